Context: an optimization exercise on an open-source flow, tuned for small area, a short achievable clock period and few clock cycles per item. The choices shown serve that exercise and are no tape-out recipe. At most, simulation tests tie the RTL to the original design; equivalence was not proved. Runs are listed by start time; runs that overlapped did not see each other's results, and the first one shown may already differ from the original design. Some runs may be left out. An edit can pass the tests and still lose a function that they never use. Only the layout flow was run in runs 3, 4, 14, 32 and 36; the RTL was not checked for function there. Power figures rest on the tool's default switching activity, not on a simulated workload.

File: flow/design.v
module compare_block #(
    parameter SIZE_DATA = 8
)(
    input logic [SIZE_DATA-1:0]     i_data_a        ,
    input logic [SIZE_DATA-1:0]     i_data_b        ,
    input logic                     i_mode          ,
    output logic [SIZE_DATA-1:0]    o_less_data     ,
    output logic [SIZE_DATA-1:0]    o_greater_data  
);
logic w_compare_result;
assign w_compare_result = (i_data_a < i_data_b);
logic w_after_compare_result;
assign w_after_compare_result = w_compare_result ^ i_mode;
always_comb begin
    o_less_data = (w_after_compare_result) ? i_data_a : i_data_b;
    o_greater_data = (w_after_compare_result) ? i_data_b : i_data_a;
end
endmodule
module insertionSort #(
    parameter NUM_VALS = 32,
    parameter SIZE_DATA = 16
)(
    input  logic                         i_clk,
    input  logic                         i_rst_n,
    input  logic                         i_start,
    input  logic [NUM_VALS*SIZE_DATA-1:0] i_data,
    output logic                         o_done,
    output logic [NUM_VALS*SIZE_DATA-1:0] o_data
);
    typedef enum logic [2:0] {
        b0,  
        b1,  
        b2,  
        b3,  
        b4,  
        b5,  
        b6,  
        b7   
    } state_t;
    state_t state;
    logic [SIZE_DATA-1:0] arr_temp [NUM_VALS-1:0];
    logic [SIZE_DATA-1:0] key;
    logic signed [$clog2(NUM_VALS)+1:0] i_sign;  
    logic [SIZE_DATA-1:0] w_less_data;
    logic [SIZE_DATA-1:0] w_greater_data;
    logic w_shift;
    assign w_shift = (i_sign >= 0) && (key < arr_temp[i_sign]);
    always_ff @(posedge i_clk or negedge i_rst_n) begin
        if (!i_rst_n) begin
            state <= b2;
            o_done <= 1'b0;
            i_sign <= 0;
        end else begin
            case (state)
                b2: begin
                    o_done <= 1'b0;
                    if (i_start)
                        state <= b3;
                end
                b3: begin
                    i_sign <= 2;  
                    state <= b4;
                end
                b4: begin
                    if (i_sign < NUM_VALS) begin
                        i_sign <= i_sign - 1;
                        state <= b5;
                    end else begin
                        state <= b7;
                    end
                end
                b5: begin
                    if (w_shift) begin
                        i_sign <= i_sign - 1;
                        state <= b5;  
                    end else begin
                        state <= b6;
                    end
                end
                b6: begin
                    i_sign <= i_sign + 2;
                    state <= b4;
                end
                b7: begin
                    o_done <= 1'b1;
                    state <= b2;  
                end
                default: state <= b2;
            endcase
        end
    end
    always_ff @(posedge i_clk) begin
        case (state)
            b2: begin
                if (i_start) begin
                    for (int i = 0; i < NUM_VALS; i++) begin
                        arr_temp[i] <= i_data[i*SIZE_DATA +: SIZE_DATA];
                    end
                end
            end
            b3: begin
                arr_temp[0] <= w_less_data;
                arr_temp[1] <= w_greater_data;
            end
            b4: begin
                if (i_sign < NUM_VALS)
                    key <= arr_temp[i_sign];
            end
            b5: begin
                if (w_shift)
                    arr_temp[i_sign + 1] <= arr_temp[i_sign];
            end
            b6: begin
                arr_temp[i_sign + 1] <= key;
            end
            b7: begin
                for (int i = 0; i < NUM_VALS; i++) begin
                    o_data[i*SIZE_DATA +: SIZE_DATA] <= arr_temp[i];
                end
            end
            default: ;
        endcase
    end
    compare_block #(
        .SIZE_DATA(SIZE_DATA)
    ) u_compare_block (
        .i_data_a(arr_temp[0]),
        .i_data_b(arr_temp[1]),
        .i_mode(1'b0),
        .o_less_data(w_less_data),
        .o_greater_data(w_greater_data)
    );
endmodule
File: flow/run.sh
#!/bin/bash
# synth_recipe.tcl (not shown) runs the flow's synth.tcl, then flattens the netlist and writes it again
# the make line also repeats each setting of config.mk as NAME=value (left out here)
make -C /OpenROAD-flow-scripts/flow DESIGN_CONFIG=/design/flow/config.mk WORK_HOME=/design/flow/orfs CLKGATE_MAP_FILE= SYNTH_SCRIPT=/design/flow/synth_recipe.tcl finish
File: flow/config.mk
export PLATFORM = sky130hd
export DESIGN_NAME = insertionSort
export DESIGN_NICKNAME = insertionSort
export VERILOG_FILES = /design/flow/design.v
export SDC_FILE = /design/flow/constraint.sdc
export NUM_CORES = 8
export LEC_CHECK = 0
export CAP_MARGIN = 20
export CORE_MARGIN = 2
export CORE_UTILIZATION = 40
export SLEW_MARGIN = 20
File: flow/constraint.sdc
create_clock -name core_clock -period 10.0 [get_ports {i_clk}]
set_input_delay 2.0000 -clock core_clock [delete_from_list [all_inputs] [get_ports {i_clk}]]
set_output_delay 2.0000 -clock core_clock [all_outputs]
set_load 0.01 [all_outputs]
==> results.yml, run 1 <==
cells_and_area:
  final_area_sq_um: 58590
  fin_nets: 4030
  area_growth_pct: 33.48
  drive_gt1_share_pct: 9.804
  final_cells: 4992
  fillCellCount: 8681
  post-route-util_pct: 53.82
grt:
  grt_pass1_vias: 30830
  grt_remaining_overflow: 0
  antenna_found_initial: 21
  grtUsageTotal_pct: 34.36
  grt_max_degree: 193
  grt_pass1_wl_mm: 262.5
clocking:
  clock_sinks: 1051
  cts-htree-levels: 3
  cts_root_buf: "clkbuf_16"
  cts_setup_buffers: 0
  hold_buffers: 0
  cts_max_path_buffers: 3
  cts_buffers: 110
  tritoncts: "yes"
  cts.clk_slew.worst_paths_ns: 0.06
  clock_latency_ns: 0.72
  ctsResizeCount: 0
worst_setup_path:
  critical_path.cell_chain: "buf_4 -> buf_4 -> mux2i_1 -> a21oi_1 -> nand3_1 -> nand4_1 -> inv_1 -> ha_1 -> o21ai_0 -> a21oi_1 -> a21oi_1 -> nor4bb_1 -> a31oi_4 -> buf_4 -> a21oi_2 -> nand2b_1"
  crit_required_ns: 10.32
  end_kind: "flip-flop"
  crit_slowest_cell: "dfrtp_4"
  criticalPathCategory: "reg2reg"
  startpoint_type: "flip-flop"
  crit_arrival_ns: 7.68
  crit_fanout: 37
  slowest_delay_ns: 0.97
placement:
  place.gp.congestion: 0.9878
  place_ws_ns: 2.772
  port_buffers: 1027
  placed_area_sq_um: 55090
  detailed_place_hpwl_mm: 147.6
  post-place-cells: 4778
timing:
  fmax_mhz: 135.8
  setup_ws_ns: 2.637
  relSlewSlack_pct: 17.76
  grt_setup_unrepaired: "no"
  whs_ns: 0.4424
  skew_ns: 0.03389
  finalHoldViolCount: 0
  worst_pin_slew_ns: 1.234
  finalSetupTns_ns: 0
  min_period_over_period_pct: 73.63
  finalCriticalPeriod_ns: 7.363
  slew_violations: 0
  setup_violations: 0
logic_synthesis:
  seq_area_frac_synth_pct: 71.78
  synth_cells: 2503
  synthArstFlopShare_pct: 1.047
  synth-warning-count: 2
  synth_top_area_cell: "edfxtp_1"
  synth_top_cell_area_share_pct: 71.15
  syn-cell-area_sq_um: 43890
  synth_cell_types: 56
  synth_fp_nets: 3057
  avgSynthCellArea_sq_um: 17.54
  synth_ff_type: "edfxtp_1"
  synth.area.top_cells: "edfxtp_1, o22a_1, mux2i_1, mux4_2, buf_6"
  ys_ff_latch: 1051
  synth_edf_count: 1040
power:
  power_mw: 15.60
  p_switching_mw: 5.674
  power_density_nw_per_um2: 266.2
  pwr-share-seq_pct: 43.9
  leakagePower_nw: 19.64
  switching_share_pct: 36.38
  p_int_mw: 9.924
  vdd_drop_max_mv: 0.1555
  pwr-share-clk_pct: 25.8
  power_frac_comb_pct: 30.3
die:
  fp.dieW_microns: 335.3
  ios: 1028
  die_area_sq_um: 112400
  num_rows: 121
  core_sq_um: 108900
  start_util_pct: 40.32
  fp.dieH_microns: 335.3
drt:
  firstDrtPassIters: 6
  vias: 31560
  avgViaCountPerCell: 6.321
  drt_iter0_markers: 5180
  drt_wl_total_mm: 199.3
  wl_per_cell_microns: 39.93
  ant_nets: 0
  drc: 0
worst_hold_path:
  hold_path_class: "reg2reg"
run_status:
  status: "timing/DRC/antenna clean"
flow_run:
  drv_cap: 0
-- final cells by class --
cell class,instances,area (sq um),share of cell area (%)
Clock buffer,128,2841,4.850
Tap cell,1414,1769,3.020
Sequential cell,1051,31520,53.79
Clock inverter,78,640.6,1.093
Timing Repair Buffer,1059,10570,18.05
Antenna cell,8,20.02,0.03417
Inverter,40,150.1,0.2563
Multi-Input combinational cell,1214,11080,18.91
-- per-layer routing --
layer / vias up / share of wire, % / global-route usage (%)
li1: 12340 / - / -
met1: 16160 / 36 / 42.45
met2: 2509 / 49 / 57.05
met3: 530 / 10 / 7.906
met4: 20 / 5.4 / 16.42
met5: - / 0.064 / 0
-- path summary, 6_finish.rpt --
| kind | start | slack [ns] | depth (start not counted) | end |
|---|---|---|---|---|
| setup / recovery | i_sign[1] | 2.64 | 16 | arr_temp[30][11] |
| hold / removal | arr_temp[2][4] | 0.44 | 0 | o_data[36] |
| setup reg to reg | i_sign[1] | 2.64 | 16 | arr_temp[30][11] |
| hold reg to reg | arr_temp[2][4] | 0.44 | 0 | o_data[36] |
| max in group asynchronous | i_rst_n | 7.86 | 1 | i_sign[0] |
| min in group asynchronous | i_rst_n | 1.67 | 1 | i_sign[3] |
-- cell families after synthesis --
logic type                 Yosys count  synth area share, %
AOI/OAI and AO/OA                  740                14.61
xor gates and xnor gates             4              0.07983
adders and majority gates           39                1.112
buffers and inverters              238                3.096
DFF                               1051                71.78
muxes                              223                7.029
and+or+nand+nor                    208                2.292
-- Yosys cell counts (6+ instances only) --
cell type	instances
edfxtp_1	1040
o22a_1	485
mux2i_1	153
nand2_1	86
clkbuf_1	78
mux4_2	68
buf_2	62
a21oi_1	60
a22oi_1	45
buf_6	44
inv_1	40
ha_1	39
nand2b_1	35
o211ai_1	31
a2bb2oi_2	26
a21oi_2	24
nand3_1	22
nand4_1	20
nor2_1	20
o22a_4	13
o21ai_0	12
dfrtp_1	10
o22ai_1	9
nor3_1	8
a21oi_4	6
buf_1	6
-- critical path: cells and delay by family (launching register included) --
family | cells | cell delay, ns
AOI/OAI and AO/OA | 6 | 1.92
adders and majority gates | 1 | 0.24
buffers and inverters | 4 | 1.54
DFF | 1 | 0.97
muxes | 1 | 0.28
and+or+nand+nor | 4 | 1.94
-- power by group through the flow --
| stage | Combinational (mW) | Sequential [mW] | Clock (mW) |
|---|---|---|---|
| floorplan | 2.55 | 6.54 | 0 |
| global placement | 4.58 | 6.93 | 0 |
| detailed placement | 4.63 | 6.91 | 0 |
| CTS | 4.65 | 6.83 | 4.03 |
| global route | 4.89 | 6.87 | 4.20 |
| finish | 4.72 | 6.85 | 4.03 |
-- sequential cells by signal, indices dropped and copies added (netlist names) --
signal and count:
o_data 512, state 3, i_sign 7, key 16, arr_temp 512, o_done 1
-- placed cells by master, fill, tap and decap left out, drive strengths merged, types with 9 or more instances in the layout --
| cell type | Yosys | layout |
|---|---|---|
| edfxtp | 1040 | 1040 |
| clkdlybuf4s50 | 0 | 1027 |
| o22a | 498 | 498 |
| mux2i | 153 | 153 |
| clkbuf | 78 | 128 |
| a21oi | 90 | 90 |
| nand2 | 86 | 86 |
| mux4 | 68 | 68 |
| clkinv | 0 | 60 |
| a22oi | 45 | 45 |
| inv | 40 | 43 |
| ha | 39 | 39 |
| nand2b | 35 | 35 |
| buf | 120 | 32 |
| o211ai | 31 | 31 |
| a2bb2oi | 30 | 30 |
| nand3 | 22 | 22 |
| nor2 | 21 | 21 |
| nand4 | 20 | 20 |
| o21ai | 12 | 12 |
| dfrtp | 10 | 10 |
| o22ai | 9 | 9 |
Testbench counts, summed over its fixed seeds: cycles 210,588, sorts 192.
==> run 2: changes to the inputs <==
==> flow/design.v (replaced) <==
module compare_block #(
    parameter SIZE_DATA = 16
)(
    input  logic [SIZE_DATA-1:0] i_a,
    input  logic [SIZE_DATA-1:0] i_b,
    output logic [SIZE_DATA-1:0] o_lo,
    output logic [SIZE_DATA-1:0] o_hi
);
    logic w_swap;
    assign w_swap = (i_b < i_a);
    assign o_lo = w_swap ? i_b : i_a;
    assign o_hi = w_swap ? i_a : i_b;
endmodule
module insertionSort #(
    parameter NUM_VALS = 32,
    parameter SIZE_DATA = 16
)(
    input  logic                          i_clk,
    input  logic                          i_rst_n,
    input  logic                          i_start,
    input  logic [NUM_VALS*SIZE_DATA-1:0] i_data,
    output logic                          o_done,
    output logic [NUM_VALS*SIZE_DATA-1:0] o_data
);
    localparam int N = NUM_VALS;
    localparam int W = SIZE_DATA;
    localparam int STEPS = N / 2;            
    logic             r_busy;
    logic [$clog2(STEPS)-1:0] r_cnt;
    logic [W-1:0] r_key [N];                 
    logic [W-1:0] w_a   [N];                 
    logic [W-1:0] w_b   [N];                 
    for (genvar p = 0; p < N/2; p++) begin : g_even
        compare_block #(.SIZE_DATA(W)) u_ce (
            .i_a(r_key[2*p]), .i_b(r_key[2*p+1]),
            .o_lo(w_a[2*p]),  .o_hi(w_a[2*p+1])
        );
    end
    assign w_b[0]   = w_a[0];
    assign w_b[N-1] = w_a[N-1];
    for (genvar p = 0; p < N/2-1; p++) begin : g_odd
        compare_block #(.SIZE_DATA(W)) u_ce (
            .i_a(w_a[2*p+1]), .i_b(w_a[2*p+2]),
            .o_lo(w_b[2*p+1]), .o_hi(w_b[2*p+2])
        );
    end
    always_ff @(posedge i_clk or negedge i_rst_n) begin
        if (!i_rst_n) begin
            r_busy <= 1'b0;
            r_cnt  <= '0;
            o_done <= 1'b0;
        end else begin
            o_done <= r_busy && (r_cnt == STEPS-1);
            if (!r_busy) begin
                r_busy <= i_start;
                r_cnt  <= '0;
            end else begin
                r_cnt <= r_cnt + 1'b1;
                if (r_cnt == STEPS-1)
                    r_busy <= 1'b0;
            end
        end
    end
    always_ff @(posedge i_clk) begin
        for (int i = 0; i < N; i++)
            r_key[i] <= r_busy ? w_b[i] : i_data[i*W +: W];
    end
    for (genvar i = 0; i < N; i++) begin : g_out
        assign o_data[i*W +: W] = r_key[i];
    end
endmodule
==> results.yml, run 2 <==
run_status:
  status: "timing/DRC/antenna clean"
timing:
  finalCriticalPeriod_ns: 6.270
  finalHoldViolCount: 0
  whs_ns: 0.4588
  slew_violations: 0
  finalSetupTns_ns: 0
  setup_ws_ns: 3.730
  grt_setup_unrepaired: "no"
  min_period_over_period_pct: 62.70
  skew_ns: 0.02768
  setup_violations: 0
  fmax_mhz: 159.5
  worst_pin_slew_ns: 1.136
  relSlewSlack_pct: 24.30
logic_synthesis:
  synth_top_area_cell: "dfxtp_1"
  seq_area_frac_synth_pct: 28.73
  synthTopCellsByCount: "nor2_1, dfxtp_1, ha_1, inv_1, a21oi_1"
  synthArstFlopShare_pct: 1.158
  synth.most_common_cell: "nor2_1"
  syn-cell-area_sq_um: 37320
  synth_top_cell_area_share_pct: 25.75
  synth_fp_nets: 5209
  synth_cell_types: 85
  ys_ff_latch: 518
  avgSynthCellArea_sq_um: 8.826
  synth_edf_count: 32
  synth-warning-count: 6
  synth.area.top_cells: "dfxtp_1, ha_1, mux2i_1, mux2_2, a21oi_1"
  synth_cells: 4228
  synth_ff_type: "dfxtp_1"
worst_setup_path:
  criticalPathCategory: "reg2reg"
  crit_required_ns: 10.50
  end_kind: "flip-flop"
  critical_path.top_delay_family: "compound AO/OA/AOI/OAI gates"
  crit_arrival_ns: 6.77
  slowest_delay_ns: 0.79
  path_buf_inv: 4
  critical_path.cell_chain: "inv_1 -> ha_1 -> a211o_1 -> a21oi_1 -> o211a_1 -> nand2_1 -> a21oi_4 -> buf_4 -> mux2i_1 -> inv_1 -> ha_1 -> a21o_1 -> a21oi_1 -> a21oi_1 -> o41ai_1 -> nand2_1 -> o31ai_4 -> buf_4 -> mux2i_1 -> mux2_2"
  cpMostUsedCell: "a21oi_1"
  startpoint_type: "flip-flop"
  crit_slowest_cell: "o31ai_4"
  crit_fanout: 16
cells_and_area:
  largest_register: "r_key"
  fillCellCount: 8751
  area_growth_pct: 36.47
  reg.largest.list: "r_key x512, r_cnt x4"
  drive_gt1_share_pct: 9.529
  mostFrequentLayoutCells: "clkdlybuf4s50_1, nor2_1, dfxtp_1, ha_1, inv_1"
  largest_reg_flops: 512
  final_common_cell: "clkdlybuf4s50_1"
  fin_nets: 6134
clocking:
  cts_buffers: 69
  cts_max_path_buffers: 3
  tritoncts: "yes"
  cts.clk_slew.worst_paths_ns: 0.06
  cts_root_buf: "clkbuf_16"
  hold_buffers: 0
  ctsResizeCount: 0
  clock_latency_ns: 0.63
  cts-htree-levels: 3
  clock_sinks: 518
  cts_setup_buffers: 0
drt:
  vias: 36750
  drc: 0
  ant_nets: 0
  wl_per_cell_microns: 26.02
  drt_iter0_markers: 2864
  firstDrtPassIters: 6
  drt_wl_total_mm: 168.9
  avgViaCountPerCell: 5.660
die:
  ios: 1028
  num_rows: 112
  fp.dieH_microns: 309.4
  start_util_pct: 40.16
  fp.dieW_microns: 309.4
  die_area_sq_um: 95750
  core_sq_um: 92910
placement:
  detailed_place_hpwl_mm: 138.6
  place.gp.congestion: 1.003
  port_buffers: 1027
  place_ws_ns: 3.823
worst_hold_path:
  hold_path_class: "reg2reg"
grt:
  grt_pass1_vias: 35590
  grt_max_degree: 139
  antenna_found_initial: 50
  grtUsageTotal_pct: 33.59
  grt_remaining_overflow: 0
  grt_pass1_wl_mm: 239.1
flow_run:
  drv_cap: 0
-- run 2: layout make-up --
type / instances / area [sq um] / area share (%)
well taps: 1254 / 1569 / 3.081
clock buffers: 103 / 1987 / 3.902
clock inverters: 20 / 118.9 / 0.2334
repair buffers: 1071 / 10640 / 20.90
multi-input cells: 3032 / 24070 / 47.26
flip-flops and latches: 518 / 10720 / 21.06
diodes: 34 / 85.08 / 0.1671
inverters: 461 / 1733 / 3.403
-- run 2: kinds of logic (layout without fill, tap and decap cells) --
family,after synthesis,after routing,synth area share [%]
adder cells (fa/ha/maj),466,466,15.62
AND/OR/NAND/NOR,837,837,9.824
multiplexers,661,661,18.61
other,0,34,0
AO/OA/AOI/OAI,1066,1066,19.91
XOR/XNOR,2,2,0.04695
flip-flops,518,518,28.73
buffers and inverters,678,1655,7.259
-- run 2: worst paths after layout --
check / startpoint / to / slack (ns) / depth (start not counted)
min in group asynchronous: i_rst_n / o_done / 1.62 / 1
hold reg to reg: r_cnt[0] / r_cnt[0] / 0.46 / 1
setup reg to reg: r_key[20][9] / r_key[19][9] / 3.73 / 20
hold / removal: r_cnt[0] / r_cnt[0] / 0.46 / 1
setup / recovery: r_key[20][9] / r_key[19][9] / 3.73 / 20
max in group asynchronous: i_rst_n / r_busy / 8.13 / 1
-- run 2: stage by stage --
stage	std cells	utilization [%]	area [sq um]
2_1_floorplan	4228	-	37320
4_1_cts	6458	54.67	50800
3_5_place_dp	6335	52.41	48690
6_report	6493	54.81	50930
5_1_grt	6489	54.80	50920
3_3_place_gp	6335	52.41	48690
-- run 2: layer usage --
metal | vias up | share of wire, % | GRT usage, %
met2 | 1381 | 47 | 55.10
met3 | 337 | 8.2 | 9.188
met1 | 17630 | 40 | 40.88
li1 | 17360 | - | -
met4 | 34 | 4.4 | 15.29
met5 | - | 0.14 | 0
Testbench counts for the RTL of run 2, summed over its fixed seeds: cycles 3,264, sorts 192.
Power of run 2 is left out: the tool's default activity adds up to more than one toggle a clock period on the data nets, which glitch-free logic cannot reach.
==> run 3: changes to the inputs <==
==> flow/design.v (replaced) <==
module compare_block #(
    parameter SIZE_DATA = 16
)(
    input  logic [SIZE_DATA-1:0] i_a,
    input  logic [SIZE_DATA-1:0] i_b,
    input  logic                 i_en,
    input  logic                 i_dn,
    output logic [SIZE_DATA-1:0] o_a,
    output logic [SIZE_DATA-1:0] o_b
);
    localparam int D = $clog2(SIZE_DATA);
    logic [SIZE_DATA-1:0] w_lt [D+1];
    logic [SIZE_DATA-1:0] w_gt [D+1];
    assign w_lt[0] = i_a & ~i_b;
    assign w_gt[0] = ~i_a & i_b;
    for (genvar d = 1; d <= D; d++) begin : g_lv
        for (genvar j = 0; j < (SIZE_DATA >> d); j++) begin : g_nd
            assign w_lt[d][j] = w_lt[d-1][2*j+1] | (~w_gt[d-1][2*j+1] & w_lt[d-1][2*j]);
            assign w_gt[d][j] = w_gt[d-1][2*j+1] | (~w_lt[d-1][2*j+1] & w_gt[d-1][2*j]);
        end
        if ((SIZE_DATA >> d) < SIZE_DATA) begin : g_pad
            assign w_lt[d][SIZE_DATA-1:(SIZE_DATA >> d)] = '0;
            assign w_gt[d][SIZE_DATA-1:(SIZE_DATA >> d)] = '0;
        end
    end
    logic w_swap;
    assign w_swap = i_en & (w_lt[D][0] ^ i_dn);
    assign o_a = w_swap ? i_b : i_a;
    assign o_b = w_swap ? i_a : i_b;
endmodule
module insertionSort #(
    parameter NUM_VALS = 32,
    parameter SIZE_DATA = 16
)(
    input  logic                          i_clk,
    input  logic                          i_rst_n,
    input  logic                          i_start,
    input  logic [NUM_VALS*SIZE_DATA-1:0] i_data,
    output logic                          o_done,
    output logic [NUM_VALS*SIZE_DATA-1:0] o_data
);
    localparam int N = 32;
    localparam int W = 16;
    localparam int L = 2;
    localparam int STEPS = 11;
    logic             r_busy;
    logic [3:0]      r_cnt;
    logic [N*W-1:0]     r_key;           
    logic [(L+1)*N*W-1:0] w_lv;          
    logic [L*N/2-1:0]   w_en;            
    logic [L*N/2-1:0]   w_dn;            
    always_comb begin
        w_en = '0;
        w_dn = '0;
        case (r_cnt)
            4'd0: begin w_en[0 +: 16] = 16'h0000; w_dn[0 +: 16] = 16'h0000; w_en[16 +: 16] = 16'hffff; w_dn[16 +: 16] = 16'haaaa; end
            4'd1: begin w_en[0 +: 16] = 16'h0000; w_dn[0 +: 16] = 16'h0000; w_en[16 +: 16] = 16'h0000; w_dn[16 +: 16] = 16'h0000; end
            4'd2: begin w_en[0 +: 16] = 16'h0000; w_dn[0 +: 16] = 16'h0000; w_en[16 +: 16] = 16'hffff; w_dn[16 +: 16] = 16'haaaa; end
            4'd3: begin w_en[0 +: 16] = 16'hffff; w_dn[0 +: 16] = 16'hcccc; w_en[16 +: 16] = 16'h0000; w_dn[16 +: 16] = 16'h0000; end
            4'd4: begin w_en[0 +: 16] = 16'h0000; w_dn[0 +: 16] = 16'h0000; w_en[16 +: 16] = 16'hffff; w_dn[16 +: 16] = 16'haaaa; end
            4'd5: begin w_en[0 +: 16] = 16'hffff; w_dn[0 +: 16] = 16'hcccc; w_en[16 +: 16] = 16'hffff; w_dn[16 +: 16] = 16'hf0f0; end
            4'd6: begin w_en[0 +: 16] = 16'h0000; w_dn[0 +: 16] = 16'h0000; w_en[16 +: 16] = 16'hffff; w_dn[16 +: 16] = 16'haaaa; end
            4'd7: begin w_en[0 +: 16] = 16'hffff; w_dn[0 +: 16] = 16'hcccc; w_en[16 +: 16] = 16'hffff; w_dn[16 +: 16] = 16'hf0f0; end
            4'd8: begin w_en[0 +: 16] = 16'hffff; w_dn[0 +: 16] = 16'hff00; w_en[16 +: 16] = 16'hffff; w_dn[16 +: 16] = 16'h0000; end
            4'd9: begin w_en[0 +: 16] = 16'hffff; w_dn[0 +: 16] = 16'h0000; w_en[16 +: 16] = 16'hffff; w_dn[16 +: 16] = 16'h0000; end
            4'd10: begin w_en[0 +: 16] = 16'hffff; w_dn[0 +: 16] = 16'h0000; w_en[16 +: 16] = 16'hffff; w_dn[16 +: 16] = 16'h0000; end
            default: ;
        endcase
    end
    assign w_lv[0 +: N*W] = r_key;
    for (genvar l = 0; l < L; l++) begin : g_lv
        for (genvar k = 0; k < N/2; k++) begin : g_ce
            localparam int PA = (2*k) >> 1;
            localparam int PB = ((2*k+1) >> 1) | (N/2);
            compare_block #(.SIZE_DATA(W)) u_ce (
                .i_a   (w_lv[(l*N + PA)*W +: W]),
                .i_b   (w_lv[(l*N + PB)*W +: W]),
                .i_en  (w_en[l*N/2 + k]),
                .i_dn  (w_dn[l*N/2 + k]),
                .o_a   (w_lv[((l+1)*N + 2*k)*W +: W]),
                .o_b   (w_lv[((l+1)*N + 2*k+1)*W +: W])
            );
        end
    end
    always_ff @(posedge i_clk or negedge i_rst_n) begin
        if (!i_rst_n) begin
            r_busy <= 1'b0;
            r_cnt  <= '0;
            o_done <= 1'b0;
        end else begin
            o_done <= r_busy && (r_cnt == STEPS-1);
            if (!r_busy) begin
                r_busy <= i_start;
                r_cnt  <= '0;
            end else begin
                r_cnt <= r_cnt + 1'b1;
                if (r_cnt == STEPS-1)
                    r_busy <= 1'b0;
            end
        end
    end
    always_ff @(posedge i_clk) begin
        r_key[0*W +: W] <= r_busy ? w_lv[(L*N + 0)*W +: W] : i_data[0*W +: W];
        r_key[8*W +: W] <= r_busy ? w_lv[(L*N + 8)*W +: W] : i_data[1*W +: W];
        r_key[16*W +: W] <= r_busy ? w_lv[(L*N + 16)*W +: W] : i_data[2*W +: W];
        r_key[24*W +: W] <= r_busy ? w_lv[(L*N + 24)*W +: W] : i_data[3*W +: W];
        r_key[1*W +: W] <= r_busy ? w_lv[(L*N + 1)*W +: W] : i_data[4*W +: W];
        r_key[9*W +: W] <= r_busy ? w_lv[(L*N + 9)*W +: W] : i_data[5*W +: W];
        r_key[17*W +: W] <= r_busy ? w_lv[(L*N + 17)*W +: W] : i_data[6*W +: W];
        r_key[25*W +: W] <= r_busy ? w_lv[(L*N + 25)*W +: W] : i_data[7*W +: W];
        r_key[2*W +: W] <= r_busy ? w_lv[(L*N + 2)*W +: W] : i_data[8*W +: W];
        r_key[10*W +: W] <= r_busy ? w_lv[(L*N + 10)*W +: W] : i_data[9*W +: W];
        r_key[18*W +: W] <= r_busy ? w_lv[(L*N + 18)*W +: W] : i_data[10*W +: W];
        r_key[26*W +: W] <= r_busy ? w_lv[(L*N + 26)*W +: W] : i_data[11*W +: W];
        r_key[3*W +: W] <= r_busy ? w_lv[(L*N + 3)*W +: W] : i_data[12*W +: W];
        r_key[11*W +: W] <= r_busy ? w_lv[(L*N + 11)*W +: W] : i_data[13*W +: W];
        r_key[19*W +: W] <= r_busy ? w_lv[(L*N + 19)*W +: W] : i_data[14*W +: W];
        r_key[27*W +: W] <= r_busy ? w_lv[(L*N + 27)*W +: W] : i_data[15*W +: W];
        r_key[4*W +: W] <= r_busy ? w_lv[(L*N + 4)*W +: W] : i_data[16*W +: W];
        r_key[12*W +: W] <= r_busy ? w_lv[(L*N + 12)*W +: W] : i_data[17*W +: W];
        r_key[20*W +: W] <= r_busy ? w_lv[(L*N + 20)*W +: W] : i_data[18*W +: W];
        r_key[28*W +: W] <= r_busy ? w_lv[(L*N + 28)*W +: W] : i_data[19*W +: W];
        r_key[5*W +: W] <= r_busy ? w_lv[(L*N + 5)*W +: W] : i_data[20*W +: W];
        r_key[13*W +: W] <= r_busy ? w_lv[(L*N + 13)*W +: W] : i_data[21*W +: W];
        r_key[21*W +: W] <= r_busy ? w_lv[(L*N + 21)*W +: W] : i_data[22*W +: W];
        r_key[29*W +: W] <= r_busy ? w_lv[(L*N + 29)*W +: W] : i_data[23*W +: W];
        r_key[6*W +: W] <= r_busy ? w_lv[(L*N + 6)*W +: W] : i_data[24*W +: W];
        r_key[14*W +: W] <= r_busy ? w_lv[(L*N + 14)*W +: W] : i_data[25*W +: W];
        r_key[22*W +: W] <= r_busy ? w_lv[(L*N + 22)*W +: W] : i_data[26*W +: W];
        r_key[30*W +: W] <= r_busy ? w_lv[(L*N + 30)*W +: W] : i_data[27*W +: W];
        r_key[7*W +: W] <= r_busy ? w_lv[(L*N + 7)*W +: W] : i_data[28*W +: W];
        r_key[15*W +: W] <= r_busy ? w_lv[(L*N + 15)*W +: W] : i_data[29*W +: W];
        r_key[23*W +: W] <= r_busy ? w_lv[(L*N + 23)*W +: W] : i_data[30*W +: W];
        r_key[31*W +: W] <= r_busy ? w_lv[(L*N + 31)*W +: W] : i_data[31*W +: W];
    end
    assign o_data[0*W +: W] = r_key[0*W +: W];
    assign o_data[1*W +: W] = r_key[1*W +: W];
    assign o_data[2*W +: W] = r_key[2*W +: W];
    assign o_data[3*W +: W] = r_key[3*W +: W];
    assign o_data[4*W +: W] = r_key[4*W +: W];
    assign o_data[5*W +: W] = r_key[5*W +: W];
    assign o_data[6*W +: W] = r_key[6*W +: W];
    assign o_data[7*W +: W] = r_key[7*W +: W];
    assign o_data[8*W +: W] = r_key[8*W +: W];
    assign o_data[9*W +: W] = r_key[9*W +: W];
    assign o_data[10*W +: W] = r_key[10*W +: W];
    assign o_data[11*W +: W] = r_key[11*W +: W];
    assign o_data[12*W +: W] = r_key[12*W +: W];
    assign o_data[13*W +: W] = r_key[13*W +: W];
    assign o_data[14*W +: W] = r_key[14*W +: W];
    assign o_data[15*W +: W] = r_key[15*W +: W];
    assign o_data[16*W +: W] = r_key[16*W +: W];
    assign o_data[17*W +: W] = r_key[17*W +: W];
    assign o_data[18*W +: W] = r_key[18*W +: W];
    assign o_data[19*W +: W] = r_key[19*W +: W];
    assign o_data[20*W +: W] = r_key[20*W +: W];
    assign o_data[21*W +: W] = r_key[21*W +: W];
    assign o_data[22*W +: W] = r_key[22*W +: W];
    assign o_data[23*W +: W] = r_key[23*W +: W];
    assign o_data[24*W +: W] = r_key[24*W +: W];
    assign o_data[25*W +: W] = r_key[25*W +: W];
    assign o_data[26*W +: W] = r_key[26*W +: W];
    assign o_data[27*W +: W] = r_key[27*W +: W];
    assign o_data[28*W +: W] = r_key[28*W +: W];
    assign o_data[29*W +: W] = r_key[29*W +: W];
    assign o_data[30*W +: W] = r_key[30*W +: W];
    assign o_data[31*W +: W] = r_key[31*W +: W];
endmodule
--- a/flow/config.mk
+++ b/flow/config.mk
@@ -9,3 +9,4 @@
 export CORE_MARGIN = 2
-export CORE_UTILIZATION = 40
+export CORE_UTILIZATION = 60
+export SETUP_SLACK_MARGIN = 5
 export SLEW_MARGIN = 20
==> results.yml, run 3 <==
run_status:
  status: "did not finish"
  stop_stage: "3_2_place_iop"
  stop_error: "[ERROR PPL-0024] Number of IO pins (1028) exceeds maximum number of available positions (950). Increase the die perimeter from 1055.62um to 1398.08um."
logic_synthesis:
  seq_area_frac_synth_pct: 25.66
  synth_fp_nets: 5558
  avgSynthCellArea_sq_um: 8.045
  synthTopCellsByCount: "dfxtp_1, mux2i_1, nand2_1, a21oi_1, nor2_1"
  synth_edf_count: 0
  synth.area.top_cells: "dfxtp_1, mux2i_1, mux2_2, maj3_1, a21oi_1"
  synth_cell_types: 95
  synth-warning-count: 4
  ys_ff_latch: 518
  syn-cell-area_sq_um: 40530
  synth_top_area_cell: "dfxtp_1"
  synth_cells: 5038
  synth.most_common_cell: "dfxtp_1"
  synthArstFlopShare_pct: 1.158
  synth_top_cell_area_share_pct: 25.29
  synth_ff_type: "dfxtp_1"
die:
  fp.dieW_microns: 263.9
  num_rows: 95
  fp.dieH_microns: 263.9
  start_util_pct: 60.46
## run 3: logic make-up after synthesis
family	Yosys count	share of synthesized area (%)
compound gates	1495	25.24
xor+xnor	1	0.02161
fa+ha+maj	217	5.421
buf+inv	581	6.051
flops	518	25.66
mux	824	21.49
simple gates	1402	16.11
==> run 4: changes to the inputs <==
--- a/flow/config.mk
+++ b/flow/config.mk
@@ -9,3 +9,3 @@
 export CORE_MARGIN = 2
-export CORE_UTILIZATION = 60
+export CORE_UTILIZATION = 40
 export SETUP_SLACK_MARGIN = 5
==> results.yml, run 4 <==
cells_and_area:
  fillCellCount: 8724
  final_common_cell: "clkdlybuf4s50_1"
  largest_register: "r_key"
  mostFrequentLayoutCells: "clkdlybuf4s50_1, nand2_1, dfxtp_1, nor2_1, mux2i_1"
  area_growth_pct: 54.36
  reg.largest.list: "r_key x512, r_cnt x4"
  final_area_sq_um: 62560
  fin_nets: 6740
  drive_gt1_share_pct: 24.33
  multi_input_area_sq_um: 32090
  largest_reg_flops: 512
  regArea_sq_um: 10640
grt:
  grtUsageTotal_pct: 49.19
  met2_usage_pct: 73.81
  grt_pass1_wl_mm: 361.1
  use_met1_pct: 58.03
  met3_usage_pct: 15.35
  antenna_found_initial: 67
  grt_remaining_overflow: 0
  top_usage_layer: "met2"
  grt_pass1_vias: 46350
  grt_max_degree: 197
run_status:
  status: "timing/DRC/antenna clean"
logic_synthesis:
  ys_ff_latch: 518
  synth_fp_nets: 5558
  synthTopCellsByCount: "dfxtp_1, mux2i_1, nand2_1, a21oi_1, nor2_1"
  synth.most_common_cell: "dfxtp_1"
  synthArstFlopShare_pct: 1.158
  synth_top_area_cell: "dfxtp_1"
  synth_cell_types: 95
  synth_cells: 5038
  syn-cell-area_sq_um: 40530
  synth.area.top_cells: "dfxtp_1, mux2i_1, mux2_2, maj3_1, a21oi_1"
  synth_top_cell_area_share_pct: 25.29
  synth_ff_type: "dfxtp_1"
  avgSynthCellArea_sq_um: 8.045
  synth_edf_count: 0
  synth-warning-count: 4
  seq_area_frac_synth_pct: 25.66
clocking:
  cts-htree-levels: 3
  cts_max_path_buffers: 3
  cts_root_buf: "clkbuf_16"
  clock_sinks: 518
  tritoncts: "yes"
  cts_buffers: 68
  clock_latency_ns: 0.66
  cts.clk_slew.worst_paths_ns: 0.06
flow_run:
  drv_cap: 0
die:
  num_rows: 116
  start_util_pct: 40.41
  core_sq_um: 100300
  die_area_sq_um: 103900
  fp.dieW_microns: 322.3
  fp.dieH_microns: 322.3
  ios: 1028
drt:
  avgViaCountPerCell: 6.664
  drt_wl_total_mm: 274.7
  drt_iter0_markers: 7517
  vias: 51070
  firstDrtPassIters: 9
  drc: 0
  ant_nets: 0
  wl_per_cell_microns: 35.84
timing:
  finalHoldViolCount: 0
  setup_violations: 0
  min_period_over_period_pct: 53.38
  slew_violations: 0
  finalCriticalPeriod_ns: 5.338
  setup_ws_ns: 4.662
  grt_setup_unrepaired: "yes"
  skew_ns: 0.02822
  worst_pin_slew_ns: 1.198
  relSlewSlack_pct: 19.95
  fmax_mhz: 187.3
  finalSetupTns_ns: 0
worst_hold_path:
  hold_path_class: "reg2reg"
worst_setup_path:
  startpoint_type: "flip-flop"
  slowest_delay_ns: 0.57
  end_kind: "flip-flop"
  crit_required_ns: 10.59
  path_buf_inv: 6
  critical_path.top_delay_family: "compound AO/OA/AOI/OAI gates"
  cpMostUsedCell: "buf_4"
  crit_arrival_ns: 5.92
  critical_path.cell_chain: "inv_1 -> maj3_1 -> maj3_1 -> a21oi_2 -> or4_4 -> nand3_4 -> buf_4 -> and2_4 -> buf_4 -> buf_4 -> o21ai_2 -> a21oi_1 -> o311ai_1 -> a211oi_4 -> o31ai_4 -> mux2i_4 -> buf_6 -> buf_12 -> mux2i_4 -> mux2_4"
  crit_slowest_cell: "dfxtp_1"
  criticalPathCategory: "reg2reg"
  crit_fanout: 6
placement:
  port_buffers: 1027
  place_ws_ns: 2.931
  placed_area_sq_um: 51800
  detailed_place_hpwl_mm: 206.9
  place.gp.congestion: 1.067
==> run 4: logic make-up after synthesis <==
logic type,share of synthesized area [%]
compound gates,25.24
flops,25.66
fa+ha+maj,5.421
simple gates,16.11
xor+xnor,0.02161
buf+inv,6.051
mux,21.49
==> run 4: metrics by stage <==
stage / util (%) / std cells / hold WS [ns]
floorplan: - / 5038 / 0.5058
global placement: 51.65 / 7171 / 0.5268
detailed placement: 51.65 / 7171 / 0.5513
CTS: 58.45 / 7461 / 0.5977
global route: 62.33 / 7644 / 0.5678
finish: 62.38 / 7664 / 0.5535
==> run 4: worst paths after layout <==
kind / start / depth (start not counted) / slack, ns / end
setup reg to reg: r_key[229] / 20 / 4.66 / r_key[403]
hold / removal: r_cnt[2] / 1 / 0.55 / o_done
max in group asynchronous: i_rst_n / 1 / 8.16 / r_busy
setup / recovery: r_key[229] / 20 / 4.66 / r_key[403]
hold reg to reg: r_cnt[2] / 1 / 0.55 / o_done
min in group asynchronous: i_rst_n / 1 / 1.60 / o_done
==> run 4: repair_timing <==
action | in CTS | in global routing
hold buffers | 0 | 0
endpoints found under the setup margin | 502 | 490
pin swaps | 51 | 124
hold endpoints to repair | 0 | 0
gates resized for setup | 606 | 531
buffers inserted | 123 | 135
gates cloned | 48 | 30
==> run 4: worst reg2reg max path, delay by kind of cell (launching register included) <==
kind / cells / cell delay [ns]
and+or+nand+nor: 3 / 0.48
muxes: 3 / 1.01
DFF: 1 / 0.57
buffers and inverters: 6 / 0.96
adders and majority gates: 2 / 0.74
AOI/OAI and AO/OA: 6 / 1.49
==> run 4: final cells by class <==
class	instances	share of cell area (%)
multi-input cells	3968	51.30
repair buffers	1389	23.53
flip-flops and latches	518	17.00
clock buffers	89	3.108
well taps	1357	2.714
inverters	275	1.668
clock inverters	30	0.5340
diodes	38	0.1520
==> run 4: metal layers <==
layer | wire [microns] | share of wire (%)
met1 | 96780 | 35
met5 | 294 | 0.11
met4 | 27470 | 10
met3 | 35390 | 13
met2 | 114800 | 42
Power of run 4 is left out for the same reason.
==> run 5: changes to the inputs <==
==> flow/design.v (replaced) <==
module compare_block #(
    parameter SIZE_DATA = 16
)(
    input  logic                   i_load,
    input  logic [1:0]             i_kind,
    input  logic [7:0]             i_rank,
    input  logic [4*SIZE_DATA-1:0] i_x,
    input  logic [4*SIZE_DATA-1:0] i_din,
    output logic [4*SIZE_DATA-1:0] o_y
);
    localparam int W = SIZE_DATA;
    localparam int D = $clog2(SIZE_DATA);
    logic [W-1:0] x [4];
    for (genvar i = 0; i < 4; i++) begin : g_x
        assign x[i] = i_x[i*W +: W];
    end
    logic [15:0] b;
    for (genvar i = 0; i < 4; i++) begin : g_ci
        for (genvar j = 0; j < 4; j++) begin : g_cj
            if (i < j) begin : g_c
                logic [W-1:0] lt [D+1];
                logic [W-1:0] gt [D+1];
                assign lt[0] = x[j] & ~x[i];
                assign gt[0] = ~x[j] & x[i];
                for (genvar d = 1; d <= D; d++) begin : g_lv
                    for (genvar m = 0; m < (W >> d); m++) begin : g_nd
                        assign gt[d][m] = gt[d-1][2*m+1] | (~lt[d-1][2*m+1] & gt[d-1][2*m]);
                        assign lt[d][m] = lt[d-1][2*m+1] | (~gt[d-1][2*m+1] & lt[d-1][2*m]);
                    end
                    assign gt[d][W-1:(W >> d)] = '0;
                    assign lt[d][W-1:(W >> d)] = '0;
                end
                assign b[i*4+j] = gt[D][0];
            end else begin : g_n
                assign b[i*4+j] = 1'b0;
            end
        end
    end
    logic [3:0] c [4];
    always_comb begin
        for (int i = 0; i < 4; i++)
            for (int j = 0; j < 4; j++)
                c[i][j] = (i < j) ? b[i*4+j] : (i > j) ? !b[j*4+i] : 1'b0;
    end
    logic [3:0] r1h [4];
    always_comb begin
        for (int i = 0; i < 4; i++) begin
            logic p, q, s;
            p = c[i][(i+1)%4]; q = c[i][(i+2)%4]; s = c[i][(i+3)%4];
            r1h[i][0] = !p & !q & !s;
            r1h[i][1] = (p & !q & !s) | (!p & q & !s) | (!p & !q & s);
            r1h[i][2] = (p & q & !s) | (p & !q & s) | (!p & q & s);
            r1h[i][3] = p & q & s;
        end
    end
    logic [3:0] sel [4];
    always_comb begin
        for (int k = 0; k < 4; k++) begin
            sel[k] = 4'b0;
            case (i_kind)
                2'd0: sel[k][k] = 1'b1;
                2'd1: for (int i = 0; i < 4; i++) sel[k][i] = r1h[i][i_rank[2*k +: 2]];
                default: ;
            endcase
        end
        if (i_kind == 2'd2) begin
            sel[0] = (b[1] ^ i_rank[0]) ? 4'b0010 : 4'b0001;
            sel[1] = (b[1] ^ i_rank[0]) ? 4'b0001 : 4'b0010;
            sel[2] = (b[11] ^ i_rank[2]) ? 4'b1000 : 4'b0100;
            sel[3] = (b[11] ^ i_rank[2]) ? 4'b0100 : 4'b1000;
        end else if (i_kind == 2'd3) begin
            sel[0] = (b[2] ^ i_rank[0]) ? 4'b0100 : 4'b0001;
            sel[2] = (b[2] ^ i_rank[0]) ? 4'b0001 : 4'b0100;
            sel[1] = (b[7] ^ i_rank[2]) ? 4'b1000 : 4'b0010;
            sel[3] = (b[7] ^ i_rank[2]) ? 4'b0010 : 4'b1000;
        end
    end
    always_comb begin
        for (int k = 0; k < 4; k++) begin
            o_y[k*W +: W] = i_load ? i_din[k*W +: W] :
                            ({W{sel[k][0]}} & x[0]) | ({W{sel[k][1]}} & x[1]) |
                            ({W{sel[k][2]}} & x[2]) | ({W{sel[k][3]}} & x[3]);
        end
    end
endmodule
module insertionSort #(
    parameter NUM_VALS = 32,
    parameter SIZE_DATA = 16
)(
    input  logic                          i_clk,
    input  logic                          i_rst_n,
    input  logic                          i_start,
    input  logic [NUM_VALS*SIZE_DATA-1:0] i_data,
    output logic                          o_done,
    output logic [NUM_VALS*SIZE_DATA-1:0] o_data
);
    localparam int N = 32;
    localparam int W = 16;
    localparam int G = N / 4;
    localparam int STEPS = 9;
    logic             r_busy;
    logic [3:0]      r_cnt;
    logic [N*W-1:0]   r_key;             
    logic [N*W-1:0]   w_perm;            
    logic [N*W-1:0]   w_next;            
    logic [N*W-1:0]   w_din;             
    logic [G*2-1:0]   w_kind;            
    logic [G*8-1:0]   w_rank;            
    always_comb begin
        w_kind = '0;
        w_rank = '0;
        case (r_cnt)
            4'd0: begin w_kind = 16'h5555; w_rank = 64'h2727d8d82727d8d8; end
            4'd1: begin w_kind = 16'h0000; w_rank = 64'he4e4e4e4e4e4e4e4; end
            4'd2: begin w_kind = 16'h5555; w_rank = 64'h2727d8d82727d8d8; end
            4'd3: begin w_kind = 16'haaaa; w_rank = 64'h0505050500000000; end
            4'd4: begin w_kind = 16'h5555; w_rank = 64'h2727d8d82727d8d8; end
            4'd5: begin w_kind = 16'h5555; w_rank = 64'h27272727d8d8d8d8; end
            4'd6: begin w_kind = 16'h5555; w_rank = 64'hd8d8d8d8d8d8d8d8; end
            4'd7: begin w_kind = 16'h5555; w_rank = 64'hd8d8d8d8d8d8d8d8; end
            4'd8: begin w_kind = 16'haaaa; w_rank = 64'h0000000000000000; end
            default: ;
        endcase
    end
    assign w_perm[0*W +: W] = r_key[0*W +: W];
    assign w_perm[1*W +: W] = r_key[16*W +: W];
    assign w_perm[2*W +: W] = r_key[4*W +: W];
    assign w_perm[3*W +: W] = r_key[20*W +: W];
    assign w_perm[4*W +: W] = r_key[1*W +: W];
    assign w_perm[5*W +: W] = r_key[17*W +: W];
    assign w_perm[6*W +: W] = r_key[5*W +: W];
    assign w_perm[7*W +: W] = r_key[21*W +: W];
    assign w_perm[8*W +: W] = r_key[2*W +: W];
    assign w_perm[9*W +: W] = r_key[18*W +: W];
    assign w_perm[10*W +: W] = r_key[6*W +: W];
    assign w_perm[11*W +: W] = r_key[22*W +: W];
    assign w_perm[12*W +: W] = r_key[3*W +: W];
    assign w_perm[13*W +: W] = r_key[19*W +: W];
    assign w_perm[14*W +: W] = r_key[7*W +: W];
    assign w_perm[15*W +: W] = r_key[23*W +: W];
    assign w_perm[16*W +: W] = r_key[8*W +: W];
    assign w_perm[17*W +: W] = r_key[24*W +: W];
    assign w_perm[18*W +: W] = r_key[12*W +: W];
    assign w_perm[19*W +: W] = r_key[28*W +: W];
    assign w_perm[20*W +: W] = r_key[9*W +: W];
    assign w_perm[21*W +: W] = r_key[25*W +: W];
    assign w_perm[22*W +: W] = r_key[13*W +: W];
    assign w_perm[23*W +: W] = r_key[29*W +: W];
    assign w_perm[24*W +: W] = r_key[10*W +: W];
    assign w_perm[25*W +: W] = r_key[26*W +: W];
    assign w_perm[26*W +: W] = r_key[14*W +: W];
    assign w_perm[27*W +: W] = r_key[30*W +: W];
    assign w_perm[28*W +: W] = r_key[11*W +: W];
    assign w_perm[29*W +: W] = r_key[27*W +: W];
    assign w_perm[30*W +: W] = r_key[15*W +: W];
    assign w_perm[31*W +: W] = r_key[31*W +: W];
    for (genvar g = 0; g < G; g++) begin : g_grp
        compare_block #(.SIZE_DATA(W)) u_grp (
            .i_load (~r_busy),
            .i_kind (w_kind[2*g +: 2]),
            .i_rank (w_rank[8*g +: 8]),
            .i_x    (w_perm[4*g*W +: 4*W]),
            .i_din  (w_din[4*g*W +: 4*W]),
            .o_y    (w_next[4*g*W +: 4*W])
        );
    end
    assign w_din[0*W +: W] = i_data[0*W +: W];
    assign w_din[4*W +: W] = i_data[1*W +: W];
    assign w_din[16*W +: W] = i_data[2*W +: W];
    assign w_din[20*W +: W] = i_data[3*W +: W];
    assign w_din[2*W +: W] = i_data[4*W +: W];
    assign w_din[6*W +: W] = i_data[5*W +: W];
    assign w_din[18*W +: W] = i_data[6*W +: W];
    assign w_din[22*W +: W] = i_data[7*W +: W];
    assign w_din[1*W +: W] = i_data[8*W +: W];
    assign w_din[5*W +: W] = i_data[9*W +: W];
    assign w_din[17*W +: W] = i_data[10*W +: W];
    assign w_din[21*W +: W] = i_data[11*W +: W];
    assign w_din[3*W +: W] = i_data[12*W +: W];
    assign w_din[7*W +: W] = i_data[13*W +: W];
    assign w_din[19*W +: W] = i_data[14*W +: W];
    assign w_din[23*W +: W] = i_data[15*W +: W];
    assign w_din[8*W +: W] = i_data[16*W +: W];
    assign w_din[12*W +: W] = i_data[17*W +: W];
    assign w_din[24*W +: W] = i_data[18*W +: W];
    assign w_din[28*W +: W] = i_data[19*W +: W];
    assign w_din[10*W +: W] = i_data[20*W +: W];
    assign w_din[14*W +: W] = i_data[21*W +: W];
    assign w_din[26*W +: W] = i_data[22*W +: W];
    assign w_din[30*W +: W] = i_data[23*W +: W];
    assign w_din[9*W +: W] = i_data[24*W +: W];
    assign w_din[13*W +: W] = i_data[25*W +: W];
    assign w_din[25*W +: W] = i_data[26*W +: W];
    assign w_din[29*W +: W] = i_data[27*W +: W];
    assign w_din[11*W +: W] = i_data[28*W +: W];
    assign w_din[15*W +: W] = i_data[29*W +: W];
    assign w_din[27*W +: W] = i_data[30*W +: W];
    assign w_din[31*W +: W] = i_data[31*W +: W];
    always_ff @(posedge i_clk or negedge i_rst_n) begin
        if (!i_rst_n) begin
            r_busy <= 1'b0;
            r_cnt  <= '0;
            o_done <= 1'b0;
        end else begin
            o_done <= r_busy && (r_cnt == STEPS-1);
            if (!r_busy) begin
                r_busy <= i_start;
                r_cnt  <= '0;
            end else begin
                r_cnt <= r_cnt + 1'b1;
                if (r_cnt == STEPS-1)
                    r_busy <= 1'b0;
            end
        end
    end
    always_ff @(posedge i_clk)
        r_key <= w_next;
    assign o_data[0*W +: W] = r_key[0*W +: W];
    assign o_data[1*W +: W] = r_key[1*W +: W];
    assign o_data[16*W +: W] = r_key[2*W +: W];
    assign o_data[17*W +: W] = r_key[3*W +: W];
    assign o_data[4*W +: W] = r_key[4*W +: W];
    assign o_data[5*W +: W] = r_key[5*W +: W];
    assign o_data[20*W +: W] = r_key[6*W +: W];
    assign o_data[21*W +: W] = r_key[7*W +: W];
    assign o_data[2*W +: W] = r_key[8*W +: W];
    assign o_data[3*W +: W] = r_key[9*W +: W];
    assign o_data[18*W +: W] = r_key[10*W +: W];
    assign o_data[19*W +: W] = r_key[11*W +: W];
    assign o_data[6*W +: W] = r_key[12*W +: W];
    assign o_data[7*W +: W] = r_key[13*W +: W];
    assign o_data[22*W +: W] = r_key[14*W +: W];
    assign o_data[23*W +: W] = r_key[15*W +: W];
    assign o_data[8*W +: W] = r_key[16*W +: W];
    assign o_data[9*W +: W] = r_key[17*W +: W];
    assign o_data[24*W +: W] = r_key[18*W +: W];
    assign o_data[25*W +: W] = r_key[19*W +: W];
    assign o_data[12*W +: W] = r_key[20*W +: W];
    assign o_data[13*W +: W] = r_key[21*W +: W];
    assign o_data[28*W +: W] = r_key[22*W +: W];
    assign o_data[29*W +: W] = r_key[23*W +: W];
    assign o_data[10*W +: W] = r_key[24*W +: W];
    assign o_data[11*W +: W] = r_key[25*W +: W];
    assign o_data[26*W +: W] = r_key[26*W +: W];
    assign o_data[27*W +: W] = r_key[27*W +: W];
    assign o_data[14*W +: W] = r_key[28*W +: W];
    assign o_data[15*W +: W] = r_key[29*W +: W];
    assign o_data[30*W +: W] = r_key[30*W +: W];
    assign o_data[31*W +: W] = r_key[31*W +: W];
endmodule
==> flow/flow/run.sh (new file) <==
#!/bin/bash
# The standard ORFS layout (standard.sh, standard synthesis unchanged)
# with two changes: the port buffers the standard flow's flow inserts use a small buffer
# cell instead of the delay buffer buffer_ports picks by default, and repair
# aims for a setup slack margin of MARGIN ns against the 10 ns clock.
# Each tool's output goes to ORFS's own logs under orfs/logs; the make output
# is kept in standard.log.
set -euo pipefail
MARGIN=$(cat flow/margin.txt)
PORTBUF=$(cat flow/portbuf.txt)
bash standard.sh "SETUP_SLACK_MARGIN=${MARGIN}" \
    "BUFFER_PORTS_ARGS=-buffer_cell ${PORTBUF}" finish > standard.log 2>&1
==> flow/flow/margin.txt (new file) <==
6.0
==> flow/flow/portbuf.txt (new file) <==
sky130_fd_sc_hd__buf_2
==> flow/standard.sh (new file) <==
#!/bin/bash
# synth_recipe.tcl (not shown) runs the flow's synth.tcl, then flattens the netlist and writes it again
# the make line also repeats each setting of config.mk as NAME=value (left out here)
make -C /OpenROAD-flow-scripts/flow DESIGN_CONFIG=/design/flow/config.mk WORK_HOME=/design/flow/orfs CLKGATE_MAP_FILE= SYNTH_SCRIPT=/design/flow/synth_recipe.tcl "${@:-finish}"
--- a/flow/config.mk
+++ b/flow/config.mk
@@ -8,5 +8,4 @@
 export CAP_MARGIN = 20
-export CORE_MARGIN = 2
-export CORE_UTILIZATION = 40
-export SETUP_SLACK_MARGIN = 5
+export CORE_AREA = 2 2 318 318
+export DIE_AREA = 0 0 320 320
 export SLEW_MARGIN = 20
removed: flow/run.sh
==> results.yml, run 5 <==
cells_and_area:
  fillCellCount: 9357
  largest_reg_flops: 512
  fin_nets: 8113
  largest_register: "r_key"
  final_area_sq_um: 59470
  post-route-util_pct: 60.25
  regArea_sq_um: 10790
  mostFrequentLayoutCells: "buf_2, nor2_1, nand2_1, a21oi_1, inv_1"
  drive_gt1_share_pct: 27.57
  reg.largest.list: "r_key x512, r_cnt x4"
  multi_input_area_sq_um: 34460
  area_growth_pct: 26.68
  final_common_cell: "buf_2"
timing:
  relSlewSlack_pct: 8.956
  skew_ns: 0.03244
  finalSetupTns_ns: 0
  setup_violations: 0
  finalHoldViolCount: 0
  grt_setup_unrepaired: "yes"
  worst_pin_slew_ns: 1.364
  fmax_mhz: 236.5
  finalCriticalPeriod_ns: 4.228
  min_period_over_period_pct: 42.28
  slew_violations: 0
drt:
  drt_wl_total_mm: 336.8
  drt_iter0_markers: 14640
  ant_nets: 0
  firstDrtPassIters: 15
  vias: 68700
  wl_per_cell_microns: 37.53
  avgViaCountPerCell: 7.655
  drc: 0
worst_setup_path:
  crit_fanout: 12
  end_kind: "primary output"
  slowest_delay_ns: 1.22
  crit_required_ns: 8.00
  criticalPathCategory: "reg2out"
  path_buf_inv: 1
  critical_path.cell_chain: "buf_2"
  crit_slowest_cell: "dfxtp_1"
  startpoint_type: "flip-flop"
  critical_path.top_delay_family: "flip-flops"
  crit_arrival_ns: 2.23
logic_synthesis:
  synthAdderAreaFrac_pct: 7.323
  synthArstFlopShare_pct: 1.158
  synth.most_common_cell: "nor2_1"
  ys_ff_latch: 518
  synth_top_area_cell: "dfxtp_1"
  synth-warning-count: 18
  synth-xor-area-share_pct: 1.567
  synth_cells: 6808
  synth_edf_count: 0
  synth.area.top_cells: "dfxtp_1, maj3_1, nor2_1, nand2_1, a221oi_1"
  synthTopCellsByCount: "nor2_1, nand2_1, clkbuf_1, dfxtp_1, a21oi_1"
  synth_fp_nets: 7330
  synthSimpleGateAreaFrac_pct: 22.11
  synth_cell_types: 107
  synth_compound_area_share_pct: 36.90
  synth_top_family_by_area: "compound AO/OA/AOI/OAI gates"
  synth_top_cell_area_share_pct: 21.83
  syn-cell-area_sq_um: 46950
  synthMuxAreaShare_pct: 0.8448
  seq_area_frac_synth_pct: 22.15
  avgSynthCellArea_sq_um: 6.896
  synth_ff_type: "dfxtp_1"
die:
  fp.dieW_microns: 320
  die_area_sq_um: 102400
  core_sq_um: 98710
  start_util_pct: 47.56
  ios: 1028
  fp.dieH_microns: 320
  num_rows: 115
placement:
  placed_area_sq_um: 52800
  port_buffers: 1027
  detailed_place_hpwl_mm: 238.3
  place.gp.congestion: 1.137
clocking:
  cts-htree-levels: 3
  cts_root_buf: "clkbuf_16"
  hold_buffers: 0
  clock_latency_ns: 0.70
  tritoncts: "yes"
  clock_sinks: 518
  cts_max_path_buffers: 3
  cts.clk_slew.worst_paths_ns: 0.06
  cts_buffers: 67
grt:
  grtUsageTotal_pct: 61.10
  antenna_found_initial: 39
  grt_max_degree: 175
  grt_remaining_overflow: 0
  grt_pass1_vias: 61530
  grt_pass1_wl_mm: 456.2
worst_hold_path:
  hold_path_class: "reg2reg"
flow_run:
  drv_cap: 0
run_status:
  status: "timing/DRC/antenna clean"
run 5: cell types whose count changed after synthesis, moves of 87 or more:
cell	before	now
a22oi_1	40	148
a21oi_1	366	453
nor2_1	341	839
a222oi_1	5	153
clkbuf_1	203	575
mux2i_1	487	36
a221oi_1	32	296
inv_1	273	396
mux2_2	331	2
maj3_1	202	328
o21ai_0	236	367
a31oi_1	45	263
nand2_1	466	709
run 5: cell type report:
class | count | area share [%]
repair buffers | 1398 | 14.37
diodes | 43 | 0.1809
flip-flops and latches | 518 | 18.15
inverters | 404 | 2.581
well taps | 1287 | 2.708
multi-input cells | 5202 | 57.95
clock inverters | 40 | 0.9362
clock buffers | 83 | 3.126
run 5: logic make-up after synthesis:
kind of cell	after synthesis
buf+inv	1096
mux	39
simple gates	2295
fa+ha+maj	341
compound gates	2435
flops	518
xor+xnor	84
run 5: final timing paths:
check	depth (start not counted)	slack (ns)	to	from
worst max register to register	14	5.83	r_key[312]	r_key[388]
worst min-delay path	2	0.58	r_key[279]	r_key[135]
worst max-delay path	1	5.77	o_data[415]	r_key[319]
max in group asynchronous	1	8.51	r_cnt[2]	i_rst_n
worst min register to register	2	0.58	r_key[279]	r_key[135]
min in group asynchronous	1	1.19	o_done	i_rst_n
run 5: per-layer routing:
metal  part of all wire, %  vias to the layer above  global-route usage, %
met4                    14                       24                  63.13
met3                    18                     2661                  34.00
li1                      -                    26920                      -
met2                    37                     7526                  81.50
met5                 0.089                        -                  2.553
met1                    31                    31570                  65.37
run 5: worst min-delay path, cell delays in order (launching register included):
cell and delay [ns]:
dfxtp_4 0.40, nand2_1 0.07, a31oi_1 0.06
run 5: repair_timing:
item	in CTS	in global routing
cloned	2	9
setup buffers	55	103
gates resized for setup	347	363
pin swaps	36	94
setup endpoints to repair	512	494
run 5: through the flow:
stage               setup WS [ns]  hold slack [ns]  std cells
finish                      5.772           0.5779       8975
global route                5.850           0.5807       8939
global placement            4.630           0.5974       8640
CTS                         5.899           0.5707       8820
floorplan                   6.303           0.5108       6808
detailed placement          4.570           0.6051       8640
Testbench counts for the RTL of run 5, summed over its fixed seeds: cycles 1,920, sorts 192.
Power of run 5 is left out for the same reason.
==> run 6: changes to the inputs <==
==> flow/flow/margin.txt (replaced) <==
6.5
==> results.yml, run 6 <==
die:
  ios: 1028
  fp.dieH_microns: 320
  fp.dieW_microns: 320
  num_rows: 115
  start_util_pct: 47.56
run_status:
  stop_error: "[ERROR GRT-0232] Routing congestion too high. Check the congestion heatmap in the GUI."
  stop_stage: "5_1_grt"
  status: "did not finish"
logic_synthesis:
  synth_cells: 6808
  synth.most_common_cell: "nor2_1"
  synth.area.top_cells: "dfxtp_1, maj3_1, nor2_1, nand2_1, a221oi_1"
  synth_ff_type: "dfxtp_1"
  synth_top_cell_area_share_pct: 21.83
  synth-xor-area-share_pct: 1.567
  ys_ff_latch: 518
  synth_fp_nets: 7330
  synthMuxAreaShare_pct: 0.8448
  synth_cell_types: 107
  synth-warning-count: 18
  synthArstFlopShare_pct: 1.158
  synthSimpleGateAreaFrac_pct: 22.11
  syn-cell-area_sq_um: 46950
  avgSynthCellArea_sq_um: 6.896
  synth_top_area_cell: "dfxtp_1"
  synthTopCellsByCount: "nor2_1, nand2_1, clkbuf_1, dfxtp_1, a21oi_1"
  seq_area_frac_synth_pct: 22.15
  synth_top_family_by_area: "compound AO/OA/AOI/OAI gates"
  synth_compound_area_share_pct: 36.90
  synth_edf_count: 0
  synthAdderAreaFrac_pct: 7.323
grt:
  grtUsageTotal_pct: 76.79
  grt_remaining_overflow: 5
  grt_max_degree: 178
placement:
  port_buffers: 1027
  place.gp.congestion: 1.150
  detailed_place_hpwl_mm: 243.4
clocking:
  hold_buffers: 0
  cts_max_path_buffers: 3
  cts_buffers: 68
  cts-htree-levels: 3
  cts_root_buf: "clkbuf_16"
  clock_sinks: 518
-- run 6: cell counts after synthesis --
Identical to the previous run, type by type.
-- run 6: worst max path at each step --
stage	cells after the start	slack, ns	endpoint
CTS	14	6.18	r_key[333]
detailed placement	11	3.92	r_key[227]
floorplan	14	6.48	r_key[185]
global placement	11	3.96	r_key[227]
-- run 6: kinds of logic after synthesis --
group	Yosys count
AOI/OAI and AO/OA	2435
xor gates and xnor gates	84
adders and majority gates	341
buffers and inverters	1096
DFF	518
muxes	39
and+or+nand+nor	2295
-- run 6: per-layer routing --
layer,GRT usage [%],overflow
met5,32.86,0
met2,92.84,4
met1,75.53,0
met3,63.72,0
met4,76.68,1
-- run 6: timing repair --
action	in CTS
buffers inserted	405
gates cloned	47
resized for setup	1516
pin swaps	448
setup endpoints to repair	850
-- run 6: through the flow --
stage	cell area, sq um	util [%]	instances	worst slack, ns
after CTS	64510	65.35	9198	6.179
after detailed placement	52850	53.54	8625	3.918
after global placement	52820	53.51	8625	3.960
after floorplan	47300	-	6808	6.483
==> run 7: changes to the inputs <==
==> flow/flow/margin.txt (replaced) <==
6.8
--- a/flow/config.mk
+++ b/flow/config.mk
@@ -7,5 +7,6 @@
 export LEC_CHECK = 0
+export ABC_AREA = 1
 export CAP_MARGIN = 20
-export CORE_AREA = 2 2 318 318
-export DIE_AREA = 0 0 320 320
+export CORE_AREA = 2 2 358 358
+export DIE_AREA = 0 0 360 360
 export SLEW_MARGIN = 20
==> results.yml, run 7 <==
grt:
  top_usage_layer: "met2"
  antenna_found_initial: 58
  grt_pass1_wl_mm: 543.8
  grtUsageTotal_pct: 58.10
  met2_usage_pct: 75.26
  grt_pass1_vias: 73430
  grt_max_degree: 204
  grt_remaining_overflow: 0
  use_met1_pct: 67.61
  met3_usage_pct: 31.98
cells_and_area:
  fillCellCount: 12240
  fin_nets: 12050
  regArea_sq_um: 12140
  final_area_sq_um: 76770
  multi_input_area_sq_um: 39760
  final_common_cell: "nand2_1"
  largest_register: "r_key"
  reg.largest.list: "r_key x512, r_cnt x4"
  mostFrequentLayoutCells: "nand2_1, nor2_1, nand3_1, buf_4, inv_1"
  area_growth_pct: 45.04
  drive_gt1_share_pct: 31.25
  largest_reg_flops: 512
worst_setup_path:
  crit_arrival_ns: 1.44
  crit_slowest_cell: "dfxtp_4"
  crit_required_ns: 8.00
  r2r_setup_slack_ns: 6.59
  slowest_delay_ns: 0.43
  criticalPathCategory: "reg2out"
  critical_path.top_delay_family: "flip-flops"
  startpoint_type: "flip-flop"
  critical_path.cell_chain: "buf_12 -> buf_6"
  end_kind: "primary output"
  crit_fanout: 3
  path_buf_inv: 2
drt:
  vias: 85510
  firstDrtPassIters: 17
  avgViaCountPerCell: 6.442
  drt_iter0_markers: 17460
  wl_per_cell_microns: 30.97
  ant_nets: 0
  drt_wl_total_mm: 411.0
  drc: 0
logic_synthesis:
  synth.most_common_cell: "nand2_1"
  synth_top_family_by_area: "simple AND/OR/NAND/NOR gates"
  synth_compound_area_share_pct: 14.18
  synth.area.top_cells: "nand2_1, dfxtp_1, nand3_1, nor2_1, inv_1"
  synth_top_cell_area_share_pct: 23.67
  synthArstFlopShare_pct: 1.158
  synth_top_area_cell: "nand2_1"
  avgSynthCellArea_sq_um: 5.292
  synth-xor-area-share_pct: 0.04964
  seq_area_frac_synth_pct: 19.65
  syn-cell-area_sq_um: 52930
  synth_ff_type: "dfxtp_1"
  synth_cells: 10000
  synthSimpleGateAreaFrac_pct: 53.69
  synthTopCellsByCount: "nand2_1, nor2_1, nand3_1, inv_1, dfxtp_1"
  ys_ff_latch: 518
  synth_fp_nets: 10530
  synth_edf_count: 0
  synthAdderAreaFrac_pct: 0.1655
  synth-warning-count: 18
  synth_cell_types: 63
  synthMuxAreaShare_pct: 0.01891
die:
  core_sq_um: 125700
  num_rows: 130
  fp.dieW_microns: 360
  ios: 1028
  fp.dieH_microns: 360
  start_util_pct: 42.10
  die_area_sq_um: 129600
clocking:
  tritoncts: "yes"
  hold_buffers: 0
  cts.clk_slew.worst_paths_ns: 0.06
  cts-htree-levels: 3
  cts_max_path_buffers: 3
  cts_buffers: 69
  clock_latency_ns: 0.73
  cts_root_buf: "clkbuf_16"
  clock_sinks: 518
placement:
  port_buffers: 1027
  place.gp.congestion: 1.093
  detailed_place_hpwl_mm: 279.2
  placed_area_sq_um: 58020
timing:
  fmax_mhz: 290.8
  setup_violations: 0
  finalHoldViolCount: 0
  skew_ns: 0.05296
  relSlewSlack_pct: 7.548
  grt_setup_unrepaired: "yes"
  min_period_over_period_pct: 34.39
  worst_pin_slew_ns: 1.382
  finalCriticalPeriod_ns: 3.439
  slew_violations: 0
  finalSetupTns_ns: 0
flow_run:
  drv_cap: 0
run_status:
  status: "timing/DRC/antenna clean"
worst_hold_path:
  hold_path_class: "reg2reg"
-- run 7: cell count changes after synthesis, moves of 296 or more --
cell      before   now
inv_1        396   735
clkbuf_1     575   148
maj3_1       328     0
nand3_1      106  1323
nand2_1      709  3338
a221oi_1     296     0
nor2_1       839  1637
-- run 7: final timing paths --
kind,depth (start not counted),start,to
worst min-delay path,2,r_key[7],r_key[7]
worst min register to register,2,r_key[7],r_key[7]
worst max-delay path,2,r_key[380],o_data[476]
worst max register to register,18,r_key[394],r_key[266]
max in group asynchronous,1,i_rst_n,r_busy
min in group asynchronous,1,i_rst_n,r_cnt[3]
-- run 7: final cells by class --
cell class,count,share of cell area (%)
Sequential cell,518,15.81
Timing Repair Buffer,2008,21.81
Tap cell,1650,2.689
Multi-Input combinational cell,8024,51.79
Clock inverter,41,0.5997
Inverter,900,4.703
Clock buffer,84,2.388
Timing Repair inverter,7,0.07334
Antenna cell,41,0.1336
-- run 7: worst register-to-register path, stage by stage, from the launching register on --
cell,delay (ns)
dfxtp_2,0.34
buf_12,0.13
buf_6,0.21
inv_2,0.12
a31oi_1,0.20
nor2b_1,0.29
nor2_4,0.09
a21oi_4,0.30
buf_4,0.18
o21ai_2,0.07
nand3_2,0.10
nor2_1,0.06
o21ai_2,0.19
nand2_4,0.16
buf_4,0.23
nand2_1,0.08
nand3_1,0.10
nor2_2,0.28
nor2_1,0.11
-- run 7: kinds of logic (layout without fill, tap and decap cells) --
| logic type | after synthesis | in the layout |
|---|---|---|
| other | 0 | 41 |
| XOR/XNOR | 3 | 3 |
| multiplexers | 1 | 1 |
| adder cells (fa/ha/maj) | 7 | 7 |
| AND/OR/NAND/NOR | 6760 | 6782 |
| AO/OA/AOI/OAI | 1228 | 1231 |
| flip-flops | 518 | 518 |
| buffers and inverters | 1486 | 3040 |
-- run 7: routing by layer --
metal	wire length, microns	up-vias
met5	1773	-
met4	49130	59
met3	78530	2596
met2	145400	8611
met1	136200	38810
li1	-	35430
-- run 7: repair_timing --
action                      CTS  global route
gates cloned                  7            31
setup endpoints to repair  1025           728
gates resized for setup    1845           715
buffers inserted            657           196
pin swaps                    17           140
-- run 7: metrics by stage --
step | setup slack, ns | hold WS, ns | util [%] | std cells
floorplan | 7.545 | 0.5338 | - | 10000
global placement | 5.471 | 0.5640 | 46.14 | 12220
detailed placement | 5.422 | 0.5761 | 46.15 | 12220
CTS | 6.610 | 0.5235 | 56.97 | 13010
global route | 6.581 | 0.5728 | 61.02 | 13260
finish | 6.561 | 0.5507 | 61.06 | 13270
Power of run 7 is left out for the same reason.
==> run 8: changes to the inputs <==
==> flow/design.v (replaced) <==
module compare_block #(
    parameter SIZE_DATA = 16
)(
    input  logic [SIZE_DATA-1:0] i_a,
    input  logic [SIZE_DATA-1:0] i_b,
    input  logic                 i_en,
    input  logic                 i_dn,
    output logic [SIZE_DATA-1:0] o_a,
    output logic [SIZE_DATA-1:0] o_b
);
    localparam int D = $clog2(SIZE_DATA);
    logic [SIZE_DATA-1:0] w_lt [D+1];
    logic [SIZE_DATA-1:0] w_gt [D+1];
    assign w_lt[0] = i_a & ~i_b;
    assign w_gt[0] = ~i_a & i_b;
    for (genvar d = 1; d <= D; d++) begin : g_lv
        for (genvar j = 0; j < (SIZE_DATA >> d); j++) begin : g_nd
            assign w_lt[d][j] = w_lt[d-1][2*j+1] | (~w_gt[d-1][2*j+1] & w_lt[d-1][2*j]);
            assign w_gt[d][j] = w_gt[d-1][2*j+1] | (~w_lt[d-1][2*j+1] & w_gt[d-1][2*j]);
        end
        if ((SIZE_DATA >> d) < SIZE_DATA) begin : g_pad
            assign w_lt[d][SIZE_DATA-1:(SIZE_DATA >> d)] = '0;
            assign w_gt[d][SIZE_DATA-1:(SIZE_DATA >> d)] = '0;
        end
    end
    logic w_swap;
    assign w_swap = i_en & (w_lt[D][0] ^ i_dn);
    assign o_a = w_swap ? i_b : i_a;
    assign o_b = w_swap ? i_a : i_b;
endmodule
module insertionSort #(
    parameter NUM_VALS = 32,
    parameter SIZE_DATA = 16
)(
    input  logic                          i_clk,
    input  logic                          i_rst_n,
    input  logic                          i_start,
    input  logic [NUM_VALS*SIZE_DATA-1:0] i_data,
    output logic                          o_done,
    output logic [NUM_VALS*SIZE_DATA-1:0] o_data
);
    localparam int N = 32;
    localparam int W = 16;
    localparam int L = 1;
    localparam int STEPS = 21;
    logic             r_busy;
    logic [4:0]      r_cnt;
    logic [N*W-1:0]     r_key;           
    logic [(L+1)*N*W-1:0] w_lv;          
    logic [L*N/2-1:0]   w_en;            
    logic [L*N/2-1:0]   w_dn;            
    always_comb begin
        w_en = '0;
        w_dn = '0;
        case (r_cnt)
            5'd0: begin w_en[0 +: 16] = 16'hffff; w_dn[0 +: 16] = 16'haaaa; end
            5'd1: begin w_en[0 +: 16] = 16'h0000; w_dn[0 +: 16] = 16'h0000; end
            5'd2: begin w_en[0 +: 16] = 16'h0000; w_dn[0 +: 16] = 16'h0000; end
            5'd3: begin w_en[0 +: 16] = 16'h0000; w_dn[0 +: 16] = 16'h0000; end
            5'd4: begin w_en[0 +: 16] = 16'hffff; w_dn[0 +: 16] = 16'haaaa; end
            5'd5: begin w_en[0 +: 16] = 16'hffff; w_dn[0 +: 16] = 16'hcccc; end
            5'd6: begin w_en[0 +: 16] = 16'h0000; w_dn[0 +: 16] = 16'h0000; end
            5'd7: begin w_en[0 +: 16] = 16'h0000; w_dn[0 +: 16] = 16'h0000; end
            5'd8: begin w_en[0 +: 16] = 16'hffff; w_dn[0 +: 16] = 16'haaaa; end
            5'd9: begin w_en[0 +: 16] = 16'hffff; w_dn[0 +: 16] = 16'hcccc; end
            5'd10: begin w_en[0 +: 16] = 16'hffff; w_dn[0 +: 16] = 16'hf0f0; end
            5'd11: begin w_en[0 +: 16] = 16'h0000; w_dn[0 +: 16] = 16'h0000; end
            5'd12: begin w_en[0 +: 16] = 16'hffff; w_dn[0 +: 16] = 16'haaaa; end
            5'd13: begin w_en[0 +: 16] = 16'hffff; w_dn[0 +: 16] = 16'hcccc; end
            5'd14: begin w_en[0 +: 16] = 16'hffff; w_dn[0 +: 16] = 16'hf0f0; end
            5'd15: begin w_en[0 +: 16] = 16'hffff; w_dn[0 +: 16] = 16'hff00; end
            5'd16: begin w_en[0 +: 16] = 16'hffff; w_dn[0 +: 16] = 16'h0000; end
            5'd17: begin w_en[0 +: 16] = 16'hffff; w_dn[0 +: 16] = 16'h0000; end
            5'd18: begin w_en[0 +: 16] = 16'hffff; w_dn[0 +: 16] = 16'h0000; end
            5'd19: begin w_en[0 +: 16] = 16'hffff; w_dn[0 +: 16] = 16'h0000; end
            5'd20: begin w_en[0 +: 16] = 16'hffff; w_dn[0 +: 16] = 16'h0000; end
            default: ;
        endcase
    end
    assign w_lv[0 +: N*W] = r_key;
    for (genvar l = 0; l < L; l++) begin : g_lv
        for (genvar k = 0; k < N/2; k++) begin : g_ce
            localparam int PA = (2*k) >> 1;
            localparam int PB = ((2*k+1) >> 1) | (N/2);
            compare_block #(.SIZE_DATA(W)) u_ce (
                .i_a   (w_lv[(l*N + PA)*W +: W]),
                .i_b   (w_lv[(l*N + PB)*W +: W]),
                .i_en  (w_en[l*N/2 + k]),
                .i_dn  (w_dn[l*N/2 + k]),
                .o_a   (w_lv[((l+1)*N + 2*k)*W +: W]),
                .o_b   (w_lv[((l+1)*N + 2*k+1)*W +: W])
            );
        end
    end
    always_ff @(posedge i_clk or negedge i_rst_n) begin
        if (!i_rst_n) begin
            r_busy <= 1'b0;
            r_cnt  <= '0;
            o_done <= 1'b0;
        end else begin
            o_done <= r_busy && (r_cnt == STEPS-1);
            if (!r_busy) begin
                r_busy <= i_start;
                r_cnt  <= '0;
            end else begin
                r_cnt <= r_cnt + 1'b1;
                if (r_cnt == STEPS-1)
                    r_busy <= 1'b0;
            end
        end
    end
    always_ff @(posedge i_clk) begin
        r_key[0*W +: W] <= r_busy ? w_lv[(L*N + 0)*W +: W] : i_data[0*W +: W];
        r_key[16*W +: W] <= r_busy ? w_lv[(L*N + 16)*W +: W] : i_data[1*W +: W];
        r_key[1*W +: W] <= r_busy ? w_lv[(L*N + 1)*W +: W] : i_data[2*W +: W];
        r_key[17*W +: W] <= r_busy ? w_lv[(L*N + 17)*W +: W] : i_data[3*W +: W];
        r_key[2*W +: W] <= r_busy ? w_lv[(L*N + 2)*W +: W] : i_data[4*W +: W];
        r_key[18*W +: W] <= r_busy ? w_lv[(L*N + 18)*W +: W] : i_data[5*W +: W];
        r_key[3*W +: W] <= r_busy ? w_lv[(L*N + 3)*W +: W] : i_data[6*W +: W];
        r_key[19*W +: W] <= r_busy ? w_lv[(L*N + 19)*W +: W] : i_data[7*W +: W];
        r_key[4*W +: W] <= r_busy ? w_lv[(L*N + 4)*W +: W] : i_data[8*W +: W];
        r_key[20*W +: W] <= r_busy ? w_lv[(L*N + 20)*W +: W] : i_data[9*W +: W];
        r_key[5*W +: W] <= r_busy ? w_lv[(L*N + 5)*W +: W] : i_data[10*W +: W];
        r_key[21*W +: W] <= r_busy ? w_lv[(L*N + 21)*W +: W] : i_data[11*W +: W];
        r_key[6*W +: W] <= r_busy ? w_lv[(L*N + 6)*W +: W] : i_data[12*W +: W];
        r_key[22*W +: W] <= r_busy ? w_lv[(L*N + 22)*W +: W] : i_data[13*W +: W];
        r_key[7*W +: W] <= r_busy ? w_lv[(L*N + 7)*W +: W] : i_data[14*W +: W];
        r_key[23*W +: W] <= r_busy ? w_lv[(L*N + 23)*W +: W] : i_data[15*W +: W];
        r_key[8*W +: W] <= r_busy ? w_lv[(L*N + 8)*W +: W] : i_data[16*W +: W];
        r_key[24*W +: W] <= r_busy ? w_lv[(L*N + 24)*W +: W] : i_data[17*W +: W];
        r_key[9*W +: W] <= r_busy ? w_lv[(L*N + 9)*W +: W] : i_data[18*W +: W];
        r_key[25*W +: W] <= r_busy ? w_lv[(L*N + 25)*W +: W] : i_data[19*W +: W];
        r_key[10*W +: W] <= r_busy ? w_lv[(L*N + 10)*W +: W] : i_data[20*W +: W];
        r_key[26*W +: W] <= r_busy ? w_lv[(L*N + 26)*W +: W] : i_data[21*W +: W];
        r_key[11*W +: W] <= r_busy ? w_lv[(L*N + 11)*W +: W] : i_data[22*W +: W];
        r_key[27*W +: W] <= r_busy ? w_lv[(L*N + 27)*W +: W] : i_data[23*W +: W];
        r_key[12*W +: W] <= r_busy ? w_lv[(L*N + 12)*W +: W] : i_data[24*W +: W];
        r_key[28*W +: W] <= r_busy ? w_lv[(L*N + 28)*W +: W] : i_data[25*W +: W];
        r_key[13*W +: W] <= r_busy ? w_lv[(L*N + 13)*W +: W] : i_data[26*W +: W];
        r_key[29*W +: W] <= r_busy ? w_lv[(L*N + 29)*W +: W] : i_data[27*W +: W];
        r_key[14*W +: W] <= r_busy ? w_lv[(L*N + 14)*W +: W] : i_data[28*W +: W];
        r_key[30*W +: W] <= r_busy ? w_lv[(L*N + 30)*W +: W] : i_data[29*W +: W];
        r_key[15*W +: W] <= r_busy ? w_lv[(L*N + 15)*W +: W] : i_data[30*W +: W];
        r_key[31*W +: W] <= r_busy ? w_lv[(L*N + 31)*W +: W] : i_data[31*W +: W];
    end
    assign o_data[0*W +: W] = r_key[0*W +: W];
    assign o_data[1*W +: W] = r_key[1*W +: W];
    assign o_data[2*W +: W] = r_key[2*W +: W];
    assign o_data[3*W +: W] = r_key[3*W +: W];
    assign o_data[4*W +: W] = r_key[4*W +: W];
    assign o_data[5*W +: W] = r_key[5*W +: W];
    assign o_data[6*W +: W] = r_key[6*W +: W];
    assign o_data[7*W +: W] = r_key[7*W +: W];
    assign o_data[8*W +: W] = r_key[8*W +: W];
    assign o_data[9*W +: W] = r_key[9*W +: W];
    assign o_data[10*W +: W] = r_key[10*W +: W];
    assign o_data[11*W +: W] = r_key[11*W +: W];
    assign o_data[12*W +: W] = r_key[12*W +: W];
    assign o_data[13*W +: W] = r_key[13*W +: W];
    assign o_data[14*W +: W] = r_key[14*W +: W];
    assign o_data[15*W +: W] = r_key[15*W +: W];
    assign o_data[16*W +: W] = r_key[16*W +: W];
    assign o_data[17*W +: W] = r_key[17*W +: W];
    assign o_data[18*W +: W] = r_key[18*W +: W];
    assign o_data[19*W +: W] = r_key[19*W +: W];
    assign o_data[20*W +: W] = r_key[20*W +: W];
    assign o_data[21*W +: W] = r_key[21*W +: W];
    assign o_data[22*W +: W] = r_key[22*W +: W];
    assign o_data[23*W +: W] = r_key[23*W +: W];
    assign o_data[24*W +: W] = r_key[24*W +: W];
    assign o_data[25*W +: W] = r_key[25*W +: W];
    assign o_data[26*W +: W] = r_key[26*W +: W];
    assign o_data[27*W +: W] = r_key[27*W +: W];
    assign o_data[28*W +: W] = r_key[28*W +: W];
    assign o_data[29*W +: W] = r_key[29*W +: W];
    assign o_data[30*W +: W] = r_key[30*W +: W];
    assign o_data[31*W +: W] = r_key[31*W +: W];
endmodule
==> flow/flow/margin.txt (replaced) <==
6.5
--- a/flow/config.mk
+++ b/flow/config.mk
@@ -7,6 +7,5 @@
 export LEC_CHECK = 0
-export ABC_AREA = 1
 export CAP_MARGIN = 20
-export CORE_AREA = 2 2 358 358
-export DIE_AREA = 0 0 360 360
+export CORE_AREA = 2 2 318 318
+export DIE_AREA = 0 0 320 320
 export SLEW_MARGIN = 20
==> results.yml, run 8 <==
grt:
  antenna_found_initial: 46
  grtUsageTotal_pct: 32.01
  grt_remaining_overflow: 0
  grt_pass1_vias: 28560
  grt_pass1_wl_mm: 230.4
  grt_max_degree: 213
placement:
  placed_area_sq_um: 34200
  detailed_place_hpwl_mm: 138.5
  post-place-cells: 5368
  port_buffers: 1027
  place.gp.congestion: 1.055
worst_setup_path:
  slowest_delay_ns: 0.56
  critical_path.cell_chain: "buf_2"
  end_kind: "primary output"
  r2r_start: "r_key[216]"
  path_buf_inv: 1
  crit_fanout: 6
  crit_slowest_cell: "dfxtp_1"
  r2r-end: "r_key[426]"
  critical_path.top_delay_family: "flip-flops"
  criticalPathCategory: "reg2out"
  crit_arrival_ns: 1.51
  r2r_setup_slack_ns: 6.55
  crit_required_ns: 8.00
  r2r_cells: 11
  startpoint_type: "flip-flop"
cells_and_area:
  area_growth_pct: 32.31
  reg.largest.list: "r_key x512, r_cnt x5"
  final_area_sq_um: 37190
  largest_reg_flops: 512
  mostFrequentLayoutCells: "buf_2, nor2_1, a21oi_1, dfxtp_1, mux2i_1"
  final_common_cell: "buf_2"
  largest_register: "r_key"
  drive_gt1_share_pct: 33.77
  final_cells: 5540
  fin_nets: 4709
die:
  fp.dieH_microns: 320
  start_util_pct: 28.48
  ios: 1028
  core_sq_um: 98710
  num_rows: 115
  fp.dieW_microns: 320
  die_area_sq_um: 102400
worst_hold_path:
  hold_path_depth: 1
  hold_end: "r_key[400]"
  hold_path_class: "reg2reg"
  hold_start: "r_key[448]"
timing:
  fmax_mhz: 285.1
  grt_setup_unrepaired: "yes"
  min_period_over_period_pct: 35.08
  worst_pin_slew_ns: 1.035
  slew_violations: 0
  skew_ns: 0.03193
  finalSetupTns_ns: 0
  finalHoldViolCount: 0
  finalCriticalPeriod_ns: 3.508
  setup_violations: 0
  relSlewSlack_pct: 31.03
drt:
  route.met3.wl_mm: 12.84
  ant_nets: 0
  avgViaCountPerCell: 5.528
  dr_wl_met2_mm: 80.45
  m1WireLength_mm: 70.59
  dr.max_layer_used: "met5"
  firstDrtPassIters: 5
  drc: 0
  wl_per_cell_microns: 31.42
  drt_iter0_markers: 3370
  vias: 30630
  drt_wl_total_mm: 174.1
logic_synthesis:
  ys_ff_latch: 519
  synth_ff_type: "dfxtp_1"
  synth.area.top_cells: "dfxtp_1, mux2i_1, a21oi_1, nor2_1, maj3_1"
  synth_top_area_cell: "dfxtp_1"
  synth_edf_count: 32
  synthTopCellsByCount: "dfxtp_1, nor2_1, a21oi_1, mux2i_1, inv_1"
  synth_cell_types: 79
  synth-warning-count: 4
  synth_fp_nets: 3750
  seq_area_frac_synth_pct: 38.22
  syn-cell-area_sq_um: 28110
  avgSynthCellArea_sq_um: 8.716
  synth_top_cell_area_share_pct: 34.18
  synthArstFlopShare_pct: 1.349
  synth.most_common_cell: "dfxtp_1"
  synth_cells: 3225
run_status:
  status: "timing/DRC/antenna clean"
clocking:
  cts_buffers: 61
  hold_buffers: 0
  tritoncts: "yes"
  cts.clk_slew.worst_paths_ns: 0.06
  cts_max_path_buffers: 3
  clock_sinks: 519
  clock_latency_ns: 0.69
  cts_root_buf: "clkbuf_16"
  cts-htree-levels: 2
flow_run:
  drv_cap: 0
==> run 8: cell families after synthesis <==
group / Yosys count / synth area share, %
compound gates: 790 / 19.00
xor+xnor: 10 / 0.3116
fa+ha+maj: 152 / 5.528
buf+inv: 375 / 6.009
flops: 519 / 38.22
mux: 369 / 13.33
simple gates: 1010 / 17.60
==> run 8: layout make-up <==
type | instances | area (sq um)
clock buffers | 81 | 1653
flip-flops and latches | 519 | 10910
clock inverters | 35 | 415.4
repair buffers | 1096 | 5854
diodes | 16 | 40.04
multi-input cells | 2335 | 16070
inverters | 171 | 641.9
fillers | 10360 | 61510
well taps | 1287 | 1610
==> run 8: worst max path at each step <==
stage | startpoint | endpoint | slack, ns | depth (start not counted)
after floorplan | r_key[240] | r_key[496] | 6.87 | 10
after global placement | r_cnt[1] | r_key[305] | 5.38 | 10
after CTS | r_cnt[0] | r_key[305] | 6.21 | 12
final | r_key[223] | o_data[223] | 6.49 | 1
after global routing | r_key[88] | r_key[175] | 6.42 | 10
after detailed placement | r_cnt[0] | r_key[305] | 5.41 | 10
==> run 8: layer usage <==
| metal | vias up | GRT usage (%) |
|---|---|---|
| li1 | 13520 | - |
| met3 | 426 | 6.225 |
| met4 | 38 | 16.43 |
| met2 | 1673 | 52.70 |
| met1 | 14970 | 39.63 |
| met5 | - | 0 |
==> run 8: through the flow <==
| step | hold slack (ns) | util [%] | setup slack (ns) |
|---|---|---|---|
| final | 0.5530 | 37.68 | 6.492 |
| after global routing | 0.5915 | 37.66 | 6.421 |
| after CTS | 0.5522 | 37.14 | 6.208 |
| after detailed placement | 0.5357 | 34.64 | 5.406 |
| after global placement | 0.5208 | 34.61 | 5.381 |
| after floorplan | 0.5261 | - | 6.875 |
==> run 8: timing repair <==
action | in CTS | in global routing
buffers inserted | 6 | 28
resized for setup | 147 | 50
endpoints found under the setup margin | 454 | 363
pin swaps | 4 | 6
cloned | 3 | 3
Testbench counts for the RTL of run 8, summed over its fixed seeds: cycles 4,224, sorts 192.
Power of run 8 is not shown: the default activity estimate is doubtful for this run.
==> run 9: changes to the inputs <==
--- a/flow/config.mk
+++ b/flow/config.mk
@@ -9,2 +9,4 @@
 export CORE_AREA = 2 2 318 318
+export CTS_CLUSTER_DIAMETER = 120
+export CTS_CLUSTER_SIZE = 20
 export DIE_AREA = 0 0 320 320
==> results.yml, run 9 <==
cells_and_area:
  largest_register: "r_key"
  largest_reg_flops: 512
  fin_nets: 4660
  mostFrequentLayoutCells: "buf_2, dfxtp_1, nor2_1, a21oi_1, mux2i_1"
  final_cells: 5454
  reg.largest.list: "r_key x512, r_cnt x5"
  area_growth_pct: 27.87
  drive_gt1_share_pct: 31.26
  final_common_cell: "buf_2"
clocking:
  cts-htree-levels: 2
  cts_buffers: 34
  cts_root_buf: "clkbuf_16"
  clock_latency_ns: 0.61
  tritoncts: "yes"
  cts.clk_slew.worst_paths_ns: 0.09
  hold_buffers: 0
  cts_max_path_buffers: 3
  clock_sinks: 519
placement:
  post-place-cells: 5368
  detailed_place_hpwl_mm: 138.5
  place.gp.congestion: 1.055
  place_ws_ns: 5.406
  port_buffers: 1027
worst_setup_path:
  slowest_delay_ns: 0.65
  criticalPathCategory: "reg2out"
  crit_slowest_cell: "dfxtp_1"
  end_kind: "primary output"
  critical_path.cell_chain: "buf_2"
  crit_fanout: 5
  r2r-end: "r_key[41]"
  startpoint_type: "flip-flop"
  crit_required_ns: 8.00
  r2r_start: "r_key[24]"
  path_buf_inv: 1
  r2r_setup_slack_ns: 6.55
  critical_path.top_delay_family: "flip-flops"
  crit_arrival_ns: 1.49
  r2r_cells: 10
logic_synthesis:
  synth_ff_type: "dfxtp_1"
  syn-cell-area_sq_um: 28110
  ys_ff_latch: 519
  seq_area_frac_synth_pct: 38.22
  synthTopCellsByCount: "dfxtp_1, nor2_1, a21oi_1, mux2i_1, inv_1"
  synth_top_area_cell: "dfxtp_1"
  synth_fp_nets: 3750
  synthArstFlopShare_pct: 1.349
  avgSynthCellArea_sq_um: 8.716
  synth.most_common_cell: "dfxtp_1"
  synth_cell_types: 79
  synth_cells: 3225
  synth-warning-count: 4
  synth.area.top_cells: "dfxtp_1, mux2i_1, a21oi_1, nor2_1, maj3_1"
  synth_top_cell_area_share_pct: 34.18
  synth_edf_count: 32
drt:
  avgViaCountPerCell: 5.532
  vias: 30170
  drt_iter0_markers: 3076
  drc: 0
  drt_wl_total_mm: 172.8
  ant_nets: 0
  wl_per_cell_microns: 31.68
  firstDrtPassIters: 6
worst_hold_path:
  hold_end: "r_key[400]"
  hold_start: "r_key[448]"
  hold_path_depth: 1
  hold_path_class: "reg2reg"
die:
  fp.dieH_microns: 320
  fp.dieW_microns: 320
  ios: 1028
  die_area_sq_um: 102400
  num_rows: 115
  start_util_pct: 28.48
  core_sq_um: 98710
flow_run:
  drv_cap: 0
timing:
  min_period_over_period_pct: 34.89
  relSlewSlack_pct: 33.84
  skew_ns: 0.02458
  worst_pin_slew_ns: 0.9924
  finalHoldViolCount: 0
  fmax_mhz: 286.6
  setup_ws_ns: 6.511
  slew_violations: 0
  setup_violations: 0
  grt_setup_unrepaired: "yes"
  finalSetupTns_ns: 0
  finalCriticalPeriod_ns: 3.489
grt:
  grt_pass1_vias: 28360
  grtUsageTotal_pct: 31.87
  met3_usage_pct: 6.073
  met2_usage_pct: 52.16
  use_met1_pct: 39.59
  grt_max_degree: 213
  top_usage_layer: "met2"
  antenna_found_initial: 38
  grt_remaining_overflow: 0
  grt_pass1_wl_mm: 229.4
run_status:
  status: "timing/DRC/antenna clean"
[run 9: worst max-delay path by stage]
stage	startpoint	to	slack, ns	cells after the start
finish	r_key[377]	o_data[377]	6.51	1
global route	r_cnt[1]	r_key[388]	6.46	12
CTS	r_key[400]	r_key[305]	6.29	11
detailed placement	r_cnt[0]	r_key[305]	5.41	10
global placement	r_cnt[1]	r_key[305]	5.38	10
floorplan	r_key[240]	r_key[496]	6.87	10
[run 9: cell families (layout without fill, tap and decap cells)]
kind of cell / Yosys count / after routing / synth area share, %
and+or+nand+nor: 1010 / 1014 / 17.60
buffers and inverters: 375 / 1298 / 6.009
xor gates and xnor gates: 10 / 10 / 0.3116
muxes: 369 / 369 / 13.33
adders and majority gates: 152 / 152 / 5.528
AOI/OAI and AO/OA: 790 / 790 / 19.00
DFF: 519 / 519 / 38.22
other: 0 / 15 / 0
[run 9: routing by layer]
layer / share of wire (%) / wire (microns)
met1: 41 / 70120
met2: 46 / 79270
met3: 7.3 / 12630
met4: 6.1 / 10550
met5: 0.12 / 203
[run 9: final cells by class]
cell class | instances | area, sq um
fillers | 10470 | 62760
multi-input cells | 2335 | 16100
flip-flops and latches | 519 | 10820
repair buffers | 1074 | 5664
well taps | 1287 | 1610
clock buffers | 45 | 965.9
inverters | 171 | 641.9
clock inverters | 8 | 100.1
diodes | 15 | 37.54
[run 9: what timing repair did]
action,CTS,global route
setup endpoints to repair,394,303
gates cloned,3,2
buffers inserted,12,1
resized for setup,87,50
pin swaps,4,5
[run 9: stage by stage]
| step | area (sq um) | hold slack (ns) | utilization [%] |
|---|---|---|---|
| finish | 35940 | 0.5609 | 36.42 |
| global route | 35920 | 0.5968 | 36.39 |
| CTS | 35650 | 0.5617 | 36.12 |
| detailed placement | 34200 | 0.5357 | 34.64 |
| global placement | 34170 | 0.5208 | 34.61 |
| floorplan | 28110 | 0.5261 | - |
Power of run 9 is not shown: the default activity estimate is doubtful for this run.
==> run 10: changes to the inputs <==
--- a/flow/config.mk
+++ b/flow/config.mk
@@ -9,4 +9,3 @@
 export CORE_AREA = 2 2 318 318
-export CTS_CLUSTER_DIAMETER = 120
-export CTS_CLUSTER_SIZE = 20
+export CTS_BUF_LIST = sky130_fd_sc_hd__clkbuf_8
 export DIE_AREA = 0 0 320 320
==> results.yml, run 10 <==
worst_setup_path:
  criticalPathCategory: "reg2out"
  crit_slowest_cell: "dfxtp_2"
  critical_path.cell_chain: "buf_2"
  critical_path.top_delay_family: "flip-flops"
  crit_fanout: 5
  end_kind: "primary output"
  crit_required_ns: 8.00
  slowest_delay_ns: 0.45
  crit_arrival_ns: 1.45
  startpoint_type: "flip-flop"
  path_buf_inv: 1
drt:
  ant_nets: 0
  firstDrtPassIters: 6
  drc: 0
  vias: 30850
  wl_per_cell_microns: 31.23
  avgViaCountPerCell: 5.497
  drt_iter0_markers: 3190
  drt_wl_total_mm: 175.3
die:
  ios: 1028
  num_rows: 115
  fp.dieH_microns: 320
  die_area_sq_um: 102400
  start_util_pct: 28.48
  fp.dieW_microns: 320
  core_sq_um: 98710
timing:
  min_period_over_period_pct: 34.54
  finalHoldViolCount: 0
  grt_setup_unrepaired: "yes"
  whs_ns: 0.5509
  worst_pin_slew_ns: 1.031
  relSlewSlack_pct: 31.29
  finalSetupTns_ns: 0
  slew_violations: 0
  skew_ns: 0.04933
  finalCriticalPeriod_ns: 3.454
  fmax_mhz: 289.5
  setup_violations: 0
grt:
  grt_max_degree: 213
  met3_usage_pct: 7.105
  grtUsageTotal_pct: 32.45
  grt_remaining_overflow: 0
  grt_pass1_wl_mm: 233.3
  top_usage_layer: "met2"
  met2_usage_pct: 52.89
  antenna_found_initial: 46
  use_met1_pct: 39.73
  grt_pass1_vias: 29210
logic_synthesis:
  avgSynthCellArea_sq_um: 8.716
  synth_cells: 3225
  synth_fp_nets: 3750
  synthArstFlopShare_pct: 1.349
  synth.area.top_cells: "dfxtp_1, mux2i_1, a21oi_1, nor2_1, maj3_1"
  synth_top_cell_area_share_pct: 34.18
  synthTopCellsByCount: "dfxtp_1, nor2_1, a21oi_1, mux2i_1, inv_1"
  synth.most_common_cell: "dfxtp_1"
  synth_ff_type: "dfxtp_1"
  synth_cell_types: 79
  synth_top_area_cell: "dfxtp_1"
  synth_edf_count: 32
  ys_ff_latch: 519
  seq_area_frac_synth_pct: 38.22
  synth-warning-count: 4
  syn-cell-area_sq_um: 28110
clocking:
  cts_max_path_buffers: 3
  cts_buffers: 97
  tritoncts: "yes"
  cts_root_buf: "clkbuf_8"
  clock_latency_ns: 0.78
  clock_sinks: 519
  hold_buffers: 0
  cts-htree-levels: 3
  cts.clk_slew.worst_paths_ns: 0.06
cells_and_area:
  drive_gt1_share_pct: 40.57
  final_common_cell: "buf_2"
  reg.largest.list: "r_key x512, r_cnt x5"
  area_growth_pct: 34.94
  largest_reg_flops: 512
  final_cells: 5613
  final_area_sq_um: 37930
  largest_register: "r_key"
  mostFrequentLayoutCells: "buf_2, nor2_1, a21oi_1, mux2i_1, dfxtp_2"
  fin_nets: 4752
placement:
  post-place-cells: 5368
  placed_area_sq_um: 34200
  detailed_place_hpwl_mm: 138.5
  port_buffers: 1027
  place.gp.congestion: 1.055
worst_hold_path:
  hold_path_class: "reg2reg"
flow_run:
  drv_cap: 0
run_status:
  status: "timing/DRC/antenna clean"
[run 10: cells by family (layout without fill, tap and decap cells)]
logic type	after synthesis	count (layout)	synth area share [%]
buffers and inverters	375	1452	6.009
AND/OR/NAND/NOR	1010	1014	17.60
XOR/XNOR	10	10	0.3116
AO/OA/AOI/OAI	790	790	19.00
adder cells (fa/ha/maj)	152	152	5.528
multiplexers	369	369	13.33
flip-flops	519	519	38.22
other	0	20	0
[run 10: cell type report]
cell class	count	area, sq um
clock buffer	123	1693
sequential	519	11400
inverter	171	641.9
timing repair buffer	1103	5972
multi-input combinational	2335	16060
fill	10410	60780
clock inverter	55	498.0
tap	1287	1610
antenna	20	50.05
[run 10: worst paths after layout]
path | startpoint | end | slack, ns | cells after the start
worst max-delay path | r_key[371] | o_data[371] | 6.55 | 1
worst min-delay path | r_key[448] | r_key[400] | 0.55 | 1
worst max register to register | r_key[280] | r_key[59] | 6.55 | 11
worst min register to register | r_key[448] | r_key[400] | 0.55 | 1
max in group asynchronous | i_rst_n | r_busy | 8.67 | 1
min in group asynchronous | i_rst_n | r_cnt[1] | 1.10 | 1
[run 10: per-layer routing]
layer | routed length (microns) | up-vias
li1 | - | 13590
met1 | 69330 | 15020
met2 | 80440 | 1733
met3 | 14310 | 463
met4 | 10980 | 40
met5 | 241 | -
[run 10: repair_timing]
action / CTS / global route
setup buffers: 33 / 9
pin swaps: 5 / 4
gates cloned: 3 / 2
hold endpoints to repair: 0 / 0
endpoints found under the setup margin: 717 / 287
gates resized for setup: 499 / 50
[run 10: through the flow]
stage,util [%],setup WS (ns)
after floorplan,-,6.875
after global placement,34.61,5.381
after detailed placement,34.64,5.406
after CTS,38.08,6.434
after global routing,38.39,6.488
final,38.43,6.546
Power of run 10 is not shown: the default activity estimate is doubtful for this run.
==> run 11: changes to the inputs <==
==> flow/flow/portbuf.txt (replaced) <==
sky130_fd_sc_hd__buf_1
--- a/flow/config.mk
+++ b/flow/config.mk
@@ -9,3 +9,4 @@
 export CORE_AREA = 2 2 318 318
-export CTS_BUF_LIST = sky130_fd_sc_hd__clkbuf_8
+export CTS_CLUSTER_DIAMETER = 120
+export CTS_CLUSTER_SIZE = 20
 export DIE_AREA = 0 0 320 320
==> results.yml, run 11 <==
die:
  start_util_pct: 28.48
  die_area_sq_um: 102400
  num_rows: 115
  fp.dieW_microns: 320
  fp.dieH_microns: 320
  core_sq_um: 98710
  ios: 1028
worst_setup_path:
  crit_fanout: 5
  critical_path.top_delay_family: "flip-flops"
  crit_arrival_ns: 1.49
  crit_slowest_cell: "dfxtp_1"
  slowest_delay_ns: 0.63
  r2r_cells: 10
  startpoint_type: "flip-flop"
  critical_path.cell_chain: "buf_1"
  criticalPathCategory: "reg2out"
  end_kind: "primary output"
  crit_required_ns: 8.00
  path_buf_inv: 1
  crit_cells: 1
logic_synthesis:
  synth_fp_nets: 3750
  synthArstFlopShare_pct: 1.349
  synth-warning-count: 4
  synth_cell_types: 79
  seq_area_frac_synth_pct: 38.22
  synthTopCellsByCount: "dfxtp_1, nor2_1, a21oi_1, mux2i_1, inv_1"
  synth_top_area_cell: "dfxtp_1"
  synth_top_cell_area_share_pct: 34.18
  avgSynthCellArea_sq_um: 8.716
  syn-cell-area_sq_um: 28110
  synth.most_common_cell: "dfxtp_1"
  synth_cells: 3225
  synth_ff_type: "dfxtp_1"
  synth_edf_count: 32
  ys_ff_latch: 519
  synth.area.top_cells: "dfxtp_1, mux2i_1, a21oi_1, nor2_1, maj3_1"
run_status:
  status: "timing/DRC/antenna clean"
cells_and_area:
  final_common_cell: "buf_1"
  fillCellCount: 10680
  largest_reg_flops: 512
  drive_gt1_share_pct: 9.146
  largest_register: "r_key"
  mostFrequentLayoutCells: "buf_1, nor2_1, a21oi_1, dfxtp_1, mux2i_1"
  fin_nets: 4659
  area_growth_pct: 23.28
  reg.largest.list: "r_key x512, r_cnt x5"
clocking:
  cts_max_path_buffers: 3
  cts-htree-levels: 1
  tritoncts: "yes"
  clock_sinks: 519
  cts_root_buf: "clkbuf_16"
  hold_buffers: 0
  clock_latency_ns: 0.67
  cts.clk_slew.worst_paths_ns: 0.09
  cts_buffers: 31
grt:
  grt_pass1_wl_mm: 228.3
  antenna_found_initial: 23
  grtUsageTotal_pct: 31.74
  grt_pass1_vias: 28120
  grt_max_degree: 241
  grt_remaining_overflow: 0
timing:
  min_period_over_period_pct: 34.91
  finalCriticalPeriod_ns: 3.491
  setup_violations: 0
  worst_pin_slew_ns: 1.067
  grt_setup_unrepaired: "yes"
  relSlewSlack_pct: 28.88
  fmax_mhz: 286.5
  finalHoldViolCount: 0
  finalSetupTns_ns: 0
  slew_violations: 0
  skew_ns: 0.02947
worst_hold_path:
  hold_path_class: "reg2reg"
  hold_path_depth: 1
drt:
  firstDrtPassIters: 6
  drt_iter0_markers: 3101
  wl_per_cell_microns: 31.76
  ant_nets: 0
  drc: 0
  drt_wl_total_mm: 172.8
  avgViaCountPerCell: 5.568
  vias: 30300
placement:
  detailed_place_hpwl_mm: 138.5
  port_buffers: 1027
  place.gp.congestion: 0.9912
flow_run:
  drv_cap: 0
-- run 11: cell counts after synthesis --
Identical to the previous run, type by type.
-- run 11: timing repair --
| item | 4_1_cts | 5_1_grt |
|---|---|---|
| hold endpoints to repair | 0 | 0 |
| gates resized for setup | 201 | 62 |
| pin swaps | 4 | 4 |
| cloned | 2 | 3 |
| setup endpoints to repair | 462 | 221 |
| buffers inserted | 9 | 4 |
-- run 11: cells by family (layout without fill, tap and decap cells) --
family	count (synthesis)	after routing	synth area share (%)
fa+ha+maj	152	152	5.528
mux	369	369	13.33
other cells	0	10	0
buf+inv	375	1290	6.009
simple gates	1010	1013	17.60
compound gates	790	791	19.00
xor+xnor	10	10	0.3116
flops	519	519	38.22
-- run 11: cell type report --
type                    instances  area (sq um)  area share [%]
clock buffers                  39         805.8           2.325
inverters                     171         641.9           1.852
clock inverters                 4         50.05          0.1444
repair buffers               1076          4409           12.72
flip-flops and latches        519         10920           31.51
multi-input cells            2335         16190           46.73
diodes                         10         25.02         0.07221
well taps                    1287          1610           4.647
-- run 11: path summary, 6_finish.rpt --
path,from,slack [ns],end
worst max-delay path,r_key[328],6.51,o_data[328]
worst min-delay path,r_key[448],0.57,r_key[384]
worst max register to register,r_key[324],6.56,r_key[155]
worst min register to register,r_key[448],0.57,r_key[384]
max in group asynchronous,i_rst_n,8.22,r_busy
min in group asynchronous,i_rst_n,1.31,r_busy
-- run 11: per-layer routing --
metal / track usage [%] / wire, microns
met5: 0 / 163
met1: 39.37 / 69370
met4: 17.63 / 11300
met2: 51.98 / 79190
met3: 5.598 / 12820
-- run 11: through the flow --
step / instance area, sq um / hold slack (ns) / worst slack [ns] / utilization (%) / std cells
2_1_floorplan: 28110 / 0.5261 / 6.875 / - / 3225
3_3_place_gp: 32880 / 0.5208 / 5.399 / 33.31 / 5369
3_5_place_dp: 32910 / 0.5610 / 5.479 / 33.34 / 5370
4_1_cts: 34330 / 0.5806 / 6.438 / 34.78 / 5424
5_1_grt: 34630 / 0.6111 / 6.488 / 35.09 / 5432
6_report: 34650 / 0.5723 / 6.509 / 35.11 / 5441
Power of run 11 is not shown: the default activity estimate is doubtful for this run.
==> run 12: changes to the inputs <==
==> flow/flow/margin.txt (replaced) <==
6.8
==> results.yml, run 12 <==
logic_synthesis:
  synth_ff_type: "dfxtp_1"
  synth.most_common_cell: "dfxtp_1"
  ys_ff_latch: 519
  seq_area_frac_synth_pct: 38.22
  synth_edf_count: 32
  synth-warning-count: 4
  synth_cells: 3225
  synth_top_cell_area_share_pct: 34.18
  synth.area.top_cells: "dfxtp_1, mux2i_1, a21oi_1, nor2_1, maj3_1"
  synth_cell_types: 79
  synthArstFlopShare_pct: 1.349
  syn-cell-area_sq_um: 28110
  synthTopCellsByCount: "dfxtp_1, nor2_1, a21oi_1, mux2i_1, inv_1"
  synth_top_area_cell: "dfxtp_1"
  synth_fp_nets: 3750
  avgSynthCellArea_sq_um: 8.716
drt:
  vias: 33850
  ant_nets: 0
  drc: 0
  drt_wl_total_mm: 190.6
  wl_per_cell_microns: 31.50
  firstDrtPassIters: 6
  avgViaCountPerCell: 5.596
  drt_iter0_markers: 3588
timing:
  relSlewSlack_pct: 32.62
  grt_setup_unrepaired: "yes"
  worst_pin_slew_ns: 1.011
  fmax_mhz: 297.9
  slew_violations: 0
  skew_ns: 0.03349
  setup_violations: 0
  finalCriticalPeriod_ns: 3.357
  finalSetupTns_ns: 0
  finalHoldViolCount: 0
  min_period_over_period_pct: 33.57
grt:
  use_met1_pct: 40.57
  grt_pass1_wl_mm: 248.8
  grt_remaining_overflow: 0
  grt_max_degree: 241
  antenna_found_initial: 24
  top_usage_layer: "met2"
  met3_usage_pct: 7.567
  met2_usage_pct: 55.52
  grtUsageTotal_pct: 34.46
  grt_pass1_vias: 31880
worst_setup_path:
  startpoint_type: "flip-flop"
  crit_slowest_cell: "buf_4"
  critical_path.top_delay_family: "buffers and inverters"
  crit_required_ns: 10.50
  crit_fanout: 240
  critical_path.cell_chain: "buf_4 -> buf_16 -> nor2_1 -> a21oi_1"
  crit_arrival_ns: 3.86
  criticalPathCategory: "reg2reg"
  path_buf_inv: 2
  slowest_delay_ns: 0.80
  end_kind: "flip-flop"
cells_and_area:
  largest_register: "r_key"
  fillCellCount: 9611
  final_common_cell: "buf_4"
  area_growth_pct: 61.16
  regArea_sq_um: 12480
  fin_nets: 5268
  reg.largest.list: "r_key x512, r_cnt x5"
  largest_reg_flops: 512
  multi_input_area_sq_um: 17530
  mostFrequentLayoutCells: "buf_4, buf_1, dfxtp_4, nor2_1, buf_6"
  drive_gt1_share_pct: 41.55
placement:
  place.gp.congestion: 0.9912
  port_buffers: 1027
  detailed_place_hpwl_mm: 138.5
die:
  num_rows: 115
  fp.dieW_microns: 320
  ios: 1028
  die_area_sq_um: 102400
  start_util_pct: 28.48
  fp.dieH_microns: 320
  core_sq_um: 98710
flow_run:
  drv_cap: 0
clocking:
  tritoncts: "yes"
  cts_max_path_buffers: 3
  cts-htree-levels: 1
  clock_latency_ns: 0.68
  cts.clk_slew.worst_paths_ns: 0.10
  hold_buffers: 0
  cts_root_buf: "clkbuf_16"
  cts_buffers: 31
  clock_sinks: 519
worst_hold_path:
  hold_path_class: "reg2reg"
run_status:
  status: "timing/DRC/antenna clean"
-- run 12: changes by cell type in the layout (fill, tap and decap cells not counted), sizes merged --
| cell | delta |
|---|---|
| nand2 | +4 |
| bufbuf | +2 |
| buf | +569 |
| clkbuf | +34 |
-- run 12: final cells by class --
cell class,instances,share of cell area [%]
antenna,10,0.05524
clock buffer,39,1.779
clock inverter,4,0.1105
inverter,171,1.417
multi-input combinational,2339,38.69
sequential,519,27.54
tap,1287,3.555
timing repair buffer,1681,26.85
-- run 12: metrics by stage --
| stage | utilization, % | worst slack [ns] | cell area [sq um] | std cells | hold WS [ns] |
|---|---|---|---|---|---|
| 2_1_floorplan | - | 6.875 | 28110 | 3225 | 0.5261 |
| 3_3_place_gp | 33.31 | 5.399 | 32880 | 5369 | 0.5208 |
| 3_5_place_dp | 33.34 | 5.479 | 32910 | 5370 | 0.5610 |
| 4_1_cts | 43.50 | 6.671 | 42940 | 5950 | 0.5752 |
| 5_1_grt | 45.88 | 6.605 | 45290 | 6044 | 0.5481 |
| 6_report | 45.90 | 6.643 | 45300 | 6050 | 0.5309 |
-- run 12: repair_timing --
item,CTS,global route
pin swaps,19,78
cloned,10,12
setup endpoints to repair,999,642
setup buffers,527,78
resized for setup,1958,296
-- run 12: cells by family (layout without fill, tap and decap cells) --
| group | after synthesis | after routing | synth area share (%) |
|---|---|---|---|
| AND/OR/NAND/NOR | 1010 | 1017 | 17.60 |
| other | 0 | 10 | 0 |
| multiplexers | 369 | 369 | 13.33 |
| adder cells (fa/ha/maj) | 152 | 152 | 5.528 |
| flip-flops | 519 | 519 | 38.22 |
| buffers and inverters | 375 | 1895 | 6.009 |
| AO/OA/AOI/OAI | 790 | 791 | 19.00 |
| XOR/XNOR | 10 | 10 | 0.3116 |
-- run 12: per-layer routing --
layer  share of wire [%]  wire (microns)  up-vias
met5               0.089             170        -
met4                 9.2           17600       26
met3                 8.5           16240      686
met2                  45           84860     2197
met1                  38           71720    16350
li1                    -               -    14600
-- run 12: worst paths after layout --
| kind | start | endpoint | slack (ns) | cells past startpoint |
|---|---|---|---|---|
| worst max-delay path | r_busy | r_key[379] | 6.64 | 4 |
| worst min register to register | r_cnt[0] | r_cnt[0] | 0.53 | 1 |
| worst max register to register | r_busy | r_key[379] | 6.64 | 4 |
| min in group asynchronous | i_rst_n | r_busy | 1.33 | 1 |
| worst min-delay path | r_cnt[0] | r_cnt[0] | 0.53 | 1 |
| max in group asynchronous | i_rst_n | r_cnt[0] | 8.17 | 1 |
-- run 12: worst reg2reg max path: cells and delay by family, from the launching register on --
kind,cells,cell delay [ns]
buffers and inverters,2,1.61
DFF,1,0.72
AOI/OAI and AO/OA,1,0.53
and+or+nand+nor,1,0.32
Power of run 12 is not shown: the default activity estimate is doubtful for this run.
==> run 13: changes to the inputs <==
==> flow/design.v: back to that of run 5 <==
==> flow/flow/margin.txt (replaced) <==
6.0
--- a/flow/config.mk
+++ b/flow/config.mk
@@ -7,7 +7,8 @@
 export LEC_CHECK = 0
+export ABC_AREA = 0
 export CAP_MARGIN = 20
-export CORE_AREA = 2 2 318 318
+export CORE_AREA = 2 2 408 408
 export CTS_CLUSTER_DIAMETER = 120
 export CTS_CLUSTER_SIZE = 20
-export DIE_AREA = 0 0 320 320
+export DIE_AREA = 0 0 410 410
 export SLEW_MARGIN = 20
==> results.yml, run 13 <==
drt:
  drt_wl_total_mm: 392.6
  drt_iter0_markers: 12510
  wl_per_cell_microns: 39.74
  ant_nets: 0
  firstDrtPassIters: 14
  vias: 67040
  drc: 0
  avgViaCountPerCell: 6.787
worst_setup_path:
  criticalPathCategory: "reg2reg"
  startpoint_type: "flip-flop"
  r2r_start: "r_key[400]"
  end_kind: "flip-flop"
  crit_required_ns: 10.53
  r2r_setup_slack_ns: 5.90
  crit_fanout: 8
  r2r-end: "r_key[329]"
  crit_arrival_ns: 4.63
  r2r_cells: 13
logic_synthesis:
  synth.area.top_cells: "dfxtp_1, maj3_1, nor2_1, nand2_1, a221oi_1"
  syn-cell-area_sq_um: 46950
  synthTopCellsByCount: "nor2_1, nand2_1, clkbuf_1, dfxtp_1, a21oi_1"
  synthArstFlopShare_pct: 1.158
  ys_ff_latch: 518
  synth_ff_type: "dfxtp_1"
  synth_top_cell_area_share_pct: 21.83
  synth.most_common_cell: "nor2_1"
  synth_fp_nets: 7330
  synth_top_area_cell: "dfxtp_1"
  synth_cells: 6808
  seq_area_frac_synth_pct: 22.15
  avgSynthCellArea_sq_um: 6.896
  synth_edf_count: 0
  synth_cell_types: 107
  synth-warning-count: 18
timing:
  finalHoldViolCount: 0
  finalCriticalPeriod_ns: 4.104
  setup_violations: 0
  skew_ns: 0.06091
  finalSetupTns_ns: 0
  whs_ns: 0.5795
  relSlewSlack_pct: 15.42
  min_period_over_period_pct: 41.04
  worst_pin_slew_ns: 1.269
  slew_violations: 0
  grt_setup_unrepaired: "yes"
  fmax_mhz: 243.7
cells_and_area:
  area_growth_pct: 25.65
  drive_gt1_share_pct: 15.12
  mostFrequentLayoutCells: "buf_1, nor2_1, nand2_1, a21oi_1, inv_1"
  largest_register: "r_key"
  largest_reg_flops: 512
  fillCellCount: 17820
  final_common_cell: "buf_1"
  multi_input_area_sq_um: 34750
  reg.largest.list: "r_key x512, r_cnt x4"
  regArea_sq_um: 10900
  fin_nets: 8175
worst_hold_path:
  hold_end: "r_cnt[0]"
  hold_start: "r_cnt[0]"
  hold_path_depth: 1
  hold_path_class: "reg2reg"
clocking:
  hold_buffers: 0
  clock_sinks: 518
  cts_max_path_buffers: 3
  cts_root_buf: "clkbuf_16"
  tritoncts: "yes"
  clock_latency_ns: 0.68
  cts-htree-levels: 2
  cts.clk_slew.worst_paths_ns: 0.10
  cts_buffers: 36
grt:
  grt_pass1_vias: 61170
  grt_pass1_wl_mm: 519.6
  grtUsageTotal_pct: 43.71
  antenna_found_initial: 50
  grt_max_degree: 159
  grt_remaining_overflow: 0
die:
  fp.dieH_microns: 410
  num_rows: 149
  core_sq_um: 164200
  ios: 1028
  fp.dieW_microns: 410
  die_area_sq_um: 168100
  start_util_pct: 28.59
placement:
  place.gp.congestion: 1.039
  detailed_place_hpwl_mm: 288.8
  port_buffers: 1027
run_status:
  status: "timing/DRC/antenna clean"
flow_run:
  drv_cap: 0
run 13: cell types whose count changed in the layout (fill, tap and decap cells not counted), sizes merged, moves of 144 or more:
cell and change:
nor2 +446, a221oi +277, buf -157, inv +237, o21ai +353, a22oi +144, maj3 +192, mux2i -299
nand2 +546, a222oi +146, a31oi +258
run 13: how the worst max path moves through the flow:
stage	start	end	slack [ns]	depth (start not counted)
finish	r_key[400]	r_key[329]	5.90	13
global route	r_key[400]	r_key[328]	5.91	14
CTS	r_cnt[3]	r_key[224]	5.90	11
detailed placement	r_key[313]	r_key[236]	4.08	11
global placement	r_key[313]	r_key[228]	3.79	11
floorplan	r_key[185]	r_key[489]	6.30	16
run 13: critical path: stages (launching register included):
cell      delay (ns)
dfxtp_4         0.40
nor2b_4         0.14
maj3_2          0.30
maj3_2          0.30
maj3_2          0.30
a222oi_1        0.43
o31ai_2         0.17
a21oi_4         0.17
buf_12          0.16
xor2_4          0.18
a211oi_4        0.12
a211oi_4        0.50
a222oi_1        0.24
a31oi_2         0.53
run 13: metrics by stage:
| step | worst slack [ns] | cell area (sq um) | std cells | util [%] |
|---|---|---|---|---|
| global route | 5.910 | 58970 | 9869 | 35.91 |
| detailed placement | 4.079 | 53080 | 9593 | 32.32 |
| global placement | 3.789 | 52930 | 9586 | 32.23 |
| floorplan | 6.303 | 46950 | 6808 | - |
| finish | 5.896 | 58990 | 9877 | 35.92 |
| CTS | 5.899 | 56930 | 9752 | 34.66 |
run 13: repair_timing:
item,in CTS,in global routing
setup endpoints to repair,514,451
pin swaps,65,79
hold endpoints to repair,0,0
buffers inserted,93,100
cloned,11,7
gates resized for setup,487,340
run 13: routing by layer:
metal / up-vias / wire, microns / global-route usage [%]
met5: - / 222 / 0
met1: 32390 / 138800 / 51.68
met2: 6046 / 160100 / 64.20
li1: 26950 / - / -
met3: 1616 / 51330 / 14.14
met4: 32 / 42070 / 36.12
run 13: cells by family after synthesis:
kind of cell / count (synthesis) / share of synthesized area (%)
buffers and inverters: 1096 / 9.106
multiplexers: 39 / 0.8448
adder cells (fa/ha/maj): 341 / 7.323
flip-flops: 518 / 22.15
XOR/XNOR: 84 / 1.567
AO/OA/AOI/OAI: 2435 / 36.90
AND/OR/NAND/NOR: 2295 / 22.11
run 13: final cells by class:
class | instances | share of cell area, %
tap | 2189 | 4.643
clock inverter | 14 | 0.2906
sequential | 518 | 18.48
timing repair buffer | 1486 | 13.41
multi-input combinational | 5207 | 58.90
antenna | 18 | 0.07635
clock buffer | 41 | 1.610
inverter | 404 | 2.590
Testbench counts for the RTL of run 13, summed over its fixed seeds: cycles 1,920, sorts 192.
Power of run 13 is not shown: default switching activity piles up to over one toggle a cycle in this logic, so the estimate is an artifact.
==> run 14: changes to the inputs <==
==> flow/design.v (replaced) <==
module compare_block #(
    parameter SIZE_DATA = 16
)(
    input  logic                   i_load,
    input  logic [1:0]             i_kind,
    input  logic [7:0]             i_rank,
    input  logic [4*SIZE_DATA-1:0] i_x,
    input  logic [4*SIZE_DATA-1:0] i_din,
    output logic [4*SIZE_DATA-1:0] o_y
);
    localparam int W = SIZE_DATA;
    logic [W-1:0] x [4];
    for (genvar i = 0; i < 4; i++) begin : g_x
        assign x[i] = i_x[i*W +: W];
    end
    function automatic logic lt(input logic [W-1:0] a, input logic [W-1:0] b);
        logic [W-1:0] l, g;
        logic nl, ng;
        integer w, m;
        l = ~a & b;
        g = a & ~b;
        for (w = W; w > 1; w = w / 2)
            for (m = 0; m < w / 2; m = m + 1) begin
                nl = l[2*m+1] | (~g[2*m+1] & l[2*m]);
                ng = g[2*m+1] | (~l[2*m+1] & g[2*m]);
                l[m] = nl;
                g[m] = ng;
            end
        lt = g[0];
    endfunction
    logic s01, s23, s02, s13;
    assign s01 = lt(x[0], x[1]) ^ i_rank[0];
    assign s23 = lt(x[2], x[3]) ^ i_rank[2];
    assign s02 = lt(x[0], x[2]) ^ i_rank[0];
    assign s13 = lt(x[1], x[3]) ^ i_rank[2];
    logic [3:0] sel [4];
    always_comb begin
        for (int k = 0; k < 4; k++)
            sel[k] = 4'b1 << k;
        if (i_kind == 2'd2) begin
            if (s01) begin sel[0] = 4'b0010; sel[1] = 4'b0001; end
            if (s23) begin sel[2] = 4'b1000; sel[3] = 4'b0100; end
        end else if (i_kind == 2'd3) begin
            if (s02) begin sel[0] = 4'b0100; sel[2] = 4'b0001; end
            if (s13) begin sel[1] = 4'b1000; sel[3] = 4'b0010; end
        end
    end
    always_comb begin
        for (int k = 0; k < 4; k++) begin
            o_y[k*W +: W] = i_load ? i_din[k*W +: W] :
                            ({W{sel[k][0]}} & x[0]) | ({W{sel[k][1]}} & x[1]) |
                            ({W{sel[k][2]}} & x[2]) | ({W{sel[k][3]}} & x[3]);
        end
    end
endmodule
module insertionSort #(
    parameter NUM_VALS = 32,
    parameter SIZE_DATA = 16
)(
    input  logic                          i_clk,
    input  logic                          i_rst_n,
    input  logic                          i_start,
    input  logic [NUM_VALS*SIZE_DATA-1:0] i_data,
    output logic                          o_done,
    output logic [NUM_VALS*SIZE_DATA-1:0] o_data
);
    localparam int N = 32;
    localparam int W = 16;
    localparam int G = N / 4;
    localparam int STEPS = 16;
    logic             r_busy;
    logic [3:0]      r_cnt;
    logic [N*W-1:0]   r_key;             
    logic [N*W-1:0]   w_perm;            
    logic [N*W-1:0]   w_next;            
    logic [N*W-1:0]   w_din;             
    logic [G*2-1:0]   w_kind;            
    logic [G*8-1:0]   w_rank;            
    always_comb begin
        w_kind = '0;
        w_rank = '0;
        case (r_cnt)
            4'd0: begin w_kind = 16'haaaa; w_rank = 64'h0500050005000500; end
            4'd1: begin w_kind = 16'hffff; w_rank = 64'h0505000005050000; end
            4'd2: begin w_kind = 16'hffff; w_rank = 64'h0505050500000000; end
            4'd3: begin w_kind = 16'haaaa; w_rank = 64'h0500050005000500; end
            4'd4: begin w_kind = 16'haaaa; w_rank = 64'h0404040404040404; end
            4'd5: begin w_kind = 16'haaaa; w_rank = 64'h0505000005050000; end
            4'd6: begin w_kind = 16'h0000; w_rank = 64'he4e4e4e4e4e4e4e4; end
            4'd7: begin w_kind = 16'haaaa; w_rank = 64'h0500050005000500; end
            4'd8: begin w_kind = 16'haaaa; w_rank = 64'h0404040404040404; end
            4'd9: begin w_kind = 16'haaaa; w_rank = 64'h0505000005050000; end
            4'd10: begin w_kind = 16'haaaa; w_rank = 64'h0505050500000000; end
            4'd11: begin w_kind = 16'haaaa; w_rank = 64'h0000000000000000; end
            4'd12: begin w_kind = 16'haaaa; w_rank = 64'h0000000000000000; end
            4'd13: begin w_kind = 16'haaaa; w_rank = 64'h0000000000000000; end
            4'd14: begin w_kind = 16'haaaa; w_rank = 64'h0000000000000000; end
            4'd15: begin w_kind = 16'haaaa; w_rank = 64'h0000000000000000; end
            default: ;
        endcase
    end
    assign w_perm[0*W +: W] = r_key[0*W +: W];
    assign w_perm[1*W +: W] = r_key[16*W +: W];
    assign w_perm[2*W +: W] = r_key[4*W +: W];
    assign w_perm[3*W +: W] = r_key[20*W +: W];
    assign w_perm[4*W +: W] = r_key[1*W +: W];
    assign w_perm[5*W +: W] = r_key[17*W +: W];
    assign w_perm[6*W +: W] = r_key[5*W +: W];
    assign w_perm[7*W +: W] = r_key[21*W +: W];
    assign w_perm[8*W +: W] = r_key[2*W +: W];
    assign w_perm[9*W +: W] = r_key[18*W +: W];
    assign w_perm[10*W +: W] = r_key[6*W +: W];
    assign w_perm[11*W +: W] = r_key[22*W +: W];
    assign w_perm[12*W +: W] = r_key[3*W +: W];
    assign w_perm[13*W +: W] = r_key[19*W +: W];
    assign w_perm[14*W +: W] = r_key[7*W +: W];
    assign w_perm[15*W +: W] = r_key[23*W +: W];
    assign w_perm[16*W +: W] = r_key[8*W +: W];
    assign w_perm[17*W +: W] = r_key[24*W +: W];
    assign w_perm[18*W +: W] = r_key[12*W +: W];
    assign w_perm[19*W +: W] = r_key[28*W +: W];
    assign w_perm[20*W +: W] = r_key[9*W +: W];
    assign w_perm[21*W +: W] = r_key[25*W +: W];
    assign w_perm[22*W +: W] = r_key[13*W +: W];
    assign w_perm[23*W +: W] = r_key[29*W +: W];
    assign w_perm[24*W +: W] = r_key[10*W +: W];
    assign w_perm[25*W +: W] = r_key[26*W +: W];
    assign w_perm[26*W +: W] = r_key[14*W +: W];
    assign w_perm[27*W +: W] = r_key[30*W +: W];
    assign w_perm[28*W +: W] = r_key[11*W +: W];
    assign w_perm[29*W +: W] = r_key[27*W +: W];
    assign w_perm[30*W +: W] = r_key[15*W +: W];
    assign w_perm[31*W +: W] = r_key[31*W +: W];
    for (genvar g = 0; g < G; g++) begin : g_grp
        compare_block #(.SIZE_DATA(W)) u_grp (
            .i_load (~r_busy),
            .i_kind (w_kind[2*g +: 2]),
            .i_rank (w_rank[8*g +: 8]),
            .i_x    (w_perm[4*g*W +: 4*W]),
            .i_din  (w_din[4*g*W +: 4*W]),
            .o_y    (w_next[4*g*W +: 4*W])
        );
    end
    assign w_din[0*W +: W] = i_data[0*W +: W];
    assign w_din[16*W +: W] = i_data[1*W +: W];
    assign w_din[1*W +: W] = i_data[2*W +: W];
    assign w_din[17*W +: W] = i_data[3*W +: W];
    assign w_din[4*W +: W] = i_data[4*W +: W];
    assign w_din[20*W +: W] = i_data[5*W +: W];
    assign w_din[5*W +: W] = i_data[6*W +: W];
    assign w_din[21*W +: W] = i_data[7*W +: W];
    assign w_din[2*W +: W] = i_data[8*W +: W];
    assign w_din[18*W +: W] = i_data[9*W +: W];
    assign w_din[3*W +: W] = i_data[10*W +: W];
    assign w_din[19*W +: W] = i_data[11*W +: W];
    assign w_din[6*W +: W] = i_data[12*W +: W];
    assign w_din[22*W +: W] = i_data[13*W +: W];
    assign w_din[7*W +: W] = i_data[14*W +: W];
    assign w_din[23*W +: W] = i_data[15*W +: W];
    assign w_din[8*W +: W] = i_data[16*W +: W];
    assign w_din[24*W +: W] = i_data[17*W +: W];
    assign w_din[9*W +: W] = i_data[18*W +: W];
    assign w_din[25*W +: W] = i_data[19*W +: W];
    assign w_din[12*W +: W] = i_data[20*W +: W];
    assign w_din[28*W +: W] = i_data[21*W +: W];
    assign w_din[13*W +: W] = i_data[22*W +: W];
    assign w_din[29*W +: W] = i_data[23*W +: W];
    assign w_din[10*W +: W] = i_data[24*W +: W];
    assign w_din[26*W +: W] = i_data[25*W +: W];
    assign w_din[11*W +: W] = i_data[26*W +: W];
    assign w_din[27*W +: W] = i_data[27*W +: W];
    assign w_din[14*W +: W] = i_data[28*W +: W];
    assign w_din[30*W +: W] = i_data[29*W +: W];
    assign w_din[15*W +: W] = i_data[30*W +: W];
    assign w_din[31*W +: W] = i_data[31*W +: W];
    always_ff @(posedge i_clk or negedge i_rst_n) begin
        if (!i_rst_n) begin
            r_busy <= 1'b0;
            r_cnt  <= '0;
            o_done <= 1'b0;
        end else begin
            o_done <= r_busy && (r_cnt == STEPS-1);
            if (!r_busy) begin
                r_busy <= i_start;
                r_cnt  <= '0;
            end else begin
                r_cnt <= r_cnt + 1'b1;
                if (r_cnt == STEPS-1)
                    r_busy <= 1'b0;
            end
        end
    end
    always_ff @(posedge i_clk)
        r_key <= w_next;
    assign o_data[0*W +: W] = r_key[0*W +: W];
    assign o_data[1*W +: W] = r_key[1*W +: W];
    assign o_data[4*W +: W] = r_key[2*W +: W];
    assign o_data[5*W +: W] = r_key[3*W +: W];
    assign o_data[2*W +: W] = r_key[4*W +: W];
    assign o_data[3*W +: W] = r_key[5*W +: W];
    assign o_data[6*W +: W] = r_key[6*W +: W];
    assign o_data[7*W +: W] = r_key[7*W +: W];
    assign o_data[8*W +: W] = r_key[8*W +: W];
    assign o_data[9*W +: W] = r_key[9*W +: W];
    assign o_data[12*W +: W] = r_key[10*W +: W];
    assign o_data[13*W +: W] = r_key[11*W +: W];
    assign o_data[10*W +: W] = r_key[12*W +: W];
    assign o_data[11*W +: W] = r_key[13*W +: W];
    assign o_data[14*W +: W] = r_key[14*W +: W];
    assign o_data[15*W +: W] = r_key[15*W +: W];
    assign o_data[16*W +: W] = r_key[16*W +: W];
    assign o_data[17*W +: W] = r_key[17*W +: W];
    assign o_data[20*W +: W] = r_key[18*W +: W];
    assign o_data[21*W +: W] = r_key[19*W +: W];
    assign o_data[18*W +: W] = r_key[20*W +: W];
    assign o_data[19*W +: W] = r_key[21*W +: W];
    assign o_data[22*W +: W] = r_key[22*W +: W];
    assign o_data[23*W +: W] = r_key[23*W +: W];
    assign o_data[24*W +: W] = r_key[24*W +: W];
    assign o_data[25*W +: W] = r_key[25*W +: W];
    assign o_data[28*W +: W] = r_key[26*W +: W];
    assign o_data[29*W +: W] = r_key[27*W +: W];
    assign o_data[26*W +: W] = r_key[28*W +: W];
    assign o_data[27*W +: W] = r_key[29*W +: W];
    assign o_data[30*W +: W] = r_key[30*W +: W];
    assign o_data[31*W +: W] = r_key[31*W +: W];
endmodule
==> flow/flow/margin.txt (replaced) <==
6.5
--- a/flow/config.mk
+++ b/flow/config.mk
@@ -7,8 +7,7 @@
 export LEC_CHECK = 0
-export ABC_AREA = 0
 export CAP_MARGIN = 20
-export CORE_AREA = 2 2 408 408
+export CORE_AREA = 2 2 318 318
 export CTS_CLUSTER_DIAMETER = 120
 export CTS_CLUSTER_SIZE = 20
-export DIE_AREA = 0 0 410 410
+export DIE_AREA = 0 0 320 320
 export SLEW_MARGIN = 20
==> results.yml, run 14 <==
drt:
  drt_wl_total_mm: 259.0
  drc: 0
  firstDrtPassIters: 9
  vias: 45440
  avgViaCountPerCell: 6.795
  wl_per_cell_microns: 38.73
  drt_iter0_markers: 7601
  ant_nets: 0
logic_synthesis:
  syn-cell-area_sq_um: 33970
  synth-warning-count: 4
  synthTopCellsByCount: "dfxtp_1, nor2_1, nand2_1, a21oi_1, inv_1"
  seq_area_frac_synth_pct: 30.62
  synth.most_common_cell: "dfxtp_1"
  avgSynthCellArea_sq_um: 7.735
  synth_edf_count: 0
  synth_top_cell_area_share_pct: 30.18
  synthArstFlopShare_pct: 1.158
  synth.area.top_cells: "dfxtp_1, maj3_1, a221o_1, a21oi_1, nor2_1"
  synth_cells: 4391
  synth_fp_nets: 4912
  synth_top_area_cell: "dfxtp_1"
  ys_ff_latch: 518
  synth_cell_types: 93
  synth_ff_type: "dfxtp_1"
cells_and_area:
  largest_reg_flops: 512
  fillCellCount: 10400
  final_common_cell: "buf_1"
  multi_input_area_sq_um: 22240
  drive_gt1_share_pct: 13.92
  mostFrequentLayoutCells: "buf_1, nand2_1, nor2_1, a21oi_1, inv_1"
  fin_nets: 5891
  reg.largest.list: "r_key x512, r_cnt x4"
  regArea_sq_um: 10840
  area_growth_pct: 26.91
  largest_register: "r_key"
worst_setup_path:
  startpoint_type: "flip-flop"
  r2r_setup_slack_ns: 6.42
  end_kind: "flip-flop"
  criticalPathCategory: "reg2reg"
  crit_fanout: 5
  r2r_cells: 12
  crit_arrival_ns: 4.10
  r2r_start: "r_key[353]"
  r2r-end: "r_key[182]"
  crit_required_ns: 10.52
clocking:
  clock_sinks: 518
  cts_max_path_buffers: 3
  cts_buffers: 36
  clock_latency_ns: 0.61
  tritoncts: "yes"
  cts_root_buf: "clkbuf_16"
  hold_buffers: 0
  cts.clk_slew.worst_paths_ns: 0.09
  cts-htree-levels: 2
timing:
  relSlewSlack_pct: 38.65
  slew_violations: 0
  finalSetupTns_ns: 0
  finalHoldViolCount: 0
  setup_violations: 0
  skew_ns: 0.04125
  worst_pin_slew_ns: 0.9169
  finalCriticalPeriod_ns: 3.581
  min_period_over_period_pct: 35.81
  grt_setup_unrepaired: "yes"
  fmax_mhz: 279.3
grt:
  grtUsageTotal_pct: 46.94
  grt_max_degree: 171
  antenna_found_initial: 39
  grt_remaining_overflow: 0
  grt_pass1_vias: 40400
  grt_pass1_wl_mm: 337.5
die:
  core_sq_um: 98710
  ios: 1028
  num_rows: 115
  start_util_pct: 34.41
  fp.dieH_microns: 320
  fp.dieW_microns: 320
  die_area_sq_um: 102400
placement:
  detailed_place_hpwl_mm: 194.7
  place.gp.congestion: 1.069
  port_buffers: 1027
worst_hold_path:
  hold_end: "r_cnt[0]"
  hold_path_class: "reg2reg"
  hold_path_depth: 1
  hold_start: "r_cnt[0]"
flow_run:
  drv_cap: 0
run_status:
  status: "timing/DRC/antenna clean"
run 14: cell types whose count changed after synthesis, sizes merged, moves of 60 or more:
cell | previous run | this run
a31oi | 264 | 62
clkbuf | 575 | 215
a221o | 59 | 207
o2bb2ai | 3 | 102
nand2 | 709 | 461
xnor2 | 71 | 11
nor2 | 839 | 469
a221oi | 298 | 157
inv | 404 | 290
a22oi | 149 | 69
o21ai | 401 | 168
a21oi | 456 | 349
a222oi | 153 | 25
run 14: kinds of logic (layout without fill, tap and decap cells):
group | Yosys count | count (layout) | synth area share (%)
compound gates | 1476 | 1477 | 32.17
simple gates | 1454 | 1463 | 19.59
buf+inv | 602 | 1583 | 7.301
flops | 518 | 518 | 30.62
fa+ha+maj | 306 | 306 | 9.169
xor+xnor | 18 | 18 | 0.5084
mux | 17 | 17 | 0.6447
other cells | 0 | 18 | 0
run 14: layout make-up:
cell class | instances | area share, %
diodes | 18 | 0.1045
flip-flops and latches | 518 | 25.16
inverters | 292 | 2.581
clock buffers | 40 | 2.221
repair buffers | 1241 | 14.28
multi-input cells | 3281 | 51.59
well taps | 1287 | 3.736
clock inverters | 10 | 0.3338
run 14: routing by layer:
metal	vias to the layer above	GRT usage, %	wire [microns]
met5	-	0	243
met4	36	33.51	25220
met3	1271	13.98	33790
met2	4178	72.47	109800
met1	21740	55.48	89930
li1	18210	-	-
run 14: critical path, stage by stage, from the launching register on:
cell	delay, ns
dfxtp_4	0.43
inv_2	0.09
maj3_2	0.35
maj3_2	0.31
o2111ai_2	0.21
a31oi_1	0.13
maj3_2	0.36
a221oi_4	0.39
mux2i_4	0.45
nand2_4	0.15
nor2_4	0.27
buf_6	0.13
a221o_2	0.24
run 14: how the worst max path moves through the flow:
stage                     startpoint    endpoint  slack (ns)  cells after the start
final                     r_key[353]  r_key[182]        6.42                     12
after global routing      r_key[105]  r_key[169]        6.36                     11
after CTS                  r_key[79]  o_data[47]        6.49                      1
after detailed placement   r_key[48]  r_key[226]        5.33                     12
after global placement     r_key[48]  r_key[226]        5.27                     12
after floorplan           r_key[496]  r_key[493]        6.73                     12
run 14: per-stage QoR:
step	hold slack (ns)	utilization, %	cells	instance area, sq um	setup WS (ns)
CTS	0.5319	42.19	6603	41640	6.489
floorplan	0.4982	-	4391	33970	6.734
finish	0.5339	43.67	6687	43100	6.419
detailed placement	0.5337	39.32	6483	38810	5.330
global route	0.5463	43.63	6671	43060	6.357
global placement	0.5274	39.31	6482	38800	5.266
run 14: what timing repair did:
action,4_1_cts,5_1_grt
setup endpoints to repair,677,392
pin swaps,34,82
gates cloned,7,17
buffers inserted,63,49
gates resized for setup,389,200
Power of run 14 is not shown: the default activity estimate is doubtful for this run.
==> run 15: changes to the inputs <==
==> flow/design.v (replaced) <==
module compare_block #(
    parameter SIZE_DATA = 16
)(
    input  logic                   i_load,
    input  logic [1:0]             i_kind,
    input  logic [7:0]             i_rank,
    input  logic [4*SIZE_DATA-1:0] i_x,
    input  logic [4*SIZE_DATA-1:0] i_din,
    output logic [4*SIZE_DATA-1:0] o_y
);
    localparam int W = SIZE_DATA;
    localparam int D = $clog2(SIZE_DATA);
    logic [W-1:0] x [4];
    for (genvar i = 0; i < 4; i++) begin : g_x
        assign x[i] = i_x[i*W +: W];
    end
    logic [15:0] b;
    for (genvar i = 0; i < 4; i++) begin : g_ci
        for (genvar j = 0; j < 4; j++) begin : g_cj
            if (i < j) begin : g_c
                logic [W-1:0] lt [D+1];
                logic [W-1:0] gt [D+1];
                assign lt[0] = x[j] & ~x[i];
                assign gt[0] = ~x[j] & x[i];
                for (genvar d = 1; d <= D; d++) begin : g_lv
                    for (genvar m = 0; m < (W >> d); m++) begin : g_nd
                        assign gt[d][m] = gt[d-1][2*m+1] | (~lt[d-1][2*m+1] & gt[d-1][2*m]);
                        assign lt[d][m] = lt[d-1][2*m+1] | (~gt[d-1][2*m+1] & lt[d-1][2*m]);
                    end
                    assign gt[d][W-1:(W >> d)] = '0;
                    assign lt[d][W-1:(W >> d)] = '0;
                end
                assign b[i*4+j] = gt[D][0];
            end else begin : g_n
                assign b[i*4+j] = 1'b0;
            end
        end
    end
    logic [3:0] c [4];
    always_comb begin
        for (int i = 0; i < 4; i++)
            for (int j = 0; j < 4; j++)
                c[i][j] = (i < j) ? b[i*4+j] : (i > j) ? !b[j*4+i] : 1'b0;
    end
    logic [3:0] r1h [4];
    always_comb begin
        for (int i = 0; i < 4; i++) begin
            logic p, q, s;
            p = c[i][(i+1)%4]; q = c[i][(i+2)%4]; s = c[i][(i+3)%4];
            r1h[i][0] = !p & !q & !s;
            r1h[i][1] = (p & !q & !s) | (!p & q & !s) | (!p & !q & s);
            r1h[i][2] = (p & q & !s) | (p & !q & s) | (!p & q & s);
            r1h[i][3] = p & q & s;
        end
    end
    logic [3:0] sel [4];
    always_comb begin
        for (int k = 0; k < 4; k++) begin
            sel[k] = 4'b0;
            case (i_kind)
                2'd0: sel[k][k] = 1'b1;
                2'd1: for (int i = 0; i < 4; i++) sel[k][i] = r1h[i][i_rank[2*k +: 2]];
                default: ;
            endcase
        end
        if (i_kind == 2'd2) begin
            sel[0] = (b[1] ^ i_rank[0]) ? 4'b0010 : 4'b0001;
            sel[1] = (b[1] ^ i_rank[0]) ? 4'b0001 : 4'b0010;
            sel[2] = (b[11] ^ i_rank[2]) ? 4'b1000 : 4'b0100;
            sel[3] = (b[11] ^ i_rank[2]) ? 4'b0100 : 4'b1000;
        end else if (i_kind == 2'd3) begin
            sel[0] = (b[2] ^ i_rank[0]) ? 4'b0100 : 4'b0001;
            sel[2] = (b[2] ^ i_rank[0]) ? 4'b0001 : 4'b0100;
            sel[1] = (b[7] ^ i_rank[2]) ? 4'b1000 : 4'b0010;
            sel[3] = (b[7] ^ i_rank[2]) ? 4'b0010 : 4'b1000;
        end
    end
    always_comb begin
        for (int k = 0; k < 4; k++) begin
            o_y[k*W +: W] = i_load ? i_din[k*W +: W] :
                            ({W{sel[k][0]}} & x[0]) | ({W{sel[k][1]}} & x[1]) |
                            ({W{sel[k][2]}} & x[2]) | ({W{sel[k][3]}} & x[3]);
        end
    end
endmodule
module insertionSort #(
    parameter NUM_VALS = 32,
    parameter SIZE_DATA = 16
)(
    input  logic                          i_clk,
    input  logic                          i_rst_n,
    input  logic                          i_start,
    input  logic [NUM_VALS*SIZE_DATA-1:0] i_data,
    output logic                          o_done,
    output logic [NUM_VALS*SIZE_DATA-1:0] o_data
);
    localparam int N = 32;
    localparam int W = 16;
    localparam int G = N / 4;
    localparam int STEPS = 9;
    logic             r_busy;
    logic [3:0]      r_cnt;
    logic [N*W-1:0]   r_key;             
    logic [N*W-1:0]   w_perm;            
    logic [N*W-1:0]   w_next;            
    logic [N*W-1:0]   w_din;             
    logic [G*2-1:0]   w_kind;            
    logic [G*8-1:0]   w_rank;            
    logic [G*2-1:0]   r_kind;            
    logic [G*8-1:0]   r_rank;            
    logic [3:0]      w_step;            
    assign w_step = r_busy ? r_cnt + 1'b1 : '0;
    always_ff @(posedge i_clk) begin
        r_kind <= w_kind;
        r_rank <= w_rank;
    end
    always_comb begin
        w_kind = '0;
        w_rank = '0;
        case (w_step)
            4'd0: begin w_kind = 16'h5555; w_rank = 64'h2727d8d82727d8d8; end
            4'd1: begin w_kind = 16'h0000; w_rank = 64'he4e4e4e4e4e4e4e4; end
            4'd2: begin w_kind = 16'h5555; w_rank = 64'h2727d8d82727d8d8; end
            4'd3: begin w_kind = 16'haaaa; w_rank = 64'h0505050500000000; end
            4'd4: begin w_kind = 16'h5555; w_rank = 64'h2727d8d82727d8d8; end
            4'd5: begin w_kind = 16'h5555; w_rank = 64'h27272727d8d8d8d8; end
            4'd6: begin w_kind = 16'h5555; w_rank = 64'hd8d8d8d8d8d8d8d8; end
            4'd7: begin w_kind = 16'h5555; w_rank = 64'hd8d8d8d8d8d8d8d8; end
            4'd8: begin w_kind = 16'haaaa; w_rank = 64'h0000000000000000; end
            default: ;
        endcase
    end
    assign w_perm[0*W +: W] = r_key[0*W +: W];
    assign w_perm[1*W +: W] = r_key[16*W +: W];
    assign w_perm[2*W +: W] = r_key[4*W +: W];
    assign w_perm[3*W +: W] = r_key[20*W +: W];
    assign w_perm[4*W +: W] = r_key[1*W +: W];
    assign w_perm[5*W +: W] = r_key[17*W +: W];
    assign w_perm[6*W +: W] = r_key[5*W +: W];
    assign w_perm[7*W +: W] = r_key[21*W +: W];
    assign w_perm[8*W +: W] = r_key[2*W +: W];
    assign w_perm[9*W +: W] = r_key[18*W +: W];
    assign w_perm[10*W +: W] = r_key[6*W +: W];
    assign w_perm[11*W +: W] = r_key[22*W +: W];
    assign w_perm[12*W +: W] = r_key[3*W +: W];
    assign w_perm[13*W +: W] = r_key[19*W +: W];
    assign w_perm[14*W +: W] = r_key[7*W +: W];
    assign w_perm[15*W +: W] = r_key[23*W +: W];
    assign w_perm[16*W +: W] = r_key[8*W +: W];
    assign w_perm[17*W +: W] = r_key[24*W +: W];
    assign w_perm[18*W +: W] = r_key[12*W +: W];
    assign w_perm[19*W +: W] = r_key[28*W +: W];
    assign w_perm[20*W +: W] = r_key[9*W +: W];
    assign w_perm[21*W +: W] = r_key[25*W +: W];
    assign w_perm[22*W +: W] = r_key[13*W +: W];
    assign w_perm[23*W +: W] = r_key[29*W +: W];
    assign w_perm[24*W +: W] = r_key[10*W +: W];
    assign w_perm[25*W +: W] = r_key[26*W +: W];
    assign w_perm[26*W +: W] = r_key[14*W +: W];
    assign w_perm[27*W +: W] = r_key[30*W +: W];
    assign w_perm[28*W +: W] = r_key[11*W +: W];
    assign w_perm[29*W +: W] = r_key[27*W +: W];
    assign w_perm[30*W +: W] = r_key[15*W +: W];
    assign w_perm[31*W +: W] = r_key[31*W +: W];
    for (genvar g = 0; g < G; g++) begin : g_grp
        compare_block #(.SIZE_DATA(W)) u_grp (
            .i_load (~r_busy),
            .i_kind (r_kind[2*g +: 2]),
            .i_rank (r_rank[8*g +: 8]),
            .i_x    (w_perm[4*g*W +: 4*W]),
            .i_din  (w_din[4*g*W +: 4*W]),
            .o_y    (w_next[4*g*W +: 4*W])
        );
    end
    assign w_din[0*W +: W] = i_data[0*W +: W];
    assign w_din[4*W +: W] = i_data[1*W +: W];
    assign w_din[16*W +: W] = i_data[2*W +: W];
    assign w_din[20*W +: W] = i_data[3*W +: W];
    assign w_din[2*W +: W] = i_data[4*W +: W];
    assign w_din[6*W +: W] = i_data[5*W +: W];
    assign w_din[18*W +: W] = i_data[6*W +: W];
    assign w_din[22*W +: W] = i_data[7*W +: W];
    assign w_din[1*W +: W] = i_data[8*W +: W];
    assign w_din[5*W +: W] = i_data[9*W +: W];
    assign w_din[17*W +: W] = i_data[10*W +: W];
    assign w_din[21*W +: W] = i_data[11*W +: W];
    assign w_din[3*W +: W] = i_data[12*W +: W];
    assign w_din[7*W +: W] = i_data[13*W +: W];
    assign w_din[19*W +: W] = i_data[14*W +: W];
    assign w_din[23*W +: W] = i_data[15*W +: W];
    assign w_din[8*W +: W] = i_data[16*W +: W];
    assign w_din[12*W +: W] = i_data[17*W +: W];
    assign w_din[24*W +: W] = i_data[18*W +: W];
    assign w_din[28*W +: W] = i_data[19*W +: W];
    assign w_din[10*W +: W] = i_data[20*W +: W];
    assign w_din[14*W +: W] = i_data[21*W +: W];
    assign w_din[26*W +: W] = i_data[22*W +: W];
    assign w_din[30*W +: W] = i_data[23*W +: W];
    assign w_din[9*W +: W] = i_data[24*W +: W];
    assign w_din[13*W +: W] = i_data[25*W +: W];
    assign w_din[25*W +: W] = i_data[26*W +: W];
    assign w_din[29*W +: W] = i_data[27*W +: W];
    assign w_din[11*W +: W] = i_data[28*W +: W];
    assign w_din[15*W +: W] = i_data[29*W +: W];
    assign w_din[27*W +: W] = i_data[30*W +: W];
    assign w_din[31*W +: W] = i_data[31*W +: W];
    always_ff @(posedge i_clk or negedge i_rst_n) begin
        if (!i_rst_n) begin
            r_busy <= 1'b0;
            r_cnt  <= '0;
            o_done <= 1'b0;
        end else begin
            o_done <= r_busy && (r_cnt == STEPS-1);
            if (!r_busy) begin
                r_busy <= i_start;
                r_cnt  <= '0;
            end else begin
                r_cnt <= r_cnt + 1'b1;
                if (r_cnt == STEPS-1)
                    r_busy <= 1'b0;
            end
        end
    end
    always_ff @(posedge i_clk)
        r_key <= w_next;
    assign o_data[0*W +: W] = r_key[0*W +: W];
    assign o_data[1*W +: W] = r_key[1*W +: W];
    assign o_data[16*W +: W] = r_key[2*W +: W];
    assign o_data[17*W +: W] = r_key[3*W +: W];
    assign o_data[4*W +: W] = r_key[4*W +: W];
    assign o_data[5*W +: W] = r_key[5*W +: W];
    assign o_data[20*W +: W] = r_key[6*W +: W];
    assign o_data[21*W +: W] = r_key[7*W +: W];
    assign o_data[2*W +: W] = r_key[8*W +: W];
    assign o_data[3*W +: W] = r_key[9*W +: W];
    assign o_data[18*W +: W] = r_key[10*W +: W];
    assign o_data[19*W +: W] = r_key[11*W +: W];
    assign o_data[6*W +: W] = r_key[12*W +: W];
    assign o_data[7*W +: W] = r_key[13*W +: W];
    assign o_data[22*W +: W] = r_key[14*W +: W];
    assign o_data[23*W +: W] = r_key[15*W +: W];
    assign o_data[8*W +: W] = r_key[16*W +: W];
    assign o_data[9*W +: W] = r_key[17*W +: W];
    assign o_data[24*W +: W] = r_key[18*W +: W];
    assign o_data[25*W +: W] = r_key[19*W +: W];
    assign o_data[12*W +: W] = r_key[20*W +: W];
    assign o_data[13*W +: W] = r_key[21*W +: W];
    assign o_data[28*W +: W] = r_key[22*W +: W];
    assign o_data[29*W +: W] = r_key[23*W +: W];
    assign o_data[10*W +: W] = r_key[24*W +: W];
    assign o_data[11*W +: W] = r_key[25*W +: W];
    assign o_data[26*W +: W] = r_key[26*W +: W];
    assign o_data[27*W +: W] = r_key[27*W +: W];
    assign o_data[14*W +: W] = r_key[28*W +: W];
    assign o_data[15*W +: W] = r_key[29*W +: W];
    assign o_data[30*W +: W] = r_key[30*W +: W];
    assign o_data[31*W +: W] = r_key[31*W +: W];
endmodule
==> flow/flow/margin.txt (replaced) <==
6.2
--- a/flow/config.mk
+++ b/flow/config.mk
@@ -7,7 +7,8 @@
 export LEC_CHECK = 0
+export ABC_AREA = 1
 export CAP_MARGIN = 20
-export CORE_AREA = 2 2 318 318
+export CORE_AREA = 2 2 378 378
 export CTS_CLUSTER_DIAMETER = 120
 export CTS_CLUSTER_SIZE = 20
-export DIE_AREA = 0 0 320 320
+export DIE_AREA = 0 0 380 380
 export SLEW_MARGIN = 20
==> results.yml, run 15 <==
run_status:
  status: "timing/DRC/antenna clean"
clocking:
  cts-htree-levels: 2
  clock_sinks: 538
  cts_max_path_buffers: 3
  cts.clk_slew.worst_paths_ns: 0.10
  tritoncts: "yes"
  cts_root_buf: "clkbuf_16"
  hold_buffers: 0
  clock_latency_ns: 0.69
  cts_buffers: 38
drt:
  drt_iter0_markers: 12180
  ant_nets: 0
  wl_per_cell_microns: 30.89
  vias: 78130
  drt_wl_total_mm: 395.1
  firstDrtPassIters: 9
  drc: 0
  avgViaCountPerCell: 6.108
logic_synthesis:
  synth_top_area_cell: "nand2_1"
  synth_fp_nets: 10740
  synth-xor-area-share_pct: 0.04875
  synth_top_family_by_area: "simple AND/OR/NAND/NOR gates"
  synth.area.top_cells: "nand2_1, dfxtp_1, nand3_1, nor2_1, inv_1"
  synthMuxAreaShare_pct: 0
  synth_ff_type: "dfxtp_1"
  synthAdderAreaFrac_pct: 0.04643
  synth-warning-count: 18
  synth_cells: 10220
  syn-cell-area_sq_um: 53900
  synth_edf_count: 0
  ys_ff_latch: 538
  seq_area_frac_synth_pct: 20.04
  synth.most_common_cell: "nand2_1"
  synthTopCellsByCount: "nand2_1, nor2_1, nand3_1, inv_1, dfxtp_1"
  synth_top_cell_area_share_pct: 25.70
  synthSimpleGateAreaFrac_pct: 54.43
  synth_cell_types: 57
  synthArstFlopShare_pct: 1.115
  avgSynthCellArea_sq_um: 5.272
  synth_compound_area_share_pct: 13.53
timing:
  setup_ws_ns: 6.116
  grt_setup_unrepaired: "yes"
  finalSetupTns_ns: 0
  finalHoldViolCount: 0
  worst_pin_slew_ns: 1.160
  finalCriticalPeriod_ns: 3.884
  setup_violations: 0
  relSlewSlack_pct: 22.38
  skew_ns: 0.04324
  slew_violations: 0
  min_period_over_period_pct: 38.84
  fmax_mhz: 257.4
cells_and_area:
  area_growth_pct: 11.41
  final_common_cell: "nand2_1"
  reg.largest.list: "r_key x512, r_rank x19, r_cnt x4"
  mostFrequentLayoutCells: "nand2_1, nor2_1, nand3_1, buf_1, inv_1"
  fin_nets: 11390
  drive_gt1_share_pct: 7.787
  largest_reg_flops: 512
  fillCellCount: 15980
  largest_register: "r_key"
grt:
  grt_remaining_overflow: 0
  grt_pass1_wl_mm: 537.0
  antenna_found_initial: 46
  grt_max_degree: 172
  grt_pass1_vias: 69670
  grtUsageTotal_pct: 51.64
die:
  fp.dieW_microns: 380
  start_util_pct: 38.53
  core_sq_um: 139900
  fp.dieH_microns: 380
  ios: 1028
  num_rows: 137
  die_area_sq_um: 144400
worst_setup_path:
  crit_fanout: 16
  end_kind: "flip-flop"
  r2r_start: "r_key[293]"
  crit_arrival_ns: 4.38
  crit_start: "r_key[293]"
  crit_required_ns: 10.50
  startpoint_type: "flip-flop"
  criticalPathCategory: "reg2reg"
  r2r_cells: 13
worst_hold_path:
  hold_path_depth: 1
  hold_path_class: "reg2reg"
  hold_start: "r_cnt[0]"
flow_run:
  drv_cap: 0
placement:
  place_ws_ns: 5.378
  place.gp.congestion: 1.100
  port_buffers: 1027
  detailed_place_hpwl_mm: 305.1
run 15: cell count changes after synthesis, moves of 135 or more:
cell	delta
maj3_1	-271
inv_1	+430
nand2_1	+3231
nor2b_1	-135
a221o_1	-207
nor2_1	+1138
a221oi_1	-155
nand4_1	+246
buf_2	+218
nand3_1	+1102
run 15: cell families (layout without fill, tap and decap cells):
kind of cell,count (synthesis),after routing
simple gates,7009,7009
buf+inv,1453,2120
compound gates,1218,1218
flops,538,538
xor+xnor,3,3
fa+ha+maj,2,2
other cells,0,26
run 15: path summary, 6_finish.rpt:
| check | slack (ns) | end |
|---|---|---|
| hold reg to reg | 0.55 | r_cnt[0] |
| max in group asynchronous | 8.20 | r_busy |
| hold / removal | 0.55 | r_cnt[0] |
| setup / recovery | 6.12 | r_key[181] |
| setup reg to reg | 6.12 | r_key[181] |
| min in group asynchronous | 1.30 | r_cnt[3] |
run 15: per-layer routing:
layer,share of wire [%],global-route usage (%)
met5,0.089,0.3307
met4,11,44.81
met3,14,20.14
met2,40,75.10
met1,34,58.83
run 15: timing repair:
action	CTS	global route
resized for setup	67	132
setup endpoints to repair	114	304
setup buffers	0	10
gates cloned	1	0
run 15: worst max-delay path, stage by stage, from the launching register on:
cell and delay, ns:
dfxtp_2 0.64, inv_1 0.30, nand2_1 0.15, nand2_1 0.06, o21ai_1 0.43, o21bai_1 0.19
nand2_1 0.08, nand2_2 0.16, nand2_2 0.11, nand2_1 0.06, o21ai_1 0.11, o21ai_4 0.61
nand2_1 0.22, a41oi_4 0.53
run 15: layout make-up:
cell class | count | area (sq um) | area share (%)
diodes | 26 | 65.06 | 0.1083
clock buffers | 44 | 1005 | 1.673
clock inverters | 17 | 207.7 | 0.3459
inverters | 863 | 3261 | 5.430
multi-input cells | 8232 | 36960 | 61.54
flip-flops and latches | 538 | 10970 | 18.26
well taps | 1876 | 2347 | 3.909
repair buffers | 1196 | 5243 | 8.730
run 15: metrics by stage:
step	hold slack [ns]	cells	cell area, sq um	utilization (%)
detailed placement	0.5303	12690	58200	41.61
finish	0.5527	12790	60050	42.93
CTS	0.5448	12760	59590	42.60
floorplan	0.4584	10220	53900	-
global route	0.5947	12770	59990	42.89
global placement	0.5242	12690	58170	41.58
Testbench counts for the RTL of run 15, summed over its fixed seeds: cycles 1,920, sorts 192.
Power of run 15 is not shown: default switching activity piles up to over one toggle a cycle in this logic, so the estimate is an artifact.
==> run 16: changes to the inputs <==
--- a/flow/design.v
+++ b/flow/design.v
@@ -108,10 +108,2 @@
     logic [G*8-1:0]   w_rank;            
-    logic [G*2-1:0]   r_kind;            
-    logic [G*8-1:0]   r_rank;            
-    logic [3:0]      w_step;            
-    assign w_step = r_busy ? r_cnt + 1'b1 : '0;
-    always_ff @(posedge i_clk) begin
-        r_kind <= w_kind;
-        r_rank <= w_rank;
-    end
     always_comb begin
@@ -119,3 +111,3 @@
         w_rank = '0;
-        case (w_step)
+        case (r_cnt)
             4'd0: begin w_kind = 16'h5555; w_rank = 64'h2727d8d82727d8d8; end
@@ -167,4 +159,4 @@
             .i_load (~r_busy),
-            .i_kind (r_kind[2*g +: 2]),
-            .i_rank (r_rank[8*g +: 8]),
+            .i_kind (w_kind[2*g +: 2]),
+            .i_rank (w_rank[8*g +: 8]),
             .i_x    (w_perm[4*g*W +: 4*W]),
==> flow/flow/margin.txt (replaced) <==
6.0
--- a/flow/config.mk
+++ b/flow/config.mk
@@ -9,6 +9,6 @@
 export CAP_MARGIN = 20
-export CORE_AREA = 2 2 378 378
+export CORE_AREA = 2 2 408 408
 export CTS_CLUSTER_DIAMETER = 120
 export CTS_CLUSTER_SIZE = 20
-export DIE_AREA = 0 0 380 380
+export DIE_AREA = 0 0 410 410
 export SLEW_MARGIN = 20
==> results.yml, run 16 <==
run_status:
  status: "timing/DRC/antenna clean"
logic_synthesis:
  synth.most_common_cell: "nand2_1"
  synth.area.top_cells: "nand2_1, dfxtp_1, nand3_1, nor2_1, inv_1"
  synth_cells: 10000
  synth-warning-count: 18
  synth_top_area_cell: "nand2_1"
  synthTopCellsByCount: "nand2_1, nor2_1, nand3_1, inv_1, dfxtp_1"
  synth_edf_count: 0
  synth_ff_type: "dfxtp_1"
  ys_ff_latch: 518
  avgSynthCellArea_sq_um: 5.292
  seq_area_frac_synth_pct: 19.65
  synth_cell_types: 63
  synthArstFlopShare_pct: 1.158
  syn-cell-area_sq_um: 52930
  synth_top_cell_area_share_pct: 23.67
  synth_fp_nets: 10530
grt:
  grt_max_degree: 207
  grt_pass1_wl_mm: 506.5
  grt_remaining_overflow: 0
  grtUsageTotal_pct: 41.91
  antenna_found_initial: 69
  grt_pass1_vias: 65720
drt:
  vias: 75580
  drt_iter0_markers: 12410
  firstDrtPassIters: 11
  avgViaCountPerCell: 5.882
  drc: 0
  drt_wl_total_mm: 374.0
  ant_nets: 0
  wl_per_cell_microns: 29.11
cells_and_area:
  reg.largest.list: "r_key x512, r_cnt x4"
  fin_nets: 11130
  area_growth_pct: 11.30
  largest_reg_flops: 512
  final_common_cell: "nand2_1"
  drive_gt1_share_pct: 6.768
  mostFrequentLayoutCells: "nand2_1, nor2_1, nand3_1, buf_1, inv_1"
  largest_register: "r_key"
worst_setup_path:
  crit_fanout: 20
  path_buf_inv: 4
  startpoint_type: "flip-flop"
  end_kind: "flip-flop"
  cpMostUsedCell: "nand2_1"
  slowest_delay_ns: 0.62
  critical_path.cell_chain: "inv_2 -> nor2_2 -> nor2_1 -> buf_4 -> inv_2 -> nand2_1 -> inv_4 -> nand3_1 -> nand2_1 -> nand2_1 -> nand4_1 -> o22a_1"
  criticalPathCategory: "reg2reg"
  critical_path.top_delay_family: "simple AND/OR/NAND/NOR gates"
  crit_arrival_ns: 4.59
  crit_slowest_cell: "nand2_1"
  crit_required_ns: 10.50
clocking:
  clock_latency_ns: 0.70
  cts-htree-levels: 2
  tritoncts: "yes"
  clock_sinks: 518
  cts.clk_slew.worst_paths_ns: 0.10
  cts_max_path_buffers: 3
  cts_buffers: 37
  cts_root_buf: "clkbuf_16"
timing:
  grt_setup_unrepaired: "yes"
  skew_ns: 0.06491
  min_period_over_period_pct: 40.95
  finalHoldViolCount: 0
  relSlewSlack_pct: 24.39
  slew_violations: 0
  worst_pin_slew_ns: 1.134
  setup_violations: 0
  fmax_mhz: 244.2
  finalCriticalPeriod_ns: 4.095
  finalSetupTns_ns: 0
placement:
  place.gp.congestion: 1.086
  port_buffers: 1027
  detailed_place_hpwl_mm: 288.5
die:
  die_area_sq_um: 168100
  ios: 1028
  fp.dieW_microns: 410
  start_util_pct: 32.23
  fp.dieH_microns: 410
  num_rows: 149
  core_sq_um: 164200
flow_run:
  drv_cap: 0
worst_hold_path:
  hold_path_class: "reg2reg"
[run 16: changes by cell type after synthesis, sizes merged, moves of 45 or more]
cell | previous run | this run
nand2 | 3813 | 3445
nand3 | 1262 | 1359
nand4 | 251 | 196
o21ai | 437 | 387
a41oi | 88 | 42
a21oi | 423 | 378
[run 16: tightest hold or removal path, stage by stage, from the launching register on]
cell and delay, ns:
dfxtp_1 0.39, nand2_1 0.09, a41oi_1 0.10
[run 16: stage by stage]
stage | hold WS (ns) | worst slack [ns] | cell area (sq um) | utilization [%] | std cells
floorplan | 0.5338 | 7.545 | 52930 | - | 10000
global placement | 0.5968 | 5.748 | 57370 | 34.93 | 12750
detailed placement | 0.5960 | 5.659 | 57370 | 34.93 | 12750
CTS | 0.6100 | 5.997 | 58540 | 35.64 | 12810
global route | 0.6344 | 5.899 | 58880 | 35.85 | 12840
finish | 0.6158 | 5.905 | 58910 | 35.87 | 12850
[run 16: cell families (layout without fill, tap and decap cells)]
kind of cell | after synthesis | after routing | synth area share, %
AOI/OAI and AO/OA | 1228 | 1228 | 14.18
xor gates and xnor gates | 3 | 3 | 0.04965
adders and majority gates | 7 | 7 | 0.1655
buffers and inverters | 1486 | 2106 | 12.25
DFF | 518 | 518 | 19.65
muxes | 1 | 1 | 0.01891
other | 0 | 37 | 0
and+or+nand+nor | 6760 | 6760 | 53.69
[run 16: timing repair]
action,4_1_cts,5_1_grt
hold buffers,0,0
gates cloned,0,1
endpoints found under the setup margin,207,281
setup buffers,0,6
resized for setup,12,106
pin swaps,0,1
[run 16: worst paths after layout]
kind,cells past startpoint,end,slack (ns),startpoint
setup / recovery,12,r_key[186],5.91,r_cnt[0]
hold / removal,2,r_key[0],0.62,r_key[0]
setup reg to reg,12,r_key[186],5.91,r_cnt[0]
hold reg to reg,2,r_key[0],0.62,r_key[0]
max in group asynchronous,1,r_busy,8.52,i_rst_n
min in group asynchronous,1,r_busy,1.21,i_rst_n
[run 16: metal layers]
metal,track usage (%),up-vias,share of wire (%)
met5,0.3736,-,0.11
met4,31.13,44,9.0
met3,17.24,1511,16
met2,57.24,6262,39
met1,52.05,34300,37
li1,-,33460,-
[run 16: final cells by class]
cell class	count	area, sq um
timing repair buffer	1150	4840
clock buffer	41	950.9
fill	19280	105300
tap	2189	2739
clock inverter	14	186.4
sequential	518	10490
inverter	900	3420
timing repair inverter	1	7.507
antenna	37	92.59
multi-input combinational	7999	36190
Testbench counts for the RTL of run 16, summed over its fixed seeds: cycles 1,920, sorts 192.
Power of run 16 is left out for the same reason.
==> run 17: changes to the inputs <==
--- a/flow/design.v
+++ b/flow/design.v
@@ -108,2 +108,10 @@
     logic [G*8-1:0]   w_rank;            
+    logic [G*2-1:0]   r_kind;            
+    logic [G*8-1:0]   r_rank;            
+    logic [3:0]      w_step;            
+    assign w_step = r_busy ? r_cnt + 1'b1 : '0;
+    always_ff @(posedge i_clk) begin
+        r_kind <= w_kind;
+        r_rank <= w_rank;
+    end
     always_comb begin
@@ -111,3 +119,3 @@
         w_rank = '0;
-        case (r_cnt)
+        case (w_step)
             4'd0: begin w_kind = 16'h5555; w_rank = 64'h2727d8d82727d8d8; end
@@ -159,4 +167,4 @@
             .i_load (~r_busy),
-            .i_kind (w_kind[2*g +: 2]),
-            .i_rank (w_rank[8*g +: 8]),
+            .i_kind (r_kind[2*g +: 2]),
+            .i_rank (r_rank[8*g +: 8]),
             .i_x    (w_perm[4*g*W +: 4*W]),
==> flow/flow/margin.txt (replaced) <==
6.3
--- a/flow/config.mk
+++ b/flow/config.mk
@@ -9,6 +9,6 @@
 export CAP_MARGIN = 20
-export CORE_AREA = 2 2 408 408
+export CORE_AREA = 2 2 358 358
 export CTS_CLUSTER_DIAMETER = 120
 export CTS_CLUSTER_SIZE = 20
-export DIE_AREA = 0 0 410 410
+export DIE_AREA = 0 0 360 360
 export SLEW_MARGIN = 20
==> results.yml, run 17 <==
worst_setup_path:
  crit_required_ns: 8.00
  criticalPathCategory: "reg2out"
  end_kind: "primary output"
  path_buf_inv: 1
  critical_path.cell_chain: "buf_1"
  critical_path.top_delay_family: "flip-flops"
  slowest_delay_ns: 0.87
  crit_slowest_cell: "dfxtp_1"
  startpoint_type: "flip-flop"
  crit_fanout: 9
  crit_arrival_ns: 1.80
flow_run:
  drv_cap: 0
logic_synthesis:
  synthTopCellsByCount: "nand2_1, nor2_1, nand3_1, inv_1, dfxtp_1"
  synthArstFlopShare_pct: 1.115
  synth-warning-count: 18
  ys_ff_latch: 538
  synth_cell_types: 57
  avgSynthCellArea_sq_um: 5.272
  synth.area.top_cells: "nand2_1, dfxtp_1, nand3_1, nor2_1, inv_1"
  synth.most_common_cell: "nand2_1"
  synth_top_cell_area_share_pct: 25.70
  synth_edf_count: 0
  seq_area_frac_synth_pct: 20.04
  synth_top_area_cell: "nand2_1"
  synth_fp_nets: 10740
  synth_cells: 10220
  syn-cell-area_sq_um: 53900
  synth_ff_type: "dfxtp_1"
grt:
  grtUsageTotal_pct: 55.53
  grt_remaining_overflow: 0
  grt_max_degree: 227
  antenna_found_initial: 44
  grt_pass1_wl_mm: 520.3
  grt_pass1_vias: 69830
clocking:
  cts.clk_slew.worst_paths_ns: 0.09
  cts_max_path_buffers: 3
  clock_latency_ns: 0.71
  hold_buffers: 0
  cts_buffers: 37
  cts_root_buf: "clkbuf_16"
  tritoncts: "yes"
  clock_sinks: 538
  cts-htree-levels: 2
drt:
  drt_wl_total_mm: 380.7
  wl_per_cell_microns: 30.38
  drt_iter0_markers: 14140
  avgViaCountPerCell: 6.335
  drc: 0
  vias: 79380
  firstDrtPassIters: 13
  ant_nets: 0
cells_and_area:
  largest_register: "r_key"
  multi_input_area_sq_um: 36950
  fillCellCount: 14030
  area_growth_pct: 10.46
  reg.largest.list: "r_key x512, r_rank x19, r_cnt x4"
  drive_gt1_share_pct: 8.291
  fin_nets: 11350
  final_common_cell: "nand2_1"
  mostFrequentLayoutCells: "nand2_1, nor2_1, nand3_1, buf_1, inv_1"
  largest_reg_flops: 512
  regArea_sq_um: 11070
die:
  core_sq_um: 125700
  ios: 1028
  die_area_sq_um: 129600
  fp.dieH_microns: 360
  num_rows: 130
  fp.dieW_microns: 360
  start_util_pct: 42.87
placement:
  place.gp.congestion: 1.145
  detailed_place_hpwl_mm: 288.5
  place_ws_ns: 5.542
  port_buffers: 1027
timing:
  min_period_over_period_pct: 37.95
  skew_ns: 0.04390
  finalCriticalPeriod_ns: 3.795
  grt_setup_unrepaired: "yes"
  setup_ws_ns: 6.205
  finalSetupTns_ns: 0
  worst_pin_slew_ns: 1.249
  fmax_mhz: 263.5
  finalHoldViolCount: 0
  slew_violations: 0
  setup_violations: 0
  relSlewSlack_pct: 16.43
run_status:
  status: "timing/DRC/antenna clean"
worst_hold_path:
  hold_path_class: "reg2reg"
## run 17: per-layer routing
metal,track usage [%],up-vias,wire length [microns]
li1,-,34080,-
met1,62.68,35720,126000
met2,77.52,7257,145800
met3,22.31,2272,59240
met4,55.42,50,48870
met5,1.924,-,726
## run 17: cell families after synthesis
logic type / Yosys count / synth area share [%]
buf+inv: 1453 / 11.91
compound gates: 1218 / 13.53
xor+xnor: 3 / 0.04876
flops: 538 / 20.04
fa+ha+maj: 2 / 0.04642
simple gates: 7009 / 54.43
## run 17: stage by stage
step                utilization (%)  cells  hold slack, ns  area, sq um
detailed placement            45.89  12440          0.4982        57700
floorplan                         -  10220          0.4584        53900
global route                  47.30  12510          0.5660        59480
CTS                           47.02  12500          0.5140        59120
finish                        47.35  12530          0.5224        59540
global placement              45.88  12440          0.4946        57690
## run 17: layout make-up
type	count	share of cell area, %
Clock inverter	13	0.2753
Multi-Input combinational cell	8233	62.07
Timing Repair Buffer	1164	8.295
Antenna cell	26	0.1093
Clock buffer	44	1.721
Tap cell	1650	3.468
Inverter	863	5.460
Sequential cell	538	18.60
## run 17: final timing paths
check | start | end | slack [ns] | depth (start not counted)
max | r_key[30] | o_data[30] | 6.20 | 1
min | r_cnt[2] | o_done | 0.52 | 1
max reg2reg | r_key[467] | r_key[322] | 6.25 | 17
min reg2reg | r_cnt[2] | o_done | 0.52 | 1
max in group asynchronous | i_rst_n | r_busy | 8.36 | 1
min in group asynchronous | i_rst_n | o_done | 1.25 | 1
## run 17: timing repair
action                     in CTS  in global routing
gates cloned                    1                  0
setup endpoints to repair     292                316
gates resized for setup       110                181
pin swaps                       1                  1
setup buffers                   1                  2
Testbench counts for the RTL of run 17, summed over its fixed seeds: cycles 1,920, sorts 192.
Power of run 17 is left out for the same reason.
==> run 18: changes to the inputs <==
==> flow/flow/margin.txt (replaced) <==
6.5
--- a/flow/config.mk
+++ b/flow/config.mk
@@ -9,6 +9,6 @@
 export CAP_MARGIN = 20
-export CORE_AREA = 2 2 358 358
+export CORE_AREA = 2 2 378 378
 export CTS_CLUSTER_DIAMETER = 120
 export CTS_CLUSTER_SIZE = 20
-export DIE_AREA = 0 0 360 360
+export DIE_AREA = 0 0 380 380
 export SLEW_MARGIN = 20
==> results.yml, run 18 <==
clocking:
  cts-htree-levels: 2
  tritoncts: "yes"
  cts_root_buf: "clkbuf_16"
  clock_sinks: 538
  hold_buffers: 0
  cts.clk_slew.worst_paths_ns: 0.09
  cts_max_path_buffers: 3
  clock_latency_ns: 0.69
  cts_buffers: 38
drt:
  firstDrtPassIters: 12
  drt_wl_total_mm: 395.1
  drt_iter0_markers: 12100
  wl_per_cell_microns: 30.83
  ant_nets: 0
  avgViaCountPerCell: 6.105
  drc: 0
  vias: 78230
grt:
  antenna_found_initial: 55
  top_usage_layer: "met2"
  grtUsageTotal_pct: 51.63
  grt_pass1_wl_mm: 537.3
  grt_pass1_vias: 69780
  grt_max_degree: 172
  met3_usage_pct: 19.95
  grt_remaining_overflow: 0
  use_met1_pct: 58.63
  met2_usage_pct: 75.17
worst_setup_path:
  path_buf_inv: 1
  slowest_delay_ns: 0.62
  criticalPathCategory: "reg2out"
  crit_fanout: 8
  critical_path.top_delay_family: "flip-flops"
  crit_slowest_cell: "dfxtp_2"
  crit_arrival_ns: 1.55
  startpoint_type: "flip-flop"
  critical_path.cell_chain: "buf_1"
  crit_required_ns: 8.00
  end_kind: "primary output"
logic_synthesis:
  synth_edf_count: 0
  syn-cell-area_sq_um: 53900
  synth_ff_type: "dfxtp_1"
  synth_top_cell_area_share_pct: 25.70
  synthArstFlopShare_pct: 1.115
  ys_ff_latch: 538
  synthTopCellsByCount: "nand2_1, nor2_1, nand3_1, inv_1, dfxtp_1"
  synth.most_common_cell: "nand2_1"
  synth.area.top_cells: "nand2_1, dfxtp_1, nand3_1, nor2_1, inv_1"
  synth-warning-count: 18
  synth_top_area_cell: "nand2_1"
  seq_area_frac_synth_pct: 20.04
  synth_fp_nets: 10740
  avgSynthCellArea_sq_um: 5.272
  synth_cell_types: 57
  synth_cells: 10220
placement:
  placed_area_sq_um: 58200
  place.gp.congestion: 1.100
  port_buffers: 1027
  detailed_place_hpwl_mm: 305.1
die:
  core_sq_um: 139900
  start_util_pct: 38.53
  fp.dieW_microns: 380
  ios: 1028
  die_area_sq_um: 144400
  num_rows: 137
  fp.dieH_microns: 380
cells_and_area:
  largest_reg_flops: 512
  mostFrequentLayoutCells: "nand2_1, nor2_1, nand3_1, buf_1, inv_1"
  area_growth_pct: 13.92
  fin_nets: 11410
  drive_gt1_share_pct: 10.89
  post-route-util_pct: 43.90
  reg.largest.list: "r_key x512, r_rank x19, r_cnt x4"
  final_area_sq_um: 61400
  largest_register: "r_key"
  final_common_cell: "nand2_1"
timing:
  fmax_mhz: 281.5
  finalSetupTns_ns: 0
  slew_violations: 0
  finalCriticalPeriod_ns: 3.553
  skew_ns: 0.03925
  worst_pin_slew_ns: 1.106
  setup_violations: 0
  relSlewSlack_pct: 26.27
  grt_setup_unrepaired: "yes"
  whs_ns: 0.5524
  min_period_over_period_pct: 35.53
  finalHoldViolCount: 0
run_status:
  status: "timing/DRC/antenna clean"
worst_hold_path:
  hold_path_class: "reg2reg"
flow_run:
  drv_cap: 0
run 18: final cells by class:
type                            instances  area, sq um
Multi-Input combinational cell       8232        37440
Clock buffer                           44         1005
Antenna cell                           28        70.07
Timing Repair Buffer                 1217         5599
Clock inverter                         17        207.7
Sequential cell                       538        11460
Inverter                              863         3272
Tap cell                             1876         2347
Fill cell                           15910        78470
run 18: repair_timing:
| action | in CTS | in global routing |
|---|---|---|
| gates resized for setup | 511 | 191 |
| endpoints found under the setup margin | 732 | 383 |
| endpoints found under the hold margin | 0 | 0 |
| gates cloned | 1 | 1 |
| setup buffers | 9 | 21 |
| pin swaps | 1 | 6 |
run 18: layer usage:
layer  up-vias  share of wire [%]
met5         -              0.091
met4        44                 11
met3      1815                 14
met2      6327                 40
met1     35850                 34
li1      34200                  -
run 18: cell families after synthesis:
logic type / after synthesis / synth area share [%]
AO/OA/AOI/OAI: 1218 / 13.53
XOR/XNOR: 3 / 0.04876
adder cells (fa/ha/maj): 2 / 0.04642
buffers and inverters: 1453 / 11.91
flip-flops: 538 / 20.04
AND/OR/NAND/NOR: 7009 / 54.43
run 18: path summary, 6_finish.rpt:
kind | from | end | slack (ns) | cells past startpoint
min | r_cnt[0] | r_cnt[0] | 0.55 | 1
min in group asynchronous | i_rst_n | r_cnt[3] | 1.29 | 1
max reg2reg | r_busy | r_key[181] | 6.49 | 5
min reg2reg | r_cnt[0] | r_cnt[0] | 0.55 | 1
max | r_key[60] | o_data[284] | 6.45 | 1
max in group asynchronous | i_rst_n | r_busy | 8.21 | 1
run 18: through the flow:
| step | instances | setup slack, ns |
|---|---|---|
| 3_3_place_gp | 12690 | 5.308 |
| 2_1_floorplan | 10220 | 7.532 |
| 4_1_cts | 12770 | 6.350 |
| 3_5_place_dp | 12690 | 5.378 |
| 5_1_grt | 12790 | 6.452 |
| 6_report | 12820 | 6.447 |
Power of run 18 is left out for the same reason.
==> run 19: changes to the inputs <==
--- a/flow/config.mk
+++ b/flow/config.mk
@@ -14 +14,2 @@
 export SLEW_MARGIN = 20
+export TNS_END_PERCENT = 10
==> results.yml, run 19 <==
logic_synthesis:
  synth_fp_nets: 10740
  synth_cells: 10220
  synth_cell_types: 57
  synth_top_cell_area_share_pct: 25.70
  seq_area_frac_synth_pct: 20.04
  syn-cell-area_sq_um: 53900
  synth-warning-count: 18
  synth_top_area_cell: "nand2_1"
  ys_ff_latch: 538
  synth.area.top_cells: "nand2_1, dfxtp_1, nand3_1, nor2_1, inv_1"
  synth_ff_type: "dfxtp_1"
  synthArstFlopShare_pct: 1.115
  synth-xor-area-share_pct: 0.04875
  synthSimpleGateAreaFrac_pct: 54.43
  synth_compound_area_share_pct: 13.53
  avgSynthCellArea_sq_um: 5.272
  synth_edf_count: 0
  synthMuxAreaShare_pct: 0
  synthAdderAreaFrac_pct: 0.04643
  synth.most_common_cell: "nand2_1"
  synth_top_family_by_area: "simple AND/OR/NAND/NOR gates"
  synthTopCellsByCount: "nand2_1, nor2_1, nand3_1, inv_1, dfxtp_1"
drt:
  drc: 0
  drt_iter0_markers: 12480
  ant_nets: 0
  avgViaCountPerCell: 6.123
  wl_per_cell_microns: 30.88
  firstDrtPassIters: 8
  drt_wl_total_mm: 395.2
  vias: 78360
die:
  start_util_pct: 38.53
  die_area_sq_um: 144400
  ios: 1028
  core_sq_um: 139900
  fp.dieH_microns: 380
  num_rows: 137
  fp.dieW_microns: 380
grt:
  grt_pass1_wl_mm: 536.9
  antenna_found_initial: 57
  met3_usage_pct: 20.33
  grtUsageTotal_pct: 51.64
  met2_usage_pct: 75.28
  use_met1_pct: 58.61
  top_usage_layer: "met2"
  grt_max_degree: 172
  grt_pass1_vias: 69710
  grt_remaining_overflow: 0
worst_setup_path:
  r2r_start: "r_key[297]"
  crit_required_ns: 10.52
  slowest_delay_ns: 0.65
  critical_path.cell_chain: "inv_1 -> nand2_1 -> nand2_1 -> nand2_1 -> nand2_1 -> a21oi_1 -> nand2_1 -> nand2_4 -> nand3_1 -> nand2_1 -> nand3_2 -> o21ai_0 -> o21ai_0 -> nand2_1"
  startpoint_type: "flip-flop"
  crit_slowest_cell: "dfxtp_2"
  r2r_cells: 14
  r2r_setup_slack_ns: 6.14
  criticalPathCategory: "reg2reg"
  end_kind: "flip-flop"
  cpMostUsedCell: "nand2_1"
  crit_arrival_ns: 4.38
  crit_fanout: 16
  r2r-end: "r_key[131]"
  path_buf_inv: 1
  critical_path.top_delay_family: "simple AND/OR/NAND/NOR gates"
worst_hold_path:
  hold_path_class: "reg2reg"
  hold_end: "r_cnt[0]"
  hold_path_depth: 1
  hold_start: "r_cnt[0]"
clocking:
  cts_buffers: 38
  cts-htree-levels: 2
  clock_latency_ns: 0.69
  tritoncts: "yes"
  clock_sinks: 538
  cts_root_buf: "clkbuf_16"
  hold_buffers: 0
  cts_max_path_buffers: 3
  cts.clk_slew.worst_paths_ns: 0.10
cells_and_area:
  largest_register: "r_key"
  mostFrequentLayoutCells: "nand2_1, nor2_1, nand3_1, buf_1, inv_1"
  final_common_cell: "nand2_1"
  largest_reg_flops: 512
  reg.largest.list: "r_key x512, r_rank x19, r_cnt x4"
  fin_nets: 11400
  fillCellCount: 15940
  area_growth_pct: 12.46
  drive_gt1_share_pct: 9.101
placement:
  port_buffers: 1027
  place.gp.congestion: 1.100
  detailed_place_hpwl_mm: 305.1
timing:
  finalHoldViolCount: 0
  setup_violations: 0
  skew_ns: 0.04179
  worst_pin_slew_ns: 1.207
  min_period_over_period_pct: 38.60
  fmax_mhz: 259.1
  slew_violations: 0
  relSlewSlack_pct: 19.24
  grt_setup_unrepaired: "yes"
  finalSetupTns_ns: 0
  finalCriticalPeriod_ns: 3.860
run_status:
  status: "timing/DRC/antenna clean"
flow_run:
  drv_cap: 0
-- run 19: kinds of logic (layout without fill, tap and decap cells) --
group,Yosys count,count (layout)
xor+xnor,3,3
other cells,0,23
fa+ha+maj,2,2
simple gates,7009,7009
flops,538,538
compound gates,1218,1218
buf+inv,1453,2130
-- run 19: through the flow --
stage	hold WS [ns]	worst slack [ns]	cell area [sq um]	utilization, %	cells
global placement	0.5242	5.308	58170	41.58	12690
floorplan	0.4584	7.532	53900	-	10220
global route	0.5947	6.264	60570	43.30	12780
CTS	0.5448	6.243	59830	42.78	12760
finish	0.5601	6.140	60620	43.34	12800
detailed placement	0.5303	5.378	58200	41.61	12690
-- run 19: routing by layer --
metal  share of wire [%]  up-vias  routed length (microns)
met5                0.11        -                      444
met4                  11       62                    43770
met3                  15     1871                    57520
met2                  40     6442                   158200
met1                  34    35820                   135300
li1                    -    34160                        -
-- run 19: timing repair --
item                                    CTS  global route
resized for setup                       159           246
endpoints found under the setup margin  732           775
cloned                                    1             0
pin swaps                                 1             5
buffers inserted                          6            14
-- run 19: cell type report --
cell class | instances | area (sq um) | share of cell area (%)
multi-input cells | 8232 | 37250 | 61.45
flip-flops and latches | 538 | 11170 | 18.43
repair buffers | 1206 | 5314 | 8.766
inverters | 863 | 3267 | 5.390
well taps | 1876 | 2347 | 3.872
clock buffers | 44 | 1005 | 1.658
clock inverters | 17 | 207.7 | 0.3426
diodes | 23 | 57.56 | 0.09495
-- run 19: worst max path at each step --
stage	start	end	slack [ns]	cells after the start
detailed placement	r_key[293]	r_key[181]	5.38	13
finish	r_key[297]	r_key[131]	6.14	14
floorplan	r_key[295]	o_data[391]	7.53	0
global route	r_key[495]	r_key[390]	6.26	15
CTS	r_key[290]	o_data[386]	6.24	1
global placement	r_key[293]	r_key[181]	5.31	13
Power of run 19 is left out for the same reason.
==> run 20: changes to the inputs <==
==> flow/flow/margin.txt (replaced) <==
6.6
--- a/flow/config.mk
+++ b/flow/config.mk
@@ -14,2 +14 @@
 export SLEW_MARGIN = 20
-export TNS_END_PERCENT = 10
==> results.yml, run 20 <==
cells_and_area:
  final_common_cell: "nand2_1"
  reg.largest.list: "r_key x512, r_rank x19, r_cnt x4"
  largest_register: "r_key"
  fin_nets: 11560
  area_growth_pct: 19.89
  final_cells: 12970
  drive_gt1_share_pct: 14.11
  largest_reg_flops: 512
  mostFrequentLayoutCells: "nand2_1, nor2_1, nand3_1, buf_1, inv_1"
timing:
  slew_violations: 0
  grt_setup_unrepaired: "yes"
  fmax_mhz: 291.0
  setup_violations: 0
  finalHoldViolCount: 0
  skew_ns: 0.04175
  finalCriticalPeriod_ns: 3.437
  finalSetupTns_ns: 0
  relSlewSlack_pct: 28.13
  worst_pin_slew_ns: 1.074
  min_period_over_period_pct: 34.37
die:
  fp.dieH_microns: 380
  fp.dieW_microns: 380
  ios: 1028
  num_rows: 137
  start_util_pct: 38.53
  die_area_sq_um: 144400
  core_sq_um: 139900
grt:
  antenna_found_initial: 56
  grtUsageTotal_pct: 52.52
  grt_pass1_vias: 70750
  grt_pass1_wl_mm: 545.9
  grt_max_degree: 172
  grt_remaining_overflow: 0
drt:
  drt_wl_total_mm: 402.6
  ant_nets: 0
  drc: 0
  wl_per_cell_microns: 31.04
  drt_iter0_markers: 12370
  avgViaCountPerCell: 6.133
  vias: 79550
  firstDrtPassIters: 12
clocking:
  tritoncts: "yes"
  cts.clk_slew.worst_paths_ns: 0.09
  cts_root_buf: "clkbuf_16"
  cts_buffers: 38
  cts_max_path_buffers: 3
  clock_sinks: 538
  clock_latency_ns: 0.70
  cts-htree-levels: 2
logic_synthesis:
  synth-warning-count: 18
  synth_cell_types: 57
  synth_ff_type: "dfxtp_1"
  synth_cells: 10220
  ys_ff_latch: 538
  syn-cell-area_sq_um: 53900
  synth.area.top_cells: "nand2_1, dfxtp_1, nand3_1, nor2_1, inv_1"
  synth_top_area_cell: "nand2_1"
  synthTopCellsByCount: "nand2_1, nor2_1, nand3_1, inv_1, dfxtp_1"
  seq_area_frac_synth_pct: 20.04
  synth_edf_count: 0
  synth_fp_nets: 10740
  synth_top_cell_area_share_pct: 25.70
  synth.most_common_cell: "nand2_1"
  synthArstFlopShare_pct: 1.115
  avgSynthCellArea_sq_um: 5.272
placement:
  port_buffers: 1027
  place.gp.congestion: 1.100
  detailed_place_hpwl_mm: 305.1
  post-place-cells: 12690
worst_hold_path:
  hold_start: "r_cnt[0]"
  hold_path_class: "reg2reg"
  hold_end: "r_cnt[0]"
  hold_path_depth: 1
worst_setup_path:
  critical_path.cell_chain: "buf_1"
  r2r_cells: 15
  r2r_start: "r_key[297]"
  crit_required_ns: 8.00
  crit_arrival_ns: 1.44
  crit_fanout: 8
  crit_slowest_cell: "dfxtp_4"
  end_kind: "primary output"
  slowest_delay_ns: 0.51
  startpoint_type: "flip-flop"
  r2r_setup_slack_ns: 6.57
  r2r-end: "r_key[128]"
  path_buf_inv: 1
  critical_path.top_delay_family: "flip-flops"
  criticalPathCategory: "reg2out"
  crit_cells: 1
flow_run:
  drv_cap: 0
run_status:
  status: "timing/DRC/antenna clean"
[run 20: logic make-up after synthesis]
kind of cell               Yosys count  synth area share [%]
buffers and inverters             1453                 11.91
DFF                                538                 20.04
AOI/OAI and AO/OA                 1218                 13.53
xor gates and xnor gates             3               0.04876
and+or+nand+nor                   7009                 54.43
adders and majority gates            2               0.04642
[run 20: area by class of cell]
| type | instances | area [sq um] |
|---|---|---|
| multi-input combinational | 8232 | 37730 |
| timing repair buffer | 1373 | 7985 |
| timing repair inverter | 1 | 7.507 |
| antenna | 25 | 62.56 |
| tap | 1876 | 2347 |
| clock buffer | 44 | 1005 |
| clock inverter | 17 | 207.7 |
| fill | 15640 | 75250 |
| inverter | 863 | 3269 |
| sequential | 538 | 12010 |
[run 20: how the worst max path moves through the flow]
stage,startpoint,end
3_3_place_gp,r_key[293],r_key[181]
3_5_place_dp,r_key[293],r_key[181]
2_1_floorplan,r_key[295],o_data[391]
4_1_cts,r_key[181],o_data[309]
5_1_grt,r_key[260],r_key[53]
6_report,r_key[60],o_data[284]
[run 20: timing repair]
item                                    in CTS  in global routing
hold buffers                                 0                  0
pin swaps                                    2                  5
endpoints found under the setup margin     958                462
setup buffers                              108                 78
gates resized for setup                   1063                299
cloned                                       1                  2
[run 20: metal layers]
metal,share of wire (%),GRT usage [%],wire (microns)
met1,34,59.21,136500
met2,40,75.83,160900
met3,14,20.48,57610
met4,12,48.42,46880
met5,0.14,0.2976,580
[run 20: metrics by stage]
stage	worst slack (ns)	utilization [%]	instance area, sq um	hold WS [ns]
2_1_floorplan	7.532	-	53900	0.4584
3_3_place_gp	5.308	41.58	58170	0.5242
3_5_place_dp	5.378	41.61	58200	0.5303
4_1_cts	6.456	44.85	62740	0.5447
5_1_grt	6.431	46.15	64560	0.5949
6_report	6.563	46.20	64620	0.5489
Power of run 20 is left out for the same reason.
==> run 21: changes to the inputs <==
==> flow/flow/margin.txt (replaced) <==
6.5
--- a/flow/config.mk
+++ b/flow/config.mk
@@ -13,2 +13,3 @@
 export DIE_AREA = 0 0 380 380
+export PLACE_DENSITY = 0.7
 export SLEW_MARGIN = 20
==> results.yml, run 21 <==
run_status:
  status: "timing/DRC/antenna clean"
drt:
  drc: 0
  drt_iter0_markers: 12690
  drt_wl_total_mm: 393.2
  avgViaCountPerCell: 6.107
  firstDrtPassIters: 10
  ant_nets: 0
  wl_per_cell_microns: 30.84
  vias: 77860
cells_and_area:
  regArea_sq_um: 11520
  final_common_cell: "nand2_1"
  fillCellCount: 16320
  fin_nets: 11360
  drive_gt1_share_pct: 10.59
  largest_register: "r_key"
  mostFrequentLayoutCells: "nand2_1, nor2_1, nand3_1, buf_1, inv_1"
  area_growth_pct: 12.90
  reg.largest.list: "r_key x512, r_rank x19, r_cnt x4"
  largest_reg_flops: 512
  multi_input_area_sq_um: 37260
worst_setup_path:
  critical_path.top_delay_family: "flip-flops"
  end_kind: "primary output"
  criticalPathCategory: "reg2out"
  crit_slowest_cell: "dfxtp_2"
  path_buf_inv: 1
  critical_path.cell_chain: "buf_1"
  crit_fanout: 8
  slowest_delay_ns: 0.56
  crit_arrival_ns: 1.55
  startpoint_type: "flip-flop"
  crit_required_ns: 8.00
timing:
  grt_setup_unrepaired: "yes"
  fmax_mhz: 281.9
  min_period_over_period_pct: 35.48
  worst_pin_slew_ns: 1.147
  whs_ns: 0.5635
  finalHoldViolCount: 0
  setup_violations: 0
  slew_violations: 0
  finalSetupTns_ns: 0
  finalCriticalPeriod_ns: 3.548
  skew_ns: 0.03183
  relSlewSlack_pct: 23.22
grt:
  grt_pass1_vias: 69040
  antenna_found_initial: 48
  met2_usage_pct: 71.60
  grtUsageTotal_pct: 51.51
  use_met1_pct: 60.18
  grt_pass1_wl_mm: 533.8
  top_usage_layer: "met2"
  grt_max_degree: 181
  met3_usage_pct: 20.57
  grt_remaining_overflow: 0
clocking:
  cts_buffers: 36
  tritoncts: "yes"
  cts-htree-levels: 2
  clock_latency_ns: 0.68
  cts.clk_slew.worst_paths_ns: 0.10
  cts_root_buf: "clkbuf_16"
  cts_max_path_buffers: 3
  hold_buffers: 0
  clock_sinks: 538
die:
  die_area_sq_um: 144400
  core_sq_um: 139900
  num_rows: 137
  ios: 1028
  start_util_pct: 38.53
  fp.dieH_microns: 380
  fp.dieW_microns: 380
logic_synthesis:
  synth.most_common_cell: "nand2_1"
  synth-warning-count: 18
  synth_cells: 10220
  synth_top_cell_area_share_pct: 25.70
  seq_area_frac_synth_pct: 20.04
  synthArstFlopShare_pct: 1.115
  synth-xor-area-share_pct: 0.04875
  synthSimpleGateAreaFrac_pct: 54.43
  synth_edf_count: 0
  synthTopCellsByCount: "nand2_1, nor2_1, nand3_1, inv_1, dfxtp_1"
  synth_cell_types: 57
  synth_top_area_cell: "nand2_1"
  synth_top_family_by_area: "simple AND/OR/NAND/NOR gates"
  syn-cell-area_sq_um: 53900
  synth_ff_type: "dfxtp_1"
  synth_fp_nets: 10740
  synth.area.top_cells: "nand2_1, dfxtp_1, nand3_1, nor2_1, inv_1"
  synthAdderAreaFrac_pct: 0.04643
  synth_compound_area_share_pct: 13.53
  synthMuxAreaShare_pct: 0
  ys_ff_latch: 538
  avgSynthCellArea_sq_um: 5.272
placement:
  detailed_place_hpwl_mm: 299.4
  port_buffers: 1027
  place.gp.congestion: 1.145
worst_hold_path:
  hold_path_class: "reg2reg"
flow_run:
  drv_cap: 0
[run 21: cell types whose count changed in the layout (fill, tap and decap cells not counted), moves of 29 or more]
cell	before	now
dfxtp_4	271	90
dfxtp_2	150	302
buf_1	880	991
buf_4	205	100
buf_2	113	29
buf_12	70	11
nor2_1	1501	1549
dfxtp_1	111	140
[run 21: kinds of logic after synthesis]
group	count (synthesis)
buffers and inverters	1453
and+or+nand+nor	7009
adders and majority gates	2
DFF	538
xor gates and xnor gates	3
AOI/OAI and AO/OA	1218
[run 21: what timing repair did]
item,CTS,global route
pin swaps,0,1
resized for setup,529,193
endpoints found under the setup margin,730,393
buffers inserted,1,14
cloned,0,1
[run 21: worst paths after layout]
path                       slack (ns)        from     endpoint  depth (start not counted)
max in group asynchronous        7.90     i_rst_n       r_busy                          1
min in group asynchronous        1.44     i_rst_n     r_cnt[1]                          1
hold reg to reg                  0.56    r_cnt[0]     r_cnt[0]                          1
setup / recovery                 6.45  r_key[318]  o_data[414]                          1
setup reg to reg                 6.46  r_key[362]   r_key[172]                         17
hold / removal                   0.56    r_cnt[0]     r_cnt[0]                          1
[run 21: per-layer routing]
| layer | routed length [microns] | part of all wire, % |
|---|---|---|
| met3 | 60460 | 15 |
| met5 | 596 | 0.15 |
| met4 | 44850 | 11 |
| met2 | 152100 | 39 |
| met1 | 135100 | 34 |
[run 21: stage by stage]
| stage | cell area, sq um | utilization [%] | std cells | worst slack [ns] |
|---|---|---|---|---|
| floorplan | 53900 | - | 10220 | 7.532 |
| global placement | 58000 | 41.46 | 12670 | 6.029 |
| detailed placement | 58000 | 41.46 | 12670 | 6.019 |
| CTS | 60010 | 42.90 | 12720 | 6.369 |
| global route | 60820 | 43.49 | 12740 | 6.390 |
| finish | 60850 | 43.50 | 12750 | 6.452 |
[run 21: cell type report]
class                           instances  share of cell area, %
Antenna cell                           12                0.04935
Sequential cell                       538                  18.93
Clock inverter                         12                 0.2056
Tap cell                             1876                  3.857
Multi-Input combinational cell       8233                  61.23
Inverter                              863                  5.359
Timing Repair Buffer                 1173                  8.768
Clock buffer                           42                  1.604
Power of run 21 is left out for the same reason.
==> run 22: changes to the inputs <==
--- a/flow/config.mk
+++ b/flow/config.mk
@@ -13,3 +13,3 @@
 export DIE_AREA = 0 0 380 380
-export PLACE_DENSITY = 0.7
+export PLACE_DENSITY = 0.5
 export SLEW_MARGIN = 20
==> results.yml, run 22 <==
worst_setup_path:
  startpoint_type: "flip-flop"
  r2r_cells: 10
  criticalPathCategory: "reg2reg"
  r2r-end: "r_key[368]"
  crit_arrival_ns: 4.19
  crit_required_ns: 10.61
  r2r_setup_slack_ns: 6.42
  r2r_start: "r_rank[12]"
  end_kind: "flip-flop"
  crit_fanout: 79
die:
  die_area_sq_um: 144400
  start_util_pct: 38.53
  ios: 1028
  num_rows: 137
  core_sq_um: 139900
  fp.dieW_microns: 380
  fp.dieH_microns: 380
timing:
  finalHoldViolCount: 0
  fmax_mhz: 279.2
  setup_violations: 0
  slew_violations: 0
  finalSetupTns_ns: 0
  grt_setup_unrepaired: "yes"
  skew_ns: 0.05406
  min_period_over_period_pct: 35.82
  relSlewSlack_pct: 18.74
  finalCriticalPeriod_ns: 3.582
  worst_pin_slew_ns: 1.214
run_status:
  status: "timing/DRC/antenna clean"
cells_and_area:
  mostFrequentLayoutCells: "nand2_1, nor2_1, nand3_1, buf_1, inv_1"
  reg.largest.list: "r_key x512, r_rank x19, r_cnt x4"
  area_growth_pct: 13.64
  largest_register: "r_key"
  final_common_cell: "nand2_1"
  fin_nets: 11420
  largest_reg_flops: 512
  drive_gt1_share_pct: 10.40
drt:
  drt_wl_total_mm: 394.6
  drc: 0
  drt_iter0_markers: 12740
  vias: 78830
  avgViaCountPerCell: 6.151
  wl_per_cell_microns: 30.79
  ant_nets: 0
  firstDrtPassIters: 8
grt:
  antenna_found_initial: 48
  grt_remaining_overflow: 0
  grt_pass1_vias: 69390
  grtUsageTotal_pct: 51.28
  grt_max_degree: 98
  grt_pass1_wl_mm: 532.0
clocking:
  cts.clk_slew.worst_paths_ns: 0.10
  clock_latency_ns: 0.71
  cts-htree-levels: 2
  tritoncts: "yes"
  cts_buffers: 38
  clock_sinks: 538
  cts_root_buf: "clkbuf_16"
  cts_max_path_buffers: 3
logic_synthesis:
  synth_cells: 10220
  synth_edf_count: 0
  avgSynthCellArea_sq_um: 5.272
  synth-warning-count: 18
  synth_cell_types: 57
  synth.most_common_cell: "nand2_1"
  synth_ff_type: "dfxtp_1"
  seq_area_frac_synth_pct: 20.04
  synth_top_area_cell: "nand2_1"
  synth_fp_nets: 10740
  ys_ff_latch: 538
  synth.area.top_cells: "nand2_1, dfxtp_1, nand3_1, nor2_1, inv_1"
  syn-cell-area_sq_um: 53900
  synthArstFlopShare_pct: 1.115
  synth_top_cell_area_share_pct: 25.70
  synthTopCellsByCount: "nand2_1, nor2_1, nand3_1, inv_1, dfxtp_1"
worst_hold_path:
  hold_path_class: "reg2reg"
  hold_end: "r_cnt[0]"
  hold_start: "r_cnt[0]"
  hold_path_depth: 1
placement:
  port_buffers: 1027
  detailed_place_hpwl_mm: 298.4
  place.gp.congestion: 1.101
flow_run:
  drv_cap: 0
run 22: cell counts after synthesis:
No cell type changed its count.
run 22: cell families (layout without fill, tap and decap cells):
kind of cell    after synthesis  count (layout)  share of synthesized area, %
compound gates             1218            1218                         13.53
other cells                   0              18                             0
fa+ha+maj                     2               2                       0.04642
buf+inv                    1453            2151                         11.91
flops                       538             538                         20.04
xor+xnor                      3               3                       0.04876
simple gates               7009            7009                         54.43
run 22: metrics by stage:
step                      hold slack, ns  setup slack, ns  instance area (sq um)  util (%)  std cells
after detailed placement          0.5387            5.854                  58340     41.71      12720
after global placement            0.5278            5.879                  58340     41.71      12720
after CTS                         0.5524            6.416                  60550     43.29      12780
final                             0.5703            6.418                  61250     43.79      12820
after floorplan                   0.4584            7.532                  53900         -      10220
after global routing              0.5906            6.333                  61220     43.77      12800
run 22: metal layers:
layer / up-vias / global-route usage [%] / share of wire, %
li1: 34200 / - / -
met1: 36240 / 59.78 / 35
met2: 6476 / 74.59 / 40
met3: 1869 / 17.07 / 14
met4: 50 / 45.66 / 11
met5: - / 0 / 0.082
run 22: how the worst max path moves through the flow:
stage / slack [ns] / startpoint / end
after detailed placement: 5.85 / r_rank[12] / r_key[256]
final: 6.42 / r_rank[12] / r_key[368]
after CTS: 6.42 / r_key[393] / r_key[256]
after floorplan: 7.53 / r_key[295] / o_data[391]
after global placement: 5.88 / r_key[391] / r_key[256]
after global routing: 6.33 / r_rank[12] / r_key[253]
run 22: layout make-up:
class	instances	area [sq um]
inverters	863	3252
fillers	15930	78620
repair buffers	1228	5754
repair inverters	1	7.507
clock inverters	17	256.5
multi-input cells	8232	37150
diodes	18	45.04
flip-flops and latches	538	11450
well taps	1876	2347
clock buffers	42	997.2
run 22: worst max-delay path, cell delays in order, from the launching register on:
cell      delay (ns)
dfxtp_1         0.59
inv_2           0.21
nor2_4          0.14
clkbuf_8        0.58
buf_16          0.38
o211ai_1        0.23
nand2_1         0.43
inv_1           0.32
o22ai_1         0.19
nor2_1          0.09
a21oi_1         0.15
run 22: timing repair:
item                                    CTS  global route
resized for setup                       495           141
gates cloned                              2             1
setup buffers                             0            15
hold buffers                              0             0
endpoints found under the setup margin  688           373
hold endpoints to repair                  0             0
pin swaps                                 0             3
Power of run 22 is left out for the same reason.
==> run 23: changes to the inputs <==
==> flow/flow/run.sh (replaced) <==
#!/bin/bash
# The standard ORFS layout (standard.sh, standard synthesis unchanged)
# with three changes: the port buffers the standard flow's flow inserts use a small buffer
# cell instead of the delay buffer buffer_ports picks by default; repair aims
# for a setup slack margin of MARGIN ns against the 10 ns clock; and after the
# floorplan the key-array flip-flops get the drive strength in flopcell.txt
# (same cell type, stronger output), before placement.
# ORFS writes each step's log under orfs/logs; the make output goes to
# standard_*.log and the resizing step's output to upsize.log.
set -euo pipefail
MARGIN=$(cat flow/margin.txt)
PORTBUF=$(cat flow/portbuf.txt)
ARGS=("SETUP_SLACK_MARGIN=${MARGIN}" "BUFFER_PORTS_ARGS=-buffer_cell ${PORTBUF}")
bash standard.sh "${ARGS[@]}" floorplan > standard_floorplan.log 2>&1
RES=$(ls -d orfs/results/*/insertionSort/base) FLOPCELL=$(cat flow/flopcell.txt) \
    openroad -no_init -exit flow/upsize.tcl > upsize.log 2>&1
bash standard.sh "${ARGS[@]}" finish > standard_finish.log 2>&1
==> flow/flow/flopcell.txt (new file) <==
sky130_fd_sc_hd__dfxtp_4
==> flow/flow/upsize.tcl (new file) <==
# Give the key-array flip-flops (r_key*) a stronger drive strength of the same
# flip-flop type, in the floorplan database, before placement.
set res $::env(RES)
read_db $res/2_floorplan.odb
set db [ord::get_db]
set to [$db findMaster $::env(FLOPCELL)]
set n 0
foreach inst [[ord::get_db_block] getInsts] {
  if {[[$inst getMaster] getName] eq "sky130_fd_sc_hd__dfxtp_1" && [string match "r_key*" [$inst getName]]} {
    $inst swapMaster $to
    incr n
  }
}
puts "resized $n flip-flops to $::env(FLOPCELL)"
write_db $res/2_floorplan.odb
--- a/flow/config.mk
+++ b/flow/config.mk
@@ -13,3 +13,2 @@
 export DIE_AREA = 0 0 380 380
-export PLACE_DENSITY = 0.5
 export SLEW_MARGIN = 20
==> results.yml, run 23 <==
die:
  fp.dieW_microns: 380
  num_rows: 137
  fp.dieH_microns: 380
  die_area_sq_um: 144400
  start_util_pct: 38.53
  core_sq_um: 139900
  ios: 1028
cells_and_area:
  reg.largest.list: "r_key x512, r_rank x19, r_cnt x4"
  final_common_cell: "nand2_1"
  area_growth_pct: 13.74
  largest_register: "r_key"
  largest_reg_flops: 512
  multi_input_area_sq_um: 37110
  fillCellCount: 15700
  regArea_sq_um: 12730
  drive_gt1_share_pct: 10.87
  fin_nets: 11280
  mostFrequentLayoutCells: "nand2_1, nor2_1, nand3_1, buf_1, inv_1"
logic_synthesis:
  synthArstFlopShare_pct: 1.115
  ys_ff_latch: 538
  synth_cell_types: 57
  seq_area_frac_synth_pct: 20.04
  avgSynthCellArea_sq_um: 5.272
  syn-cell-area_sq_um: 53900
  synth_edf_count: 0
  synth_top_cell_area_share_pct: 25.70
  synth.area.top_cells: "nand2_1, dfxtp_1, nand3_1, nor2_1, inv_1"
  synth-warning-count: 18
  synth.most_common_cell: "nand2_1"
  synth_top_area_cell: "nand2_1"
  synthTopCellsByCount: "nand2_1, nor2_1, nand3_1, inv_1, dfxtp_1"
  synth_ff_type: "dfxtp_1"
  synth_fp_nets: 10740
  synth_cells: 10220
timing:
  setup_violations: 0
  grt_setup_unrepaired: "yes"
  finalHoldViolCount: 0
  finalSetupTns_ns: 0
  slew_violations: 0
  relSlewSlack_pct: 22.31
  finalCriticalPeriod_ns: 3.639
  fmax_mhz: 274.8
  setup_ws_ns: 6.361
  worst_pin_slew_ns: 1.157
  skew_ns: 0.04115
  min_period_over_period_pct: 36.39
clocking:
  cts_buffers: 40
  cts_max_path_buffers: 3
  cts-htree-levels: 2
  cts_root_buf: "clkbuf_16"
  cts.clk_slew.worst_paths_ns: 0.10
  clock_latency_ns: 0.70
  tritoncts: "yes"
  clock_sinks: 538
  hold_buffers: 0
grt:
  grt_pass1_vias: 69470
  grtUsageTotal_pct: 51.09
  grt_max_degree: 195
  grt_remaining_overflow: 0
  antenna_found_initial: 53
  grt_pass1_wl_mm: 530.6
worst_setup_path:
  crit_fanout: 6
  crit_required_ns: 8.00
  critical_path.cell_chain: "buf_4 -> buf_1"
  startpoint_type: "flip-flop"
  slowest_delay_ns: 0.58
  end_kind: "primary output"
  criticalPathCategory: "reg2out"
  crit_slowest_cell: "dfxtp_4"
  crit_arrival_ns: 1.64
drt:
  wl_per_cell_microns: 30.89
  drt_wl_total_mm: 392.2
  drt_iter0_markers: 12340
  avgViaCountPerCell: 6.157
  ant_nets: 0
  vias: 78160
  drc: 0
  firstDrtPassIters: 10
run_status:
  status: "timing/DRC/antenna clean"
placement:
  place_ws_ns: 5.954
  place.gp.congestion: 1.096
  port_buffers: 1027
  detailed_place_hpwl_mm: 298.3
flow_run:
  drv_cap: 0
worst_hold_path:
  hold_path_class: "reg2reg"
==> run 23: cell count changes in the layout (fill, tap and decap cells not counted), moves of 7 or more <==
cell      previous run  this run
buf_4              142        50
dfxtp_4             82       512
clkbuf_1             2         9
buf_6               49         4
diode_2             18        29
nor2_2              63        83
nor2_1            1557      1545
nand2_2            112       120
nor2_4              25        17
dfxtp_1            182        20
dfxtp_2            268         0
==> run 23: cell families after synthesis <==
logic type | after synthesis | synth area share (%)
AND/OR/NAND/NOR | 7009 | 54.43
XOR/XNOR | 3 | 0.04876
AO/OA/AOI/OAI | 1218 | 13.53
buffers and inverters | 1453 | 11.91
flip-flops | 538 | 20.04
adder cells (fa/ha/maj) | 2 | 0.04642
==> run 23: per-stage QoR <==
| stage | hold slack, ns | instance area [sq um] | std cells | utilization [%] |
|---|---|---|---|---|
| CTS | 0.5529 | 60660 | 12650 | 43.37 |
| global placement | 0.5202 | 59130 | 12570 | 42.27 |
| floorplan | 0.4584 | 53900 | 10220 | - |
| global route | 0.5893 | 61250 | 12670 | 43.79 |
| finish | 0.5696 | 61310 | 12690 | 43.83 |
| detailed placement | 0.5401 | 59130 | 12570 | 42.27 |
==> run 23: what timing repair did <==
item / CTS / global route
setup buffers: 8 / 17
endpoints found under the hold margin: 0 / 0
pin swaps: 0 / 6
resized for setup: 53 / 105
setup endpoints to repair: 185 / 219
==> run 23: worst paths after layout <==
kind	from	to	slack, ns	cells after the start
setup / recovery	r_key[270]	o_data[142]	6.36	2
setup reg to reg	r_key[266]	r_key[30]	6.50	15
hold reg to reg	r_cnt[0]	r_cnt[0]	0.57	1
min in group asynchronous	i_rst_n	o_done	1.37	1
max in group asynchronous	i_rst_n	r_busy	8.06	1
hold / removal	r_cnt[0]	r_cnt[0]	0.57	1
==> run 23: final cells by class <==
cell class              instances  area share (%)
clock inverters                19          0.3918
multi-input cells            8232           60.54
repair buffers               1085           7.235
clock buffers                  52           1.810
well taps                    1876           3.829
flip-flops and latches        538           20.76
inverters                     863           5.321
diodes                         29          0.1184
==> run 23: critical path: cells and delay by family, from the launching register on <==
family	cells	cell delay, ns
buf+inv	2	0.35
flops	1	0.58
==> run 23: layer usage <==
metal  vias to the layer above  track usage, %  wire [microns]
met1                     35760           58.51          135400
met4                        44           48.79           45160
li1                      33980               -               -
met2                      6517           73.53          156200
met5                         -          0.4299             404
met3                      1862           17.69           55000
Power of run 23 is left out for the same reason.
==> run 24: changes to the inputs <==
==> flow/flow/flopcell.txt (replaced) <==
sky130_fd_sc_hd__dfxtp_2
==> results.yml, run 24 <==
logic_synthesis:
  avgSynthCellArea_sq_um: 5.272
  seq_area_frac_synth_pct: 20.04
  synth_fp_nets: 10740
  synth_edf_count: 0
  synth_top_cell_area_share_pct: 25.70
  synthTopCellsByCount: "nand2_1, nor2_1, nand3_1, inv_1, dfxtp_1"
  synth-warning-count: 18
  synth_cells: 10220
  synth_ff_type: "dfxtp_1"
  synth.area.top_cells: "nand2_1, dfxtp_1, nand3_1, nor2_1, inv_1"
  synth_top_area_cell: "nand2_1"
  synth.most_common_cell: "nand2_1"
  syn-cell-area_sq_um: 53900
  ys_ff_latch: 538
  synthArstFlopShare_pct: 1.115
  synth_cell_types: 57
timing:
  min_period_over_period_pct: 35.56
  fmax_mhz: 281.2
  relSlewSlack_pct: 13.84
  worst_pin_slew_ns: 1.292
  skew_ns: 0.03965
  setup_violations: 0
  setup_ws_ns: 6.444
  finalCriticalPeriod_ns: 3.556
  slew_violations: 0
  grt_setup_unrepaired: "yes"
  finalHoldViolCount: 0
  finalSetupTns_ns: 0
die:
  fp.dieH_microns: 380
  num_rows: 137
  start_util_pct: 38.53
  ios: 1028
  core_sq_um: 139900
  die_area_sq_um: 144400
  fp.dieW_microns: 380
grt:
  grtUsageTotal_pct: 52.93
  grt_pass1_wl_mm: 545.7
  grt_pass1_vias: 69130
  antenna_found_initial: 48
  grt_max_degree: 199
  grt_remaining_overflow: 0
worst_setup_path:
  end_kind: "flip-flop"
  r2r_cells: 18
  crit_arrival_ns: 4.12
  startpoint_type: "flip-flop"
  crit_slowest_cell: "dfxtp_4"
  crit_fanout: 16
  slowest_delay_ns: 0.60
  criticalPathCategory: "reg2reg"
  critical_path.cell_chain: "inv_1 -> nand2_1 -> nand3_1 -> nand2_1 -> nand2_1 -> nand2_1 -> nand2_1 -> nand2_1 -> nor2_1 -> nor2_2 -> nand3_1 -> nand3_1 -> nand2_1 -> nand2_1 -> nand4_1 -> nand3_1 -> nor2_1 -> nor2_1"
  crit_required_ns: 10.57
  cpMostUsedCell: "nand2_1"
drt:
  avgViaCountPerCell: 6.221
  route.met3.wl_mm: 59.12
  drc: 0
  firstDrtPassIters: 7
  dr_wl_met2_mm: 158.6
  dr.max_layer_used: "met5"
  wl_per_cell_microns: 31.90
  vias: 79020
  ant_nets: 0
  drt_iter0_markers: 12160
  drt_wl_total_mm: 405.2
  m1WireLength_mm: 139.3
cells_and_area:
  mostFrequentLayoutCells: "nand2_1, nor2_1, nand3_1, buf_1, inv_1"
  area_growth_pct: 12.17
  largest_register: "r_key"
  reg.largest.list: "r_key x512, r_rank x19, r_cnt x4"
  largest_reg_flops: 512
  drive_gt1_share_pct: 10.87
  fin_nets: 11290
  fillCellCount: 15980
  final_common_cell: "nand2_1"
placement:
  detailed_place_hpwl_mm: 305.4
  place.gp.congestion: 1.096
  place_ws_ns: 5.457
  port_buffers: 1027
clocking:
  cts_max_path_buffers: 3
  tritoncts: "yes"
  cts_root_buf: "clkbuf_16"
  cts.clk_slew.worst_paths_ns: 0.10
  cts-htree-levels: 2
  clock_sinks: 538
  cts_buffers: 37
  clock_latency_ns: 0.69
worst_hold_path:
  hold_path_depth: 1
  hold_path_class: "reg2reg"
flow_run:
  drv_cap: 0
run_status:
  status: "timing/DRC/antenna clean"
[run 24: cell types whose count changed in the layout (fill, tap and decap cells not counted), sizes merged]
cell | before | now
buf | 1085 | 1092
clkbuf | 52 | 45
clkinv | 20 | 15
clkinvlp | 5 | 10
diode | 29 | 40
inv | 856 | 852
nor2 | 1645 | 1646
[run 24: metrics by stage]
step / instance area (sq um) / hold slack (ns) / std cells / util (%)
final: 60460 / 0.5399 / 12700 / 43.22
after global routing: 60370 / 0.6009 / 12660 / 43.16
after CTS: 59740 / 0.5379 / 12640 / 42.71
after detailed placement: 57850 / 0.5246 / 12570 / 41.36
after global placement: 57850 / 0.5237 / 12570 / 41.36
after floorplan: 53900 / 0.4584 / 10220 / -
[run 24: final cells by class]
type,count,area (sq um),area share [%]
Timing Repair inverter,1,5.005,0.008278
Sequential cell,538,11960,19.77
Inverter,863,3271,5.410
Clock inverter,14,182.7,0.3021
Tap cell,1876,2347,3.882
Multi-Input combinational cell,8233,37140,61.43
Clock buffer,42,964.7,1.596
Antenna cell,40,100.1,0.1656
Timing Repair Buffer,1095,4496,7.436
[run 24: cells by family after synthesis]
family | share of synthesized area (%)
xor+xnor | 0.04876
compound gates | 13.53
buf+inv | 11.91
simple gates | 54.43
fa+ha+maj | 0.04642
flops | 20.04
[run 24: worst max-delay path: cells and delay by family (launching register included)]
family / cells / cell delay (ns)
buf+inv: 1 / 0.22
flops: 1 / 0.60
simple gates: 17 / 2.60
[run 24: repair_timing]
item / in CTS / in global routing
setup endpoints to repair: 555 / 340
resized for setup: 238 / 124
pin swaps: 1 / 3
hold buffers: 0 / 0
setup buffers: 13 / 22
cloned: 1 / 1
[run 24: worst paths after layout]
path                       slack (ns)         end       start
setup / recovery                 6.44  r_key[262]  r_key[457]
hold reg to reg                  0.54    r_cnt[0]    r_cnt[0]
min in group asynchronous        1.36      o_done     i_rst_n
setup reg to reg                 6.44  r_key[262]  r_key[457]
hold / removal                   0.54    r_cnt[0]    r_cnt[0]
max in group asynchronous        8.05      r_busy     i_rst_n
[run 24: routing by layer]
metal	GRT usage, %	vias to the layer above
li1	-	33990
met1	61.21	36260
met2	74.21	6791
met3	20.03	1933
met4	50.58	38
met5	0	-
Power of run 24 is left out for the same reason.
==> run 25: changes to the inputs <==
==> flow/flow/run.sh (replaced) <==
#!/bin/bash
# The standard ORFS layout (standard.sh, standard synthesis unchanged)
# with two changes: the port buffers the standard flow's flow inserts use a small buffer
# cell instead of the delay buffer buffer_ports picks by default, and repair
# aims for a setup slack margin of MARGIN ns against the 10 ns clock.
# Each tool's output goes to ORFS's own logs under orfs/logs; the make output
# is kept in standard.log.
set -euo pipefail
MARGIN=$(cat flow/margin.txt)
PORTBUF=$(cat flow/portbuf.txt)
bash standard.sh "SETUP_SLACK_MARGIN=${MARGIN}" \
    "BUFFER_PORTS_ARGS=-buffer_cell ${PORTBUF}" finish > standard.log 2>&1
--- a/flow/config.mk
+++ b/flow/config.mk
@@ -10,4 +10,4 @@
 export CORE_AREA = 2 2 378 378
-export CTS_CLUSTER_DIAMETER = 120
-export CTS_CLUSTER_SIZE = 20
+export CTS_CLUSTER_DIAMETER = 100
+export CTS_CLUSTER_SIZE = 16
 export DIE_AREA = 0 0 380 380
removed: flow/flow/flopcell.txt
removed: flow/flow/upsize.tcl
==> results.yml, run 25 <==
logic_synthesis:
  synth_cells: 10220
  synth_fp_nets: 10740
  ys_ff_latch: 538
  synth-warning-count: 18
  synth_cell_types: 57
  syn-cell-area_sq_um: 53900
  synth_top_area_cell: "nand2_1"
  synth_ff_type: "dfxtp_1"
  seq_area_frac_synth_pct: 20.04
  synth_edf_count: 0
  synthArstFlopShare_pct: 1.115
  avgSynthCellArea_sq_um: 5.272
  synthTopCellsByCount: "nand2_1, nor2_1, nand3_1, inv_1, dfxtp_1"
  synth_top_cell_area_share_pct: 25.70
  synth.most_common_cell: "nand2_1"
  synth.area.top_cells: "nand2_1, dfxtp_1, nand3_1, nor2_1, inv_1"
timing:
  relSlewSlack_pct: 25.16
  setup_violations: 0
  skew_ns: 0.04173
  finalSetupTns_ns: 0
  finalCriticalPeriod_ns: 3.565
  fmax_mhz: 280.5
  worst_pin_slew_ns: 1.123
  min_period_over_period_pct: 35.65
  slew_violations: 0
  grt_setup_unrepaired: "yes"
  finalHoldViolCount: 0
worst_setup_path:
  end_kind: "flip-flop"
  crit_arrival_ns: 4.11
  crit_start: "r_busy"
  slowest_delay_ns: 0.82
  crit_fanout: 54
  criticalPathCategory: "reg2reg"
  critical_path.cell_chain: "inv_6 -> buf_4 -> buf_4 -> a21oi_1 -> a41oi_4"
  r2r_start: "r_busy"
  crit_slowest_cell: "buf_4"
  startpoint_type: "flip-flop"
  cpMostUsedCell: "buf_4"
  crit_required_ns: 10.54
  r2r_setup_slack_ns: 6.43
grt:
  grt_pass1_vias: 70030
  top_usage_layer: "met2"
  grt_pass1_wl_mm: 538.9
  grt_max_degree: 172
  met3_usage_pct: 20.05
  grtUsageTotal_pct: 51.79
  met2_usage_pct: 75.28
  grt_remaining_overflow: 0
  use_met1_pct: 58.88
  antenna_found_initial: 51
die:
  fp.dieH_microns: 380
  core_sq_um: 139900
  fp.dieW_microns: 380
  start_util_pct: 38.53
  num_rows: 137
  ios: 1028
  die_area_sq_um: 144400
placement:
  detailed_place_hpwl_mm: 305.1
  port_buffers: 1027
  placed_area_sq_um: 58200
  place.gp.congestion: 1.100
clocking:
  clock_latency_ns: 0.71
  cts-htree-levels: 2
  hold_buffers: 0
  cts.clk_slew.worst_paths_ns: 0.08
  tritoncts: "yes"
  cts_root_buf: "clkbuf_16"
  clock_sinks: 538
  cts_max_path_buffers: 3
  cts_buffers: 47
cells_and_area:
  largest_reg_flops: 512
  fin_nets: 11410
  reg.largest.list: "r_key x512, r_rank x19, r_cnt x4"
  final_common_cell: "nand2_1"
  regArea_sq_um: 11500
  final_area_sq_um: 61660
  drive_gt1_share_pct: 11.10
  largest_register: "r_key"
  mostFrequentLayoutCells: "nand2_1, nor2_1, nand3_1, buf_1, inv_1"
  fillCellCount: 15870
  area_growth_pct: 14.40
  multi_input_area_sq_um: 37400
drt:
  ant_nets: 0
  drt_iter0_markers: 12250
  drc: 0
  wl_per_cell_microns: 30.94
  vias: 78680
  firstDrtPassIters: 10
  avgViaCountPerCell: 6.139
  drt_wl_total_mm: 396.5
flow_run:
  drv_cap: 0
run_status:
  status: "timing/DRC/antenna clean"
worst_hold_path:
  hold_path_class: "reg2reg"
  hold_start: "r_cnt[0]"
run 25: cell counts after synthesis:
Identical to the previous run, type by type.
run 25: path summary, 6_finish.rpt:
kind                               to  cells past startpoint
setup / recovery           r_key[181]                      5
min in group asynchronous      r_busy                      1
setup reg to reg           r_key[181]                      5
hold reg to reg              r_cnt[0]                      1
max in group asynchronous      r_busy                      1
hold / removal               r_cnt[0]                      1
run 25: logic make-up after synthesis:
group	Yosys count	share of synthesized area (%)
adder cells (fa/ha/maj)	2	0.04642
AND/OR/NAND/NOR	7009	54.43
XOR/XNOR	3	0.04876
buffers and inverters	1453	11.91
AO/OA/AOI/OAI	1218	13.53
flip-flops	538	20.04
run 25: cell type report:
type                       count  share of cell area [%]
multi-input combinational   8232                   60.66
sequential                   538                   18.65
timing repair buffer        1209                   9.054
inverter                     863                   5.306
tap                         1876                   3.807
clock buffer                  57                   2.033
clock inverter                18                  0.3997
antenna                       23                 0.09334
run 25: per-stage QoR:
step | instances | utilization, % | setup slack, ns | hold WS, ns
2_1_floorplan | 10220 | - | 7.532 | 0.4584
3_3_place_gp | 12690 | 41.58 | 5.308 | 0.5242
3_5_place_dp | 12690 | 41.61 | 5.378 | 0.5303
4_1_cts | 12780 | 43.53 | 6.386 | 0.5425
5_1_grt | 12800 | 44.05 | 6.397 | 0.5922
6_report | 12820 | 44.08 | 6.435 | 0.5481
run 25: timing repair:
action / in CTS / in global routing
cloned: 1 / 1
pin swaps: 1 / 4
hold endpoints to repair: 0 / 0
endpoints found under the setup margin: 764 / 361
setup buffers: 11 / 11
gates resized for setup: 560 / 173
run 25: layer usage:
metal  vias up  routed length, microns
li1      34190                       -
met4        46                   44780
met1     36160                  135800
met5         -                     377
met3      1905                   57060
met2      6377                  158500
run 25: worst max-delay path: cells and delay by family, from the launching register on:
family	cells	cell delay [ns]
flops	1	0.72
buf+inv	3	1.92
compound gates	2	0.64
Power of run 25 is left out for the same reason.
==> run 26: changes to the inputs <==
--- a/flow/config.mk
+++ b/flow/config.mk
@@ -9,6 +9,6 @@
 export CAP_MARGIN = 20
-export CORE_AREA = 2 2 378 378
-export CTS_CLUSTER_DIAMETER = 100
-export CTS_CLUSTER_SIZE = 16
-export DIE_AREA = 0 0 380 380
+export CORE_AREA = 2 2 398 398
+export CTS_CLUSTER_DIAMETER = 120
+export CTS_CLUSTER_SIZE = 20
+export DIE_AREA = 0 0 400 400
 export SLEW_MARGIN = 20
==> results.yml, run 26 <==
drt:
  vias: 78100
  avgViaCountPerCell: 6.014
  drt_wl_total_mm: 399.5
  wl_per_cell_microns: 30.76
  drc: 0
  firstDrtPassIters: 12
  ant_nets: 0
  drt_iter0_markers: 11400
die:
  num_rows: 145
  core_sq_um: 156000
  ios: 1028
  die_area_sq_um: 160000
  fp.dieW_microns: 400
  start_util_pct: 34.55
  fp.dieH_microns: 400
cells_and_area:
  mostFrequentLayoutCells: "nand2_1, nor2_1, nand3_1, buf_1, inv_1"
  final_cells: 12990
  largest_reg_flops: 512
  area_growth_pct: 14.63
  drive_gt1_share_pct: 10.91
  largest_register: "r_key"
  final_common_cell: "nand2_1"
  final_area_sq_um: 61790
  reg.largest.list: "r_key x512, r_rank x19, r_cnt x4"
  fin_nets: 11400
logic_synthesis:
  synth_fp_nets: 10740
  synth.area.top_cells: "nand2_1, dfxtp_1, nand3_1, nor2_1, inv_1"
  synth_top_area_cell: "nand2_1"
  avgSynthCellArea_sq_um: 5.272
  synthTopCellsByCount: "nand2_1, nor2_1, nand3_1, inv_1, dfxtp_1"
  synth_cells: 10220
  seq_area_frac_synth_pct: 20.04
  synth-warning-count: 18
  synthArstFlopShare_pct: 1.115
  synth_cell_types: 57
  synth_top_cell_area_share_pct: 25.70
  syn-cell-area_sq_um: 53900
  ys_ff_latch: 538
  synth_ff_type: "dfxtp_1"
  synth.most_common_cell: "nand2_1"
  synth_edf_count: 0
placement:
  place.gp.congestion: 1.092
  placed_area_sq_um: 58370
  port_buffers: 1027
  post-place-cells: 12870
  detailed_place_hpwl_mm: 303.3
grt:
  grt_max_degree: 208
  grt_remaining_overflow: 0
  grt_pass1_wl_mm: 538.3
  grtUsageTotal_pct: 47.41
  grt_pass1_vias: 69720
  antenna_found_initial: 41
worst_setup_path:
  crit_start: "r_kind[15]"
  criticalPathCategory: "reg2reg"
  crit_fanout: 11
  end_kind: "flip-flop"
  path_buf_inv: 4
  crit_required_ns: 10.53
  crit_slowest_cell: "nor2_2"
  slowest_delay_ns: 0.74
  startpoint_type: "flip-flop"
  r2r_start: "r_kind[15]"
  critical_path.top_delay_family: "simple AND/OR/NAND/NOR gates"
  critical_path.cell_chain: "inv_1 -> nor2_2 -> inv_1 -> buf_4 -> a21oi_1 -> o21ai_2 -> nand2_1 -> clkinvlp_4 -> nand2_1 -> o21ai_0 -> nor2_2 -> nor2_1"
  crit_arrival_ns: 4.17
timing:
  fmax_mhz: 274.3
  skew_ns: 0.05353
  setup_violations: 0
  worst_pin_slew_ns: 1.163
  grt_setup_unrepaired: "yes"
  min_period_over_period_pct: 36.45
  slew_violations: 0
  finalCriticalPeriod_ns: 3.645
  finalHoldViolCount: 0
  finalSetupTns_ns: 0
  relSlewSlack_pct: 22.45
clocking:
  tritoncts: "yes"
  cts-htree-levels: 2
  clock_sinks: 538
  cts_buffers: 40
  hold_buffers: 0
  cts_root_buf: "clkbuf_16"
  cts_max_path_buffers: 3
  cts.clk_slew.worst_paths_ns: 0.09
  clock_latency_ns: 0.69
flow_run:
  drv_cap: 0
worst_hold_path:
  hold_path_class: "reg2reg"
  hold_start: "r_cnt[0]"
run_status:
  status: "timing/DRC/antenna clean"
==> run 26: changes by cell type in the layout (fill, tap and decap cells not counted), moves of 8 or more <==
cell     change
buf_4       -19
dfxtp_4     +19
nor2_1      +16
buf_8       +12
dfxtp_1     -12
nor2_2      -12
nand2_2      -9
nand2_1      +8
==> run 26: metal layers <==
metal | global-route usage [%] | vias up | part of all wire [%]
li1 | - | 34170 | -
met1 | 55.26 | 35650 | 35
met2 | 67.93 | 6362 | 40
met3 | 15.82 | 1883 | 14
met4 | 44.04 | 40 | 11
met5 | 1.059 | - | 0.11
==> run 26: cell families after synthesis <==
group,count (synthesis),share of synthesized area [%]
xor gates and xnor gates,3,0.04876
buffers and inverters,1453,11.91
DFF,538,20.04
and+or+nand+nor,7009,54.43
AOI/OAI and AO/OA,1218,13.53
adders and majority gates,2,0.04642
==> run 26: cell type report <==
cell class	count	area [sq um]
flip-flops and latches	538	11560
fillers	17870	94240
inverters	863	3271
clock inverters	19	240.2
multi-input cells	8233	37290
well taps	2058	2575
repair buffers	1208	5733
diodes	21	52.55
clock buffers	47	1059
==> run 26: worst register-to-register path: cells and delay by family, from the launching register on <==
kind	cells	cell delay, ns
AOI/OAI and AO/OA	3	0.47
buffers and inverters	4	0.90
DFF	1	0.46
and+or+nand+nor	5	1.69
==> run 26: repair_timing <==
action | in CTS | in global routing
resized for setup | 575 | 202
pin swaps | 1 | 6
setup buffers | 3 | 23
endpoints found under the hold margin | 0 | 0
endpoints found under the setup margin | 810 | 350
gates cloned | 2 | 0
==> run 26: path summary, 6_finish.rpt <==
check | end | cells past startpoint | slack (ns)
max in group asynchronous | r_busy | 1 | 8.33
min reg2reg | r_cnt[0] | 1 | 0.56
max reg2reg | r_key[170] | 12 | 6.35
min | r_cnt[0] | 1 | 0.56
min in group asynchronous | o_done | 1 | 1.26
max | r_key[170] | 12 | 6.35
==> run 26: stage by stage <==
stage                     worst slack (ns)  hold WS (ns)  util, %
after floorplan                      7.532        0.4584        -
after global placement               5.599        0.5204    37.41
after detailed placement             5.491        0.5360    37.41
after CTS                            6.398        0.5499    38.95
after global routing                 6.451        0.5895    39.57
final                                6.355        0.5630    39.60
Power of run 26 is left out for the same reason.
==> run 27: changes to the inputs <==
==> flow/flow/margin.txt (replaced) <==
6.55
--- a/flow/config.mk
+++ b/flow/config.mk
@@ -9,6 +9,6 @@
 export CAP_MARGIN = 20
-export CORE_AREA = 2 2 398 398
+export CORE_AREA = 2 2 378 378
 export CTS_CLUSTER_DIAMETER = 120
 export CTS_CLUSTER_SIZE = 20
-export DIE_AREA = 0 0 400 400
+export DIE_AREA = 0 0 380 380
 export SLEW_MARGIN = 20
==> results.yml, run 27 <==
timing:
  relSlewSlack_pct: 6.679
  finalCriticalPeriod_ns: 3.514
  worst_pin_slew_ns: 1.395
  setup_violations: 0
  slew_violations: 0
  min_period_over_period_pct: 35.14
  fmax_mhz: 284.6
  finalSetupTns_ns: 0
  finalHoldViolCount: 0
  grt_setup_unrepaired: "yes"
  skew_ns: 0.04018
drt:
  wl_per_cell_microns: 30.93
  drt_wl_total_mm: 396.8
  vias: 78490
  ant_nets: 0
  drt_iter0_markers: 12740
  firstDrtPassIters: 12
  drc: 0
  avgViaCountPerCell: 6.119
run_status:
  status: "timing/DRC/antenna clean"
worst_setup_path:
  r2r_start: "r_key[303]"
  crit_required_ns: 8.00
  crit_fanout: 11
  r2r-end: "r_key[131]"
  startpoint_type: "flip-flop"
  r2r_cells: 16
  criticalPathCategory: "reg2out"
  r2r_setup_slack_ns: 6.53
  crit_arrival_ns: 1.51
  end_kind: "primary output"
placement:
  detailed_place_hpwl_mm: 305.1
  place.gp.congestion: 1.100
  port_buffers: 1027
worst_hold_path:
  hold_path_class: "reg2reg"
  hold_path_depth: 1
  hold_end: "r_cnt[0]"
  hold_start: "r_cnt[0]"
clocking:
  tritoncts: "yes"
  hold_buffers: 0
  cts-htree-levels: 2
  clock_latency_ns: 0.69
  cts_root_buf: "clkbuf_16"
  cts_max_path_buffers: 3
  cts.clk_slew.worst_paths_ns: 0.09
  clock_sinks: 538
  cts_buffers: 38
cells_and_area:
  largest_reg_flops: 512
  fillCellCount: 15830
  largest_register: "r_key"
  reg.largest.list: "r_key x512, r_rank x19, r_cnt x4"
  fin_nets: 11420
  final_common_cell: "nand2_1"
  area_growth_pct: 15.41
  mostFrequentLayoutCells: "nand2_1, nor2_1, nand3_1, buf_1, inv_1"
  drive_gt1_share_pct: 11.60
logic_synthesis:
  synth_fp_nets: 10740
  avgSynthCellArea_sq_um: 5.272
  synth_cells: 10220
  syn-cell-area_sq_um: 53900
  synth_cell_types: 57
  synth_ff_type: "dfxtp_1"
  synth.area.top_cells: "nand2_1, dfxtp_1, nand3_1, nor2_1, inv_1"
  synthArstFlopShare_pct: 1.115
  seq_area_frac_synth_pct: 20.04
  synth_top_area_cell: "nand2_1"
  synthTopCellsByCount: "nand2_1, nor2_1, nand3_1, inv_1, dfxtp_1"
  synth_edf_count: 0
  ys_ff_latch: 538
  synth.most_common_cell: "nand2_1"
  synth_top_cell_area_share_pct: 25.70
  synth-warning-count: 18
die:
  core_sq_um: 139900
  start_util_pct: 38.53
  ios: 1028
  fp.dieW_microns: 380
  num_rows: 137
  fp.dieH_microns: 380
  die_area_sq_um: 144400
grt:
  antenna_found_initial: 51
  grtUsageTotal_pct: 51.82
  grt_remaining_overflow: 0
  grt_max_degree: 172
  grt_pass1_vias: 70150
  grt_pass1_wl_mm: 539.0
flow_run:
  drv_cap: 0
run 27: cell type report:
type                    instances  area (sq um)  share of cell area (%)
repair buffers               1233          6053                   9.731
clock buffers                  44          1005                   1.615
clock inverters                17         207.7                  0.3339
diodes                         24         60.06                 0.09654
inverters                     863          3276                   5.266
repair inverters                1         7.507                 0.01207
flip-flops and latches        538         11650                   18.73
multi-input cells            8232         37600                   60.44
well taps                    1876          2347                   3.773
run 27: metal layers:
layer | routed length, microns | vias up | track usage (%)
met2 | 159000 | 6345 | 75.28
met4 | 44370 | 44 | 45.76
met5 | 394 | - | 0
li1 | - | 34230 | -
met1 | 136000 | 35950 | 59.11
met3 | 57000 | 1926 | 19.73
run 27: kinds of logic (layout without fill, tap and decap cells):
logic type / Yosys count / in the layout / synth area share (%)
simple gates: 7009 / 7009 / 54.43
buf+inv: 1453 / 2158 / 11.91
compound gates: 1218 / 1218 / 13.53
flops: 538 / 538 / 20.04
xor+xnor: 3 / 3 / 0.04876
fa+ha+maj: 2 / 2 / 0.04642
other cells: 0 / 24 / 0
run 27: how the worst max path moves through the flow:
| stage | endpoint | from | slack, ns | cells past startpoint |
|---|---|---|---|---|
| floorplan | o_data[391] | r_key[295] | 7.53 | 0 |
| detailed placement | r_key[181] | r_key[293] | 5.38 | 13 |
| finish | o_data[172] | r_key[396] | 6.49 | 2 |
| CTS | o_data[309] | r_key[181] | 6.46 | 1 |
| global placement | r_key[181] | r_key[293] | 5.31 | 13 |
| global route | r_key[131] | r_key[360] | 6.47 | 14 |
run 27: through the flow:
step / util (%) / area, sq um / setup WS [ns] / cells / hold WS (ns)
4_1_cts: 43.72 / 61150 / 6.456 / 12790 / 0.5447
6_report: 44.47 / 62210 / 6.486 / 12830 / 0.5503
3_3_place_gp: 41.58 / 58170 / 5.308 / 12690 / 0.5242
3_5_place_dp: 41.61 / 58200 / 5.378 / 12690 / 0.5303
5_1_grt: 44.43 / 62150 / 6.469 / 12800 / 0.5949
2_1_floorplan: - / 53900 / 7.532 / 10220 / 0.4584
run 27: repair_timing:
action	4_1_cts	5_1_grt
cloned	1	2
setup buffers	30	16
endpoints found under the setup margin	865	333
gates resized for setup	715	220
pin swaps	2	4
run 27: critical path, stage by stage (launching register included):
cell     delay, ns
dfxtp_1       0.41
buf_8         0.24
buf_2         0.18
Power of run 27 is left out for the same reason.
==> run 28: changes to the inputs <==
==> flow/flow/margin.txt (replaced) <==
6.45
==> results.yml, run 28 <==
logic_synthesis:
  synth.most_common_cell: "nand2_1"
  synth_fp_nets: 10740
  synthTopCellsByCount: "nand2_1, nor2_1, nand3_1, inv_1, dfxtp_1"
  ys_ff_latch: 538
  seq_area_frac_synth_pct: 20.04
  syn-cell-area_sq_um: 53900
  avgSynthCellArea_sq_um: 5.272
  synth_top_area_cell: "nand2_1"
  synthArstFlopShare_pct: 1.115
  synth-warning-count: 18
  synth_cells: 10220
  synth_cell_types: 57
  synth_compound_area_share_pct: 13.53
  synth-xor-area-share_pct: 0.04875
  synthAdderAreaFrac_pct: 0.04643
  synth_edf_count: 0
  synth_ff_type: "dfxtp_1"
  synth.area.top_cells: "nand2_1, dfxtp_1, nand3_1, nor2_1, inv_1"
  synthMuxAreaShare_pct: 0
  synth_top_family_by_area: "simple AND/OR/NAND/NOR gates"
  synth_top_cell_area_share_pct: 25.70
  synthSimpleGateAreaFrac_pct: 54.43
die:
  fp.dieH_microns: 380
  fp.dieW_microns: 380
  num_rows: 137
  ios: 1028
  core_sq_um: 139900
  start_util_pct: 38.53
  die_area_sq_um: 144400
timing:
  worst_pin_slew_ns: 1.082
  skew_ns: 0.03629
  finalCriticalPeriod_ns: 3.618
  slew_violations: 0
  fmax_mhz: 276.4
  setup_violations: 0
  grt_setup_unrepaired: "yes"
  finalSetupTns_ns: 0
  min_period_over_period_pct: 36.18
  relSlewSlack_pct: 27.85
  finalHoldViolCount: 0
clocking:
  cts_buffers: 38
  clock_sinks: 538
  clock_latency_ns: 0.69
  cts_max_path_buffers: 3
  tritoncts: "yes"
  cts.clk_slew.worst_paths_ns: 0.10
  cts_root_buf: "clkbuf_16"
  cts-htree-levels: 2
drt:
  ant_nets: 0
  drt_iter0_markers: 11950
  drt_wl_total_mm: 395.1
  drc: 0
  wl_per_cell_microns: 30.83
  firstDrtPassIters: 12
  vias: 78310
  avgViaCountPerCell: 6.111
cells_and_area:
  reg.largest.list: "r_key x512, r_rank x19, r_cnt x4"
  fin_nets: 11400
  mostFrequentLayoutCells: "nand2_1, nor2_1, nand3_1, buf_1, inv_1"
  final_common_cell: "nand2_1"
  fillCellCount: 15920
  drive_gt1_share_pct: 10.35
  largest_register: "r_key"
  area_growth_pct: 13.09
  largest_reg_flops: 512
worst_setup_path:
  startpoint_type: "flip-flop"
  crit_arrival_ns: 4.14
  criticalPathCategory: "reg2reg"
  crit_fanout: 10
  crit_required_ns: 10.53
  r2r_setup_slack_ns: 6.38
  end_kind: "flip-flop"
placement:
  port_buffers: 1027
  place.gp.congestion: 1.100
  detailed_place_hpwl_mm: 305.1
grt:
  grt_max_degree: 172
  met2_usage_pct: 74.84
  grt_pass1_wl_mm: 537.1
  grt_pass1_vias: 69710
  grtUsageTotal_pct: 51.64
  use_met1_pct: 58.45
  antenna_found_initial: 52
  grt_remaining_overflow: 0
  met3_usage_pct: 20.23
  top_usage_layer: "met2"
flow_run:
  drv_cap: 0
worst_hold_path:
  hold_path_class: "reg2reg"
run_status:
  status: "timing/DRC/antenna clean"
==> run 28: cell types whose count changed in the layout (fill, tap and decap cells not counted), sizes merged <==
cell | previous run | this run
clkinvlp | 10 | 5
clkbuf | 55 | 48
buf | 1221 | 1208
clkinv | 13 | 14
diode | 24 | 33
inv | 856 | 859
==> run 28: layout make-up <==
class | instances | area, sq um | area share (%)
timing repair buffer | 1213 | 5449 | 8.939
inverter | 863 | 3261 | 5.349
clock buffer | 44 | 1005 | 1.648
tap | 1876 | 2347 | 3.851
sequential | 538 | 11290 | 18.52
multi-input combinational | 8232 | 37310 | 61.21
clock inverter | 17 | 207.7 | 0.3407
antenna | 33 | 82.58 | 0.1355
==> run 28: stage by stage <==
step           hold slack, ns  area [sq um]  std cells  utilization (%)  setup WS (ns)
6_report               0.5510         60960      12820            43.58          6.382
5_1_grt                0.5947         60880      12780            43.52          6.410
4_1_cts                0.5448         60100      12760            42.97          6.310
3_5_place_dp           0.5303         58200      12690            41.61          5.378
3_3_place_gp           0.5242         58170      12690            41.58          5.308
2_1_floorplan          0.4584         53900      10220                -          7.532
==> run 28: metal layers <==
layer | up-vias | share of wire [%]
met5 | - | 0.18
met1 | 35820 | 34
met3 | 1915 | 14
met2 | 6334 | 40
met4 | 54 | 11
li1 | 34190 | -
==> run 28: cells by family after synthesis <==
kind of cell / Yosys count
buf+inv: 1453
compound gates: 1218
flops: 538
fa+ha+maj: 2
simple gates: 7009
xor+xnor: 3
==> run 28: final timing paths <==
kind | end | cells after the start | startpoint
worst max-delay path | r_key[183] | 15 | r_key[297]
worst min-delay path | r_cnt[0] | 1 | r_cnt[0]
worst max register to register | r_key[183] | 15 | r_key[297]
worst min register to register | r_cnt[0] | 1 | r_cnt[0]
max in group asynchronous | r_busy | 1 | i_rst_n
min in group asynchronous | r_cnt[3] | 1 | i_rst_n
==> run 28: what timing repair did <==
action                     4_1_cts  5_1_grt
gates cloned                     1        0
hold buffers                     0        0
pin swaps                        0        7
resized for setup              374      172
buffers inserted                 3       24
setup endpoints to repair      582      344
==> run 28: critical path, cell delays in order (launching register included) <==
cell     delay (ns)
dfxtp_2        0.65
inv_1          0.24
nand2_1        0.15
nand2_1        0.13
nand2_1        0.09
nand2_1        0.07
a21oi_1        0.34
nand2_1        0.16
nand2_4        0.17
a21oi_1        0.10
o21ai_2        0.17
nand2_1        0.16
a31oi_4        0.27
buf_4          0.29
nand2_1        0.07
a41oi_1        0.39
Power of run 28 is left out for the same reason.
==> run 29: changes to the inputs <==
--- a/flow/design.v
+++ b/flow/design.v
@@ -4,4 +4,3 @@
     input  logic                   i_load,
-    input  logic [1:0]             i_kind,
-    input  logic [7:0]             i_rank,
+    input  logic [23:0]            i_ctl,
     input  logic [4*SIZE_DATA-1:0] i_x,
@@ -55,23 +54,29 @@
     end
+    logic s01, s23, s02, s13;
+    assign s01 = i_ctl[16] & (b[1] ^ i_ctl[18]);
+    assign s23 = i_ctl[16] & (b[11] ^ i_ctl[19]);
+    assign s02 = i_ctl[17] & (b[2] ^ i_ctl[18]);
+    assign s13 = i_ctl[17] & (b[7] ^ i_ctl[19]);
     logic [3:0] sel [4];
-    always_comb begin
-        for (int k = 0; k < 4; k++) begin
-            sel[k] = 4'b0;
-            case (i_kind)
-                2'd0: sel[k][k] = 1'b1;
-                2'd1: for (int i = 0; i < 4; i++) sel[k][i] = r1h[i][i_rank[2*k +: 2]];
-                default: ;
-            endcase
-        end
-        if (i_kind == 2'd2) begin
-            sel[0] = (b[1] ^ i_rank[0]) ? 4'b0010 : 4'b0001;
-            sel[1] = (b[1] ^ i_rank[0]) ? 4'b0001 : 4'b0010;
-            sel[2] = (b[11] ^ i_rank[2]) ? 4'b1000 : 4'b0100;
-            sel[3] = (b[11] ^ i_rank[2]) ? 4'b0100 : 4'b1000;
-        end else if (i_kind == 2'd3) begin
-            sel[0] = (b[2] ^ i_rank[0]) ? 4'b0100 : 4'b0001;
-            sel[2] = (b[2] ^ i_rank[0]) ? 4'b0001 : 4'b0100;
-            sel[1] = (b[7] ^ i_rank[2]) ? 4'b1000 : 4'b0010;
-            sel[3] = (b[7] ^ i_rank[2]) ? 4'b0010 : 4'b1000;
-        end
+    logic [3:0] keep;
+    assign keep[0] = i_ctl[20] | (i_ctl[16] & !s01) | (i_ctl[17] & !s02);
+    assign keep[1] = i_ctl[20] | (i_ctl[16] & !s01) | (i_ctl[17] & !s13);
+    assign keep[2] = i_ctl[20] | (i_ctl[16] & !s23) | (i_ctl[17] & !s02);
+    assign keep[3] = i_ctl[20] | (i_ctl[16] & !s23) | (i_ctl[17] & !s13);
+    always_comb begin
+        for (int k = 0; k < 4; k++)
+            for (int i = 0; i < 4; i++)
+                sel[k][i] = |(i_ctl[4*k +: 4] & r1h[i]);
+        sel[0][0] = sel[0][0] | keep[0];
+        sel[1][1] = sel[1][1] | keep[1];
+        sel[2][2] = sel[2][2] | keep[2];
+        sel[3][3] = sel[3][3] | keep[3];
+        sel[0][1] = sel[0][1] | s01;
+        sel[1][0] = sel[1][0] | s01;
+        sel[2][3] = sel[2][3] | s23;
+        sel[3][2] = sel[3][2] | s23;
+        sel[0][2] = sel[0][2] | s02;
+        sel[2][0] = sel[2][0] | s02;
+        sel[1][3] = sel[1][3] | s13;
+        sel[3][1] = sel[3][1] | s13;
     end
@@ -106,25 +111,20 @@
     logic [N*W-1:0]   w_din;             
-    logic [G*2-1:0]   w_kind;            
-    logic [G*8-1:0]   w_rank;            
-    logic [G*2-1:0]   r_kind;            
-    logic [G*8-1:0]   r_rank;            
+    logic [G*24-1:0]  w_ctl;             
+    logic [G*24-1:0]  r_ctl;             
     logic [3:0]      w_step;            
     assign w_step = r_busy ? r_cnt + 1'b1 : '0;
-    always_ff @(posedge i_clk) begin
-        r_kind <= w_kind;
-        r_rank <= w_rank;
-    end
-    always_comb begin
-        w_kind = '0;
-        w_rank = '0;
+    always_ff @(posedge i_clk)
+        r_ctl <= w_ctl;
+    always_comb begin
+        w_ctl = '0;
         case (w_step)
-            4'd0: begin w_kind = 16'h5555; w_rank = 64'h2727d8d82727d8d8; end
-            4'd1: begin w_kind = 16'h0000; w_rank = 64'he4e4e4e4e4e4e4e4; end
-            4'd2: begin w_kind = 16'h5555; w_rank = 64'h2727d8d82727d8d8; end
-            4'd3: begin w_kind = 16'haaaa; w_rank = 64'h0505050500000000; end
-            4'd4: begin w_kind = 16'h5555; w_rank = 64'h2727d8d82727d8d8; end
-            4'd5: begin w_kind = 16'h5555; w_rank = 64'h27272727d8d8d8d8; end
-            4'd6: begin w_kind = 16'h5555; w_rank = 64'hd8d8d8d8d8d8d8d8; end
-            4'd7: begin w_kind = 16'h5555; w_rank = 64'hd8d8d8d8d8d8d8d8; end
-            4'd8: begin w_kind = 16'haaaa; w_rank = 64'h0000000000000000; end
+            4'd0: w_ctl = 192'h001428001428008241008241001428001428008241008241;
+            4'd1: w_ctl = 192'h100000100000100000100000100000100000100000100000;
+            4'd2: w_ctl = 192'h001428001428008241008241001428001428008241008241;
+            4'd3: w_ctl = 192'h0d00000d00000d00000d0000010000010000010000010000;
+            4'd4: w_ctl = 192'h001428001428008241008241001428001428008241008241;
+            4'd5: w_ctl = 192'h001428001428001428001428008241008241008241008241;
+            4'd6: w_ctl = 192'h008241008241008241008241008241008241008241008241;
+            4'd7: w_ctl = 192'h008241008241008241008241008241008241008241008241;
+            4'd8: w_ctl = 192'h010000010000010000010000010000010000010000010000;
             default: ;
@@ -167,4 +167,3 @@
             .i_load (~r_busy),
-            .i_kind (r_kind[2*g +: 2]),
-            .i_rank (r_rank[8*g +: 8]),
+            .i_ctl  (r_ctl[24*g +: 24]),
             .i_x    (w_perm[4*g*W +: 4*W]),
==> flow/flow/margin.txt (replaced) <==
6.5
==> results.yml, run 29 <==
logic_synthesis:
  synthArstFlopShare_pct: 1.136
  synthMuxAreaShare_pct: 0
  synth_compound_area_share_pct: 10.41
  synthAdderAreaFrac_pct: 0.04897
  synth_ff_type: "dfxtp_1"
  synth_top_cell_area_share_pct: 31.74
  synth.area.top_cells: "nand2_1, dfxtp_1, nor2_1, nand3_1, inv_1"
  syn-cell-area_sq_um: 51100
  seq_area_frac_synth_pct: 20.75
  synth_cells: 9890
  synth-xor-area-share_pct: 0.01714
  synth_edf_count: 0
  synth.most_common_cell: "nand2_1"
  synth_top_area_cell: "nand2_1"
  synthSimpleGateAreaFrac_pct: 57.76
  synth-warning-count: 18
  ys_ff_latch: 528
  synth_fp_nets: 10410
  avgSynthCellArea_sq_um: 5.166
  synth_cell_types: 57
  synthTopCellsByCount: "nand2_1, nor2_1, nand3_1, inv_1, dfxtp_1"
  synth_top_family_by_area: "simple AND/OR/NAND/NOR gates"
cells_and_area:
  fillCellCount: 16040
  final_common_cell: "nand2_1"
  mostFrequentLayoutCells: "nand2_1, nor2_1, buf_1, nand3_1, inv_1"
  area_growth_pct: 13.40
  reg.largest.list: "r_key x512, r_ctl x10, r_cnt x4"
  fin_nets: 11050
  regArea_sq_um: 11250
  drive_gt1_share_pct: 10.61
  largest_register: "r_key"
  multi_input_area_sq_um: 35210
  largest_reg_flops: 512
timing:
  fmax_mhz: 282.9
  relSlewSlack_pct: 23.19
  grt_setup_unrepaired: "yes"
  finalSetupTns_ns: 0
  worst_pin_slew_ns: 1.149
  whs_ns: 0.5177
  finalHoldViolCount: 0
  min_period_over_period_pct: 35.35
  finalCriticalPeriod_ns: 3.535
  skew_ns: 0.05881
  setup_violations: 0
  slew_violations: 0
grt:
  grt_remaining_overflow: 0
  grt_pass1_wl_mm: 495.0
  antenna_found_initial: 31
  grt_max_degree: 169
  grt_pass1_vias: 63270
  grtUsageTotal_pct: 48.00
drt:
  drc: 0
  vias: 72250
  avgViaCountPerCell: 5.807
  wl_per_cell_microns: 29.48
  ant_nets: 0
  firstDrtPassIters: 9
  drt_iter0_markers: 11020
  drt_wl_total_mm: 366.9
clocking:
  cts_root_buf: "clkbuf_16"
  clock_sinks: 528
  hold_buffers: 0
  cts-htree-levels: 2
  cts_buffers: 38
  clock_latency_ns: 0.69
  cts.clk_slew.worst_paths_ns: 0.09
  cts_max_path_buffers: 3
  tritoncts: "yes"
worst_setup_path:
  crit_arrival_ns: 1.54
  r2r_start: "r_key[365]"
  end_kind: "primary output"
  criticalPathCategory: "reg2out"
  crit_required_ns: 8.00
  startpoint_type: "flip-flop"
  crit_fanout: 11
  slowest_delay_ns: 0.56
  critical_path.cell_chain: "buf_1"
  critical_path.top_delay_family: "flip-flops"
  path_buf_inv: 1
  crit_slowest_cell: "dfxtp_2"
  crit_start: "r_key[462]"
die:
  core_sq_um: 139900
  die_area_sq_um: 144400
  ios: 1028
  fp.dieW_microns: 380
  fp.dieH_microns: 380
  num_rows: 137
  start_util_pct: 36.53
placement:
  place.gp.congestion: 1.104
  port_buffers: 1027
  detailed_place_hpwl_mm: 285.7
worst_hold_path:
  hold_start: "r_cnt[2]"
  hold_path_class: "reg2reg"
flow_run:
  drv_cap: 0
run_status:
  status: "timing/DRC/antenna clean"
-- run 29: cell count changes after synthesis, moves of 60 or more --
| cell | previous run | this run |
|---|---|---|
| a41oi_1 | 88 | 1 |
| a21oi_1 | 390 | 232 |
| nand2_1 | 3690 | 4321 |
| nand3_1 | 1230 | 936 |
| inv_1 | 720 | 578 |
| nor2_1 | 1600 | 1681 |
| nand4_1 | 251 | 98 |
| o21ai_0 | 277 | 217 |
-- run 29: cells by family after synthesis --
kind of cell | count (synthesis)
AO/OA/AOI/OAI | 842
XOR/XNOR | 1
adder cells (fa/ha/maj) | 2
buffers and inverters | 1277
flip-flops | 528
AND/OR/NAND/NOR | 7240
-- run 29: timing repair --
action,CTS,global route
gates cloned,0,0
buffers inserted,5,23
resized for setup,533,85
pin swaps,1,4
setup endpoints to repair,652,160
-- run 29: final cells by class --
| type | instances | share of cell area [%] |
|---|---|---|
| diodes | 16 | 0.06910 |
| clock buffers | 44 | 1.751 |
| clock inverters | 16 | 0.4600 |
| inverters | 727 | 4.738 |
| multi-input cells | 8085 | 60.77 |
| flip-flops and latches | 528 | 19.42 |
| well taps | 1876 | 4.051 |
| repair buffers | 1151 | 8.737 |
-- run 29: worst paths after layout --
check                              end  depth (start not counted)  slack, ns
setup / recovery           o_data[238]                          1       6.46
hold / removal                  o_done                          1       0.52
setup reg to reg            r_key[191]                         17       6.48
hold reg to reg                 o_done                          1       0.52
max in group asynchronous       r_busy                          1       8.24
min in group asynchronous       o_done                          1       1.32
-- run 29: layer usage --
layer	global-route usage [%]	vias to the layer above	wire [microns]
met5	0	-	108
met4	38.85	14	36300
met3	15.15	1185	51440
met2	66.85	5663	142800
met1	60.34	33280	136300
li1	-	32110	-
-- run 29: metrics by stage --
| stage | instance area (sq um) | util, % | setup WS (ns) | std cells |
|---|---|---|---|---|
| after floorplan | 51100 | - | 7.538 | 9890 |
| after global placement | 55150 | 39.43 | 5.653 | 12340 |
| after detailed placement | 55150 | 39.43 | 5.681 | 12340 |
| after CTS | 57330 | 40.99 | 6.501 | 12400 |
| after global routing | 57920 | 41.41 | 6.399 | 12430 |
| final | 57940 | 41.42 | 6.465 | 12440 |
Testbench counts for the RTL of run 29, summed over its fixed seeds: cycles 1,920, sorts 192.
Power of run 29 is not shown: the default activity estimate is doubtful for this run.
==> run 30: changes to the inputs <==
==> flow/flow/margin.txt (replaced) <==
6.6
==> results.yml, run 30 <==
worst_setup_path:
  r2r_start: "r_key[60]"
  r2r_cells: 16
  cpMostUsedCell: "nand2_1"
  crit_fanout: 16
  criticalPathCategory: "reg2reg"
  crit_slowest_cell: "nor2_1"
  crit_start: "r_key[60]"
  crit_end: "r_key[242]"
  r2r-end: "r_key[242]"
  crit_required_ns: 10.50
  crit_arrival_ns: 3.95
  critical_path.cell_chain: "buf_4 -> inv_1 -> nor2_1 -> nand2_1 -> nand2_1 -> a21oi_1 -> nand2_1 -> a21oi_4 -> inv_4 -> nand3_2 -> o22ai_4 -> buf_4 -> nand2_1 -> nand3_1 -> nor2_1 -> nor2_1"
  end_kind: "flip-flop"
  startpoint_type: "flip-flop"
  r2r_setup_slack_ns: 6.55
  slowest_delay_ns: 0.66
grt:
  antenna_found_initial: 37
  grt_remaining_overflow: 0
  grt_pass1_wl_mm: 498.7
  grt_max_degree: 169
  grtUsageTotal_pct: 48.36
  grt_pass1_vias: 63660
clocking:
  cts_buffers: 38
  clock_sinks: 528
  cts_max_path_buffers: 3
  hold_buffers: 0
  clock_latency_ns: 0.69
  cts.clk_slew.worst_paths_ns: 0.09
  cts_root_buf: "clkbuf_16"
  cts-htree-levels: 2
  tritoncts: "yes"
cells_and_area:
  final_common_cell: "nand2_1"
  fin_nets: 11130
  area_growth_pct: 17.05
  mostFrequentLayoutCells: "nand2_1, nor2_1, nand3_1, buf_1, inv_1"
  reg.largest.list: "r_key x512, r_ctl x10, r_cnt x4"
  largest_register: "r_key"
  largest_reg_flops: 512
  drive_gt1_share_pct: 12.57
logic_synthesis:
  avgSynthCellArea_sq_um: 5.166
  synth_cell_types: 57
  synth.most_common_cell: "nand2_1"
  seq_area_frac_synth_pct: 20.75
  synthTopCellsByCount: "nand2_1, nor2_1, nand3_1, inv_1, dfxtp_1"
  synth_top_cell_area_share_pct: 31.74
  synthArstFlopShare_pct: 1.136
  ys_ff_latch: 528
  synth.area.top_cells: "nand2_1, dfxtp_1, nor2_1, nand3_1, inv_1"
  synth_ff_type: "dfxtp_1"
  synth_fp_nets: 10410
  synth_edf_count: 0
  synth-warning-count: 18
  synth_cells: 9890
  synth_top_area_cell: "nand2_1"
  syn-cell-area_sq_um: 51100
flow_run:
  drv_cap: 0
timing:
  grt_setup_unrepaired: "yes"
  min_period_over_period_pct: 34.51
  relSlewSlack_pct: 23.70
  fmax_mhz: 289.8
  finalCriticalPeriod_ns: 3.451
  finalSetupTns_ns: 0
  skew_ns: 0.06278
  worst_pin_slew_ns: 1.141
  setup_violations: 0
  finalHoldViolCount: 0
  slew_violations: 0
drt:
  firstDrtPassIters: 8
  drt_wl_total_mm: 369.2
  vias: 72770
  avgViaCountPerCell: 5.808
  wl_per_cell_microns: 29.47
  drc: 0
  drt_iter0_markers: 10740
  ant_nets: 0
placement:
  place.gp.congestion: 1.104
  detailed_place_hpwl_mm: 285.7
  port_buffers: 1027
die:
  fp.dieH_microns: 380
  start_util_pct: 36.53
  ios: 1028
  fp.dieW_microns: 380
  die_area_sq_um: 144400
  core_sq_um: 139900
  num_rows: 137
run_status:
  status: "timing/DRC/antenna clean"
worst_hold_path:
  hold_path_class: "reg2reg"
run 30: cell count changes in the layout (fill, tap and decap cells not counted), moves of 8 or more:
cell,previous run,this run
buf_6,15,31
nand3_4,20,28
nor2_2,43,58
buf_8,0,11
dfxtp_4,56,283
dfxtp_2,352,182
nand3_2,43,35
dfxtp_1,114,57
buf_4,101,157
nor2_1,1641,1622
buf_2,42,80
buf_1,979,923
buf_12,12,26
run 30: worst min path at each step:
stage	depth (start not counted)	end	startpoint
after detailed placement	1	o_done	r_cnt[2]
after CTS	1	o_done	r_cnt[2]
after global routing	1	o_done	r_cnt[2]
final	1	o_done	r_cnt[2]
after floorplan	1	o_done	r_cnt[2]
after global placement	1	o_done	r_cnt[2]
run 30: cells by family (layout without fill, tap and decap cells):
group / count (synthesis) / count (layout) / share of synthesized area (%)
AO/OA/AOI/OAI: 842 / 842 / 10.41
AND/OR/NAND/NOR: 7240 / 7240 / 57.76
other: 0 / 18 / 0
buffers and inverters: 1277 / 2022 / 11.02
XOR/XNOR: 1 / 1 / 0.01714
flip-flops: 528 / 528 / 20.75
adder cells (fa/ha/maj): 2 / 2 / 0.04897
run 30: routing by layer:
layer | part of all wire (%) | vias up | GRT usage [%]
met1 | 37 | 33530 | 60.29
li1 | - | 32300 | -
met2 | 39 | 5701 | 67.52
met3 | 14 | 1211 | 15.89
met4 | 10 | 28 | 39.04
met5 | 0.049 | - | 0
run 30: what timing repair did:
item / 4_1_cts / 5_1_grt
endpoints found under the hold margin: 0 / 0
buffers inserted: 73 / 39
pin swaps: 4 / 5
setup endpoints to repair: 802 / 168
gates resized for setup: 953 / 121
run 30: metrics by stage:
stage | cell area, sq um | hold WS, ns | cells | setup WS, ns | util, %
global route | 59780 | 0.5563 | 12520 | 6.509 | 42.74
floorplan | 51100 | 0.4640 | 9890 | 7.538 | -
global placement | 55150 | 0.5026 | 12340 | 5.653 | 39.43
CTS | 58920 | 0.5184 | 12470 | 6.600 | 42.13
finish | 59810 | 0.5215 | 12530 | 6.549 | 42.76
detailed placement | 55150 | 0.5037 | 12340 | 5.681 | 39.43
run 30: final cells by class:
class | instances | area, sq um
Sequential cell | 528 | 11890
Clock inverter | 16 | 266.5
Multi-Input combinational cell | 8085 | 35370
Clock buffer | 44 | 1015
Tap cell | 1876 | 2347
Fill cell | 15910 | 80070
Antenna cell | 18 | 45.04
Timing Repair Buffer | 1235 | 6123
Inverter | 727 | 2745
run 30: worst max-delay path, delay by kind of cell, from the launching register on:
family / cells / cell delay, ns
buffers and inverters: 4 / 0.70
DFF: 1 / 0.42
AOI/OAI and AO/OA: 3 / 0.61
and+or+nand+nor: 9 / 1.51
Power of run 30 is not shown: the default activity estimate is doubtful for this run.
==> run 31: changes to the inputs <==
==> flow/flow/margin.txt (replaced) <==
6.7
==> results.yml, run 31 <==
logic_synthesis:
  avgSynthCellArea_sq_um: 5.166
  seq_area_frac_synth_pct: 20.75
  synthArstFlopShare_pct: 1.136
  synth_top_cell_area_share_pct: 31.74
  synth_top_area_cell: "nand2_1"
  synth_cell_types: 57
  synth.area.top_cells: "nand2_1, dfxtp_1, nor2_1, nand3_1, inv_1"
  synth_fp_nets: 10410
  synth-warning-count: 18
  synth_edf_count: 0
  synthTopCellsByCount: "nand2_1, nor2_1, nand3_1, inv_1, dfxtp_1"
  synth_ff_type: "dfxtp_1"
  synth_cells: 9890
  ys_ff_latch: 528
  syn-cell-area_sq_um: 51100
  synth.most_common_cell: "nand2_1"
cells_and_area:
  fin_nets: 11630
  final_common_cell: "nand2_1"
  reg.largest.list: "r_key x512, r_ctl x10, r_cnt x4"
  mostFrequentLayoutCells: "nand2_1, nor2_1, nand3_1, buf_1, buf_4"
  drive_gt1_share_pct: 18.11
  area_growth_pct: 27.71
  largest_register: "r_key"
  largest_reg_flops: 512
die:
  core_sq_um: 139900
  fp.dieH_microns: 380
  start_util_pct: 36.53
  die_area_sq_um: 144400
  num_rows: 137
  ios: 1028
  fp.dieW_microns: 380
timing:
  finalCriticalPeriod_ns: 3.438
  finalSetupTns_ns: 0
  min_period_over_period_pct: 34.38
  setup_ws_ns: 6.562
  slew_violations: 0
  grt_setup_unrepaired: "yes"
  finalHoldViolCount: 0
  worst_pin_slew_ns: 1.066
  skew_ns: 0.06325
  fmax_mhz: 290.9
  relSlewSlack_pct: 28.96
  setup_violations: 0
drt:
  drt_iter0_markers: 11690
  ant_nets: 0
  wl_per_cell_microns: 29.79
  drc: 0
  firstDrtPassIters: 10
  vias: 76160
  drt_wl_total_mm: 388.2
  avgViaCountPerCell: 5.843
worst_setup_path:
  crit_required_ns: 8.00
  r2r_start: "r_key[151]"
  crit_slowest_cell: "dfxtp_4"
  critical_path.cell_chain: "buf_6 -> buf_6"
  critical_path.top_delay_family: "flip-flops"
  slowest_delay_ns: 0.52
  end_kind: "primary output"
  criticalPathCategory: "reg2out"
  crit_arrival_ns: 1.44
  crit_fanout: 3
  r2r_setup_slack_ns: 6.60
  r2r_cells: 20
  cpMostUsedCell: "buf_6"
  path_buf_inv: 2
  r2r-end: "r_key[336]"
  startpoint_type: "flip-flop"
clocking:
  cts_buffers: 38
  cts_root_buf: "clkbuf_16"
  cts.clk_slew.worst_paths_ns: 0.10
  cts-htree-levels: 2
  tritoncts: "yes"
  cts_max_path_buffers: 3
  clock_latency_ns: 0.70
  clock_sinks: 528
worst_hold_path:
  hold_start: "r_key[94]"
  hold_end: "r_key[126]"
  hold_path_class: "reg2reg"
  hold_path_depth: 2
grt:
  grt_pass1_vias: 66500
  grt_remaining_overflow: 0
  grt_pass1_wl_mm: 521.6
  grtUsageTotal_pct: 50.73
  antenna_found_initial: 42
  grt_max_degree: 169
flow_run:
  drv_cap: 0
placement:
  place.gp.congestion: 1.104
  port_buffers: 1027
  detailed_place_hpwl_mm: 285.7
  place_ws_ns: 5.681
run_status:
  status: "timing/DRC/antenna clean"
==> run 31: worst reg2reg max path: stages, from the launching register on <==
cell and delay [ns]:
dfxtp_4 0.52, buf_4 0.21, buf_12 0.12, inv_1 0.06, nand2_1 0.08, nand2_1 0.10
a21oi_1 0.16, nand2_1 0.06, nand2_1 0.18, nand2_1 0.13, nand2_2 0.15, nand2_1 0.09
nand3_1 0.14, nand2_4 0.16, inv_2 0.12, nand3_4 0.26, buf_4 0.26, nand2_1 0.05
nand2_1 0.05, nor2_1 0.29, nor2_1 0.11
==> run 31: final cells by class <==
class / instances / area [sq um]
timing repair buffer: 1736 / 10740
clock buffer: 44 / 1015
clock inverter: 16 / 266.5
tap: 1876 / 2347
inverter: 727 / 2758
fill: 15460 / 74620
sequential: 528 / 12360
antenna: 21 / 52.55
multi-input combinational: 8085 / 35720
==> run 31: worst max-delay path by stage <==
stage                           from         end  slack, ns  cells past startpoint
after CTS                 r_key[157]  o_data[61]       6.60                      1
final                     r_key[151]  o_data[55]       6.56                      2
after global routing      r_key[334]   r_key[54]       6.56                     14
after floorplan           r_key[194]  o_data[98]       7.54                      0
after global placement    r_key[148]  r_key[342]       5.65                     16
after detailed placement  r_key[148]  r_key[342]       5.68                     16
==> run 31: metrics by stage <==
stage	std cells	utilization (%)	hold WS (ns)	area (sq um)
6_report	13030	46.65	0.4988	65260
5_1_grt	13020	46.64	0.5442	65230
4_1_cts	12930	45.56	0.5184	63730
3_5_place_dp	12340	39.43	0.5037	55150
3_3_place_gp	12340	39.43	0.5026	55150
2_1_floorplan	9890	-	0.4640	51100
==> run 31: routing by layer <==
metal / vias to the layer above / share of wire (%) / global-route usage [%]
met5: - / 0.045 / 0
met4: 26 / 11 / 43.77
met3: 1542 / 15 / 17.96
met2: 6268 / 38 / 69.93
met1: 35000 / 36 / 62.13
li1: 33320 / - / -
==> run 31: kinds of logic (layout without fill, tap and decap cells) <==
kind of cell | count (synthesis) | count (layout) | synth area share [%]
AOI/OAI and AO/OA | 842 | 842 | 10.41
xor gates and xnor gates | 1 | 1 | 0.01714
adders and majority gates | 2 | 2 | 0.04897
buffers and inverters | 1277 | 2523 | 11.02
DFF | 528 | 528 | 20.75
other | 0 | 21 | 0
and+or+nand+nor | 7240 | 7240 | 57.76
==> run 31: what timing repair did <==
item / CTS / global route
gates resized for setup: 1394 / 180
pin swaps: 5 / 19
hold buffers: 0 / 0
endpoints found under the setup margin: 888 / 326
setup buffers: 529 / 84
Power of run 31 is not shown: the default activity estimate is doubtful for this run.
==> run 32: changes to the inputs <==
--- a/flow/design.v
+++ b/flow/design.v
@@ -84,3 +84,3 @@
         for (int k = 0; k < 4; k++) begin
-            o_y[k*W +: W] = i_load ? i_din[k*W +: W] :
+            o_y[k*W +: W] = ({W{i_load}} & i_din[k*W +: W]) |
                             ({W{sel[k][0]}} & x[0]) | ({W{sel[k][1]}} & x[1]) |
@@ -114,5 +114,11 @@
     logic [3:0]      w_step;            
+    logic             w_run;             
     assign w_step = r_busy ? r_cnt + 1'b1 : '0;
-    always_ff @(posedge i_clk)
-        r_ctl <= w_ctl;
+    assign w_run  = r_busy ? (r_cnt != STEPS-1) : i_start;
+    always_ff @(posedge i_clk or negedge i_rst_n) begin
+        if (!i_rst_n)
+            r_ctl <= '0;
+        else
+            r_ctl <= w_run ? w_ctl : '0;
+    end
     always_comb begin
==> flow/flow/margin.txt (replaced) <==
6.5
==> results.yml, run 32 <==
cells_and_area:
  area_growth_pct: 13.99
  reg.largest.list: "r_key x512, r_ctl x10, r_cnt x4"
  final_area_sq_um: 57050
  final_common_cell: "nand2_1"
  final_cells: 12350
  largest_register: "r_key"
  fillCellCount: 16200
  drive_gt1_share_pct: 9.356
  fin_nets: 10960
  largest_reg_flops: 512
  mostFrequentLayoutCells: "nand2_1, buf_1, nor2_1, inv_1, nand3_1"
logic_synthesis:
  synth_top_area_cell: "nand2_1"
  synthTopCellsByCount: "nand2_1, nor2_1, inv_1, dfxtp_1, nand3_1"
  syn-cell-area_sq_um: 50050
  avgSynthCellArea_sq_um: 5.171
  synth_fp_nets: 10200
  synth.most_common_cell: "nand2_1"
  synth_cell_types: 55
  synth_edf_count: 0
  synth.area.top_cells: "nand2_1, dfxtp_1, nor2_1, inv_1, nand3_1"
  synth_cells: 9678
  synth-warning-count: 18
  synth_ff_type: "dfxtp_1"
  synth_top_cell_area_share_pct: 36.83
  ys_ff_latch: 528
  seq_area_frac_synth_pct: 21.28
  synthArstFlopShare_pct: 3.030
clocking:
  clock_sinks: 528
  tritoncts: "yes"
  cts-htree-levels: 2
  clock_latency_ns: 0.67
  cts.clk_slew.worst_paths_ns: 0.09
  cts_buffers: 37
  cts_root_buf: "clkbuf_16"
  hold_buffers: 0
  cts_max_path_buffers: 3
timing:
  relSlewSlack_pct: 23.66
  min_period_over_period_pct: 36.50
  finalSetupTns_ns: 0
  finalCriticalPeriod_ns: 3.650
  finalHoldViolCount: 0
  grt_setup_unrepaired: "yes"
  skew_ns: 0.04798
  worst_pin_slew_ns: 1.142
  slew_violations: 0
  setup_violations: 0
  fmax_mhz: 274.0
worst_setup_path:
  slowest_delay_ns: 0.57
  path_buf_inv: 1
  end_kind: "primary output"
  startpoint_type: "flip-flop"
  crit_fanout: 11
  criticalPathCategory: "reg2out"
  crit_arrival_ns: 1.65
  critical_path.cell_chain: "buf_1"
  crit_slowest_cell: "dfxtp_4"
  crit_required_ns: 8.00
  critical_path.top_delay_family: "flip-flops"
drt:
  drt_wl_total_mm: 376.0
  drc: 0
  vias: 71440
  wl_per_cell_microns: 30.45
  firstDrtPassIters: 7
  avgViaCountPerCell: 5.785
  drt_iter0_markers: 11160
  ant_nets: 0
placement:
  placed_area_sq_um: 54670
  detailed_place_hpwl_mm: 295.8
  place.gp.congestion: 1.101
  post-place-cells: 12250
  port_buffers: 1027
die:
  start_util_pct: 35.78
  fp.dieW_microns: 380
  fp.dieH_microns: 380
  num_rows: 137
  ios: 1028
  die_area_sq_um: 144400
  core_sq_um: 139900
grt:
  grt_pass1_vias: 63730
  grt_remaining_overflow: 0
  grt_max_degree: 150
  grtUsageTotal_pct: 49.35
  antenna_found_initial: 46
  grt_pass1_wl_mm: 506.5
flow_run:
  drv_cap: 0
worst_hold_path:
  hold_path_class: "reg2reg"
run_status:
  status: "timing/DRC/antenna clean"
-- run 32: changes by cell type after synthesis, moves of 19 or more --
cell / before / now
o21ai_1: 113 / 35
clkbuf_2: 7 / 38
nand4_1: 98 / 194
buf_2: 292 / 218
a22oi_1: 1 / 66
inv_1: 578 / 860
clkbuf_1: 121 / 81
nand3_1: 936 / 511
inv_2: 142 / 117
nand2_1: 4321 / 4911
nor2_1: 1681 / 869
a21boi_0: 2 / 43
a21oi_1: 232 / 396
o21ai_0: 217 / 236
-- run 32: path summary, 6_finish.rpt --
check	start	endpoint	slack, ns	depth (start not counted)
worst max-delay path	r_key[211]	o_data[115]	6.35	1
worst min-delay path	r_cnt[2]	o_done	0.49	1
worst max register to register	r_key[398]	r_key[262]	6.45	15
worst min register to register	r_cnt[2]	o_done	0.49	1
max in group asynchronous	i_rst_n	r_busy	7.86	1
min in group asynchronous	i_rst_n	o_done	1.48	1
-- run 32: cells by family after synthesis --
family / count (synthesis) / share of synthesized area (%)
AO/OA/AOI/OAI: 1041 / 12.60
XOR/XNOR: 1 / 0.01750
adder cells (fa/ha/maj): 2 / 0.04999
buffers and inverters: 1419 / 12.10
flip-flops: 528 / 21.28
AND/OR/NAND/NOR: 6687 / 53.95
-- run 32: routing by layer --
metal  vias up  GRT usage [%]  wire length, microns
met3      1486          15.49                 49960
met1     32660          59.28                135800
met4        32          42.09                 39510
met5         -         0.3307                   209
li1      31560              -                     -
met2      5713          71.18                150500
-- run 32: worst reg2reg max path, delay by kind of cell (launching register included) --
family                 cells  cell delay, ns
DFF                        1            0.32
buffers and inverters      4            0.73
AOI/OAI and AO/OA          4            1.13
and+or+nand+nor            7            1.10
-- run 32: per-stage QoR --
step	util [%]	hold slack (ns)	setup slack, ns
3_5_place_dp	39.09	0.4969	6.004
5_1_grt	40.76	0.5269	6.364
4_1_cts	40.44	0.4913	6.247
2_1_floorplan	-	0.4640	7.436
6_report	40.79	0.4947	6.350
3_3_place_gp	39.09	0.4942	5.953
-- run 32: timing repair --
item                                    CTS  global route
pin swaps                                 3             7
setup buffers                             4            23
endpoints found under the setup margin  519           141
resized for setup                       449            81
-- run 32: final cells by class --
type                    count  area (sq um)  area share [%]
repair buffers           1157          4965           8.702
diodes                     20         50.05         0.08772
flip-flops and latches    528         11310           19.82
well taps                1876          2347           4.114
multi-input cells        7731         33550           58.81
inverters                 984          3716           6.513
clock inverters            13         167.7          0.2939
clock buffers              40         947.2           1.660
Power of run 32 is not shown: the default activity estimate is doubtful for this run.
==> run 33: changes to the inputs <==
--- a/flow/design.v
+++ b/flow/design.v
@@ -4,3 +4,3 @@
     input  logic                   i_load,
-    input  logic [23:0]            i_ctl,
+    input  logic [4:0]             i_ctl,
     input  logic [4*SIZE_DATA-1:0] i_x,
@@ -54,17 +54,18 @@
     end
-    logic s01, s23, s02, s13;
-    assign s01 = i_ctl[16] & (b[1] ^ i_ctl[18]);
-    assign s23 = i_ctl[16] & (b[11] ^ i_ctl[19]);
-    assign s02 = i_ctl[17] & (b[2] ^ i_ctl[18]);
-    assign s13 = i_ctl[17] & (b[7] ^ i_ctl[19]);
+    logic s01, s23;
+    assign s01 = i_ctl[2] & (b[1] ^ i_ctl[3]);
+    assign s23 = i_ctl[2] & (b[11] ^ i_ctl[3]);
     logic [3:0] sel [4];
     logic [3:0] keep;
-    assign keep[0] = i_ctl[20] | (i_ctl[16] & !s01) | (i_ctl[17] & !s02);
-    assign keep[1] = i_ctl[20] | (i_ctl[16] & !s01) | (i_ctl[17] & !s13);
-    assign keep[2] = i_ctl[20] | (i_ctl[16] & !s23) | (i_ctl[17] & !s02);
-    assign keep[3] = i_ctl[20] | (i_ctl[16] & !s23) | (i_ctl[17] & !s13);
-    always_comb begin
-        for (int k = 0; k < 4; k++)
-            for (int i = 0; i < 4; i++)
-                sel[k][i] = |(i_ctl[4*k +: 4] & r1h[i]);
+    assign keep[0] = i_ctl[4] | (i_ctl[2] & !s01);
+    assign keep[1] = i_ctl[4] | (i_ctl[2] & !s01);
+    assign keep[2] = i_ctl[4] | (i_ctl[2] & !s23);
+    assign keep[3] = i_ctl[4] | (i_ctl[2] & !s23);
+    always_comb begin
+        for (int i = 0; i < 4; i++) begin
+            sel[0][i] = (i_ctl[0] & r1h[i][0]) | (i_ctl[1] & r1h[i][3]);
+            sel[1][i] = (i_ctl[0] & r1h[i][2]) | (i_ctl[1] & r1h[i][1]);
+            sel[2][i] = (i_ctl[0] & r1h[i][1]) | (i_ctl[1] & r1h[i][2]);
+            sel[3][i] = (i_ctl[0] & r1h[i][3]) | (i_ctl[1] & r1h[i][0]);
+        end
         sel[0][0] = sel[0][0] | keep[0];
@@ -77,6 +78,2 @@
         sel[3][2] = sel[3][2] | s23;
-        sel[0][2] = sel[0][2] | s02;
-        sel[2][0] = sel[2][0] | s02;
-        sel[1][3] = sel[1][3] | s13;
-        sel[3][1] = sel[3][1] | s13;
     end
@@ -111,4 +108,4 @@
     logic [N*W-1:0]   w_din;             
-    logic [G*24-1:0]  w_ctl;             
-    logic [G*24-1:0]  r_ctl;             
+    logic [G*5-1:0]  w_ctl;             
+    logic [G*5-1:0]  r_ctl;             
     logic [3:0]      w_step;            
@@ -126,11 +123,11 @@
         case (w_step)
-            4'd0: w_ctl = 192'h001428001428008241008241001428001428008241008241;
-            4'd1: w_ctl = 192'h100000100000100000100000100000100000100000100000;
-            4'd2: w_ctl = 192'h001428001428008241008241001428001428008241008241;
-            4'd3: w_ctl = 192'h0d00000d00000d00000d0000010000010000010000010000;
-            4'd4: w_ctl = 192'h001428001428008241008241001428001428008241008241;
-            4'd5: w_ctl = 192'h001428001428001428001428008241008241008241008241;
-            4'd6: w_ctl = 192'h008241008241008241008241008241008241008241008241;
-            4'd7: w_ctl = 192'h008241008241008241008241008241008241008241008241;
-            4'd8: w_ctl = 192'h010000010000010000010000010000010000010000010000;
+            4'd0: w_ctl = 40'h1082110821;
+            4'd1: w_ctl = 40'h8421084210;
+            4'd2: w_ctl = 40'h1082110821;
+            4'd3: w_ctl = 40'h6318c21084;
+            4'd4: w_ctl = 40'h1082110821;
+            4'd5: w_ctl = 40'h1084208421;
+            4'd6: w_ctl = 40'h0842108421;
+            4'd7: w_ctl = 40'h0842108421;
+            4'd8: w_ctl = 40'h2108421084;
             default: ;
@@ -173,3 +170,3 @@
             .i_load (~r_busy),
-            .i_ctl  (r_ctl[24*g +: 24]),
+            .i_ctl  (r_ctl[5*g +: 5]),
             .i_x    (w_perm[4*g*W +: 4*W]),
==> results.yml, run 33 <==
clocking:
  cts-htree-levels: 2
  cts.clk_slew.worst_paths_ns: 0.09
  cts_root_buf: "clkbuf_16"
  clock_sinks: 528
  cts_buffers: 40
  cts_max_path_buffers: 3
  clock_latency_ns: 0.69
  tritoncts: "yes"
  hold_buffers: 0
timing:
  relSlewSlack_pct: 25.75
  grt_setup_unrepaired: "yes"
  worst_pin_slew_ns: 1.112
  setup_violations: 0
  skew_ns: 0.03422
  finalHoldViolCount: 0
  slew_violations: 0
  fmax_mhz: 277.2
  finalCriticalPeriod_ns: 3.608
  min_period_over_period_pct: 36.08
  finalSetupTns_ns: 0
  setup_ws_ns: 6.392
cells_and_area:
  mostFrequentLayoutCells: "nand2_1, buf_1, nor2_1, inv_1, nand3_1"
  post-route-util_pct: 40.43
  area_growth_pct: 13.37
  final_area_sq_um: 56560
  multi_input_area_sq_um: 33230
  final_common_cell: "nand2_1"
  fin_nets: 10790
  reg.largest.list: "r_key x512, r_ctl x10, r_cnt x4"
  largest_reg_flops: 512
  regArea_sq_um: 11360
  fillCellCount: 16040
  largest_register: "r_key"
  drive_gt1_share_pct: 9.839
drt:
  ant_nets: 0
  firstDrtPassIters: 8
  wl_per_cell_microns: 29.24
  avgViaCountPerCell: 5.779
  drt_wl_total_mm: 356.6
  drc: 0
  vias: 70480
  drt_iter0_markers: 10560
worst_setup_path:
  r2r_cells: 17
  crit_fanout: 10
  end_kind: "flip-flop"
  startpoint_type: "flip-flop"
  crit_required_ns: 10.62
  criticalPathCategory: "reg2reg"
  crit_arrival_ns: 4.23
run_status:
  status: "timing/DRC/antenna clean"
grt:
  antenna_found_initial: 46
  grt_pass1_wl_mm: 481.3
  grtUsageTotal_pct: 46.64
  grt_pass1_vias: 62180
  grt_remaining_overflow: 0
  grt_max_degree: 103
die:
  fp.dieH_microns: 380
  core_sq_um: 139900
  start_util_pct: 35.67
  die_area_sq_um: 144400
  num_rows: 137
  ios: 1028
  fp.dieW_microns: 380
worst_hold_path:
  hold_path_depth: 1
  hold_path_class: "reg2reg"
logic_synthesis:
  synth_ff_type: "dfxtp_1"
  synth_edf_count: 0
  ys_ff_latch: 528
  avgSynthCellArea_sq_um: 5.211
  synth_cells: 9574
  syn-cell-area_sq_um: 49890
  synthTopCellsByCount: "nand2_1, nor2_1, inv_1, nand3_1, dfxtp_1"
  synth_cell_types: 59
  synth-warning-count: 18
  synth.area.top_cells: "nand2_1, dfxtp_1, nor2_1, inv_1, nand3_1"
  synthArstFlopShare_pct: 3.030
  synth.most_common_cell: "nand2_1"
  seq_area_frac_synth_pct: 21.35
  synth_top_area_cell: "nand2_1"
  synth_top_cell_area_share_pct: 35.16
  synth_fp_nets: 10090
placement:
  detailed_place_hpwl_mm: 279.4
  place_ws_ns: 6.289
  port_buffers: 1027
  placed_area_sq_um: 54230
  place.gp.congestion: 1.169
flow_run:
  drv_cap: 0
run 33: changes by cell type after synthesis, sizes merged, moves of 8 or more:
cell / before / now
buf: 316 / 328
nor2: 887 / 955
nand3: 560 / 575
o22ai: 38 / 59
a31oi: 29 / 40
o2bb2ai: 15 / 0
clkbuf: 119 / 111
o21ai: 287 / 326
clkinv: 7 / 17
a22oi: 66 / 79
nand4: 199 / 179
nand2: 5003 / 4759
run 33: path summary, 6_finish.rpt:
check / startpoint / end / slack [ns]
setup / recovery: r_key[327] / r_key[30] / 6.39
hold / removal: r_cnt[2] / o_done / 0.53
setup reg to reg: r_key[327] / r_key[30] / 6.39
hold reg to reg: r_cnt[2] / o_done / 0.53
max in group asynchronous: i_rst_n / r_busy / 7.93
min in group asynchronous: i_rst_n / o_done / 1.44
run 33: cell families (layout without fill, tap and decap cells):
group | count (synthesis) | count (layout) | share of synthesized area [%]
simple gates | 6504 | 6504 | 52.80
buf+inv | 1434 | 2156 | 12.29
compound gates | 1105 | 1105 | 13.50
flops | 528 | 528 | 21.35
fa+ha+maj | 2 | 2 | 0.05015
xor+xnor | 1 | 1 | 0.01756
other cells | 0 | 23 | 0
run 33: metal layers:
metal	up-vias	part of all wire [%]	global-route usage, %
met4	24	8.3	31.42
met3	1240	16	17.92
met1	32320	38	59.69
met5	-	0.049	0.1984
met2	5689	38	64.08
li1	31200	-	-
run 33: cell type report:
class	count	area share [%]
Clock inverter	17	0.3739
Inverter	995	6.626
Clock buffer	45	1.876
Multi-Input combinational cell	7612	58.76
Antenna cell	23	0.1018
Timing Repair Buffer	1099	8.033
Tap cell	1876	4.150
Sequential cell	528	20.08
run 33: what timing repair did:
action	CTS	global route
pin swaps	1	2
cloned	0	0
buffers inserted	2	2
resized for setup	517	74
endpoints found under the setup margin	444	142
run 33: critical path, stage by stage, from the launching register on:
cell and delay [ns]:
dfxtp_1 0.35, buf_4 0.25, inv_1 0.17, nand2_1 0.11
nand3_1 0.11, o211ai_1 0.11, nor2_1 0.06, o21ai_0 0.09
nand2_1 0.20, nand2_1 0.12, nand2_2 0.12, nor2_2 0.22
nor2_1 0.07, nor2_2 0.53, nand2_2 0.36, nor2_1 0.42
nor2_1 0.10, nand2_1 0.12
run 33: stage by stage:
step	std cells	hold WS, ns
after CTS	12170	0.5219
after floorplan	9574	0.4640
final	12200	0.5276
after detailed placement	12110	0.5059
after global placement	12110	0.4988
after global routing	12190	0.5625
Testbench counts for the RTL of run 33, summed over its fixed seeds: cycles 1,920, sorts 192.
Power of run 33 is not shown: the default activity estimate is doubtful for this run.
==> run 34: changes to the inputs <==
==> flow/flow/margin.txt (replaced) <==
6.0
--- a/flow/config.mk
+++ b/flow/config.mk
@@ -7,3 +7,3 @@
 export LEC_CHECK = 0
-export ABC_AREA = 1
+export ABC_AREA = 0
 export CAP_MARGIN = 20
==> results.yml, run 34 <==
worst_setup_path:
  crit_arrival_ns: 4.59
  end_kind: "flip-flop"
  r2r-end: "r_key[282]"
  startpoint_type: "flip-flop"
  r2r_start: "r_key[448]"
  crit_required_ns: 10.50
  r2r_cells: 12
  r2r_setup_slack_ns: 5.91
  criticalPathCategory: "reg2reg"
  crit_fanout: 8
logic_synthesis:
  synth_fp_nets: 6037
  synth.most_common_cell: "nand2_1"
  synth_cell_types: 115
  ys_ff_latch: 528
  synth_edf_count: 0
  avgSynthCellArea_sq_um: 7.666
  synth_top_cell_area_share_pct: 24.22
  synth_ff_type: "dfxtp_1"
  syn-cell-area_sq_um: 42310
  synth-warning-count: 18
  synthArstFlopShare_pct: 3.030
  synth_top_area_cell: "dfxtp_1"
  synth.area.top_cells: "dfxtp_1, a222oi_1, maj3_1, nand2_1, a22oi_1"
  synthTopCellsByCount: "nand2_1, dfxtp_1, clkbuf_1, a222oi_1, inv_1"
  seq_area_frac_synth_pct: 25.17
  synth_cells: 5520
drt:
  vias: 57520
  avgViaCountPerCell: 6.982
  ant_nets: 0
  firstDrtPassIters: 17
  drt_wl_total_mm: 345.8
  drc: 0
  wl_per_cell_microns: 41.98
  drt_iter0_markers: 11800
die:
  start_util_pct: 30.25
  num_rows: 137
  core_sq_um: 139900
  die_area_sq_um: 144400
  ios: 1028
  fp.dieW_microns: 380
  fp.dieH_microns: 380
grt:
  grt_remaining_overflow: 0
  grt_pass1_wl_mm: 454.7
  grt_pass1_vias: 51820
  grt_max_degree: 122
  grtUsageTotal_pct: 44.68
  antenna_found_initial: 56
run_status:
  status: "timing/DRC/antenna clean"
clocking:
  cts_max_path_buffers: 3
  clock_sinks: 528
  tritoncts: "yes"
  cts_buffers: 37
  hold_buffers: 0
  cts.clk_slew.worst_paths_ns: 0.10
  clock_latency_ns: 0.67
  cts-htree-levels: 2
  cts_root_buf: "clkbuf_16"
worst_hold_path:
  hold_start: "r_key[257]"
  hold_end: "r_key[1]"
  hold_path_depth: 2
  hold_path_class: "reg2reg"
placement:
  detailed_place_hpwl_mm: 260.1
  place.gp.congestion: 1.068
  port_buffers: 1027
cells_and_area:
  largest_reg_flops: 512
  reg.largest.list: "r_key x512, r_ctl x10, r_cnt x4"
  mostFrequentLayoutCells: "buf_1, nand2_1, a222oi_1, inv_1, maj3_1"
  largest_register: "r_key"
  drive_gt1_share_pct: 12.85
  area_growth_pct: 21.33
  fin_nets: 6842
  final_common_cell: "buf_1"
timing:
  slew_violations: 0
  min_period_over_period_pct: 40.94
  setup_violations: 0
  skew_ns: 0.04078
  fmax_mhz: 244.2
  finalSetupTns_ns: 0
  finalCriticalPeriod_ns: 4.094
  finalHoldViolCount: 0
  worst_pin_slew_ns: 1.176
  relSlewSlack_pct: 21.61
  grt_setup_unrepaired: "yes"
flow_run:
  drv_cap: 0
-- run 34: changes by cell type in the layout (fill, tap and decap cells not counted), sizes merged, moves of 141 or more --
| cell | delta |
|---|---|
| nand2 | -4050 |
| nor2 | -710 |
| inv | -592 |
| nand3 | -452 |
| maj3 | +410 |
| a222oi | +406 |
| a22oi | +272 |
| buf | +254 |
| a21oi | -220 |
| a221o | +204 |
| nand4 | -171 |
| nand2b | +151 |
| nor2b | +141 |
-- run 34: cell type report --
cell class,count,area (sq um)
multi-input combinational,4017,28790
inverter,396,1506
clock inverter,13,195.2
antenna,21,52.55
clock buffer,42,997.2
timing repair buffer,1345,6485
tap,1876,2347
fill,15110,88540
sequential,528,10970
-- run 34: worst max-delay path, cell delays in order, from the launching register on --
cell	delay [ns]
dfxtp_4	0.41
nand2b_1	0.16
maj3_1	0.39
maj3_2	0.35
o211ai_1	0.28
nand4b_1	0.15
o2111a_2	0.22
maj3_2	0.40
xnor2_2	0.21
a21oi_1	0.11
or3_4	0.50
a221o_1	0.35
a221o_1	0.41
-- run 34: repair_timing --
item | in CTS | in global routing
endpoints found under the hold margin | 0 | 0
setup endpoints to repair | 511 | 412
cloned | 1 | 5
pin swaps | 36 | 62
gates resized for setup | 235 | 218
buffers inserted | 49 | 69
-- run 34: stage by stage --
stage	instance area [sq um]	std cells	hold WS (ns)	setup slack, ns	utilization, %
floorplan	42310	5520	0.5214	6.392	-
global placement	47610	8037	0.5409	5.217	34.04
detailed placement	47610	8038	0.5619	5.191	34.04
CTS	50010	8143	0.5812	5.910	35.76
global route	51300	8224	0.5979	5.935	36.68
finish	51340	8238	0.5819	5.906	36.70
-- run 34: routing by layer --
metal / global-route usage, % / wire, microns / up-vias
met4: 28.42 / 29810 / 34
met2: 65.28 / 139100 / 5622
met5: 0 / 218 / -
met3: 17.88 / 51970 / 1405
met1: 54.24 / 124800 / 27690
li1: - / - / 22770
-- run 34: logic make-up (layout without fill, tap and decap cells) --
logic type / after synthesis / in the layout / share of synthesized area (%)
AND/OR/NAND/NOR: 1547 / 1549 / 17.08
AO/OA/AOI/OAI: 2000 / 2002 / 37.22
multiplexers: 20 / 20 / 0.4820
adder cells (fa/ha/maj): 411 / 412 / 9.796
buffers and inverters: 980 / 1796 / 9.551
XOR/XNOR: 34 / 34 / 0.7038
flip-flops: 528 / 528 / 25.17
other: 0 / 21 / 0
-- run 34: how the worst max path moves through the flow --
stage	start	end	slack, ns
2_1_floorplan	r_key[201]	r_key[277]	6.39
3_5_place_dp	r_key[392]	r_key[291]	5.19
3_3_place_gp	r_key[401]	r_key[366]	5.22
4_1_cts	r_key[188]	r_key[464]	5.91
5_1_grt	r_key[508]	r_key[481]	5.93
6_report	r_key[448]	r_key[282]	5.91
Power of run 34 is not shown: the default activity estimate is doubtful for this run.
==> run 35: changes to the inputs <==
==> flow/flow/margin.txt (replaced) <==
6.2
==> results.yml, run 35 <==
worst_setup_path:
  end_kind: "flip-flop"
  crit_slowest_cell: "dfxtp_4"
  startpoint_type: "flip-flop"
  critical_path.cell_chain: "nor2b_4 -> maj3_2 -> maj3_2 -> maj3_2 -> a221o_1 -> a21oi_2 -> o21ai_1 -> maj3_2 -> or2_4 -> buf_4 -> o221ai_4 -> a221o_1"
  criticalPathCategory: "reg2reg"
  crit_required_ns: 10.50
  slowest_delay_ns: 0.47
  crit_fanout: 8
  cpMostUsedCell: "maj3_2"
  crit_arrival_ns: 4.46
logic_synthesis:
  synth_edf_count: 0
  synthTopCellsByCount: "nand2_1, dfxtp_1, clkbuf_1, a222oi_1, inv_1"
  synth_top_area_cell: "dfxtp_1"
  synth-warning-count: 18
  ys_ff_latch: 528
  synth_fp_nets: 6037
  synth_top_cell_area_share_pct: 24.22
  synth_cells: 5520
  synth.area.top_cells: "dfxtp_1, a222oi_1, maj3_1, nand2_1, a22oi_1"
  synth_cell_types: 115
  synth_ff_type: "dfxtp_1"
  syn-cell-area_sq_um: 42310
  synthArstFlopShare_pct: 3.030
  synth.most_common_cell: "nand2_1"
  avgSynthCellArea_sq_um: 7.666
  seq_area_frac_synth_pct: 25.17
cells_and_area:
  reg.largest.list: "r_key x512, r_ctl x10, r_cnt x4"
  drive_gt1_share_pct: 18.53
  fillCellCount: 14890
  post-route-util_pct: 38.80
  largest_register: "r_key"
  fin_nets: 7019
  largest_reg_flops: 512
  multi_input_area_sq_um: 29610
  regArea_sq_um: 11220
  area_growth_pct: 28.26
  mostFrequentLayoutCells: "buf_1, nand2_1, a222oi_1, buf_4, inv_1"
  final_common_cell: "buf_1"
timing:
  skew_ns: 0.04659
  min_period_over_period_pct: 39.66
  worst_pin_slew_ns: 1.273
  fmax_mhz: 252.1
  setup_violations: 0
  finalSetupTns_ns: 0
  relSlewSlack_pct: 15.12
  grt_setup_unrepaired: "yes"
  finalHoldViolCount: 0
  finalCriticalPeriod_ns: 3.966
  slew_violations: 0
clocking:
  cts-htree-levels: 2
  tritoncts: "yes"
  cts_root_buf: "clkbuf_16"
  cts_max_path_buffers: 3
  cts_buffers: 37
  hold_buffers: 0
  clock_latency_ns: 0.67
  clock_sinks: 528
  cts.clk_slew.worst_paths_ns: 0.10
grt:
  grt_pass1_vias: 52970
  grtUsageTotal_pct: 45.40
  antenna_found_initial: 65
  grt_max_degree: 122
  grt_remaining_overflow: 0
  grt_pass1_wl_mm: 462.4
drt:
  drt_iter0_markers: 12280
  drt_wl_total_mm: 353.4
  wl_per_cell_microns: 41.98
  avgViaCountPerCell: 7.014
  drc: 0
  ant_nets: 0
  firstDrtPassIters: 28
  vias: 59050
placement:
  detailed_place_hpwl_mm: 260.1
  port_buffers: 1027
  place.gp.congestion: 1.068
run_status:
  status: "timing/DRC/antenna clean"
worst_hold_path:
  hold_path_class: "reg2reg"
die:
  ios: 1028
  die_area_sq_um: 144400
  num_rows: 137
  core_sq_um: 139900
  fp.dieH_microns: 380
  start_util_pct: 30.25
  fp.dieW_microns: 380
flow_run:
  drv_cap: 0
## run 35: layer usage
metal / part of all wire (%) / vias to the layer above / global-route usage, %
li1: - / 23160 / -
met1: 35 / 28280 / 54.62
met2: 40 / 5947 / 65.51
met3: 15 / 1628 / 18.82
met4: 9.5 / 36 / 30.92
met5: 0.071 / - / 0
## run 35: layout make-up
cell class,count,area share (%)
Timing Repair Buffer,1516,15.34
Sequential cell,528,20.67
Clock inverter,13,0.3596
Tap cell,1876,4.325
Multi-Input combinational cell,4023,54.55
Inverter,396,2.806
Antenna cell,24,0.1107
Clock buffer,42,1.837
## run 35: through the flow
step                area (sq um)  setup slack [ns]  instances  hold WS [ns]
finish                     54270             6.034       8418        0.5456
global route               54230             6.051       8402        0.5646
CTS                        51690             6.131       8252        0.5681
detailed placement         47610             5.191       8038        0.5619
global placement           47610             5.217       8037        0.5409
floorplan                  42310             6.392       5520        0.5214
## run 35: final timing paths
kind                            start  slack, ns    endpoint  cells past startpoint
max                        r_key[496]       6.03  r_key[464]                     12
min                        r_key[257]       0.55    r_key[1]                      2
max in group asynchronous     i_rst_n       7.92    r_ctl[5]                      1
min in group asynchronous     i_rst_n       1.45      o_done                      1
max reg2reg                r_key[496]       6.03  r_key[464]                     12
min reg2reg                r_key[257]       0.55    r_key[1]                      2
## run 35: what timing repair did
item,CTS,global route
gates resized for setup,470,373
setup endpoints to repair,548,447
cloned,11,10
buffers inserted,148,132
pin swaps,122,174
## run 35: logic make-up after synthesis
kind of cell / count (synthesis) / synth area share, %
multiplexers: 20 / 0.4820
AND/OR/NAND/NOR: 1547 / 17.08
flip-flops: 528 / 25.17
buffers and inverters: 980 / 9.551
XOR/XNOR: 34 / 0.7038
AO/OA/AOI/OAI: 2000 / 37.22
adder cells (fa/ha/maj): 411 / 9.796
## run 35: critical path: cells and delay by family, from the launching register on
family | cells | cell delay, ns
compound gates | 5 | 1.45
buf+inv | 1 | 0.16
fa+ha+maj | 4 | 1.35
simple gates | 2 | 0.36
flops | 1 | 0.47
Power of run 35 is not shown: the default activity estimate is doubtful for this run.
==> run 36: changes to the inputs <==
==> flow/design.v: back to that of run 32 <==
==> flow/flow/margin.txt (replaced) <==
6.6
--- a/flow/config.mk
+++ b/flow/config.mk
@@ -7,3 +7,3 @@
 export LEC_CHECK = 0
-export ABC_AREA = 0
+export ABC_AREA = 1
 export CAP_MARGIN = 20
==> results.yml, run 36 <==
run_status:
  status: "timing/DRC/antenna clean"
clocking:
  tritoncts: "yes"
  cts_max_path_buffers: 3
  cts_buffers: 37
  cts_root_buf: "clkbuf_16"
  clock_latency_ns: 0.67
  cts.clk_slew.worst_paths_ns: 0.09
  cts-htree-levels: 2
  hold_buffers: 0
  clock_sinks: 528
worst_setup_path:
  r2r_setup_slack_ns: 6.58
  crit_fanout: 11
  end_kind: "primary output"
  startpoint_type: "flip-flop"
  slowest_delay_ns: 0.57
  r2r_cells: 16
  critical_path.top_delay_family: "flip-flops"
  crit_slowest_cell: "dfxtp_4"
  crit_cells: 1
  path_buf_inv: 1
  crit_arrival_ns: 1.55
  critical_path.cell_chain: "clkbuf_2"
  criticalPathCategory: "reg2out"
  crit_required_ns: 8.00
timing:
  fmax_mhz: 281.8
  finalSetupTns_ns: 0
  relSlewSlack_pct: 26.43
  finalCriticalPeriod_ns: 3.549
  skew_ns: 0.05672
  grt_setup_unrepaired: "yes"
  slew_violations: 0
  worst_pin_slew_ns: 1.103
  min_period_over_period_pct: 35.49
  whs_ns: 0.4800
  setup_violations: 0
  finalHoldViolCount: 0
placement:
  detailed_place_hpwl_mm: 295.8
  placed_area_sq_um: 54670
  port_buffers: 1027
  place.gp.congestion: 1.101
drt:
  drt_iter0_markers: 10700
  ant_nets: 0
  wl_per_cell_microns: 30.58
  vias: 71740
  firstDrtPassIters: 9
  drc: 0
  avgViaCountPerCell: 5.778
  drt_wl_total_mm: 379.7
cells_and_area:
  drive_gt1_share_pct: 11.28
  fin_nets: 11030
  area_growth_pct: 17.25
  post-route-util_pct: 41.95
  mostFrequentLayoutCells: "nand2_1, buf_1, nor2_1, inv_1, nand3_1"
  largest_reg_flops: 512
  final_common_cell: "nand2_1"
  final_area_sq_um: 58680
  largest_register: "r_key"
  reg.largest.list: "r_key x512, r_ctl x10, r_cnt x4"
logic_synthesis:
  synth_edf_count: 0
  synth.most_common_cell: "nand2_1"
  synthArstFlopShare_pct: 3.030
  synth_compound_area_share_pct: 12.60
  synth_ff_type: "dfxtp_1"
  ys_ff_latch: 528
  synth-warning-count: 18
  synthAdderAreaFrac_pct: 0.05000
  syn-cell-area_sq_um: 50050
  synth_cell_types: 55
  seq_area_frac_synth_pct: 21.28
  synth_top_cell_area_share_pct: 36.83
  synthSimpleGateAreaFrac_pct: 53.95
  synthMuxAreaShare_pct: 0
  synth_top_area_cell: "nand2_1"
  synth-xor-area-share_pct: 0.01750
  synthTopCellsByCount: "nand2_1, nor2_1, inv_1, dfxtp_1, nand3_1"
  synth.area.top_cells: "nand2_1, dfxtp_1, nor2_1, inv_1, nand3_1"
  synth_cells: 9678
  avgSynthCellArea_sq_um: 5.171
  synth_fp_nets: 10200
  synth_top_family_by_area: "simple AND/OR/NAND/NOR gates"
worst_hold_path:
  hold_path_depth: 1
  hold_path_class: "reg2reg"
grt:
  grt_pass1_wl_mm: 511.1
  antenna_found_initial: 47
  grt_remaining_overflow: 0
  grt_max_degree: 150
  grt_pass1_vias: 64110
  grtUsageTotal_pct: 49.90
die:
  core_sq_um: 139900
  num_rows: 137
  start_util_pct: 35.78
  fp.dieH_microns: 380
  fp.dieW_microns: 380
  ios: 1028
  die_area_sq_um: 144400
flow_run:
  drv_cap: 0
-- run 36: timing repair --
item / in CTS / in global routing
cloned: 0 / 0
resized for setup: 843 / 88
setup buffers: 67 / 32
setup endpoints to repair: 781 / 187
pin swaps: 4 / 6
-- run 36: cells by family after synthesis --
logic type | Yosys count
xor gates and xnor gates | 1
DFF | 528
AOI/OAI and AO/OA | 1041
adders and majority gates | 2
buffers and inverters | 1419
and+or+nand+nor | 6687
-- run 36: stage by stage --
stage	worst slack, ns	std cells
5_1_grt	6.472	12410
2_1_floorplan	7.436	9678
6_report	6.451	12420
3_5_place_dp	6.004	12250
3_3_place_gp	5.953	12250
4_1_cts	6.408	12370
-- run 36: path summary, 6_finish.rpt --
check,to,from
worst max-delay path,o_data[115],r_key[211]
worst max register to register,r_key[232],r_key[114]
worst min-delay path,o_done,r_cnt[2]
min in group asynchronous,r_cnt[3],i_rst_n
worst min register to register,o_done,r_cnt[2]
max in group asynchronous,r_busy,i_rst_n
-- run 36: area by class of cell --
| cell class | instances | area (sq um) |
|---|---|---|
| fill | 16100 | 81190 |
| sequential | 528 | 11740 |
| inverter | 984 | 3712 |
| antenna | 16 | 40.04 |
| multi-input combinational | 7731 | 33610 |
| tap | 1876 | 2347 |
| timing repair buffer | 1229 | 6118 |
| clock inverter | 13 | 167.7 |
| clock buffer | 40 | 947.2 |
-- run 36: routing by layer --
layer,share of wire [%],track usage (%),vias up
li1,-,-,31700
met1,36,59.71,32780
met2,40,71.29,5719
met3,13,15.93,1511
met4,11,44.19,34
met5,0.075,0.4299,-
Power of run 36 is not shown: the default activity estimate is doubtful for this run.
==> run 37: changes to the inputs <==
==> flow/design.v: back to that of run 33 <==
==> results.yml, run 37 <==
worst_hold_path:
  hold_path_class: "reg2reg"
  hold_end: "o_done"
  hold_path_depth: 1
  hold_start: "r_cnt[2]"
cells_and_area:
  final_common_cell: "nand2_1"
  area_growth_pct: 16.84
  largest_reg_flops: 512
  fin_nets: 10870
  drive_gt1_share_pct: 11.77
  mostFrequentLayoutCells: "nand2_1, nor2_1, buf_1, inv_1, nand3_1"
  reg.largest.list: "r_key x512, r_ctl x10, r_cnt x4"
  largest_register: "r_key"
die:
  fp.dieH_microns: 380
  ios: 1028
  num_rows: 137
  fp.dieW_microns: 380
  start_util_pct: 35.67
  die_area_sq_um: 144400
  core_sq_um: 139900
logic_synthesis:
  synth_fp_nets: 10090
  synth_edf_count: 0
  ys_ff_latch: 528
  avgSynthCellArea_sq_um: 5.211
  synthArstFlopShare_pct: 3.030
  synth_cell_types: 59
  synth-warning-count: 18
  seq_area_frac_synth_pct: 21.35
  synth.most_common_cell: "nand2_1"
  synth_top_area_cell: "nand2_1"
  synth_top_cell_area_share_pct: 35.16
  synth.area.top_cells: "nand2_1, dfxtp_1, nor2_1, inv_1, nand3_1"
  synthTopCellsByCount: "nand2_1, nor2_1, inv_1, nand3_1, dfxtp_1"
  synth_ff_type: "dfxtp_1"
  synth_cells: 9574
  syn-cell-area_sq_um: 49890
timing:
  skew_ns: 0.03490
  grt_setup_unrepaired: "yes"
  slew_violations: 0
  setup_ws_ns: 6.534
  min_period_over_period_pct: 34.66
  finalSetupTns_ns: 0
  relSlewSlack_pct: 20.16
  fmax_mhz: 288.5
  setup_violations: 0
  finalCriticalPeriod_ns: 3.466
  worst_pin_slew_ns: 1.196
  finalHoldViolCount: 0
clocking:
  clock_latency_ns: 0.69
  tritoncts: "yes"
  cts.clk_slew.worst_paths_ns: 0.10
  clock_sinks: 528
  cts_buffers: 40
  cts-htree-levels: 2
  cts_max_path_buffers: 3
  cts_root_buf: "clkbuf_16"
flow_run:
  drv_cap: 0
worst_setup_path:
  critical_path.top_delay_family: "compound AO/OA/AOI/OAI gates"
  end_kind: "flip-flop"
  r2r_cells: 11
  crit_required_ns: 10.53
  cpMostUsedCell: "nand2_1"
  startpoint_type: "flip-flop"
  r2r_start: "r_key[471]"
  slowest_delay_ns: 0.83
  critical_path.cell_chain: "inv_1 -> nand2_1 -> nand3_1 -> nand2_1 -> o21a_1 -> nand2_1 -> a21oi_4 -> nand3_2 -> o211ai_2 -> a21oi_1 -> nand2_1"
  r2r_setup_slack_ns: 6.53
  crit_arrival_ns: 3.99
  crit_fanout: 16
  path_buf_inv: 1
  crit_slowest_cell: "o211ai_2"
  criticalPathCategory: "reg2reg"
  r2r-end: "r_key[381]"
grt:
  antenna_found_initial: 58
  grtUsageTotal_pct: 46.97
  grt_remaining_overflow: 0
  grt_pass1_wl_mm: 484.5
  grt_max_degree: 103
  grt_pass1_vias: 62440
drt:
  vias: 71190
  avgViaCountPerCell: 5.798
  drt_iter0_markers: 10950
  ant_nets: 0
  drc: 0
  drt_wl_total_mm: 359.3
  firstDrtPassIters: 7
  wl_per_cell_microns: 29.27
placement:
  place_ws_ns: 6.289
  port_buffers: 1027
  place.gp.congestion: 1.169
  detailed_place_hpwl_mm: 279.4
run_status:
  status: "timing/DRC/antenna clean"
-- run 37: changes by cell type in the layout (fill, tap and decap cells not counted), moves of 31 or more --
| cell | delta |
|---|---|
| nor2_1 | +65 |
| nand2_1 | -239 |
| dfxtp_1 | -40 |
| dfxtp_2 | -31 |
| buf_1 | -33 |
| dfxtp_4 | +71 |
-- run 37: cell type report --
class                           count  area, sq um
Timing Repair Buffer             1177         5598
Sequential cell                   528        11970
Multi-Input combinational cell   7612        33280
Fill cell                       15900        81590
Tap cell                         1876         2347
Inverter                          995         3750
Antenna cell                       27        67.56
Clock inverter                     17        211.5
Clock buffer                       45         1061
-- run 37: worst reg2reg max path, delay by kind of cell (launching register included) --
kind	cells	cell delay, ns
simple gates	6	1.10
buf+inv	1	0.24
compound gates	4	1.49
flops	1	0.50
-- run 37: kinds of logic after synthesis --
kind of cell	synth area share, %
flops	21.35
simple gates	52.80
compound gates	13.50
xor+xnor	0.01756
fa+ha+maj	0.05015
buf+inv	12.29
-- run 37: what timing repair did --
| action | in CTS | in global routing |
|---|---|---|
| pin swaps | 3 | 4 |
| hold buffers | 0 | 0 |
| resized for setup | 945 | 85 |
| buffers inserted | 49 | 33 |
| setup endpoints to repair | 623 | 136 |
-- run 37: worst max path at each step --
stage,start,to,slack (ns),depth (start not counted)
floorplan,i_start,r_ctl[37],7.43,6
global placement,r_key[320],r_key[44],6.19,12
detailed placement,r_key[281],r_key[120],6.29,13
CTS,r_key[235],o_data[363],6.49,1
global route,r_key[187],r_key[472],6.49,17
finish,r_key[471],r_key[381],6.53,11
-- run 37: per-layer routing --
| layer | vias up | track usage, % | share of wire, % |
|---|---|---|---|
| li1 | 31370 | - | - |
| met4 | 40 | 30.97 | 8.2 |
| met2 | 5837 | 64.53 | 38 |
| met5 | - | 0.7606 | 0.11 |
| met1 | 32650 | 60.51 | 38 |
| met3 | 1293 | 17.74 | 15 |
-- run 37: per-stage QoR --
stage	area, sq um	instances	hold WS [ns]	util [%]
detailed placement	54230	12110	0.5059	38.77
finish	58290	12280	0.5312	41.67
global placement	54210	12110	0.4988	38.76
global route	58250	12260	0.5627	41.65
floorplan	49890	9574	0.4640	-
CTS	57650	12220	0.5218	41.21
Testbench counts for the RTL of run 37, summed over its fixed seeds: cycles 1,920, sorts 192.
Power of run 37 is not shown: the default activity estimate is doubtful for this run.
==> run 38: changes to the inputs <==
--- a/flow/config.mk
+++ b/flow/config.mk
@@ -9,6 +9,6 @@
 export CAP_MARGIN = 20
-export CORE_AREA = 2 2 378 378
+export CORE_AREA = 2 2 358 358
 export CTS_CLUSTER_DIAMETER = 120
 export CTS_CLUSTER_SIZE = 20
-export DIE_AREA = 0 0 380 380
+export DIE_AREA = 0 0 360 360
 export SLEW_MARGIN = 20
==> results.yml, run 38 <==
grt:
  grtUsageTotal_pct: 51.97
  antenna_found_initial: 58
  grt_pass1_vias: 62950
  grt_remaining_overflow: 0
  grt_pass1_wl_mm: 482.1
  grt_max_degree: 83
logic_synthesis:
  synth_cell_types: 59
  seq_area_frac_synth_pct: 21.35
  synth_edf_count: 0
  synth_ff_type: "dfxtp_1"
  synth-warning-count: 18
  synth_fp_nets: 10090
  synth.area.top_cells: "nand2_1, dfxtp_1, nor2_1, inv_1, nand3_1"
  synthArstFlopShare_pct: 3.030
  avgSynthCellArea_sq_um: 5.211
  synth_cells: 9574
  synth.most_common_cell: "nand2_1"
  ys_ff_latch: 528
  synthTopCellsByCount: "nand2_1, nor2_1, inv_1, nand3_1, dfxtp_1"
  synth_top_area_cell: "nand2_1"
  syn-cell-area_sq_um: 49890
  synth_top_cell_area_share_pct: 35.16
worst_hold_path:
  hold_path_class: "reg2reg"
  hold_start: "r_cnt[2]"
timing:
  finalHoldViolCount: 0
  grt_setup_unrepaired: "yes"
  slew_violations: 0
  worst_pin_slew_ns: 1.137
  skew_ns: 0.03506
  setup_violations: 0
  finalSetupTns_ns: 0
  min_period_over_period_pct: 34.35
  fmax_mhz: 291.1
  relSlewSlack_pct: 24.13
  finalCriticalPeriod_ns: 3.435
worst_setup_path:
  critical_path.cell_chain: "buf_1"
  crit_fanout: 5
  criticalPathCategory: "reg2out"
  critical_path.top_delay_family: "flip-flops"
  startpoint_type: "flip-flop"
  crit_arrival_ns: 1.44
  r2r_start: "r_key[15]"
  crit_slowest_cell: "dfxtp_1"
  end_kind: "primary output"
  slowest_delay_ns: 0.55
  crit_start: "r_key[28]"
  crit_required_ns: 8.00
  path_buf_inv: 1
drt:
  drt_wl_total_mm: 356.1
  drc: 0
  ant_nets: 0
  firstDrtPassIters: 7
  vias: 71810
  drt_iter0_markers: 12000
  wl_per_cell_microns: 29.62
  avgViaCountPerCell: 5.973
die:
  num_rows: 130
  ios: 1028
  die_area_sq_um: 129600
  fp.dieW_microns: 360
  core_sq_um: 125700
  fp.dieH_microns: 360
  start_util_pct: 39.68
cells_and_area:
  drive_gt1_share_pct: 11.55
  mostFrequentLayoutCells: "nand2_1, nor2_1, buf_1, inv_1, nand3_1"
  reg.largest.list: "r_key x512, r_ctl x10, r_cnt x4"
  multi_input_area_sq_um: 33310
  fin_nets: 10840
  final_common_cell: "nand2_1"
  largest_register: "r_key"
  largest_reg_flops: 512
  regArea_sq_um: 11960
  fillCellCount: 14270
  area_growth_pct: 15.71
clocking:
  cts.clk_slew.worst_paths_ns: 0.10
  cts-htree-levels: 2
  clock_sinks: 528
  clock_latency_ns: 0.69
  cts_buffers: 39
  cts_root_buf: "clkbuf_16"
  cts_max_path_buffers: 3
  tritoncts: "yes"
placement:
  detailed_place_hpwl_mm: 275.3
  place.gp.congestion: 1.135
  port_buffers: 1027
flow_run:
  drv_cap: 0
run_status:
  status: "timing/DRC/antenna clean"
[run 38: final cells by class]
| cell class | count | area share [%] |
|---|---|---|
| diodes | 27 | 0.1171 |
| clock buffers | 47 | 1.869 |
| clock inverters | 17 | 0.4574 |
| inverters | 995 | 6.514 |
| multi-input cells | 7612 | 57.70 |
| flip-flops and latches | 528 | 20.71 |
| well taps | 1650 | 3.577 |
| repair buffers | 1148 | 9.052 |
[run 38: what timing repair did]
| item | in CTS | in global routing |
|---|---|---|
| buffers inserted | 40 | 11 |
| resized for setup | 927 | 73 |
| pin swaps | 0 | 2 |
| setup endpoints to repair | 666 | 99 |
| hold buffers | 0 | 0 |
[run 38: per-stage QoR]
stage               instances  util, %  worst slack [ns]  area [sq um]  hold WS, ns
global route            12010    45.87             6.573         57680       0.5611
detailed placement      11880    42.91             6.137         53950       0.5084
global placement        11880    42.91             6.162         53950       0.5012
floorplan                9574        -             7.431         49890       0.4640
CTS                     11990    45.58             6.429         57310       0.5234
finish                  12020    45.91             6.565         57720       0.5221
[run 38: metal layers]
layer / global-route usage, % / up-vias / share of wire (%)
li1: - / 31300 / -
met1: 66.81 / 32800 / 37
met2: 70.43 / 6271 / 38
met3: 20.81 / 1411 / 16
met4: 35.01 / 30 / 8.4
met5: 0 / - / 0.059
[run 38: final timing paths]
path	to	slack, ns	cells past startpoint
min	o_done	0.52	1
min reg2reg	o_done	0.52	1
max reg2reg	r_key[3]	6.65	14
max in group asynchronous	r_busy	7.92	1
max	o_data[28]	6.56	1
min in group asynchronous	r_cnt[1]	1.42	1
[run 38: cells by family after synthesis]
group	Yosys count	share of synthesized area [%]
xor+xnor	1	0.01756
buf+inv	1434	12.29
simple gates	6504	52.80
fa+ha+maj	2	0.05015
flops	528	21.35
compound gates	1105	13.50
Power of run 38 is not shown: the default activity estimate is doubtful for this run.
==> run 39: changes to the inputs <==
--- a/flow/config.mk
+++ b/flow/config.mk
@@ -9,6 +9,6 @@
 export CAP_MARGIN = 20
-export CORE_AREA = 2 2 358 358
+export CORE_AREA = 2 2 338 338
 export CTS_CLUSTER_DIAMETER = 120
 export CTS_CLUSTER_SIZE = 20
-export DIE_AREA = 0 0 360 360
+export DIE_AREA = 0 0 340 340
 export SLEW_MARGIN = 20
==> results.yml, run 39 <==
run_status:
  status: "timing/DRC/antenna clean"
logic_synthesis:
  synth_edf_count: 0
  synth_ff_type: "dfxtp_1"
  synth_fp_nets: 10090
  synthTopCellsByCount: "nand2_1, nor2_1, inv_1, nand3_1, dfxtp_1"
  seq_area_frac_synth_pct: 21.35
  synth_cells: 9574
  ys_ff_latch: 528
  avgSynthCellArea_sq_um: 5.211
  syn-cell-area_sq_um: 49890
  synthArstFlopShare_pct: 3.030
  synth.most_common_cell: "nand2_1"
  synth-warning-count: 18
  synth_top_area_cell: "nand2_1"
  synth_cell_types: 59
  synth_top_cell_area_share_pct: 35.16
  synth.area.top_cells: "nand2_1, dfxtp_1, nor2_1, inv_1, nand3_1"
cells_and_area:
  largest_reg_flops: 512
  final_area_sq_um: 57170
  area_growth_pct: 14.60
  largest_register: "r_key"
  post-route-util_pct: 50.96
  fillCellCount: 12310
  final_common_cell: "nand2_1"
  reg.largest.list: "r_key x512, r_ctl x10, r_cnt x4"
  drive_gt1_share_pct: 11.14
  mostFrequentLayoutCells: "nand2_1, nor2_1, buf_1, inv_1, nand3_1"
  fin_nets: 10830
drt:
  drt_iter0_markers: 12070
  wl_per_cell_microns: 28.78
  vias: 72500
  ant_nets: 0
  drt_wl_total_mm: 341.1
  firstDrtPassIters: 13
  avgViaCountPerCell: 6.116
  drc: 0
grt:
  grt_pass1_vias: 63620
  grtUsageTotal_pct: 55.78
  grt_max_degree: 106
  met3_usage_pct: 26.83
  grt_remaining_overflow: 0
  use_met1_pct: 68.12
  antenna_found_initial: 52
  grt_pass1_wl_mm: 465.6
  met2_usage_pct: 74.09
  top_usage_layer: "met2"
placement:
  port_buffers: 1027
  place.gp.congestion: 1.156
  placed_area_sq_um: 53790
  detailed_place_hpwl_mm: 261.4
timing:
  skew_ns: 0.03244
  finalSetupTns_ns: 0
  setup_violations: 0
  relSlewSlack_pct: 19.19
  slew_violations: 0
  whs_ns: 0.5309
  worst_pin_slew_ns: 1.212
  finalCriticalPeriod_ns: 3.536
  grt_setup_unrepaired: "yes"
  finalHoldViolCount: 0
  fmax_mhz: 282.8
  min_period_over_period_pct: 35.36
clocking:
  cts_max_path_buffers: 3
  cts-htree-levels: 2
  tritoncts: "yes"
  clock_latency_ns: 0.68
  cts_root_buf: "clkbuf_16"
  cts_buffers: 36
  hold_buffers: 0
  clock_sinks: 528
  cts.clk_slew.worst_paths_ns: 0.10
die:
  num_rows: 123
  core_sq_um: 112200
  fp.dieW_microns: 340
  fp.dieH_microns: 340
  ios: 1028
  die_area_sq_um: 115600
  start_util_pct: 44.47
worst_hold_path:
  hold_path_class: "reg2reg"
worst_setup_path:
  crit_fanout: 10
  end_kind: "flip-flop"
  startpoint_type: "flip-flop"
  crit_required_ns: 10.54
  criticalPathCategory: "reg2reg"
  crit_arrival_ns: 4.08
flow_run:
  drv_cap: 0
[run 39: layout make-up]
cell class	count	area [sq um]	area share (%)
Multi-Input combinational cell	7612	33300	58.24
Sequential cell	528	11760	20.58
Timing Repair Buffer	1142	5278	9.231
Inverter	995	3761	6.579
Tap cell	1500	1877	3.283
Clock buffer	43	979.7	1.714
Clock inverter	12	155.1	0.2714
Antenna cell	21	52.55	0.09192
Timing Repair inverter	1	7.507	0.01313
[run 39: timing repair]
item	4_1_cts	5_1_grt
buffers inserted	25	17
pin swaps	0	2
gates resized for setup	772	149
setup endpoints to repair	553	194
cloned	0	1
[run 39: path summary, 6_finish.rpt]
kind                            startpoint         to  slack [ns]  cells after the start
worst max-delay path            r_key[329]  r_key[30]        6.46                     16
worst min-delay path             r_key[12]  r_key[60]        0.53                      2
worst max register to register  r_key[329]  r_key[30]        6.46                     16
worst min register to register   r_key[12]  r_key[60]        0.53                      2
max in group asynchronous          i_rst_n     r_busy        7.99                      1
min in group asynchronous          i_rst_n     o_done        1.42                      1
[run 39: through the flow]
step	instances	setup WS [ns]
after detailed placement	11740	6.035
final	11850	6.464
after global placement	11740	5.960
after CTS	11820	6.600
after floorplan	9574	7.431
after global routing	11840	6.552
[run 39: critical path, stage by stage, from the launching register on]
cell	delay (ns)
dfxtp_1	0.37
buf_6	0.20
buf_4	0.14
inv_1	0.16
nand2_1	0.13
o21ai_0	0.08
nand3_1	0.10
nand2_1	0.05
a21oi_1	0.32
nand2_2	0.18
nor2_2	0.25
nor2_1	0.11
nor2_4	0.32
nand2_2	0.31
nor2_1	0.30
nor2_1	0.08
nand2_1	0.30
[run 39: cells by family after synthesis]
kind of cell / Yosys count / synth area share, %
buffers and inverters: 1434 / 12.29
AND/OR/NAND/NOR: 6504 / 52.80
XOR/XNOR: 1 / 0.01756
AO/OA/AOI/OAI: 1105 / 13.50
flip-flops: 528 / 21.35
adder cells (fa/ha/maj): 2 / 0.05015
[run 39: layer usage]
metal / vias up / wire length, microns
met5: - / 243
met4: 38 / 34990
met3: 1791 / 61750
met2: 6663 / 125200
met1: 32700 / 118900
li1: 31310 / -
Power of run 39 is not shown: the default activity estimate is doubtful for this run.
==> run 40: changes to the inputs <==
==> flow/flow/margin.txt (replaced) <==
6.7
--- a/flow/config.mk
+++ b/flow/config.mk
@@ -9,6 +9,6 @@
 export CAP_MARGIN = 20
-export CORE_AREA = 2 2 338 338
+export CORE_AREA = 2 2 358 358
 export CTS_CLUSTER_DIAMETER = 120
 export CTS_CLUSTER_SIZE = 20
-export DIE_AREA = 0 0 340 340
+export DIE_AREA = 0 0 360 360
 export SLEW_MARGIN = 20
==> results.yml, run 40 <==
cells_and_area:
  fin_nets: 11260
  area_growth_pct: 24.57
  post-route-util_pct: 49.43
  final_common_cell: "nand2_1"
  mostFrequentLayoutCells: "nand2_1, nor2_1, inv_1, buf_1, buf_4"
  largest_register: "r_key"
  fillCellCount: 13890
  reg.largest.list: "r_key x512, r_ctl x10, r_cnt x4"
  final_area_sq_um: 62150
  regArea_sq_um: 12420
  largest_reg_flops: 512
  drive_gt1_share_pct: 16.19
  multi_input_area_sq_um: 33590
logic_synthesis:
  seq_area_frac_synth_pct: 21.35
  synth_fp_nets: 10090
  avgSynthCellArea_sq_um: 5.211
  synth_cell_types: 59
  synth-warning-count: 18
  synthArstFlopShare_pct: 3.030
  synth.most_common_cell: "nand2_1"
  synth_top_cell_area_share_pct: 35.16
  synth.area.top_cells: "nand2_1, dfxtp_1, nor2_1, inv_1, nand3_1"
  synthTopCellsByCount: "nand2_1, nor2_1, inv_1, nand3_1, dfxtp_1"
  synth_cells: 9574
  synth_top_area_cell: "nand2_1"
  ys_ff_latch: 528
  synth_edf_count: 0
  synth_ff_type: "dfxtp_1"
  syn-cell-area_sq_um: 49890
clocking:
  cts_max_path_buffers: 3
  clock_latency_ns: 0.69
  cts.clk_slew.worst_paths_ns: 0.10
  cts_root_buf: "clkbuf_16"
  hold_buffers: 0
  cts_buffers: 39
  clock_sinks: 528
  cts-htree-levels: 2
  tritoncts: "yes"
drt:
  firstDrtPassIters: 8
  drc: 0
  vias: 74700
  drt_iter0_markers: 13260
  drt_wl_total_mm: 373.9
  wl_per_cell_microns: 30.04
  avgViaCountPerCell: 6.002
  ant_nets: 0
grt:
  grt_pass1_vias: 65390
  antenna_found_initial: 71
  grt_max_degree: 83
  grt_pass1_wl_mm: 503.8
  grt_remaining_overflow: 0
  grtUsageTotal_pct: 54.57
placement:
  detailed_place_hpwl_mm: 275.3
  place.gp.congestion: 1.135
  port_buffers: 1027
  placed_area_sq_um: 53950
worst_setup_path:
  crit_required_ns: 8.00
  critical_path.top_delay_family: "flip-flops"
  crit_fanout: 2
  crit_slowest_cell: "dfxtp_4"
  end_kind: "primary output"
  startpoint_type: "flip-flop"
  critical_path.cell_chain: "buf_6"
  slowest_delay_ns: 0.49
  path_buf_inv: 1
  criticalPathCategory: "reg2out"
  crit_cells: 1
  r2r_cells: 6
  crit_arrival_ns: 1.36
worst_hold_path:
  hold_path_class: "reg2reg"
  hold_path_depth: 1
timing:
  worst_pin_slew_ns: 1.251
  min_period_over_period_pct: 33.56
  relSlewSlack_pct: 16.49
  finalCriticalPeriod_ns: 3.356
  fmax_mhz: 298.0
  grt_setup_unrepaired: "yes"
  setup_violations: 0
  skew_ns: 0.03359
  slew_violations: 0
  finalSetupTns_ns: 0
  finalHoldViolCount: 0
run_status:
  status: "timing/DRC/antenna clean"
die:
  die_area_sq_um: 129600
  fp.dieW_microns: 360
  fp.dieH_microns: 360
  core_sq_um: 125700
  start_util_pct: 39.68
  ios: 1028
  num_rows: 130
flow_run:
  drv_cap: 0
==> run 40: cell counts after synthesis <==
No cell type changed its count.
==> run 40: area by class of cell <==
cell class / instances / share of cell area (%)
Antenna cell: 32 / 0.1289
Clock buffer: 47 / 1.735
Clock inverter: 17 / 0.4248
Inverter: 995 / 6.080
Multi-Input combinational cell: 7612 / 54.05
Sequential cell: 528 / 19.99
Tap cell: 1650 / 3.322
Timing Repair Buffer: 1564 / 14.27
==> run 40: worst paths after layout <==
| check | start | end | slack, ns |
|---|---|---|---|
| min in group asynchronous | i_rst_n | o_done | 1.41 |
| min | r_cnt[2] | o_done | 0.53 |
| max in group asynchronous | i_rst_n | r_busy | 7.95 |
| max reg2reg | r_busy | r_key[334] | 6.69 |
| min reg2reg | r_cnt[2] | o_done | 0.53 |
| max | r_key[378] | o_data[474] | 6.64 |
==> run 40: per-stage QoR <==
| stage | setup WS (ns) | hold slack, ns | cells |
|---|---|---|---|
| final | 6.644 | 0.5268 | 12450 |
| after global routing | 6.652 | 0.5604 | 12420 |
| after CTS | 6.599 | 0.5234 | 12370 |
| after detailed placement | 6.137 | 0.5084 | 11880 |
| after global placement | 6.162 | 0.5012 | 11880 |
| after floorplan | 7.431 | 0.4640 | 9574 |
==> run 40: what timing repair did <==
item	CTS	global route
hold endpoints to repair	0	0
setup endpoints to repair	765	262
buffers inserted	428	39
pin swaps	0	9
gates resized for setup	1315	134
==> run 40: cell families after synthesis <==
| family | Yosys count | synth area share, % |
|---|---|---|
| buf+inv | 1434 | 12.29 |
| fa+ha+maj | 2 | 0.05015 |
| compound gates | 1105 | 13.50 |
| simple gates | 6504 | 52.80 |
| xor+xnor | 1 | 0.01756 |
| flops | 528 | 21.35 |
==> run 40: routing by layer <==
metal  global-route usage [%]  share of wire, %  up-vias
met3                    25.95                18     1594
li1                         -                 -    32160
met2                    71.64                36     6771
met4                    40.69               9.5       54
met1                    67.99                36    34130
met5                   0.6659              0.14        -
Power of run 40 is not shown: the default activity estimate is doubtful for this run.
==> run 41: changes to the inputs <==
==> flow/flow/margin.txt (replaced) <==
6.6
--- a/flow/config.mk
+++ b/flow/config.mk
@@ -9,6 +9,6 @@
 export CAP_MARGIN = 20
-export CORE_AREA = 2 2 358 358
+export CORE_AREA = 2 2 348 348
 export CTS_CLUSTER_DIAMETER = 120
 export CTS_CLUSTER_SIZE = 20
-export DIE_AREA = 0 0 360 360
+export DIE_AREA = 0 0 350 350
 export SLEW_MARGIN = 20
==> results.yml, run 41 <==
drt:
  vias: 71500
  drt_iter0_markers: 12470
  drt_wl_total_mm: 343.1
  drc: 0
  firstDrtPassIters: 10
  avgViaCountPerCell: 5.990
  wl_per_cell_microns: 28.74
  ant_nets: 0
grt:
  grt_pass1_vias: 62150
  grt_max_degree: 142
  met3_usage_pct: 24.00
  grtUsageTotal_pct: 53.05
  met2_usage_pct: 70.55
  grt_pass1_wl_mm: 462.6
  grt_remaining_overflow: 0
  use_met1_pct: 66.10
  top_usage_layer: "met2"
  antenna_found_initial: 57
worst_setup_path:
  crit_arrival_ns: 3.75
  criticalPathCategory: "reg2reg"
  crit_fanout: 17
  crit_required_ns: 10.27
  end_kind: "flip-flop"
  startpoint_type: "flip-flop"
run_status:
  status: "timing/DRC/antenna clean"
cells_and_area:
  area_growth_pct: 13.86
  largest_register: "r_key"
  fin_nets: 10810
  drive_gt1_share_pct: 10.76
  fillCellCount: 13360
  largest_reg_flops: 512
  post-route-util_pct: 47.97
  mostFrequentLayoutCells: "nand2_1, nor2_1, buf_1, inv_1, nand3_1"
  final_common_cell: "nand2_1"
  reg.largest.list: "r_key x512, r_ctl x10, r_cnt x4"
timing:
  finalSetupTns_ns: 0
  fmax_mhz: 287.5
  grt_setup_unrepaired: "yes"
  slew_violations: 0
  setup_violations: 0
  skew_ns: 0.03547
  finalCriticalPeriod_ns: 3.478
  worst_pin_slew_ns: 1.164
  finalHoldViolCount: 0
  min_period_over_period_pct: 34.78
  relSlewSlack_pct: 22.17
logic_synthesis:
  seq_area_frac_synth_pct: 21.35
  synth_cell_types: 59
  synthArstFlopShare_pct: 3.030
  synth.most_common_cell: "nand2_1"
  ys_ff_latch: 528
  synth_fp_nets: 10090
  synth_ff_type: "dfxtp_1"
  avgSynthCellArea_sq_um: 5.211
  synth_edf_count: 0
  synth.area.top_cells: "nand2_1, dfxtp_1, nor2_1, inv_1, nand3_1"
  synth_cells: 9574
  synthTopCellsByCount: "nand2_1, nor2_1, inv_1, nand3_1, dfxtp_1"
  synth_top_cell_area_share_pct: 35.16
  synth-warning-count: 18
  synth_top_area_cell: "nand2_1"
  syn-cell-area_sq_um: 49890
clocking:
  cts-htree-levels: 2
  cts_root_buf: "clkbuf_16"
  cts_max_path_buffers: 3
  clock_latency_ns: 0.67
  clock_sinks: 528
  tritoncts: "yes"
  cts_buffers: 37
  cts.clk_slew.worst_paths_ns: 0.10
die:
  start_util_pct: 42.14
  fp.dieH_microns: 350
  ios: 1028
  num_rows: 126
  core_sq_um: 118400
  die_area_sq_um: 122500
  fp.dieW_microns: 350
flow_run:
  drv_cap: 0
placement:
  port_buffers: 1027
  detailed_place_hpwl_mm: 265.0
  place.gp.congestion: 1.159
worst_hold_path:
  hold_path_class: "reg2reg"
[run 41: cell counts after synthesis]
No cell type changed its count.
[run 41: cells by family (layout without fill, tap and decap cells)]
| logic type | count (synthesis) | after routing | share of synthesized area (%) |
|---|---|---|---|
| other | 0 | 24 | 0 |
| XOR/XNOR | 1 | 1 | 0.01756 |
| flip-flops | 528 | 528 | 21.35 |
| adder cells (fa/ha/maj) | 2 | 2 | 0.05015 |
| buffers and inverters | 1434 | 2173 | 12.29 |
| AO/OA/AOI/OAI | 1105 | 1105 | 13.50 |
| AND/OR/NAND/NOR | 6504 | 6504 | 52.80 |
[run 41: cell type report]
type | count | area, sq um | share of cell area [%]
Antenna cell | 24 | 60.06 | 0.1057
Clock buffer | 45 | 1006 | 1.771
Clock inverter | 14 | 162.7 | 0.2864
Inverter | 995 | 3755 | 6.611
Multi-Input combinational cell | 7612 | 33280 | 58.59
Sequential cell | 528 | 11670 | 20.55
Tap cell | 1600 | 2002 | 3.525
Timing Repair Buffer | 1119 | 4865 | 8.565
[run 41: worst paths after layout]
check | from | to | slack, ns | cells after the start
max in group asynchronous | i_rst_n | r_busy | 7.94 | 1
min in group asynchronous | i_rst_n | r_cnt[1] | 1.45 | 1
min reg2reg | r_cnt[2] | o_done | 0.52 | 1
min | r_cnt[2] | o_done | 0.52 | 1
max reg2reg | r_key[155] | r_key[329] | 6.52 | 12
max | r_key[155] | r_key[329] | 6.52 | 12
[run 41: worst max-delay path, stage by stage, from the launching register on]
cell and delay, ns:
dfxtp_2 0.52, inv_1 0.16, nand2_1 0.13, a21boi_1 0.21, nand2_1 0.16, a21oi_4 0.22, nand2_1 0.08, nand2_2 0.14
nand2_1 0.09, nand3_1 0.14, nand2_2 0.29, o21ai_0 0.29, nand4_1 0.64
[run 41: per-stage QoR]
| step | hold slack (ns) | setup WS, ns | instances | area (sq um) |
|---|---|---|---|---|
| 3_5_place_dp | 0.4969 | 6.253 | 11820 | 53840 |
| 3_3_place_gp | 0.4947 | 6.235 | 11820 | 53840 |
| 6_report | 0.5152 | 6.522 | 11940 | 56800 |
| 4_1_cts | 0.5131 | 6.546 | 11900 | 56390 |
| 5_1_grt | 0.5309 | 6.582 | 11920 | 56770 |
| 2_1_floorplan | 0.4640 | 7.431 | 9574 | 49890 |
[run 41: layer usage]
metal	part of all wire, %	routed length, microns
met5	0.085	290
met4	9.0	30850
met3	17	59660
met2	37	128700
met1	36	123600
[run 41: what timing repair did]
action | in CTS | in global routing
pin swaps | 1 | 2
hold buffers | 0 | 0
gates resized for setup | 751 | 64
setup buffers | 13 | 17
setup endpoints to repair | 565 | 117
Power of run 41 is not shown: the default activity estimate is doubtful for this run.
==> run 42: changes to the inputs <==
--- a/flow/config.mk
+++ b/flow/config.mk
@@ -9,6 +9,7 @@
 export CAP_MARGIN = 20
-export CORE_AREA = 2 2 348 348
+export CORE_AREA = 2 2 358 358
 export CTS_CLUSTER_DIAMETER = 120
 export CTS_CLUSTER_SIZE = 20
-export DIE_AREA = 0 0 350 350
+export DIE_AREA = 0 0 360 360
+export PLACE_DENSITY = 0.65
 export SLEW_MARGIN = 20
==> results.yml, run 42 <==
worst_setup_path:
  critical_path.cell_chain: "nand2_1 -> nand2_1 -> nand2_1 -> a21oi_1 -> nand2_1 -> inv_2 -> nand2_2 -> nand2_1 -> nand2_1 -> nand3_2 -> nand2_2 -> nand2_1 -> nand2_1 -> nor2_1 -> nand2_1"
  slowest_delay_ns: 0.51
  cpMostUsedCell: "nand2_1"
  criticalPathCategory: "reg2reg"
  critical_path.top_delay_family: "simple AND/OR/NAND/NOR gates"
  crit_arrival_ns: 3.93
  crit_fanout: 11
  path_buf_inv: 1
  end_kind: "flip-flop"
  startpoint_type: "flip-flop"
  crit_slowest_cell: "dfxtp_2"
  crit_required_ns: 10.47
timing:
  finalSetupTns_ns: 0
  finalHoldViolCount: 0
  slew_violations: 0
  finalCriticalPeriod_ns: 3.457
  fmax_mhz: 289.2
  relSlewSlack_pct: 20.30
  worst_pin_slew_ns: 1.194
  setup_violations: 0
  skew_ns: 0.05622
  grt_setup_unrepaired: "yes"
  min_period_over_period_pct: 34.57
  setup_ws_ns: 6.543
drt:
  drt_iter0_markers: 12080
  wl_per_cell_microns: 29.52
  firstDrtPassIters: 7
  ant_nets: 0
  drt_wl_total_mm: 355.6
  vias: 72030
  avgViaCountPerCell: 5.979
  drc: 0
placement:
  placed_area_sq_um: 53910
  port_buffers: 1027
  detailed_place_hpwl_mm: 274.2
  place.gp.congestion: 1.172
  place_ws_ns: 5.934
cells_and_area:
  final_area_sq_um: 57900
  reg.largest.list: "r_key x512, r_ctl x10, r_cnt x4"
  final_common_cell: "nand2_1"
  area_growth_pct: 16.06
  fillCellCount: 14260
  mostFrequentLayoutCells: "nand2_1, nor2_1, buf_1, inv_1, nand3_1"
  largest_reg_flops: 512
  largest_register: "r_key"
  fin_nets: 10870
  drive_gt1_share_pct: 11.78
run_status:
  status: "timing/DRC/antenna clean"
grt:
  grtUsageTotal_pct: 52.03
  antenna_found_initial: 54
  grt_max_degree: 165
  grt_remaining_overflow: 0
  grt_pass1_wl_mm: 481.7
  grt_pass1_vias: 62420
clocking:
  clock_latency_ns: 0.71
  clock_sinks: 528
  cts_buffers: 38
  cts_max_path_buffers: 3
  cts-htree-levels: 2
  cts.clk_slew.worst_paths_ns: 0.11
  cts_root_buf: "clkbuf_16"
  tritoncts: "yes"
logic_synthesis:
  synth.area.top_cells: "nand2_1, dfxtp_1, nor2_1, inv_1, nand3_1"
  synth_fp_nets: 10090
  synthTopCellsByCount: "nand2_1, nor2_1, inv_1, nand3_1, dfxtp_1"
  ys_ff_latch: 528
  synthArstFlopShare_pct: 3.030
  synth.most_common_cell: "nand2_1"
  synth_cells: 9574
  seq_area_frac_synth_pct: 21.35
  synth_cell_types: 59
  synth_top_cell_area_share_pct: 35.16
  synth-warning-count: 18
  synth_top_area_cell: "nand2_1"
  syn-cell-area_sq_um: 49890
  synth_ff_type: "dfxtp_1"
  avgSynthCellArea_sq_um: 5.211
  synth_edf_count: 0
die:
  fp.dieW_microns: 360
  start_util_pct: 39.68
  core_sq_um: 125700
  num_rows: 130
  ios: 1028
  die_area_sq_um: 129600
  fp.dieH_microns: 360
worst_hold_path:
  hold_path_class: "reg2reg"
flow_run:
  drv_cap: 0
[run 42: worst min-delay path, cell delays in order, from the launching register on]
cell and delay (ns):
dfxtp_1 0.35, nand2_1 0.07, nand3_1 0.07
[run 42: cell families after synthesis]
| family | count (synthesis) | synth area share [%] |
|---|---|---|
| simple gates | 6504 | 52.80 |
| buf+inv | 1434 | 12.29 |
| compound gates | 1105 | 13.50 |
| flops | 528 | 21.35 |
| fa+ha+maj | 2 | 0.05015 |
| xor+xnor | 1 | 0.01756 |
[run 42: layout make-up]
| type | count | area (sq um) | area share (%) |
|---|---|---|---|
| repair buffers | 1177 | 5456 | 9.424 |
| clock buffers | 42 | 997.2 | 1.722 |
| flip-flops and latches | 528 | 11990 | 20.70 |
| well taps | 1650 | 2064 | 3.566 |
| diodes | 24 | 60.06 | 0.1037 |
| clock inverters | 19 | 252.7 | 0.4365 |
| multi-input cells | 7612 | 33310 | 57.54 |
| inverters | 995 | 3765 | 6.503 |
[run 42: layer usage]
metal,wire length [microns],track usage [%],vias to the layer above
met5,284,0.4809,-
met3,60180,22.01,1432
li1,-,-,31380
met1,131500,66.76,32970
met4,31440,36.33,34
met2,132200,69.14,6223
[run 42: worst paths after layout]
kind / from / endpoint / slack [ns] / depth (start not counted)
setup / recovery: r_key[511] / r_key[471] / 6.54 / 15
hold / removal: r_key[12] / r_key[60] / 0.52 / 2
setup reg to reg: r_key[511] / r_key[471] / 6.54 / 15
hold reg to reg: r_key[12] / r_key[60] / 0.52 / 2
max in group asynchronous: i_rst_n / r_busy / 7.97 / 1
min in group asynchronous: i_rst_n / r_busy / 1.38 / 1
[run 42: timing repair]
| item | CTS | global route |
|---|---|---|
| hold buffers | 0 | 0 |
| resized for setup | 915 | 102 |
| buffers inserted | 61 | 26 |
| endpoints found under the hold margin | 0 | 0 |
| pin swaps | 0 | 2 |
| setup endpoints to repair | 612 | 197 |
[run 42: stage by stage]
| step | hold slack, ns | std cells | utilization (%) |
|---|---|---|---|
| CTS | 0.5121 | 12000 | 45.56 |
| global placement | 0.4954 | 11880 | 42.88 |
| floorplan | 0.4640 | 9574 | - |
| detailed placement | 0.5004 | 11880 | 42.88 |
| finish | 0.5194 | 12050 | 46.05 |
| global route | 0.5506 | 12030 | 46.02 |
Power of run 42 is not shown: the default activity estimate is doubtful for this run.
==> run 43: changes to the inputs <==
--- a/flow/config.mk
+++ b/flow/config.mk
@@ -13,3 +13,2 @@
 export DIE_AREA = 0 0 360 360
-export PLACE_DENSITY = 0.65
-export SLEW_MARGIN = 20
+export SLEW_MARGIN = 50
==> results.yml, run 43 <==
run_status:
  status: "timing/DRC/antenna clean"
worst_setup_path:
  r2r_start: "r_key[435]"
  crit_slowest_cell: "dfxtp_2"
  r2r-end: "r_key[475]"
  crit_required_ns: 10.44
  r2r_cells: 17
  end_kind: "flip-flop"
  critical_path.cell_chain: "inv_1 -> nand2_1 -> o21ai_0 -> o21ai_0 -> nand2_1 -> nand2_1 -> nand2_1 -> nand2_1 -> nand2_1 -> nand2_2 -> nand3_1 -> nand4_1 -> nand2_2 -> nand2_1 -> nand2_1 -> nor2_1 -> nand2_1"
  r2r_setup_slack_ns: 6.56
  cpMostUsedCell: "nand2_1"
  slowest_delay_ns: 0.47
  crit_arrival_ns: 3.89
  startpoint_type: "flip-flop"
  criticalPathCategory: "reg2reg"
  crit_fanout: 16
clocking:
  cts_max_path_buffers: 3
  cts_root_buf: "clkbuf_16"
  clock_latency_ns: 0.68
  cts-htree-levels: 2
  hold_buffers: 0
  clock_sinks: 528
  tritoncts: "yes"
  cts_buffers: 39
  cts.clk_slew.worst_paths_ns: 0.09
logic_synthesis:
  synth_ff_type: "dfxtp_1"
  synth-xor-area-share_pct: 0.01756
  synth.area.top_cells: "nand2_1, dfxtp_1, nor2_1, inv_1, nand3_1"
  synth_top_cell_area_share_pct: 35.16
  synth_top_family_by_area: "simple AND/OR/NAND/NOR gates"
  synth_cell_types: 59
  synth_edf_count: 0
  seq_area_frac_synth_pct: 21.35
  synth_cells: 9574
  synth-warning-count: 18
  synth_top_area_cell: "nand2_1"
  syn-cell-area_sq_um: 49890
  synthArstFlopShare_pct: 3.030
  ys_ff_latch: 528
  synthMuxAreaShare_pct: 0
  synthTopCellsByCount: "nand2_1, nor2_1, inv_1, nand3_1, dfxtp_1"
  avgSynthCellArea_sq_um: 5.211
  synth_compound_area_share_pct: 13.50
  synthAdderAreaFrac_pct: 0.05016
  synthSimpleGateAreaFrac_pct: 52.80
  synth_fp_nets: 10090
  synth.most_common_cell: "nand2_1"
timing:
  skew_ns: 0.03429
  grt_setup_unrepaired: "no"
  slew_violations: 0
  setup_violations: 0
  finalCriticalPeriod_ns: 3.444
  finalHoldViolCount: 0
  relSlewSlack_pct: 48.84
  worst_pin_slew_ns: 0.7655
  fmax_mhz: 290.3
  min_period_over_period_pct: 34.44
  finalSetupTns_ns: 0
worst_hold_path:
  hold_start: "r_cnt[2]"
  hold_end: "o_done"
  hold_path_class: "reg2reg"
  hold_path_depth: 1
cells_and_area:
  mostFrequentLayoutCells: "nand2_1, nor2_1, buf_1, inv_1, nand3_1"
  largest_reg_flops: 512
  largest_register: "r_key"
  fin_nets: 10850
  drive_gt1_share_pct: 11.63
  area_growth_pct: 16.30
  reg.largest.list: "r_key x512, r_ctl x10, r_cnt x4"
  final_common_cell: "nand2_1"
drt:
  drt_iter0_markers: 12370
  drt_wl_total_mm: 355.5
  drc: 0
  vias: 71700
  firstDrtPassIters: 14
  avgViaCountPerCell: 5.959
  wl_per_cell_microns: 29.54
  ant_nets: 0
flow_run:
  drv_cap: 0
grt:
  grt_pass1_wl_mm: 482.3
  grt_max_degree: 83
  grt_pass1_vias: 62660
  antenna_found_initial: 48
  grt_remaining_overflow: 0
  grtUsageTotal_pct: 51.99
die:
  fp.dieH_microns: 360
  die_area_sq_um: 129600
  ios: 1028
  start_util_pct: 39.68
  num_rows: 130
  core_sq_um: 125700
  fp.dieW_microns: 360
placement:
  detailed_place_hpwl_mm: 275.4
  place.gp.congestion: 1.135
  port_buffers: 1027
==> run 43: kinds of logic after synthesis <==
| group | after synthesis |
|---|---|
| buf+inv | 1434 |
| simple gates | 6504 |
| xor+xnor | 1 |
| compound gates | 1105 |
| fa+ha+maj | 2 |
| flops | 528 |
==> run 43: worst max-delay path by stage <==
stage	slack [ns]	startpoint	cells after the start	to
6_report	6.56	r_key[435]	17	r_key[475]
5_1_grt	6.59	r_key[379]	17	r_key[238]
4_1_cts	6.45	r_key[33]	1	o_data[257]
3_5_place_dp	6.30	r_key[390]	17	r_key[299]
3_3_place_gp	6.16	r_key[43]	14	r_key[184]
2_1_floorplan	7.43	i_start	6	r_ctl[37]
==> run 43: critical path: cells and delay by family (launching register included) <==
kind,cells,cell delay [ns]
buffers and inverters,1,0.18
AND/OR/NAND/NOR,14,2.39
AO/OA/AOI/OAI,2,0.16
flip-flops,1,0.47
==> run 43: final cells by class <==
class	instances	area [sq um]
timing repair buffer	1161	5378
clock buffer	48	1084
sequential	528	11940
inverter	995	3764
multi-input combinational	7612	33530
fill	14160	67710
tap	1650	2064
clock inverter	16	205.2
antenna	23	57.56
==> run 43: per-stage QoR <==
step,cell area [sq um],setup WS (ns),util [%],cells,hold WS (ns)
finish,58020,6.556,46.14,12030,0.5196
global route,57980,6.586,46.11,12020,0.5606
CTS,57280,6.447,45.56,11980,0.5231
detailed placement,54260,6.301,43.15,11880,0.5137
global placement,53950,6.162,42.91,11880,0.5012
floorplan,49890,7.431,-,9574,0.4640
==> run 43: routing by layer <==
layer / part of all wire, % / wire length [microns] / global-route usage, %
met5: 0.062 / 222 / 0
met2: 38 / 133300 / 70.24
met3: 16 / 58460 / 19.45
met4: 8.6 / 30420 / 34.77
met1: 37 / 133000 / 67.94
==> run 43: repair_timing <==
item	CTS	global route
setup buffers	31	32
pin swaps	0	1
cloned	0	0
endpoints found under the setup margin	523	154
gates resized for setup	820	117
Power of run 43 is not shown: the default activity estimate is doubtful for this run.
==> run 44: changes to the inputs <==
--- a/flow/config.mk
+++ b/flow/config.mk
@@ -13,2 +13,2 @@
 export DIE_AREA = 0 0 360 360
-export SLEW_MARGIN = 50
+export SLEW_MARGIN = 70
==> results.yml, run 44 <==
placement:
  place.gp.congestion: 1.135
  port_buffers: 1027
  post-place-cells: 11940
  detailed_place_hpwl_mm: 277.9
worst_setup_path:
  crit_cells: 1
  crit_required_ns: 8.00
  slowest_delay_ns: 0.49
  critical_path.cell_chain: "buf_2"
  r2r_cells: 15
  crit_slowest_cell: "dfxtp_4"
  startpoint_type: "flip-flop"
  end_kind: "primary output"
  criticalPathCategory: "reg2out"
  crit_arrival_ns: 1.44
  critical_path.top_delay_family: "flip-flops"
  crit_fanout: 3
  path_buf_inv: 1
grt:
  top_usage_layer: "met2"
  grtUsageTotal_pct: 51.88
  met3_usage_pct: 22.48
  grt_pass1_wl_mm: 481.3
  use_met1_pct: 65.41
  met2_usage_pct: 70.50
  grt_pass1_vias: 63280
  grt_max_degree: 83
  grt_remaining_overflow: 0
  antenna_found_initial: 47
drt:
  avgViaCountPerCell: 5.957
  wl_per_cell_microns: 29.46
  drc: 0
  ant_nets: 0
  firstDrtPassIters: 8
  vias: 72000
  drt_iter0_markers: 12210
  drt_wl_total_mm: 356.1
timing:
  relSlewSlack_pct: 65.33
  grt_setup_unrepaired: "no"
  finalSetupTns_ns: 0
  slew_violations: 0
  fmax_mhz: 291.1
  min_period_over_period_pct: 34.36
  worst_pin_slew_ns: 0.5195
  finalCriticalPeriod_ns: 3.436
  finalHoldViolCount: 0
  setup_violations: 0
  skew_ns: 0.03868
die:
  die_area_sq_um: 129600
  num_rows: 130
  fp.dieW_microns: 360
  start_util_pct: 39.68
  core_sq_um: 125700
  ios: 1028
  fp.dieH_microns: 360
worst_hold_path:
  hold_path_depth: 1
  hold_path_class: "reg2reg"
logic_synthesis:
  synth_cell_types: 59
  synth-warning-count: 18
  ys_ff_latch: 528
  synth_fp_nets: 10090
  synth_cells: 9574
  syn-cell-area_sq_um: 49890
  synth_top_area_cell: "nand2_1"
  synth_ff_type: "dfxtp_1"
  synthTopCellsByCount: "nand2_1, nor2_1, inv_1, nand3_1, dfxtp_1"
  synth_top_cell_area_share_pct: 35.16
  synthArstFlopShare_pct: 3.030
  synth.area.top_cells: "nand2_1, dfxtp_1, nor2_1, inv_1, nand3_1"
  synth_edf_count: 0
  synth.most_common_cell: "nand2_1"
  seq_area_frac_synth_pct: 21.35
  avgSynthCellArea_sq_um: 5.211
clocking:
  clock_latency_ns: 0.69
  clock_sinks: 528
  cts_buffers: 40
  cts_max_path_buffers: 3
  cts.clk_slew.worst_paths_ns: 0.10
  cts-htree-levels: 2
  hold_buffers: 0
  cts_root_buf: "clkbuf_16"
  tritoncts: "yes"
cells_and_area:
  regArea_sq_um: 11960
  reg.largest.list: "r_key x512, r_ctl x10, r_cnt x4"
  area_growth_pct: 17.92
  final_cells: 12090
  largest_register: "r_key"
  largest_reg_flops: 512
  multi_input_area_sq_um: 33790
  final_common_cell: "nand2_1"
  fin_nets: 10900
  mostFrequentLayoutCells: "nand2_1, nor2_1, buf_1, inv_1, nand3_1"
  fillCellCount: 14190
  drive_gt1_share_pct: 12.25
run_status:
  status: "timing/DRC/antenna clean"
flow_run:
  drv_cap: 0
[run 44: cell count changes in the layout (fill, tap and decap cells not counted), moves of 8 or more]
cell and change:
buf_2 +19, nand3_2 -13, buf_6 +17, nand2_4 +14, clkbuf_2 -10, nand2_1 -8
nand3_4 +13, buf_4 +18
[run 44: final timing paths]
path                             from          end  slack, ns
max                         r_key[37]  o_data[261]       6.56
min                          r_cnt[2]       o_done       0.53
max reg2reg                r_key[323]    r_key[30]       6.64
min reg2reg                  r_cnt[2]       o_done       0.53
max in group asynchronous     i_rst_n       r_busy       8.61
min in group asynchronous     i_rst_n       o_done       1.18
[run 44: cell families (layout without fill, tap and decap cells)]
logic type	count (synthesis)	count (layout)	share of synthesized area [%]
fa+ha+maj	2	2	0.05015
other cells	0	25	0
buf+inv	1434	2271	12.29
compound gates	1105	1105	13.50
flops	528	528	21.35
xor+xnor	1	1	0.01756
simple gates	6504	6504	52.80
[run 44: what timing repair did]
item	in CTS	in global routing
gates resized for setup	529	53
setup endpoints to repair	394	63
cloned	0	0
pin swaps	0	1
buffers inserted	34	15
[run 44: cell type report]
| class | count | share of cell area [%] |
|---|---|---|
| Multi-Input combinational cell | 7612 | 57.44 |
| Timing Repair Buffer | 1207 | 9.918 |
| Antenna cell | 25 | 0.1063 |
| Clock buffer | 50 | 1.872 |
| Clock inverter | 19 | 0.4020 |
| Tap cell | 1650 | 3.509 |
| Inverter | 995 | 6.430 |
| Sequential cell | 528 | 20.33 |
[run 44: routing by layer]
layer	up-vias	share of wire, %	wire (microns)
met3	1358	17	59990
met2	6233	38	135200
met4	46	8.2	29100
met5	-	0.084	300
met1	32910	37	131400
li1	31450	-	-
[run 44: metrics by stage]
step | utilization (%) | hold slack (ns) | setup WS, ns | area (sq um)
floorplan | - | 0.4640 | 7.431 | 49890
global placement | 42.91 | 0.5012 | 6.162 | 53950
detailed placement | 44.23 | 0.5132 | 6.456 | 55610
CTS | 46.41 | 0.5224 | 6.564 | 58350
global route | 46.76 | 0.5622 | 6.600 | 58790
finish | 46.79 | 0.5298 | 6.564 | 58830
Power of run 44 is not shown: the default activity estimate is doubtful for this run.
==> run 45: changes to the inputs <==
==> flow/flow/margin.txt (replaced) <==
6.7
==> results.yml, run 45 <==
grt:
  grtUsageTotal_pct: 54.47
  antenna_found_initial: 55
  grt_pass1_vias: 65230
  grt_pass1_wl_mm: 503.1
  grt_remaining_overflow: 0
  grt_max_degree: 83
timing:
  skew_ns: 0.03409
  fmax_mhz: 298.0
  slew_violations: 0
  whs_ns: 0.5373
  setup_ws_ns: 6.644
  worst_pin_slew_ns: 0.4828
  grt_setup_unrepaired: "yes"
  setup_violations: 0
  relSlewSlack_pct: 67.81
  finalSetupTns_ns: 0
  finalCriticalPeriod_ns: 3.356
  min_period_over_period_pct: 33.56
  finalHoldViolCount: 0
clocking:
  clock_sinks: 528
  cts_root_buf: "clkbuf_16"
  tritoncts: "yes"
  cts_buffers: 40
  cts.clk_slew.worst_paths_ns: 0.10
  cts_max_path_buffers: 3
  hold_buffers: 0
  clock_latency_ns: 0.68
  cts-htree-levels: 2
cells_and_area:
  fillCellCount: 13860
  largest_reg_flops: 512
  reg.largest.list: "r_key x512, r_ctl x10, r_cnt x4"
  area_growth_pct: 25.69
  largest_register: "r_key"
  fin_nets: 11270
  final_common_cell: "nand2_1"
  mostFrequentLayoutCells: "nand2_1, nor2_1, inv_1, buf_1, nand3_1"
  drive_gt1_share_pct: 16.47
worst_setup_path:
  criticalPathCategory: "reg2out"
  r2r_setup_slack_ns: 6.69
  startpoint_type: "flip-flop"
  r2r_cells: 17
  crit_fanout: 2
  r2r-end: "r_key[358]"
  crit_start: "r_key[378]"
  r2r_start: "r_key[474]"
  path_buf_inv: 1
  critical_path.top_delay_family: "flip-flops"
  slowest_delay_ns: 0.49
  crit_slowest_cell: "dfxtp_4"
  end_kind: "primary output"
  crit_arrival_ns: 1.36
  crit_required_ns: 8.00
  critical_path.cell_chain: "buf_6"
logic_synthesis:
  synth_fp_nets: 10090
  synthTopCellsByCount: "nand2_1, nor2_1, inv_1, nand3_1, dfxtp_1"
  synthAdderAreaFrac_pct: 0.05016
  ys_ff_latch: 528
  synth_top_area_cell: "nand2_1"
  synth_top_family_by_area: "simple AND/OR/NAND/NOR gates"
  synth-xor-area-share_pct: 0.01756
  seq_area_frac_synth_pct: 21.35
  synth_edf_count: 0
  syn-cell-area_sq_um: 49890
  synth.most_common_cell: "nand2_1"
  synthMuxAreaShare_pct: 0
  synth_ff_type: "dfxtp_1"
  synth_cells: 9574
  synth_compound_area_share_pct: 13.50
  synth_cell_types: 59
  synthSimpleGateAreaFrac_pct: 52.80
  synthArstFlopShare_pct: 3.030
  synth_top_cell_area_share_pct: 35.16
  synth-warning-count: 18
  synth.area.top_cells: "nand2_1, dfxtp_1, nor2_1, inv_1, nand3_1"
  avgSynthCellArea_sq_um: 5.211
drt:
  drt_wl_total_mm: 373.1
  drt_iter0_markers: 13110
  drc: 0
  avgViaCountPerCell: 6.009
  vias: 74870
  firstDrtPassIters: 10
  ant_nets: 0
  wl_per_cell_microns: 29.94
run_status:
  status: "timing/DRC/antenna clean"
worst_hold_path:
  hold_start: "r_cnt[2]"
  hold_path_depth: 1
  hold_path_class: "reg2reg"
  hold_end: "o_done"
die:
  ios: 1028
  start_util_pct: 39.68
  core_sq_um: 125700
  fp.dieH_microns: 360
  num_rows: 130
  die_area_sq_um: 129600
  fp.dieW_microns: 360
placement:
  place_ws_ns: 6.456
  detailed_place_hpwl_mm: 277.9
  place.gp.congestion: 1.135
  port_buffers: 1027
flow_run:
  drv_cap: 0
run 45: cell counts after synthesis:
Identical to the previous run, type by type.
run 45: how the worst max path moves through the flow:
stage | slack, ns | to | cells after the start
detailed placement | 6.46 | r_key[299] | 15
global placement | 6.16 | r_key[184] | 14
global route | 6.66 | o_data[346] | 1
finish | 6.64 | o_data[474] | 1
CTS | 6.56 | o_data[263] | 1
floorplan | 7.43 | r_ctl[37] | 6
run 45: cell families (layout without fill, tap and decap cells):
logic type	after synthesis	in the layout
adder cells (fa/ha/maj)	2	2
AO/OA/AOI/OAI	1105	1105
XOR/XNOR	1	1
AND/OR/NAND/NOR	6504	6504
buffers and inverters	1434	2637
flip-flops	528	528
other	0	33
run 45: repair_timing:
action                                  in CTS  in global routing
gates resized for setup                    922                 68
buffers inserted                           401                 12
pin swaps                                    0                  7
endpoints found under the setup margin     516                103
run 45: final cells by class:
type | count | area (sq um) | share of cell area (%)
inverter | 995 | 3799 | 6.058
clock inverter | 19 | 236.5 | 0.3772
multi-input combinational | 7612 | 33910 | 54.08
antenna | 33 | 82.58 | 0.1317
tap | 1650 | 2064 | 3.293
clock buffer | 50 | 1101 | 1.756
sequential | 528 | 12410 | 19.79
timing repair buffer | 1573 | 9100 | 14.51
run 45: per-layer routing:
| layer | GRT usage (%) | wire, microns | share of wire, % |
|---|---|---|---|
| met5 | 0 | 313 | 0.084 |
| met4 | 39.23 | 34570 | 9.3 |
| met3 | 25.95 | 65260 | 17 |
| met2 | 72.19 | 137200 | 37 |
| met1 | 67.85 | 135700 | 36 |
run 45: per-stage QoR:
stage | cell area, sq um | cells | util, %
floorplan | 49890 | 9574 | -
global placement | 53950 | 11880 | 42.91
detailed placement | 55610 | 11940 | 44.23
CTS | 62120 | 12410 | 49.41
global route | 62640 | 12440 | 49.82
finish | 62700 | 12460 | 49.87
Power of run 45 is not shown: the default activity estimate is doubtful for this run.
==> run 46: changes to the inputs <==
==> flow/flow/margin.txt (replaced) <==
6.6
--- a/flow/config.mk
+++ b/flow/config.mk
@@ -13,2 +13,2 @@
 export DIE_AREA = 0 0 360 360
-export SLEW_MARGIN = 70
+export SLEW_MARGIN = 90
==> results.yml, run 46 <==
logic_synthesis:
  syn-cell-area_sq_um: 49890
  avgSynthCellArea_sq_um: 5.211
  synthArstFlopShare_pct: 3.030
  synth_top_family_by_area: "simple AND/OR/NAND/NOR gates"
  synth_cells: 9574
  synth-xor-area-share_pct: 0.01756
  synth.area.top_cells: "nand2_1, dfxtp_1, nor2_1, inv_1, nand3_1"
  synth_cell_types: 59
  synth_edf_count: 0
  synth.most_common_cell: "nand2_1"
  synthMuxAreaShare_pct: 0
  synth_ff_type: "dfxtp_1"
  synth_compound_area_share_pct: 13.50
  synth_top_area_cell: "nand2_1"
  seq_area_frac_synth_pct: 21.35
  synth-warning-count: 18
  synthAdderAreaFrac_pct: 0.05016
  synth_fp_nets: 10090
  synth_top_cell_area_share_pct: 35.16
  ys_ff_latch: 528
  synthTopCellsByCount: "nand2_1, nor2_1, inv_1, nand3_1, dfxtp_1"
  synthSimpleGateAreaFrac_pct: 52.80
clocking:
  cts_buffers: 39
  clock_sinks: 528
  hold_buffers: 0
  cts_max_path_buffers: 3
  cts_root_buf: "clkbuf_16"
  cts-htree-levels: 2
die:
  num_rows: 130
  start_util_pct: 39.68
  ios: 1028
  fp.dieW_microns: 360
  fp.dieH_microns: 360
grt:
  grt_remaining_overflow: 90
  grt_pass1_wl_mm: 625.7
  grtUsageTotal_pct: 66.37
  grt_pass1_vias: 89660
  grt_max_degree: 22
run_status:
  status: "did not finish"
  stop_stage: "5_1_grt"
  stop_error: "[ERROR GRT-0116] Global routing finished with congestion. Check the congestion regions in the DRC Viewer."
placement:
  port_buffers: 1027
  detailed_place_hpwl_mm: 322.2
  place.gp.congestion: 1.135
## run 46: through the flow
step	cells	worst slack, ns	util [%]	instance area (sq um)	hold WS (ns)
after floorplan	9574	7.431	-	49890	0.4640
after global placement	11880	6.162	42.91	53950	0.5012
after detailed placement	13940	1.516	65.70	82610	0.4808
after CTS	14550	6.097	73.90	92920	0.5031
## run 46: cell families after synthesis
logic type               after synthesis
AO/OA/AOI/OAI                       1105
XOR/XNOR                               1
adder cells (fa/ha/maj)                2
buffers and inverters               1434
flip-flops                           528
AND/OR/NAND/NOR                     6504
## run 46: worst max-delay path by stage
stage                    start         end  slack (ns)  cells after the start
global placement     r_key[43]  r_key[184]        6.16                     14
CTS                 r_key[351]  r_key[101]        6.10                     34
detailed placement  r_key[255]  r_key[497]        1.52                     32
floorplan              i_start   r_ctl[37]        7.43                      6
## run 46: timing repair
action,CTS
pin swaps,326
cloned,1
gates resized for setup,2809
setup buffers,539
hold endpoints to repair,0
setup endpoints to repair,647
## run 46: routing by layer
| layer | overflow | global-route usage, % |
|---|---|---|
| met1 | 6 | 72.95 |
| met2 | 45 | 83.81 |
| met3 | 8 | 43.01 |
| met4 | 31 | 61.07 |
| met5 | 0 | 13.95 |

[afterwards: timing with drivers on the ports]
In the flow no input, the clock included, has a driving cell. The finished layouts below were timed again as built, in two steps.
Step 1 assumes that a clkbuf_16 drives the clock port and a buf_2 every other input.
Step 2 moves the port delays by t, midway between the first and last clock arrival at a register: inputs arrive t later, outputs are due t later. That takes back most of the time a late clock gives input paths.
a / b / c = no drivers / after step 1 / after step 2; a / b = the first two.
run	t (ns)	setup WS [ns]	hold slack, ns	cell pins on the clock port's net
run 1	0.776	2.637 / 2.637 / 2.637	0.442 / 0.442 / 0.442	1
run 2	0.692	3.730 / 3.730 / 3.730	0.459 / 0.459 / 0.459	1
run 4	0.729	4.662 / 4.662 / 4.662	0.554 / 0.554 / 0.554	1
run 5	0.769	5.772 / 5.685 / 5.828	0.578 / 0.578 / 0.578	1
run 7	0.795	6.561 / 6.471 / 6.590	0.551 / 0.551 / 0.551	1
run 8	0.749	6.492 / 6.418 / 6.547	0.553 / 0.553 / 0.553	1
run 9	0.671	6.511 / 6.440 / 6.548	0.561 / 0.561 / 0.561	1
run 10	0.823	6.546 / 6.476 / 6.549	0.551 / 0.551 / 0.551	1
run 11	0.724	6.509 / 6.436 / 6.557	0.572 / 0.572 / 0.572	1
run 12	0.730	6.643 / 6.621 / 6.643	0.531 / 0.531 / 0.531	1
run 13	0.723	5.896 / 5.896 / 5.896	0.579 / 0.579 / 0.579	1
run 14	0.664	6.419 / 6.366 / 6.419	0.534 / 0.534 / 0.534	1
run 15	0.768	6.116 / 6.025 / 6.116	0.553 / 0.553 / 0.553	1
run 16	0.764	5.905 / 5.886 / 5.905	0.616 / 0.616 / 0.616	1
run 17	0.780	6.205 / 6.110 / 6.252	0.522 / 0.522 / 0.522	1
run 18	0.766	6.447 / 6.351 / 6.492	0.552 / 0.552 / 0.552	1
run 19	0.762	6.140 / 6.106 / 6.140	0.560 / 0.560 / 0.560	1
run 20	0.769	6.563 / 6.470 / 6.571	0.549 / 0.549 / 0.549	1
run 21	0.761	6.452 / 6.354 / 6.458	0.563 / 0.563 / 0.563	1
run 22	0.778	6.418 / 6.363 / 6.418	0.570 / 0.570 / 0.570	1
run 23	0.779	6.361 / 6.265 / 6.505	0.570 / 0.570 / 0.570	1
run 24	0.762	6.444 / 6.357 / 6.444	0.540 / 0.540 / 0.540	1
run 25	0.786	6.435 / 6.352 / 6.435	0.548 / 0.548 / 0.548	1
run 26	0.760	6.355 / 6.355 / 6.355	0.563 / 0.563 / 0.563	1
run 27	0.768	6.486 / 6.388 / 6.526	0.550 / 0.550 / 0.550	1
run 28	0.764	6.382 / 6.312 / 6.382	0.551 / 0.551 / 0.551	1
run 29	0.744	6.465 / 6.378 / 6.484	0.518 / 0.518 / 0.518	1
run 30	0.748	6.549 / 6.476 / 6.549	0.522 / 0.522 / 0.522	1
run 31	0.755	6.562 / 6.473 / 6.560	0.499 / 0.499 / 0.499	1
run 32	0.744	6.350 / 6.253 / 6.437	0.495 / 0.495 / 0.495	1
run 33	0.753	6.392 / 6.374 / 6.392	0.528 / 0.528 / 0.528	1
run 34	0.730	5.906 / 5.906 / 5.906	0.582 / 0.582 / 0.582	1
run 35	0.728	6.034 / 6.007 / 6.034	0.546 / 0.546 / 0.546	1
run 36	0.742	6.451 / 6.354 / 6.522	0.480 / 0.480 / 0.480	1
run 37	0.756	6.534 / 6.480 / 6.534	0.531 / 0.531 / 0.531	1
run 38	0.760	6.565 / 6.480 / 6.582	0.522 / 0.522 / 0.522	1
run 39	0.750	6.464 / 6.464 / 6.464	0.531 / 0.531 / 0.531	1
run 40	0.764	6.644 / 6.557 / 6.675	0.527 / 0.527 / 0.527	1
run 41	0.738	6.522 / 6.447 / 6.522	0.515 / 0.515 / 0.515	1
run 42	0.776	6.543 / 6.470 / 6.543	0.519 / 0.519 / 0.519	1
run 43	0.746	6.556 / 6.490 / 6.515	0.520 / 0.520 / 0.520	1
run 44	0.750	6.564 / 6.483 / 6.642	0.530 / 0.530 / 0.530	1
run 45	0.750	6.644 / 6.562 / 6.694	0.537 / 0.537 / 0.537	1
After both steps setup and hold are still met in every run listed. The setup slack of run 43, which loses most, moves by -0.066 ns with the drivers and by -0.041 ns with both steps.
